This design comes from an exercise in tuning for small area and a short achievable clock period on the open sky130 flow, not from production work. At most, simulation tests tie the RTL to the original design; equivalence was not proved. The runs stand in the order in which they began. Some may have run side by side, so a run need not build on the results above it, and the first need not be the original design. Some runs may be left out. An edit can pass the tests and still lose a function that they never use. The RTL of runs 3 to 5, 11 and 18 was laid out without a check of its function. Power and IR drop assume default switching activity.

**flow/run.sh**
```bash
#!/bin/bash
# synth_recipe.tcl (not shown) runs the flow's synth.tcl, then flattens the netlist and writes it again
# the make line also repeats each setting of config.mk as NAME=value (left out here)
make -C /OpenROAD-flow-scripts/flow DESIGN_CONFIG=/design/flow/config.mk WORK_HOME=/design/flow/orfs CLKGATE_MAP_FILE= SYNTH_SCRIPT=/design/flow/synth_recipe.tcl finish
```
**flow/config.mk**
```make
export PLATFORM = sky130hd
export DESIGN_NAME = risc6_core
export DESIGN_NICKNAME = risc6_core
export VERILOG_FILES = /design/flow/design.v
export SDC_FILE = /design/flow/constraint.sdc
export NUM_CORES = 4
export LEC_CHECK = 0
export ABC_AREA = 1
export CAP_MARGIN = 20
export CORE_MARGIN = 2
export CORE_UTILIZATION = 40
export SLEW_MARGIN = 20
```
**flow/constraint.sdc**
```tcl
create_clock -name core_clock -period 6.0 [get_ports {clk}]
set_input_delay 1.2000 -clock core_clock [delete_from_list [all_inputs] [get_ports {clk}]]
set_output_delay 1.2000 -clock core_clock [all_outputs]
set_load 0.01 [all_outputs]
```
**flow/design.v**
```verilog
module risc6_core (
    input clk,
    input rst,
    input [31:0] instr,
    output reg [31:0] pc,
    output reg [31:0] R0, R1, R2, R3,
    output [31:0] R4, R5, R6, R7,
    output reg halt
);
    assign R4 = 32'd0;
    assign R5 = 32'd0;
    assign R6 = 32'd0;
    assign R7 = 32'd0;
    wire [5:0] op = instr[31:26];
    reg        ir_we;
    reg [2:0]  ir_op;
    reg [1:0]  ir_rd;
    reg [23:0] ir_imm;
    always @(posedge clk or posedge rst) begin
        if (rst)
            ir_we <= 1'b0;
        else
            ir_we <= (op[5:3] == 3'd0) && (op[2:1] != 2'b11);
    end
    always @(posedge clk) begin
        ir_op  <= op[2:0];
        ir_rd  <= instr[25:24];
        ir_imm <= instr[23:0];
    end
    always @(posedge clk or posedge rst) begin
        if (rst) begin
            pc   <= 32'd0;
            halt <= 1'b0;
        end else begin
            pc   <= (op == 6'd6) ? {8'd0, instr[23:0]} : pc + 32'd1;
            halt <= halt | (op[5:3] != 3'd0);
        end
    end
    wire [1:0] ra = ir_imm[23:22];
    wire [1:0] rb = ir_imm[21:20];
    reg [31:0] a, b;
    always @(*) begin
        case (ra)
            2'd0: a = R0;
            2'd1: a = R1;
            2'd2: a = R2;
            default: a = R3;
        endcase
        case (rb)
            2'd0: b = R0;
            2'd1: b = R1;
            2'd2: b = R2;
            default: b = R3;
        endcase
    end
    reg [31:0] res;
    always @(*) begin
        case (ir_op)
            3'd0: res = {8'd0, ir_imm};
            3'd1: res = a + b;
            3'd2: res = a - b;
            3'd3: res = a & b;
            3'd4: res = a | b;
            default: res = a ^ b;
        endcase
    end
    always @(posedge clk or posedge rst) begin
        if (rst) begin
            R0 <= 32'd0; R1 <= 32'd0; R2 <= 32'd0; R3 <= 32'd0;
        end else if (ir_we) begin
            case (ir_rd)
                2'd0: R0 <= res;
                2'd1: R1 <= res;
                2'd2: R2 <= res;
                default: R3 <= res;
            endcase
        end
    end
endmodule
```
==> results.tsv, run 1 <==
metric	value	unit
synth_simple_gate_area_share	31.2	%
post-synth-top-area-fraction	27.6	%
synth_top_family_by_area	simple AND/OR/NAND/NOR gates	
yosys.area.top_type	dfrtp_1	
gp_congestion	0.999	
syn_inst	2090	
insertion_delay	0.46	ns
reg2reg_from	ir_imm[20]	
routed_via_density	5.48	
ys.flop_type	dfrtp_1	
ys_seq_area_share	31.5	%
min_period	5.40	ns
yosys.area_share.adder	9.08	%
vias	14900	
clock_sinks	191	
r2r-end	R1[21]	
synth_xor_area_share	2.86	%
final_nets	2384	
port_buffers	194	
rsz0062_at_grt	no	
cp.arrival	5.75	ns
synthTopCellsByArea	dfrtp_1, nand2_1, ha_1	
drive_gt1_share	5.45	%
fp-row-count	70	
dieArea	0.0383	mm²
coreArea	0.0363	mm²
diodes	0	
final_util	47.3	%
grt_first_pass_wirelength	84300	µm
area_growth	17.1	%
fin_ws	0.600	ns
ys_types	49	
synthArstFlopShare	84.8	%
hp-class	flop to flop	
final_cell_mix	nand2_1, nand3_1, o21ai_0	
crit_family	simple AND/OR/NAND/NOR gates	
tightestPinTransition	1.00	ns
fmax	0.185	GHz
cts.htree.levels	4	
vdd_ir_drop_max	0.000247	V
die_y	196	µm
reg2reg_slack	0.60	ns
hold_viol	0	
syn_area	0.0147	mm²
clock_skew	0.0121	ns
layout_commonest_cell	nand2_1	
grt_pass1_vias	13900	
worst_ep_required_time	6.35	ns
outcome	no timing/DRC/antenna violations	
power.leakage	8.37	nW
slowest_delay	0.80	ns
die_x	196	µm
setup_viol	0	
path_depth	27	
synth_compound_area_share	11.7	%
grt_max_degree	75	
cts-root-buf	clkbuf_16	
drt.antenna.violating_nets	0	
post_drt_wl_per_cell	20.3	µm
slew_viol_final	0	
muxShareOfSynthArea	0	%
cp-end-kind	flop	
critPathKind	flop to flop	
holdBufCountCts	0	
cts_resized	0	
fin_crit_sh	90.0	%
ys_warn_count	1	
hpwl	42400	µm
syn-mean-instance-area	7.03	µm²
dp_worst_setup_slack	0.829	ns
cap_violations	0	
cts_setup_buffers	0	
grt_use_total	28.8	%
cts_buffers	17	
cts.clk_slew.worst_paths	0.07	ns
crit_end	R1[21]	
overflow	0	
path_max_fanout	37	
initial_core_util	40.4	%
reg2reg_depth	27	
crit_buf_inv	2	
antenna_found_initial	0	
cts-root-to-sink-buffers	2	
ios	323	
cts_tree	yes	
path_common_cell	nand2_1	
power.density	407	mW/mm²
crit_slowest_cell	dfxtp_2	
max-slew-margin-rel	32.9	%
synth-edff-count	0	
drtPass1Iterations	6	
crit_path_start_kind	flop	
setup-tns-final	0	ns
worstSetupStartpoint	ir_imm[20]	
drt_iter0_drc	1520	
route.detailed.drc	0	
totalWireLength	55400	µm
ys_ff_latch	191	
## kinds of logic after synthesis
| logic type | after synthesis |
|---|---|
| xor+xnor | 48 |
| buf+inv | 384 |
| simple gates | 1044 |
| compound gates | 316 |
| fa+ha+maj | 106 |
| other cells | 1 |
| flops | 191 |
## cell type report
class | count | area [µm²]
well taps | 468 | 586
repair buffers | 219 | 2130
inverters | 173 | 657
multi-input cells | 1642 | 8580
clock inverters | 11 | 115
flip-flops and latches | 191 | 4640
clock buffers | 21 | 504
fillers | 3584 | 19100
## power breakdown
part	switching, W	total, W	internal, W
clock network	0.000562	0.00122	0.000659
logic	0.00216	0.00361	0.00145
registers	0.000537	0.00217	0.00163
## worst min path at each step
stage,from,to,slack [ns],depth (start not counted)
6_report,halt,halt,0.47,1
5_1_grt,halt,halt,0.50,1
4_1_cts,halt,halt,0.47,1
3_5_place_dp,halt,halt,0.45,1
3_3_place_gp,halt,halt,0.45,1
2_1_floorplan,halt,halt,0.51,1
## metal layers
layer  up-vias  routed length [µm]  track usage (%)  part of all wire (%)
li1       6919                   -                -                     -
met1      7040               25000             41.6                    45
met2       875               23500             42.9                    42
met3        86                5490             6.23                   9.9
met4         0                1390             8.76                   2.5
met5         -                   0                0                     0
## cell usage after synthesis (all sizes together), types with 2 or more instances
library cell,count
nor3,30
o21ai,203
or2,19
xnor2,8
o21bai,5
dfrtp,162
clkinv,4
nor4,7
a221oi,10
buf,145
dfxtp,29
a21oi,64
xor2,40
ha,105
clkbuf,66
inv,169
nand3b,8
a31oi,6
nand3,212
o2111ai,5
a21boi,2
a211oi,8
nand4,38
o21a,4
nand2,606
nor2,122
a21o,6
## worst reg2reg max path, stage by stage (launching register included)
cell	delay, ns
dfxtp_2	0.80
inv_2	0.43
nor2_1	0.23
nand2_1	0.08
nand3_1	0.10
nor2_2	0.06
ha_1	0.20
inv_1	0.11
nor2_2	0.06
nand2_1	0.12
nor2_4	0.06
nand2_2	0.10
nand2_1	0.09
xor2_1	0.19
ha_1	0.37
nand2_1	0.14
nor2_1	0.18
nand4_1	0.10
o21ai_0	0.62
nand2_1	0.11
nand2_1	0.21
nand2_1	0.08
nand2_1	0.11
a21oi_1	0.07
o21ai_0	0.21
nand2_1	0.26
nand3_1	0.13
nand2_1	0.06
## flip-flops by register name, indices dropped and copies added, names as in the netlist
signal and count:
ir_we 1, ir_imm 24, R2 32, R0 32, ir_rd 2, ir_op 3, halt 1, pc 32
R3 32, R1 32
## through the flow
step,total power [W],hold slack [ns],cell area (µm²),instances
floorplan,0.00413,0.512,15200,2217
global placement,0.00567,0.451,16600,2693
detailed placement,0.00570,0.452,16600,2693
CTS,0.00694,0.470,17200,2725
global route,0.00745,0.502,17200,2725
finish,0.00700,0.468,17200,2725
==> run 2: changes to the inputs <==
--- a/flow/config.mk
+++ b/flow/config.mk
@@ -9,4 +9,5 @@
 export CAP_MARGIN = 20
 export CORE_MARGIN = 2
 export CORE_UTILIZATION = 40
+export SETUP_SLACK_MARGIN = 3
 export SLEW_MARGIN = 20
==> results.tsv, run 2 <==
metric	value	unit	change
cts.clk_slew.worst_paths	0.08	ns	about the same
syn_inst	2090		unchanged
gp_congestion	0.945		-5.5%
hpwl	41700	µm	-1.8%
port_buffers	194		unchanged
route.detailed.drc	0		unchanged
tightestPinTransition	1.22	ns	+0.213 ns
layout_commonest_cell	nand2_1		
drt_iter0_drc	1549		+1.9%
overflow	0		unchanged
vias	15900		+6.8%
die_x	196	µm	unchanged
ys_ff_latch	191		unchanged
synth-edff-count	0		unchanged
cts_tree	yes		
synthTopCellsByArea	dfrtp_1, nand2_1, ha_1		
grt_use_total	30.7	%	+1.9 points
ys_warn_count	1		unchanged
nFillCells	3282		-8.4%
min_period	4.15	ns	-1.25 ns
dieArea	0.0383	mm²	unchanged
fmax	0.241	GHz	+30%
cap_violations	0		unchanged
cts-root-to-sink-buffers	2		unchanged
worst_ep_required_time	6.35	ns	about the same
yosys.cell_count.top_type	nand2_1		
ys_types	49		unchanged
setup_viol	0		unchanged
rsz0062_at_grt	yes		
syn-mean-instance-area	7.03	µm²	unchanged
path_max_fanout	8		-78%
cts.htree.levels	4		unchanged
drive_gt1_share	25.5	%	+20 points
holdBufCountCts	0		unchanged
routed_via_density	5.48		about the same
coreArea	0.0363	mm²	unchanged
hold_viol	0		unchanged
drt.antenna.violating_nets	0		unchanged
syn_area	0.0147	mm²	unchanged
initial_core_util	40.4	%	unchanged
grt_first_pass_wirelength	90100	µm	+6.8%
outcome	no timing/DRC/antenna violations		
antenna_found_initial	1		+1
totalWireLength	60200	µm	+8.6%
ys_seq_area_share	31.5	%	unchanged
cp-end-kind	flop		
insertion_delay	0.46	ns	about the same
power.leakage	9.74	nW	+16%
cp.arrival	4.50	ns	-1.25 ns
critPathKind	flop to flop		
post_drt_wl_per_cell	20.7	µm	+1.8%
cts_buffers	17		unchanged
drtPass1Iterations	6		unchanged
area_growth	42.4	%	
clock_skew	0.0116	ns	-0.000477 ns
hp-class	flop to flop		
power.density	423	mW/mm²	+3.9%
cts-root-buf	clkbuf_16		
dp_worst_setup_slack	0.797	ns	-0.0322 ns
ys.flop_type	dfrtp_1		
slew_viol_final	0		unchanged
clock_sinks	191		unchanged
ios	323		unchanged
grt_pass1_vias	15300		+10%
fin_crit_sh	69.1	%	-21 points
fp-row-count	70		unchanged
final_cell_mix	nand2_1, clkdlybuf4s50_1, dfrtp_1		
post-synth-top-area-fraction	27.6	%	unchanged
multi_input_area	0.0105	mm²	+22%
synthArstFlopShare	84.8	%	unchanged
final_nets	2567		+7.7%
die_y	196	µm	unchanged
max-slew-margin-rel	18.9	%	-14 points
yosys.area.top_type	dfrtp_1		
grt_max_degree	163		+120%
crit_path_start_kind	flop		
hold_ws	0.487	ns	+0.0188 ns
setup-tns-final	0	ns	unchanged
vdd_ir_drop_max	0.000227	V	-8.2%
fin_ws	1.85	ns	+1.25 ns
register_area	0.00464	mm²	+0.13%
synth.top_cells.by_count	nand2_1, nand3_1, o21ai_0		
-- run 2: cell counts after synthesis --
Identical to the previous run, type by type.
-- run 2: kinds of logic after synthesis --
| logic type | count (synthesis) | share of synthesized area [%] |
|---|---|---|
| simple gates | 1044 | 31.2 |
| xor+xnor | 48 | 2.86 |
| other cells | 1 | 0.0255 |
| compound gates | 316 | 11.7 |
| fa+ha+maj | 106 | 9.08 |
| buf+inv | 384 | 13.6 |
| flops | 191 | 31.5 |
-- run 2: cell type report --
cell class	count	area share (%)
Timing Repair inverter	3	0.144
Clock buffer	18	2.05
Antenna cell	1	0.0120
Sequential cell	191	22.2
Tap cell	468	2.80
Clock inverter	14	0.891
Timing Repair Buffer	399	18.4
Multi-Input combinational cell	1642	50.1
Inverter	173	3.45
-- run 2: routing by layer --
layer  routed length, µm  track usage [%]  up-vias
li1                    -                -     7278
met1               25600             42.4     7577
met2               26400             46.9      923
met3                5670             5.84      156
met4                2520             13.4        0
met5                   0                0        -
-- run 2: what timing repair did --
action / CTS / global route
setup buffers: 129 / 46
resized for setup: 410 / 118
pin swaps: 139 / 108
endpoints found under the setup margin: 124 / 124
gates cloned: 6 / 1
-- run 2: worst paths after layout --
path | cells after the start | startpoint | endpoint | slack (ns)
max in group asynchronous | 3 | rst | pc[12] | 3.77
setup reg to reg | 27 | ir_imm[20] | R3[31] | 1.85
min in group asynchronous | 3 | rst | R1[27] | 1.16
hold reg to reg | 1 | halt | halt | 0.49
hold / removal | 1 | halt | halt | 0.49
setup / recovery | 27 | ir_imm[20] | R3[31] | 1.85
-- run 2: power by group --
group | switching (W) | internal [W]
clock | 0.000547 | 0.000664
combinational | 0.00299 | 0.00247
sequential | 0.000536 | 0.00163
-- run 2: per-stage QoR --
step | util (%) | area [µm²] | cells | power, W
6_report | 57.5 | 20900 | 2909 | 0.00884
5_1_grt | 57.5 | 20900 | 2908 | 0.00934
4_1_cts | 55.1 | 20000 | 2861 | 0.00823
3_5_place_dp | 46.0 | 16700 | 2694 | 0.00575
3_3_place_gp | 46.0 | 16700 | 2694 | 0.00572
2_1_floorplan | - | 15300 | 2217 | 0.00421
-- run 2: critical path: stages (launching register included) --
cell and delay, ns:
dfxtp_4 0.47, buf_12 0.14, nand2_8 0.04, buf_4 0.15
or2_1 0.25, nand2_4 0.11, nand2_4 0.07, nor2_4 0.10
nand2_2 0.09, nor2_4 0.17, nand2_4 0.08, nor2_4 0.19
a21oi_4 0.10, nor2_4 0.19, nand2_2 0.11, xor2_4 0.17
ha_4 0.26, a21o_1 0.20, nor2_2 0.10, nor2_1 0.06
nor3_2 0.13, o21ai_1 0.11, a21oi_2 0.23, nand3_1 0.13
nand3_2 0.10, nand3_2 0.12, nand2_1 0.07, nand2_1 0.06
==> run 3: changes to the inputs <==
--- a/flow/design.v
+++ b/flow/design.v
@@ -53,15 +53,36 @@
             default: b = R3;
         endcase
     end
+    wire arith = (ir_op == 3'd1) | (ir_op == 3'd2);
+    wire sub   = (ir_op == 3'd2);
+    wire [31:0] bx = b ^ {32{sub}};
+    wire [31:0] g  = a & bx & {32{arith}};
+    wire [31:0] p  = a ^ bx;
+    reg [31:0] G, P;
+    reg [31:0] c;
+    integer l, i, j;
+    always @(*) begin
+        G = g;
+        P = p;
+        G[0] = g[0] | (p[0] & sub);
+        for (l = 0; l < 5; l = l + 1) begin
+            for (i = 31; i >= 0; i = i - 1) begin
+                if (i[l]) begin
+                    j = ((i >> l) << l) - 1;
+                    G[i] = G[i] | (P[i] & G[j]);
+                    P[i] = P[i] & P[j];
+                end
+            end
+        end
+        c = {G[30:0], sub};
+    end
     reg [31:0] res;
     always @(*) begin
         case (ir_op)
             3'd0: res = {8'd0, ir_imm};
-            3'd1: res = a + b;
-            3'd2: res = a - b;
             3'd3: res = a & b;
             3'd4: res = a | b;
-            default: res = a ^ b;
+            default: res = p ^ c;
         endcase
     end
     always @(posedge clk or posedge rst) begin
==> results.tsv, run 3 <==
metric	value	unit	change
outcome	no timing/DRC/antenna violations		
ys_ff_latch	191		unchanged
yosys.area.top_type	dfrtp_1		
synth.top_cells.by_count	nand2_1, dfrtp_1, o21ai_0		
path_max_fanout	27		+19
die_y	183	µm	-6.7%
fin_area	0.0168	mm²	-20%
drt.antenna.violating_nets	0		unchanged
vdd_ir_drop_max	0.000190	V	-16%
critPathKind	flop to flop		
clock_sinks	191		unchanged
routed_via_density	5.33		-2.7%
slew_viol_final	0		unchanged
register_area	0.00465	mm²	+0.13%
cts.htree.levels	4		unchanged
ys_warn_count	1		unchanged
cp-end-kind	flop		
crit_path_start_kind	flop		
tightestPinTransition	0.722	ns	-0.494 ns
clock_skew	0.0139	ns	+0.00228 ns
gp_congestion	0.890		-5.8%
drive_gt1_share	16.1	%	-9.4 points
place_area	0.0146	mm²	-12%
cts_tree	yes		
setup_viol	0		unchanged
fp-row-count	65		-7.1%
nFillCells	2917		-11%
antenna_found_initial	0		-1
drtPass1Iterations	7		+1
ios	323		unchanged
post_drt_wl_per_cell	19.3	µm	-6.6%
yosys.cell_count.top_type	nand2_1		
ys_seq_area_share	36.3	%	+4.8 points
layout_commonest_cell	nand2_1		
grt_use_total	27.2	%	-3.5 points
post-synth-top-area-fraction	31.8	%	+4.2 points
final_nets	2087		-19%
overflow	0		unchanged
rsz0062_at_grt	yes		
hold_viol	0		unchanged
syn_inst	1791		-14%
hpwl	30600	µm	-27%
power.leakage	8.18	nW	-16%
initial_core_util	40.5	%	+0.13 points
setup-tns-final	0	ns	unchanged
cap_violations	0		unchanged
final_cell_mix	nand2_1, clkdlybuf4s50_1, dfrtp_1		
port_buffers	194		unchanged
min_period	3.40	ns	-0.745 ns
power.density	374	mW/mm²	-12%
grt_pass1_vias	11900		-23%
dieArea	0.0334	mm²	-13%
grt_max_degree	120		-26%
area_growth	31.3	%	
cts_buffers	17		unchanged
ys.flop_type	dfrtp_1		
holdBufCountCts	0		unchanged
fmax	0.294	GHz	+22%
ys_types	55		+12%
hp-class	flop to flop		
cp.arrival	3.72	ns	-0.78 ns
multi_input_area	0.00754	mm²	-28%
die_x	183	µm	-6.7%
insertion_delay	0.45	ns	about the same
route.detailed.drc	0		unchanged
totalWireLength	46900	µm	-22%
vias	13000		-19%
fin_crit_sh	56.7	%	-12 points
cts-root-to-sink-buffers	2		unchanged
synthArstFlopShare	84.8	%	unchanged
grt_first_pass_wirelength	69300	µm	-23%
cts.clk_slew.worst_paths	0.07	ns	about the same
drt_iter0_drc	1318		-15%
synth-edff-count	0		unchanged
syn-mean-instance-area	7.13	µm²	+1.4%
coreArea	0.0315	mm²	-13%
synthTopCellsByArea	dfrtp_1, nand2_1, buf_4		
cts-root-buf	clkbuf_16		
syn_area	0.0128	mm²	-13%
diodes	0		-1
max-slew-margin-rel	51.8	%	+33 points
worst_ep_required_time	6.32	ns	-0.03 ns
==> run 3: cell types whose count changed after synthesis, moves of 14 or more <==
cell       before  now
a21oi_1        63   31
clkbuf_1       66   52
ha_1          105   38
inv_1         164  108
nand2_1       603  676
nand3_1       211   79
nand4_1        27   10
nor2_1        115   59
o2111ai_1       5   23
o21ai_0       199  162
==> run 3: worst paths after layout <==
check / endpoint / cells after the start / slack [ns] / start
worst max-delay path: R2[17] / 23 / 2.60 / ir_imm[20]
max in group asynchronous: R1[21] / 3 / 3.94 / rst
min in group asynchronous: R1[26] / 2 / 1.07 / rst
worst min-delay path: halt / 1 / 0.49 / halt
worst max register to register: R2[17] / 23 / 2.60 / ir_imm[20]
worst min register to register: halt / 1 / 0.49 / halt
==> run 3: layout make-up <==
cell class              instances  area share, %
clock buffers                  18           2.56
clock inverters                13           1.11
inverters                     122           3.03
multi-input cells            1401           45.0
flip-flops and latches        191           27.8
well taps                     402           3.00
repair buffers                279           17.4
repair inverters                3          0.127
==> run 3: worst max-delay path, stage by stage, from the launching register on <==
cell	delay, ns
dfxtp_4	0.35
buf_12	0.15
nand2_8	0.15
buf_12	0.22
o2111ai_1	0.18
o21ai_2	0.13
xor2_1	0.23
ha_1	0.28
ha_2	0.19
inv_2	0.05
nand2_2	0.06
nand2_2	0.06
nand2_2	0.06
nand2_2	0.07
nand2_4	0.07
nand2_4	0.10
nand2_8	0.07
ha_4	0.15
a21o_1	0.15
xor2_1	0.14
nand2_1	0.08
o2111ai_2	0.14
nand2_1	0.09
o21ai_1	0.06
==> run 3: metal layers <==
layer  part of all wire [%]  vias to the layer above  global-route usage, %  wire length, µm
li1                       -                     6007                      -                -
met5                      0                        -                      0                0
met3                    7.4                      128                   4.17             3460
met2                     46                      665                   44.3            21400
met4                    5.1                        0                   13.5             2390
met1                     42                     6151                   35.4            19600
==> run 3: cells by family after synthesis <==
logic type	Yosys count	synth area share (%)
adder cells (fa/ha/maj)	38	3.73
other	1	0.0294
buffers and inverters	327	13.8
AO/OA/AOI/OAI	285	13.4
XOR/XNOR	57	3.91
AND/OR/NAND/NOR	892	28.9
flip-flops	191	36.3
==> run 3: timing repair <==
item                                   in CTS  in global routing
gates cloned                                9                  1
resized for setup                         124                127
setup endpoints to repair                 128                123
buffers inserted                           32                 25
pin swaps                                  34                 43
endpoints found under the hold margin       0                  0
==> run 3: through the flow <==
stage | setup WS, ns | cells | hold WS [ns] | util (%) | power (W)
after floorplan | 2.68 | 1918 | 0.512 | - | 0.00344
after global placement | 1.94 | 2330 | 0.456 | 46.5 | 0.00462
after detailed placement | 1.77 | 2330 | 0.455 | 46.5 | 0.00465
after CTS | 2.66 | 2402 | 0.485 | 51.1 | 0.00606
after global routing | 2.42 | 2429 | 0.540 | 53.2 | 0.00663
final | 2.60 | 2429 | 0.488 | 53.2 | 0.00626
==> run 3: power breakdown <==
group	switching (W)	internal [W]
logic	0.00152	0.00133
clock network	0.000536	0.000699
registers	0.000531	0.00164
total	0.00259	0.00367
==> run 4: changes to the inputs <==
==> flow/design.v (replaced) <==
module risc6_core (
    input clk,
    input rst,
    input [31:0] instr,
    output reg [31:0] pc,
    output reg [31:0] R0, R1, R2, R3,
    output [31:0] R4, R5, R6, R7,
    output reg halt
);
    assign R4 = 32'd0;
    assign R5 = 32'd0;
    assign R6 = 32'd0;
    assign R7 = 32'd0;
    wire [5:0] op = instr[31:26];
    wire       lo = (op[5:3] == 3'd0);
    reg        ir_we;       
    reg [1:0]  ir_rd;
    reg        ir_ldi;
    reg        ir_and;
    reg        ir_or;
    reg        ir_arith;    
    reg        ir_sub;
    reg [3:0]  ir_sa;       
    reg [3:0]  ir_sb;       
    reg [19:0] ir_imm;      
    always @(posedge clk or posedge rst) begin
        if (rst)
            ir_we <= 1'b0;
        else
            ir_we <= lo && (op[2:1] != 2'b11);
    end
    always @(posedge clk) begin
        ir_rd    <= instr[25:24];
        ir_ldi   <= (op[2:0] == 3'd0);
        ir_and   <= (op[2:0] == 3'd3);
        ir_or    <= (op[2:0] == 3'd4);
        ir_arith <= (op[2:1] == 2'b00) && op[0] || (op[2:0] == 3'd2);
        ir_sub   <= (op[2:0] == 3'd2);
        ir_sa    <= 4'b0001 << instr[23:22];
        ir_sb    <= 4'b0001 << instr[21:20];
        ir_imm   <= instr[19:0];
    end
    always @(posedge clk or posedge rst) begin
        if (rst) begin
            pc   <= 32'd0;
            halt <= 1'b0;
        end else begin
            pc   <= (op == 6'd6) ? {8'd0, instr[23:0]} : pc + 32'd1;
            halt <= halt | ~lo;
        end
    end
    wire [31:0] a = ({32{ir_sa[0]}} & R0) | ({32{ir_sa[1]}} & R1) |
                    ({32{ir_sa[2]}} & R2) | ({32{ir_sa[3]}} & R3);
    wire [31:0] b = ({32{ir_sb[0]}} & R0) | ({32{ir_sb[1]}} & R1) |
                    ({32{ir_sb[2]}} & R2) | ({32{ir_sb[3]}} & R3);
    wire [31:0] bx = b ^ {32{ir_sub}};
    wire [31:0] g  = a & (bx & {32{ir_arith}});
    wire [31:0] p  = a ^ bx;
    reg [31:0] G, P;
    reg [31:0] c;
    integer l, i, j;
    always @(*) begin
        G = g;
        P = p;
        G[0] = g[0] | (p[0] & ir_sub);
        for (l = 0; l < 5; l = l + 1) begin
            for (i = 31; i >= 0; i = i - 1) begin
                if (i[l]) begin
                    j = ((i >> l) << l) - 1;
                    G[i] = G[i] | (P[i] & G[j]);
                    P[i] = P[i] & P[j];
                end
            end
        end
        c = {G[30:0], ir_sub};
    end
    wire [23:0] imm = {ir_sa[3] | ir_sa[2], ir_sa[3] | ir_sa[1],
                       ir_sb[3] | ir_sb[2], ir_sb[3] | ir_sb[1], ir_imm};
    reg [31:0] res;
    always @(*) begin
        if (ir_ldi)
            res = {8'd0, imm};
        else if (ir_and)
            res = a & b;
        else if (ir_or)
            res = a | b;
        else
            res = p ^ c;
    end
    always @(posedge clk or posedge rst) begin
        if (rst) begin
            R0 <= 32'd0; R1 <= 32'd0; R2 <= 32'd0; R3 <= 32'd0;
        end else if (ir_we) begin
            case (ir_rd)
                2'd0: R0 <= res;
                2'd1: R1 <= res;
                2'd2: R2 <= res;
                default: R3 <= res;
            endcase
        end
    end
endmodule
==> results.tsv, run 4 <==
metric	value	unit	change
ios	323		unchanged
min_period	3.42	ns	+0.0174 ns
grt_max_degree	163		+36%
grt_pass1_vias	13500		+14%
power.leakage	8.85	nW	+8.3%
port_buffers	194		unchanged
placedCellCount	2761		+18%
ys_ff_latch	197		+3.1%
die_y	192	µm	+4.9%
drt_iter0_drc	1318		unchanged
fin_crit_sh	57.0	%	+0.29 points
cts_buffers	17		unchanged
syn_area	0.0141	mm²	+10%
syn-mean-instance-area	6.46	µm²	-9.3%
die_x	192	µm	+4.9%
crit_family	compound AO/OA/AOI/OAI gates		
rsz0062_at_grt	yes		
grt_use_total	27.0	%	-0.26 points
syn_inst	2176		+21%
clock_skew	0.0157	ns	+0.00183 ns
cap_violations	0		unchanged
cts.htree.levels	4		unchanged
initial_core_util	40.6	%	+0.075 points
post_drt_wl_per_cell	17.6	µm	-8.6%
synthTopCellsByArea	dfrtp_1, nand2_1, nand3_1		
hold_viol	0		unchanged
gp_congestion	0.888		-0.12%
path_max_fanout	17		-37%
totalWireLength	49900	µm	+6.4%
ys.flop_type	dfrtp_1		
yosys.area.top_type	dfrtp_1		
drive_gt1_share	14.0	%	-2.1 points
routed_via_density	5.17		-3.0%
holdBufCountCts	0		unchanged
critPathKind	flop to flop		
setup-tns-final	0	ns	unchanged
synthArstFlopShare	82.2	%	-2.6 points
cp.arrival	3.80	ns	+0.08 ns
ys_warn_count	1		unchanged
outcome	no timing/DRC/antenna violations		
cts.clk_slew.worst_paths	0.08	ns	about the same
layout_commonest_cell	nand2_1		
coreArea	0.0346	mm²	+10%
fp-row-count	68		+4.6%
total_power	0.00591	W	-5.6%
power.density	337	mW/mm²	-9.7%
vdd_ir_drop_max	0.000247	V	+30%
multi_input_area	0.00820	mm²	+8.7%
crit_buf_inv	3		unchanged
post-synth-top-area-fraction	28.8	%	-2.9 points
antenna_found_initial	0		unchanged
worst_ep_required_time	6.38	ns	+0.06 ns
hpwl	31600	µm	+3.3%
path_common_cell	nand2_4		
tightestPinTransition	1.11	ns	+0.389 ns
drtPass1Iterations	7		unchanged
ys_seq_area_share	33.8	%	-2.5 points
diodes	0		unchanged
slowest_delay	0.36	ns	about the same
final_cell_count_no_fill	2828		+16%
drt.antenna.violating_nets	0		unchanged
synth.top_cells.by_count	nand2_1, nand3_1, inv_1		
crit_slowest_cell	dfxtp_4		
max-slew-margin-rel	25.9	%	-26 points
cp-end-kind	flop		
crit_path_start_kind	flop		
grt_first_pass_wirelength	75700	µm	+9.3%
area_growth	24.5	%	
register_area	0.00478	mm²	+2.8%
ys_types	47		-15%
setup_viol	0		unchanged
fmax	0.293	GHz	-0.51%
fin_area	0.0175	mm²	+4.6%
place_area	0.0160	mm²	+9.2%
route.detailed.drc	0		unchanged
yosys.cell_count.top_type	nand2_1		
clock_sinks	197		+3.1%
overflow	0		unchanged
final_nets	2401		+15%
insertion_delay	0.47	ns	+0.02 ns
cts-root-buf	clkbuf_16		
cts-root-to-sink-buffers	2		unchanged
final_cell_mix	nand2_1, clkdlybuf4s50_1, inv_1		
dieArea	0.0367	mm²	+10%
synth-edff-count	0		unchanged
nFillCells	3475		+19%
hp-class	flop to flop		
vias	14600		+13%
slew_viol_final	0		unchanged
crit_chain	buf_12, a221oi_4, xor2_2, xor2_1, inv_1, ha_2, o21bai_1, ha_2, inv_2, nand2_2, nand3_2, nand2_4, nand2_4, nand2_4, nand2_4, nand2_8, ha_4, a31oi_4, xor2_1, nand2_1, a21oi_2, o22ai_2, o21ai_1		
cts_tree	yes		
[run 4: path summary, 6_finish.rpt]
check | from | to | slack, ns | cells past startpoint
max | ir_sb[3] | R2[17] | 2.58 | 23
min | halt | halt | 0.47 | 1
max reg2reg | ir_sb[3] | R2[17] | 2.58 | 23
min reg2reg | halt | halt | 0.47 | 1
max in group asynchronous | rst | R2[0] | 3.75 | 3
min in group asynchronous | rst | halt | 1.23 | 3
[run 4: cell families after synthesis]
group | synth area share (%)
other cells | 0.0267
compound gates | 6.90
fa+ha+maj | 0.623
buf+inv | 15.7
simple gates | 41.3
flops | 33.8
xor+xnor | 1.62
[run 4: area by class of cell]
cell class	instances	area share (%)
multi-input cells	1693	46.8
clock inverters	14	0.772
well taps	455	3.25
inverters	201	4.46
clock buffers	18	2.51
repair buffers	250	14.9
flip-flops and latches	197	27.3
[run 4: repair_timing]
item,in CTS,in global routing
pin swaps,13,39
cloned,3,3
setup endpoints to repair,137,124
resized for setup,50,99
buffers inserted,19,10
[run 4: report_power, final]
| part | internal [W] | switching [W] | total, W |
|---|---|---|---|
| clock | 0.000563 | 0.000597 | 0.00116 |
| sequential | 0.00164 | 0.000434 | 0.00207 |
| combinational | 0.00118 | 0.00150 | 0.00268 |
| total | 0.00338 | 0.00253 | 0.00591 |
[run 4: stage by stage]
| stage | hold WS [ns] | setup WS, ns | utilization [%] |
|---|---|---|---|
| after global placement | 0.458 | 2.08 | 46.2 |
| after detailed placement | 0.460 | 1.97 | 46.2 |
| after CTS | 0.480 | 2.65 | 49.0 |
| after floorplan | 0.512 | 2.57 | - |
| final | 0.474 | 2.58 | 50.6 |
| after global routing | 0.507 | 2.43 | 50.6 |
[run 4: routing by layer]
layer / up-vias / share of wire, % / GRT usage [%]
met5: - / 0 / 0
met3: 97 / 9.2 / 6.61
met1: 6880 / 43 / 35.3
met2: 644 / 45 / 42.8
li1: 7001 / - / -
met4: 0 / 2.7 / 10.3
==> run 5: changes to the inputs <==
--- a/flow/config.mk
+++ b/flow/config.mk
@@ -5,7 +5,7 @@
 export SDC_FILE = /design/flow/constraint.sdc
 export NUM_CORES = 4
 export LEC_CHECK = 0
-export ABC_AREA = 1
+export ABC_AREA = 0
 export CAP_MARGIN = 20
 export CORE_MARGIN = 2
 export CORE_UTILIZATION = 40
==> results.tsv, run 5 <==
metric	value	unit	change
drtPass1Iterations	5		-2
max-slew-margin-rel	23.6	%	-2.3 points
ys_types	86		+83%
drt.antenna.violating_nets	0		unchanged
final_cell_mix	nand2_1, clkdlybuf4s50_1, dfrtp_1		
totalWireLength	46300	µm	-7.1%
syn-mean-instance-area	8.40	µm²	+30%
antenna_found_initial	0		unchanged
post-synth-top-area-fraction	29.7	%	+0.92 points
cts-root-buf	clkbuf_16		
power.density	362	mW/mm²	+7.3%
rsz0062_at_grt	yes		
critPathKind	flop to flop		
ys_seq_area_share	34.9	%	+1.1 points
hpwl	30600	µm	-3.2%
tightestPinTransition	1.14	ns	+0.0309 ns
diodes	0		unchanged
final_nets	1870		-22%
port_buffers	194		unchanged
register_area	0.00478	mm²	unchanged
synth.top_cells.by_count	nand2_1, dfrtp_1, o21ai_0		
outcome	no timing/DRC/antenna violations		
cts_buffers	17		unchanged
layout_commonest_cell	nand2_1		
area_growth	29.1	%	
ys_warn_count	1		unchanged
hold_ws	0.487	ns	+0.0130 ns
slew_viol_final	0		unchanged
cts-root-to-sink-buffers	2		unchanged
min_period	3.80	ns	+0.380 ns
synthArstFlopShare	82.2	%	unchanged
clock_sinks	197		unchanged
post_drt_wl_per_cell	20.2	µm	+15%
grt_max_degree	163		unchanged
path_max_fanout	5		-12
fin_crit_sh	63.3	%	+6.3 points
drive_gt1_share	17.0	%	+3.0 points
ios	323		unchanged
syn_inst	1624		-25%
fp-row-count	67		-1.5%
gp_congestion	0.882		-0.75%
clock_skew	0.0213	ns	+0.00561 ns
cp-end-kind	flop		
overflow	0		unchanged
cts.clk_slew.worst_paths	0.08	ns	about the same
drt_iter0_drc	900		-32%
cap_violations	0		unchanged
grt_pass1_vias	12400		-8.7%
synth-edff-count	0		unchanged
vdd_ir_drop_max	0.000236	V	-4.5%
ys.flop_type	dfrtp_1		
setup_viol	0		unchanged
yosys.area.top_type	dfrtp_1		
vias	13100		-10%
setup-tns-final	0	ns	unchanged
crit_path_start_kind	flop		
die_x	189	µm	-1.5%
grt_first_pass_wirelength	70600	µm	-6.7%
cp.arrival	4.20	ns	+0.40 ns
total_power	0.00638	W	+7.9%
die_y	189	µm	-1.5%
coreArea	0.0335	mm²	-3.2%
multi_input_area	0.00877	mm²	+7.0%
cts_tree	yes		
insertion_delay	0.48	ns	about the same
ys_ff_latch	197		unchanged
syn_area	0.0136	mm²	-3.1%
hp-class	flop to flop		
nFillCells	3128		-10%
initial_core_util	40.7	%	about the same
fmax	0.263	GHz	-10%
worst_ep_required_time	6.40	ns	+0.02 ns
power.leakage	7.14	nW	-19%
routed_via_density	5.72		+11%
cts.htree.levels	4		unchanged
synthTopCellsByArea	dfrtp_1, buf_4, nand2_1		
yosys.cell_count.top_type	nand2_1		
grt_use_total	25.4	%	-1.5 points
route.detailed.drc	0		unchanged
hold_viol	0		unchanged
dieArea	0.0356	mm²	-3.0%
-- run 5: cell types whose count changed after synthesis, moves of 20 or more --
cell / change
nor2_2: -22
xnor2_1: +44
nand2_2: -43
mux2_2: +24
o211ai_1: +21
inv_1: -165
o21ai_0: +86
a22oi_1: +107
a22o_1: +37
a21oi_1: +32
nand4_1: -20
nand2_1: -634
nand3_1: -173
inv_2: -22
-- run 5: per-layer routing --
layer  GRT usage, %  share of wire, %
met5              0                 0
met4           9.31               2.6
met3           6.80               8.5
met2           40.4                46
met1           33.3                43
-- run 5: final timing paths --
| path | start | endpoint | slack, ns | cells past startpoint |
|---|---|---|---|---|
| max | ir_sb[1] | R3[9] | 2.20 | 24 |
| max reg2reg | ir_sb[1] | R3[9] | 2.20 | 24 |
| max in group asynchronous | rst | R0[23] | 4.03 | 3 |
| min in group asynchronous | rst | R1[19] | 1.36 | 3 |
| min reg2reg | halt | halt | 0.49 | 1 |
| min | halt | halt | 0.49 | 1 |
-- run 5: worst max-delay path, stage by stage (launching register included) --
cell and delay [ns]:
dfxtp_2 0.33, buf_12 0.13, a22oi_2 0.15, nand2_2 0.12, xnor2_4 0.16, xor2_1 0.14, ha_2 0.19, a31o_4 0.21
ha_4 0.15, a31o_4 0.22, o21ai_4 0.09, nand2_2 0.08, a22o_4 0.26, nand2_2 0.07, o21ai_2 0.06, ha_4 0.20
nor2_4 0.09, xnor2_2 0.10, nand3_1 0.09, o21ai_1 0.06, a22oi_1 0.19, nor2_1 0.09, a2111oi_2 0.28, a21oi_2 0.10
o21ai_1 0.16
-- run 5: report_power, final --
group / internal, W / switching [W]
registers: 0.00166 / 0.000474
logic: 0.00145 / 0.00152
clock network: 0.000650 / 0.000618
-- run 5: cells by family after synthesis --
kind of cell    count (synthesis)  share of synthesized area [%]
compound gates                552                           28.3
xor+xnor                       83                           5.74
fa+ha+maj                      15                           1.23
buf+inv                       232                           10.8
flops                         197                           34.9
mux                            32                           2.57
other cells                     1                         0.0275
simple gates                  512                           16.5
-- run 5: area by class of cell --
type	count	share of cell area (%)
Clock buffer	17	2.42
Tap cell	448	3.18
Multi-Input combinational cell	1322	49.8
Sequential cell	197	27.2
Timing Repair Buffer	284	16.0
Clock inverter	15	1.29
Inverter	7	0.185
-- run 5: repair_timing --
action,CTS,global route
setup buffers,48,14
cloned,3,0
hold buffers,0,0
pin swaps,40,53
endpoints found under the setup margin,124,119
gates resized for setup,121,102
-- run 5: through the flow --
step / cell area [µm²] / worst slack [ns] / util (%) / cells
2_1_floorplan: 14300 / 1.90 / - / 1751
6_report: 17600 / 2.20 / 52.5 / 2290
3_3_place_gp: 15500 / 1.61 / 46.3 / 2193
3_5_place_dp: 15500 / 1.54 / 46.3 / 2193
5_1_grt: 17600 / 2.03 / 52.5 / 2290
4_1_cts: 17100 / 2.13 / 51.1 / 2276
==> run 6: changes to the inputs <==
==> flow/design.v (replaced) <==
module r6_mux4h (input [3:0] s, input [3:0] d, output y);
    assign y = (s[0] & d[0]) | (s[1] & d[1]) | (s[2] & d[2]) | (s[3] & d[3]);
endmodule
module r6_xor (input a, input b, output y);
    assign y = a ^ b;
endmodule
module r6_gt (input a, input bx, input b, input arith,
              output ng, output nt, output nab);
    assign ng  = ~(a & (bx & arith));
    assign nt  = ~(a | bx);
    assign nab = ~(a & b);
endmodule
module r6_pe #(parameter IMM = 1, parameter INV = 0) (
    input p, input nab, input nt, input imm,
    input ldi, input andf, input orf, input xcls,
    output pe);
    wire e = (IMM ? (ldi & imm) : 1'b0) | (andf & ~nab) | (orf & ~nt) | (xcls & p);
    assign pe = INV ? ~e : e;
endmodule
module r6_wb (
    input c, input pe, input [3:0] we, input [3:0] r,
    output [3:0] d);
    wire res = pe ^ c;
    assign d = ({4{res}} & we) | (r & ~we);
endmodule
module r6_pgn #(parameter HN = 0, parameter LN = 0, parameter ON = 1) (
    input gh, input ph, input gl, input pl, output go, output po);
    wire Gh = HN ? ~gh : gh;
    wire Ph = HN ? ~ph : ph;
    wire Gl = LN ? ~gl : gl;
    wire Pl = LN ? ~pl : pl;
    wire G = Gh | (Ph & Gl);
    wire P = Ph & Pl;
    assign go = ON ? ~G : G;
    assign po = ON ? ~P : P;
endmodule
module r6_gn #(parameter HN = 0, parameter LN = 0, parameter ON = 1) (
    input gh, input ph, input gl, output go);
    wire Gh = HN ? ~gh : gh;
    wire Ph = HN ? ~ph : ph;
    wire Gl = LN ? ~gl : gl;
    wire G = Gh | (Ph & Gl);
    assign go = ON ? ~G : G;
endmodule
module risc6_core (
    input clk,
    input rst,
    input [31:0] instr,
    output reg [31:0] pc,
    output reg [31:0] R0, R1, R2, R3,
    output [31:0] R4, R5, R6, R7,
    output reg halt
);
    assign R4 = 32'd0;
    assign R5 = 32'd0;
    assign R6 = 32'd0;
    assign R7 = 32'd0;
    wire [5:0] op = instr[31:26];
    wire       lo = (op[5:3] == 3'd0);
    reg        ir_we;       
    reg [1:0]  ir_rd;
    reg        ir_ldi;
    reg        ir_and;
    reg        ir_or;
    reg        ir_xcls;     
    reg        ir_arith;    
    reg        ir_sub;
    reg [3:0]  ir_sa;       
    reg [3:0]  ir_sb;       
    reg [19:0] ir_imm;      
    always @(posedge clk or posedge rst) begin
        if (rst)
            ir_we <= 1'b0;
        else
            ir_we <= lo && (op[2:1] != 2'b11);
    end
    always @(posedge clk) begin
        ir_rd    <= instr[25:24];
        ir_ldi   <= (op[2:0] == 3'd0);
        ir_and   <= (op[2:0] == 3'd3);
        ir_or    <= (op[2:0] == 3'd4);
        ir_xcls  <= (op[2:0] == 3'd1) || (op[2:0] == 3'd2) || (op[2:0] == 3'd5);
        ir_arith <= (op[2:0] == 3'd1) || (op[2:0] == 3'd2);
        ir_sub   <= (op[2:0] == 3'd2);
        ir_sa    <= 4'b0001 << instr[23:22];
        ir_sb    <= 4'b0001 << instr[21:20];
        ir_imm   <= instr[19:0];
    end
    always @(posedge clk or posedge rst) begin
        if (rst) begin
            pc   <= 32'd0;
            halt <= 1'b0;
        end else begin
            pc   <= (op == 6'd6) ? {8'd0, instr[23:0]} : pc + 32'd1;
            halt <= halt | ~lo;
        end
    end
    wire [23:0] imm = {ir_sa[3] | ir_sa[2], ir_sa[3] | ir_sa[1],
                       ir_sb[3] | ir_sb[2], ir_sb[3] | ir_sb[1], ir_imm};
    wire [3:0] wen = {4{ir_we}} & (4'b0001 << ir_rd);
    wire [31:0] a, b, bx, p, ng, nt, nab, pe;
    wire [31:0] d0, d1, d2, d3;
    r6_mux4h ma0 (.s(ir_sa), .d({R3[0], R2[0], R1[0], R0[0]}), .y(a[0]));
    r6_mux4h mb0 (.s(ir_sb), .d({R3[0], R2[0], R1[0], R0[0]}), .y(b[0]));
    r6_xor   xb0 (.a(b[0]), .b(ir_sub), .y(bx[0]));
    r6_xor   xp0 (.a(a[0]), .b(bx[0]), .y(p[0]));
    r6_gt    gt0 (.a(a[0]), .bx(bx[0]), .b(b[0]), .arith(ir_arith), .ng(ng[0]), .nt(nt[0]), .nab(nab[0]));
    r6_mux4h ma1 (.s(ir_sa), .d({R3[1], R2[1], R1[1], R0[1]}), .y(a[1]));
    r6_mux4h mb1 (.s(ir_sb), .d({R3[1], R2[1], R1[1], R0[1]}), .y(b[1]));
    r6_xor   xb1 (.a(b[1]), .b(ir_sub), .y(bx[1]));
    r6_xor   xp1 (.a(a[1]), .b(bx[1]), .y(p[1]));
    r6_gt    gt1 (.a(a[1]), .bx(bx[1]), .b(b[1]), .arith(ir_arith), .ng(ng[1]), .nt(nt[1]), .nab(nab[1]));
    r6_mux4h ma2 (.s(ir_sa), .d({R3[2], R2[2], R1[2], R0[2]}), .y(a[2]));
    r6_mux4h mb2 (.s(ir_sb), .d({R3[2], R2[2], R1[2], R0[2]}), .y(b[2]));
    r6_xor   xb2 (.a(b[2]), .b(ir_sub), .y(bx[2]));
    r6_xor   xp2 (.a(a[2]), .b(bx[2]), .y(p[2]));
    r6_gt    gt2 (.a(a[2]), .bx(bx[2]), .b(b[2]), .arith(ir_arith), .ng(ng[2]), .nt(nt[2]), .nab(nab[2]));
    r6_mux4h ma3 (.s(ir_sa), .d({R3[3], R2[3], R1[3], R0[3]}), .y(a[3]));
    r6_mux4h mb3 (.s(ir_sb), .d({R3[3], R2[3], R1[3], R0[3]}), .y(b[3]));
    r6_xor   xb3 (.a(b[3]), .b(ir_sub), .y(bx[3]));
    r6_xor   xp3 (.a(a[3]), .b(bx[3]), .y(p[3]));
    r6_gt    gt3 (.a(a[3]), .bx(bx[3]), .b(b[3]), .arith(ir_arith), .ng(ng[3]), .nt(nt[3]), .nab(nab[3]));
    r6_mux4h ma4 (.s(ir_sa), .d({R3[4], R2[4], R1[4], R0[4]}), .y(a[4]));
    r6_mux4h mb4 (.s(ir_sb), .d({R3[4], R2[4], R1[4], R0[4]}), .y(b[4]));
    r6_xor   xb4 (.a(b[4]), .b(ir_sub), .y(bx[4]));
    r6_xor   xp4 (.a(a[4]), .b(bx[4]), .y(p[4]));
    r6_gt    gt4 (.a(a[4]), .bx(bx[4]), .b(b[4]), .arith(ir_arith), .ng(ng[4]), .nt(nt[4]), .nab(nab[4]));
    r6_mux4h ma5 (.s(ir_sa), .d({R3[5], R2[5], R1[5], R0[5]}), .y(a[5]));
    r6_mux4h mb5 (.s(ir_sb), .d({R3[5], R2[5], R1[5], R0[5]}), .y(b[5]));
    r6_xor   xb5 (.a(b[5]), .b(ir_sub), .y(bx[5]));
    r6_xor   xp5 (.a(a[5]), .b(bx[5]), .y(p[5]));
    r6_gt    gt5 (.a(a[5]), .bx(bx[5]), .b(b[5]), .arith(ir_arith), .ng(ng[5]), .nt(nt[5]), .nab(nab[5]));
    r6_mux4h ma6 (.s(ir_sa), .d({R3[6], R2[6], R1[6], R0[6]}), .y(a[6]));
    r6_mux4h mb6 (.s(ir_sb), .d({R3[6], R2[6], R1[6], R0[6]}), .y(b[6]));
    r6_xor   xb6 (.a(b[6]), .b(ir_sub), .y(bx[6]));
    r6_xor   xp6 (.a(a[6]), .b(bx[6]), .y(p[6]));
    r6_gt    gt6 (.a(a[6]), .bx(bx[6]), .b(b[6]), .arith(ir_arith), .ng(ng[6]), .nt(nt[6]), .nab(nab[6]));
    r6_mux4h ma7 (.s(ir_sa), .d({R3[7], R2[7], R1[7], R0[7]}), .y(a[7]));
    r6_mux4h mb7 (.s(ir_sb), .d({R3[7], R2[7], R1[7], R0[7]}), .y(b[7]));
    r6_xor   xb7 (.a(b[7]), .b(ir_sub), .y(bx[7]));
    r6_xor   xp7 (.a(a[7]), .b(bx[7]), .y(p[7]));
    r6_gt    gt7 (.a(a[7]), .bx(bx[7]), .b(b[7]), .arith(ir_arith), .ng(ng[7]), .nt(nt[7]), .nab(nab[7]));
    r6_mux4h ma8 (.s(ir_sa), .d({R3[8], R2[8], R1[8], R0[8]}), .y(a[8]));
    r6_mux4h mb8 (.s(ir_sb), .d({R3[8], R2[8], R1[8], R0[8]}), .y(b[8]));
    r6_xor   xb8 (.a(b[8]), .b(ir_sub), .y(bx[8]));
    r6_xor   xp8 (.a(a[8]), .b(bx[8]), .y(p[8]));
    r6_gt    gt8 (.a(a[8]), .bx(bx[8]), .b(b[8]), .arith(ir_arith), .ng(ng[8]), .nt(nt[8]), .nab(nab[8]));
    r6_mux4h ma9 (.s(ir_sa), .d({R3[9], R2[9], R1[9], R0[9]}), .y(a[9]));
    r6_mux4h mb9 (.s(ir_sb), .d({R3[9], R2[9], R1[9], R0[9]}), .y(b[9]));
    r6_xor   xb9 (.a(b[9]), .b(ir_sub), .y(bx[9]));
    r6_xor   xp9 (.a(a[9]), .b(bx[9]), .y(p[9]));
    r6_gt    gt9 (.a(a[9]), .bx(bx[9]), .b(b[9]), .arith(ir_arith), .ng(ng[9]), .nt(nt[9]), .nab(nab[9]));
    r6_mux4h ma10 (.s(ir_sa), .d({R3[10], R2[10], R1[10], R0[10]}), .y(a[10]));
    r6_mux4h mb10 (.s(ir_sb), .d({R3[10], R2[10], R1[10], R0[10]}), .y(b[10]));
    r6_xor   xb10 (.a(b[10]), .b(ir_sub), .y(bx[10]));
    r6_xor   xp10 (.a(a[10]), .b(bx[10]), .y(p[10]));
    r6_gt    gt10 (.a(a[10]), .bx(bx[10]), .b(b[10]), .arith(ir_arith), .ng(ng[10]), .nt(nt[10]), .nab(nab[10]));
    r6_mux4h ma11 (.s(ir_sa), .d({R3[11], R2[11], R1[11], R0[11]}), .y(a[11]));
    r6_mux4h mb11 (.s(ir_sb), .d({R3[11], R2[11], R1[11], R0[11]}), .y(b[11]));
    r6_xor   xb11 (.a(b[11]), .b(ir_sub), .y(bx[11]));
    r6_xor   xp11 (.a(a[11]), .b(bx[11]), .y(p[11]));
    r6_gt    gt11 (.a(a[11]), .bx(bx[11]), .b(b[11]), .arith(ir_arith), .ng(ng[11]), .nt(nt[11]), .nab(nab[11]));
    r6_mux4h ma12 (.s(ir_sa), .d({R3[12], R2[12], R1[12], R0[12]}), .y(a[12]));
    r6_mux4h mb12 (.s(ir_sb), .d({R3[12], R2[12], R1[12], R0[12]}), .y(b[12]));
    r6_xor   xb12 (.a(b[12]), .b(ir_sub), .y(bx[12]));
    r6_xor   xp12 (.a(a[12]), .b(bx[12]), .y(p[12]));
    r6_gt    gt12 (.a(a[12]), .bx(bx[12]), .b(b[12]), .arith(ir_arith), .ng(ng[12]), .nt(nt[12]), .nab(nab[12]));
    r6_mux4h ma13 (.s(ir_sa), .d({R3[13], R2[13], R1[13], R0[13]}), .y(a[13]));
    r6_mux4h mb13 (.s(ir_sb), .d({R3[13], R2[13], R1[13], R0[13]}), .y(b[13]));
    r6_xor   xb13 (.a(b[13]), .b(ir_sub), .y(bx[13]));
    r6_xor   xp13 (.a(a[13]), .b(bx[13]), .y(p[13]));
    r6_gt    gt13 (.a(a[13]), .bx(bx[13]), .b(b[13]), .arith(ir_arith), .ng(ng[13]), .nt(nt[13]), .nab(nab[13]));
    r6_mux4h ma14 (.s(ir_sa), .d({R3[14], R2[14], R1[14], R0[14]}), .y(a[14]));
    r6_mux4h mb14 (.s(ir_sb), .d({R3[14], R2[14], R1[14], R0[14]}), .y(b[14]));
    r6_xor   xb14 (.a(b[14]), .b(ir_sub), .y(bx[14]));
    r6_xor   xp14 (.a(a[14]), .b(bx[14]), .y(p[14]));
    r6_gt    gt14 (.a(a[14]), .bx(bx[14]), .b(b[14]), .arith(ir_arith), .ng(ng[14]), .nt(nt[14]), .nab(nab[14]));
    r6_mux4h ma15 (.s(ir_sa), .d({R3[15], R2[15], R1[15], R0[15]}), .y(a[15]));
    r6_mux4h mb15 (.s(ir_sb), .d({R3[15], R2[15], R1[15], R0[15]}), .y(b[15]));
    r6_xor   xb15 (.a(b[15]), .b(ir_sub), .y(bx[15]));
    r6_xor   xp15 (.a(a[15]), .b(bx[15]), .y(p[15]));
    r6_gt    gt15 (.a(a[15]), .bx(bx[15]), .b(b[15]), .arith(ir_arith), .ng(ng[15]), .nt(nt[15]), .nab(nab[15]));
    r6_mux4h ma16 (.s(ir_sa), .d({R3[16], R2[16], R1[16], R0[16]}), .y(a[16]));
    r6_mux4h mb16 (.s(ir_sb), .d({R3[16], R2[16], R1[16], R0[16]}), .y(b[16]));
    r6_xor   xb16 (.a(b[16]), .b(ir_sub), .y(bx[16]));
    r6_xor   xp16 (.a(a[16]), .b(bx[16]), .y(p[16]));
    r6_gt    gt16 (.a(a[16]), .bx(bx[16]), .b(b[16]), .arith(ir_arith), .ng(ng[16]), .nt(nt[16]), .nab(nab[16]));
    r6_mux4h ma17 (.s(ir_sa), .d({R3[17], R2[17], R1[17], R0[17]}), .y(a[17]));
    r6_mux4h mb17 (.s(ir_sb), .d({R3[17], R2[17], R1[17], R0[17]}), .y(b[17]));
    r6_xor   xb17 (.a(b[17]), .b(ir_sub), .y(bx[17]));
    r6_xor   xp17 (.a(a[17]), .b(bx[17]), .y(p[17]));
    r6_gt    gt17 (.a(a[17]), .bx(bx[17]), .b(b[17]), .arith(ir_arith), .ng(ng[17]), .nt(nt[17]), .nab(nab[17]));
    r6_mux4h ma18 (.s(ir_sa), .d({R3[18], R2[18], R1[18], R0[18]}), .y(a[18]));
    r6_mux4h mb18 (.s(ir_sb), .d({R3[18], R2[18], R1[18], R0[18]}), .y(b[18]));
    r6_xor   xb18 (.a(b[18]), .b(ir_sub), .y(bx[18]));
    r6_xor   xp18 (.a(a[18]), .b(bx[18]), .y(p[18]));
    r6_gt    gt18 (.a(a[18]), .bx(bx[18]), .b(b[18]), .arith(ir_arith), .ng(ng[18]), .nt(nt[18]), .nab(nab[18]));
    r6_mux4h ma19 (.s(ir_sa), .d({R3[19], R2[19], R1[19], R0[19]}), .y(a[19]));
    r6_mux4h mb19 (.s(ir_sb), .d({R3[19], R2[19], R1[19], R0[19]}), .y(b[19]));
    r6_xor   xb19 (.a(b[19]), .b(ir_sub), .y(bx[19]));
    r6_xor   xp19 (.a(a[19]), .b(bx[19]), .y(p[19]));
    r6_gt    gt19 (.a(a[19]), .bx(bx[19]), .b(b[19]), .arith(ir_arith), .ng(ng[19]), .nt(nt[19]), .nab(nab[19]));
    r6_mux4h ma20 (.s(ir_sa), .d({R3[20], R2[20], R1[20], R0[20]}), .y(a[20]));
    r6_mux4h mb20 (.s(ir_sb), .d({R3[20], R2[20], R1[20], R0[20]}), .y(b[20]));
    r6_xor   xb20 (.a(b[20]), .b(ir_sub), .y(bx[20]));
    r6_xor   xp20 (.a(a[20]), .b(bx[20]), .y(p[20]));
    r6_gt    gt20 (.a(a[20]), .bx(bx[20]), .b(b[20]), .arith(ir_arith), .ng(ng[20]), .nt(nt[20]), .nab(nab[20]));
    r6_mux4h ma21 (.s(ir_sa), .d({R3[21], R2[21], R1[21], R0[21]}), .y(a[21]));
    r6_mux4h mb21 (.s(ir_sb), .d({R3[21], R2[21], R1[21], R0[21]}), .y(b[21]));
    r6_xor   xb21 (.a(b[21]), .b(ir_sub), .y(bx[21]));
    r6_xor   xp21 (.a(a[21]), .b(bx[21]), .y(p[21]));
    r6_gt    gt21 (.a(a[21]), .bx(bx[21]), .b(b[21]), .arith(ir_arith), .ng(ng[21]), .nt(nt[21]), .nab(nab[21]));
    r6_mux4h ma22 (.s(ir_sa), .d({R3[22], R2[22], R1[22], R0[22]}), .y(a[22]));
    r6_mux4h mb22 (.s(ir_sb), .d({R3[22], R2[22], R1[22], R0[22]}), .y(b[22]));
    r6_xor   xb22 (.a(b[22]), .b(ir_sub), .y(bx[22]));
    r6_xor   xp22 (.a(a[22]), .b(bx[22]), .y(p[22]));
    r6_gt    gt22 (.a(a[22]), .bx(bx[22]), .b(b[22]), .arith(ir_arith), .ng(ng[22]), .nt(nt[22]), .nab(nab[22]));
    r6_mux4h ma23 (.s(ir_sa), .d({R3[23], R2[23], R1[23], R0[23]}), .y(a[23]));
    r6_mux4h mb23 (.s(ir_sb), .d({R3[23], R2[23], R1[23], R0[23]}), .y(b[23]));
    r6_xor   xb23 (.a(b[23]), .b(ir_sub), .y(bx[23]));
    r6_xor   xp23 (.a(a[23]), .b(bx[23]), .y(p[23]));
    r6_gt    gt23 (.a(a[23]), .bx(bx[23]), .b(b[23]), .arith(ir_arith), .ng(ng[23]), .nt(nt[23]), .nab(nab[23]));
    r6_mux4h ma24 (.s(ir_sa), .d({R3[24], R2[24], R1[24], R0[24]}), .y(a[24]));
    r6_mux4h mb24 (.s(ir_sb), .d({R3[24], R2[24], R1[24], R0[24]}), .y(b[24]));
    r6_xor   xb24 (.a(b[24]), .b(ir_sub), .y(bx[24]));
    r6_xor   xp24 (.a(a[24]), .b(bx[24]), .y(p[24]));
    r6_gt    gt24 (.a(a[24]), .bx(bx[24]), .b(b[24]), .arith(ir_arith), .ng(ng[24]), .nt(nt[24]), .nab(nab[24]));
    r6_mux4h ma25 (.s(ir_sa), .d({R3[25], R2[25], R1[25], R0[25]}), .y(a[25]));
    r6_mux4h mb25 (.s(ir_sb), .d({R3[25], R2[25], R1[25], R0[25]}), .y(b[25]));
    r6_xor   xb25 (.a(b[25]), .b(ir_sub), .y(bx[25]));
    r6_xor   xp25 (.a(a[25]), .b(bx[25]), .y(p[25]));
    r6_gt    gt25 (.a(a[25]), .bx(bx[25]), .b(b[25]), .arith(ir_arith), .ng(ng[25]), .nt(nt[25]), .nab(nab[25]));
    r6_mux4h ma26 (.s(ir_sa), .d({R3[26], R2[26], R1[26], R0[26]}), .y(a[26]));
    r6_mux4h mb26 (.s(ir_sb), .d({R3[26], R2[26], R1[26], R0[26]}), .y(b[26]));
    r6_xor   xb26 (.a(b[26]), .b(ir_sub), .y(bx[26]));
    r6_xor   xp26 (.a(a[26]), .b(bx[26]), .y(p[26]));
    r6_gt    gt26 (.a(a[26]), .bx(bx[26]), .b(b[26]), .arith(ir_arith), .ng(ng[26]), .nt(nt[26]), .nab(nab[26]));
    r6_mux4h ma27 (.s(ir_sa), .d({R3[27], R2[27], R1[27], R0[27]}), .y(a[27]));
    r6_mux4h mb27 (.s(ir_sb), .d({R3[27], R2[27], R1[27], R0[27]}), .y(b[27]));
    r6_xor   xb27 (.a(b[27]), .b(ir_sub), .y(bx[27]));
    r6_xor   xp27 (.a(a[27]), .b(bx[27]), .y(p[27]));
    r6_gt    gt27 (.a(a[27]), .bx(bx[27]), .b(b[27]), .arith(ir_arith), .ng(ng[27]), .nt(nt[27]), .nab(nab[27]));
    r6_mux4h ma28 (.s(ir_sa), .d({R3[28], R2[28], R1[28], R0[28]}), .y(a[28]));
    r6_mux4h mb28 (.s(ir_sb), .d({R3[28], R2[28], R1[28], R0[28]}), .y(b[28]));
    r6_xor   xb28 (.a(b[28]), .b(ir_sub), .y(bx[28]));
    r6_xor   xp28 (.a(a[28]), .b(bx[28]), .y(p[28]));
    r6_gt    gt28 (.a(a[28]), .bx(bx[28]), .b(b[28]), .arith(ir_arith), .ng(ng[28]), .nt(nt[28]), .nab(nab[28]));
    r6_mux4h ma29 (.s(ir_sa), .d({R3[29], R2[29], R1[29], R0[29]}), .y(a[29]));
    r6_mux4h mb29 (.s(ir_sb), .d({R3[29], R2[29], R1[29], R0[29]}), .y(b[29]));
    r6_xor   xb29 (.a(b[29]), .b(ir_sub), .y(bx[29]));
    r6_xor   xp29 (.a(a[29]), .b(bx[29]), .y(p[29]));
    r6_gt    gt29 (.a(a[29]), .bx(bx[29]), .b(b[29]), .arith(ir_arith), .ng(ng[29]), .nt(nt[29]), .nab(nab[29]));
    r6_mux4h ma30 (.s(ir_sa), .d({R3[30], R2[30], R1[30], R0[30]}), .y(a[30]));
    r6_mux4h mb30 (.s(ir_sb), .d({R3[30], R2[30], R1[30], R0[30]}), .y(b[30]));
    r6_xor   xb30 (.a(b[30]), .b(ir_sub), .y(bx[30]));
    r6_xor   xp30 (.a(a[30]), .b(bx[30]), .y(p[30]));
    r6_gt    gt30 (.a(a[30]), .bx(bx[30]), .b(b[30]), .arith(ir_arith), .ng(ng[30]), .nt(nt[30]), .nab(nab[30]));
    r6_mux4h ma31 (.s(ir_sa), .d({R3[31], R2[31], R1[31], R0[31]}), .y(a[31]));
    r6_mux4h mb31 (.s(ir_sb), .d({R3[31], R2[31], R1[31], R0[31]}), .y(b[31]));
    r6_xor   xb31 (.a(b[31]), .b(ir_sub), .y(bx[31]));
    r6_xor   xp31 (.a(a[31]), .b(bx[31]), .y(p[31]));
    r6_gt    gt31 (.a(a[31]), .bx(bx[31]), .b(b[31]), .arith(ir_arith), .ng(ng[31]), .nt(nt[31]), .nab(nab[31]));
    wire pgc_0_g;
    r6_gn #(.HN(1), .LN(0), .ON(0)) nc_0 (.gh(ng[0]), .ph(nt[0]), .gl(ir_sub), .go(pgc_0_g));
    wire pg0_1_g;
    r6_gn #(.HN(1), .LN(0), .ON(0)) n0_1 (.gh(ng[1]), .ph(nt[1]), .gl(pgc_0_g), .go(pg0_1_g));
    wire pg0_3_g;
    wire pg0_3_p;
    r6_pgn #(.HN(1), .LN(1), .ON(0)) n0_3 (.gh(ng[3]), .ph(nt[3]), .gl(ng[2]), .pl(nt[2]), .go(pg0_3_g), .po(pg0_3_p));
    wire pg0_5_g;
    wire pg0_5_p;
    r6_pgn #(.HN(1), .LN(1), .ON(0)) n0_5 (.gh(ng[5]), .ph(nt[5]), .gl(ng[4]), .pl(nt[4]), .go(pg0_5_g), .po(pg0_5_p));
    wire pg0_7_g;
    wire pg0_7_p;
    r6_pgn #(.HN(1), .LN(1), .ON(0)) n0_7 (.gh(ng[7]), .ph(nt[7]), .gl(ng[6]), .pl(nt[6]), .go(pg0_7_g), .po(pg0_7_p));
    wire pg0_9_g;
    wire pg0_9_p;
    r6_pgn #(.HN(1), .LN(1), .ON(0)) n0_9 (.gh(ng[9]), .ph(nt[9]), .gl(ng[8]), .pl(nt[8]), .go(pg0_9_g), .po(pg0_9_p));
    wire pg0_11_g;
    wire pg0_11_p;
    r6_pgn #(.HN(1), .LN(1), .ON(0)) n0_11 (.gh(ng[11]), .ph(nt[11]), .gl(ng[10]), .pl(nt[10]), .go(pg0_11_g), .po(pg0_11_p));
    wire pg0_13_g;
    wire pg0_13_p;
    r6_pgn #(.HN(1), .LN(1), .ON(0)) n0_13 (.gh(ng[13]), .ph(nt[13]), .gl(ng[12]), .pl(nt[12]), .go(pg0_13_g), .po(pg0_13_p));
    wire pg0_15_g;
    wire pg0_15_p;
    r6_pgn #(.HN(1), .LN(1), .ON(0)) n0_15 (.gh(ng[15]), .ph(nt[15]), .gl(ng[14]), .pl(nt[14]), .go(pg0_15_g), .po(pg0_15_p));
    wire pg0_17_g;
    wire pg0_17_p;
    r6_pgn #(.HN(1), .LN(1), .ON(0)) n0_17 (.gh(ng[17]), .ph(nt[17]), .gl(ng[16]), .pl(nt[16]), .go(pg0_17_g), .po(pg0_17_p));
    wire pg0_19_g;
    wire pg0_19_p;
    r6_pgn #(.HN(1), .LN(1), .ON(0)) n0_19 (.gh(ng[19]), .ph(nt[19]), .gl(ng[18]), .pl(nt[18]), .go(pg0_19_g), .po(pg0_19_p));
    wire pg0_21_g;
    wire pg0_21_p;
    r6_pgn #(.HN(1), .LN(1), .ON(0)) n0_21 (.gh(ng[21]), .ph(nt[21]), .gl(ng[20]), .pl(nt[20]), .go(pg0_21_g), .po(pg0_21_p));
    wire pg0_23_g;
    wire pg0_23_p;
    r6_pgn #(.HN(1), .LN(1), .ON(0)) n0_23 (.gh(ng[23]), .ph(nt[23]), .gl(ng[22]), .pl(nt[22]), .go(pg0_23_g), .po(pg0_23_p));
    wire pg0_25_g;
    wire pg0_25_p;
    r6_pgn #(.HN(1), .LN(1), .ON(0)) n0_25 (.gh(ng[25]), .ph(nt[25]), .gl(ng[24]), .pl(nt[24]), .go(pg0_25_g), .po(pg0_25_p));
    wire pg0_27_g;
    wire pg0_27_p;
    r6_pgn #(.HN(1), .LN(1), .ON(0)) n0_27 (.gh(ng[27]), .ph(nt[27]), .gl(ng[26]), .pl(nt[26]), .go(pg0_27_g), .po(pg0_27_p));
    wire pg0_29_g;
    wire pg0_29_p;
    r6_pgn #(.HN(1), .LN(1), .ON(0)) n0_29 (.gh(ng[29]), .ph(nt[29]), .gl(ng[28]), .pl(nt[28]), .go(pg0_29_g), .po(pg0_29_p));
    wire pg0_31_g;
    wire pg0_31_p;
    r6_pgn #(.HN(1), .LN(1), .ON(0)) n0_31 (.gh(ng[31]), .ph(nt[31]), .gl(ng[30]), .pl(nt[30]), .go(pg0_31_g), .po(pg0_31_p));
    wire pg1_2_g;
    r6_gn #(.HN(1), .LN(0), .ON(0)) n1_2 (.gh(ng[2]), .ph(nt[2]), .gl(pg0_1_g), .go(pg1_2_g));
    wire pg1_3_g;
    r6_gn #(.HN(0), .LN(0), .ON(1)) n1_3 (.gh(pg0_3_g), .ph(pg0_3_p), .gl(pg0_1_g), .go(pg1_3_g));
    wire pg1_6_g;
    wire pg1_6_p;
    r6_pgn #(.HN(1), .LN(0), .ON(0)) n1_6 (.gh(ng[6]), .ph(nt[6]), .gl(pg0_5_g), .pl(pg0_5_p), .go(pg1_6_g), .po(pg1_6_p));
    wire pg1_7_g;
    wire pg1_7_p;
    r6_pgn #(.HN(0), .LN(0), .ON(1)) n1_7 (.gh(pg0_7_g), .ph(pg0_7_p), .gl(pg0_5_g), .pl(pg0_5_p), .go(pg1_7_g), .po(pg1_7_p));
    wire pg1_10_g;
    wire pg1_10_p;
    r6_pgn #(.HN(1), .LN(0), .ON(0)) n1_10 (.gh(ng[10]), .ph(nt[10]), .gl(pg0_9_g), .pl(pg0_9_p), .go(pg1_10_g), .po(pg1_10_p));
    wire pg1_11_g;
    wire pg1_11_p;
    r6_pgn #(.HN(0), .LN(0), .ON(1)) n1_11 (.gh(pg0_11_g), .ph(pg0_11_p), .gl(pg0_9_g), .pl(pg0_9_p), .go(pg1_11_g), .po(pg1_11_p));
    wire pg1_14_g;
    wire pg1_14_p;
    r6_pgn #(.HN(1), .LN(0), .ON(0)) n1_14 (.gh(ng[14]), .ph(nt[14]), .gl(pg0_13_g), .pl(pg0_13_p), .go(pg1_14_g), .po(pg1_14_p));
    wire pg1_15_g;
    wire pg1_15_p;
    r6_pgn #(.HN(0), .LN(0), .ON(1)) n1_15 (.gh(pg0_15_g), .ph(pg0_15_p), .gl(pg0_13_g), .pl(pg0_13_p), .go(pg1_15_g), .po(pg1_15_p));
    wire pg1_18_g;
    wire pg1_18_p;
    r6_pgn #(.HN(1), .LN(0), .ON(0)) n1_18 (.gh(ng[18]), .ph(nt[18]), .gl(pg0_17_g), .pl(pg0_17_p), .go(pg1_18_g), .po(pg1_18_p));
    wire pg1_19_g;
    wire pg1_19_p;
    r6_pgn #(.HN(0), .LN(0), .ON(1)) n1_19 (.gh(pg0_19_g), .ph(pg0_19_p), .gl(pg0_17_g), .pl(pg0_17_p), .go(pg1_19_g), .po(pg1_19_p));
    wire pg1_22_g;
    wire pg1_22_p;
    r6_pgn #(.HN(1), .LN(0), .ON(0)) n1_22 (.gh(ng[22]), .ph(nt[22]), .gl(pg0_21_g), .pl(pg0_21_p), .go(pg1_22_g), .po(pg1_22_p));
    wire pg1_23_g;
    wire pg1_23_p;
    r6_pgn #(.HN(0), .LN(0), .ON(1)) n1_23 (.gh(pg0_23_g), .ph(pg0_23_p), .gl(pg0_21_g), .pl(pg0_21_p), .go(pg1_23_g), .po(pg1_23_p));
    wire pg1_26_g;
    wire pg1_26_p;
    r6_pgn #(.HN(1), .LN(0), .ON(0)) n1_26 (.gh(ng[26]), .ph(nt[26]), .gl(pg0_25_g), .pl(pg0_25_p), .go(pg1_26_g), .po(pg1_26_p));
    wire pg1_27_g;
    wire pg1_27_p;
    r6_pgn #(.HN(0), .LN(0), .ON(1)) n1_27 (.gh(pg0_27_g), .ph(pg0_27_p), .gl(pg0_25_g), .pl(pg0_25_p), .go(pg1_27_g), .po(pg1_27_p));
    wire pg1_30_g;
    wire pg1_30_p;
    r6_pgn #(.HN(1), .LN(0), .ON(0)) n1_30 (.gh(ng[30]), .ph(nt[30]), .gl(pg0_29_g), .pl(pg0_29_p), .go(pg1_30_g), .po(pg1_30_p));
    wire pg1_31_g;
    wire pg1_31_p;
    r6_pgn #(.HN(0), .LN(0), .ON(1)) n1_31 (.gh(pg0_31_g), .ph(pg0_31_p), .gl(pg0_29_g), .pl(pg0_29_p), .go(pg1_31_g), .po(pg1_31_p));
    wire pg2_4_g;
    r6_gn #(.HN(1), .LN(1), .ON(0)) n2_4 (.gh(ng[4]), .ph(nt[4]), .gl(pg1_3_g), .go(pg2_4_g));
    wire pg2_5_g;
    r6_gn #(.HN(0), .LN(1), .ON(1)) n2_5 (.gh(pg0_5_g), .ph(pg0_5_p), .gl(pg1_3_g), .go(pg2_5_g));
    wire pg2_6_g;
    r6_gn #(.HN(0), .LN(1), .ON(1)) n2_6 (.gh(pg1_6_g), .ph(pg1_6_p), .gl(pg1_3_g), .go(pg2_6_g));
    wire pg2_7_g;
    r6_gn #(.HN(1), .LN(1), .ON(0)) n2_7 (.gh(pg1_7_g), .ph(pg1_7_p), .gl(pg1_3_g), .go(pg2_7_g));
    wire pg2_12_g;
    wire pg2_12_p;
    r6_pgn #(.HN(1), .LN(1), .ON(0)) n2_12 (.gh(ng[12]), .ph(nt[12]), .gl(pg1_11_g), .pl(pg1_11_p), .go(pg2_12_g), .po(pg2_12_p));
    wire pg2_13_g;
    wire pg2_13_p;
    r6_pgn #(.HN(0), .LN(1), .ON(1)) n2_13 (.gh(pg0_13_g), .ph(pg0_13_p), .gl(pg1_11_g), .pl(pg1_11_p), .go(pg2_13_g), .po(pg2_13_p));
    wire pg2_14_g;
    wire pg2_14_p;
    r6_pgn #(.HN(0), .LN(1), .ON(1)) n2_14 (.gh(pg1_14_g), .ph(pg1_14_p), .gl(pg1_11_g), .pl(pg1_11_p), .go(pg2_14_g), .po(pg2_14_p));
    wire pg2_15_g;
    wire pg2_15_p;
    r6_pgn #(.HN(1), .LN(1), .ON(0)) n2_15 (.gh(pg1_15_g), .ph(pg1_15_p), .gl(pg1_11_g), .pl(pg1_11_p), .go(pg2_15_g), .po(pg2_15_p));
    wire pg2_20_g;
    wire pg2_20_p;
    r6_pgn #(.HN(1), .LN(1), .ON(0)) n2_20 (.gh(ng[20]), .ph(nt[20]), .gl(pg1_19_g), .pl(pg1_19_p), .go(pg2_20_g), .po(pg2_20_p));
    wire pg2_21_g;
    wire pg2_21_p;
    r6_pgn #(.HN(0), .LN(1), .ON(1)) n2_21 (.gh(pg0_21_g), .ph(pg0_21_p), .gl(pg1_19_g), .pl(pg1_19_p), .go(pg2_21_g), .po(pg2_21_p));
    wire pg2_22_g;
    wire pg2_22_p;
    r6_pgn #(.HN(0), .LN(1), .ON(1)) n2_22 (.gh(pg1_22_g), .ph(pg1_22_p), .gl(pg1_19_g), .pl(pg1_19_p), .go(pg2_22_g), .po(pg2_22_p));
    wire pg2_23_g;
    wire pg2_23_p;
    r6_pgn #(.HN(1), .LN(1), .ON(0)) n2_23 (.gh(pg1_23_g), .ph(pg1_23_p), .gl(pg1_19_g), .pl(pg1_19_p), .go(pg2_23_g), .po(pg2_23_p));
    wire pg2_28_g;
    wire pg2_28_p;
    r6_pgn #(.HN(1), .LN(1), .ON(0)) n2_28 (.gh(ng[28]), .ph(nt[28]), .gl(pg1_27_g), .pl(pg1_27_p), .go(pg2_28_g), .po(pg2_28_p));
    wire pg2_29_g;
    wire pg2_29_p;
    r6_pgn #(.HN(0), .LN(1), .ON(1)) n2_29 (.gh(pg0_29_g), .ph(pg0_29_p), .gl(pg1_27_g), .pl(pg1_27_p), .go(pg2_29_g), .po(pg2_29_p));
    wire pg2_30_g;
    wire pg2_30_p;
    r6_pgn #(.HN(0), .LN(1), .ON(1)) n2_30 (.gh(pg1_30_g), .ph(pg1_30_p), .gl(pg1_27_g), .pl(pg1_27_p), .go(pg2_30_g), .po(pg2_30_p));
    wire pg2_31_g;
    wire pg2_31_p;
    r6_pgn #(.HN(1), .LN(1), .ON(0)) n2_31 (.gh(pg1_31_g), .ph(pg1_31_p), .gl(pg1_27_g), .pl(pg1_27_p), .go(pg2_31_g), .po(pg2_31_p));
    wire pg3_8_g;
    r6_gn #(.HN(1), .LN(0), .ON(0)) n3_8 (.gh(ng[8]), .ph(nt[8]), .gl(pg2_7_g), .go(pg3_8_g));
    wire pg3_9_g;
    r6_gn #(.HN(0), .LN(0), .ON(1)) n3_9 (.gh(pg0_9_g), .ph(pg0_9_p), .gl(pg2_7_g), .go(pg3_9_g));
    wire pg3_10_g;
    r6_gn #(.HN(0), .LN(0), .ON(1)) n3_10 (.gh(pg1_10_g), .ph(pg1_10_p), .gl(pg2_7_g), .go(pg3_10_g));
    wire pg3_11_g;
    r6_gn #(.HN(1), .LN(0), .ON(0)) n3_11 (.gh(pg1_11_g), .ph(pg1_11_p), .gl(pg2_7_g), .go(pg3_11_g));
    wire pg3_12_g;
    r6_gn #(.HN(0), .LN(0), .ON(1)) n3_12 (.gh(pg2_12_g), .ph(pg2_12_p), .gl(pg2_7_g), .go(pg3_12_g));
    wire pg3_13_g;
    r6_gn #(.HN(1), .LN(0), .ON(0)) n3_13 (.gh(pg2_13_g), .ph(pg2_13_p), .gl(pg2_7_g), .go(pg3_13_g));
    wire pg3_14_g;
    r6_gn #(.HN(1), .LN(0), .ON(0)) n3_14 (.gh(pg2_14_g), .ph(pg2_14_p), .gl(pg2_7_g), .go(pg3_14_g));
    wire pg3_15_g;
    r6_gn #(.HN(0), .LN(0), .ON(1)) n3_15 (.gh(pg2_15_g), .ph(pg2_15_p), .gl(pg2_7_g), .go(pg3_15_g));
    wire pg3_24_g;
    wire pg3_24_p;
    r6_pgn #(.HN(1), .LN(0), .ON(0)) n3_24 (.gh(ng[24]), .ph(nt[24]), .gl(pg2_23_g), .pl(pg2_23_p), .go(pg3_24_g), .po(pg3_24_p));
    wire pg3_25_g;
    wire pg3_25_p;
    r6_pgn #(.HN(0), .LN(0), .ON(1)) n3_25 (.gh(pg0_25_g), .ph(pg0_25_p), .gl(pg2_23_g), .pl(pg2_23_p), .go(pg3_25_g), .po(pg3_25_p));
    wire pg3_26_g;
    wire pg3_26_p;
    r6_pgn #(.HN(0), .LN(0), .ON(1)) n3_26 (.gh(pg1_26_g), .ph(pg1_26_p), .gl(pg2_23_g), .pl(pg2_23_p), .go(pg3_26_g), .po(pg3_26_p));
    wire pg3_27_g;
    wire pg3_27_p;
    r6_pgn #(.HN(1), .LN(0), .ON(0)) n3_27 (.gh(pg1_27_g), .ph(pg1_27_p), .gl(pg2_23_g), .pl(pg2_23_p), .go(pg3_27_g), .po(pg3_27_p));
    wire pg3_28_g;
    wire pg3_28_p;
    r6_pgn #(.HN(0), .LN(0), .ON(1)) n3_28 (.gh(pg2_28_g), .ph(pg2_28_p), .gl(pg2_23_g), .pl(pg2_23_p), .go(pg3_28_g), .po(pg3_28_p));
    wire pg3_29_g;
    wire pg3_29_p;
    r6_pgn #(.HN(1), .LN(0), .ON(0)) n3_29 (.gh(pg2_29_g), .ph(pg2_29_p), .gl(pg2_23_g), .pl(pg2_23_p), .go(pg3_29_g), .po(pg3_29_p));
    wire pg3_30_g;
    wire pg3_30_p;
    r6_pgn #(.HN(1), .LN(0), .ON(0)) n3_30 (.gh(pg2_30_g), .ph(pg2_30_p), .gl(pg2_23_g), .pl(pg2_23_p), .go(pg3_30_g), .po(pg3_30_p));
    wire pg3_31_g;
    wire pg3_31_p;
    r6_pgn #(.HN(0), .LN(0), .ON(1)) n3_31 (.gh(pg2_31_g), .ph(pg2_31_p), .gl(pg2_23_g), .pl(pg2_23_p), .go(pg3_31_g), .po(pg3_31_p));
    wire pg4_16_g;
    r6_gn #(.HN(1), .LN(1), .ON(0)) n4_16 (.gh(ng[16]), .ph(nt[16]), .gl(pg3_15_g), .go(pg4_16_g));
    wire pg4_17_g;
    r6_gn #(.HN(0), .LN(1), .ON(1)) n4_17 (.gh(pg0_17_g), .ph(pg0_17_p), .gl(pg3_15_g), .go(pg4_17_g));
    wire pg4_18_g;
    r6_gn #(.HN(0), .LN(1), .ON(1)) n4_18 (.gh(pg1_18_g), .ph(pg1_18_p), .gl(pg3_15_g), .go(pg4_18_g));
    wire pg4_19_g;
    r6_gn #(.HN(1), .LN(1), .ON(0)) n4_19 (.gh(pg1_19_g), .ph(pg1_19_p), .gl(pg3_15_g), .go(pg4_19_g));
    wire pg4_20_g;
    r6_gn #(.HN(0), .LN(1), .ON(1)) n4_20 (.gh(pg2_20_g), .ph(pg2_20_p), .gl(pg3_15_g), .go(pg4_20_g));
    wire pg4_21_g;
    r6_gn #(.HN(1), .LN(1), .ON(0)) n4_21 (.gh(pg2_21_g), .ph(pg2_21_p), .gl(pg3_15_g), .go(pg4_21_g));
    wire pg4_22_g;
    r6_gn #(.HN(1), .LN(1), .ON(0)) n4_22 (.gh(pg2_22_g), .ph(pg2_22_p), .gl(pg3_15_g), .go(pg4_22_g));
    wire pg4_23_g;
    r6_gn #(.HN(0), .LN(1), .ON(1)) n4_23 (.gh(pg2_23_g), .ph(pg2_23_p), .gl(pg3_15_g), .go(pg4_23_g));
    wire pg4_24_g;
    r6_gn #(.HN(0), .LN(1), .ON(1)) n4_24 (.gh(pg3_24_g), .ph(pg3_24_p), .gl(pg3_15_g), .go(pg4_24_g));
    wire pg4_25_g;
    r6_gn #(.HN(1), .LN(1), .ON(0)) n4_25 (.gh(pg3_25_g), .ph(pg3_25_p), .gl(pg3_15_g), .go(pg4_25_g));
    wire pg4_26_g;
    r6_gn #(.HN(1), .LN(1), .ON(0)) n4_26 (.gh(pg3_26_g), .ph(pg3_26_p), .gl(pg3_15_g), .go(pg4_26_g));
    wire pg4_27_g;
    r6_gn #(.HN(0), .LN(1), .ON(1)) n4_27 (.gh(pg3_27_g), .ph(pg3_27_p), .gl(pg3_15_g), .go(pg4_27_g));
    wire pg4_28_g;
    r6_gn #(.HN(1), .LN(1), .ON(0)) n4_28 (.gh(pg3_28_g), .ph(pg3_28_p), .gl(pg3_15_g), .go(pg4_28_g));
    wire pg4_29_g;
    r6_gn #(.HN(0), .LN(1), .ON(1)) n4_29 (.gh(pg3_29_g), .ph(pg3_29_p), .gl(pg3_15_g), .go(pg4_29_g));
    wire pg4_30_g;
    r6_gn #(.HN(0), .LN(1), .ON(1)) n4_30 (.gh(pg3_30_g), .ph(pg3_30_p), .gl(pg3_15_g), .go(pg4_30_g));
    wire pg4_31_g;
    r6_gn #(.HN(1), .LN(1), .ON(0)) n4_31 (.gh(pg3_31_g), .ph(pg3_31_p), .gl(pg3_15_g), .go(pg4_31_g));
    r6_pe #(.IMM(1), .INV(0)) pe0 (.p(p[0]), .nab(nab[0]), .nt(nt[0]), .imm(imm[0]), .ldi(ir_ldi), .andf(ir_and), .orf(ir_or), .xcls(ir_xcls), .pe(pe[0]));
    r6_wb wb0 (.c(ir_sub), .pe(pe[0]), .we(wen), .r({R3[0], R2[0], R1[0], R0[0]}), .d({d3[0], d2[0], d1[0], d0[0]}));
    r6_pe #(.IMM(1), .INV(0)) pe1 (.p(p[1]), .nab(nab[1]), .nt(nt[1]), .imm(imm[1]), .ldi(ir_ldi), .andf(ir_and), .orf(ir_or), .xcls(ir_xcls), .pe(pe[1]));
    r6_wb wb1 (.c(pgc_0_g), .pe(pe[1]), .we(wen), .r({R3[1], R2[1], R1[1], R0[1]}), .d({d3[1], d2[1], d1[1], d0[1]}));
    r6_pe #(.IMM(1), .INV(0)) pe2 (.p(p[2]), .nab(nab[2]), .nt(nt[2]), .imm(imm[2]), .ldi(ir_ldi), .andf(ir_and), .orf(ir_or), .xcls(ir_xcls), .pe(pe[2]));
    r6_wb wb2 (.c(pg0_1_g), .pe(pe[2]), .we(wen), .r({R3[2], R2[2], R1[2], R0[2]}), .d({d3[2], d2[2], d1[2], d0[2]}));
    r6_pe #(.IMM(1), .INV(0)) pe3 (.p(p[3]), .nab(nab[3]), .nt(nt[3]), .imm(imm[3]), .ldi(ir_ldi), .andf(ir_and), .orf(ir_or), .xcls(ir_xcls), .pe(pe[3]));
    r6_wb wb3 (.c(pg1_2_g), .pe(pe[3]), .we(wen), .r({R3[3], R2[3], R1[3], R0[3]}), .d({d3[3], d2[3], d1[3], d0[3]}));
    r6_pe #(.IMM(1), .INV(1)) pe4 (.p(p[4]), .nab(nab[4]), .nt(nt[4]), .imm(imm[4]), .ldi(ir_ldi), .andf(ir_and), .orf(ir_or), .xcls(ir_xcls), .pe(pe[4]));
    r6_wb wb4 (.c(pg1_3_g), .pe(pe[4]), .we(wen), .r({R3[4], R2[4], R1[4], R0[4]}), .d({d3[4], d2[4], d1[4], d0[4]}));
    r6_pe #(.IMM(1), .INV(0)) pe5 (.p(p[5]), .nab(nab[5]), .nt(nt[5]), .imm(imm[5]), .ldi(ir_ldi), .andf(ir_and), .orf(ir_or), .xcls(ir_xcls), .pe(pe[5]));
    r6_wb wb5 (.c(pg2_4_g), .pe(pe[5]), .we(wen), .r({R3[5], R2[5], R1[5], R0[5]}), .d({d3[5], d2[5], d1[5], d0[5]}));
    r6_pe #(.IMM(1), .INV(1)) pe6 (.p(p[6]), .nab(nab[6]), .nt(nt[6]), .imm(imm[6]), .ldi(ir_ldi), .andf(ir_and), .orf(ir_or), .xcls(ir_xcls), .pe(pe[6]));
    r6_wb wb6 (.c(pg2_5_g), .pe(pe[6]), .we(wen), .r({R3[6], R2[6], R1[6], R0[6]}), .d({d3[6], d2[6], d1[6], d0[6]}));
    r6_pe #(.IMM(1), .INV(1)) pe7 (.p(p[7]), .nab(nab[7]), .nt(nt[7]), .imm(imm[7]), .ldi(ir_ldi), .andf(ir_and), .orf(ir_or), .xcls(ir_xcls), .pe(pe[7]));
    r6_wb wb7 (.c(pg2_6_g), .pe(pe[7]), .we(wen), .r({R3[7], R2[7], R1[7], R0[7]}), .d({d3[7], d2[7], d1[7], d0[7]}));
    r6_pe #(.IMM(1), .INV(0)) pe8 (.p(p[8]), .nab(nab[8]), .nt(nt[8]), .imm(imm[8]), .ldi(ir_ldi), .andf(ir_and), .orf(ir_or), .xcls(ir_xcls), .pe(pe[8]));
    r6_wb wb8 (.c(pg2_7_g), .pe(pe[8]), .we(wen), .r({R3[8], R2[8], R1[8], R0[8]}), .d({d3[8], d2[8], d1[8], d0[8]}));
    r6_pe #(.IMM(1), .INV(0)) pe9 (.p(p[9]), .nab(nab[9]), .nt(nt[9]), .imm(imm[9]), .ldi(ir_ldi), .andf(ir_and), .orf(ir_or), .xcls(ir_xcls), .pe(pe[9]));
    r6_wb wb9 (.c(pg3_8_g), .pe(pe[9]), .we(wen), .r({R3[9], R2[9], R1[9], R0[9]}), .d({d3[9], d2[9], d1[9], d0[9]}));
    r6_pe #(.IMM(1), .INV(1)) pe10 (.p(p[10]), .nab(nab[10]), .nt(nt[10]), .imm(imm[10]), .ldi(ir_ldi), .andf(ir_and), .orf(ir_or), .xcls(ir_xcls), .pe(pe[10]));
    r6_wb wb10 (.c(pg3_9_g), .pe(pe[10]), .we(wen), .r({R3[10], R2[10], R1[10], R0[10]}), .d({d3[10], d2[10], d1[10], d0[10]}));
    r6_pe #(.IMM(1), .INV(1)) pe11 (.p(p[11]), .nab(nab[11]), .nt(nt[11]), .imm(imm[11]), .ldi(ir_ldi), .andf(ir_and), .orf(ir_or), .xcls(ir_xcls), .pe(pe[11]));
    r6_wb wb11 (.c(pg3_10_g), .pe(pe[11]), .we(wen), .r({R3[11], R2[11], R1[11], R0[11]}), .d({d3[11], d2[11], d1[11], d0[11]}));
    r6_pe #(.IMM(1), .INV(0)) pe12 (.p(p[12]), .nab(nab[12]), .nt(nt[12]), .imm(imm[12]), .ldi(ir_ldi), .andf(ir_and), .orf(ir_or), .xcls(ir_xcls), .pe(pe[12]));
    r6_wb wb12 (.c(pg3_11_g), .pe(pe[12]), .we(wen), .r({R3[12], R2[12], R1[12], R0[12]}), .d({d3[12], d2[12], d1[12], d0[12]}));
    r6_pe #(.IMM(1), .INV(1)) pe13 (.p(p[13]), .nab(nab[13]), .nt(nt[13]), .imm(imm[13]), .ldi(ir_ldi), .andf(ir_and), .orf(ir_or), .xcls(ir_xcls), .pe(pe[13]));
    r6_wb wb13 (.c(pg3_12_g), .pe(pe[13]), .we(wen), .r({R3[13], R2[13], R1[13], R0[13]}), .d({d3[13], d2[13], d1[13], d0[13]}));
    r6_pe #(.IMM(1), .INV(0)) pe14 (.p(p[14]), .nab(nab[14]), .nt(nt[14]), .imm(imm[14]), .ldi(ir_ldi), .andf(ir_and), .orf(ir_or), .xcls(ir_xcls), .pe(pe[14]));
    r6_wb wb14 (.c(pg3_13_g), .pe(pe[14]), .we(wen), .r({R3[14], R2[14], R1[14], R0[14]}), .d({d3[14], d2[14], d1[14], d0[14]}));
    r6_pe #(.IMM(1), .INV(0)) pe15 (.p(p[15]), .nab(nab[15]), .nt(nt[15]), .imm(imm[15]), .ldi(ir_ldi), .andf(ir_and), .orf(ir_or), .xcls(ir_xcls), .pe(pe[15]));
    r6_wb wb15 (.c(pg3_14_g), .pe(pe[15]), .we(wen), .r({R3[15], R2[15], R1[15], R0[15]}), .d({d3[15], d2[15], d1[15], d0[15]}));
    r6_pe #(.IMM(1), .INV(1)) pe16 (.p(p[16]), .nab(nab[16]), .nt(nt[16]), .imm(imm[16]), .ldi(ir_ldi), .andf(ir_and), .orf(ir_or), .xcls(ir_xcls), .pe(pe[16]));
    r6_wb wb16 (.c(pg3_15_g), .pe(pe[16]), .we(wen), .r({R3[16], R2[16], R1[16], R0[16]}), .d({d3[16], d2[16], d1[16], d0[16]}));
    r6_pe #(.IMM(1), .INV(0)) pe17 (.p(p[17]), .nab(nab[17]), .nt(nt[17]), .imm(imm[17]), .ldi(ir_ldi), .andf(ir_and), .orf(ir_or), .xcls(ir_xcls), .pe(pe[17]));
    r6_wb wb17 (.c(pg4_16_g), .pe(pe[17]), .we(wen), .r({R3[17], R2[17], R1[17], R0[17]}), .d({d3[17], d2[17], d1[17], d0[17]}));
    r6_pe #(.IMM(1), .INV(1)) pe18 (.p(p[18]), .nab(nab[18]), .nt(nt[18]), .imm(imm[18]), .ldi(ir_ldi), .andf(ir_and), .orf(ir_or), .xcls(ir_xcls), .pe(pe[18]));
    r6_wb wb18 (.c(pg4_17_g), .pe(pe[18]), .we(wen), .r({R3[18], R2[18], R1[18], R0[18]}), .d({d3[18], d2[18], d1[18], d0[18]}));
    r6_pe #(.IMM(1), .INV(1)) pe19 (.p(p[19]), .nab(nab[19]), .nt(nt[19]), .imm(imm[19]), .ldi(ir_ldi), .andf(ir_and), .orf(ir_or), .xcls(ir_xcls), .pe(pe[19]));
    r6_wb wb19 (.c(pg4_18_g), .pe(pe[19]), .we(wen), .r({R3[19], R2[19], R1[19], R0[19]}), .d({d3[19], d2[19], d1[19], d0[19]}));
    r6_pe #(.IMM(1), .INV(0)) pe20 (.p(p[20]), .nab(nab[20]), .nt(nt[20]), .imm(imm[20]), .ldi(ir_ldi), .andf(ir_and), .orf(ir_or), .xcls(ir_xcls), .pe(pe[20]));
    r6_wb wb20 (.c(pg4_19_g), .pe(pe[20]), .we(wen), .r({R3[20], R2[20], R1[20], R0[20]}), .d({d3[20], d2[20], d1[20], d0[20]}));
    r6_pe #(.IMM(1), .INV(1)) pe21 (.p(p[21]), .nab(nab[21]), .nt(nt[21]), .imm(imm[21]), .ldi(ir_ldi), .andf(ir_and), .orf(ir_or), .xcls(ir_xcls), .pe(pe[21]));
    r6_wb wb21 (.c(pg4_20_g), .pe(pe[21]), .we(wen), .r({R3[21], R2[21], R1[21], R0[21]}), .d({d3[21], d2[21], d1[21], d0[21]}));
    r6_pe #(.IMM(1), .INV(0)) pe22 (.p(p[22]), .nab(nab[22]), .nt(nt[22]), .imm(imm[22]), .ldi(ir_ldi), .andf(ir_and), .orf(ir_or), .xcls(ir_xcls), .pe(pe[22]));
    r6_wb wb22 (.c(pg4_21_g), .pe(pe[22]), .we(wen), .r({R3[22], R2[22], R1[22], R0[22]}), .d({d3[22], d2[22], d1[22], d0[22]}));
    r6_pe #(.IMM(1), .INV(0)) pe23 (.p(p[23]), .nab(nab[23]), .nt(nt[23]), .imm(imm[23]), .ldi(ir_ldi), .andf(ir_and), .orf(ir_or), .xcls(ir_xcls), .pe(pe[23]));
    r6_wb wb23 (.c(pg4_22_g), .pe(pe[23]), .we(wen), .r({R3[23], R2[23], R1[23], R0[23]}), .d({d3[23], d2[23], d1[23], d0[23]}));
    r6_pe #(.IMM(0), .INV(1)) pe24 (.p(p[24]), .nab(nab[24]), .nt(nt[24]), .imm(1'b0), .ldi(ir_ldi), .andf(ir_and), .orf(ir_or), .xcls(ir_xcls), .pe(pe[24]));
    r6_wb wb24 (.c(pg4_23_g), .pe(pe[24]), .we(wen), .r({R3[24], R2[24], R1[24], R0[24]}), .d({d3[24], d2[24], d1[24], d0[24]}));
    r6_pe #(.IMM(0), .INV(1)) pe25 (.p(p[25]), .nab(nab[25]), .nt(nt[25]), .imm(1'b0), .ldi(ir_ldi), .andf(ir_and), .orf(ir_or), .xcls(ir_xcls), .pe(pe[25]));
    r6_wb wb25 (.c(pg4_24_g), .pe(pe[25]), .we(wen), .r({R3[25], R2[25], R1[25], R0[25]}), .d({d3[25], d2[25], d1[25], d0[25]}));
    r6_pe #(.IMM(0), .INV(0)) pe26 (.p(p[26]), .nab(nab[26]), .nt(nt[26]), .imm(1'b0), .ldi(ir_ldi), .andf(ir_and), .orf(ir_or), .xcls(ir_xcls), .pe(pe[26]));
    r6_wb wb26 (.c(pg4_25_g), .pe(pe[26]), .we(wen), .r({R3[26], R2[26], R1[26], R0[26]}), .d({d3[26], d2[26], d1[26], d0[26]}));
    r6_pe #(.IMM(0), .INV(0)) pe27 (.p(p[27]), .nab(nab[27]), .nt(nt[27]), .imm(1'b0), .ldi(ir_ldi), .andf(ir_and), .orf(ir_or), .xcls(ir_xcls), .pe(pe[27]));
    r6_wb wb27 (.c(pg4_26_g), .pe(pe[27]), .we(wen), .r({R3[27], R2[27], R1[27], R0[27]}), .d({d3[27], d2[27], d1[27], d0[27]}));
    r6_pe #(.IMM(0), .INV(1)) pe28 (.p(p[28]), .nab(nab[28]), .nt(nt[28]), .imm(1'b0), .ldi(ir_ldi), .andf(ir_and), .orf(ir_or), .xcls(ir_xcls), .pe(pe[28]));
    r6_wb wb28 (.c(pg4_27_g), .pe(pe[28]), .we(wen), .r({R3[28], R2[28], R1[28], R0[28]}), .d({d3[28], d2[28], d1[28], d0[28]}));
    r6_pe #(.IMM(0), .INV(0)) pe29 (.p(p[29]), .nab(nab[29]), .nt(nt[29]), .imm(1'b0), .ldi(ir_ldi), .andf(ir_and), .orf(ir_or), .xcls(ir_xcls), .pe(pe[29]));
    r6_wb wb29 (.c(pg4_28_g), .pe(pe[29]), .we(wen), .r({R3[29], R2[29], R1[29], R0[29]}), .d({d3[29], d2[29], d1[29], d0[29]}));
    r6_pe #(.IMM(0), .INV(1)) pe30 (.p(p[30]), .nab(nab[30]), .nt(nt[30]), .imm(1'b0), .ldi(ir_ldi), .andf(ir_and), .orf(ir_or), .xcls(ir_xcls), .pe(pe[30]));
    r6_wb wb30 (.c(pg4_29_g), .pe(pe[30]), .we(wen), .r({R3[30], R2[30], R1[30], R0[30]}), .d({d3[30], d2[30], d1[30], d0[30]}));
    r6_pe #(.IMM(0), .INV(1)) pe31 (.p(p[31]), .nab(nab[31]), .nt(nt[31]), .imm(1'b0), .ldi(ir_ldi), .andf(ir_and), .orf(ir_or), .xcls(ir_xcls), .pe(pe[31]));
    r6_wb wb31 (.c(pg4_30_g), .pe(pe[31]), .we(wen), .r({R3[31], R2[31], R1[31], R0[31]}), .d({d3[31], d2[31], d1[31], d0[31]}));
    always @(posedge clk or posedge rst) begin
        if (rst) begin
            R0 <= 32'd0; R1 <= 32'd0; R2 <= 32'd0; R3 <= 32'd0;
        end else begin
            R0 <= d0; R1 <= d1; R2 <= d2; R3 <= d3;
        end
    end
endmodule
--- a/flow/config.mk
+++ b/flow/config.mk
@@ -9,5 +9,6 @@
 export CAP_MARGIN = 20
 export CORE_MARGIN = 2
 export CORE_UTILIZATION = 40
-export SETUP_SLACK_MARGIN = 3
+export SETUP_SLACK_MARGIN = 3.5
 export SLEW_MARGIN = 20
+export SYNTH_HIERARCHICAL = 1
==> results.tsv, run 6 <==
metric	value	unit	change
outcome	no timing/DRC/antenna violations		
hp-class	flop to flop		
fmax	0.350	GHz	+33%
critPathKind	flop to flop		
hold_viol	0		unchanged
cp-end-kind	flop		
cap_violations	0		unchanged
ys_warn_count	7		+6
path_max_fanout	6		+1
port_buffers	194		unchanged
fp-row-count	64		-4.5%
cp.arrival	3.15	ns	-1.05 ns
max-slew-margin-rel	34.6	%	+11 points
clock_skew	0.0126	ns	-0.00876 ns
drive_gt1_share	28.2	%	+11 points
cts_tree	yes		
total_power	0.00680	W	+6.7%
p_seq_share	31.8	%	-1.7 points
setup_viol	0		unchanged
p_switching	0.00290	W	+11%
cts-root-to-sink-buffers	2		unchanged
use_met3	4.66	%	-2.1 points
cts.htree.levels	4		unchanged
worstSetupStartpoint	ir_sb[0]		
insertion_delay	0.45	ns	-0.03 ns
cts.clk_slew.worst_paths	0.08	ns	about the same
ios	323		unchanged
drt.antenna.violating_nets	0		unchanged
final_cell_mix	dlygate4sd2_1, nor2_1, nand2_1		
syn_inst	1466		-9.7%
dieArea	0.0327	mm²	-8.0%
p_sw_share	42.7	%	+1.7 points
internal_power	0.00390	W	+3.6%
met1_usage	33.9	%	+0.66 points
crit_path_start_kind	flop		
layout_commonest_cell	dlygate4sd2_1		
overflow	0		unchanged
drt_iter0_drc	1068		+19%
rsz0062_at_grt	yes		
reg2reg_from	ir_sb[0]		
route.detailed.drc	0		unchanged
antenna_found_initial	0		unchanged
grt_max_degree	163		unchanged
hold_ws	0.469	ns	-0.0180 ns
grt_pass1_vias	12100		-1.7%
tightestPinTransition	0.981	ns	-0.161 ns
grt_use_total	26.8	%	+1.3 points
coreArea	0.0307	mm²	-8.3%
slew_viol_final	0		unchanged
power.leakage	7.72	nW	+8.0%
cts-root-buf	clkbuf_16		
die_y	181	µm	-4.1%
post_drt_wl_per_cell	19.6	µm	-3.0%
final_cell_count_no_fill	2263		-1.2%
totalWireLength	44400	µm	-4.1%
pwr-share-comb	51.7	%	+5.0 points
drtPass1Iterations	6		+1
hpwl	25400	µm	-17%
vias	12400		-5.4%
area_growth	42.8	%	
cts_buffers	17		unchanged
top_usage_layer	met2		
vdd_ir_drop_max	0.000193	V	-18%
grt.met2_usage	45.3	%	+5.0 points
syn-mean-instance-area	8.54	µm²	+1.8%
holdBufCountCts	0		unchanged
min_period	2.86	ns	-0.942 ns
setup-tns-final	0	ns	unchanged
placedCellCount	2050		-6.5%
clock_sinks	198		+0.51%
routed_via_density	5.47		-4.2%
fin_crit_sh	47.6	%	-16 points
syn_area	0.0125	mm²	-8.1%
initial_core_util	40.7	%	+0.074 points
worst_ep_required_time	6.29	ns	-0.11 ns
clkPwrFrac	16.5	%	-3.4 points
min_from	halt		
power.density	380	mW/mm²	+5.0%
gp_congestion	0.883		+0.12%
die_x	181	µm	-4.1%
grt_first_pass_wirelength	68500	µm	-2.9%
diodes	0		unchanged
final_nets	1889		+1.0%
## run 6: cell count changes in the layout (fill, tap and decap cells not counted), moves of 38 or more
cell / previous run / this run
dlygate4sd2_1: 0 / 163
nand2_1: 249 / 154
a22o_1: 38 / 0
buf_4: 66 / 146
o21ai_1: 62 / 15
clkdlybuf4s50_1: 194 / 30
inv_1: 3 / 56
nor2_1: 91 / 160
a21oi_1: 45 / 111
o21ai_0: 90 / 19
## run 6: metrics by stage
step                area [µm²]  setup WS (ns)  utilization (%)
finish                   17900           3.14             58.2
CTS                      17300           3.26             56.2
detailed placement       14700           2.58             47.9
global placement         14700           2.67             47.9
floorplan                13200           2.74                -
global route             17900           3.05             58.2
## run 6: cell type report
class	count	area (µm²)
Tap cell	396	495
Sequential cell	198	4840
Multi-Input combinational cell	1186	8170
Inverter	68	269
Fill cell	2732	12900
Timing Repair Buffer	383	3560
Clock buffer	19	433
Clock inverter	13	115
## run 6: repair_timing
action	CTS	global route
resized for setup	325	94
pin swaps	71	93
buffers inserted	158	22
endpoints found under the setup margin	282	113
cloned	1	0
## run 6: final timing paths
kind | endpoint | slack [ns] | cells past startpoint
setup reg to reg | R0[30] | 3.14 | 16
min in group asynchronous | pc[20] | 1.36 | 3
setup / recovery | R0[30] | 3.14 | 16
max in group asynchronous | R0[12] | 3.93 | 3
hold / removal | halt | 0.47 | 1
hold reg to reg | halt | 0.47 | 1
## run 6: power groups by stage
stage / logic [W] / registers [W] / clock network, W
after floorplan: 0.00153 / 0.00230 / 0
after global placement: 0.00266 / 0.00232 / 0
after detailed placement: 0.00270 / 0.00232 / 0
after CTS: 0.00325 / 0.00215 / 0.00114
after global routing: 0.00380 / 0.00222 / 0.00119
final: 0.00352 / 0.00216 / 0.00112
## run 6: routing by layer
layer / wire [µm] / up-vias
met1: 17900 / 6041
met4: 1340 / 0
met5: 0 / -
met3: 3480 / 102
li1: - / 5648
met2: 21700 / 595
## run 6: critical path, stage by stage (launching register included)
cell and delay, ns:
dfxtp_4 0.38, buf_8 0.15, buf_6 0.13, a22oi_2 0.19
nand2_2 0.13, xor2_4 0.21, nor2_2 0.14, nor2_2 0.07
a21oi_2 0.20, o21ai_4 0.10, a21oi_4 0.18, buf_12 0.14
buf_12 0.14, inv_2 0.05, a21oi_4 0.19, xnor2_4 0.17
a21oi_1 0.09
==> run 7: changes to the inputs <==
--- a/flow/config.mk
+++ b/flow/config.mk
@@ -8,7 +8,7 @@
 export ABC_AREA = 0
 export CAP_MARGIN = 20
 export CORE_MARGIN = 2
-export CORE_UTILIZATION = 40
+export CORE_UTILIZATION = 55
 export SETUP_SLACK_MARGIN = 3.5
 export SLEW_MARGIN = 20
 export SYNTH_HIERARCHICAL = 1
==> results.tsv, run 7 <==
metric	value	unit	change
cts_buffers	17		unchanged
route.detailed.drc	0		unchanged
syn-mean-instance-area	8.54	µm²	unchanged
holdBufCountCts	0		unchanged
cts-root-buf	clkbuf_16		
die_y	155	µm	-14%
setup-tns-final	0	ns	unchanged
top_usage_layer	met2		
clock_skew	0.0182	ns	+0.00566 ns
drt.antenna.violating_nets	0		unchanged
vdd_ir_drop_max	0.000227	V	+18%
dieArea	0.0240	mm²	-27%
cts_tree	yes		
hp-class	flop to flop		
initial_core_util	55.7	%	+15 points
grt_first_pass_wirelength	65900	µm	-3.9%
totalWireLength	44000	µm	-1.0%
drtPass1Iterations	7		+1
met1_usage	45.4	%	+12 points
dp_worst_setup_slack	2.66	ns	+0.0763 ns
max-slew-margin-rel	24.7	%	-9.9 points
insertion_delay	0.45	ns	about the same
syn_inst	1466		unchanged
cp.arrival	3.11	ns	-0.04 ns
setup_viol	0		unchanged
fmax	0.356	GHz	+1.7%
diodes	0		unchanged
hold_viol	0		unchanged
drive_gt1_share	26.4	%	-1.8 points
grt.met2_usage	57.1	%	+12 points
cts.clk_slew.worst_paths	0.09	ns	about the same
cts.htree.levels	4		unchanged
fin_crit_sh	46.8	%	-0.78 points
grt_use_total	35.1	%	+8.4 points
path_max_fanout	7		+1
power.leakage	7.58	nW	-1.7%
antenna_found_initial	1		+1
ios	323		unchanged
min_from	halt		
crit_path_start_kind	flop		
tightestPinTransition	1.13	ns	+0.148 ns
critPathKind	flop to flop		
cp-end-kind	flop		
ys_warn_count	7		unchanged
die_x	155	µm	-14%
power.density	389	mW/mm²	+2.3%
vias	12700		+2.5%
slew_viol_final	0		unchanged
drt_iter0_drc	1128		+5.6%
overflow	0		unchanged
coreArea	0.0225	mm²	-27%
final_nets	1863		-1.4%
final_cell_mix	dlygate4sd2_1, nor2_1, nand2_1		
area_growth	38.8	%	
worst_ep_required_time	6.30	ns	about the same
clock_sinks	198		unchanged
cap_violations	0		unchanged
total_power	0.00676	W	-0.57%
port_buffers	194		unchanged
hpwl	23700	µm	-6.8%
outcome	no timing/DRC/antenna violations		
min_period	2.81	ns	-0.0466 ns
grt_max_degree	163		unchanged
reg2reg_from	ir_sb[0]		
use_met3	7.05	%	+2.4 points
routed_via_density	5.97		+9.1%
worstSetupStartpoint	ir_sb[0]		
rsz0062_at_grt	yes		
layout_commonest_cell	dlygate4sd2_1		
grt_pass1_vias	12000		-1.6%
cts-root-to-sink-buffers	2		unchanged
syn_area	0.0125	mm²	unchanged
fin_ws	3.19	ns	+0.0466 ns
fp-row-count	55		-14%
hold_ws	0.478	ns	+0.00925 ns
post_drt_wl_per_cell	20.7	µm	+5.4%
gp_congestion	0.880		-0.37%
-- run 7: worst max-delay path, stage by stage, from the launching register on --
cell	delay, ns
dfxtp_4	0.41
buf_12	0.16
buf_6	0.12
a22oi_2	0.18
nand2_2	0.13
xor2_4	0.19
nor2_4	0.15
o21ai_2	0.09
a21oi_4	0.16
o21ai_4	0.08
buf_12	0.14
a21oi_4	0.18
buf_8	0.17
o21ai_2	0.08
xnor2_2	0.28
a21oi_1	0.11
-- run 7: metal layers --
| layer | up-vias | wire (µm) |
|---|---|---|
| met4 | 0 | 2110 |
| met2 | 808 | 20500 |
| met3 | 154 | 4530 |
| met1 | 6143 | 16800 |
| met5 | - | 0 |
| li1 | 5587 | - |
-- run 7: path summary, 6_finish.rpt --
| check | slack, ns | cells after the start | endpoint |
|---|---|---|---|
| setup / recovery | 3.19 | 15 | R3[17] |
| hold / removal | 0.48 | 1 | halt |
| setup reg to reg | 3.19 | 15 | R3[17] |
| hold reg to reg | 0.48 | 1 | halt |
| max in group asynchronous | 3.75 | 3 | R1[3] |
| min in group asynchronous | 1.17 | 3 | halt |
-- run 7: layout make-up --
type | instances | area, µm²
Sequential cell | 198 | 4830
Multi-Input combinational cell | 1187 | 8020
Clock buffer | 17 | 425
Clock inverter | 15 | 214
Fill cell | 1612 | 5120
Timing Repair Buffer | 356 | 3280
Inverter | 68 | 259
Tap cell | 285 | 357
-- run 7: timing repair --
action / CTS / global route
gates cloned: 1 / 0
setup endpoints to repair: 281 / 126
buffers inserted: 124 / 29
gates resized for setup: 260 / 110
pin swaps: 43 / 91
-- run 7: power by group --
part / internal (W) / switching (W) / total, W
Combinational: 0.00152 / 0.00185 / 0.00337
Clock: 0.000587 / 0.000646 / 0.00123
Sequential: 0.00172 / 0.000439 / 0.00216
Total: 0.00383 / 0.00293 / 0.00676
-- run 7: metrics by stage --
stage | area, µm² | cells | utilization [%]
floorplan | 13200 | 1593 | -
global placement | 14600 | 1940 | 64.9
detailed placement | 14600 | 1940 | 64.9
CTS | 16600 | 2097 | 74.0
global route | 17400 | 2126 | 77.3
finish | 17400 | 2126 | 77.3
--- run 8: outline of the changes from run 7 ---
flow/design.v: 545 -> 760 lines; modules unchanged: 6
  r6_ao: new, 3 lines
  r6_lx: new, 3 lines
  r6_pe: edited, 7 -> 3 lines
  risc6_core: edited, 501 -> 714 lines, shown in part
==> module r6_ao as of run 8 <==
module r6_ao (input andn, input nab, input orn, input nt, output x);
    assign x = ~((andn | nab) & (orn | nt));
endmodule
==> module r6_lx as of run 8 <==
module r6_lx #(parameter IMM = 1) (input ldi, input imm, input xcls, input p, output y);
    assign y = ~((IMM ? (ldi & imm) : 1'b0) | (xcls & p));
endmodule
==> module r6_pe as of run 8 <==
module r6_pe #(parameter INV = 0) (input x, input y, output pe);
    assign pe = INV ? ~(x | ~y) : (x | ~y);
endmodule
==> module risc6_core, changes in run 8, first 43 of 804 lines <==
@@ -16,13 +16,13 @@
     reg        ir_we;       
     reg [1:0]  ir_rd;
     reg        ir_ldi;
-    reg        ir_and;
-    reg        ir_or;
+    reg        ir_andn;     
+    reg        ir_orn;      
     reg        ir_xcls;     
     reg        ir_arith;    
     reg        ir_sub;
-    reg [3:0]  ir_sa;       
-    reg [3:0]  ir_sb;       
+    reg [3:0]  ir_sa, ir_sa_h;    
+    reg [3:0]  ir_sb, ir_sb_h;    
     reg [19:0] ir_imm;      
     always @(posedge clk or posedge rst) begin
         if (rst)
@@ -33,13 +33,15 @@
     always @(posedge clk) begin
         ir_rd    <= instr[25:24];
         ir_ldi   <= (op[2:0] == 3'd0);
-        ir_and   <= (op[2:0] == 3'd3);
-        ir_or    <= (op[2:0] == 3'd4);
+        ir_andn  <= (op[2:0] != 3'd3);
+        ir_orn   <= (op[2:0] != 3'd4);
         ir_xcls  <= (op[2:0] == 3'd1) || (op[2:0] == 3'd2) || (op[2:0] == 3'd5);
         ir_arith <= (op[2:0] == 3'd1) || (op[2:0] == 3'd2);
         ir_sub   <= (op[2:0] == 3'd2);
         ir_sa    <= 4'b0001 << instr[23:22];
         ir_sb    <= 4'b0001 << instr[21:20];
+        ir_sa_h  <= {instr[23:22] == 2'd3, instr[23:22] == 2'd2, instr[23:22] == 2'd1, instr[23:22] == 2'd0};
+        ir_sb_h  <= {instr[21:20] == 2'd3, instr[21:20] == 2'd2, instr[21:20] == 2'd1, instr[21:20] == 2'd0};
         ir_imm   <= instr[19:0];
     end
     always @(posedge clk or posedge rst) begin
@@ -54,442 +56,653 @@
     wire [23:0] imm = {ir_sa[3] | ir_sa[2], ir_sa[3] | ir_sa[1],
                        ir_sb[3] | ir_sb[2], ir_sb[3] | ir_sb[1], ir_imm};
     wire [3:0] wen = {4{ir_we}} & (4'b0001 << ir_rd);
-    wire [31:0] a, b, bx, p, ng, nt, nab, pe;
+    wire [31:0] a, b, bx, p, ng, nt, nab, x, y, pe;
     wire [31:0] d0, d1, d2, d3;
removed: flow/run.sh
==> flow/flow/run.sh (new file) <==
#!/bin/bash
# Standard layout, with plain buffers (not delay cells) on the ports.
set -e
cp standard.sh standard_sh_copy.log
export BUFFER_PORTS_ARGS="-buffer_cell sky130_fd_sc_hd__buf_1"
bash standard.sh > standard.log 2>&1
==> flow/standard.sh (new file) <==
#!/bin/bash
# synth_recipe.tcl (not shown) runs the flow's synth.tcl, then flattens the netlist and writes it again
# the make line also repeats each setting of config.mk as NAME=value (left out here)
make -C /OpenROAD-flow-scripts/flow DESIGN_CONFIG=/design/flow/config.mk WORK_HOME=/design/flow/orfs CLKGATE_MAP_FILE= SYNTH_SCRIPT=/design/flow/synth_recipe.tcl "${@:-finish}"
==> results.tsv, run 8 <==
metric	value	unit	change
crit_end	R1[31]		
final_cell_mix	buf_1, nor2_1, dfrtp_1		
clkPwrFrac	22.5	%	+4.3 points
hold_viol	0		unchanged
clock_skew	0.00834	ns	-0.00990 ns
pwr-share-comb	43.9	%	-5.9 points
crit_family	compound AO/OA/AOI/OAI gates		
cts-root-buf	clkbuf_16		
grt_pass1_vias	10900		-8.7%
post_drt_wl_per_cell	20.2	µm	-2.3%
die_x	156	µm	+0.80%
drt_iter0_drc	1185		+5.1%
path_max_fanout	8		+1
dp_worst_setup_slack	2.78	ns	+0.116 ns
syn_area	0.0127	mm²	+1.7%
reg2reg_from	ir_sb[0]		
fin_crit_sh	45.5	%	-1.4 points
overflow	0		unchanged
path_depth	12		-3
antenna_found_initial	0		-1
fin_area	0.0165	mm²	-5.0%
fmax	0.366	GHz	+3.0%
cp-end-kind	flop		
crit_chain	buf_8, a22oi_1, nand2_1, xor2_2, nand3_2, o21ai_4, a21oi_4, o21ai_4, a21oi_4, o21ai_2, xnor2_2, a21oi_1		
r2r-end	R1[31]		
final_nets	1816		-2.5%
p_seq_share	33.5	%	+1.6 points
max-slew-margin-rel	34.4	%	+9.6 points
coreArea	0.0227	mm²	+0.92%
ys_warn_count	7		unchanged
setup_viol	0		unchanged
crit_path_start_kind	flop		
reg2reg_slack	3.27	ns	+0.08 ns
power.leakage	6.56	nW	-13%
grt_use_total	31.4	%	-3.8 points
crit_buf_inv	1		-3
fin_ws	3.27	ns	+0.0815 ns
cap_violations	0		unchanged
holdBufCountCts	0		unchanged
tightestPinTransition	0.984	ns	-0.145 ns
worstSetupStartpoint	ir_sb[0]		
routed_via_density	5.95		-0.27%
crit_slowest_cell	dfxtp_4		
final_util	72.7	%	-4.6 points
clock_sinks	206		+4.0%
vdd_ir_drop_max	0.000272	V	+20%
cts.htree.levels	1		-3
port_buffers	194		unchanged
vias	12400		-2.3%
drive_gt1_share	24.9	%	-1.5 points
cts_tree	yes		
hp-class	flop to flop		
fp-row-count	55		unchanged
internal_power	0.00390	W	+1.8%
drtPass1Iterations	7		unchanged
dieArea	0.0244	mm²	+1.6%
slew_viol_final	0		unchanged
min_period	2.73	ns	-0.0815 ns
hpwl	27600	µm	+17%
ios	323		unchanged
cts.clk_slew.worst_paths	0.06	ns	-0.03 ns
insertion_delay	0.54	ns	+0.09 ns
rsz0062_at_grt	yes		
cts_buffers	23		+6
outcome	no timing/DRC/antenna violations		
route.detailed.drc	0		unchanged
total_power	0.00698	W	+3.2%
layout_commonest_cell	buf_1		
power.density	423	mW/mm²	+8.7%
gp_congestion	1.05		+19%
cp.arrival	3.12	ns	about the same
critPathKind	flop to flop		
initial_core_util	56.1	%	+0.41 points
reg2reg_depth	12		-3
die_y	156	µm	+0.80%
grt_max_degree	163		unchanged
syn_inst	1509		+2.9%
drt.antenna.violating_nets	0		unchanged
worst_ep_required_time	6.39	ns	+0.09 ns
slowest_delay	0.38	ns	-0.03 ns
p_switching	0.00308	W	+5.0%
totalWireLength	42100	µm	-4.3%
place_area	0.0134	mm²	-8.0%
setup-tns-final	0	ns	unchanged
cts-root-to-sink-buffers	3		+1
diodes	0		unchanged
syn-mean-instance-area	8.44	µm²	-1.2%
area_growth	29.6	%	
p_sw_share	44.1	%	+0.77 points
grt_first_pass_wirelength	61000	µm	-7.4%
==> run 8: power by group through the flow <==
stage / logic [W] / registers, W / clock network, W
floorplan: 0.00153 / 0.00237 / 0
global placement: 0.00225 / 0.00234 / 0
detailed placement: 0.00230 / 0.00233 / 0
CTS: 0.00258 / 0.00231 / 0.00160
global route: 0.00333 / 0.00239 / 0.00164
finish: 0.00307 / 0.00234 / 0.00157
==> run 8: repair_timing <==
action / CTS / global route
gates resized for setup: 149 / 191
endpoints found under the setup margin: 119 / 122
pin swaps: 18 / 135
endpoints found under the hold margin: 0 / 0
buffers inserted: 26 / 29
==> run 8: layout make-up <==
class                           count  area [µm²]
Multi-Input combinational cell   1272        8910
Fill cell                        1713        6200
Sequential cell                   206        4980
Timing Repair Buffer              259        1340
Clock buffer                       31         678
Tap cell                          285         357
Clock inverter                     11         174
Inverter                           19        75.1
==> run 8: layer usage <==
metal | track usage (%) | wire, µm
met4 | 7.86 | 1490
met2 | 52.3 | 20500
met5 | 0 | 0
met3 | 3.89 | 3040
met1 | 43.7 | 17100
==> run 8: stage by stage <==
stage / hold WS (ns) / instances
final: 0.471 / 2083
after global routing: 0.496 / 2083
after floorplan: 0.504 / 1636
after detailed placement: 0.459 / 1986
after CTS: 0.473 / 2054
after global placement: 0.448 / 1986
==> run 8: worst min-delay path by stage <==
stage,endpoint,cells after the start,from
after floorplan,halt,1,halt
after global placement,halt,1,halt
after detailed placement,halt,1,halt
after CTS,halt,1,halt
after global routing,halt,1,halt
final,halt,1,halt
==> run 9: changes to the inputs <==
--- a/flow/config.mk
+++ b/flow/config.mk
@@ -9,6 +9,6 @@
 export CAP_MARGIN = 20
 export CORE_MARGIN = 2
 export CORE_UTILIZATION = 55
-export SETUP_SLACK_MARGIN = 3.5
+export SETUP_SLACK_MARGIN = 3.2
 export SLEW_MARGIN = 20
 export SYNTH_HIERARCHICAL = 1
==> results.tsv, run 9 <==
metric	value	unit	change
outcome	no timing/DRC/antenna violations		
cp.arrival	3.13	ns	about the same
diodes	0		unchanged
crit_chain	a22oi_1, nand2_1, xor2_1, nor2_1, o21ai_1, a21oi_2, o21ai_1, a21oi_2, o21ai_2, xnor2_2, a21oi_1		
overflow	0		unchanged
reg2reg_from	ir_sb[2]		
nFillCells	2004		+17%
path_max_fanout	17		+9
fmax	0.362	GHz	-1.1%
hold_viol	0		unchanged
slew_viol_final	0		unchanged
route.detailed.drc	0		unchanged
critPathKind	flop to flop		
syn_area	0.0127	mm²	unchanged
cts-root-buf	clkbuf_16		
tightestPinTransition	0.924	ns	-0.0604 ns
drt_iter0_drc	1024		-14%
ys_warn_count	7		unchanged
cap_violations	0		unchanged
crit_family	compound AO/OA/AOI/OAI gates		
crit_buf_inv	0		-1
antenna_found_initial	0		unchanged
worstSetupStartpoint	ir_sb[2]		
fin_crit_sh	46.0	%	+0.52 points
layout_commonest_cell	nor2_1		
die_x	156	µm	unchanged
hpwl	28100	µm	+1.7%
setup-tns-final	0	ns	unchanged
grt_use_total	31.0	%	-0.42 points
routed_via_density	5.83		-2.0%
clock_sinks	206		unchanged
total_power	0.00622	W	-11%
port_buffers	194		unchanged
drt.antenna.violating_nets	0		unchanged
drive_gt1_share	15.0	%	-9.8 points
min_period	2.76	ns	+0.0312 ns
cts.htree.levels	1		unchanged
max-slew-margin-rel	38.4	%	+4.0 points
die_y	156	µm	unchanged
grt_first_pass_wirelength	60200	µm	-1.4%
rsz0062_at_grt	yes		
power.leakage	6.04	nW	-7.9%
final_cell_mix	nor2_1, buf_1, nand2_1		
area_growth	15.7	%	
min_from	halt		
coreArea	0.0227	mm²	unchanged
cts_tree	yes		
syn-mean-instance-area	8.44	µm²	unchanged
cts.clk_slew.worst_paths	0.06	ns	about the same
wl_met1	16500	µm	-3.5%
slowest_delay	0.42	ns	+0.04 ns
fp-row-count	55		unchanged
post_drt_wl_per_cell	19.2	µm	-5.1%
clock_skew	0.0137	ns	+0.00533 ns
crit_path_start_kind	flop		
setup_viol	0		unchanged
top_layer_used	met4		
dieArea	0.0244	mm²	unchanged
gp_congestion	0.972		-7.4%
syn_inst	1509		unchanged
cp-end-kind	flop		
grt_max_degree	163		unchanged
worst_ep_required_time	6.37	ns	-0.02 ns
drtPass1Iterations	6		-1
hp-class	flop to flop		
final_nets	1774		-2.3%
multi_input_area	0.00761	mm²	-15%
hold_ws	0.474	ns	+0.00272 ns
grt_pass1_vias	11000		+0.49%
wl_met3	2550	µm	-16%
vdd_ir_drop_max	0.000334	V	+23%
ios	323		unchanged
holdBufCountCts	0		unchanged
crit_slowest_cell	dfxtp_4		
cts_buffers	23		unchanged
cts-root-to-sink-buffers	3		unchanged
reg2reg_slack	3.24	ns	-0.03 ns
insertion_delay	0.54	ns	about the same
wl_met2	19000	µm	-7.1%
vias	11900		-4.0%
register_area	0.00498	mm²	about the same
initial_core_util	56.1	%	unchanged
totalWireLength	39100	µm	-7.0%
power.density	422	mW/mm²	-0.15%
==> run 9: cell type report <==
type	instances	share of cell area, %
clock buffer	30	4.49
clock inverter	12	0.739
inverter	19	0.510
multi-input combinational	1272	51.7
sequential	206	33.8
tap	285	2.42
timing repair buffer	217	6.37
==> run 9: report_power, final <==
part	internal, W	leakage [nW]	switching (W)
Clock	0.000826	0.383	0.000597
Combinational	0.000891	3.40	0.00157
Sequential	0.00178	2.26	0.000557
==> run 9: layer usage <==
| metal | GRT usage, % | vias up |
|---|---|---|
| met4 | 8.91 | 0 |
| li1 | - | 5591 |
| met1 | 42.9 | 5747 |
| met5 | 0 | - |
| met2 | 51.6 | 501 |
| met3 | 3.25 | 70 |
==> run 9: worst reg2reg max path: stages (launching register included) <==
cell and delay, ns:
dfxtp_4 0.42, a22oi_1 0.21, nand2_1 0.12, xor2_1 0.19
nor2_1 0.34, o21ai_1 0.19, a21oi_2 0.19, o21ai_1 0.13
a21oi_2 0.26, o21ai_2 0.15, xnor2_2 0.28, a21oi_1 0.11
==> run 9: path summary, 6_finish.rpt <==
path	endpoint	depth (start not counted)
worst max register to register	R2[26]	11
worst min register to register	halt	1
min in group asynchronous	R0[13]	3
max in group asynchronous	pc[8]	3
worst max-delay path	R2[26]	11
worst min-delay path	halt	1
==> run 9: per-stage QoR <==
step                area (µm²)  instances  util (%)  setup slack [ns]
finish                   14700       2041      64.9              3.24
global route             14700       2041      64.9              3.08
CTS                      14300       2031      63.0              3.21
detailed placement       13400       1987      59.1              2.66
global placement         13400       1987      59.1              2.76
floorplan                13200       1636         -              2.74
==> run 9: what timing repair did <==
action,4_1_cts,5_1_grt
setup buffers,2,10
pin swaps,1,14
gates resized for setup,31,72
endpoints found under the setup margin,108,96
gates cloned,0,0
==> run 10: changes to the inputs <==
==> flow/design.v: back to that of run 6 <==
--- a/flow/config.mk
+++ b/flow/config.mk
@@ -9,6 +9,6 @@
 export CAP_MARGIN = 20
 export CORE_MARGIN = 2
 export CORE_UTILIZATION = 55
-export SETUP_SLACK_MARGIN = 3.2
+export SETUP_SLACK_MARGIN = 3.5
 export SLEW_MARGIN = 20
 export SYNTH_HIERARCHICAL = 1
==> results.tsv, run 10 <==
metric	value	unit	change
crit_chain	buf_8, a22oi_1, nand2_1, xor2_2, nor2_2, nor2_2, a21oi_4, o21ai_4, a21oi_4, buf_12, inv_4, a21oi_4, xnor2_4, a21oi_1		
final_cell_mix	buf_1, dfrtp_1, nand2_1, nor2_1, conb_1		
final_nets	1799		+1.4%
diodes	0		unchanged
clock_skew	0.0185	ns	+0.00487 ns
p_seq_share	36.2	%	-1.3 points
path_max_fanout	8		-9
total_power	0.00628	W	+0.96%
grt_first_pass_wirelength	62900	µm	+4.5%
cp.arrival	3.10	ns	-0.03 ns
grt_use_total	33.5	%	+2.6 points
die_y	155	µm	-0.80%
setup_viol	0		unchanged
p_sw_share	45.7	%	+1.9 points
reg2reg_from	ir_sb[2]		
setup-tns-final	0	ns	unchanged
overflow	0		unchanged
fin_ws	3.20	ns	-0.0385 ns
crit_end	R3[18]		
ys_warn_count	7		unchanged
cts.htree.levels	4		+3
rsz0062_at_grt	yes		
slowest_delay	0.42	ns	about the same
cts_buffers	17		-26%
drive_gt1_share	22.5	%	+7.4 points
p_switching	0.00287	W	+5.3%
layout_commonest_cell	buf_1		
reg2reg_depth	14		+3
clkPwrFrac	19.6	%	-3.3 points
crit_slowest_cell	dfxtp_4		
fp-row-count	55		unchanged
drt.antenna.violating_nets	0		unchanged
dieArea	0.0240	mm²	-1.6%
reg2reg_slack	3.20	ns	-0.04 ns
final_util	70.2	%	+5.3 points
gp_congestion	0.869		-11%
initial_core_util	55.7	%	-0.41 points
fmax	0.357	GHz	-1.4%
cts-root-buf	clkbuf_16		
syn-mean-instance-area	8.54	µm²	+1.3%
die_x	155	µm	-0.80%
crit_path_start_kind	flop		
vdd_ir_drop_max	0.000231	V	-31%
slew_viol_final	0		unchanged
clock_sinks	198		-3.9%
syn_area	0.0125	mm²	-1.6%
dp_worst_setup_slack	2.72	ns	+0.0524 ns
power.density	397	mW/mm²	-5.9%
grt_pass1_vias	11200		+2.1%
routed_via_density	5.80		-0.62%
max-slew-margin-rel	34.7	%	-3.7 points
r2r-end	R3[18]		
cts_tree	yes		
coreArea	0.0225	mm²	-0.91%
internal_power	0.00341	W	-2.4%
route.detailed.drc	0		unchanged
power.leakage	6.50	nW	+7.5%
hpwl	23600	µm	-16%
cts-root-to-sink-buffers	2		-1
drt_iter0_drc	1204		+18%
ios	323		unchanged
nFillCells	1781		-11%
vias	12000		+0.40%
tightestPinTransition	0.979	ns	+0.0552 ns
drtPass1Iterations	6		unchanged
hold_viol	0		unchanged
area_growth	26.1	%	
hp-class	flop to flop		
port_buffers	194		unchanged
critPathKind	flop to flop		
cap_violations	0		unchanged
syn_inst	1466		-2.8%
worst_ep_required_time	6.30	ns	-0.07 ns
antenna_found_initial	0		unchanged
path_common_cell	a21oi_4		
worstSetupStartpoint	ir_sb[2]		
totalWireLength	41400	µm	+5.7%
outcome	no timing/DRC/antenna violations		
cp-end-kind	flop		
grt_max_degree	163		unchanged
cts.clk_slew.worst_paths	0.09	ns	+0.03 ns
pwr-share-comb	44.1	%	+4.5 points
insertion_delay	0.45	ns	-0.09 ns
post_drt_wl_per_cell	20.1	µm	+4.6%
min_period	2.80	ns	+0.0385 ns
fin_crit_sh	46.6	%	+0.64 points
## run 10: cell types whose count changed in the layout (fill, tap and decap cells not counted), sizes merged, moves of 24 or more
cell,delta
buf,+75
o22ai,-32
o21ai,-26
nor2,-36
inv,+54
a22oi,-24
## run 10: critical path, delay by kind of cell, from the launching register on
family                 cells  cell delay (ns)
AO/OA/AOI/OAI              6             1.02
XOR/XNOR                   2             0.36
buffers and inverters      3             0.38
flip-flops                 1             0.42
AND/OR/NAND/NOR            3             0.47
## run 10: what timing repair did
item | CTS | global route
gates resized for setup | 101 | 93
pin swaps | 65 | 75
setup endpoints to repair | 119 | 116
cloned | 1 | 0
hold buffers | 0 | 0
setup buffers | 72 | 17
## run 10: power groups by stage
stage	registers, W	logic, W	clock network (W)
floorplan	0.00230	0.00153	0
global placement	0.00230	0.00218	0
detailed placement	0.00230	0.00222	0
CTS	0.00225	0.00253	0.00124
global route	0.00233	0.00303	0.00129
finish	0.00228	0.00277	0.00123
## run 10: worst min-delay path by stage
stage                     start   end  slack, ns  cells after the start
after floorplan            halt  halt       0.50                      1
after global placement     halt  halt       0.45                      1
after detailed placement   halt  halt       0.45                      1
after CTS                  halt  halt       0.47                      1
after global routing       halt  halt       0.54                      1
final                      halt  halt       0.47                      1
## run 10: layout make-up
class	count	area, µm²	share of cell area (%)
clock buffer	17	425	2.69
tap	285	357	2.26
multi-input combinational	1187	8040	50.9
sequential	198	4810	30.5
timing repair buffer	292	1680	10.6
inverter	68	269	1.70
clock inverter	15	216	1.37
## run 10: metal layers
metal	global-route usage, %	up-vias	wire, µm
li1	-	5458	-
met1	43.9	5714	16700
met2	55.9	671	19500
met3	5.85	114	3640
met4	12.7	0	1520
met5	0	-	0
## run 10: per-stage QoR
| stage | hold slack, ns | instances | cell area [µm²] |
|---|---|---|---|
| floorplan | 0.504 | 1593 | 13200 |
| global placement | 0.449 | 1940 | 13400 |
| detailed placement | 0.454 | 1940 | 13400 |
| CTS | 0.475 | 2045 | 15200 |
| global route | 0.540 | 2062 | 15800 |
| finish | 0.474 | 2062 | 15800 |
==> run 11: changes to the inputs <==
--- a/flow/design.v
+++ b/flow/design.v
@@ -10,12 +10,14 @@
     assign nt  = ~(a | bx);
     assign nab = ~(a & b);
 endmodule
-module r6_pe #(parameter IMM = 1, parameter INV = 0) (
-    input p, input nab, input nt, input imm,
-    input ldi, input andf, input orf, input xcls,
-    output pe);
-    wire e = (IMM ? (ldi & imm) : 1'b0) | (andf & ~nab) | (orf & ~nt) | (xcls & p);
-    assign pe = INV ? ~e : e;
+module r6_ao (input andn, input nab, input orn, input nt, output x);
+    assign x = ~((andn | nab) & (orn | nt));
+endmodule
+module r6_lx #(parameter IMM = 1) (input ldi, input imm, input xcls, input p, output y);
+    assign y = ~((IMM ? (ldi & imm) : 1'b0) | (xcls & p));
+endmodule
+module r6_pe #(parameter INV = 0) (input x, input y, output pe);
+    assign pe = INV ? ~(x | ~y) : (x | ~y);
 endmodule
 module r6_wb (
     input c, input pe, input [3:0] we, input [3:0] r,
@@ -60,13 +62,13 @@
     reg        ir_we;       
     reg [1:0]  ir_rd;
     reg        ir_ldi;
-    reg        ir_and;
-    reg        ir_or;
+    reg        ir_andn;     
+    reg        ir_orn;      
     reg        ir_xcls;     
     reg        ir_arith;    
     reg        ir_sub;
-    reg [3:0]  ir_sa;       
-    reg [3:0]  ir_sb;       
+    reg [3:0]  ir_sa, ir_sa_h;    
+    reg [3:0]  ir_sb, ir_sb_h;    
     reg [19:0] ir_imm;      
     always @(posedge clk or posedge rst) begin
         if (rst)
@@ -77,13 +79,15 @@
     always @(posedge clk) begin
         ir_rd    <= instr[25:24];
         ir_ldi   <= (op[2:0] == 3'd0);
-        ir_and   <= (op[2:0] == 3'd3);
-        ir_or    <= (op[2:0] == 3'd4);
+        ir_andn  <= (op[2:0] != 3'd3);
+        ir_orn   <= (op[2:0] != 3'd4);
         ir_xcls  <= (op[2:0] == 3'd1) || (op[2:0] == 3'd2) || (op[2:0] == 3'd5);
         ir_arith <= (op[2:0] == 3'd1) || (op[2:0] == 3'd2);
         ir_sub   <= (op[2:0] == 3'd2);
         ir_sa    <= 4'b0001 << instr[23:22];
         ir_sb    <= 4'b0001 << instr[21:20];
+        ir_sa_h  <= {instr[23:22] == 2'd3, instr[23:22] == 2'd2, instr[23:22] == 2'd1, instr[23:22] == 2'd0};
+        ir_sb_h  <= {instr[21:20] == 2'd3, instr[21:20] == 2'd2, instr[21:20] == 2'd1, instr[21:20] == 2'd0};
         ir_imm   <= instr[19:0];
     end
     always @(posedge clk or posedge rst) begin
@@ -98,168 +102,232 @@
     wire [23:0] imm = {ir_sa[3] | ir_sa[2], ir_sa[3] | ir_sa[1],
                        ir_sb[3] | ir_sb[2], ir_sb[3] | ir_sb[1], ir_imm};
     wire [3:0] wen = {4{ir_we}} & (4'b0001 << ir_rd);
-    wire [31:0] a, b, bx, p, ng, nt, nab, pe;
+    wire [31:0] a, b, bx, p, ng, nt, nab, x, y, pe;
     wire [31:0] d0, d1, d2, d3;
     r6_mux4h ma0 (.s(ir_sa), .d({R3[0], R2[0], R1[0], R0[0]}), .y(a[0]));
     r6_mux4h mb0 (.s(ir_sb), .d({R3[0], R2[0], R1[0], R0[0]}), .y(b[0]));
     r6_xor   xb0 (.a(b[0]), .b(ir_sub), .y(bx[0]));
     r6_xor   xp0 (.a(a[0]), .b(bx[0]), .y(p[0]));
     r6_gt    gt0 (.a(a[0]), .bx(bx[0]), .b(b[0]), .arith(ir_arith), .ng(ng[0]), .nt(nt[0]), .nab(nab[0]));
+    r6_ao    ao0 (.andn(ir_andn), .nab(nab[0]), .orn(ir_orn), .nt(nt[0]), .x(x[0]));
+    r6_lx #(.IMM(1)) lx0 (.ldi(ir_ldi), .imm(imm[0]), .xcls(ir_xcls), .p(p[0]), .y(y[0]));
     r6_mux4h ma1 (.s(ir_sa), .d({R3[1], R2[1], R1[1], R0[1]}), .y(a[1]));
     r6_mux4h mb1 (.s(ir_sb), .d({R3[1], R2[1], R1[1], R0[1]}), .y(b[1]));
     r6_xor   xb1 (.a(b[1]), .b(ir_sub), .y(bx[1]));
     r6_xor   xp1 (.a(a[1]), .b(bx[1]), .y(p[1]));
     r6_gt    gt1 (.a(a[1]), .bx(bx[1]), .b(b[1]), .arith(ir_arith), .ng(ng[1]), .nt(nt[1]), .nab(nab[1]));
+    r6_ao    ao1 (.andn(ir_andn), .nab(nab[1]), .orn(ir_orn), .nt(nt[1]), .x(x[1]));
+    r6_lx #(.IMM(1)) lx1 (.ldi(ir_ldi), .imm(imm[1]), .xcls(ir_xcls), .p(p[1]), .y(y[1]));
     r6_mux4h ma2 (.s(ir_sa), .d({R3[2], R2[2], R1[2], R0[2]}), .y(a[2]));
     r6_mux4h mb2 (.s(ir_sb), .d({R3[2], R2[2], R1[2], R0[2]}), .y(b[2]));
     r6_xor   xb2 (.a(b[2]), .b(ir_sub), .y(bx[2]));
     r6_xor   xp2 (.a(a[2]), .b(bx[2]), .y(p[2]));
     r6_gt    gt2 (.a(a[2]), .bx(bx[2]), .b(b[2]), .arith(ir_arith), .ng(ng[2]), .nt(nt[2]), .nab(nab[2]));
+    r6_ao    ao2 (.andn(ir_andn), .nab(nab[2]), .orn(ir_orn), .nt(nt[2]), .x(x[2]));
+    r6_lx #(.IMM(1)) lx2 (.ldi(ir_ldi), .imm(imm[2]), .xcls(ir_xcls), .p(p[2]), .y(y[2]));
     r6_mux4h ma3 (.s(ir_sa), .d({R3[3], R2[3], R1[3], R0[3]}), .y(a[3]));
     r6_mux4h mb3 (.s(ir_sb), .d({R3[3], R2[3], R1[3], R0[3]}), .y(b[3]));
     r6_xor   xb3 (.a(b[3]), .b(ir_sub), .y(bx[3]));
     r6_xor   xp3 (.a(a[3]), .b(bx[3]), .y(p[3]));
     r6_gt    gt3 (.a(a[3]), .bx(bx[3]), .b(b[3]), .arith(ir_arith), .ng(ng[3]), .nt(nt[3]), .nab(nab[3]));
+    r6_ao    ao3 (.andn(ir_andn), .nab(nab[3]), .orn(ir_orn), .nt(nt[3]), .x(x[3]));
+    r6_lx #(.IMM(1)) lx3 (.ldi(ir_ldi), .imm(imm[3]), .xcls(ir_xcls), .p(p[3]), .y(y[3]));
     r6_mux4h ma4 (.s(ir_sa), .d({R3[4], R2[4], R1[4], R0[4]}), .y(a[4]));
     r6_mux4h mb4 (.s(ir_sb), .d({R3[4], R2[4], R1[4], R0[4]}), .y(b[4]));
     r6_xor   xb4 (.a(b[4]), .b(ir_sub), .y(bx[4]));
     r6_xor   xp4 (.a(a[4]), .b(bx[4]), .y(p[4]));
     r6_gt    gt4 (.a(a[4]), .bx(bx[4]), .b(b[4]), .arith(ir_arith), .ng(ng[4]), .nt(nt[4]), .nab(nab[4]));
+    r6_ao    ao4 (.andn(ir_andn), .nab(nab[4]), .orn(ir_orn), .nt(nt[4]), .x(x[4]));
+    r6_lx #(.IMM(1)) lx4 (.ldi(ir_ldi), .imm(imm[4]), .xcls(ir_xcls), .p(p[4]), .y(y[4]));
     r6_mux4h ma5 (.s(ir_sa), .d({R3[5], R2[5], R1[5], R0[5]}), .y(a[5]));
     r6_mux4h mb5 (.s(ir_sb), .d({R3[5], R2[5], R1[5], R0[5]}), .y(b[5]));
     r6_xor   xb5 (.a(b[5]), .b(ir_sub), .y(bx[5]));
     r6_xor   xp5 (.a(a[5]), .b(bx[5]), .y(p[5]));
     r6_gt    gt5 (.a(a[5]), .bx(bx[5]), .b(b[5]), .arith(ir_arith), .ng(ng[5]), .nt(nt[5]), .nab(nab[5]));
+    r6_ao    ao5 (.andn(ir_andn), .nab(nab[5]), .orn(ir_orn), .nt(nt[5]), .x(x[5]));
+    r6_lx #(.IMM(1)) lx5 (.ldi(ir_ldi), .imm(imm[5]), .xcls(ir_xcls), .p(p[5]), .y(y[5]));
     r6_mux4h ma6 (.s(ir_sa), .d({R3[6], R2[6], R1[6], R0[6]}), .y(a[6]));
     r6_mux4h mb6 (.s(ir_sb), .d({R3[6], R2[6], R1[6], R0[6]}), .y(b[6]));
     r6_xor   xb6 (.a(b[6]), .b(ir_sub), .y(bx[6]));
     r6_xor   xp6 (.a(a[6]), .b(bx[6]), .y(p[6]));
     r6_gt    gt6 (.a(a[6]), .bx(bx[6]), .b(b[6]), .arith(ir_arith), .ng(ng[6]), .nt(nt[6]), .nab(nab[6]));
+    r6_ao    ao6 (.andn(ir_andn), .nab(nab[6]), .orn(ir_orn), .nt(nt[6]), .x(x[6]));
+    r6_lx #(.IMM(1)) lx6 (.ldi(ir_ldi), .imm(imm[6]), .xcls(ir_xcls), .p(p[6]), .y(y[6]));
     r6_mux4h ma7 (.s(ir_sa), .d({R3[7], R2[7], R1[7], R0[7]}), .y(a[7]));
     r6_mux4h mb7 (.s(ir_sb), .d({R3[7], R2[7], R1[7], R0[7]}), .y(b[7]));
     r6_xor   xb7 (.a(b[7]), .b(ir_sub), .y(bx[7]));
     r6_xor   xp7 (.a(a[7]), .b(bx[7]), .y(p[7]));
     r6_gt    gt7 (.a(a[7]), .bx(bx[7]), .b(b[7]), .arith(ir_arith), .ng(ng[7]), .nt(nt[7]), .nab(nab[7]));
+    r6_ao    ao7 (.andn(ir_andn), .nab(nab[7]), .orn(ir_orn), .nt(nt[7]), .x(x[7]));
+    r6_lx #(.IMM(1)) lx7 (.ldi(ir_ldi), .imm(imm[7]), .xcls(ir_xcls), .p(p[7]), .y(y[7]));
     r6_mux4h ma8 (.s(ir_sa), .d({R3[8], R2[8], R1[8], R0[8]}), .y(a[8]));
     r6_mux4h mb8 (.s(ir_sb), .d({R3[8], R2[8], R1[8], R0[8]}), .y(b[8]));
     r6_xor   xb8 (.a(b[8]), .b(ir_sub), .y(bx[8]));
     r6_xor   xp8 (.a(a[8]), .b(bx[8]), .y(p[8]));
     r6_gt    gt8 (.a(a[8]), .bx(bx[8]), .b(b[8]), .arith(ir_arith), .ng(ng[8]), .nt(nt[8]), .nab(nab[8]));
+    r6_ao    ao8 (.andn(ir_andn), .nab(nab[8]), .orn(ir_orn), .nt(nt[8]), .x(x[8]));
+    r6_lx #(.IMM(1)) lx8 (.ldi(ir_ldi), .imm(imm[8]), .xcls(ir_xcls), .p(p[8]), .y(y[8]));
     r6_mux4h ma9 (.s(ir_sa), .d({R3[9], R2[9], R1[9], R0[9]}), .y(a[9]));
     r6_mux4h mb9 (.s(ir_sb), .d({R3[9], R2[9], R1[9], R0[9]}), .y(b[9]));
     r6_xor   xb9 (.a(b[9]), .b(ir_sub), .y(bx[9]));
     r6_xor   xp9 (.a(a[9]), .b(bx[9]), .y(p[9]));
     r6_gt    gt9 (.a(a[9]), .bx(bx[9]), .b(b[9]), .arith(ir_arith), .ng(ng[9]), .nt(nt[9]), .nab(nab[9]));
+    r6_ao    ao9 (.andn(ir_andn), .nab(nab[9]), .orn(ir_orn), .nt(nt[9]), .x(x[9]));
+    r6_lx #(.IMM(1)) lx9 (.ldi(ir_ldi), .imm(imm[9]), .xcls(ir_xcls), .p(p[9]), .y(y[9]));
     r6_mux4h ma10 (.s(ir_sa), .d({R3[10], R2[10], R1[10], R0[10]}), .y(a[10]));
     r6_mux4h mb10 (.s(ir_sb), .d({R3[10], R2[10], R1[10], R0[10]}), .y(b[10]));
     r6_xor   xb10 (.a(b[10]), .b(ir_sub), .y(bx[10]));
     r6_xor   xp10 (.a(a[10]), .b(bx[10]), .y(p[10]));
     r6_gt    gt10 (.a(a[10]), .bx(bx[10]), .b(b[10]), .arith(ir_arith), .ng(ng[10]), .nt(nt[10]), .nab(nab[10]));
+    r6_ao    ao10 (.andn(ir_andn), .nab(nab[10]), .orn(ir_orn), .nt(nt[10]), .x(x[10]));
+    r6_lx #(.IMM(1)) lx10 (.ldi(ir_ldi), .imm(imm[10]), .xcls(ir_xcls), .p(p[10]), .y(y[10]));
     r6_mux4h ma11 (.s(ir_sa), .d({R3[11], R2[11], R1[11], R0[11]}), .y(a[11]));
     r6_mux4h mb11 (.s(ir_sb), .d({R3[11], R2[11], R1[11], R0[11]}), .y(b[11]));
     r6_xor   xb11 (.a(b[11]), .b(ir_sub), .y(bx[11]));
     r6_xor   xp11 (.a(a[11]), .b(bx[11]), .y(p[11]));
     r6_gt    gt11 (.a(a[11]), .bx(bx[11]), .b(b[11]), .arith(ir_arith), .ng(ng[11]), .nt(nt[11]), .nab(nab[11]));
+    r6_ao    ao11 (.andn(ir_andn), .nab(nab[11]), .orn(ir_orn), .nt(nt[11]), .x(x[11]));
+    r6_lx #(.IMM(1)) lx11 (.ldi(ir_ldi), .imm(imm[11]), .xcls(ir_xcls), .p(p[11]), .y(y[11]));
     r6_mux4h ma12 (.s(ir_sa), .d({R3[12], R2[12], R1[12], R0[12]}), .y(a[12]));
     r6_mux4h mb12 (.s(ir_sb), .d({R3[12], R2[12], R1[12], R0[12]}), .y(b[12]));
     r6_xor   xb12 (.a(b[12]), .b(ir_sub), .y(bx[12]));
     r6_xor   xp12 (.a(a[12]), .b(bx[12]), .y(p[12]));
     r6_gt    gt12 (.a(a[12]), .bx(bx[12]), .b(b[12]), .arith(ir_arith), .ng(ng[12]), .nt(nt[12]), .nab(nab[12]));
+    r6_ao    ao12 (.andn(ir_andn), .nab(nab[12]), .orn(ir_orn), .nt(nt[12]), .x(x[12]));
+    r6_lx #(.IMM(1)) lx12 (.ldi(ir_ldi), .imm(imm[12]), .xcls(ir_xcls), .p(p[12]), .y(y[12]));
     r6_mux4h ma13 (.s(ir_sa), .d({R3[13], R2[13], R1[13], R0[13]}), .y(a[13]));
     r6_mux4h mb13 (.s(ir_sb), .d({R3[13], R2[13], R1[13], R0[13]}), .y(b[13]));
     r6_xor   xb13 (.a(b[13]), .b(ir_sub), .y(bx[13]));
     r6_xor   xp13 (.a(a[13]), .b(bx[13]), .y(p[13]));
     r6_gt    gt13 (.a(a[13]), .bx(bx[13]), .b(b[13]), .arith(ir_arith), .ng(ng[13]), .nt(nt[13]), .nab(nab[13]));
+    r6_ao    ao13 (.andn(ir_andn), .nab(nab[13]), .orn(ir_orn), .nt(nt[13]), .x(x[13]));
+    r6_lx #(.IMM(1)) lx13 (.ldi(ir_ldi), .imm(imm[13]), .xcls(ir_xcls), .p(p[13]), .y(y[13]));
     r6_mux4h ma14 (.s(ir_sa), .d({R3[14], R2[14], R1[14], R0[14]}), .y(a[14]));
     r6_mux4h mb14 (.s(ir_sb), .d({R3[14], R2[14], R1[14], R0[14]}), .y(b[14]));
     r6_xor   xb14 (.a(b[14]), .b(ir_sub), .y(bx[14]));
     r6_xor   xp14 (.a(a[14]), .b(bx[14]), .y(p[14]));
     r6_gt    gt14 (.a(a[14]), .bx(bx[14]), .b(b[14]), .arith(ir_arith), .ng(ng[14]), .nt(nt[14]), .nab(nab[14]));
+    r6_ao    ao14 (.andn(ir_andn), .nab(nab[14]), .orn(ir_orn), .nt(nt[14]), .x(x[14]));
+    r6_lx #(.IMM(1)) lx14 (.ldi(ir_ldi), .imm(imm[14]), .xcls(ir_xcls), .p(p[14]), .y(y[14]));
     r6_mux4h ma15 (.s(ir_sa), .d({R3[15], R2[15], R1[15], R0[15]}), .y(a[15]));
     r6_mux4h mb15 (.s(ir_sb), .d({R3[15], R2[15], R1[15], R0[15]}), .y(b[15]));
     r6_xor   xb15 (.a(b[15]), .b(ir_sub), .y(bx[15]));
     r6_xor   xp15 (.a(a[15]), .b(bx[15]), .y(p[15]));
     r6_gt    gt15 (.a(a[15]), .bx(bx[15]), .b(b[15]), .arith(ir_arith), .ng(ng[15]), .nt(nt[15]), .nab(nab[15]));
-    r6_mux4h ma16 (.s(ir_sa), .d({R3[16], R2[16], R1[16], R0[16]}), .y(a[16]));
-    r6_mux4h mb16 (.s(ir_sb), .d({R3[16], R2[16], R1[16], R0[16]}), .y(b[16]));
+    r6_ao    ao15 (.andn(ir_andn), .nab(nab[15]), .orn(ir_orn), .nt(nt[15]), .x(x[15]));
+    r6_lx #(.IMM(1)) lx15 (.ldi(ir_ldi), .imm(imm[15]), .xcls(ir_xcls), .p(p[15]), .y(y[15]));
+    r6_mux4h ma16 (.s(ir_sa_h), .d({R3[16], R2[16], R1[16], R0[16]}), .y(a[16]));
+    r6_mux4h mb16 (.s(ir_sb_h), .d({R3[16], R2[16], R1[16], R0[16]}), .y(b[16]));
     r6_xor   xb16 (.a(b[16]), .b(ir_sub), .y(bx[16]));
     r6_xor   xp16 (.a(a[16]), .b(bx[16]), .y(p[16]));
     r6_gt    gt16 (.a(a[16]), .bx(bx[16]), .b(b[16]), .arith(ir_arith), .ng(ng[16]), .nt(nt[16]), .nab(nab[16]));
-    r6_mux4h ma17 (.s(ir_sa), .d({R3[17], R2[17], R1[17], R0[17]}), .y(a[17]));
-    r6_mux4h mb17 (.s(ir_sb), .d({R3[17], R2[17], R1[17], R0[17]}), .y(b[17]));
+    r6_ao    ao16 (.andn(ir_andn), .nab(nab[16]), .orn(ir_orn), .nt(nt[16]), .x(x[16]));
+    r6_lx #(.IMM(1)) lx16 (.ldi(ir_ldi), .imm(imm[16]), .xcls(ir_xcls), .p(p[16]), .y(y[16]));
+    r6_mux4h ma17 (.s(ir_sa_h), .d({R3[17], R2[17], R1[17], R0[17]}), .y(a[17]));
+    r6_mux4h mb17 (.s(ir_sb_h), .d({R3[17], R2[17], R1[17], R0[17]}), .y(b[17]));
     r6_xor   xb17 (.a(b[17]), .b(ir_sub), .y(bx[17]));
     r6_xor   xp17 (.a(a[17]), .b(bx[17]), .y(p[17]));
     r6_gt    gt17 (.a(a[17]), .bx(bx[17]), .b(b[17]), .arith(ir_arith), .ng(ng[17]), .nt(nt[17]), .nab(nab[17]));
-    r6_mux4h ma18 (.s(ir_sa), .d({R3[18], R2[18], R1[18], R0[18]}), .y(a[18]));
-    r6_mux4h mb18 (.s(ir_sb), .d({R3[18], R2[18], R1[18], R0[18]}), .y(b[18]));
+    r6_ao    ao17 (.andn(ir_andn), .nab(nab[17]), .orn(ir_orn), .nt(nt[17]), .x(x[17]));
+    r6_lx #(.IMM(1)) lx17 (.ldi(ir_ldi), .imm(imm[17]), .xcls(ir_xcls), .p(p[17]), .y(y[17]));
+    r6_mux4h ma18 (.s(ir_sa_h), .d({R3[18], R2[18], R1[18], R0[18]}), .y(a[18]));
+    r6_mux4h mb18 (.s(ir_sb_h), .d({R3[18], R2[18], R1[18], R0[18]}), .y(b[18]));
     r6_xor   xb18 (.a(b[18]), .b(ir_sub), .y(bx[18]));
     r6_xor   xp18 (.a(a[18]), .b(bx[18]), .y(p[18]));
     r6_gt    gt18 (.a(a[18]), .bx(bx[18]), .b(b[18]), .arith(ir_arith), .ng(ng[18]), .nt(nt[18]), .nab(nab[18]));
-    r6_mux4h ma19 (.s(ir_sa), .d({R3[19], R2[19], R1[19], R0[19]}), .y(a[19]));
-    r6_mux4h mb19 (.s(ir_sb), .d({R3[19], R2[19], R1[19], R0[19]}), .y(b[19]));
+    r6_ao    ao18 (.andn(ir_andn), .nab(nab[18]), .orn(ir_orn), .nt(nt[18]), .x(x[18]));
+    r6_lx #(.IMM(1)) lx18 (.ldi(ir_ldi), .imm(imm[18]), .xcls(ir_xcls), .p(p[18]), .y(y[18]));
+    r6_mux4h ma19 (.s(ir_sa_h), .d({R3[19], R2[19], R1[19], R0[19]}), .y(a[19]));
+    r6_mux4h mb19 (.s(ir_sb_h), .d({R3[19], R2[19], R1[19], R0[19]}), .y(b[19]));
     r6_xor   xb19 (.a(b[19]), .b(ir_sub), .y(bx[19]));
     r6_xor   xp19 (.a(a[19]), .b(bx[19]), .y(p[19]));
     r6_gt    gt19 (.a(a[19]), .bx(bx[19]), .b(b[19]), .arith(ir_arith), .ng(ng[19]), .nt(nt[19]), .nab(nab[19]));
-    r6_mux4h ma20 (.s(ir_sa), .d({R3[20], R2[20], R1[20], R0[20]}), .y(a[20]));
-    r6_mux4h mb20 (.s(ir_sb), .d({R3[20], R2[20], R1[20], R0[20]}), .y(b[20]));
+    r6_ao    ao19 (.andn(ir_andn), .nab(nab[19]), .orn(ir_orn), .nt(nt[19]), .x(x[19]));
+    r6_lx #(.IMM(1)) lx19 (.ldi(ir_ldi), .imm(imm[19]), .xcls(ir_xcls), .p(p[19]), .y(y[19]));
+    r6_mux4h ma20 (.s(ir_sa_h), .d({R3[20], R2[20], R1[20], R0[20]}), .y(a[20]));
+    r6_mux4h mb20 (.s(ir_sb_h), .d({R3[20], R2[20], R1[20], R0[20]}), .y(b[20]));
     r6_xor   xb20 (.a(b[20]), .b(ir_sub), .y(bx[20]));
     r6_xor   xp20 (.a(a[20]), .b(bx[20]), .y(p[20]));
     r6_gt    gt20 (.a(a[20]), .bx(bx[20]), .b(b[20]), .arith(ir_arith), .ng(ng[20]), .nt(nt[20]), .nab(nab[20]));
-    r6_mux4h ma21 (.s(ir_sa), .d({R3[21], R2[21], R1[21], R0[21]}), .y(a[21]));
-    r6_mux4h mb21 (.s(ir_sb), .d({R3[21], R2[21], R1[21], R0[21]}), .y(b[21]));
+    r6_ao    ao20 (.andn(ir_andn), .nab(nab[20]), .orn(ir_orn), .nt(nt[20]), .x(x[20]));
+    r6_lx #(.IMM(1)) lx20 (.ldi(ir_ldi), .imm(imm[20]), .xcls(ir_xcls), .p(p[20]), .y(y[20]));
+    r6_mux4h ma21 (.s(ir_sa_h), .d({R3[21], R2[21], R1[21], R0[21]}), .y(a[21]));
+    r6_mux4h mb21 (.s(ir_sb_h), .d({R3[21], R2[21], R1[21], R0[21]}), .y(b[21]));
     r6_xor   xb21 (.a(b[21]), .b(ir_sub), .y(bx[21]));
     r6_xor   xp21 (.a(a[21]), .b(bx[21]), .y(p[21]));
     r6_gt    gt21 (.a(a[21]), .bx(bx[21]), .b(b[21]), .arith(ir_arith), .ng(ng[21]), .nt(nt[21]), .nab(nab[21]));
-    r6_mux4h ma22 (.s(ir_sa), .d({R3[22], R2[22], R1[22], R0[22]}), .y(a[22]));
-    r6_mux4h mb22 (.s(ir_sb), .d({R3[22], R2[22], R1[22], R0[22]}), .y(b[22]));
+    r6_ao    ao21 (.andn(ir_andn), .nab(nab[21]), .orn(ir_orn), .nt(nt[21]), .x(x[21]));
+    r6_lx #(.IMM(1)) lx21 (.ldi(ir_ldi), .imm(imm[21]), .xcls(ir_xcls), .p(p[21]), .y(y[21]));
+    r6_mux4h ma22 (.s(ir_sa_h), .d({R3[22], R2[22], R1[22], R0[22]}), .y(a[22]));
+    r6_mux4h mb22 (.s(ir_sb_h), .d({R3[22], R2[22], R1[22], R0[22]}), .y(b[22]));
     r6_xor   xb22 (.a(b[22]), .b(ir_sub), .y(bx[22]));
     r6_xor   xp22 (.a(a[22]), .b(bx[22]), .y(p[22]));
     r6_gt    gt22 (.a(a[22]), .bx(bx[22]), .b(b[22]), .arith(ir_arith), .ng(ng[22]), .nt(nt[22]), .nab(nab[22]));
-    r6_mux4h ma23 (.s(ir_sa), .d({R3[23], R2[23], R1[23], R0[23]}), .y(a[23]));
-    r6_mux4h mb23 (.s(ir_sb), .d({R3[23], R2[23], R1[23], R0[23]}), .y(b[23]));
+    r6_ao    ao22 (.andn(ir_andn), .nab(nab[22]), .orn(ir_orn), .nt(nt[22]), .x(x[22]));
+    r6_lx #(.IMM(1)) lx22 (.ldi(ir_ldi), .imm(imm[22]), .xcls(ir_xcls), .p(p[22]), .y(y[22]));
+    r6_mux4h ma23 (.s(ir_sa_h), .d({R3[23], R2[23], R1[23], R0[23]}), .y(a[23]));
+    r6_mux4h mb23 (.s(ir_sb_h), .d({R3[23], R2[23], R1[23], R0[23]}), .y(b[23]));
     r6_xor   xb23 (.a(b[23]), .b(ir_sub), .y(bx[23]));
     r6_xor   xp23 (.a(a[23]), .b(bx[23]), .y(p[23]));
     r6_gt    gt23 (.a(a[23]), .bx(bx[23]), .b(b[23]), .arith(ir_arith), .ng(ng[23]), .nt(nt[23]), .nab(nab[23]));
-    r6_mux4h ma24 (.s(ir_sa), .d({R3[24], R2[24], R1[24], R0[24]}), .y(a[24]));
-    r6_mux4h mb24 (.s(ir_sb), .d({R3[24], R2[24], R1[24], R0[24]}), .y(b[24]));
+    r6_ao    ao23 (.andn(ir_andn), .nab(nab[23]), .orn(ir_orn), .nt(nt[23]), .x(x[23]));
+    r6_lx #(.IMM(1)) lx23 (.ldi(ir_ldi), .imm(imm[23]), .xcls(ir_xcls), .p(p[23]), .y(y[23]));
+    r6_mux4h ma24 (.s(ir_sa_h), .d({R3[24], R2[24], R1[24], R0[24]}), .y(a[24]));
+    r6_mux4h mb24 (.s(ir_sb_h), .d({R3[24], R2[24], R1[24], R0[24]}), .y(b[24]));
     r6_xor   xb24 (.a(b[24]), .b(ir_sub), .y(bx[24]));
     r6_xor   xp24 (.a(a[24]), .b(bx[24]), .y(p[24]));
     r6_gt    gt24 (.a(a[24]), .bx(bx[24]), .b(b[24]), .arith(ir_arith), .ng(ng[24]), .nt(nt[24]), .nab(nab[24]));
-    r6_mux4h ma25 (.s(ir_sa), .d({R3[25], R2[25], R1[25], R0[25]}), .y(a[25]));
-    r6_mux4h mb25 (.s(ir_sb), .d({R3[25], R2[25], R1[25], R0[25]}), .y(b[25]));
+    r6_ao    ao24 (.andn(ir_andn), .nab(nab[24]), .orn(ir_orn), .nt(nt[24]), .x(x[24]));
+    r6_lx #(.IMM(0)) lx24 (.ldi(ir_ldi), .imm(1'b0), .xcls(ir_xcls), .p(p[24]), .y(y[24]));
+    r6_mux4h ma25 (.s(ir_sa_h), .d({R3[25], R2[25], R1[25], R0[25]}), .y(a[25]));
+    r6_mux4h mb25 (.s(ir_sb_h), .d({R3[25], R2[25], R1[25], R0[25]}), .y(b[25]));
     r6_xor   xb25 (.a(b[25]), .b(ir_sub), .y(bx[25]));
     r6_xor   xp25 (.a(a[25]), .b(bx[25]), .y(p[25]));
     r6_gt    gt25 (.a(a[25]), .bx(bx[25]), .b(b[25]), .arith(ir_arith), .ng(ng[25]), .nt(nt[25]), .nab(nab[25]));
-    r6_mux4h ma26 (.s(ir_sa), .d({R3[26], R2[26], R1[26], R0[26]}), .y(a[26]));
-    r6_mux4h mb26 (.s(ir_sb), .d({R3[26], R2[26], R1[26], R0[26]}), .y(b[26]));
+    r6_ao    ao25 (.andn(ir_andn), .nab(nab[25]), .orn(ir_orn), .nt(nt[25]), .x(x[25]));
+    r6_lx #(.IMM(0)) lx25 (.ldi(ir_ldi), .imm(1'b0), .xcls(ir_xcls), .p(p[25]), .y(y[25]));
+    r6_mux4h ma26 (.s(ir_sa_h), .d({R3[26], R2[26], R1[26], R0[26]}), .y(a[26]));
+    r6_mux4h mb26 (.s(ir_sb_h), .d({R3[26], R2[26], R1[26], R0[26]}), .y(b[26]));
     r6_xor   xb26 (.a(b[26]), .b(ir_sub), .y(bx[26]));
     r6_xor   xp26 (.a(a[26]), .b(bx[26]), .y(p[26]));
     r6_gt    gt26 (.a(a[26]), .bx(bx[26]), .b(b[26]), .arith(ir_arith), .ng(ng[26]), .nt(nt[26]), .nab(nab[26]));
-    r6_mux4h ma27 (.s(ir_sa), .d({R3[27], R2[27], R1[27], R0[27]}), .y(a[27]));
-    r6_mux4h mb27 (.s(ir_sb), .d({R3[27], R2[27], R1[27], R0[27]}), .y(b[27]));
+    r6_ao    ao26 (.andn(ir_andn), .nab(nab[26]), .orn(ir_orn), .nt(nt[26]), .x(x[26]));
+    r6_lx #(.IMM(0)) lx26 (.ldi(ir_ldi), .imm(1'b0), .xcls(ir_xcls), .p(p[26]), .y(y[26]));
+    r6_mux4h ma27 (.s(ir_sa_h), .d({R3[27], R2[27], R1[27], R0[27]}), .y(a[27]));
+    r6_mux4h mb27 (.s(ir_sb_h), .d({R3[27], R2[27], R1[27], R0[27]}), .y(b[27]));
     r6_xor   xb27 (.a(b[27]), .b(ir_sub), .y(bx[27]));
     r6_xor   xp27 (.a(a[27]), .b(bx[27]), .y(p[27]));
     r6_gt    gt27 (.a(a[27]), .bx(bx[27]), .b(b[27]), .arith(ir_arith), .ng(ng[27]), .nt(nt[27]), .nab(nab[27]));
-    r6_mux4h ma28 (.s(ir_sa), .d({R3[28], R2[28], R1[28], R0[28]}), .y(a[28]));
-    r6_mux4h mb28 (.s(ir_sb), .d({R3[28], R2[28], R1[28], R0[28]}), .y(b[28]));
+    r6_ao    ao27 (.andn(ir_andn), .nab(nab[27]), .orn(ir_orn), .nt(nt[27]), .x(x[27]));
+    r6_lx #(.IMM(0)) lx27 (.ldi(ir_ldi), .imm(1'b0), .xcls(ir_xcls), .p(p[27]), .y(y[27]));
+    r6_mux4h ma28 (.s(ir_sa_h), .d({R3[28], R2[28], R1[28], R0[28]}), .y(a[28]));
+    r6_mux4h mb28 (.s(ir_sb_h), .d({R3[28], R2[28], R1[28], R0[28]}), .y(b[28]));
     r6_xor   xb28 (.a(b[28]), .b(ir_sub), .y(bx[28]));
     r6_xor   xp28 (.a(a[28]), .b(bx[28]), .y(p[28]));
     r6_gt    gt28 (.a(a[28]), .bx(bx[28]), .b(b[28]), .arith(ir_arith), .ng(ng[28]), .nt(nt[28]), .nab(nab[28]));
-    r6_mux4h ma29 (.s(ir_sa), .d({R3[29], R2[29], R1[29], R0[29]}), .y(a[29]));
-    r6_mux4h mb29 (.s(ir_sb), .d({R3[29], R2[29], R1[29], R0[29]}), .y(b[29]));
+    r6_ao    ao28 (.andn(ir_andn), .nab(nab[28]), .orn(ir_orn), .nt(nt[28]), .x(x[28]));
+    r6_lx #(.IMM(0)) lx28 (.ldi(ir_ldi), .imm(1'b0), .xcls(ir_xcls), .p(p[28]), .y(y[28]));
+    r6_mux4h ma29 (.s(ir_sa_h), .d({R3[29], R2[29], R1[29], R0[29]}), .y(a[29]));
+    r6_mux4h mb29 (.s(ir_sb_h), .d({R3[29], R2[29], R1[29], R0[29]}), .y(b[29]));
     r6_xor   xb29 (.a(b[29]), .b(ir_sub), .y(bx[29]));
     r6_xor   xp29 (.a(a[29]), .b(bx[29]), .y(p[29]));
     r6_gt    gt29 (.a(a[29]), .bx(bx[29]), .b(b[29]), .arith(ir_arith), .ng(ng[29]), .nt(nt[29]), .nab(nab[29]));
-    r6_mux4h ma30 (.s(ir_sa), .d({R3[30], R2[30], R1[30], R0[30]}), .y(a[30]));
-    r6_mux4h mb30 (.s(ir_sb), .d({R3[30], R2[30], R1[30], R0[30]}), .y(b[30]));
+    r6_ao    ao29 (.andn(ir_andn), .nab(nab[29]), .orn(ir_orn), .nt(nt[29]), .x(x[29]));
+    r6_lx #(.IMM(0)) lx29 (.ldi(ir_ldi), .imm(1'b0), .xcls(ir_xcls), .p(p[29]), .y(y[29]));
+    r6_mux4h ma30 (.s(ir_sa_h), .d({R3[30], R2[30], R1[30], R0[30]}), .y(a[30]));
+    r6_mux4h mb30 (.s(ir_sb_h), .d({R3[30], R2[30], R1[30], R0[30]}), .y(b[30]));
     r6_xor   xb30 (.a(b[30]), .b(ir_sub), .y(bx[30]));
     r6_xor   xp30 (.a(a[30]), .b(bx[30]), .y(p[30]));
     r6_gt    gt30 (.a(a[30]), .bx(bx[30]), .b(b[30]), .arith(ir_arith), .ng(ng[30]), .nt(nt[30]), .nab(nab[30]));
-    r6_mux4h ma31 (.s(ir_sa), .d({R3[31], R2[31], R1[31], R0[31]}), .y(a[31]));
-    r6_mux4h mb31 (.s(ir_sb), .d({R3[31], R2[31], R1[31], R0[31]}), .y(b[31]));
+    r6_ao    ao30 (.andn(ir_andn), .nab(nab[30]), .orn(ir_orn), .nt(nt[30]), .x(x[30]));
+    r6_lx #(.IMM(0)) lx30 (.ldi(ir_ldi), .imm(1'b0), .xcls(ir_xcls), .p(p[30]), .y(y[30]));
+    r6_mux4h ma31 (.s(ir_sa_h), .d({R3[31], R2[31], R1[31], R0[31]}), .y(a[31]));
+    r6_mux4h mb31 (.s(ir_sb_h), .d({R3[31], R2[31], R1[31], R0[31]}), .y(b[31]));
     r6_xor   xb31 (.a(b[31]), .b(ir_sub), .y(bx[31]));
     r6_xor   xp31 (.a(a[31]), .b(bx[31]), .y(p[31]));
     r6_gt    gt31 (.a(a[31]), .bx(bx[31]), .b(b[31]), .arith(ir_arith), .ng(ng[31]), .nt(nt[31]), .nab(nab[31]));
+    r6_ao    ao31 (.andn(ir_andn), .nab(nab[31]), .orn(ir_orn), .nt(nt[31]), .x(x[31]));
+    r6_lx #(.IMM(0)) lx31 (.ldi(ir_ldi), .imm(1'b0), .xcls(ir_xcls), .p(p[31]), .y(y[31]));
     wire pgc_0_g;
     r6_gn #(.HN(1), .LN(0), .ON(0)) nc_0 (.gh(ng[0]), .ph(nt[0]), .gl(ir_sub), .go(pgc_0_g));
     wire pg0_1_g;
@@ -471,69 +539,69 @@
     r6_gn #(.HN(0), .LN(1), .ON(1)) n4_30 (.gh(pg3_30_g), .ph(pg3_30_p), .gl(pg3_15_g), .go(pg4_30_g));
     wire pg4_31_g;
     r6_gn #(.HN(1), .LN(1), .ON(0)) n4_31 (.gh(pg3_31_g), .ph(pg3_31_p), .gl(pg3_15_g), .go(pg4_31_g));
-    r6_pe #(.IMM(1), .INV(0)) pe0 (.p(p[0]), .nab(nab[0]), .nt(nt[0]), .imm(imm[0]), .ldi(ir_ldi), .andf(ir_and), .orf(ir_or), .xcls(ir_xcls), .pe(pe[0]));
+    r6_pe #(.INV(0)) pe0 (.x(x[0]), .y(y[0]), .pe(pe[0]));
     r6_wb wb0 (.c(ir_sub), .pe(pe[0]), .we(wen), .r({R3[0], R2[0], R1[0], R0[0]}), .d({d3[0], d2[0], d1[0], d0[0]}));
-    r6_pe #(.IMM(1), .INV(0)) pe1 (.p(p[1]), .nab(nab[1]), .nt(nt[1]), .imm(imm[1]), .ldi(ir_ldi), .andf(ir_and), .orf(ir_or), .xcls(ir_xcls), .pe(pe[1]));
+    r6_pe #(.INV(0)) pe1 (.x(x[1]), .y(y[1]), .pe(pe[1]));
     r6_wb wb1 (.c(pgc_0_g), .pe(pe[1]), .we(wen), .r({R3[1], R2[1], R1[1], R0[1]}), .d({d3[1], d2[1], d1[1], d0[1]}));
-    r6_pe #(.IMM(1), .INV(0)) pe2 (.p(p[2]), .nab(nab[2]), .nt(nt[2]), .imm(imm[2]), .ldi(ir_ldi), .andf(ir_and), .orf(ir_or), .xcls(ir_xcls), .pe(pe[2]));
+    r6_pe #(.INV(0)) pe2 (.x(x[2]), .y(y[2]), .pe(pe[2]));
     r6_wb wb2 (.c(pg0_1_g), .pe(pe[2]), .we(wen), .r({R3[2], R2[2], R1[2], R0[2]}), .d({d3[2], d2[2], d1[2], d0[2]}));
-    r6_pe #(.IMM(1), .INV(0)) pe3 (.p(p[3]), .nab(nab[3]), .nt(nt[3]), .imm(imm[3]), .ldi(ir_ldi), .andf(ir_and), .orf(ir_or), .xcls(ir_xcls), .pe(pe[3]));
+    r6_pe #(.INV(0)) pe3 (.x(x[3]), .y(y[3]), .pe(pe[3]));
     r6_wb wb3 (.c(pg1_2_g), .pe(pe[3]), .we(wen), .r({R3[3], R2[3], R1[3], R0[3]}), .d({d3[3], d2[3], d1[3], d0[3]}));
-    r6_pe #(.IMM(1), .INV(1)) pe4 (.p(p[4]), .nab(nab[4]), .nt(nt[4]), .imm(imm[4]), .ldi(ir_ldi), .andf(ir_and), .orf(ir_or), .xcls(ir_xcls), .pe(pe[4]));
+    r6_pe #(.INV(1)) pe4 (.x(x[4]), .y(y[4]), .pe(pe[4]));
     r6_wb wb4 (.c(pg1_3_g), .pe(pe[4]), .we(wen), .r({R3[4], R2[4], R1[4], R0[4]}), .d({d3[4], d2[4], d1[4], d0[4]}));
-    r6_pe #(.IMM(1), .INV(0)) pe5 (.p(p[5]), .nab(nab[5]), .nt(nt[5]), .imm(imm[5]), .ldi(ir_ldi), .andf(ir_and), .orf(ir_or), .xcls(ir_xcls), .pe(pe[5]));
+    r6_pe #(.INV(0)) pe5 (.x(x[5]), .y(y[5]), .pe(pe[5]));
     r6_wb wb5 (.c(pg2_4_g), .pe(pe[5]), .we(wen), .r({R3[5], R2[5], R1[5], R0[5]}), .d({d3[5], d2[5], d1[5], d0[5]}));
-    r6_pe #(.IMM(1), .INV(1)) pe6 (.p(p[6]), .nab(nab[6]), .nt(nt[6]), .imm(imm[6]), .ldi(ir_ldi), .andf(ir_and), .orf(ir_or), .xcls(ir_xcls), .pe(pe[6]));
+    r6_pe #(.INV(1)) pe6 (.x(x[6]), .y(y[6]), .pe(pe[6]));
     r6_wb wb6 (.c(pg2_5_g), .pe(pe[6]), .we(wen), .r({R3[6], R2[6], R1[6], R0[6]}), .d({d3[6], d2[6], d1[6], d0[6]}));
-    r6_pe #(.IMM(1), .INV(1)) pe7 (.p(p[7]), .nab(nab[7]), .nt(nt[7]), .imm(imm[7]), .ldi(ir_ldi), .andf(ir_and), .orf(ir_or), .xcls(ir_xcls), .pe(pe[7]));
+    r6_pe #(.INV(1)) pe7 (.x(x[7]), .y(y[7]), .pe(pe[7]));
     r6_wb wb7 (.c(pg2_6_g), .pe(pe[7]), .we(wen), .r({R3[7], R2[7], R1[7], R0[7]}), .d({d3[7], d2[7], d1[7], d0[7]}));
-    r6_pe #(.IMM(1), .INV(0)) pe8 (.p(p[8]), .nab(nab[8]), .nt(nt[8]), .imm(imm[8]), .ldi(ir_ldi), .andf(ir_and), .orf(ir_or), .xcls(ir_xcls), .pe(pe[8]));
+    r6_pe #(.INV(0)) pe8 (.x(x[8]), .y(y[8]), .pe(pe[8]));
     r6_wb wb8 (.c(pg2_7_g), .pe(pe[8]), .we(wen), .r({R3[8], R2[8], R1[8], R0[8]}), .d({d3[8], d2[8], d1[8], d0[8]}));
-    r6_pe #(.IMM(1), .INV(0)) pe9 (.p(p[9]), .nab(nab[9]), .nt(nt[9]), .imm(imm[9]), .ldi(ir_ldi), .andf(ir_and), .orf(ir_or), .xcls(ir_xcls), .pe(pe[9]));
+    r6_pe #(.INV(0)) pe9 (.x(x[9]), .y(y[9]), .pe(pe[9]));
     r6_wb wb9 (.c(pg3_8_g), .pe(pe[9]), .we(wen), .r({R3[9], R2[9], R1[9], R0[9]}), .d({d3[9], d2[9], d1[9], d0[9]}));
-    r6_pe #(.IMM(1), .INV(1)) pe10 (.p(p[10]), .nab(nab[10]), .nt(nt[10]), .imm(imm[10]), .ldi(ir_ldi), .andf(ir_and), .orf(ir_or), .xcls(ir_xcls), .pe(pe[10]));
+    r6_pe #(.INV(1)) pe10 (.x(x[10]), .y(y[10]), .pe(pe[10]));
     r6_wb wb10 (.c(pg3_9_g), .pe(pe[10]), .we(wen), .r({R3[10], R2[10], R1[10], R0[10]}), .d({d3[10], d2[10], d1[10], d0[10]}));
-    r6_pe #(.IMM(1), .INV(1)) pe11 (.p(p[11]), .nab(nab[11]), .nt(nt[11]), .imm(imm[11]), .ldi(ir_ldi), .andf(ir_and), .orf(ir_or), .xcls(ir_xcls), .pe(pe[11]));
+    r6_pe #(.INV(1)) pe11 (.x(x[11]), .y(y[11]), .pe(pe[11]));
     r6_wb wb11 (.c(pg3_10_g), .pe(pe[11]), .we(wen), .r({R3[11], R2[11], R1[11], R0[11]}), .d({d3[11], d2[11], d1[11], d0[11]}));
-    r6_pe #(.IMM(1), .INV(0)) pe12 (.p(p[12]), .nab(nab[12]), .nt(nt[12]), .imm(imm[12]), .ldi(ir_ldi), .andf(ir_and), .orf(ir_or), .xcls(ir_xcls), .pe(pe[12]));
+    r6_pe #(.INV(0)) pe12 (.x(x[12]), .y(y[12]), .pe(pe[12]));
     r6_wb wb12 (.c(pg3_11_g), .pe(pe[12]), .we(wen), .r({R3[12], R2[12], R1[12], R0[12]}), .d({d3[12], d2[12], d1[12], d0[12]}));
-    r6_pe #(.IMM(1), .INV(1)) pe13 (.p(p[13]), .nab(nab[13]), .nt(nt[13]), .imm(imm[13]), .ldi(ir_ldi), .andf(ir_and), .orf(ir_or), .xcls(ir_xcls), .pe(pe[13]));
+    r6_pe #(.INV(1)) pe13 (.x(x[13]), .y(y[13]), .pe(pe[13]));
     r6_wb wb13 (.c(pg3_12_g), .pe(pe[13]), .we(wen), .r({R3[13], R2[13], R1[13], R0[13]}), .d({d3[13], d2[13], d1[13], d0[13]}));
-    r6_pe #(.IMM(1), .INV(0)) pe14 (.p(p[14]), .nab(nab[14]), .nt(nt[14]), .imm(imm[14]), .ldi(ir_ldi), .andf(ir_and), .orf(ir_or), .xcls(ir_xcls), .pe(pe[14]));
+    r6_pe #(.INV(0)) pe14 (.x(x[14]), .y(y[14]), .pe(pe[14]));
     r6_wb wb14 (.c(pg3_13_g), .pe(pe[14]), .we(wen), .r({R3[14], R2[14], R1[14], R0[14]}), .d({d3[14], d2[14], d1[14], d0[14]}));
-    r6_pe #(.IMM(1), .INV(0)) pe15 (.p(p[15]), .nab(nab[15]), .nt(nt[15]), .imm(imm[15]), .ldi(ir_ldi), .andf(ir_and), .orf(ir_or), .xcls(ir_xcls), .pe(pe[15]));
+    r6_pe #(.INV(0)) pe15 (.x(x[15]), .y(y[15]), .pe(pe[15]));
     r6_wb wb15 (.c(pg3_14_g), .pe(pe[15]), .we(wen), .r({R3[15], R2[15], R1[15], R0[15]}), .d({d3[15], d2[15], d1[15], d0[15]}));
-    r6_pe #(.IMM(1), .INV(1)) pe16 (.p(p[16]), .nab(nab[16]), .nt(nt[16]), .imm(imm[16]), .ldi(ir_ldi), .andf(ir_and), .orf(ir_or), .xcls(ir_xcls), .pe(pe[16]));
+    r6_pe #(.INV(1)) pe16 (.x(x[16]), .y(y[16]), .pe(pe[16]));
     r6_wb wb16 (.c(pg3_15_g), .pe(pe[16]), .we(wen), .r({R3[16], R2[16], R1[16], R0[16]}), .d({d3[16], d2[16], d1[16], d0[16]}));
-    r6_pe #(.IMM(1), .INV(0)) pe17 (.p(p[17]), .nab(nab[17]), .nt(nt[17]), .imm(imm[17]), .ldi(ir_ldi), .andf(ir_and), .orf(ir_or), .xcls(ir_xcls), .pe(pe[17]));
+    r6_pe #(.INV(0)) pe17 (.x(x[17]), .y(y[17]), .pe(pe[17]));
     r6_wb wb17 (.c(pg4_16_g), .pe(pe[17]), .we(wen), .r({R3[17], R2[17], R1[17], R0[17]}), .d({d3[17], d2[17], d1[17], d0[17]}));
-    r6_pe #(.IMM(1), .INV(1)) pe18 (.p(p[18]), .nab(nab[18]), .nt(nt[18]), .imm(imm[18]), .ldi(ir_ldi), .andf(ir_and), .orf(ir_or), .xcls(ir_xcls), .pe(pe[18]));
+    r6_pe #(.INV(1)) pe18 (.x(x[18]), .y(y[18]), .pe(pe[18]));
     r6_wb wb18 (.c(pg4_17_g), .pe(pe[18]), .we(wen), .r({R3[18], R2[18], R1[18], R0[18]}), .d({d3[18], d2[18], d1[18], d0[18]}));
-    r6_pe #(.IMM(1), .INV(1)) pe19 (.p(p[19]), .nab(nab[19]), .nt(nt[19]), .imm(imm[19]), .ldi(ir_ldi), .andf(ir_and), .orf(ir_or), .xcls(ir_xcls), .pe(pe[19]));
+    r6_pe #(.INV(1)) pe19 (.x(x[19]), .y(y[19]), .pe(pe[19]));
     r6_wb wb19 (.c(pg4_18_g), .pe(pe[19]), .we(wen), .r({R3[19], R2[19], R1[19], R0[19]}), .d({d3[19], d2[19], d1[19], d0[19]}));
-    r6_pe #(.IMM(1), .INV(0)) pe20 (.p(p[20]), .nab(nab[20]), .nt(nt[20]), .imm(imm[20]), .ldi(ir_ldi), .andf(ir_and), .orf(ir_or), .xcls(ir_xcls), .pe(pe[20]));
+    r6_pe #(.INV(0)) pe20 (.x(x[20]), .y(y[20]), .pe(pe[20]));
     r6_wb wb20 (.c(pg4_19_g), .pe(pe[20]), .we(wen), .r({R3[20], R2[20], R1[20], R0[20]}), .d({d3[20], d2[20], d1[20], d0[20]}));
-    r6_pe #(.IMM(1), .INV(1)) pe21 (.p(p[21]), .nab(nab[21]), .nt(nt[21]), .imm(imm[21]), .ldi(ir_ldi), .andf(ir_and), .orf(ir_or), .xcls(ir_xcls), .pe(pe[21]));
+    r6_pe #(.INV(1)) pe21 (.x(x[21]), .y(y[21]), .pe(pe[21]));
     r6_wb wb21 (.c(pg4_20_g), .pe(pe[21]), .we(wen), .r({R3[21], R2[21], R1[21], R0[21]}), .d({d3[21], d2[21], d1[21], d0[21]}));
-    r6_pe #(.IMM(1), .INV(0)) pe22 (.p(p[22]), .nab(nab[22]), .nt(nt[22]), .imm(imm[22]), .ldi(ir_ldi), .andf(ir_and), .orf(ir_or), .xcls(ir_xcls), .pe(pe[22]));
+    r6_pe #(.INV(0)) pe22 (.x(x[22]), .y(y[22]), .pe(pe[22]));
     r6_wb wb22 (.c(pg4_21_g), .pe(pe[22]), .we(wen), .r({R3[22], R2[22], R1[22], R0[22]}), .d({d3[22], d2[22], d1[22], d0[22]}));
-    r6_pe #(.IMM(1), .INV(0)) pe23 (.p(p[23]), .nab(nab[23]), .nt(nt[23]), .imm(imm[23]), .ldi(ir_ldi), .andf(ir_and), .orf(ir_or), .xcls(ir_xcls), .pe(pe[23]));
+    r6_pe #(.INV(0)) pe23 (.x(x[23]), .y(y[23]), .pe(pe[23]));
     r6_wb wb23 (.c(pg4_22_g), .pe(pe[23]), .we(wen), .r({R3[23], R2[23], R1[23], R0[23]}), .d({d3[23], d2[23], d1[23], d0[23]}));
-    r6_pe #(.IMM(0), .INV(1)) pe24 (.p(p[24]), .nab(nab[24]), .nt(nt[24]), .imm(1'b0), .ldi(ir_ldi), .andf(ir_and), .orf(ir_or), .xcls(ir_xcls), .pe(pe[24]));
+    r6_pe #(.INV(1)) pe24 (.x(x[24]), .y(y[24]), .pe(pe[24]));
     r6_wb wb24 (.c(pg4_23_g), .pe(pe[24]), .we(wen), .r({R3[24], R2[24], R1[24], R0[24]}), .d({d3[24], d2[24], d1[24], d0[24]}));
-    r6_pe #(.IMM(0), .INV(1)) pe25 (.p(p[25]), .nab(nab[25]), .nt(nt[25]), .imm(1'b0), .ldi(ir_ldi), .andf(ir_and), .orf(ir_or), .xcls(ir_xcls), .pe(pe[25]));
+    r6_pe #(.INV(1)) pe25 (.x(x[25]), .y(y[25]), .pe(pe[25]));
     r6_wb wb25 (.c(pg4_24_g), .pe(pe[25]), .we(wen), .r({R3[25], R2[25], R1[25], R0[25]}), .d({d3[25], d2[25], d1[25], d0[25]}));
-    r6_pe #(.IMM(0), .INV(0)) pe26 (.p(p[26]), .nab(nab[26]), .nt(nt[26]), .imm(1'b0), .ldi(ir_ldi), .andf(ir_and), .orf(ir_or), .xcls(ir_xcls), .pe(pe[26]));
+    r6_pe #(.INV(0)) pe26 (.x(x[26]), .y(y[26]), .pe(pe[26]));
     r6_wb wb26 (.c(pg4_25_g), .pe(pe[26]), .we(wen), .r({R3[26], R2[26], R1[26], R0[26]}), .d({d3[26], d2[26], d1[26], d0[26]}));
-    r6_pe #(.IMM(0), .INV(0)) pe27 (.p(p[27]), .nab(nab[27]), .nt(nt[27]), .imm(1'b0), .ldi(ir_ldi), .andf(ir_and), .orf(ir_or), .xcls(ir_xcls), .pe(pe[27]));
+    r6_pe #(.INV(0)) pe27 (.x(x[27]), .y(y[27]), .pe(pe[27]));
     r6_wb wb27 (.c(pg4_26_g), .pe(pe[27]), .we(wen), .r({R3[27], R2[27], R1[27], R0[27]}), .d({d3[27], d2[27], d1[27], d0[27]}));
-    r6_pe #(.IMM(0), .INV(1)) pe28 (.p(p[28]), .nab(nab[28]), .nt(nt[28]), .imm(1'b0), .ldi(ir_ldi), .andf(ir_and), .orf(ir_or), .xcls(ir_xcls), .pe(pe[28]));
+    r6_pe #(.INV(1)) pe28 (.x(x[28]), .y(y[28]), .pe(pe[28]));
     r6_wb wb28 (.c(pg4_27_g), .pe(pe[28]), .we(wen), .r({R3[28], R2[28], R1[28], R0[28]}), .d({d3[28], d2[28], d1[28], d0[28]}));
-    r6_pe #(.IMM(0), .INV(0)) pe29 (.p(p[29]), .nab(nab[29]), .nt(nt[29]), .imm(1'b0), .ldi(ir_ldi), .andf(ir_and), .orf(ir_or), .xcls(ir_xcls), .pe(pe[29]));
+    r6_pe #(.INV(0)) pe29 (.x(x[29]), .y(y[29]), .pe(pe[29]));
     r6_wb wb29 (.c(pg4_28_g), .pe(pe[29]), .we(wen), .r({R3[29], R2[29], R1[29], R0[29]}), .d({d3[29], d2[29], d1[29], d0[29]}));
-    r6_pe #(.IMM(0), .INV(1)) pe30 (.p(p[30]), .nab(nab[30]), .nt(nt[30]), .imm(1'b0), .ldi(ir_ldi), .andf(ir_and), .orf(ir_or), .xcls(ir_xcls), .pe(pe[30]));
+    r6_pe #(.INV(1)) pe30 (.x(x[30]), .y(y[30]), .pe(pe[30]));
     r6_wb wb30 (.c(pg4_29_g), .pe(pe[30]), .we(wen), .r({R3[30], R2[30], R1[30], R0[30]}), .d({d3[30], d2[30], d1[30], d0[30]}));
-    r6_pe #(.IMM(0), .INV(1)) pe31 (.p(p[31]), .nab(nab[31]), .nt(nt[31]), .imm(1'b0), .ldi(ir_ldi), .andf(ir_and), .orf(ir_or), .xcls(ir_xcls), .pe(pe[31]));
+    r6_pe #(.INV(1)) pe31 (.x(x[31]), .y(y[31]), .pe(pe[31]));
     r6_wb wb31 (.c(pg4_30_g), .pe(pe[31]), .we(wen), .r({R3[31], R2[31], R1[31], R0[31]}), .d({d3[31], d2[31], d1[31], d0[31]}));
     always @(posedge clk or posedge rst) begin
         if (rst) begin
--- a/flow/config.mk
+++ b/flow/config.mk
@@ -9,6 +9,6 @@
 export CAP_MARGIN = 20
 export CORE_MARGIN = 2
 export CORE_UTILIZATION = 55
-export SETUP_SLACK_MARGIN = 3.5
+export SETUP_SLACK_MARGIN = 3.2
 export SLEW_MARGIN = 20
 export SYNTH_HIERARCHICAL = 1
==> results.tsv, run 11 <==
metric	value	unit	change
outcome	no timing/DRC/antenna violations		
path_max_fanout	8		unchanged
reg2reg_slack	3.21	ns	about the same
reg2reg_from	ir_sb[2]		
crit_chain	buf_8, a22oi_2, nand2_2, xor2_2, nor2_2, nor2_2, a21oi_4, o21ai_4, buf_12, a21oi_4, inv_1, a21oi_2, xnor2_2, a21oi_1		
rsz0062_at_grt	yes		
max-slew-margin-rel	24.9	%	-9.9 points
min_period	2.79	ns	-0.00472 ns
cts_tree	yes		
tightestPinTransition	1.13	ns	+0.148 ns
antenna_found_initial	0		unchanged
fmax	0.358	GHz	+0.17%
internal_power	0.00360	W	+5.7%
cts-root-buf	clkbuf_16		
cp.arrival	3.16	ns	+0.06 ns
critPathKind	flop to flop		
crit_path_start_kind	flop		
power.leakage	6.33	nW	-2.7%
cts_buffers	24		+7
area_growth	21.1	%	
worstSetupStartpoint	ir_sb[2]		
vdd_ir_drop_max	0.000252	V	+9.0%
insertion_delay	0.53	ns	+0.08 ns
cap_violations	0		unchanged
setup_viol	0		unchanged
fin_ws	3.21	ns	+0.00472 ns
hold_viol	0		unchanged
p_sw_share	42.8	%	-2.9 points
worst_ep_required_time	6.36	ns	+0.06 ns
cts.htree.levels	1		-3
crit_slowest_cell	dfxtp_4		
syn-mean-instance-area	8.63	µm²	+1.1%
grt_first_pass_wirelength	58300	µm	-7.3%
fin_crit_sh	46.6	%	-0.079 points
min_to	halt		
final_util	68.2	%	-2.0 points
port_buffers	194		unchanged
slowest_delay	0.40	ns	-0.02 ns
hold_ws	0.481	ns	+0.00725 ns
pwr-share-comb	39.7	%	-4.4 points
final_cell_mix	buf_1, nor2_1, dfrtp_1		
coreArea	0.0220	mm²	-2.4%
r2r-end	R3[21]		
overflow	0		unchanged
grt_use_total	30.9	%	-2.7 points
ys_warn_count	7		unchanged
dieArea	0.0237	mm²	-1.2%
nFillCells	1830		+2.8%
die_x	154	µm	-0.59%
placedCellCount	1903		-1.9%
vias	11700		-2.2%
cts-root-to-sink-buffers	3		+1
syn_inst	1433		-2.3%
diodes	0		unchanged
grt_pass1_vias	10600		-5.5%
hold_path_depth	1		unchanged
initial_core_util	56.3	%	+0.68 points
gp_congestion	0.836		-3.8%
setup-tns-final	0	ns	unchanged
reg2reg_depth	14		unchanged
dp_worst_setup_slack	2.66	ns	-0.0562 ns
syn_area	0.0124	mm²	-1.2%
route.detailed.drc	0		unchanged
drtPass1Iterations	7		+1
final_cell_count_no_fill	2000		-3.0%
ios	323		unchanged
clkPwrFrac	23.0	%	+3.4 points
min_from	halt		
fp-row-count	54		-1.8%
totalWireLength	39900	µm	-3.6%
clock_sinks	206		+4.0%
layout_commonest_cell	buf_1		
crit_buf_inv	3		unchanged
hp-class	flop to flop		
die_y	154	µm	-0.59%
crit_family	compound AO/OA/AOI/OAI gates		
slew_viol_final	0		unchanged
post_drt_wl_per_cell	19.9	µm	-0.60%
power.density	420	mW/mm²	+5.7%
cp-end-kind	flop		
p_switching	0.00269	W	-6.1%
drt_iter0_drc	1043		-13%
final_nets	1737		-3.4%
drive_gt1_share	18.8	%	-3.7 points
p_seq_share	37.4	%	+1.2 points
cts.clk_slew.worst_paths	0.06	ns	-0.03 ns
routed_via_density	5.85		+0.87%
grt_max_degree	163		unchanged
clock_skew	0.0154	ns	-0.00310 ns
hpwl	24100	µm	+2.0%
drt.antenna.violating_nets	0		unchanged
## run 11: changes by cell type in the layout (fill, tap and decap cells not counted), moves of 12 or more
cell / change
a21oi_1: +16
a21oi_2: -12
a22oi_2: +27
buf_4: -23
inv_1: -20
nand2_1: -24
o2111ai_2: -14
o22ai_1: +32
## run 11: layout make-up
| type | instances | area (µm²) | share of cell area (%) |
|---|---|---|---|
| Multi-Input combinational cell | 1175 | 7440 | 49.7 |
| Sequential cell | 206 | 4990 | 33.3 |
| Timing Repair Buffer | 254 | 1270 | 8.48 |
| Clock buffer | 35 | 693 | 4.63 |
| Tap cell | 280 | 350 | 2.34 |
| Inverter | 41 | 158 | 1.05 |
| Clock inverter | 9 | 78.8 | 0.526 |
## run 11: timing repair
item / 4_1_cts / 5_1_grt
cloned: 1 / 0
endpoints found under the setup margin: 96 / 92
hold buffers: 0 / 0
gates resized for setup: 50 / 109
pin swaps: 8 / 75
buffers inserted: 16 / 36
## run 11: metal layers
layer | up-vias | global-route usage (%) | part of all wire [%]
li1 | 5362 | - | -
met5 | - | 0 | 0
met2 | 590 | 51.1 | 48
met4 | 0 | 10.9 | 3.8
met3 | 106 | 4.17 | 7.6
met1 | 5640 | 41.7 | 41
## run 11: worst max-delay path by stage
stage                         to  slack [ns]  cells after the start
final                     R3[21]        3.21                     14
after CTS                 R3[27]        3.21                     15
after detailed placement  R3[21]        2.66                     13
after global placement    R1[24]        2.69                     13
after floorplan            R0[0]        2.74                      1
after global routing      R1[30]        3.14                     14
## run 11: power by group through the flow
stage               Sequential (W)  Combinational, W  Clock (W)
floorplan                  0.00237           0.00143          0
global placement           0.00235           0.00209          0
detailed placement         0.00236           0.00214          0
CTS                        0.00233           0.00225    0.00145
global route               0.00240           0.00274    0.00151
finish                     0.00235           0.00250    0.00145
## run 11: per-stage QoR
stage | power (W) | area, µm²
after floorplan | 0.00380 | 12900
after global placement | 0.00444 | 13100
after detailed placement | 0.00450 | 13100
after CTS | 0.00604 | 14200
after global routing | 0.00665 | 15000
final | 0.00630 | 15000
==> run 12: changes to the inputs <==
==> flow/design.v: back to that of run 8 <==
--- a/flow/config.mk
+++ b/flow/config.mk
@@ -9,6 +9,7 @@
 export CAP_MARGIN = 20
 export CORE_MARGIN = 2
 export CORE_UTILIZATION = 55
+export CTS_BUF_LIST = sky130_fd_sc_hd__clkbuf_8
 export SETUP_SLACK_MARGIN = 3.2
 export SLEW_MARGIN = 20
 export SYNTH_HIERARCHICAL = 1
==> results.tsv, run 12 <==
metric	value	unit	change
min_period	2.79	ns	-0.000530 ns
clock_skew	0.0309	ns	+0.0154 ns
total_power	0.00616	W	-2.2%
post_drt_wl_per_cell	19.2	µm	-3.9%
path_max_fanout	9		+1
cp-end-kind	flop		
p_switching	0.00277	W	+2.9%
ios	323		unchanged
cts_tree	yes		
cts-root-to-sink-buffers	3		unchanged
antenna_found_initial	0		unchanged
grt_use_total	31.0	%	+0.13 points
crit_buf_inv	1		-2
rsz0062_at_grt	yes		
reg2reg_from	ir_sb[0]		
fp-row-count	55		+1.9%
p_sw_share	45.1	%	+2.3 points
grt_max_degree	163		unchanged
power.leakage	6.15	nW	-2.8%
route.detailed.drc	0		unchanged
vias	12100		+3.3%
critPathKind	flop to flop		
clock_sinks	206		unchanged
die_y	156	µm	+1.4%
tightestPinTransition	0.950	ns	-0.177 ns
initial_core_util	56.1	%	-0.28 points
slowest_delay	0.39	ns	about the same
max-slew-margin-rel	36.7	%	+12 points
fin_crit_sh	46.6	%	about the same
fin_area	0.0150	mm²	-0.18%
crit_slowest_cell	dfxtp_4		
outcome	no timing/DRC/antenna violations		
syn_inst	1509		+5.3%
grt_pass1_vias	11100		+4.6%
hold_ws	0.476	ns	-0.00496 ns
internal_power	0.00338	W	-6.1%
overflow	0		unchanged
ys_warn_count	7		unchanged
cts.htree.levels	2		+1
hpwl	28100	µm	+17%
layout_commonest_cell	buf_1		
cts_buffers	36		+50%
cap_violations	0		unchanged
insertion_delay	0.54	ns	about the same
area_growth	17.5	%	
worst_ep_required_time	6.36	ns	about the same
vdd_ir_drop_max	0.000233	V	-7.6%
drtPass1Iterations	6		-1
hp-class	flop to flop		
fmax	0.358	GHz	about the same
drt_iter0_drc	970		-7.0%
grt_first_pass_wirelength	60000	µm	+2.8%
crit_family	compound AO/OA/AOI/OAI gates		
crit_path_start_kind	flop		
drive_gt1_share	17.3	%	-1.5 points
port_buffers	194		unchanged
coreArea	0.0227	mm²	+3.4%
diodes	0		unchanged
pwr-share-comb	41.8	%	+2.1 points
place_area	0.0134	mm²	+2.7%
final_nets	1793		+3.2%
crit_chain	buf_4, a22oi_1, nand2_1, xor2_2, nand3_1, o21ai_2, a21oi_2, o21ai_2, a21oi_4, o21ai_2, xnor2_2, a21oi_1		
setup_viol	0		unchanged
power.density	412	mW/mm²	-2.1%
final_cell_mix	buf_1, nor2_1, nand2_1		
slew_viol_final	0		unchanged
path_common_cell	o21ai_2		
gp_congestion	0.972		+16%
hold_viol	0		unchanged
fin_ws	3.21	ns	+0.000530 ns
clkPwrFrac	20.4	%	-2.6 points
drt.antenna.violating_nets	0		unchanged
p_seq_share	37.8	%	+0.4 points
dieArea	0.0244	mm²	+2.8%
syn_area	0.0127	mm²	+2.9%
min_from	halt		
routed_via_density	5.84		-0.21%
holdBufCountCts	0		unchanged
worstSetupStartpoint	ir_sb[0]		
setup-tns-final	0	ns	unchanged
cp.arrival	3.15	ns	about the same
syn-mean-instance-area	8.44	µm²	-2.3%
cts-root-buf	clkbuf_8		
totalWireLength	39700	µm	-0.53%
dp_worst_setup_slack	2.66	ns	+0.00379 ns
cts.clk_slew.worst_paths	0.06	ns	about the same
die_x	156	µm	+1.4%
## run 12: layer usage
metal | up-vias | part of all wire [%] | global-route usage, %
li1 | 5635 | - | -
met1 | 5794 | 42 | 42.4
met2 | 557 | 48 | 51.5
met3 | 96 | 6.8 | 3.83
met4 | 0 | 3.4 | 9.70
met5 | - | 0 | 0
## run 12: worst paths after layout
check                           cells past startpoint  slack (ns)      to
max in group asynchronous                           3        4.35  R0[18]
min in group asynchronous                           3        0.88  R0[13]
worst min register to register                      1        0.48    halt
worst max-delay path                               12        3.21  R2[26]
worst max register to register                     12        3.21  R2[26]
worst min-delay path                                1        0.48    halt
## run 12: power by group through the flow
| stage | Combinational (W) | Sequential (W) | Clock [W] |
|---|---|---|---|
| global route | 0.00284 | 0.00238 | 0.00133 |
| finish | 0.00257 | 0.00233 | 0.00125 |
| detailed placement | 0.00230 | 0.00234 | 0 |
| floorplan | 0.00152 | 0.00237 | 0 |
| global placement | 0.00225 | 0.00234 | 0 |
| CTS | 0.00233 | 0.00232 | 0.00127 |
## run 12: cell type report
class | instances | area [µm²]
Timing Repair Buffer | 223 | 996
Clock inverter | 21 | 95.1
Multi-Input combinational cell | 1272 | 7850
Clock buffer | 44 | 606
Tap cell | 285 | 357
Sequential cell | 206 | 4980
Fill cell | 1995 | 7750
Inverter | 19 | 75.1
## run 12: through the flow
stage                     utilization [%]  std cells
final                                65.9       2070
after global routing                 65.9       2070
after CTS                            62.7       2054
after detailed placement             59.1       1987
after global placement               59.1       1987
after floorplan                         -       1636
## run 12: timing repair
action / CTS / global route
buffers inserted: 2 / 16
resized for setup: 30 / 119
pin swaps: 1 / 21
setup endpoints to repair: 108 / 97
cloned: 0 / 0
==> run 13: changes to the inputs <==
==> flow/flow/run.sh (replaced) <==
#!/bin/bash
# Standard layout, with plain buffers (not delay cells) on the ports and
# no dummy loads in the clock tree.
set -e
export BUFFER_PORTS_ARGS="-buffer_cell sky130_fd_sc_hd__buf_1"
export CTS_ARGS="-sink_clustering_enable -repair_clock_nets -dont_use_dummy_load"
bash standard.sh > standard.log 2>&1
--- a/flow/config.mk
+++ b/flow/config.mk
@@ -9,7 +9,6 @@
 export CAP_MARGIN = 20
 export CORE_MARGIN = 2
 export CORE_UTILIZATION = 55
-export CTS_BUF_LIST = sky130_fd_sc_hd__clkbuf_8
 export SETUP_SLACK_MARGIN = 3.2
 export SLEW_MARGIN = 20
 export SYNTH_HIERARCHICAL = 1
==> results.tsv, run 13 <==
metric	value	unit	change
diodes	0		unchanged
cp.arrival	3.07	ns	-0.08 ns
syn_area	0.0127	mm²	unchanged
die_y	156	µm	unchanged
gp_congestion	0.972		unchanged
final_util	64.1	%	-1.7 points
power.density	410	mW/mm²	-0.33%
overflow	0		unchanged
drtPass1Iterations	5		-1
hp-class	flop to flop		
path_common_cell	nand2_1		
hpwl	28100	µm	unchanged
min_period	2.74	ns	-0.0559 ns
cts-root-to-sink-buffers	3		unchanged
slowest_delay	0.41	ns	+0.02 ns
clock_skew	0.0461	ns	+0.0153 ns
antenna_found_initial	0		unchanged
vias	11900		-1.8%
max-slew-margin-rel	36.5	%	-0.15 points
final_cell_mix	nor2_1, buf_1, nand2_1		
hold_viol	0		unchanged
area_growth	14.4	%	
final_cell_count_no_fill	2022		-2.3%
ios	323		unchanged
cts.htree.levels	1		-1
fp-row-count	55		unchanged
insertion_delay	0.53	ns	about the same
vdd_ir_drop_max	0.000304	V	+31%
crit_path_start_kind	flop		
setup_viol	0		unchanged
grt.met2_usage	51.7	%	+0.17 points
cts_tree	yes		
setup-tns-final	0	ns	unchanged
power.leakage	5.94	nW	-3.4%
dieArea	0.0244	mm²	unchanged
tightestPinTransition	0.952	ns	+0.00228 ns
grt_max_degree	163		unchanged
route.detailed.drc	0		unchanged
drive_gt1_share	14.3	%	-3.0 points
use_met3	3.33	%	-0.50 points
rsz0062_at_grt	yes		
cap_violations	0		unchanged
drt.antenna.violating_nets	0		unchanged
ys_warn_count	7		unchanged
port_buffers	194		unchanged
syn-mean-instance-area	8.44	µm²	unchanged
fin_crit_sh	45.6	%	-0.93 points
final_nets	1774		-1.1%
post_drt_wl_per_cell	19.2	µm	+0.20%
crit_slowest_cell	dfxtp_4		
syn_inst	1509		unchanged
drt_iter0_drc	1051		+8.4%
fmax	0.365	GHz	+2.0%
worst_ep_required_time	6.33	ns	-0.03 ns
coreArea	0.0227	mm²	unchanged
placedCellCount	1987		unchanged
cts-root-buf	clkbuf_16		
crit_chain	a22oi_1, nand2_1, xor2_2, nor2_2, nor2_1, nand2_1, o21ai_4, a21oi_4, o21ai_2, xnor2_2, a21oi_1		
grt_use_total	30.8	%	-0.21 points
top_usage_layer	met2		
slew_viol_final	0		unchanged
totalWireLength	38800	µm	-2.1%
cts_buffers	23		-36%
initial_core_util	56.1	%	unchanged
layout_commonest_cell	nor2_1		
die_x	156	µm	unchanged
grt_pass1_vias	10900		-1.0%
cts.clk_slew.worst_paths	0.05	ns	about the same
critPathKind	flop to flop		
outcome	no timing/DRC/antenna violations		
grt_first_pass_wirelength	59900	µm	about the same
clock_sinks	206		unchanged
cp-end-kind	flop		
path_max_fanout	17		+8
holdBufCountCts	0		unchanged
routed_via_density	5.87		+0.58%
hold_ws	0.473	ns	-0.00358 ns
met1_usage	42.4	%	+0.046 points
-- run 13: final timing paths --
| check | startpoint | to | slack, ns | depth (start not counted) |
|---|---|---|---|---|
| worst max-delay path | ir_sb[2] | R2[29] | 3.26 | 11 |
| worst min-delay path | halt | halt | 0.47 | 1 |
| worst max register to register | ir_sb[2] | R2[29] | 3.26 | 11 |
| worst min register to register | halt | halt | 0.47 | 1 |
| max in group asynchronous | rst | pc[8] | 4.34 | 3 |
| min in group asynchronous | rst | R0[15] | 0.93 | 3 |
-- run 13: worst max-delay path: cells and delay by family, from the launching register on --
family           cells  cell delay (ns)
AO/OA/AOI/OAI        5             0.97
XOR/XNOR             2             0.44
flip-flops           1             0.41
AND/OR/NAND/NOR      4             0.71
-- run 13: metrics by stage --
stage                     cell area [µm²]  power, W  worst slack [ns]
after floorplan                     13200   0.00389              2.74
final                               14600   0.00597              3.26
after detailed placement            13400   0.00464              2.66
after global placement              13400   0.00459              2.76
after global routing                14600   0.00637              3.07
after CTS                           14200   0.00586              3.21
-- run 13: report_power, final --
part	leakage, nW	switching (W)	internal (W)
logic	3.39	0.00158	0.000891
registers	2.26	0.000550	0.00178
clock network	0.283	0.000511	0.000668
-- run 13: routing by layer --
metal  part of all wire, %  vias up
met4                   2.4        0
met3                   6.0       68
met2                    49      487
met5                     0        -
li1                      -     5564
met1                    43     5751
-- run 13: cell type report --
cell class | instances | area, µm²
Tap cell | 285 | 357
Timing Repair Buffer | 217 | 951
Inverter | 19 | 75.1
Clock buffer | 23 | 576
Sequential cell | 206 | 4980
Multi-Input combinational cell | 1272 | 7620
Fill cell | 2006 | 8150
-- run 13: repair_timing --
| item | 4_1_cts | 5_1_grt |
|---|---|---|
| pin swaps | 1 | 11 |
| gates resized for setup | 35 | 71 |
| setup buffers | 5 | 7 |
| setup endpoints to repair | 108 | 98 |
| gates cloned | 0 | 0 |
| endpoints found under the hold margin | 0 | 0 |
==> run 14: changes to the inputs <==
==> flow/flow/run.sh (replaced) <==
#!/bin/bash
# Standard layout, with plain buffers (not delay cells) on the ports.
set -e
cp standard.sh standard_sh_copy.log
export BUFFER_PORTS_ARGS="-buffer_cell sky130_fd_sc_hd__buf_1"
bash standard.sh > standard.log 2>&1
--- a/flow/config.mk
+++ b/flow/config.mk
@@ -9,6 +9,6 @@
 export CAP_MARGIN = 20
 export CORE_MARGIN = 2
 export CORE_UTILIZATION = 55
-export SETUP_SLACK_MARGIN = 3.2
+export SETUP_SLACK_MARGIN = 3.0
 export SLEW_MARGIN = 20
 export SYNTH_HIERARCHICAL = 1
==> results.tsv, run 14 <==
metric	value	unit	change
layout_commonest_cell	nor2_1		
fp-row-count	55		unchanged
slew_viol_final	0		unchanged
hp-class	flop to flop		
setup-tns-final	0	ns	unchanged
fin_area	0.0143	mm²	-2.0%
crit_end	R1[27]		
drt_iter0_drc	1091		+3.8%
syn-mean-instance-area	8.44	µm²	unchanged
overflow	0		unchanged
insertion_delay	0.53	ns	about the same
fin_crit_sh	47.0	%	+1.4 points
power.density	424	mW/mm²	+3.4%
initial_core_util	56.1	%	unchanged
dieArea	0.0244	mm²	unchanged
cts.htree.levels	1		unchanged
ios	323		unchanged
path_max_fanout	17		unchanged
reg2reg_slack	3.18	ns	-0.08 ns
vias	11900		+0.25%
cts-root-buf	clkbuf_16		
gp_congestion	0.968		-0.39%
grt_first_pass_wirelength	60000	µm	+0.10%
cap_violations	0		unchanged
critPathKind	flop to flop		
diodes	0		unchanged
ys_warn_count	7		unchanged
cts-root-to-sink-buffers	3		unchanged
power.leakage	5.87	nW	-1.2%
post_drt_wl_per_cell	19.2	µm	-0.25%
drtPass1Iterations	5		unchanged
tightestPinTransition	1.08	ns	+0.129 ns
fmax	0.354	GHz	-3.0%
die_y	156	µm	unchanged
vdd_ir_drop_max	0.000264	V	-13%
drt.antenna.violating_nets	0		unchanged
grt_pass1_vias	10900		-0.64%
worstSetupStartpoint	ir_sb[2]		
cts_buffers	23		unchanged
worst_ep_required_time	6.37	ns	+0.04 ns
routed_via_density	5.86		-0.19%
final_cell_mix	nor2_1, buf_1, nand2_1		
syn_inst	1509		unchanged
min_period	2.82	ns	+0.0841 ns
max-slew-margin-rel	27.9	%	-8.6 points
place_area	0.0134	mm²	about the same
cts_tree	yes		
cp-end-kind	flop		
rsz0062_at_grt	yes		
reg2reg_depth	11		unchanged
final_util	62.8	%	-1.3 points
final_cell_count_no_fill	2031		+0.45%
coreArea	0.0227	mm²	unchanged
grt_use_total	31.0	%	+0.24 points
cts.clk_slew.worst_paths	0.06	ns	about the same
hold_viol	0		unchanged
final_nets	1764		-0.56%
setup_viol	0		unchanged
reg2reg_from	ir_sb[2]		
r2r-end	R1[27]		
crit_path_start_kind	flop		
hpwl	27800	µm	-0.91%
syn_area	0.0127	mm²	unchanged
placedCellCount	1986		-0.050%
clock_sinks	206		unchanged
holdBufCountCts	0		unchanged
route.detailed.drc	0		unchanged
outcome	no timing/DRC/antenna violations		
totalWireLength	38900	µm	+0.19%
area_growth	12.1	%	
die_x	156	µm	unchanged
cp.arrival	3.19	ns	+0.12 ns
drive_gt1_share	10.7	%	-3.6 points
clock_skew	0.0112	ns	-0.0349 ns
grt_max_degree	163		unchanged
port_buffers	194		unchanged
antenna_found_initial	0		unchanged
## run 14: worst min path at each step
stage,start,to,slack [ns],cells after the start
final,halt,halt,0.49,1
after global routing,halt,halt,0.52,1
after CTS,halt,halt,0.50,1
after detailed placement,halt,halt,0.48,1
after global placement,halt,halt,0.45,1
after floorplan,halt,halt,0.50,1
## run 14: cell type report
cell class,instances,area (µm²)
tap,285,357
clock inverter,5,43.8
sequential,206,4980
fill,2038,8440
clock buffer,37,699
multi-input combinational,1272,7270
inverter,19,75.1
timing repair buffer,207,851
## run 14: routing by layer
layer / vias to the layer above / part of all wire, % / global-route usage (%)
met5: - / 0 / 0
met4: 0 / 3.4 / 11.0
met3: 88 / 6.7 / 3.86
met2: 513 / 48 / 50.9
met1: 5730 / 42 / 42.5
li1: 5569 / - / -
## run 14: where the power goes
group | internal [W] | total (W) | switching (W)
registers | 0.00178 | 0.00233 | 0.000556
logic | 0.000827 | 0.00233 | 0.00151
clock network | 0.000803 | 0.00139 | 0.000583
## run 14: critical path: stages (launching register included)
cell and delay (ns):
dfxtp_4 0.41, a22oi_1 0.20, nand2_1 0.14, xor2_1 0.20, nor2_1 0.32, nor2_1 0.13
a21oi_2 0.30, inv_1 0.09, a21oi_2 0.21, o21ai_1 0.14, xnor2_1 0.38, a21oi_1 0.13
## run 14: metrics by stage
| stage | worst slack, ns | power, W | hold WS, ns |
|---|---|---|---|
| final | 3.18 | 0.00605 | 0.486 |
| after global routing | 2.96 | 0.00645 | 0.522 |
| after CTS | 3.12 | 0.00603 | 0.497 |
| after detailed placement | 2.58 | 0.00463 | 0.478 |
| after global placement | 2.70 | 0.00459 | 0.450 |
| after floorplan | 2.74 | 0.00389 | 0.504 |
## run 14: timing repair
item,in CTS,in global routing
setup endpoints to repair,91,64
pin swaps,1,0
resized for setup,16,18
buffers inserted,3,0
==> run 15: changes to the inputs <==
==> flow/flow/run.sh (replaced) <==
#!/bin/bash
# Standard layout, with plain buffers (not delay cells) on the ports, and
# a clock tree with larger sink clusters and no dummy loads.
set -e
export BUFFER_PORTS_ARGS="-buffer_cell sky130_fd_sc_hd__buf_1"
export CTS_ARGS="-sink_clustering_enable -repair_clock_nets -dont_use_dummy_load -sink_clustering_size 30 -sink_clustering_max_diameter 120"
bash standard.sh > standard.log 2>&1
==> results.tsv, run 15 <==
metric	value	unit	change
drtPass1Iterations	6		+1
fmax	0.350	GHz	-1.3%
post_drt_wl_per_cell	19.1	µm	-0.22%
cp.arrival	3.20	ns	about the same
setup-tns-final	0	ns	unchanged
power.density	390	mW/mm²	-8.0%
setup_viol	0		unchanged
routed_via_density	5.89		+0.46%
route.detailed.drc	0		unchanged
vias	11800		-0.97%
ys_warn_count	7		unchanged
cts_tree	yes		
clock_sinks	206		unchanged
final_cell_count_no_fill	2002		-1.4%
insertion_delay	0.48	ns	-0.05 ns
clock_skew	0.0157	ns	+0.00448 ns
grt_first_pass_wirelength	59000	µm	-1.7%
slew_viol_final	0		unchanged
area_growth	8.76	%	
critPathKind	flop to flop		
fp-row-count	55		unchanged
p_sw_share	46.2	%	+2.4 points
ios	323		unchanged
hold_viol	0		unchanged
final_cell_mix	nor2_1, buf_1, nand2_1		
die_x	156	µm	unchanged
power.leakage	5.65	nW	-3.7%
rsz0062_at_grt	yes		
cap_violations	0		unchanged
placedCellCount	1986		unchanged
hpwl	27800	µm	unchanged
antenna_found_initial	0		unchanged
final_util	61.0	%	-1.9 points
syn-mean-instance-area	8.44	µm²	unchanged
cts_buffers	10		-57%
cts.htree.levels	1		unchanged
gp_congestion	0.968		unchanged
drt.antenna.violating_nets	0		unchanged
path_max_fanout	4		-13
dieArea	0.0244	mm²	unchanged
cts-root-buf	clkbuf_16		
vdd_ir_drop_max	0.000268	V	+1.7%
final_nets	1754		-0.57%
max-slew-margin-rel	32.9	%	+4.9 points
syn_inst	1509		unchanged
overflow	0		unchanged
p_switching	0.00249	W	-5.8%
tightestPinTransition	1.01	ns	-0.0742 ns
initial_core_util	56.1	%	unchanged
grt_use_total	30.5	%	-0.54 points
min_period	2.86	ns	+0.0371 ns
port_buffers	194		unchanged
cts-root-to-sink-buffers	3		unchanged
pwr-share-comb	43.4	%	+4.8 points
drt_iter0_drc	1017		-6.8%
outcome	no timing/DRC/antenna violations		
grt_max_degree	163		unchanged
cp-end-kind	flop		
drive_gt1_share	9.84	%	-0.87 points
syn_area	0.0127	mm²	unchanged
place_area	0.0134	mm²	unchanged
worst_ep_required_time	6.34	ns	-0.03 ns
die_y	156	µm	unchanged
fin_crit_sh	47.6	%	+0.62 points
hold_ws	0.501	ns	+0.0152 ns
fin_area	0.0138	mm²	-3.0%
diodes	0		unchanged
crit_path_start_kind	flop		
hp-class	flop to flop		
internal_power	0.00291	W	-15%
layout_commonest_cell	nor2_1		
p_seq_share	43.0	%	+4.5 points
coreArea	0.0227	mm²	unchanged
totalWireLength	38300	µm	-1.6%
grt_pass1_vias	10700		-1.5%
cts.clk_slew.worst_paths	0.11	ns	+0.05 ns
clkPwrFrac	13.6	%	-9.3 points
-- run 15: repair_timing --
item                                    4_1_cts  5_1_grt
pin swaps                                     1        1
hold buffers                                  0        0
endpoints found under the setup margin       95       68
setup buffers                                 1        5
gates resized for setup                      18       21
-- run 15: worst paths after layout --
kind | startpoint | end | slack (ns) | depth (start not counted)
setup / recovery | R0[1] | R3[15] | 3.14 | 10
hold / removal | halt | halt | 0.50 | 1
setup reg to reg | R0[1] | R3[15] | 3.14 | 10
hold reg to reg | halt | halt | 0.50 | 1
max in group asynchronous | rst | R2[18] | 4.37 | 3
min in group asynchronous | rst | R2[13] | 0.94 | 3
-- run 15: through the flow --
stage | setup slack [ns] | total power [W]
3_3_place_gp | 2.70 | 0.00459
2_1_floorplan | 2.74 | 0.00389
4_1_cts | 3.02 | 0.00537
5_1_grt | 2.93 | 0.00578
6_report | 3.14 | 0.00540
3_5_place_dp | 2.58 | 0.00463
-- run 15: final cells by class --
class	instances	area, µm²
Multi-Input combinational cell	1272	7300
Clock buffer	10	250
Timing Repair Buffer	210	886
Sequential cell	206	4980
Fill cell	2083	8860
Inverter	19	75.1
Tap cell	285	357
-- run 15: power by group through the flow --
stage	Combinational, W	Sequential, W	Clock (W)
3_3_place_gp	0.00225	0.00233	0
2_1_floorplan	0.00152	0.00237	0
4_1_cts	0.00231	0.00231	0.000752
6_report	0.00234	0.00232	0.000734
3_5_place_dp	0.00230	0.00234	0
5_1_grt	0.00262	0.00238	0.000789
-- run 15: routing by layer --
metal	up-vias	wire length (µm)	track usage, %
met5	-	0	0
met4	0	1250	9.92
met3	80	2620	3.25
met2	511	18300	50.2
met1	5658	16100	42.3
li1	5535	-	-
-- run 15: worst max-delay path, stage by stage, from the launching register on --
cell     delay (ns)
dfrtp_1        0.45
a22oi_1        0.19
nand2_1        0.14
xor2_1         0.28
nand3_1        0.20
o21ai_1        0.28
a21oi_2        0.11
o21ai_1        0.35
a21oi_2        0.12
xnor2_1        0.47
a21oi_1        0.14
==> run 16: changes to the inputs <==
--- a/flow/config.mk
+++ b/flow/config.mk
@@ -8,7 +8,8 @@
 export ABC_AREA = 0
 export CAP_MARGIN = 20
 export CORE_MARGIN = 2
-export CORE_UTILIZATION = 55
-export SETUP_SLACK_MARGIN = 3.0
+export CORE_UTILIZATION = 65
+export PLACE_DENSITY = 0.72
+export SETUP_SLACK_MARGIN = 3.2
 export SLEW_MARGIN = 20
 export SYNTH_HIERARCHICAL = 1
==> results.tsv, run 16 <==
metric	value	unit	change
outcome	no timing/DRC/antenna violations		
drive_gt1_share	14.0	%	+4.1 points
cap_violations	0		unchanged
syn_area	0.0127	mm²	unchanged
p_switching	0.00257	W	+2.9%
cts.htree.levels	1		unchanged
cp.arrival	3.08	ns	-0.12 ns
internal_power	0.00296	W	+2.0%
clock_sinks	206		unchanged
setup-tns-final	0	ns	unchanged
antenna_found_initial	0		unchanged
ys_warn_count	7		unchanged
post_drt_wl_per_cell	19.2	µm	+0.36%
drt.antenna.violating_nets	0		unchanged
layout_commonest_cell	nor2_1		
vias	12100		+2.4%
max-slew-margin-rel	38.2	%	+5.4 points
syn_inst	1509		unchanged
p_sw_share	46.4	%	+0.22 points
die_y	144	µm	-7.8%
place_area	0.0134	mm²	-0.18%
cts_buffers	10		unchanged
vdd_ir_drop_max	0.000327	V	+22%
cts-root-buf	clkbuf_16		
final_cell_mix	nor2_1, buf_1, nand2_1		
port_buffers	194		unchanged
critPathKind	flop to flop		
grt_max_degree	163		unchanged
routed_via_density	6.07		+3.1%
cts-root-to-sink-buffers	3		unchanged
clkPwrFrac	13.1	%	-0.5 points
tightestPinTransition	0.918	ns	-0.0887 ns
coreArea	0.0193	mm²	-15%
insertion_delay	0.50	ns	+0.02 ns
area_growth	11.8	%	
die_x	144	µm	-7.8%
cp-end-kind	flop		
worst_ep_required_time	6.30	ns	-0.04 ns
hold_ws	0.489	ns	-0.0114 ns
pwr-share-comb	44.8	%	+1.4 points
syn-mean-instance-area	8.44	µm²	unchanged
dieArea	0.0207	mm²	-15%
diodes	0		unchanged
final_nets	1762		+0.46%
grt_use_total	35.3	%	+4.8 points
slew_viol_final	0		unchanged
ios	323		unchanged
fp-row-count	51		-7.3%
grt_first_pass_wirelength	57900	µm	-1.8%
clock_skew	0.0594	ns	+0.0436 ns
hp-class	flop to flop		
cts.clk_slew.worst_paths	0.11	ns	about the same
drt_iter0_drc	1008		-0.88%
power.density	388	mW/mm²	-0.37%
path_max_fanout	17		+13
rsz0062_at_grt	yes		
fin_area	0.0142	mm²	+2.8%
totalWireLength	38200	µm	-0.25%
power.leakage	5.78	nW	+2.3%
holdBufCountCts	0		unchanged
grt_pass1_vias	10900		+1.8%
initial_core_util	65.9	%	+9.8 points
drtPass1Iterations	6		unchanged
hpwl	27400	µm	-1.7%
total_power	0.00553	W	+2.4%
min_period	2.78	ns	-0.0775 ns
cts_tree	yes		
overflow	0		unchanged
fin_crit_sh	46.4	%	-1.3 points
hold_viol	0		unchanged
crit_path_start_kind	flop		
fmax	0.360	GHz	+2.8%
route.detailed.drc	0		unchanged
gp_congestion	1.03		+6.9%
p_seq_share	42.1	%	-0.9 points
setup_viol	0		unchanged
run 16: layout make-up:
cell class,instances,area (µm²)
inverter,19,75.1
fill,1579,5100
sequential,206,4980
clock buffer,10,250
tap,265,332
multi-input combinational,1272,7650
timing repair buffer,218,946
run 16: worst paths after layout:
| path | slack, ns | cells after the start | from | end |
|---|---|---|---|---|
| max | 3.22 | 13 | ir_sb[2] | R0[30] |
| min | 0.49 | 1 | halt | halt |
| max reg2reg | 3.22 | 13 | ir_sb[2] | R0[30] |
| min reg2reg | 0.49 | 1 | halt | halt |
| max in group asynchronous | 4.40 | 3 | rst | R2[18] |
| min in group asynchronous | 0.96 | 3 | rst | R0[25] |
run 16: critical path, stage by stage, from the launching register on:
cell and delay [ns]:
dfxtp_4 0.43, a22oi_1 0.21, nand2_1 0.13, xor2_2 0.21, nor2_1 0.10, o21ai_2 0.24, inv_1 0.12, o21ai_4 0.24
inv_1 0.11, o21ai_4 0.19, a21oi_2 0.12, o21ai_2 0.21, xnor2_2 0.17, a21oi_1 0.10
run 16: timing repair:
action                                  in CTS  in global routing
pin swaps                                    1                  9
endpoints found under the hold margin        0                  0
endpoints found under the setup margin     108                 98
setup buffers                                6                  8
gates resized for setup                     34                 78
run 16: stage by stage:
stage / instances / setup slack [ns] / util (%)
finish: 1990 / 3.22 / 73.6
global route: 1990 / 3.00 / 73.6
CTS: 1982 / 3.19 / 71.4
detailed placement: 1966 / 2.66 / 69.2
global placement: 1966 / 2.83 / 69.2
floorplan: 1636 / 2.74 / -
run 16: layer usage:
layer  up-vias  track usage, %  wire (µm)
li1       5533               -          -
met1      5756            46.2      14800
met2       684            58.6      18900
met3        98            5.40       3100
met4         0            14.4       1300
met5         -               0          0
run 16: power groups by stage:
stage | Sequential, W | Combinational [W] | Clock (W)
6_report | 0.00233 | 0.00248 | 0.000726
4_1_cts | 0.00231 | 0.00232 | 0.000737
2_1_floorplan | 0.00237 | 0.00152 | 0
5_1_grt | 0.00238 | 0.00274 | 0.000786
3_5_place_dp | 0.00234 | 0.00228 | 0
3_3_place_gp | 0.00233 | 0.00222 | 0
==> run 17: changes to the inputs <==
--- a/flow/config.mk
+++ b/flow/config.mk
@@ -8,8 +8,7 @@
 export ABC_AREA = 0
 export CAP_MARGIN = 20
 export CORE_MARGIN = 2
-export CORE_UTILIZATION = 65
-export PLACE_DENSITY = 0.72
+export CORE_UTILIZATION = 55
 export SETUP_SLACK_MARGIN = 3.2
 export SLEW_MARGIN = 20
 export SYNTH_HIERARCHICAL = 1
==> results.tsv, run 17 <==
metric	value	unit	change
outcome	no timing/DRC/antenna violations		
fin_crit_sh	46.7	%	+0.38 points
clkPwrFrac	13.2	%	about the same
min_period	2.80	ns	+0.0229 ns
cp.arrival	3.13	ns	+0.05 ns
internal_power	0.00295	W	-0.39%
nFillCells	2081		+32%
p_seq_share	42.3	%	+0.2 points
cts-root-to-sink-buffers	3		unchanged
final_cell_mix	nor2_1, buf_1, nand2_1		
cp-end-kind	flop		
setup_viol	0		unchanged
min_to	halt		
diodes	0		unchanged
die_y	156	µm	+8.5%
crit_chain	a22oi_1, nand2_1, xor2_1, nor2_1, o21ai_1, a21oi_2, o21ai_1, a21oi_2, o21ai_2, xnor2_2, a21oi_1		
grt_max_degree	163		unchanged
die_x	156	µm	+8.5%
route.detailed.drc	0		unchanged
multi_input_area	0.00754	mm²	-1.4%
overflow	0		unchanged
cts_buffers	10		unchanged
totalWireLength	38500	µm	+0.90%
drtPass1Iterations	5		-1
vdd_ir_drop_max	0.000241	V	-26%
p_switching	0.00253	W	-1.2%
rsz0062_at_grt	yes		
reg2reg_slack	3.20	ns	-0.02 ns
insertion_delay	0.47	ns	-0.03 ns
fmax	0.357	GHz	-0.81%
crit_path_start_kind	flop		
final_cell_count_no_fill	2007		+0.85%
hold_ws	0.487	ns	-0.00209 ns
crit_slowest_cell	dfxtp_4		
area_growth	11.0	%	
grt_first_pass_wirelength	59100	µm	+2.1%
grt_use_total	30.4	%	-4.8 points
tightestPinTransition	0.920	ns	+0.00252 ns
clock_sinks	206		unchanged
slowest_delay	0.44	ns	about the same
syn_inst	1509		unchanged
layout_commonest_cell	nor2_1		
drt.antenna.violating_nets	0		unchanged
cts_tree	yes		
worst_ep_required_time	6.32	ns	+0.02 ns
cts-root-buf	clkbuf_16		
cts.htree.levels	1		unchanged
gp_congestion	0.972		-6.1%
min_from	halt		
routed_via_density	5.85		-3.5%
initial_core_util	56.1	%	-9.8 points
power.leakage	5.76	nW	-0.30%
vias	11700		-2.7%
clock_skew	0.0120	ns	-0.0473 ns
pwr-share-comb	44.5	%	-0.3 points
hp-class	flop to flop		
hold_path_depth	1		unchanged
ios	323		unchanged
r2r-end	R2[26]		
placedCellCount	1987		+1.1%
hpwl	28100	µm	+2.6%
fin_ws	3.20	ns	-0.0229 ns
dieArea	0.0244	mm²	+18%
reg2reg_depth	11		-2
syn-mean-instance-area	8.44	µm²	unchanged
final_nets	1759		-0.17%
max-slew-margin-rel	38.6	%	+0.40 points
cts.clk_slew.worst_paths	0.11	ns	about the same
fp-row-count	55		+7.8%
port_buffers	194		unchanged
ys_warn_count	7		unchanged
drt_iter0_drc	1018		+0.99%
reg2reg_from	ir_sb[2]		
setup-tns-final	0	ns	unchanged
coreArea	0.0227	mm²	+17%
path_max_fanout	17		unchanged
p_sw_share	46.2	%	-0.20 points
final_util	62.2	%	-11 points
power.density	388	mW/mm²	about the same
grt_pass1_vias	10800		-0.56%
drive_gt1_share	12.8	%	-1.2 points
post_drt_wl_per_cell	19.2	µm	about the same
critPathKind	flop to flop		
slew_viol_final	0		unchanged
dp_worst_setup_slack	2.66	ns	+0.00360 ns
hold_viol	0		unchanged
register_area	0.00498	mm²	about the same
cap_violations	0		unchanged
antenna_found_initial	0		unchanged
syn_area	0.0127	mm²	unchanged
run 17: per-stage QoR:
stage	instance area [µm²]	power [W]
after CTS	13800	0.00539
final	14100	0.00549
after floorplan	13200	0.00389
after detailed placement	13400	0.00464
after global placement	13400	0.00459
after global routing	14100	0.00587
run 17: power groups by stage:
stage | combinational [W] | sequential [W] | clock, W
after floorplan | 0.00152 | 0.00237 | 0
after global placement | 0.00225 | 0.00234 | 0
after detailed placement | 0.00230 | 0.00234 | 0
after CTS | 0.00233 | 0.00231 | 0.000748
after global routing | 0.00270 | 0.00238 | 0.000788
final | 0.00244 | 0.00232 | 0.000725
run 17: timing repair:
action / in CTS / in global routing
setup endpoints to repair: 108 / 100
hold buffers: 0 / 0
buffers inserted: 2 / 8
pin swaps: 1 / 5
gates resized for setup: 30 / 57
gates cloned: 0 / 0
run 17: worst max-delay path: cells and delay by family, from the launching register on:
kind | cells | cell delay (ns)
DFF | 1 | 0.44
AOI/OAI and AO/OA | 7 | 1.27
xor gates and xnor gates | 2 | 0.49
and+or+nand+nor | 2 | 0.44
run 17: worst max-delay path by stage:
| stage | start | to | depth (start not counted) |
|---|---|---|---|
| final | ir_sb[2] | R2[26] | 11 |
| after global routing | ir_sb_h[2] | R2[20] | 11 |
| after CTS | R0[0] | R2[28] | 13 |
| after detailed placement | ir_sb[3] | R2[24] | 13 |
| after global placement | ir_sb[2] | R2[24] | 13 |
| after floorplan | rst | R0[0] | 1 |
run 17: layout make-up:
type	instances	area share (%)
tap	285	2.52
sequential	206	35.3
timing repair buffer	215	6.54
multi-input combinational	1272	53.4
clock buffer	10	1.77
inverter	19	0.531
run 17: routing by layer:
metal / track usage, % / vias to the layer above / wire [µm]
li1: - / 5535 / -
met1: 42.1 / 5662 / 16400
met2: 51.2 / 489 / 18800
met3: 2.78 / 57 / 2390
met4: 8.61 / 0 / 968
met5: 0 / - / 0
==> run 18: changes to the inputs <==
--- a/flow/design.v
+++ b/flow/design.v
@@ -332,424 +332,277 @@
     r6_gn #(.HN(1), .LN(0), .ON(0)) nc_0 (.gh(ng[0]), .ph(nt[0]), .gl(ir_sub), .go(pgc_0_g));
     wire pg0_1_g;
     r6_gn #(.HN(1), .LN(0), .ON(0)) n0_1 (.gh(ng[1]), .ph(nt[1]), .gl(pgc_0_g), .go(pg0_1_g));
-    wire pg0_2_g;
-    wire pg0_2_p;
-    r6_pgn #(.HN(1), .LN(1), .ON(0)) n0_2 (.gh(ng[2]), .ph(nt[2]), .gl(ng[1]), .pl(nt[1]), .go(pg0_2_g), .po(pg0_2_p));
     wire pg0_3_g;
     wire pg0_3_p;
     r6_pgn #(.HN(1), .LN(1), .ON(0)) n0_3 (.gh(ng[3]), .ph(nt[3]), .gl(ng[2]), .pl(nt[2]), .go(pg0_3_g), .po(pg0_3_p));
-    wire pg0_4_g;
-    wire pg0_4_p;
-    r6_pgn #(.HN(1), .LN(1), .ON(0)) n0_4 (.gh(ng[4]), .ph(nt[4]), .gl(ng[3]), .pl(nt[3]), .go(pg0_4_g), .po(pg0_4_p));
     wire pg0_5_g;
     wire pg0_5_p;
     r6_pgn #(.HN(1), .LN(1), .ON(0)) n0_5 (.gh(ng[5]), .ph(nt[5]), .gl(ng[4]), .pl(nt[4]), .go(pg0_5_g), .po(pg0_5_p));
-    wire pg0_6_g;
-    wire pg0_6_p;
-    r6_pgn #(.HN(1), .LN(1), .ON(0)) n0_6 (.gh(ng[6]), .ph(nt[6]), .gl(ng[5]), .pl(nt[5]), .go(pg0_6_g), .po(pg0_6_p));
     wire pg0_7_g;
     wire pg0_7_p;
     r6_pgn #(.HN(1), .LN(1), .ON(0)) n0_7 (.gh(ng[7]), .ph(nt[7]), .gl(ng[6]), .pl(nt[6]), .go(pg0_7_g), .po(pg0_7_p));
-    wire pg0_8_g;
-    wire pg0_8_p;
-    r6_pgn #(.HN(1), .LN(1), .ON(0)) n0_8 (.gh(ng[8]), .ph(nt[8]), .gl(ng[7]), .pl(nt[7]), .go(pg0_8_g), .po(pg0_8_p));
     wire pg0_9_g;
     wire pg0_9_p;
     r6_pgn #(.HN(1), .LN(1), .ON(0)) n0_9 (.gh(ng[9]), .ph(nt[9]), .gl(ng[8]), .pl(nt[8]), .go(pg0_9_g), .po(pg0_9_p));
-    wire pg0_10_g;
-    wire pg0_10_p;
-    r6_pgn #(.HN(1), .LN(1), .ON(0)) n0_10 (.gh(ng[10]), .ph(nt[10]), .gl(ng[9]), .pl(nt[9]), .go(pg0_10_g), .po(pg0_10_p));
     wire pg0_11_g;
     wire pg0_11_p;
     r6_pgn #(.HN(1), .LN(1), .ON(0)) n0_11 (.gh(ng[11]), .ph(nt[11]), .gl(ng[10]), .pl(nt[10]), .go(pg0_11_g), .po(pg0_11_p));
-    wire pg0_12_g;
-    wire pg0_12_p;
-    r6_pgn #(.HN(1), .LN(1), .ON(0)) n0_12 (.gh(ng[12]), .ph(nt[12]), .gl(ng[11]), .pl(nt[11]), .go(pg0_12_g), .po(pg0_12_p));
     wire pg0_13_g;
     wire pg0_13_p;
     r6_pgn #(.HN(1), .LN(1), .ON(0)) n0_13 (.gh(ng[13]), .ph(nt[13]), .gl(ng[12]), .pl(nt[12]), .go(pg0_13_g), .po(pg0_13_p));
-    wire pg0_14_g;
-    wire pg0_14_p;
-    r6_pgn #(.HN(1), .LN(1), .ON(0)) n0_14 (.gh(ng[14]), .ph(nt[14]), .gl(ng[13]), .pl(nt[13]), .go(pg0_14_g), .po(pg0_14_p));
     wire pg0_15_g;
     wire pg0_15_p;
     r6_pgn #(.HN(1), .LN(1), .ON(0)) n0_15 (.gh(ng[15]), .ph(nt[15]), .gl(ng[14]), .pl(nt[14]), .go(pg0_15_g), .po(pg0_15_p));
-    wire pg0_16_g;
-    wire pg0_16_p;
-    r6_pgn #(.HN(1), .LN(1), .ON(0)) n0_16 (.gh(ng[16]), .ph(nt[16]), .gl(ng[15]), .pl(nt[15]), .go(pg0_16_g), .po(pg0_16_p));
     wire pg0_17_g;
     wire pg0_17_p;
     r6_pgn #(.HN(1), .LN(1), .ON(0)) n0_17 (.gh(ng[17]), .ph(nt[17]), .gl(ng[16]), .pl(nt[16]), .go(pg0_17_g), .po(pg0_17_p));
-    wire pg0_18_g;
-    wire pg0_18_p;
-    r6_pgn #(.HN(1), .LN(1), .ON(0)) n0_18 (.gh(ng[18]), .ph(nt[18]), .gl(ng[17]), .pl(nt[17]), .go(pg0_18_g), .po(pg0_18_p));
     wire pg0_19_g;
     wire pg0_19_p;
     r6_pgn #(.HN(1), .LN(1), .ON(0)) n0_19 (.gh(ng[19]), .ph(nt[19]), .gl(ng[18]), .pl(nt[18]), .go(pg0_19_g), .po(pg0_19_p));
-    wire pg0_20_g;
-    wire pg0_20_p;
-    r6_pgn #(.HN(1), .LN(1), .ON(0)) n0_20 (.gh(ng[20]), .ph(nt[20]), .gl(ng[19]), .pl(nt[19]), .go(pg0_20_g), .po(pg0_20_p));
     wire pg0_21_g;
     wire pg0_21_p;
     r6_pgn #(.HN(1), .LN(1), .ON(0)) n0_21 (.gh(ng[21]), .ph(nt[21]), .gl(ng[20]), .pl(nt[20]), .go(pg0_21_g), .po(pg0_21_p));
-    wire pg0_22_g;
-    wire pg0_22_p;
-    r6_pgn #(.HN(1), .LN(1), .ON(0)) n0_22 (.gh(ng[22]), .ph(nt[22]), .gl(ng[21]), .pl(nt[21]), .go(pg0_22_g), .po(pg0_22_p));
     wire pg0_23_g;
     wire pg0_23_p;
     r6_pgn #(.HN(1), .LN(1), .ON(0)) n0_23 (.gh(ng[23]), .ph(nt[23]), .gl(ng[22]), .pl(nt[22]), .go(pg0_23_g), .po(pg0_23_p));
-    wire pg0_24_g;
-    wire pg0_24_p;
-    r6_pgn #(.HN(1), .LN(1), .ON(0)) n0_24 (.gh(ng[24]), .ph(nt[24]), .gl(ng[23]), .pl(nt[23]), .go(pg0_24_g), .po(pg0_24_p));
     wire pg0_25_g;
     wire pg0_25_p;
     r6_pgn #(.HN(1), .LN(1), .ON(0)) n0_25 (.gh(ng[25]), .ph(nt[25]), .gl(ng[24]), .pl(nt[24]), .go(pg0_25_g), .po(pg0_25_p));
-    wire pg0_26_g;
-    wire pg0_26_p;
-    r6_pgn #(.HN(1), .LN(1), .ON(0)) n0_26 (.gh(ng[26]), .ph(nt[26]), .gl(ng[25]), .pl(nt[25]), .go(pg0_26_g), .po(pg0_26_p));
     wire pg0_27_g;
     wire pg0_27_p;
     r6_pgn #(.HN(1), .LN(1), .ON(0)) n0_27 (.gh(ng[27]), .ph(nt[27]), .gl(ng[26]), .pl(nt[26]), .go(pg0_27_g), .po(pg0_27_p));
-    wire pg0_28_g;
-    wire pg0_28_p;
-    r6_pgn #(.HN(1), .LN(1), .ON(0)) n0_28 (.gh(ng[28]), .ph(nt[28]), .gl(ng[27]), .pl(nt[27]), .go(pg0_28_g), .po(pg0_28_p));
     wire pg0_29_g;
     wire pg0_29_p;
     r6_pgn #(.HN(1), .LN(1), .ON(0)) n0_29 (.gh(ng[29]), .ph(nt[29]), .gl(ng[28]), .pl(nt[28]), .go(pg0_29_g), .po(pg0_29_p));
-    wire pg0_30_g;
-    wire pg0_30_p;
-    r6_pgn #(.HN(1), .LN(1), .ON(0)) n0_30 (.gh(ng[30]), .ph(nt[30]), .gl(ng[29]), .pl(nt[29]), .go(pg0_30_g), .po(pg0_30_p));
     wire pg0_31_g;
     wire pg0_31_p;
     r6_pgn #(.HN(1), .LN(1), .ON(0)) n0_31 (.gh(ng[31]), .ph(nt[31]), .gl(ng[30]), .pl(nt[30]), .go(pg0_31_g), .po(pg0_31_p));
-    wire pg1_2_g;
-    r6_gn #(.HN(0), .LN(0), .ON(1)) n1_2 (.gh(pg0_2_g), .ph(pg0_2_p), .gl(pgc_0_g), .go(pg1_2_g));
     wire pg1_3_g;
     r6_gn #(.HN(0), .LN(0), .ON(1)) n1_3 (.gh(pg0_3_g), .ph(pg0_3_p), .gl(pg0_1_g), .go(pg1_3_g));
-    wire pg1_4_g;
-    wire pg1_4_p;
-    r6_pgn #(.HN(0), .LN(0), .ON(1)) n1_4 (.gh(pg0_4_g), .ph(pg0_4_p), .gl(pg0_2_g), .pl(pg0_2_p), .go(pg1_4_g), .po(pg1_4_p));
     wire pg1_5_g;
     wire pg1_5_p;
     r6_pgn #(.HN(0), .LN(0), .ON(1)) n1_5 (.gh(pg0_5_g), .ph(pg0_5_p), .gl(pg0_3_g), .pl(pg0_3_p), .go(pg1_5_g), .po(pg1_5_p));
-    wire pg1_6_g;
-    wire pg1_6_p;
-    r6_pgn #(.HN(0), .LN(0), .ON(1)) n1_6 (.gh(pg0_6_g), .ph(pg0_6_p), .gl(pg0_4_g), .pl(pg0_4_p), .go(pg1_6_g), .po(pg1_6_p));
     wire pg1_7_g;
     wire pg1_7_p;
     r6_pgn #(.HN(0), .LN(0), .ON(1)) n1_7 (.gh(pg0_7_g), .ph(pg0_7_p), .gl(pg0_5_g), .pl(pg0_5_p), .go(pg1_7_g), .po(pg1_7_p));
-    wire pg1_8_g;
-    wire pg1_8_p;
-    r6_pgn #(.HN(0), .LN(0), .ON(1)) n1_8 (.gh(pg0_8_g), .ph(pg0_8_p), .gl(pg0_6_g), .pl(pg0_6_p), .go(pg1_8_g), .po(pg1_8_p));
     wire pg1_9_g;
     wire pg1_9_p;
     r6_pgn #(.HN(0), .LN(0), .ON(1)) n1_9 (.gh(pg0_9_g), .ph(pg0_9_p), .gl(pg0_7_g), .pl(pg0_7_p), .go(pg1_9_g), .po(pg1_9_p));
-    wire pg1_10_g;
-    wire pg1_10_p;
-    r6_pgn #(.HN(0), .LN(0), .ON(1)) n1_10 (.gh(pg0_10_g), .ph(pg0_10_p), .gl(pg0_8_g), .pl(pg0_8_p), .go(pg1_10_g), .po(pg1_10_p));
     wire pg1_11_g;
     wire pg1_11_p;
     r6_pgn #(.HN(0), .LN(0), .ON(1)) n1_11 (.gh(pg0_11_g), .ph(pg0_11_p), .gl(pg0_9_g), .pl(pg0_9_p), .go(pg1_11_g), .po(pg1_11_p));
-    wire pg1_12_g;
-    wire pg1_12_p;
-    r6_pgn #(.HN(0), .LN(0), .ON(1)) n1_12 (.gh(pg0_12_g), .ph(pg0_12_p), .gl(pg0_10_g), .pl(pg0_10_p), .go(pg1_12_g), .po(pg1_12_p));
     wire pg1_13_g;
     wire pg1_13_p;
     r6_pgn #(.HN(0), .LN(0), .ON(1)) n1_13 (.gh(pg0_13_g), .ph(pg0_13_p), .gl(pg0_11_g), .pl(pg0_11_p), .go(pg1_13_g), .po(pg1_13_p));
-    wire pg1_14_g;
-    wire pg1_14_p;
-    r6_pgn #(.HN(0), .LN(0), .ON(1)) n1_14 (.gh(pg0_14_g), .ph(pg0_14_p), .gl(pg0_12_g), .pl(pg0_12_p), .go(pg1_14_g), .po(pg1_14_p));
     wire pg1_15_g;
     wire pg1_15_p;
     r6_pgn #(.HN(0), .LN(0), .ON(1)) n1_15 (.gh(pg0_15_g), .ph(pg0_15_p), .gl(pg0_13_g), .pl(pg0_13_p), .go(pg1_15_g), .po(pg1_15_p));
-    wire pg1_16_g;
-    wire pg1_16_p;
-    r6_pgn #(.HN(0), .LN(0), .ON(1)) n1_16 (.gh(pg0_16_g), .ph(pg0_16_p), .gl(pg0_14_g), .pl(pg0_14_p), .go(pg1_16_g), .po(pg1_16_p));
     wire pg1_17_g;
     wire pg1_17_p;
     r6_pgn #(.HN(0), .LN(0), .ON(1)) n1_17 (.gh(pg0_17_g), .ph(pg0_17_p), .gl(pg0_15_g), .pl(pg0_15_p), .go(pg1_17_g), .po(pg1_17_p));
-    wire pg1_18_g;
-    wire pg1_18_p;
-    r6_pgn #(.HN(0), .LN(0), .ON(1)) n1_18 (.gh(pg0_18_g), .ph(pg0_18_p), .gl(pg0_16_g), .pl(pg0_16_p), .go(pg1_18_g), .po(pg1_18_p));
     wire pg1_19_g;
     wire pg1_19_p;
     r6_pgn #(.HN(0), .LN(0), .ON(1)) n1_19 (.gh(pg0_19_g), .ph(pg0_19_p), .gl(pg0_17_g), .pl(pg0_17_p), .go(pg1_19_g), .po(pg1_19_p));
-    wire pg1_20_g;
-    wire pg1_20_p;
-    r6_pgn #(.HN(0), .LN(0), .ON(1)) n1_20 (.gh(pg0_20_g), .ph(pg0_20_p), .gl(pg0_18_g), .pl(pg0_18_p), .go(pg1_20_g), .po(pg1_20_p));
     wire pg1_21_g;
     wire pg1_21_p;
     r6_pgn #(.HN(0), .LN(0), .ON(1)) n1_21 (.gh(pg0_21_g), .ph(pg0_21_p), .gl(pg0_19_g), .pl(pg0_19_p), .go(pg1_21_g), .po(pg1_21_p));
-    wire pg1_22_g;
-    wire pg1_22_p;
-    r6_pgn #(.HN(0), .LN(0), .ON(1)) n1_22 (.gh(pg0_22_g), .ph(pg0_22_p), .gl(pg0_20_g), .pl(pg0_20_p), .go(pg1_22_g), .po(pg1_22_p));
     wire pg1_23_g;
     wire pg1_23_p;
     r6_pgn #(.HN(0), .LN(0), .ON(1)) n1_23 (.gh(pg0_23_g), .ph(pg0_23_p), .gl(pg0_21_g), .pl(pg0_21_p), .go(pg1_23_g), .po(pg1_23_p));
-    wire pg1_24_g;
-    wire pg1_24_p;
-    r6_pgn #(.HN(0), .LN(0), .ON(1)) n1_24 (.gh(pg0_24_g), .ph(pg0_24_p), .gl(pg0_22_g), .pl(pg0_22_p), .go(pg1_24_g), .po(pg1_24_p));
     wire pg1_25_g;
     wire pg1_25_p;
     r6_pgn #(.HN(0), .LN(0), .ON(1)) n1_25 (.gh(pg0_25_g), .ph(pg0_25_p), .gl(pg0_23_g), .pl(pg0_23_p), .go(pg1_25_g), .po(pg1_25_p));
-    wire pg1_26_g;
-    wire pg1_26_p;
-    r6_pgn #(.HN(0), .LN(0), .ON(1)) n1_26 (.gh(pg0_26_g), .ph(pg0_26_p), .gl(pg0_24_g), .pl(pg0_24_p), .go(pg1_26_g), .po(pg1_26_p));
     wire pg1_27_g;
     wire pg1_27_p;
     r6_pgn #(.HN(0), .LN(0), .ON(1)) n1_27 (.gh(pg0_27_g), .ph(pg0_27_p), .gl(pg0_25_g), .pl(pg0_25_p), .go(pg1_27_g), .po(pg1_27_p));
-    wire pg1_28_g;
-    wire pg1_28_p;
-    r6_pgn #(.HN(0), .LN(0), .ON(1)) n1_28 (.gh(pg0_28_g), .ph(pg0_28_p), .gl(pg0_26_g), .pl(pg0_26_p), .go(pg1_28_g), .po(pg1_28_p));
     wire pg1_29_g;
     wire pg1_29_p;
     r6_pgn #(.HN(0), .LN(0), .ON(1)) n1_29 (.gh(pg0_29_g), .ph(pg0_29_p), .gl(pg0_27_g), .pl(pg0_27_p), .go(pg1_29_g), .po(pg1_29_p));
-    wire pg1_30_g;
-    wire pg1_30_p;
-    r6_pgn #(.HN(0), .LN(0), .ON(1)) n1_30 (.gh(pg0_30_g), .ph(pg0_30_p), .gl(pg0_28_g), .pl(pg0_28_p), .go(pg1_30_g), .po(pg1_30_p));
     wire pg1_31_g;
     wire pg1_31_p;
     r6_pgn #(.HN(0), .LN(0), .ON(1)) n1_31 (.gh(pg0_31_g), .ph(pg0_31_p), .gl(pg0_29_g), .pl(pg0_29_p), .go(pg1_31_g), .po(pg1_31_p));
-    wire pg2_4_g;
-    r6_gn #(.HN(1), .LN(0), .ON(0)) n2_4 (.gh(pg1_4_g), .ph(pg1_4_p), .gl(pgc_0_g), .go(pg2_4_g));
     wire pg2_5_g;
     r6_gn #(.HN(1), .LN(0), .ON(0)) n2_5 (.gh(pg1_5_g), .ph(pg1_5_p), .gl(pg0_1_g), .go(pg2_5_g));
-    wire pg2_6_g;
-    r6_gn #(.HN(1), .LN(1), .ON(0)) n2_6 (.gh(pg1_6_g), .ph(pg1_6_p), .gl(pg1_2_g), .go(pg2_6_g));
     wire pg2_7_g;
     r6_gn #(.HN(1), .LN(1), .ON(0)) n2_7 (.gh(pg1_7_g), .ph(pg1_7_p), .gl(pg1_3_g), .go(pg2_7_g));
-    wire pg2_8_g;
-    wire pg2_8_p;
-    r6_pgn #(.HN(1), .LN(1), .ON(0)) n2_8 (.gh(pg1_8_g), .ph(pg1_8_p), .gl(pg1_4_g), .pl(pg1_4_p), .go(pg2_8_g), .po(pg2_8_p));
     wire pg2_9_g;
     wire pg2_9_p;
     r6_pgn #(.HN(1), .LN(1), .ON(0)) n2_9 (.gh(pg1_9_g), .ph(pg1_9_p), .gl(pg1_5_g), .pl(pg1_5_p), .go(pg2_9_g), .po(pg2_9_p));
-    wire pg2_10_g;
-    wire pg2_10_p;
-    r6_pgn #(.HN(1), .LN(1), .ON(0)) n2_10 (.gh(pg1_10_g), .ph(pg1_10_p), .gl(pg1_6_g), .pl(pg1_6_p), .go(pg2_10_g), .po(pg2_10_p));
     wire pg2_11_g;
     wire pg2_11_p;
     r6_pgn #(.HN(1), .LN(1), .ON(0)) n2_11 (.gh(pg1_11_g), .ph(pg1_11_p), .gl(pg1_7_g), .pl(pg1_7_p), .go(pg2_11_g), .po(pg2_11_p));
-    wire pg2_12_g;
-    wire pg2_12_p;
-    r6_pgn #(.HN(1), .LN(1), .ON(0)) n2_12 (.gh(pg1_12_g), .ph(pg1_12_p), .gl(pg1_8_g), .pl(pg1_8_p), .go(pg2_12_g), .po(pg2_12_p));
     wire pg2_13_g;
     wire pg2_13_p;
     r6_pgn #(.HN(1), .LN(1), .ON(0)) n2_13 (.gh(pg1_13_g), .ph(pg1_13_p), .gl(pg1_9_g), .pl(pg1_9_p), .go(pg2_13_g), .po(pg2_13_p));
-    wire pg2_14_g;
-    wire pg2_14_p;
-    r6_pgn #(.HN(1), .LN(1), .ON(0)) n2_14 (.gh(pg1_14_g), .ph(pg1_14_p), .gl(pg1_10_g), .pl(pg1_10_p), .go(pg2_14_g), .po(pg2_14_p));
     wire pg2_15_g;
     wire pg2_15_p;
     r6_pgn #(.HN(1), .LN(1), .ON(0)) n2_15 (.gh(pg1_15_g), .ph(pg1_15_p), .gl(pg1_11_g), .pl(pg1_11_p), .go(pg2_15_g), .po(pg2_15_p));
-    wire pg2_16_g;
-    wire pg2_16_p;
-    r6_pgn #(.HN(1), .LN(1), .ON(0)) n2_16 (.gh(pg1_16_g), .ph(pg1_16_p), .gl(pg1_12_g), .pl(pg1_12_p), .go(pg2_16_g), .po(pg2_16_p));
     wire pg2_17_g;
     wire pg2_17_p;
     r6_pgn #(.HN(1), .LN(1), .ON(0)) n2_17 (.gh(pg1_17_g), .ph(pg1_17_p), .gl(pg1_13_g), .pl(pg1_13_p), .go(pg2_17_g), .po(pg2_17_p));
-    wire pg2_18_g;
-    wire pg2_18_p;
-    r6_pgn #(.HN(1), .LN(1), .ON(0)) n2_18 (.gh(pg1_18_g), .ph(pg1_18_p), .gl(pg1_14_g), .pl(pg1_14_p), .go(pg2_18_g), .po(pg2_18_p));
     wire pg2_19_g;
     wire pg2_19_p;
     r6_pgn #(.HN(1), .LN(1), .ON(0)) n2_19 (.gh(pg1_19_g), .ph(pg1_19_p), .gl(pg1_15_g), .pl(pg1_15_p), .go(pg2_19_g), .po(pg2_19_p));
-    wire pg2_20_g;
-    wire pg2_20_p;
-    r6_pgn #(.HN(1), .LN(1), .ON(0)) n2_20 (.gh(pg1_20_g), .ph(pg1_20_p), .gl(pg1_16_g), .pl(pg1_16_p), .go(pg2_20_g), .po(pg2_20_p));
     wire pg2_21_g;
     wire pg2_21_p;
     r6_pgn #(.HN(1), .LN(1), .ON(0)) n2_21 (.gh(pg1_21_g), .ph(pg1_21_p), .gl(pg1_17_g), .pl(pg1_17_p), .go(pg2_21_g), .po(pg2_21_p));
-    wire pg2_22_g;
-    wire pg2_22_p;
-    r6_pgn #(.HN(1), .LN(1), .ON(0)) n2_22 (.gh(pg1_22_g), .ph(pg1_22_p), .gl(pg1_18_g), .pl(pg1_18_p), .go(pg2_22_g), .po(pg2_22_p));
     wire pg2_23_g;
     wire pg2_23_p;
     r6_pgn #(.HN(1), .LN(1), .ON(0)) n2_23 (.gh(pg1_23_g), .ph(pg1_23_p), .gl(pg1_19_g), .pl(pg1_19_p), .go(pg2_23_g), .po(pg2_23_p));
-    wire pg2_24_g;
-    wire pg2_24_p;
-    r6_pgn #(.HN(1), .LN(1), .ON(0)) n2_24 (.gh(pg1_24_g), .ph(pg1_24_p), .gl(pg1_20_g), .pl(pg1_20_p), .go(pg2_24_g), .po(pg2_24_p));
     wire pg2_25_g;
     wire pg2_25_p;
     r6_pgn #(.HN(1), .LN(1), .ON(0)) n2_25 (.gh(pg1_25_g), .ph(pg1_25_p), .gl(pg1_21_g), .pl(pg1_21_p), .go(pg2_25_g), .po(pg2_25_p));
-    wire pg2_26_g;
-    wire pg2_26_p;
-    r6_pgn #(.HN(1), .LN(1), .ON(0)) n2_26 (.gh(pg1_26_g), .ph(pg1_26_p), .gl(pg1_22_g), .pl(pg1_22_p), .go(pg2_26_g), .po(pg2_26_p));
     wire pg2_27_g;
     wire pg2_27_p;
     r6_pgn #(.HN(1), .LN(1), .ON(0)) n2_27 (.gh(pg1_27_g), .ph(pg1_27_p), .gl(pg1_23_g), .pl(pg1_23_p), .go(pg2_27_g), .po(pg2_27_p));
-    wire pg2_28_g;
-    wire pg2_28_p;
-    r6_pgn #(.HN(1), .LN(1), .ON(0)) n2_28 (.gh(pg1_28_g), .ph(pg1_28_p), .gl(pg1_24_g), .pl(pg1_24_p), .go(pg2_28_g), .po(pg2_28_p));
     wire pg2_29_g;
     wire pg2_29_p;
     r6_pgn #(.HN(1), .LN(1), .ON(0)) n2_29 (.gh(pg1_29_g), .ph(pg1_29_p), .gl(pg1_25_g), .pl(pg1_25_p), .go(pg2_29_g), .po(pg2_29_p));
-    wire pg2_30_g;
-    wire pg2_30_p;
-    r6_pgn #(.HN(1), .LN(1), .ON(0)) n2_30 (.gh(pg1_30_g), .ph(pg1_30_p), .gl(pg1_26_g), .pl(pg1_26_p), .go(pg2_30_g), .po(pg2_30_p));
     wire pg2_31_g;
     wire pg2_31_p;
     r6_pgn #(.HN(1), .LN(1), .ON(0)) n2_31 (.gh(pg1_31_g), .ph(pg1_31_p), .gl(pg1_27_g), .pl(pg1_27_p), .go(pg2_31_g), .po(pg2_31_p));
-    wire pg3_8_g;
-    r6_gn #(.HN(0), .LN(0), .ON(1)) n3_8 (.gh(pg2_8_g), .ph(pg2_8_p), .gl(pgc_0_g), .go(pg3_8_g));
     wire pg3_9_g;
     r6_gn #(.HN(0), .LN(0), .ON(1)) n3_9 (.gh(pg2_9_g), .ph(pg2_9_p), .gl(pg0_1_g), .go(pg3_9_g));
-    wire pg3_10_g;
-    r6_gn #(.HN(0), .LN(1), .ON(1)) n3_10 (.gh(pg2_10_g), .ph(pg2_10_p), .gl(pg1_2_g), .go(pg3_10_g));
     wire pg3_11_g;
     r6_gn #(.HN(0), .LN(1), .ON(1)) n3_11 (.gh(pg2_11_g), .ph(pg2_11_p), .gl(pg1_3_g), .go(pg3_11_g));
-    wire pg3_12_g;
-    r6_gn #(.HN(0), .LN(0), .ON(1)) n3_12 (.gh(pg2_12_g), .ph(pg2_12_p), .gl(pg2_4_g), .go(pg3_12_g));
     wire pg3_13_g;
     r6_gn #(.HN(0), .LN(0), .ON(1)) n3_13 (.gh(pg2_13_g), .ph(pg2_13_p), .gl(pg2_5_g), .go(pg3_13_g));
-    wire pg3_14_g;
-    r6_gn #(.HN(0), .LN(0), .ON(1)) n3_14 (.gh(pg2_14_g), .ph(pg2_14_p), .gl(pg2_6_g), .go(pg3_14_g));
     wire pg3_15_g;
     r6_gn #(.HN(0), .LN(0), .ON(1)) n3_15 (.gh(pg2_15_g), .ph(pg2_15_p), .gl(pg2_7_g), .go(pg3_15_g));
-    wire pg3_16_g;
-    wire pg3_16_p;
-    r6_pgn #(.HN(0), .LN(0), .ON(1)) n3_16 (.gh(pg2_16_g), .ph(pg2_16_p), .gl(pg2_8_g), .pl(pg2_8_p), .go(pg3_16_g), .po(pg3_16_p));
     wire pg3_17_g;
     wire pg3_17_p;
     r6_pgn #(.HN(0), .LN(0), .ON(1)) n3_17 (.gh(pg2_17_g), .ph(pg2_17_p), .gl(pg2_9_g), .pl(pg2_9_p), .go(pg3_17_g), .po(pg3_17_p));
-    wire pg3_18_g;
-    wire pg3_18_p;
-    r6_pgn #(.HN(0), .LN(0), .ON(1)) n3_18 (.gh(pg2_18_g), .ph(pg2_18_p), .gl(pg2_10_g), .pl(pg2_10_p), .go(pg3_18_g), .po(pg3_18_p));
     wire pg3_19_g;
     wire pg3_19_p;
     r6_pgn #(.HN(0), .LN(0), .ON(1)) n3_19 (.gh(pg2_19_g), .ph(pg2_19_p), .gl(pg2_11_g), .pl(pg2_11_p), .go(pg3_19_g), .po(pg3_19_p));
-    wire pg3_20_g;
-    wire pg3_20_p;
-    r6_pgn #(.HN(0), .LN(0), .ON(1)) n3_20 (.gh(pg2_20_g), .ph(pg2_20_p), .gl(pg2_12_g), .pl(pg2_12_p), .go(pg3_20_g), .po(pg3_20_p));
     wire pg3_21_g;
     wire pg3_21_p;
     r6_pgn #(.HN(0), .LN(0), .ON(1)) n3_21 (.gh(pg2_21_g), .ph(pg2_21_p), .gl(pg2_13_g), .pl(pg2_13_p), .go(pg3_21_g), .po(pg3_21_p));
-    wire pg3_22_g;
-    wire pg3_22_p;
-    r6_pgn #(.HN(0), .LN(0), .ON(1)) n3_22 (.gh(pg2_22_g), .ph(pg2_22_p), .gl(pg2_14_g), .pl(pg2_14_p), .go(pg3_22_g), .po(pg3_22_p));
     wire pg3_23_g;
     wire pg3_23_p;
     r6_pgn #(.HN(0), .LN(0), .ON(1)) n3_23 (.gh(pg2_23_g), .ph(pg2_23_p), .gl(pg2_15_g), .pl(pg2_15_p), .go(pg3_23_g), .po(pg3_23_p));
-    wire pg3_24_g;
-    wire pg3_24_p;
-    r6_pgn #(.HN(0), .LN(0), .ON(1)) n3_24 (.gh(pg2_24_g), .ph(pg2_24_p), .gl(pg2_16_g), .pl(pg2_16_p), .go(pg3_24_g), .po(pg3_24_p));
     wire pg3_25_g;
     wire pg3_25_p;
     r6_pgn #(.HN(0), .LN(0), .ON(1)) n3_25 (.gh(pg2_25_g), .ph(pg2_25_p), .gl(pg2_17_g), .pl(pg2_17_p), .go(pg3_25_g), .po(pg3_25_p));
-    wire pg3_26_g;
-    wire pg3_26_p;
-    r6_pgn #(.HN(0), .LN(0), .ON(1)) n3_26 (.gh(pg2_26_g), .ph(pg2_26_p), .gl(pg2_18_g), .pl(pg2_18_p), .go(pg3_26_g), .po(pg3_26_p));
     wire pg3_27_g;
     wire pg3_27_p;
     r6_pgn #(.HN(0), .LN(0), .ON(1)) n3_27 (.gh(pg2_27_g), .ph(pg2_27_p), .gl(pg2_19_g), .pl(pg2_19_p), .go(pg3_27_g), .po(pg3_27_p));
-    wire pg3_28_g;
-    wire pg3_28_p;
-    r6_pgn #(.HN(0), .LN(0), .ON(1)) n3_28 (.gh(pg2_28_g), .ph(pg2_28_p), .gl(pg2_20_g), .pl(pg2_20_p), .go(pg3_28_g), .po(pg3_28_p));
     wire pg3_29_g;
     wire pg3_29_p;
     r6_pgn #(.HN(0), .LN(0), .ON(1)) n3_29 (.gh(pg2_29_g), .ph(pg2_29_p), .gl(pg2_21_g), .pl(pg2_21_p), .go(pg3_29_g), .po(pg3_29_p));
-    wire pg3_30_g;
-    wire pg3_30_p;
-    r6_pgn #(.HN(0), .LN(0), .ON(1)) n3_30 (.gh(pg2_30_g), .ph(pg2_30_p), .gl(pg2_22_g), .pl(pg2_22_p), .go(pg3_30_g), .po(pg3_30_p));
     wire pg3_31_g;
     wire pg3_31_p;
     r6_pgn #(.HN(0), .LN(0), .ON(1)) n3_31 (.gh(pg2_31_g), .ph(pg2_31_p), .gl(pg2_23_g), .pl(pg2_23_p), .go(pg3_31_g), .po(pg3_31_p));
-    wire pg4_16_g;
-    r6_gn #(.HN(1), .LN(0), .ON(0)) n4_16 (.gh(pg3_16_g), .ph(pg3_16_p), .gl(pgc_0_g), .go(pg4_16_g));
     wire pg4_17_g;
     r6_gn #(.HN(1), .LN(0), .ON(0)) n4_17 (.gh(pg3_17_g), .ph(pg3_17_p), .gl(pg0_1_g), .go(pg4_17_g));
-    wire pg4_18_g;
-    r6_gn #(.HN(1), .LN(1), .ON(0)) n4_18 (.gh(pg3_18_g), .ph(pg3_18_p), .gl(pg1_2_g), .go(pg4_18_g));
     wire pg4_19_g;
     r6_gn #(.HN(1), .LN(1), .ON(0)) n4_19 (.gh(pg3_19_g), .ph(pg3_19_p), .gl(pg1_3_g), .go(pg4_19_g));
-    wire pg4_20_g;
-    r6_gn #(.HN(1), .LN(0), .ON(0)) n4_20 (.gh(pg3_20_g), .ph(pg3_20_p), .gl(pg2_4_g), .go(pg4_20_g));
     wire pg4_21_g;
     r6_gn #(.HN(1), .LN(0), .ON(0)) n4_21 (.gh(pg3_21_g), .ph(pg3_21_p), .gl(pg2_5_g), .go(pg4_21_g));
-    wire pg4_22_g;
-    r6_gn #(.HN(1), .LN(0), .ON(0)) n4_22 (.gh(pg3_22_g), .ph(pg3_22_p), .gl(pg2_6_g), .go(pg4_22_g));
     wire pg4_23_g;
     r6_gn #(.HN(1), .LN(0), .ON(0)) n4_23 (.gh(pg3_23_g), .ph(pg3_23_p), .gl(pg2_7_g), .go(pg4_23_g));
-    wire pg4_24_g;
-    r6_gn #(.HN(1), .LN(1), .ON(0)) n4_24 (.gh(pg3_24_g), .ph(pg3_24_p), .gl(pg3_8_g), .go(pg4_24_g));
     wire pg4_25_g;
     r6_gn #(.HN(1), .LN(1), .ON(0)) n4_25 (.gh(pg3_25_g), .ph(pg3_25_p), .gl(pg3_9_g), .go(pg4_25_g));
-    wire pg4_26_g;
-    r6_gn #(.HN(1), .LN(1), .ON(0)) n4_26 (.gh(pg3_26_g), .ph(pg3_26_p), .gl(pg3_10_g), .go(pg4_26_g));
     wire pg4_27_g;
     r6_gn #(.HN(1), .LN(1), .ON(0)) n4_27 (.gh(pg3_27_g), .ph(pg3_27_p), .gl(pg3_11_g), .go(pg4_27_g));
-    wire pg4_28_g;
-    r6_gn #(.HN(1), .LN(1), .ON(0)) n4_28 (.gh(pg3_28_g), .ph(pg3_28_p), .gl(pg3_12_g), .go(pg4_28_g));
     wire pg4_29_g;
     r6_gn #(.HN(1), .LN(1), .ON(0)) n4_29 (.gh(pg3_29_g), .ph(pg3_29_p), .gl(pg3_13_g), .go(pg4_29_g));
-    wire pg4_30_g;
-    r6_gn #(.HN(1), .LN(1), .ON(0)) n4_30 (.gh(pg3_30_g), .ph(pg3_30_p), .gl(pg3_14_g), .go(pg4_30_g));
     wire pg4_31_g;
     r6_gn #(.HN(1), .LN(1), .ON(0)) n4_31 (.gh(pg3_31_g), .ph(pg3_31_p), .gl(pg3_15_g), .go(pg4_31_g));
+    wire pg5_2_g;
+    r6_gn #(.HN(1), .LN(0), .ON(0)) n5_2 (.gh(ng[2]), .ph(nt[2]), .gl(pg0_1_g), .go(pg5_2_g));
+    wire pg5_4_g;
+    r6_gn #(.HN(1), .LN(1), .ON(0)) n5_4 (.gh(ng[4]), .ph(nt[4]), .gl(pg1_3_g), .go(pg5_4_g));
+    wire pg5_6_g;
+    r6_gn #(.HN(1), .LN(0), .ON(0)) n5_6 (.gh(ng[6]), .ph(nt[6]), .gl(pg2_5_g), .go(pg5_6_g));
+    wire pg5_8_g;
+    r6_gn #(.HN(1), .LN(0), .ON(0)) n5_8 (.gh(ng[8]), .ph(nt[8]), .gl(pg2_7_g), .go(pg5_8_g));
+    wire pg5_10_g;
+    r6_gn #(.HN(1), .LN(1), .ON(0)) n5_10 (.gh(ng[10]), .ph(nt[10]), .gl(pg3_9_g), .go(pg5_10_g));
+    wire pg5_12_g;
+    r6_gn #(.HN(1), .LN(1), .ON(0)) n5_12 (.gh(ng[12]), .ph(nt[12]), .gl(pg3_11_g), .go(pg5_12_g));
+    wire pg5_14_g;
+    r6_gn #(.HN(1), .LN(1), .ON(0)) n5_14 (.gh(ng[14]), .ph(nt[14]), .gl(pg3_13_g), .go(pg5_14_g));
+    wire pg5_16_g;
+    r6_gn #(.HN(1), .LN(1), .ON(0)) n5_16 (.gh(ng[16]), .ph(nt[16]), .gl(pg3_15_g), .go(pg5_16_g));
+    wire pg5_18_g;
+    r6_gn #(.HN(1), .LN(0), .ON(0)) n5_18 (.gh(ng[18]), .ph(nt[18]), .gl(pg4_17_g), .go(pg5_18_g));
+    wire pg5_20_g;
+    r6_gn #(.HN(1), .LN(0), .ON(0)) n5_20 (.gh(ng[20]), .ph(nt[20]), .gl(pg4_19_g), .go(pg5_20_g));
+    wire pg5_22_g;
+    r6_gn #(.HN(1), .LN(0), .ON(0)) n5_22 (.gh(ng[22]), .ph(nt[22]), .gl(pg4_21_g), .go(pg5_22_g));
+    wire pg5_24_g;
+    r6_gn #(.HN(1), .LN(0), .ON(0)) n5_24 (.gh(ng[24]), .ph(nt[24]), .gl(pg4_23_g), .go(pg5_24_g));
+    wire pg5_26_g;
+    r6_gn #(.HN(1), .LN(0), .ON(0)) n5_26 (.gh(ng[26]), .ph(nt[26]), .gl(pg4_25_g), .go(pg5_26_g));
+    wire pg5_28_g;
+    r6_gn #(.HN(1), .LN(0), .ON(0)) n5_28 (.gh(ng[28]), .ph(nt[28]), .gl(pg4_27_g), .go(pg5_28_g));
+    wire pg5_30_g;
+    r6_gn #(.HN(1), .LN(0), .ON(0)) n5_30 (.gh(ng[30]), .ph(nt[30]), .gl(pg4_29_g), .go(pg5_30_g));
     r6_pe #(.INV(0)) pe0 (.x(x[0]), .y(y[0]), .pe(pe[0]));
     r6_wb wb0 (.c(ir_sub), .pe(pe[0]), .we(wen), .r({R3[0], R2[0], R1[0], R0[0]}), .d({d3[0], d2[0], d1[0], d0[0]}));
     r6_pe #(.INV(0)) pe1 (.x(x[1]), .y(y[1]), .pe(pe[1]));
     r6_wb wb1 (.c(pgc_0_g), .pe(pe[1]), .we(wen), .r({R3[1], R2[1], R1[1], R0[1]}), .d({d3[1], d2[1], d1[1], d0[1]}));
     r6_pe #(.INV(0)) pe2 (.x(x[2]), .y(y[2]), .pe(pe[2]));
     r6_wb wb2 (.c(pg0_1_g), .pe(pe[2]), .we(wen), .r({R3[2], R2[2], R1[2], R0[2]}), .d({d3[2], d2[2], d1[2], d0[2]}));
-    r6_pe #(.INV(1)) pe3 (.x(x[3]), .y(y[3]), .pe(pe[3]));
-    r6_wb wb3 (.c(pg1_2_g), .pe(pe[3]), .we(wen), .r({R3[3], R2[3], R1[3], R0[3]}), .d({d3[3], d2[3], d1[3], d0[3]}));
+    r6_pe #(.INV(0)) pe3 (.x(x[3]), .y(y[3]), .pe(pe[3]));
+    r6_wb wb3 (.c(pg5_2_g), .pe(pe[3]), .we(wen), .r({R3[3], R2[3], R1[3], R0[3]}), .d({d3[3], d2[3], d1[3], d0[3]}));
     r6_pe #(.INV(1)) pe4 (.x(x[4]), .y(y[4]), .pe(pe[4]));
     r6_wb wb4 (.c(pg1_3_g), .pe(pe[4]), .we(wen), .r({R3[4], R2[4], R1[4], R0[4]}), .d({d3[4], d2[4], d1[4], d0[4]}));
     r6_pe #(.INV(0)) pe5 (.x(x[5]), .y(y[5]), .pe(pe[5]));
-    r6_wb wb5 (.c(pg2_4_g), .pe(pe[5]), .we(wen), .r({R3[5], R2[5], R1[5], R0[5]}), .d({d3[5], d2[5], d1[5], d0[5]}));
+    r6_wb wb5 (.c(pg5_4_g), .pe(pe[5]), .we(wen), .r({R3[5], R2[5], R1[5], R0[5]}), .d({d3[5], d2[5], d1[5], d0[5]}));
     r6_pe #(.INV(0)) pe6 (.x(x[6]), .y(y[6]), .pe(pe[6]));
     r6_wb wb6 (.c(pg2_5_g), .pe(pe[6]), .we(wen), .r({R3[6], R2[6], R1[6], R0[6]}), .d({d3[6], d2[6], d1[6], d0[6]}));
     r6_pe #(.INV(0)) pe7 (.x(x[7]), .y(y[7]), .pe(pe[7]));
-    r6_wb wb7 (.c(pg2_6_g), .pe(pe[7]), .we(wen), .r({R3[7], R2[7], R1[7], R0[7]}), .d({d3[7], d2[7], d1[7], d0[7]}));
+    r6_wb wb7 (.c(pg5_6_g), .pe(pe[7]), .we(wen), .r({R3[7], R2[7], R1[7], R0[7]}), .d({d3[7], d2[7], d1[7], d0[7]}));
     r6_pe #(.INV(0)) pe8 (.x(x[8]), .y(y[8]), .pe(pe[8]));
     r6_wb wb8 (.c(pg2_7_g), .pe(pe[8]), .we(wen), .r({R3[8], R2[8], R1[8], R0[8]}), .d({d3[8], d2[8], d1[8], d0[8]}));
-    r6_pe #(.INV(1)) pe9 (.x(x[9]), .y(y[9]), .pe(pe[9]));
-    r6_wb wb9 (.c(pg3_8_g), .pe(pe[9]), .we(wen), .r({R3[9], R2[9], R1[9], R0[9]}), .d({d3[9], d2[9], d1[9], d0[9]}));
+    r6_pe #(.INV(0)) pe9 (.x(x[9]), .y(y[9]), .pe(pe[9]));
+    r6_wb wb9 (.c(pg5_8_g), .pe(pe[9]), .we(wen), .r({R3[9], R2[9], R1[9], R0[9]}), .d({d3[9], d2[9], d1[9], d0[9]}));
     r6_pe #(.INV(1)) pe10 (.x(x[10]), .y(y[10]), .pe(pe[10]));
     r6_wb wb10 (.c(pg3_9_g), .pe(pe[10]), .we(wen), .r({R3[10], R2[10], R1[10], R0[10]}), .d({d3[10], d2[10], d1[10], d0[10]}));
-    r6_pe #(.INV(1)) pe11 (.x(x[11]), .y(y[11]), .pe(pe[11]));
-    r6_wb wb11 (.c(pg3_10_g), .pe(pe[11]), .we(wen), .r({R3[11], R2[11], R1[11], R0[11]}), .d({d3[11], d2[11], d1[11], d0[11]}));
+    r6_pe #(.INV(0)) pe11 (.x(x[11]), .y(y[11]), .pe(pe[11]));
+    r6_wb wb11 (.c(pg5_10_g), .pe(pe[11]), .we(wen), .r({R3[11], R2[11], R1[11], R0[11]}), .d({d3[11], d2[11], d1[11], d0[11]}));
     r6_pe #(.INV(1)) pe12 (.x(x[12]), .y(y[12]), .pe(pe[12]));
     r6_wb wb12 (.c(pg3_11_g), .pe(pe[12]), .we(wen), .r({R3[12], R2[12], R1[12], R0[12]}), .d({d3[12], d2[12], d1[12], d0[12]}));
-    r6_pe #(.INV(1)) pe13 (.x(x[13]), .y(y[13]), .pe(pe[13]));
-    r6_wb wb13 (.c(pg3_12_g), .pe(pe[13]), .we(wen), .r({R3[13], R2[13], R1[13], R0[13]}), .d({d3[13], d2[13], d1[13], d0[13]}));
+    r6_pe #(.INV(0)) pe13 (.x(x[13]), .y(y[13]), .pe(pe[13]));
+    r6_wb wb13 (.c(pg5_12_g), .pe(pe[13]), .we(wen), .r({R3[13], R2[13], R1[13], R0[13]}), .d({d3[13], d2[13], d1[13], d0[13]}));
     r6_pe #(.INV(1)) pe14 (.x(x[14]), .y(y[14]), .pe(pe[14]));
     r6_wb wb14 (.c(pg3_13_g), .pe(pe[14]), .we(wen), .r({R3[14], R2[14], R1[14], R0[14]}), .d({d3[14], d2[14], d1[14], d0[14]}));
-    r6_pe #(.INV(1)) pe15 (.x(x[15]), .y(y[15]), .pe(pe[15]));
-    r6_wb wb15 (.c(pg3_14_g), .pe(pe[15]), .we(wen), .r({R3[15], R2[15], R1[15], R0[15]}), .d({d3[15], d2[15], d1[15], d0[15]}));
+    r6_pe #(.INV(0)) pe15 (.x(x[15]), .y(y[15]), .pe(pe[15]));
+    r6_wb wb15 (.c(pg5_14_g), .pe(pe[15]), .we(wen), .r({R3[15], R2[15], R1[15], R0[15]}), .d({d3[15], d2[15], d1[15], d0[15]}));
     r6_pe #(.INV(1)) pe16 (.x(x[16]), .y(y[16]), .pe(pe[16]));
     r6_wb wb16 (.c(pg3_15_g), .pe(pe[16]), .we(wen), .r({R3[16], R2[16], R1[16], R0[16]}), .d({d3[16], d2[16], d1[16], d0[16]}));
     r6_pe #(.INV(0)) pe17 (.x(x[17]), .y(y[17]), .pe(pe[17]));
-    r6_wb wb17 (.c(pg4_16_g), .pe(pe[17]), .we(wen), .r({R3[17], R2[17], R1[17], R0[17]}), .d({d3[17], d2[17], d1[17], d0[17]}));
+    r6_wb wb17 (.c(pg5_16_g), .pe(pe[17]), .we(wen), .r({R3[17], R2[17], R1[17], R0[17]}), .d({d3[17], d2[17], d1[17], d0[17]}));
     r6_pe #(.INV(0)) pe18 (.x(x[18]), .y(y[18]), .pe(pe[18]));
     r6_wb wb18 (.c(pg4_17_g), .pe(pe[18]), .we(wen), .r({R3[18], R2[18], R1[18], R0[18]}), .d({d3[18], d2[18], d1[18], d0[18]}));
     r6_pe #(.INV(0)) pe19 (.x(x[19]), .y(y[19]), .pe(pe[19]));
-    r6_wb wb19 (.c(pg4_18_g), .pe(pe[19]), .we(wen), .r({R3[19], R2[19], R1[19], R0[19]}), .d({d3[19], d2[19], d1[19], d0[19]}));
+    r6_wb wb19 (.c(pg5_18_g), .pe(pe[19]), .we(wen), .r({R3[19], R2[19], R1[19], R0[19]}), .d({d3[19], d2[19], d1[19], d0[19]}));
     r6_pe #(.INV(0)) pe20 (.x(x[20]), .y(y[20]), .pe(pe[20]));
     r6_wb wb20 (.c(pg4_19_g), .pe(pe[20]), .we(wen), .r({R3[20], R2[20], R1[20], R0[20]}), .d({d3[20], d2[20], d1[20], d0[20]}));
     r6_pe #(.INV(0)) pe21 (.x(x[21]), .y(y[21]), .pe(pe[21]));
-    r6_wb wb21 (.c(pg4_20_g), .pe(pe[21]), .we(wen), .r({R3[21], R2[21], R1[21], R0[21]}), .d({d3[21], d2[21], d1[21], d0[21]}));
+    r6_wb wb21 (.c(pg5_20_g), .pe(pe[21]), .we(wen), .r({R3[21], R2[21], R1[21], R0[21]}), .d({d3[21], d2[21], d1[21], d0[21]}));
     r6_pe #(.INV(0)) pe22 (.x(x[22]), .y(y[22]), .pe(pe[22]));
     r6_wb wb22 (.c(pg4_21_g), .pe(pe[22]), .we(wen), .r({R3[22], R2[22], R1[22], R0[22]}), .d({d3[22], d2[22], d1[22], d0[22]}));
     r6_pe #(.INV(0)) pe23 (.x(x[23]), .y(y[23]), .pe(pe[23]));
-    r6_wb wb23 (.c(pg4_22_g), .pe(pe[23]), .we(wen), .r({R3[23], R2[23], R1[23], R0[23]}), .d({d3[23], d2[23], d1[23], d0[23]}));
+    r6_wb wb23 (.c(pg5_22_g), .pe(pe[23]), .we(wen), .r({R3[23], R2[23], R1[23], R0[23]}), .d({d3[23], d2[23], d1[23], d0[23]}));
     r6_pe #(.INV(0)) pe24 (.x(x[24]), .y(y[24]), .pe(pe[24]));
     r6_wb wb24 (.c(pg4_23_g), .pe(pe[24]), .we(wen), .r({R3[24], R2[24], R1[24], R0[24]}), .d({d3[24], d2[24], d1[24], d0[24]}));
     r6_pe #(.INV(0)) pe25 (.x(x[25]), .y(y[25]), .pe(pe[25]));
-    r6_wb wb25 (.c(pg4_24_g), .pe(pe[25]), .we(wen), .r({R3[25], R2[25], R1[25], R0[25]}), .d({d3[25], d2[25], d1[25], d0[25]}));
+    r6_wb wb25 (.c(pg5_24_g), .pe(pe[25]), .we(wen), .r({R3[25], R2[25], R1[25], R0[25]}), .d({d3[25], d2[25], d1[25], d0[25]}));
     r6_pe #(.INV(0)) pe26 (.x(x[26]), .y(y[26]), .pe(pe[26]));
     r6_wb wb26 (.c(pg4_25_g), .pe(pe[26]), .we(wen), .r({R3[26], R2[26], R1[26], R0[26]}), .d({d3[26], d2[26], d1[26], d0[26]}));
     r6_pe #(.INV(0)) pe27 (.x(x[27]), .y(y[27]), .pe(pe[27]));
-    r6_wb wb27 (.c(pg4_26_g), .pe(pe[27]), .we(wen), .r({R3[27], R2[27], R1[27], R0[27]}), .d({d3[27], d2[27], d1[27], d0[27]}));
+    r6_wb wb27 (.c(pg5_26_g), .pe(pe[27]), .we(wen), .r({R3[27], R2[27], R1[27], R0[27]}), .d({d3[27], d2[27], d1[27], d0[27]}));
     r6_pe #(.INV(0)) pe28 (.x(x[28]), .y(y[28]), .pe(pe[28]));
     r6_wb wb28 (.c(pg4_27_g), .pe(pe[28]), .we(wen), .r({R3[28], R2[28], R1[28], R0[28]}), .d({d3[28], d2[28], d1[28], d0[28]}));
     r6_pe #(.INV(0)) pe29 (.x(x[29]), .y(y[29]), .pe(pe[29]));
-    r6_wb wb29 (.c(pg4_28_g), .pe(pe[29]), .we(wen), .r({R3[29], R2[29], R1[29], R0[29]}), .d({d3[29], d2[29], d1[29], d0[29]}));
+    r6_wb wb29 (.c(pg5_28_g), .pe(pe[29]), .we(wen), .r({R3[29], R2[29], R1[29], R0[29]}), .d({d3[29], d2[29], d1[29], d0[29]}));
     r6_pe #(.INV(0)) pe30 (.x(x[30]), .y(y[30]), .pe(pe[30]));
     r6_wb wb30 (.c(pg4_29_g), .pe(pe[30]), .we(wen), .r({R3[30], R2[30], R1[30], R0[30]}), .d({d3[30], d2[30], d1[30], d0[30]}));
     r6_pe #(.INV(0)) pe31 (.x(x[31]), .y(y[31]), .pe(pe[31]));
-    r6_wb wb31 (.c(pg4_30_g), .pe(pe[31]), .we(wen), .r({R3[31], R2[31], R1[31], R0[31]}), .d({d3[31], d2[31], d1[31], d0[31]}));
+    r6_wb wb31 (.c(pg5_30_g), .pe(pe[31]), .we(wen), .r({R3[31], R2[31], R1[31], R0[31]}), .d({d3[31], d2[31], d1[31], d0[31]}));
     always @(posedge clk or posedge rst) begin
         if (rst) begin
             R0 <= 32'd0; R1 <= 32'd0; R2 <= 32'd0; R3 <= 32'd0;
==> results.tsv, run 18 <==
metric	value	unit	change
outcome	no timing/DRC/antenna violations		
syn_inst	1416		-6.2%
grt_max_degree	163		unchanged
route.detailed.drc	0		unchanged
clock_skew	0.0697	ns	+0.0577 ns
syn-mean-instance-area	8.62	µm²	+2.2%
port_buffers	194		unchanged
gp_congestion	0.902		-7.1%
tightestPinTransition	1.06	ns	+0.144 ns
dp_worst_setup_slack	2.52	ns	-0.143 ns
overflow	0		unchanged
ys_warn_count	7		unchanged
cts.clk_slew.worst_paths	0.12	ns	about the same
nFillCells	1781		-14%
crit_chain	buf_8, a22oi_2, nand2_2, xor2_4, nand3_1, o21ai_4, a21oi_4, o21ai_4, a21oi_4, o21ai_4, inv_2, o21ai_4, xnor2_4, a21oi_1		
reg2reg_slack	3.15	ns	-0.04 ns
cts_tree	yes		
clock_sinks	206		unchanged
fin_ws	3.15	ns	-0.0420 ns
layout_commonest_cell	buf_1		
min_to	halt		
cts_buffers	10		unchanged
grt_first_pass_wirelength	57500	µm	-2.7%
final_util	68.4	%	+6.1 points
setup-tns-final	0	ns	unchanged
reg2reg_from	ir_sb[2]		
area_growth	22.2	%	
drt_iter0_drc	929		-8.7%
fmax	0.351	GHz	-1.5%
power.density	385	mW/mm²	-0.78%
vdd_ir_drop_max	0.000304	V	+26%
diodes	0		unchanged
grt_pass1_vias	10400		-4.3%
fin_crit_sh	47.4	%	+0.70 points
cts-root-buf	clkbuf_16		
die_y	153	µm	-2.0%
drt.antenna.violating_nets	0		unchanged
antenna_found_initial	0		unchanged
slew_viol_final	0		unchanged
cts-root-to-sink-buffers	3		unchanged
cp-end-kind	flop		
final_cell_mix	buf_1, dfrtp_1, nor2_1		
insertion_delay	0.50	ns	+0.03 ns
hp-class	flop to flop		
max-slew-margin-rel	29.1	%	-9.6 points
min_period	2.85	ns	+0.0420 ns
drive_gt1_share	20.7	%	+7.9 points
register_area	0.00498	mm²	about the same
worst_ep_required_time	6.30	ns	-0.02 ns
crit_slowest_cell	dfxtp_4		
place_area	0.0129	mm²	-4.0%
fin_area	0.0149	mm²	+5.6%
path_common_cell	o21ai_4		
setup_viol	0		unchanged
r2r-end	R3[31]		
die_x	153	µm	-2.0%
totalWireLength	38700	µm	+0.51%
worstSetupStartpoint	ir_sb[2]		
syn_area	0.0122	mm²	-4.1%
ios	323		unchanged
cp.arrival	3.15	ns	+0.02 ns
final_nets	1718		-2.3%
min_from	halt		
initial_core_util	55.9	%	-0.14 points
routed_via_density	5.88		+0.57%
cap_violations	0		unchanged
hpwl	24400	µm	-13%
power.leakage	6.00	nW	+4.1%
drtPass1Iterations	8		+3
vias	11500		-1.7%
coreArea	0.0218	mm²	-3.9%
path_max_fanout	8		-9
dieArea	0.0234	mm²	-4.0%
rsz0062_at_grt	yes		
total_power	0.00575	W	+4.8%
hold_path_depth	1		unchanged
hold_viol	0		unchanged
grt_use_total	30.4	%	-0.065 points
holdBufCountCts	0		unchanged
post_drt_wl_per_cell	19.7	µm	+2.9%
critPathKind	flop to flop		
reg2reg_depth	14		+3
cts.htree.levels	1		unchanged
multi_input_area	0.00786	mm²	+4.2%
crit_path_start_kind	flop		
slowest_delay	0.42	ns	-0.02 ns
fp-row-count	54		-1.8%
## run 18: cell count changes in the layout (fill, tap and decap cells not counted), moves of 9 or more
cell	previous run	this run
nor2_1	211	162
buf_4	18	57
nand2_1	175	138
o21ai_1	50	15
a21oi_2	51	26
nor2_4	2	27
a22oi_1	128	110
a22oi_2	24	42
xor2_1	64	46
o21ai_4	4	19
xor2_2	8	21
a21oi_1	137	127
nand2_2	0	10
buf_6	0	9
## run 18: through the flow
step	instances	hold WS, ns
5_1_grt	1961	0.532
3_5_place_dp	1887	0.458
4_1_cts	1915	0.484
6_report	1961	0.480
2_1_floorplan	1543	0.504
3_3_place_gp	1887	0.449
## run 18: per-layer routing
layer	track usage [%]	wire, µm	part of all wire (%)
met1	43.4	16000	41
met2	49.0	18400	47
met3	3.66	3090	8.0
met4	8.60	1240	3.2
met5	0	0	0
## run 18: worst max path at each step
stage / endpoint / slack [ns] / cells past startpoint
CTS: R3[31] / 3.17 / 14
global route: R3[25] / 3.05 / 13
floorplan: R0[0] / 2.74 / 1
detailed placement: R2[25] / 2.52 / 14
finish: R3[31] / 3.15 / 14
global placement: R2[25] / 2.57 / 14
## run 18: area by class of cell
cell class	count	share of cell area (%)
clock buffers	10	1.68
inverters	24	0.629
repair buffers	267	9.23
flip-flops and latches	206	33.4
multi-input cells	1174	52.7
well taps	280	2.35
## run 18: worst max-delay path: cells and delay by family, from the launching register on
kind	cells	cell delay [ns]
xor gates and xnor gates	2	0.42
buffers and inverters	2	0.23
AOI/OAI and AO/OA	8	1.26
and+or+nand+nor	2	0.30
DFF	1	0.42
## run 18: what timing repair did
item	CTS	global route
pin swaps	7	95
endpoints found under the setup margin	104	100
gates resized for setup	85	182
buffers inserted	18	45
## run 18: where the power goes
part           leakage (nW)  internal [W]  switching, W  total, W
clock                 0.123      0.000303      0.000435  0.000738
sequential             2.26       0.00177      0.000578   0.00235
combinational          3.61       0.00103       0.00163   0.00266
total                  6.00       0.00310       0.00264   0.00575
==> run 19: changes to the inputs <==
--- a/flow/design.v
+++ b/flow/design.v
@@ -216,113 +216,113 @@
     r6_gt    gt15 (.a(a[15]), .bx(bx[15]), .b(b[15]), .arith(ir_arith), .ng(ng[15]), .nt(nt[15]), .nab(nab[15]));
     r6_ao    ao15 (.andn(ir_andn), .nab(nab[15]), .orn(ir_orn), .nt(nt[15]), .x(x[15]));
     r6_lx #(.IMM(1)) lx15 (.ldi(ir_ldi), .imm(imm[15]), .xcls(ir_xcls), .p(p[15]), .y(y[15]));
-    r6_mux4h ma16 (.s(ir_sa_h), .d({R3[16], R2[16], R1[16], R0[16]}), .y(a[16]));
-    r6_mux4h mb16 (.s(ir_sb_h), .d({R3[16], R2[16], R1[16], R0[16]}), .y(b[16]));
+    r6_mux4h ma16 (.s(ir_sa), .d({R3[16], R2[16], R1[16], R0[16]}), .y(a[16]));
+    r6_mux4h mb16 (.s(ir_sb), .d({R3[16], R2[16], R1[16], R0[16]}), .y(b[16]));
     r6_xor   xb16 (.a(b[16]), .b(ir_sub), .y(bx[16]));
     r6_xor   xp16 (.a(a[16]), .b(bx[16]), .y(p[16]));
     r6_gt    gt16 (.a(a[16]), .bx(bx[16]), .b(b[16]), .arith(ir_arith), .ng(ng[16]), .nt(nt[16]), .nab(nab[16]));
     r6_ao    ao16 (.andn(ir_andn), .nab(nab[16]), .orn(ir_orn), .nt(nt[16]), .x(x[16]));
     r6_lx #(.IMM(1)) lx16 (.ldi(ir_ldi), .imm(imm[16]), .xcls(ir_xcls), .p(p[16]), .y(y[16]));
-    r6_mux4h ma17 (.s(ir_sa_h), .d({R3[17], R2[17], R1[17], R0[17]}), .y(a[17]));
-    r6_mux4h mb17 (.s(ir_sb_h), .d({R3[17], R2[17], R1[17], R0[17]}), .y(b[17]));
+    r6_mux4h ma17 (.s(ir_sa), .d({R3[17], R2[17], R1[17], R0[17]}), .y(a[17]));
+    r6_mux4h mb17 (.s(ir_sb), .d({R3[17], R2[17], R1[17], R0[17]}), .y(b[17]));
     r6_xor   xb17 (.a(b[17]), .b(ir_sub), .y(bx[17]));
     r6_xor   xp17 (.a(a[17]), .b(bx[17]), .y(p[17]));
     r6_gt    gt17 (.a(a[17]), .bx(bx[17]), .b(b[17]), .arith(ir_arith), .ng(ng[17]), .nt(nt[17]), .nab(nab[17]));
     r6_ao    ao17 (.andn(ir_andn), .nab(nab[17]), .orn(ir_orn), .nt(nt[17]), .x(x[17]));
     r6_lx #(.IMM(1)) lx17 (.ldi(ir_ldi), .imm(imm[17]), .xcls(ir_xcls), .p(p[17]), .y(y[17]));
-    r6_mux4h ma18 (.s(ir_sa_h), .d({R3[18], R2[18], R1[18], R0[18]}), .y(a[18]));
-    r6_mux4h mb18 (.s(ir_sb_h), .d({R3[18], R2[18], R1[18], R0[18]}), .y(b[18]));
+    r6_mux4h ma18 (.s(ir_sa), .d({R3[18], R2[18], R1[18], R0[18]}), .y(a[18]));
+    r6_mux4h mb18 (.s(ir_sb), .d({R3[18], R2[18], R1[18], R0[18]}), .y(b[18]));
     r6_xor   xb18 (.a(b[18]), .b(ir_sub), .y(bx[18]));
     r6_xor   xp18 (.a(a[18]), .b(bx[18]), .y(p[18]));
     r6_gt    gt18 (.a(a[18]), .bx(bx[18]), .b(b[18]), .arith(ir_arith), .ng(ng[18]), .nt(nt[18]), .nab(nab[18]));
     r6_ao    ao18 (.andn(ir_andn), .nab(nab[18]), .orn(ir_orn), .nt(nt[18]), .x(x[18]));
     r6_lx #(.IMM(1)) lx18 (.ldi(ir_ldi), .imm(imm[18]), .xcls(ir_xcls), .p(p[18]), .y(y[18]));
-    r6_mux4h ma19 (.s(ir_sa_h), .d({R3[19], R2[19], R1[19], R0[19]}), .y(a[19]));
-    r6_mux4h mb19 (.s(ir_sb_h), .d({R3[19], R2[19], R1[19], R0[19]}), .y(b[19]));
+    r6_mux4h ma19 (.s(ir_sa), .d({R3[19], R2[19], R1[19], R0[19]}), .y(a[19]));
+    r6_mux4h mb19 (.s(ir_sb), .d({R3[19], R2[19], R1[19], R0[19]}), .y(b[19]));
     r6_xor   xb19 (.a(b[19]), .b(ir_sub), .y(bx[19]));
     r6_xor   xp19 (.a(a[19]), .b(bx[19]), .y(p[19]));
     r6_gt    gt19 (.a(a[19]), .bx(bx[19]), .b(b[19]), .arith(ir_arith), .ng(ng[19]), .nt(nt[19]), .nab(nab[19]));
     r6_ao    ao19 (.andn(ir_andn), .nab(nab[19]), .orn(ir_orn), .nt(nt[19]), .x(x[19]));
     r6_lx #(.IMM(1)) lx19 (.ldi(ir_ldi), .imm(imm[19]), .xcls(ir_xcls), .p(p[19]), .y(y[19]));
-    r6_mux4h ma20 (.s(ir_sa_h), .d({R3[20], R2[20], R1[20], R0[20]}), .y(a[20]));
-    r6_mux4h mb20 (.s(ir_sb_h), .d({R3[20], R2[20], R1[20], R0[20]}), .y(b[20]));
+    r6_mux4h ma20 (.s(ir_sa), .d({R3[20], R2[20], R1[20], R0[20]}), .y(a[20]));
+    r6_mux4h mb20 (.s(ir_sb), .d({R3[20], R2[20], R1[20], R0[20]}), .y(b[20]));
     r6_xor   xb20 (.a(b[20]), .b(ir_sub), .y(bx[20]));
     r6_xor   xp20 (.a(a[20]), .b(bx[20]), .y(p[20]));
     r6_gt    gt20 (.a(a[20]), .bx(bx[20]), .b(b[20]), .arith(ir_arith), .ng(ng[20]), .nt(nt[20]), .nab(nab[20]));
     r6_ao    ao20 (.andn(ir_andn), .nab(nab[20]), .orn(ir_orn), .nt(nt[20]), .x(x[20]));
     r6_lx #(.IMM(1)) lx20 (.ldi(ir_ldi), .imm(imm[20]), .xcls(ir_xcls), .p(p[20]), .y(y[20]));
-    r6_mux4h ma21 (.s(ir_sa_h), .d({R3[21], R2[21], R1[21], R0[21]}), .y(a[21]));
-    r6_mux4h mb21 (.s(ir_sb_h), .d({R3[21], R2[21], R1[21], R0[21]}), .y(b[21]));
+    r6_mux4h ma21 (.s(ir_sa), .d({R3[21], R2[21], R1[21], R0[21]}), .y(a[21]));
+    r6_mux4h mb21 (.s(ir_sb), .d({R3[21], R2[21], R1[21], R0[21]}), .y(b[21]));
     r6_xor   xb21 (.a(b[21]), .b(ir_sub), .y(bx[21]));
     r6_xor   xp21 (.a(a[21]), .b(bx[21]), .y(p[21]));
     r6_gt    gt21 (.a(a[21]), .bx(bx[21]), .b(b[21]), .arith(ir_arith), .ng(ng[21]), .nt(nt[21]), .nab(nab[21]));
     r6_ao    ao21 (.andn(ir_andn), .nab(nab[21]), .orn(ir_orn), .nt(nt[21]), .x(x[21]));
     r6_lx #(.IMM(1)) lx21 (.ldi(ir_ldi), .imm(imm[21]), .xcls(ir_xcls), .p(p[21]), .y(y[21]));
-    r6_mux4h ma22 (.s(ir_sa_h), .d({R3[22], R2[22], R1[22], R0[22]}), .y(a[22]));
-    r6_mux4h mb22 (.s(ir_sb_h), .d({R3[22], R2[22], R1[22], R0[22]}), .y(b[22]));
+    r6_mux4h ma22 (.s(ir_sa), .d({R3[22], R2[22], R1[22], R0[22]}), .y(a[22]));
+    r6_mux4h mb22 (.s(ir_sb), .d({R3[22], R2[22], R1[22], R0[22]}), .y(b[22]));
     r6_xor   xb22 (.a(b[22]), .b(ir_sub), .y(bx[22]));
     r6_xor   xp22 (.a(a[22]), .b(bx[22]), .y(p[22]));
     r6_gt    gt22 (.a(a[22]), .bx(bx[22]), .b(b[22]), .arith(ir_arith), .ng(ng[22]), .nt(nt[22]), .nab(nab[22]));
     r6_ao    ao22 (.andn(ir_andn), .nab(nab[22]), .orn(ir_orn), .nt(nt[22]), .x(x[22]));
     r6_lx #(.IMM(1)) lx22 (.ldi(ir_ldi), .imm(imm[22]), .xcls(ir_xcls), .p(p[22]), .y(y[22]));
-    r6_mux4h ma23 (.s(ir_sa_h), .d({R3[23], R2[23], R1[23], R0[23]}), .y(a[23]));
-    r6_mux4h mb23 (.s(ir_sb_h), .d({R3[23], R2[23], R1[23], R0[23]}), .y(b[23]));
+    r6_mux4h ma23 (.s(ir_sa), .d({R3[23], R2[23], R1[23], R0[23]}), .y(a[23]));
+    r6_mux4h mb23 (.s(ir_sb), .d({R3[23], R2[23], R1[23], R0[23]}), .y(b[23]));
     r6_xor   xb23 (.a(b[23]), .b(ir_sub), .y(bx[23]));
     r6_xor   xp23 (.a(a[23]), .b(bx[23]), .y(p[23]));
     r6_gt    gt23 (.a(a[23]), .bx(bx[23]), .b(b[23]), .arith(ir_arith), .ng(ng[23]), .nt(nt[23]), .nab(nab[23]));
     r6_ao    ao23 (.andn(ir_andn), .nab(nab[23]), .orn(ir_orn), .nt(nt[23]), .x(x[23]));
     r6_lx #(.IMM(1)) lx23 (.ldi(ir_ldi), .imm(imm[23]), .xcls(ir_xcls), .p(p[23]), .y(y[23]));
-    r6_mux4h ma24 (.s(ir_sa_h), .d({R3[24], R2[24], R1[24], R0[24]}), .y(a[24]));
-    r6_mux4h mb24 (.s(ir_sb_h), .d({R3[24], R2[24], R1[24], R0[24]}), .y(b[24]));
+    r6_mux4h ma24 (.s(ir_sa), .d({R3[24], R2[24], R1[24], R0[24]}), .y(a[24]));
+    r6_mux4h mb24 (.s(ir_sb), .d({R3[24], R2[24], R1[24], R0[24]}), .y(b[24]));
     r6_xor   xb24 (.a(b[24]), .b(ir_sub), .y(bx[24]));
     r6_xor   xp24 (.a(a[24]), .b(bx[24]), .y(p[24]));
     r6_gt    gt24 (.a(a[24]), .bx(bx[24]), .b(b[24]), .arith(ir_arith), .ng(ng[24]), .nt(nt[24]), .nab(nab[24]));
     r6_ao    ao24 (.andn(ir_andn), .nab(nab[24]), .orn(ir_orn), .nt(nt[24]), .x(x[24]));
     r6_lx #(.IMM(0)) lx24 (.ldi(ir_ldi), .imm(1'b0), .xcls(ir_xcls), .p(p[24]), .y(y[24]));
-    r6_mux4h ma25 (.s(ir_sa_h), .d({R3[25], R2[25], R1[25], R0[25]}), .y(a[25]));
-    r6_mux4h mb25 (.s(ir_sb_h), .d({R3[25], R2[25], R1[25], R0[25]}), .y(b[25]));
+    r6_mux4h ma25 (.s(ir_sa), .d({R3[25], R2[25], R1[25], R0[25]}), .y(a[25]));
+    r6_mux4h mb25 (.s(ir_sb), .d({R3[25], R2[25], R1[25], R0[25]}), .y(b[25]));
     r6_xor   xb25 (.a(b[25]), .b(ir_sub), .y(bx[25]));
     r6_xor   xp25 (.a(a[25]), .b(bx[25]), .y(p[25]));
     r6_gt    gt25 (.a(a[25]), .bx(bx[25]), .b(b[25]), .arith(ir_arith), .ng(ng[25]), .nt(nt[25]), .nab(nab[25]));
     r6_ao    ao25 (.andn(ir_andn), .nab(nab[25]), .orn(ir_orn), .nt(nt[25]), .x(x[25]));
     r6_lx #(.IMM(0)) lx25 (.ldi(ir_ldi), .imm(1'b0), .xcls(ir_xcls), .p(p[25]), .y(y[25]));
-    r6_mux4h ma26 (.s(ir_sa_h), .d({R3[26], R2[26], R1[26], R0[26]}), .y(a[26]));
-    r6_mux4h mb26 (.s(ir_sb_h), .d({R3[26], R2[26], R1[26], R0[26]}), .y(b[26]));
+    r6_mux4h ma26 (.s(ir_sa), .d({R3[26], R2[26], R1[26], R0[26]}), .y(a[26]));
+    r6_mux4h mb26 (.s(ir_sb), .d({R3[26], R2[26], R1[26], R0[26]}), .y(b[26]));
     r6_xor   xb26 (.a(b[26]), .b(ir_sub), .y(bx[26]));
     r6_xor   xp26 (.a(a[26]), .b(bx[26]), .y(p[26]));
     r6_gt    gt26 (.a(a[26]), .bx(bx[26]), .b(b[26]), .arith(ir_arith), .ng(ng[26]), .nt(nt[26]), .nab(nab[26]));
     r6_ao    ao26 (.andn(ir_andn), .nab(nab[26]), .orn(ir_orn), .nt(nt[26]), .x(x[26]));
     r6_lx #(.IMM(0)) lx26 (.ldi(ir_ldi), .imm(1'b0), .xcls(ir_xcls), .p(p[26]), .y(y[26]));
-    r6_mux4h ma27 (.s(ir_sa_h), .d({R3[27], R2[27], R1[27], R0[27]}), .y(a[27]));
-    r6_mux4h mb27 (.s(ir_sb_h), .d({R3[27], R2[27], R1[27], R0[27]}), .y(b[27]));
+    r6_mux4h ma27 (.s(ir_sa), .d({R3[27], R2[27], R1[27], R0[27]}), .y(a[27]));
+    r6_mux4h mb27 (.s(ir_sb), .d({R3[27], R2[27], R1[27], R0[27]}), .y(b[27]));
     r6_xor   xb27 (.a(b[27]), .b(ir_sub), .y(bx[27]));
     r6_xor   xp27 (.a(a[27]), .b(bx[27]), .y(p[27]));
     r6_gt    gt27 (.a(a[27]), .bx(bx[27]), .b(b[27]), .arith(ir_arith), .ng(ng[27]), .nt(nt[27]), .nab(nab[27]));
     r6_ao    ao27 (.andn(ir_andn), .nab(nab[27]), .orn(ir_orn), .nt(nt[27]), .x(x[27]));
     r6_lx #(.IMM(0)) lx27 (.ldi(ir_ldi), .imm(1'b0), .xcls(ir_xcls), .p(p[27]), .y(y[27]));
-    r6_mux4h ma28 (.s(ir_sa_h), .d({R3[28], R2[28], R1[28], R0[28]}), .y(a[28]));
-    r6_mux4h mb28 (.s(ir_sb_h), .d({R3[28], R2[28], R1[28], R0[28]}), .y(b[28]));
+    r6_mux4h ma28 (.s(ir_sa), .d({R3[28], R2[28], R1[28], R0[28]}), .y(a[28]));
+    r6_mux4h mb28 (.s(ir_sb), .d({R3[28], R2[28], R1[28], R0[28]}), .y(b[28]));
     r6_xor   xb28 (.a(b[28]), .b(ir_sub), .y(bx[28]));
     r6_xor   xp28 (.a(a[28]), .b(bx[28]), .y(p[28]));
     r6_gt    gt28 (.a(a[28]), .bx(bx[28]), .b(b[28]), .arith(ir_arith), .ng(ng[28]), .nt(nt[28]), .nab(nab[28]));
     r6_ao    ao28 (.andn(ir_andn), .nab(nab[28]), .orn(ir_orn), .nt(nt[28]), .x(x[28]));
     r6_lx #(.IMM(0)) lx28 (.ldi(ir_ldi), .imm(1'b0), .xcls(ir_xcls), .p(p[28]), .y(y[28]));
-    r6_mux4h ma29 (.s(ir_sa_h), .d({R3[29], R2[29], R1[29], R0[29]}), .y(a[29]));
-    r6_mux4h mb29 (.s(ir_sb_h), .d({R3[29], R2[29], R1[29], R0[29]}), .y(b[29]));
+    r6_mux4h ma29 (.s(ir_sa), .d({R3[29], R2[29], R1[29], R0[29]}), .y(a[29]));
+    r6_mux4h mb29 (.s(ir_sb), .d({R3[29], R2[29], R1[29], R0[29]}), .y(b[29]));
     r6_xor   xb29 (.a(b[29]), .b(ir_sub), .y(bx[29]));
     r6_xor   xp29 (.a(a[29]), .b(bx[29]), .y(p[29]));
     r6_gt    gt29 (.a(a[29]), .bx(bx[29]), .b(b[29]), .arith(ir_arith), .ng(ng[29]), .nt(nt[29]), .nab(nab[29]));
     r6_ao    ao29 (.andn(ir_andn), .nab(nab[29]), .orn(ir_orn), .nt(nt[29]), .x(x[29]));
     r6_lx #(.IMM(0)) lx29 (.ldi(ir_ldi), .imm(1'b0), .xcls(ir_xcls), .p(p[29]), .y(y[29]));
-    r6_mux4h ma30 (.s(ir_sa_h), .d({R3[30], R2[30], R1[30], R0[30]}), .y(a[30]));
-    r6_mux4h mb30 (.s(ir_sb_h), .d({R3[30], R2[30], R1[30], R0[30]}), .y(b[30]));
+    r6_mux4h ma30 (.s(ir_sa), .d({R3[30], R2[30], R1[30], R0[30]}), .y(a[30]));
+    r6_mux4h mb30 (.s(ir_sb), .d({R3[30], R2[30], R1[30], R0[30]}), .y(b[30]));
     r6_xor   xb30 (.a(b[30]), .b(ir_sub), .y(bx[30]));
     r6_xor   xp30 (.a(a[30]), .b(bx[30]), .y(p[30]));
     r6_gt    gt30 (.a(a[30]), .bx(bx[30]), .b(b[30]), .arith(ir_arith), .ng(ng[30]), .nt(nt[30]), .nab(nab[30]));
     r6_ao    ao30 (.andn(ir_andn), .nab(nab[30]), .orn(ir_orn), .nt(nt[30]), .x(x[30]));
     r6_lx #(.IMM(0)) lx30 (.ldi(ir_ldi), .imm(1'b0), .xcls(ir_xcls), .p(p[30]), .y(y[30]));
-    r6_mux4h ma31 (.s(ir_sa_h), .d({R3[31], R2[31], R1[31], R0[31]}), .y(a[31]));
-    r6_mux4h mb31 (.s(ir_sb_h), .d({R3[31], R2[31], R1[31], R0[31]}), .y(b[31]));
+    r6_mux4h ma31 (.s(ir_sa), .d({R3[31], R2[31], R1[31], R0[31]}), .y(a[31]));
+    r6_mux4h mb31 (.s(ir_sb), .d({R3[31], R2[31], R1[31], R0[31]}), .y(b[31]));
     r6_xor   xb31 (.a(b[31]), .b(ir_sub), .y(bx[31]));
     r6_xor   xp31 (.a(a[31]), .b(bx[31]), .y(p[31]));
     r6_gt    gt31 (.a(a[31]), .bx(bx[31]), .b(b[31]), .arith(ir_arith), .ng(ng[31]), .nt(nt[31]), .nab(nab[31]));
@@ -332,277 +332,424 @@
     r6_gn #(.HN(1), .LN(0), .ON(0)) nc_0 (.gh(ng[0]), .ph(nt[0]), .gl(ir_sub), .go(pgc_0_g));
     wire pg0_1_g;
     r6_gn #(.HN(1), .LN(0), .ON(0)) n0_1 (.gh(ng[1]), .ph(nt[1]), .gl(pgc_0_g), .go(pg0_1_g));
+    wire pg0_2_g;
+    wire pg0_2_p;
+    r6_pgn #(.HN(1), .LN(1), .ON(0)) n0_2 (.gh(ng[2]), .ph(nt[2]), .gl(ng[1]), .pl(nt[1]), .go(pg0_2_g), .po(pg0_2_p));
     wire pg0_3_g;
     wire pg0_3_p;
     r6_pgn #(.HN(1), .LN(1), .ON(0)) n0_3 (.gh(ng[3]), .ph(nt[3]), .gl(ng[2]), .pl(nt[2]), .go(pg0_3_g), .po(pg0_3_p));
+    wire pg0_4_g;
+    wire pg0_4_p;
+    r6_pgn #(.HN(1), .LN(1), .ON(0)) n0_4 (.gh(ng[4]), .ph(nt[4]), .gl(ng[3]), .pl(nt[3]), .go(pg0_4_g), .po(pg0_4_p));
     wire pg0_5_g;
     wire pg0_5_p;
     r6_pgn #(.HN(1), .LN(1), .ON(0)) n0_5 (.gh(ng[5]), .ph(nt[5]), .gl(ng[4]), .pl(nt[4]), .go(pg0_5_g), .po(pg0_5_p));
+    wire pg0_6_g;
+    wire pg0_6_p;
+    r6_pgn #(.HN(1), .LN(1), .ON(0)) n0_6 (.gh(ng[6]), .ph(nt[6]), .gl(ng[5]), .pl(nt[5]), .go(pg0_6_g), .po(pg0_6_p));
     wire pg0_7_g;
     wire pg0_7_p;
     r6_pgn #(.HN(1), .LN(1), .ON(0)) n0_7 (.gh(ng[7]), .ph(nt[7]), .gl(ng[6]), .pl(nt[6]), .go(pg0_7_g), .po(pg0_7_p));
+    wire pg0_8_g;
+    wire pg0_8_p;
+    r6_pgn #(.HN(1), .LN(1), .ON(0)) n0_8 (.gh(ng[8]), .ph(nt[8]), .gl(ng[7]), .pl(nt[7]), .go(pg0_8_g), .po(pg0_8_p));
     wire pg0_9_g;
     wire pg0_9_p;
     r6_pgn #(.HN(1), .LN(1), .ON(0)) n0_9 (.gh(ng[9]), .ph(nt[9]), .gl(ng[8]), .pl(nt[8]), .go(pg0_9_g), .po(pg0_9_p));
+    wire pg0_10_g;
+    wire pg0_10_p;
+    r6_pgn #(.HN(1), .LN(1), .ON(0)) n0_10 (.gh(ng[10]), .ph(nt[10]), .gl(ng[9]), .pl(nt[9]), .go(pg0_10_g), .po(pg0_10_p));
     wire pg0_11_g;
     wire pg0_11_p;
     r6_pgn #(.HN(1), .LN(1), .ON(0)) n0_11 (.gh(ng[11]), .ph(nt[11]), .gl(ng[10]), .pl(nt[10]), .go(pg0_11_g), .po(pg0_11_p));
+    wire pg0_12_g;
+    wire pg0_12_p;
+    r6_pgn #(.HN(1), .LN(1), .ON(0)) n0_12 (.gh(ng[12]), .ph(nt[12]), .gl(ng[11]), .pl(nt[11]), .go(pg0_12_g), .po(pg0_12_p));
     wire pg0_13_g;
     wire pg0_13_p;
     r6_pgn #(.HN(1), .LN(1), .ON(0)) n0_13 (.gh(ng[13]), .ph(nt[13]), .gl(ng[12]), .pl(nt[12]), .go(pg0_13_g), .po(pg0_13_p));
+    wire pg0_14_g;
+    wire pg0_14_p;
+    r6_pgn #(.HN(1), .LN(1), .ON(0)) n0_14 (.gh(ng[14]), .ph(nt[14]), .gl(ng[13]), .pl(nt[13]), .go(pg0_14_g), .po(pg0_14_p));
     wire pg0_15_g;
     wire pg0_15_p;
     r6_pgn #(.HN(1), .LN(1), .ON(0)) n0_15 (.gh(ng[15]), .ph(nt[15]), .gl(ng[14]), .pl(nt[14]), .go(pg0_15_g), .po(pg0_15_p));
+    wire pg0_16_g;
+    wire pg0_16_p;
+    r6_pgn #(.HN(1), .LN(1), .ON(0)) n0_16 (.gh(ng[16]), .ph(nt[16]), .gl(ng[15]), .pl(nt[15]), .go(pg0_16_g), .po(pg0_16_p));
     wire pg0_17_g;
     wire pg0_17_p;
     r6_pgn #(.HN(1), .LN(1), .ON(0)) n0_17 (.gh(ng[17]), .ph(nt[17]), .gl(ng[16]), .pl(nt[16]), .go(pg0_17_g), .po(pg0_17_p));
+    wire pg0_18_g;
+    wire pg0_18_p;
+    r6_pgn #(.HN(1), .LN(1), .ON(0)) n0_18 (.gh(ng[18]), .ph(nt[18]), .gl(ng[17]), .pl(nt[17]), .go(pg0_18_g), .po(pg0_18_p));
     wire pg0_19_g;
     wire pg0_19_p;
     r6_pgn #(.HN(1), .LN(1), .ON(0)) n0_19 (.gh(ng[19]), .ph(nt[19]), .gl(ng[18]), .pl(nt[18]), .go(pg0_19_g), .po(pg0_19_p));
+    wire pg0_20_g;
+    wire pg0_20_p;
+    r6_pgn #(.HN(1), .LN(1), .ON(0)) n0_20 (.gh(ng[20]), .ph(nt[20]), .gl(ng[19]), .pl(nt[19]), .go(pg0_20_g), .po(pg0_20_p));
     wire pg0_21_g;
     wire pg0_21_p;
     r6_pgn #(.HN(1), .LN(1), .ON(0)) n0_21 (.gh(ng[21]), .ph(nt[21]), .gl(ng[20]), .pl(nt[20]), .go(pg0_21_g), .po(pg0_21_p));
+    wire pg0_22_g;
+    wire pg0_22_p;
+    r6_pgn #(.HN(1), .LN(1), .ON(0)) n0_22 (.gh(ng[22]), .ph(nt[22]), .gl(ng[21]), .pl(nt[21]), .go(pg0_22_g), .po(pg0_22_p));
     wire pg0_23_g;
     wire pg0_23_p;
     r6_pgn #(.HN(1), .LN(1), .ON(0)) n0_23 (.gh(ng[23]), .ph(nt[23]), .gl(ng[22]), .pl(nt[22]), .go(pg0_23_g), .po(pg0_23_p));
+    wire pg0_24_g;
+    wire pg0_24_p;
+    r6_pgn #(.HN(1), .LN(1), .ON(0)) n0_24 (.gh(ng[24]), .ph(nt[24]), .gl(ng[23]), .pl(nt[23]), .go(pg0_24_g), .po(pg0_24_p));
     wire pg0_25_g;
     wire pg0_25_p;
     r6_pgn #(.HN(1), .LN(1), .ON(0)) n0_25 (.gh(ng[25]), .ph(nt[25]), .gl(ng[24]), .pl(nt[24]), .go(pg0_25_g), .po(pg0_25_p));
+    wire pg0_26_g;
+    wire pg0_26_p;
+    r6_pgn #(.HN(1), .LN(1), .ON(0)) n0_26 (.gh(ng[26]), .ph(nt[26]), .gl(ng[25]), .pl(nt[25]), .go(pg0_26_g), .po(pg0_26_p));
     wire pg0_27_g;
     wire pg0_27_p;
     r6_pgn #(.HN(1), .LN(1), .ON(0)) n0_27 (.gh(ng[27]), .ph(nt[27]), .gl(ng[26]), .pl(nt[26]), .go(pg0_27_g), .po(pg0_27_p));
+    wire pg0_28_g;
+    wire pg0_28_p;
+    r6_pgn #(.HN(1), .LN(1), .ON(0)) n0_28 (.gh(ng[28]), .ph(nt[28]), .gl(ng[27]), .pl(nt[27]), .go(pg0_28_g), .po(pg0_28_p));
     wire pg0_29_g;
     wire pg0_29_p;
     r6_pgn #(.HN(1), .LN(1), .ON(0)) n0_29 (.gh(ng[29]), .ph(nt[29]), .gl(ng[28]), .pl(nt[28]), .go(pg0_29_g), .po(pg0_29_p));
+    wire pg0_30_g;
+    wire pg0_30_p;
+    r6_pgn #(.HN(1), .LN(1), .ON(0)) n0_30 (.gh(ng[30]), .ph(nt[30]), .gl(ng[29]), .pl(nt[29]), .go(pg0_30_g), .po(pg0_30_p));
     wire pg0_31_g;
     wire pg0_31_p;
     r6_pgn #(.HN(1), .LN(1), .ON(0)) n0_31 (.gh(ng[31]), .ph(nt[31]), .gl(ng[30]), .pl(nt[30]), .go(pg0_31_g), .po(pg0_31_p));
+    wire pg1_2_g;
+    r6_gn #(.HN(0), .LN(0), .ON(1)) n1_2 (.gh(pg0_2_g), .ph(pg0_2_p), .gl(pgc_0_g), .go(pg1_2_g));
     wire pg1_3_g;
     r6_gn #(.HN(0), .LN(0), .ON(1)) n1_3 (.gh(pg0_3_g), .ph(pg0_3_p), .gl(pg0_1_g), .go(pg1_3_g));
+    wire pg1_4_g;
+    wire pg1_4_p;
+    r6_pgn #(.HN(0), .LN(0), .ON(1)) n1_4 (.gh(pg0_4_g), .ph(pg0_4_p), .gl(pg0_2_g), .pl(pg0_2_p), .go(pg1_4_g), .po(pg1_4_p));
     wire pg1_5_g;
     wire pg1_5_p;
     r6_pgn #(.HN(0), .LN(0), .ON(1)) n1_5 (.gh(pg0_5_g), .ph(pg0_5_p), .gl(pg0_3_g), .pl(pg0_3_p), .go(pg1_5_g), .po(pg1_5_p));
+    wire pg1_6_g;
+    wire pg1_6_p;
+    r6_pgn #(.HN(0), .LN(0), .ON(1)) n1_6 (.gh(pg0_6_g), .ph(pg0_6_p), .gl(pg0_4_g), .pl(pg0_4_p), .go(pg1_6_g), .po(pg1_6_p));
     wire pg1_7_g;
     wire pg1_7_p;
     r6_pgn #(.HN(0), .LN(0), .ON(1)) n1_7 (.gh(pg0_7_g), .ph(pg0_7_p), .gl(pg0_5_g), .pl(pg0_5_p), .go(pg1_7_g), .po(pg1_7_p));
+    wire pg1_8_g;
+    wire pg1_8_p;
+    r6_pgn #(.HN(0), .LN(0), .ON(1)) n1_8 (.gh(pg0_8_g), .ph(pg0_8_p), .gl(pg0_6_g), .pl(pg0_6_p), .go(pg1_8_g), .po(pg1_8_p));
     wire pg1_9_g;
     wire pg1_9_p;
     r6_pgn #(.HN(0), .LN(0), .ON(1)) n1_9 (.gh(pg0_9_g), .ph(pg0_9_p), .gl(pg0_7_g), .pl(pg0_7_p), .go(pg1_9_g), .po(pg1_9_p));
+    wire pg1_10_g;
+    wire pg1_10_p;
+    r6_pgn #(.HN(0), .LN(0), .ON(1)) n1_10 (.gh(pg0_10_g), .ph(pg0_10_p), .gl(pg0_8_g), .pl(pg0_8_p), .go(pg1_10_g), .po(pg1_10_p));
     wire pg1_11_g;
     wire pg1_11_p;
     r6_pgn #(.HN(0), .LN(0), .ON(1)) n1_11 (.gh(pg0_11_g), .ph(pg0_11_p), .gl(pg0_9_g), .pl(pg0_9_p), .go(pg1_11_g), .po(pg1_11_p));
+    wire pg1_12_g;
+    wire pg1_12_p;
+    r6_pgn #(.HN(0), .LN(0), .ON(1)) n1_12 (.gh(pg0_12_g), .ph(pg0_12_p), .gl(pg0_10_g), .pl(pg0_10_p), .go(pg1_12_g), .po(pg1_12_p));
     wire pg1_13_g;
     wire pg1_13_p;
     r6_pgn #(.HN(0), .LN(0), .ON(1)) n1_13 (.gh(pg0_13_g), .ph(pg0_13_p), .gl(pg0_11_g), .pl(pg0_11_p), .go(pg1_13_g), .po(pg1_13_p));
+    wire pg1_14_g;
+    wire pg1_14_p;
+    r6_pgn #(.HN(0), .LN(0), .ON(1)) n1_14 (.gh(pg0_14_g), .ph(pg0_14_p), .gl(pg0_12_g), .pl(pg0_12_p), .go(pg1_14_g), .po(pg1_14_p));
     wire pg1_15_g;
     wire pg1_15_p;
     r6_pgn #(.HN(0), .LN(0), .ON(1)) n1_15 (.gh(pg0_15_g), .ph(pg0_15_p), .gl(pg0_13_g), .pl(pg0_13_p), .go(pg1_15_g), .po(pg1_15_p));
+    wire pg1_16_g;
+    wire pg1_16_p;
+    r6_pgn #(.HN(0), .LN(0), .ON(1)) n1_16 (.gh(pg0_16_g), .ph(pg0_16_p), .gl(pg0_14_g), .pl(pg0_14_p), .go(pg1_16_g), .po(pg1_16_p));
     wire pg1_17_g;
     wire pg1_17_p;
     r6_pgn #(.HN(0), .LN(0), .ON(1)) n1_17 (.gh(pg0_17_g), .ph(pg0_17_p), .gl(pg0_15_g), .pl(pg0_15_p), .go(pg1_17_g), .po(pg1_17_p));
+    wire pg1_18_g;
+    wire pg1_18_p;
+    r6_pgn #(.HN(0), .LN(0), .ON(1)) n1_18 (.gh(pg0_18_g), .ph(pg0_18_p), .gl(pg0_16_g), .pl(pg0_16_p), .go(pg1_18_g), .po(pg1_18_p));
     wire pg1_19_g;
     wire pg1_19_p;
     r6_pgn #(.HN(0), .LN(0), .ON(1)) n1_19 (.gh(pg0_19_g), .ph(pg0_19_p), .gl(pg0_17_g), .pl(pg0_17_p), .go(pg1_19_g), .po(pg1_19_p));
+    wire pg1_20_g;
+    wire pg1_20_p;
+    r6_pgn #(.HN(0), .LN(0), .ON(1)) n1_20 (.gh(pg0_20_g), .ph(pg0_20_p), .gl(pg0_18_g), .pl(pg0_18_p), .go(pg1_20_g), .po(pg1_20_p));
     wire pg1_21_g;
     wire pg1_21_p;
     r6_pgn #(.HN(0), .LN(0), .ON(1)) n1_21 (.gh(pg0_21_g), .ph(pg0_21_p), .gl(pg0_19_g), .pl(pg0_19_p), .go(pg1_21_g), .po(pg1_21_p));
+    wire pg1_22_g;
+    wire pg1_22_p;
+    r6_pgn #(.HN(0), .LN(0), .ON(1)) n1_22 (.gh(pg0_22_g), .ph(pg0_22_p), .gl(pg0_20_g), .pl(pg0_20_p), .go(pg1_22_g), .po(pg1_22_p));
     wire pg1_23_g;
     wire pg1_23_p;
     r6_pgn #(.HN(0), .LN(0), .ON(1)) n1_23 (.gh(pg0_23_g), .ph(pg0_23_p), .gl(pg0_21_g), .pl(pg0_21_p), .go(pg1_23_g), .po(pg1_23_p));
+    wire pg1_24_g;
+    wire pg1_24_p;
+    r6_pgn #(.HN(0), .LN(0), .ON(1)) n1_24 (.gh(pg0_24_g), .ph(pg0_24_p), .gl(pg0_22_g), .pl(pg0_22_p), .go(pg1_24_g), .po(pg1_24_p));
     wire pg1_25_g;
     wire pg1_25_p;
     r6_pgn #(.HN(0), .LN(0), .ON(1)) n1_25 (.gh(pg0_25_g), .ph(pg0_25_p), .gl(pg0_23_g), .pl(pg0_23_p), .go(pg1_25_g), .po(pg1_25_p));
+    wire pg1_26_g;
+    wire pg1_26_p;
+    r6_pgn #(.HN(0), .LN(0), .ON(1)) n1_26 (.gh(pg0_26_g), .ph(pg0_26_p), .gl(pg0_24_g), .pl(pg0_24_p), .go(pg1_26_g), .po(pg1_26_p));
     wire pg1_27_g;
     wire pg1_27_p;
     r6_pgn #(.HN(0), .LN(0), .ON(1)) n1_27 (.gh(pg0_27_g), .ph(pg0_27_p), .gl(pg0_25_g), .pl(pg0_25_p), .go(pg1_27_g), .po(pg1_27_p));
+    wire pg1_28_g;
+    wire pg1_28_p;
+    r6_pgn #(.HN(0), .LN(0), .ON(1)) n1_28 (.gh(pg0_28_g), .ph(pg0_28_p), .gl(pg0_26_g), .pl(pg0_26_p), .go(pg1_28_g), .po(pg1_28_p));
     wire pg1_29_g;
     wire pg1_29_p;
     r6_pgn #(.HN(0), .LN(0), .ON(1)) n1_29 (.gh(pg0_29_g), .ph(pg0_29_p), .gl(pg0_27_g), .pl(pg0_27_p), .go(pg1_29_g), .po(pg1_29_p));
+    wire pg1_30_g;
+    wire pg1_30_p;
+    r6_pgn #(.HN(0), .LN(0), .ON(1)) n1_30 (.gh(pg0_30_g), .ph(pg0_30_p), .gl(pg0_28_g), .pl(pg0_28_p), .go(pg1_30_g), .po(pg1_30_p));
     wire pg1_31_g;
     wire pg1_31_p;
     r6_pgn #(.HN(0), .LN(0), .ON(1)) n1_31 (.gh(pg0_31_g), .ph(pg0_31_p), .gl(pg0_29_g), .pl(pg0_29_p), .go(pg1_31_g), .po(pg1_31_p));
+    wire pg2_4_g;
+    r6_gn #(.HN(1), .LN(0), .ON(0)) n2_4 (.gh(pg1_4_g), .ph(pg1_4_p), .gl(pgc_0_g), .go(pg2_4_g));
     wire pg2_5_g;
     r6_gn #(.HN(1), .LN(0), .ON(0)) n2_5 (.gh(pg1_5_g), .ph(pg1_5_p), .gl(pg0_1_g), .go(pg2_5_g));
+    wire pg2_6_g;
+    r6_gn #(.HN(1), .LN(1), .ON(0)) n2_6 (.gh(pg1_6_g), .ph(pg1_6_p), .gl(pg1_2_g), .go(pg2_6_g));
     wire pg2_7_g;
     r6_gn #(.HN(1), .LN(1), .ON(0)) n2_7 (.gh(pg1_7_g), .ph(pg1_7_p), .gl(pg1_3_g), .go(pg2_7_g));
+    wire pg2_8_g;
+    wire pg2_8_p;
+    r6_pgn #(.HN(1), .LN(1), .ON(0)) n2_8 (.gh(pg1_8_g), .ph(pg1_8_p), .gl(pg1_4_g), .pl(pg1_4_p), .go(pg2_8_g), .po(pg2_8_p));
     wire pg2_9_g;
     wire pg2_9_p;
     r6_pgn #(.HN(1), .LN(1), .ON(0)) n2_9 (.gh(pg1_9_g), .ph(pg1_9_p), .gl(pg1_5_g), .pl(pg1_5_p), .go(pg2_9_g), .po(pg2_9_p));
+    wire pg2_10_g;
+    wire pg2_10_p;
+    r6_pgn #(.HN(1), .LN(1), .ON(0)) n2_10 (.gh(pg1_10_g), .ph(pg1_10_p), .gl(pg1_6_g), .pl(pg1_6_p), .go(pg2_10_g), .po(pg2_10_p));
     wire pg2_11_g;
     wire pg2_11_p;
     r6_pgn #(.HN(1), .LN(1), .ON(0)) n2_11 (.gh(pg1_11_g), .ph(pg1_11_p), .gl(pg1_7_g), .pl(pg1_7_p), .go(pg2_11_g), .po(pg2_11_p));
+    wire pg2_12_g;
+    wire pg2_12_p;
+    r6_pgn #(.HN(1), .LN(1), .ON(0)) n2_12 (.gh(pg1_12_g), .ph(pg1_12_p), .gl(pg1_8_g), .pl(pg1_8_p), .go(pg2_12_g), .po(pg2_12_p));
     wire pg2_13_g;
     wire pg2_13_p;
     r6_pgn #(.HN(1), .LN(1), .ON(0)) n2_13 (.gh(pg1_13_g), .ph(pg1_13_p), .gl(pg1_9_g), .pl(pg1_9_p), .go(pg2_13_g), .po(pg2_13_p));
+    wire pg2_14_g;
+    wire pg2_14_p;
+    r6_pgn #(.HN(1), .LN(1), .ON(0)) n2_14 (.gh(pg1_14_g), .ph(pg1_14_p), .gl(pg1_10_g), .pl(pg1_10_p), .go(pg2_14_g), .po(pg2_14_p));
     wire pg2_15_g;
     wire pg2_15_p;
     r6_pgn #(.HN(1), .LN(1), .ON(0)) n2_15 (.gh(pg1_15_g), .ph(pg1_15_p), .gl(pg1_11_g), .pl(pg1_11_p), .go(pg2_15_g), .po(pg2_15_p));
+    wire pg2_16_g;
+    wire pg2_16_p;
+    r6_pgn #(.HN(1), .LN(1), .ON(0)) n2_16 (.gh(pg1_16_g), .ph(pg1_16_p), .gl(pg1_12_g), .pl(pg1_12_p), .go(pg2_16_g), .po(pg2_16_p));
     wire pg2_17_g;
     wire pg2_17_p;
     r6_pgn #(.HN(1), .LN(1), .ON(0)) n2_17 (.gh(pg1_17_g), .ph(pg1_17_p), .gl(pg1_13_g), .pl(pg1_13_p), .go(pg2_17_g), .po(pg2_17_p));
+    wire pg2_18_g;
+    wire pg2_18_p;
+    r6_pgn #(.HN(1), .LN(1), .ON(0)) n2_18 (.gh(pg1_18_g), .ph(pg1_18_p), .gl(pg1_14_g), .pl(pg1_14_p), .go(pg2_18_g), .po(pg2_18_p));
     wire pg2_19_g;
     wire pg2_19_p;
     r6_pgn #(.HN(1), .LN(1), .ON(0)) n2_19 (.gh(pg1_19_g), .ph(pg1_19_p), .gl(pg1_15_g), .pl(pg1_15_p), .go(pg2_19_g), .po(pg2_19_p));
+    wire pg2_20_g;
+    wire pg2_20_p;
+    r6_pgn #(.HN(1), .LN(1), .ON(0)) n2_20 (.gh(pg1_20_g), .ph(pg1_20_p), .gl(pg1_16_g), .pl(pg1_16_p), .go(pg2_20_g), .po(pg2_20_p));
     wire pg2_21_g;
     wire pg2_21_p;
     r6_pgn #(.HN(1), .LN(1), .ON(0)) n2_21 (.gh(pg1_21_g), .ph(pg1_21_p), .gl(pg1_17_g), .pl(pg1_17_p), .go(pg2_21_g), .po(pg2_21_p));
+    wire pg2_22_g;
+    wire pg2_22_p;
+    r6_pgn #(.HN(1), .LN(1), .ON(0)) n2_22 (.gh(pg1_22_g), .ph(pg1_22_p), .gl(pg1_18_g), .pl(pg1_18_p), .go(pg2_22_g), .po(pg2_22_p));
     wire pg2_23_g;
     wire pg2_23_p;
     r6_pgn #(.HN(1), .LN(1), .ON(0)) n2_23 (.gh(pg1_23_g), .ph(pg1_23_p), .gl(pg1_19_g), .pl(pg1_19_p), .go(pg2_23_g), .po(pg2_23_p));
+    wire pg2_24_g;
+    wire pg2_24_p;
+    r6_pgn #(.HN(1), .LN(1), .ON(0)) n2_24 (.gh(pg1_24_g), .ph(pg1_24_p), .gl(pg1_20_g), .pl(pg1_20_p), .go(pg2_24_g), .po(pg2_24_p));
     wire pg2_25_g;
     wire pg2_25_p;
     r6_pgn #(.HN(1), .LN(1), .ON(0)) n2_25 (.gh(pg1_25_g), .ph(pg1_25_p), .gl(pg1_21_g), .pl(pg1_21_p), .go(pg2_25_g), .po(pg2_25_p));
+    wire pg2_26_g;
+    wire pg2_26_p;
+    r6_pgn #(.HN(1), .LN(1), .ON(0)) n2_26 (.gh(pg1_26_g), .ph(pg1_26_p), .gl(pg1_22_g), .pl(pg1_22_p), .go(pg2_26_g), .po(pg2_26_p));
     wire pg2_27_g;
     wire pg2_27_p;
     r6_pgn #(.HN(1), .LN(1), .ON(0)) n2_27 (.gh(pg1_27_g), .ph(pg1_27_p), .gl(pg1_23_g), .pl(pg1_23_p), .go(pg2_27_g), .po(pg2_27_p));
+    wire pg2_28_g;
+    wire pg2_28_p;
+    r6_pgn #(.HN(1), .LN(1), .ON(0)) n2_28 (.gh(pg1_28_g), .ph(pg1_28_p), .gl(pg1_24_g), .pl(pg1_24_p), .go(pg2_28_g), .po(pg2_28_p));
     wire pg2_29_g;
     wire pg2_29_p;
     r6_pgn #(.HN(1), .LN(1), .ON(0)) n2_29 (.gh(pg1_29_g), .ph(pg1_29_p), .gl(pg1_25_g), .pl(pg1_25_p), .go(pg2_29_g), .po(pg2_29_p));
+    wire pg2_30_g;
+    wire pg2_30_p;
+    r6_pgn #(.HN(1), .LN(1), .ON(0)) n2_30 (.gh(pg1_30_g), .ph(pg1_30_p), .gl(pg1_26_g), .pl(pg1_26_p), .go(pg2_30_g), .po(pg2_30_p));
     wire pg2_31_g;
     wire pg2_31_p;
     r6_pgn #(.HN(1), .LN(1), .ON(0)) n2_31 (.gh(pg1_31_g), .ph(pg1_31_p), .gl(pg1_27_g), .pl(pg1_27_p), .go(pg2_31_g), .po(pg2_31_p));
+    wire pg3_8_g;
+    r6_gn #(.HN(0), .LN(0), .ON(1)) n3_8 (.gh(pg2_8_g), .ph(pg2_8_p), .gl(pgc_0_g), .go(pg3_8_g));
     wire pg3_9_g;
     r6_gn #(.HN(0), .LN(0), .ON(1)) n3_9 (.gh(pg2_9_g), .ph(pg2_9_p), .gl(pg0_1_g), .go(pg3_9_g));
+    wire pg3_10_g;
+    r6_gn #(.HN(0), .LN(1), .ON(1)) n3_10 (.gh(pg2_10_g), .ph(pg2_10_p), .gl(pg1_2_g), .go(pg3_10_g));
     wire pg3_11_g;
     r6_gn #(.HN(0), .LN(1), .ON(1)) n3_11 (.gh(pg2_11_g), .ph(pg2_11_p), .gl(pg1_3_g), .go(pg3_11_g));
+    wire pg3_12_g;
+    r6_gn #(.HN(0), .LN(0), .ON(1)) n3_12 (.gh(pg2_12_g), .ph(pg2_12_p), .gl(pg2_4_g), .go(pg3_12_g));
     wire pg3_13_g;
     r6_gn #(.HN(0), .LN(0), .ON(1)) n3_13 (.gh(pg2_13_g), .ph(pg2_13_p), .gl(pg2_5_g), .go(pg3_13_g));
+    wire pg3_14_g;
+    r6_gn #(.HN(0), .LN(0), .ON(1)) n3_14 (.gh(pg2_14_g), .ph(pg2_14_p), .gl(pg2_6_g), .go(pg3_14_g));
     wire pg3_15_g;
     r6_gn #(.HN(0), .LN(0), .ON(1)) n3_15 (.gh(pg2_15_g), .ph(pg2_15_p), .gl(pg2_7_g), .go(pg3_15_g));
+    wire pg3_16_g;
+    wire pg3_16_p;
+    r6_pgn #(.HN(0), .LN(0), .ON(1)) n3_16 (.gh(pg2_16_g), .ph(pg2_16_p), .gl(pg2_8_g), .pl(pg2_8_p), .go(pg3_16_g), .po(pg3_16_p));
     wire pg3_17_g;
     wire pg3_17_p;
     r6_pgn #(.HN(0), .LN(0), .ON(1)) n3_17 (.gh(pg2_17_g), .ph(pg2_17_p), .gl(pg2_9_g), .pl(pg2_9_p), .go(pg3_17_g), .po(pg3_17_p));
+    wire pg3_18_g;
+    wire pg3_18_p;
+    r6_pgn #(.HN(0), .LN(0), .ON(1)) n3_18 (.gh(pg2_18_g), .ph(pg2_18_p), .gl(pg2_10_g), .pl(pg2_10_p), .go(pg3_18_g), .po(pg3_18_p));
     wire pg3_19_g;
     wire pg3_19_p;
     r6_pgn #(.HN(0), .LN(0), .ON(1)) n3_19 (.gh(pg2_19_g), .ph(pg2_19_p), .gl(pg2_11_g), .pl(pg2_11_p), .go(pg3_19_g), .po(pg3_19_p));
+    wire pg3_20_g;
+    wire pg3_20_p;
+    r6_pgn #(.HN(0), .LN(0), .ON(1)) n3_20 (.gh(pg2_20_g), .ph(pg2_20_p), .gl(pg2_12_g), .pl(pg2_12_p), .go(pg3_20_g), .po(pg3_20_p));
     wire pg3_21_g;
     wire pg3_21_p;
     r6_pgn #(.HN(0), .LN(0), .ON(1)) n3_21 (.gh(pg2_21_g), .ph(pg2_21_p), .gl(pg2_13_g), .pl(pg2_13_p), .go(pg3_21_g), .po(pg3_21_p));
+    wire pg3_22_g;
+    wire pg3_22_p;
+    r6_pgn #(.HN(0), .LN(0), .ON(1)) n3_22 (.gh(pg2_22_g), .ph(pg2_22_p), .gl(pg2_14_g), .pl(pg2_14_p), .go(pg3_22_g), .po(pg3_22_p));
     wire pg3_23_g;
     wire pg3_23_p;
     r6_pgn #(.HN(0), .LN(0), .ON(1)) n3_23 (.gh(pg2_23_g), .ph(pg2_23_p), .gl(pg2_15_g), .pl(pg2_15_p), .go(pg3_23_g), .po(pg3_23_p));
+    wire pg3_24_g;
+    wire pg3_24_p;
+    r6_pgn #(.HN(0), .LN(0), .ON(1)) n3_24 (.gh(pg2_24_g), .ph(pg2_24_p), .gl(pg2_16_g), .pl(pg2_16_p), .go(pg3_24_g), .po(pg3_24_p));
     wire pg3_25_g;
     wire pg3_25_p;
     r6_pgn #(.HN(0), .LN(0), .ON(1)) n3_25 (.gh(pg2_25_g), .ph(pg2_25_p), .gl(pg2_17_g), .pl(pg2_17_p), .go(pg3_25_g), .po(pg3_25_p));
+    wire pg3_26_g;
+    wire pg3_26_p;
+    r6_pgn #(.HN(0), .LN(0), .ON(1)) n3_26 (.gh(pg2_26_g), .ph(pg2_26_p), .gl(pg2_18_g), .pl(pg2_18_p), .go(pg3_26_g), .po(pg3_26_p));
     wire pg3_27_g;
     wire pg3_27_p;
     r6_pgn #(.HN(0), .LN(0), .ON(1)) n3_27 (.gh(pg2_27_g), .ph(pg2_27_p), .gl(pg2_19_g), .pl(pg2_19_p), .go(pg3_27_g), .po(pg3_27_p));
+    wire pg3_28_g;
+    wire pg3_28_p;
+    r6_pgn #(.HN(0), .LN(0), .ON(1)) n3_28 (.gh(pg2_28_g), .ph(pg2_28_p), .gl(pg2_20_g), .pl(pg2_20_p), .go(pg3_28_g), .po(pg3_28_p));
     wire pg3_29_g;
     wire pg3_29_p;
     r6_pgn #(.HN(0), .LN(0), .ON(1)) n3_29 (.gh(pg2_29_g), .ph(pg2_29_p), .gl(pg2_21_g), .pl(pg2_21_p), .go(pg3_29_g), .po(pg3_29_p));
+    wire pg3_30_g;
+    wire pg3_30_p;
+    r6_pgn #(.HN(0), .LN(0), .ON(1)) n3_30 (.gh(pg2_30_g), .ph(pg2_30_p), .gl(pg2_22_g), .pl(pg2_22_p), .go(pg3_30_g), .po(pg3_30_p));
     wire pg3_31_g;
     wire pg3_31_p;
     r6_pgn #(.HN(0), .LN(0), .ON(1)) n3_31 (.gh(pg2_31_g), .ph(pg2_31_p), .gl(pg2_23_g), .pl(pg2_23_p), .go(pg3_31_g), .po(pg3_31_p));
+    wire pg4_16_g;
+    r6_gn #(.HN(1), .LN(0), .ON(0)) n4_16 (.gh(pg3_16_g), .ph(pg3_16_p), .gl(pgc_0_g), .go(pg4_16_g));
     wire pg4_17_g;
     r6_gn #(.HN(1), .LN(0), .ON(0)) n4_17 (.gh(pg3_17_g), .ph(pg3_17_p), .gl(pg0_1_g), .go(pg4_17_g));
+    wire pg4_18_g;
+    r6_gn #(.HN(1), .LN(1), .ON(0)) n4_18 (.gh(pg3_18_g), .ph(pg3_18_p), .gl(pg1_2_g), .go(pg4_18_g));
     wire pg4_19_g;
     r6_gn #(.HN(1), .LN(1), .ON(0)) n4_19 (.gh(pg3_19_g), .ph(pg3_19_p), .gl(pg1_3_g), .go(pg4_19_g));
+    wire pg4_20_g;
+    r6_gn #(.HN(1), .LN(0), .ON(0)) n4_20 (.gh(pg3_20_g), .ph(pg3_20_p), .gl(pg2_4_g), .go(pg4_20_g));
     wire pg4_21_g;
     r6_gn #(.HN(1), .LN(0), .ON(0)) n4_21 (.gh(pg3_21_g), .ph(pg3_21_p), .gl(pg2_5_g), .go(pg4_21_g));
+    wire pg4_22_g;
+    r6_gn #(.HN(1), .LN(0), .ON(0)) n4_22 (.gh(pg3_22_g), .ph(pg3_22_p), .gl(pg2_6_g), .go(pg4_22_g));
     wire pg4_23_g;
     r6_gn #(.HN(1), .LN(0), .ON(0)) n4_23 (.gh(pg3_23_g), .ph(pg3_23_p), .gl(pg2_7_g), .go(pg4_23_g));
+    wire pg4_24_g;
+    r6_gn #(.HN(1), .LN(1), .ON(0)) n4_24 (.gh(pg3_24_g), .ph(pg3_24_p), .gl(pg3_8_g), .go(pg4_24_g));
     wire pg4_25_g;
     r6_gn #(.HN(1), .LN(1), .ON(0)) n4_25 (.gh(pg3_25_g), .ph(pg3_25_p), .gl(pg3_9_g), .go(pg4_25_g));
+    wire pg4_26_g;
+    r6_gn #(.HN(1), .LN(1), .ON(0)) n4_26 (.gh(pg3_26_g), .ph(pg3_26_p), .gl(pg3_10_g), .go(pg4_26_g));
     wire pg4_27_g;
     r6_gn #(.HN(1), .LN(1), .ON(0)) n4_27 (.gh(pg3_27_g), .ph(pg3_27_p), .gl(pg3_11_g), .go(pg4_27_g));
+    wire pg4_28_g;
+    r6_gn #(.HN(1), .LN(1), .ON(0)) n4_28 (.gh(pg3_28_g), .ph(pg3_28_p), .gl(pg3_12_g), .go(pg4_28_g));
     wire pg4_29_g;
     r6_gn #(.HN(1), .LN(1), .ON(0)) n4_29 (.gh(pg3_29_g), .ph(pg3_29_p), .gl(pg3_13_g), .go(pg4_29_g));
+    wire pg4_30_g;
+    r6_gn #(.HN(1), .LN(1), .ON(0)) n4_30 (.gh(pg3_30_g), .ph(pg3_30_p), .gl(pg3_14_g), .go(pg4_30_g));
     wire pg4_31_g;
     r6_gn #(.HN(1), .LN(1), .ON(0)) n4_31 (.gh(pg3_31_g), .ph(pg3_31_p), .gl(pg3_15_g), .go(pg4_31_g));
-    wire pg5_2_g;
-    r6_gn #(.HN(1), .LN(0), .ON(0)) n5_2 (.gh(ng[2]), .ph(nt[2]), .gl(pg0_1_g), .go(pg5_2_g));
-    wire pg5_4_g;
-    r6_gn #(.HN(1), .LN(1), .ON(0)) n5_4 (.gh(ng[4]), .ph(nt[4]), .gl(pg1_3_g), .go(pg5_4_g));
-    wire pg5_6_g;
-    r6_gn #(.HN(1), .LN(0), .ON(0)) n5_6 (.gh(ng[6]), .ph(nt[6]), .gl(pg2_5_g), .go(pg5_6_g));
-    wire pg5_8_g;
-    r6_gn #(.HN(1), .LN(0), .ON(0)) n5_8 (.gh(ng[8]), .ph(nt[8]), .gl(pg2_7_g), .go(pg5_8_g));
-    wire pg5_10_g;
-    r6_gn #(.HN(1), .LN(1), .ON(0)) n5_10 (.gh(ng[10]), .ph(nt[10]), .gl(pg3_9_g), .go(pg5_10_g));
-    wire pg5_12_g;
-    r6_gn #(.HN(1), .LN(1), .ON(0)) n5_12 (.gh(ng[12]), .ph(nt[12]), .gl(pg3_11_g), .go(pg5_12_g));
-    wire pg5_14_g;
-    r6_gn #(.HN(1), .LN(1), .ON(0)) n5_14 (.gh(ng[14]), .ph(nt[14]), .gl(pg3_13_g), .go(pg5_14_g));
-    wire pg5_16_g;
-    r6_gn #(.HN(1), .LN(1), .ON(0)) n5_16 (.gh(ng[16]), .ph(nt[16]), .gl(pg3_15_g), .go(pg5_16_g));
-    wire pg5_18_g;
-    r6_gn #(.HN(1), .LN(0), .ON(0)) n5_18 (.gh(ng[18]), .ph(nt[18]), .gl(pg4_17_g), .go(pg5_18_g));
-    wire pg5_20_g;
-    r6_gn #(.HN(1), .LN(0), .ON(0)) n5_20 (.gh(ng[20]), .ph(nt[20]), .gl(pg4_19_g), .go(pg5_20_g));
-    wire pg5_22_g;
-    r6_gn #(.HN(1), .LN(0), .ON(0)) n5_22 (.gh(ng[22]), .ph(nt[22]), .gl(pg4_21_g), .go(pg5_22_g));
-    wire pg5_24_g;
-    r6_gn #(.HN(1), .LN(0), .ON(0)) n5_24 (.gh(ng[24]), .ph(nt[24]), .gl(pg4_23_g), .go(pg5_24_g));
-    wire pg5_26_g;
-    r6_gn #(.HN(1), .LN(0), .ON(0)) n5_26 (.gh(ng[26]), .ph(nt[26]), .gl(pg4_25_g), .go(pg5_26_g));
-    wire pg5_28_g;
-    r6_gn #(.HN(1), .LN(0), .ON(0)) n5_28 (.gh(ng[28]), .ph(nt[28]), .gl(pg4_27_g), .go(pg5_28_g));
-    wire pg5_30_g;
-    r6_gn #(.HN(1), .LN(0), .ON(0)) n5_30 (.gh(ng[30]), .ph(nt[30]), .gl(pg4_29_g), .go(pg5_30_g));
     r6_pe #(.INV(0)) pe0 (.x(x[0]), .y(y[0]), .pe(pe[0]));
     r6_wb wb0 (.c(ir_sub), .pe(pe[0]), .we(wen), .r({R3[0], R2[0], R1[0], R0[0]}), .d({d3[0], d2[0], d1[0], d0[0]}));
     r6_pe #(.INV(0)) pe1 (.x(x[1]), .y(y[1]), .pe(pe[1]));
     r6_wb wb1 (.c(pgc_0_g), .pe(pe[1]), .we(wen), .r({R3[1], R2[1], R1[1], R0[1]}), .d({d3[1], d2[1], d1[1], d0[1]}));
     r6_pe #(.INV(0)) pe2 (.x(x[2]), .y(y[2]), .pe(pe[2]));
     r6_wb wb2 (.c(pg0_1_g), .pe(pe[2]), .we(wen), .r({R3[2], R2[2], R1[2], R0[2]}), .d({d3[2], d2[2], d1[2], d0[2]}));
-    r6_pe #(.INV(0)) pe3 (.x(x[3]), .y(y[3]), .pe(pe[3]));
-    r6_wb wb3 (.c(pg5_2_g), .pe(pe[3]), .we(wen), .r({R3[3], R2[3], R1[3], R0[3]}), .d({d3[3], d2[3], d1[3], d0[3]}));
+    r6_pe #(.INV(1)) pe3 (.x(x[3]), .y(y[3]), .pe(pe[3]));
+    r6_wb wb3 (.c(pg1_2_g), .pe(pe[3]), .we(wen), .r({R3[3], R2[3], R1[3], R0[3]}), .d({d3[3], d2[3], d1[3], d0[3]}));
     r6_pe #(.INV(1)) pe4 (.x(x[4]), .y(y[4]), .pe(pe[4]));
     r6_wb wb4 (.c(pg1_3_g), .pe(pe[4]), .we(wen), .r({R3[4], R2[4], R1[4], R0[4]}), .d({d3[4], d2[4], d1[4], d0[4]}));
     r6_pe #(.INV(0)) pe5 (.x(x[5]), .y(y[5]), .pe(pe[5]));
-    r6_wb wb5 (.c(pg5_4_g), .pe(pe[5]), .we(wen), .r({R3[5], R2[5], R1[5], R0[5]}), .d({d3[5], d2[5], d1[5], d0[5]}));
+    r6_wb wb5 (.c(pg2_4_g), .pe(pe[5]), .we(wen), .r({R3[5], R2[5], R1[5], R0[5]}), .d({d3[5], d2[5], d1[5], d0[5]}));
     r6_pe #(.INV(0)) pe6 (.x(x[6]), .y(y[6]), .pe(pe[6]));
     r6_wb wb6 (.c(pg2_5_g), .pe(pe[6]), .we(wen), .r({R3[6], R2[6], R1[6], R0[6]}), .d({d3[6], d2[6], d1[6], d0[6]}));
     r6_pe #(.INV(0)) pe7 (.x(x[7]), .y(y[7]), .pe(pe[7]));
-    r6_wb wb7 (.c(pg5_6_g), .pe(pe[7]), .we(wen), .r({R3[7], R2[7], R1[7], R0[7]}), .d({d3[7], d2[7], d1[7], d0[7]}));
+    r6_wb wb7 (.c(pg2_6_g), .pe(pe[7]), .we(wen), .r({R3[7], R2[7], R1[7], R0[7]}), .d({d3[7], d2[7], d1[7], d0[7]}));
     r6_pe #(.INV(0)) pe8 (.x(x[8]), .y(y[8]), .pe(pe[8]));
     r6_wb wb8 (.c(pg2_7_g), .pe(pe[8]), .we(wen), .r({R3[8], R2[8], R1[8], R0[8]}), .d({d3[8], d2[8], d1[8], d0[8]}));
-    r6_pe #(.INV(0)) pe9 (.x(x[9]), .y(y[9]), .pe(pe[9]));
-    r6_wb wb9 (.c(pg5_8_g), .pe(pe[9]), .we(wen), .r({R3[9], R2[9], R1[9], R0[9]}), .d({d3[9], d2[9], d1[9], d0[9]}));
+    r6_pe #(.INV(1)) pe9 (.x(x[9]), .y(y[9]), .pe(pe[9]));
+    r6_wb wb9 (.c(pg3_8_g), .pe(pe[9]), .we(wen), .r({R3[9], R2[9], R1[9], R0[9]}), .d({d3[9], d2[9], d1[9], d0[9]}));
     r6_pe #(.INV(1)) pe10 (.x(x[10]), .y(y[10]), .pe(pe[10]));
     r6_wb wb10 (.c(pg3_9_g), .pe(pe[10]), .we(wen), .r({R3[10], R2[10], R1[10], R0[10]}), .d({d3[10], d2[10], d1[10], d0[10]}));
-    r6_pe #(.INV(0)) pe11 (.x(x[11]), .y(y[11]), .pe(pe[11]));
-    r6_wb wb11 (.c(pg5_10_g), .pe(pe[11]), .we(wen), .r({R3[11], R2[11], R1[11], R0[11]}), .d({d3[11], d2[11], d1[11], d0[11]}));
+    r6_pe #(.INV(1)) pe11 (.x(x[11]), .y(y[11]), .pe(pe[11]));
+    r6_wb wb11 (.c(pg3_10_g), .pe(pe[11]), .we(wen), .r({R3[11], R2[11], R1[11], R0[11]}), .d({d3[11], d2[11], d1[11], d0[11]}));
     r6_pe #(.INV(1)) pe12 (.x(x[12]), .y(y[12]), .pe(pe[12]));
     r6_wb wb12 (.c(pg3_11_g), .pe(pe[12]), .we(wen), .r({R3[12], R2[12], R1[12], R0[12]}), .d({d3[12], d2[12], d1[12], d0[12]}));
-    r6_pe #(.INV(0)) pe13 (.x(x[13]), .y(y[13]), .pe(pe[13]));
-    r6_wb wb13 (.c(pg5_12_g), .pe(pe[13]), .we(wen), .r({R3[13], R2[13], R1[13], R0[13]}), .d({d3[13], d2[13], d1[13], d0[13]}));
+    r6_pe #(.INV(1)) pe13 (.x(x[13]), .y(y[13]), .pe(pe[13]));
+    r6_wb wb13 (.c(pg3_12_g), .pe(pe[13]), .we(wen), .r({R3[13], R2[13], R1[13], R0[13]}), .d({d3[13], d2[13], d1[13], d0[13]}));
     r6_pe #(.INV(1)) pe14 (.x(x[14]), .y(y[14]), .pe(pe[14]));
     r6_wb wb14 (.c(pg3_13_g), .pe(pe[14]), .we(wen), .r({R3[14], R2[14], R1[14], R0[14]}), .d({d3[14], d2[14], d1[14], d0[14]}));
-    r6_pe #(.INV(0)) pe15 (.x(x[15]), .y(y[15]), .pe(pe[15]));
-    r6_wb wb15 (.c(pg5_14_g), .pe(pe[15]), .we(wen), .r({R3[15], R2[15], R1[15], R0[15]}), .d({d3[15], d2[15], d1[15], d0[15]}));
+    r6_pe #(.INV(1)) pe15 (.x(x[15]), .y(y[15]), .pe(pe[15]));
+    r6_wb wb15 (.c(pg3_14_g), .pe(pe[15]), .we(wen), .r({R3[15], R2[15], R1[15], R0[15]}), .d({d3[15], d2[15], d1[15], d0[15]}));
     r6_pe #(.INV(1)) pe16 (.x(x[16]), .y(y[16]), .pe(pe[16]));
     r6_wb wb16 (.c(pg3_15_g), .pe(pe[16]), .we(wen), .r({R3[16], R2[16], R1[16], R0[16]}), .d({d3[16], d2[16], d1[16], d0[16]}));
     r6_pe #(.INV(0)) pe17 (.x(x[17]), .y(y[17]), .pe(pe[17]));
-    r6_wb wb17 (.c(pg5_16_g), .pe(pe[17]), .we(wen), .r({R3[17], R2[17], R1[17], R0[17]}), .d({d3[17], d2[17], d1[17], d0[17]}));
+    r6_wb wb17 (.c(pg4_16_g), .pe(pe[17]), .we(wen), .r({R3[17], R2[17], R1[17], R0[17]}), .d({d3[17], d2[17], d1[17], d0[17]}));
     r6_pe #(.INV(0)) pe18 (.x(x[18]), .y(y[18]), .pe(pe[18]));
     r6_wb wb18 (.c(pg4_17_g), .pe(pe[18]), .we(wen), .r({R3[18], R2[18], R1[18], R0[18]}), .d({d3[18], d2[18], d1[18], d0[18]}));
     r6_pe #(.INV(0)) pe19 (.x(x[19]), .y(y[19]), .pe(pe[19]));
-    r6_wb wb19 (.c(pg5_18_g), .pe(pe[19]), .we(wen), .r({R3[19], R2[19], R1[19], R0[19]}), .d({d3[19], d2[19], d1[19], d0[19]}));
+    r6_wb wb19 (.c(pg4_18_g), .pe(pe[19]), .we(wen), .r({R3[19], R2[19], R1[19], R0[19]}), .d({d3[19], d2[19], d1[19], d0[19]}));
     r6_pe #(.INV(0)) pe20 (.x(x[20]), .y(y[20]), .pe(pe[20]));
     r6_wb wb20 (.c(pg4_19_g), .pe(pe[20]), .we(wen), .r({R3[20], R2[20], R1[20], R0[20]}), .d({d3[20], d2[20], d1[20], d0[20]}));
     r6_pe #(.INV(0)) pe21 (.x(x[21]), .y(y[21]), .pe(pe[21]));
-    r6_wb wb21 (.c(pg5_20_g), .pe(pe[21]), .we(wen), .r({R3[21], R2[21], R1[21], R0[21]}), .d({d3[21], d2[21], d1[21], d0[21]}));
+    r6_wb wb21 (.c(pg4_20_g), .pe(pe[21]), .we(wen), .r({R3[21], R2[21], R1[21], R0[21]}), .d({d3[21], d2[21], d1[21], d0[21]}));
     r6_pe #(.INV(0)) pe22 (.x(x[22]), .y(y[22]), .pe(pe[22]));
     r6_wb wb22 (.c(pg4_21_g), .pe(pe[22]), .we(wen), .r({R3[22], R2[22], R1[22], R0[22]}), .d({d3[22], d2[22], d1[22], d0[22]}));
     r6_pe #(.INV(0)) pe23 (.x(x[23]), .y(y[23]), .pe(pe[23]));
-    r6_wb wb23 (.c(pg5_22_g), .pe(pe[23]), .we(wen), .r({R3[23], R2[23], R1[23], R0[23]}), .d({d3[23], d2[23], d1[23], d0[23]}));
+    r6_wb wb23 (.c(pg4_22_g), .pe(pe[23]), .we(wen), .r({R3[23], R2[23], R1[23], R0[23]}), .d({d3[23], d2[23], d1[23], d0[23]}));
     r6_pe #(.INV(0)) pe24 (.x(x[24]), .y(y[24]), .pe(pe[24]));
     r6_wb wb24 (.c(pg4_23_g), .pe(pe[24]), .we(wen), .r({R3[24], R2[24], R1[24], R0[24]}), .d({d3[24], d2[24], d1[24], d0[24]}));
     r6_pe #(.INV(0)) pe25 (.x(x[25]), .y(y[25]), .pe(pe[25]));
-    r6_wb wb25 (.c(pg5_24_g), .pe(pe[25]), .we(wen), .r({R3[25], R2[25], R1[25], R0[25]}), .d({d3[25], d2[25], d1[25], d0[25]}));
+    r6_wb wb25 (.c(pg4_24_g), .pe(pe[25]), .we(wen), .r({R3[25], R2[25], R1[25], R0[25]}), .d({d3[25], d2[25], d1[25], d0[25]}));
     r6_pe #(.INV(0)) pe26 (.x(x[26]), .y(y[26]), .pe(pe[26]));
     r6_wb wb26 (.c(pg4_25_g), .pe(pe[26]), .we(wen), .r({R3[26], R2[26], R1[26], R0[26]}), .d({d3[26], d2[26], d1[26], d0[26]}));
     r6_pe #(.INV(0)) pe27 (.x(x[27]), .y(y[27]), .pe(pe[27]));
-    r6_wb wb27 (.c(pg5_26_g), .pe(pe[27]), .we(wen), .r({R3[27], R2[27], R1[27], R0[27]}), .d({d3[27], d2[27], d1[27], d0[27]}));
+    r6_wb wb27 (.c(pg4_26_g), .pe(pe[27]), .we(wen), .r({R3[27], R2[27], R1[27], R0[27]}), .d({d3[27], d2[27], d1[27], d0[27]}));
     r6_pe #(.INV(0)) pe28 (.x(x[28]), .y(y[28]), .pe(pe[28]));
     r6_wb wb28 (.c(pg4_27_g), .pe(pe[28]), .we(wen), .r({R3[28], R2[28], R1[28], R0[28]}), .d({d3[28], d2[28], d1[28], d0[28]}));
     r6_pe #(.INV(0)) pe29 (.x(x[29]), .y(y[29]), .pe(pe[29]));
-    r6_wb wb29 (.c(pg5_28_g), .pe(pe[29]), .we(wen), .r({R3[29], R2[29], R1[29], R0[29]}), .d({d3[29], d2[29], d1[29], d0[29]}));
+    r6_wb wb29 (.c(pg4_28_g), .pe(pe[29]), .we(wen), .r({R3[29], R2[29], R1[29], R0[29]}), .d({d3[29], d2[29], d1[29], d0[29]}));
     r6_pe #(.INV(0)) pe30 (.x(x[30]), .y(y[30]), .pe(pe[30]));
     r6_wb wb30 (.c(pg4_29_g), .pe(pe[30]), .we(wen), .r({R3[30], R2[30], R1[30], R0[30]}), .d({d3[30], d2[30], d1[30], d0[30]}));
     r6_pe #(.INV(0)) pe31 (.x(x[31]), .y(y[31]), .pe(pe[31]));
-    r6_wb wb31 (.c(pg5_30_g), .pe(pe[31]), .we(wen), .r({R3[31], R2[31], R1[31], R0[31]}), .d({d3[31], d2[31], d1[31], d0[31]}));
+    r6_wb wb31 (.c(pg4_30_g), .pe(pe[31]), .we(wen), .r({R3[31], R2[31], R1[31], R0[31]}), .d({d3[31], d2[31], d1[31], d0[31]}));
     always @(posedge clk or posedge rst) begin
         if (rst) begin
             R0 <= 32'd0; R1 <= 32'd0; R2 <= 32'd0; R3 <= 32'd0;
==> results.tsv, run 19 <==
metric	value	unit	change
initial_core_util	55.7	%	-0.19 points
overflow	0		unchanged
nFillCells	2013		+13%
cts_buffers	17		+7
slew_viol_final	0		unchanged
fmax	0.373	GHz	+6.2%
area_growth	16.5	%	
crit_slowest_cell	dfxtp_4		
insertion_delay	0.44	ns	-0.06 ns
min_from	halt		
cap_violations	0		unchanged
fin_crit_sh	44.7	%	-2.8 points
port_buffers	194		unchanged
reg2reg_from	ir_sa[0]		
hold_viol	0		unchanged
path_max_fanout	32		+24
fin_area	0.0146	mm²	-2.1%
dieArea	0.0240	mm²	+2.7%
clock_skew	0.0274	ns	-0.0424 ns
power.density	395	mW/mm²	+2.5%
reg2reg_depth	10		-4
diodes	0		unchanged
drtPass1Iterations	5		-3
grt_max_degree	163		unchanged
r2r-end	R3[15]		
grt_use_total	31.3	%	+0.95 points
syn_area	0.0125	mm²	+2.8%
setup_viol	0		unchanged
final_cell_mix	buf_1, nand2_1, nor2_1		
outcome	no timing/DRC/antenna violations		
post_drt_wl_per_cell	18.8	µm	-4.6%
final_nets	1776		+3.4%
min_to	halt		
p_switching	0.00262	W	-0.93%
ios	323		unchanged
cts.clk_slew.worst_paths	0.08	ns	-0.04 ns
crit_buf_inv	1		-1
clkPwrFrac	16.5	%	+3.7 points
ys_warn_count	7		unchanged
vias	11700		+1.5%
hp-class	flop to flop		
drt.antenna.violating_nets	0		unchanged
gp_congestion	0.959		+6.3%
pwr-share-comb	44.7	%	-1.6 points
hold_path_depth	1		unchanged
cts-root-buf	clkbuf_16		
tightestPinTransition	1.04	ns	-0.0252 ns
cp-end-kind	flop		
hold_ws	0.475	ns	-0.00516 ns
min_period	2.68	ns	-0.165 ns
crit_path_start_kind	flop		
cp.arrival	2.95	ns	-0.20 ns
internal_power	0.00315	W	+1.5%
grt_first_pass_wirelength	59700	µm	+3.8%
slowest_delay	0.66	ns	+0.24 ns
critPathKind	flop to flop		
crit_chain	a22oi_1, nand2_1, nor2_1, o21ai_2, buf_4, a21oi_2, o21ai_2, a21oi_2, xnor2_1, a21oi_1		
totalWireLength	38100	µm	-1.6%
syn_inst	1502		+6.1%
die_x	155	µm	+1.3%
clock_sinks	198		-3.9%
reg2reg_slack	3.32	ns	+0.17 ns
holdBufCountCts	0		unchanged
drive_gt1_share	16.8	%	-3.9 points
routed_via_density	5.78		-1.7%
syn-mean-instance-area	8.35	µm²	-3.1%
die_y	155	µm	+1.3%
antenna_found_initial	0		unchanged
setup-tns-final	0	ns	unchanged
fp-row-count	55		+1.9%
max-slew-margin-rel	30.7	%	+1.7 points
power.leakage	5.87	nW	-2.2%
p_sw_share	45.4	%	-0.59 points
total_power	0.00577	W	+0.37%
place_area	0.0132	mm²	+2.9%
cts_tree	yes		
cts.htree.levels	4		+3
grt_pass1_vias	11200		+7.6%
route.detailed.drc	0		unchanged
drt_iter0_drc	886		-4.6%
vdd_ir_drop_max	0.000214	V	-30%
p_seq_share	38.8	%	-2.0 points
coreArea	0.0225	mm²	+3.1%
hpwl	25900	µm	+6.1%
crit_family	compound AO/OA/AOI/OAI gates		
cts-root-to-sink-buffers	2		-1
layout_commonest_cell	buf_1		
rsz0062_at_grt	yes		
worst_ep_required_time	6.27	ns	-0.03 ns
==> run 19: worst register-to-register path, delay by kind of cell, from the launching register on <==
kind | cells | cell delay, ns
xor gates and xnor gates | 1 | 0.42
buffers and inverters | 1 | 0.15
AOI/OAI and AO/OA | 6 | 1.04
DFF | 1 | 0.66
and+or+nand+nor | 2 | 0.24
==> run 19: repair_timing <==
action,in CTS,in global routing
hold endpoints to repair,0,0
gates resized for setup,24,119
setup buffers,16,13
setup endpoints to repair,109,98
pin swaps,1,8
gates cloned,0,0
==> run 19: per-stage QoR <==
step	std cells	setup slack, ns	utilization, %
global route	2024	3.14	64.9
detailed placement	1978	2.59	58.8
global placement	1978	2.67	58.8
floorplan	1629	2.74	-
finish	2024	3.32	64.9
CTS	2011	3.16	61.9
==> run 19: final cells by class <==
type / count / area, µm² / area share [%]
clock buffer: 17 / 425 / 2.91
timing repair buffer: 234 / 1110 / 7.62
tap: 285 / 357 / 2.44
sequential: 198 / 4810 / 32.9
inverter: 16 / 63.8 / 0.437
multi-input combinational: 1274 / 7840 / 53.7
==> run 19: how the worst max path moves through the flow <==
stage | from | end | slack, ns | depth (start not counted)
after floorplan | rst | R0[0] | 2.74 | 1
after global placement | ir_sb[3] | R3[24] | 2.67 | 13
after detailed placement | ir_sb[1] | R0[24] | 2.59 | 13
after CTS | ir_sb[0] | R1[31] | 3.16 | 12
after global routing | R0[1] | R1[31] | 3.14 | 11
final | ir_sa[0] | R3[15] | 3.32 | 10
==> run 19: power by group through the flow <==
stage | clock [W] | sequential, W | combinational, W
after floorplan | 0 | 0.00231 | 0.00153
after global placement | 0 | 0.00226 | 0.00226
after detailed placement | 0 | 0.00226 | 0.00230
after CTS | 0.000970 | 0.00223 | 0.00237
after global routing | 0.00102 | 0.00230 | 0.00286
final | 0.000952 | 0.00224 | 0.00258
==> run 19: layer usage <==
layer	up-vias	part of all wire, %	GRT usage, %
li1	5562	-	-
met1	5603	41	39.9
met2	469	50	54.0
met3	74	6.5	5.52
met4	0	2.3	10.5
met5	-	0	0
==> run 20: changes to the inputs <==
--- a/flow/config.mk
+++ b/flow/config.mk
@@ -12,3 +12,4 @@
 export SETUP_SLACK_MARGIN = 3.2
 export SLEW_MARGIN = 20
 export SYNTH_HIERARCHICAL = 1
+export TNS_END_PERCENT = 0
==> results.tsv, run 20 <==
metric	value	unit	change
power.density	398	mW/mm²	+0.77%
cts-root-buf	clkbuf_16		
fin_ws	3.21	ns	-0.111 ns
overflow	0		unchanged
ys_warn_count	7		unchanged
routed_via_density	5.88		+1.7%
holdBufCountCts	0		unchanged
drt_iter0_drc	1067		+20%
syn-mean-instance-area	8.35	µm²	unchanged
pwr-share-comb	44.7	%	about the same
power.leakage	5.86	nW	-0.18%
slew_viol_final	0		unchanged
ios	323		unchanged
dp_worst_setup_slack	2.31	ns	-0.276 ns
fp-row-count	55		unchanged
setup-tns-final	0	ns	unchanged
grt_first_pass_wirelength	60200	µm	+0.89%
grt_max_degree	79		-52%
place_area	0.0133	mm²	+0.24%
crit_path_start_kind	flop		
route.detailed.drc	0		unchanged
final_cell_count_no_fill	2020		-0.20%
hold_path_depth	1		unchanged
clkPwrFrac	16.6	%	about the same
final_nets	1772		-0.23%
clock_sinks	198		unchanged
setup_viol	0		unchanged
grt_pass1_vias	11100		-0.59%
worst_ep_required_time	6.26	ns	about the same
placedCellCount	1986		+0.40%
vdd_ir_drop_max	0.000260	V	+21%
rsz0062_at_grt	yes		
cts_tree	yes		
cts.clk_slew.worst_paths	0.09	ns	about the same
fmax	0.358	GHz	-4.0%
coreArea	0.0225	mm²	unchanged
hold_viol	0		unchanged
drive_gt1_share	15.3	%	-1.6 points
critPathKind	flop to flop		
die_x	155	µm	unchanged
dieArea	0.0240	mm²	unchanged
internal_power	0.00314	W	-0.38%
p_sw_share	45.6	%	+0.15 points
clock_skew	0.0321	ns	+0.00476 ns
insertion_delay	0.44	ns	about the same
post_drt_wl_per_cell	19.7	µm	+4.8%
hpwl	26400	µm	+1.9%
die_y	155	µm	unchanged
cts_buffers	17		unchanged
syn_area	0.0125	mm²	unchanged
area_growth	15.4	%	
cts.htree.levels	4		unchanged
hp-class	flop to flop		
antenna_found_initial	0		unchanged
grt_use_total	31.7	%	+0.40 points
totalWireLength	39900	µm	+4.6%
cp.arrival	3.05	ns	+0.10 ns
tightestPinTransition	1.08	ns	+0.0361 ns
p_switching	0.00263	W	+0.21%
cap_violations	0		unchanged
min_period	2.79	ns	+0.111 ns
port_buffers	194		unchanged
layout_commonest_cell	buf_1		
reg2reg_depth	12		+2
diodes	0		unchanged
initial_core_util	55.7	%	unchanged
syn_inst	1502		unchanged
path_max_fanout	16		-50%
drtPass1Iterations	6		+1
final_cell_mix	buf_1, nor2_1, nand2_1		
p_seq_share	38.7	%	about the same
max-slew-margin-rel	28.3	%	-2.4 points
outcome	no timing/DRC/antenna violations		
gp_congestion	0.937		-2.3%
fin_crit_sh	46.5	%	+1.9 points
drt.antenna.violating_nets	0		unchanged
cts-root-to-sink-buffers	2		unchanged
vias	11900		+1.5%
fin_area	0.0145	mm²	-0.87%
cp-end-kind	flop		
==> run 20: changes by cell type in the layout (fill, tap and decap cells not counted), sizes merged <==
cell	before	now
clkbuf	17	18
buf	234	229
==> run 20: path summary, 6_finish.rpt <==
| check | startpoint | to | slack (ns) |
|---|---|---|---|
| worst max register to register | ir_sb[2] | R2[29] | 3.21 |
| worst min register to register | halt | halt | 0.48 |
| worst max-delay path | ir_sb[2] | R2[29] | 3.21 |
| worst min-delay path | halt | halt | 0.48 |
| min in group asynchronous | rst | pc[0] | 0.82 |
| max in group asynchronous | rst | R2[24] | 3.94 |
==> run 20: critical path, stage by stage, from the launching register on <==
cell       delay [ns]
dfxtp_4          0.39
clkbuf_16        0.20
a22oi_1          0.24
nand2_1          0.16
xor2_2           0.29
nand3_1          0.19
o21ai_2          0.24
a21oi_2          0.11
o21ai_2          0.21
a21oi_4          0.07
o21ai_2          0.21
xnor2_2          0.17
a21oi_1          0.11
==> run 20: area by class of cell <==
| class | instances | area [µm²] |
|---|---|---|
| fillers | 2007 | 8020 |
| multi-input cells | 1274 | 7750 |
| flip-flops and latches | 198 | 4790 |
| repair buffers | 230 | 1100 |
| clock buffers | 17 | 425 |
| well taps | 285 | 357 |
| inverters | 16 | 63.8 |
==> run 20: power groups by stage <==
stage	combinational [W]	sequential, W	clock, W
after floorplan	0.00153	0.00231	0
after global placement	0.00228	0.00224	0
after detailed placement	0.00233	0.00224	0
after CTS	0.00236	0.00222	0.000972
after global routing	0.00284	0.00228	0.00102
final	0.00258	0.00223	0.000957
==> run 20: timing repair <==
item / CTS / global route
pin swaps: 1 / 11
setup endpoints to repair: 120 / 103
resized for setup: 23 / 109
setup buffers: 4 / 12
cloned: 0 / 1
==> run 20: metrics by stage <==
step	hold slack [ns]	power, W	utilization [%]
floorplan	0.504	0.00384	-
global placement	0.451	0.00452	59.0
detailed placement	0.456	0.00457	59.0
global route	0.515	0.00614	64.4
CTS	0.480	0.00555	61.5
finish	0.478	0.00576	64.4
==> run 20: per-layer routing <==
| metal | routed length, µm | track usage [%] |
|---|---|---|
| met4 | 829 | 8.51 |
| met3 | 2900 | 5.57 |
| met1 | 16100 | 40.9 |
| met5 | 0 | 0 |
| met2 | 20000 | 55.1 |
==> run 21: changes to the inputs <==
--- a/flow/config.mk
+++ b/flow/config.mk
@@ -8,8 +8,8 @@
 export ABC_AREA = 0
 export CAP_MARGIN = 20
 export CORE_MARGIN = 2
-export CORE_UTILIZATION = 55
+export CORE_UTILIZATION = 65
+export PLACE_DENSITY = 0.72
 export SETUP_SLACK_MARGIN = 3.2
 export SLEW_MARGIN = 20
 export SYNTH_HIERARCHICAL = 1
-export TNS_END_PERCENT = 0
==> results.tsv, run 21 <==
metric	value	unit	change
vdd_ir_drop_max	0.000257	V	-1.2%
grt_use_total	36.9	%	+5.2 points
crit_buf_inv	3		+2
hold_viol	0		unchanged
initial_core_util	66.6	%	+11 points
internal_power	0.00317	W	+1.1%
drt.antenna.violating_nets	0		unchanged
path_max_fanout	10		-6
area_growth	18.0	%	
port_buffers	194		unchanged
cp-end-kind	flop		
insertion_delay	0.45	ns	about the same
syn-mean-instance-area	8.35	µm²	unchanged
clock_skew	0.0316	ns	-0.000508 ns
slew_viol_final	0		unchanged
p_switching	0.00271	W	+3.4%
power.density	398	mW/mm²	about the same
gp_congestion	0.968		+3.3%
crit_slowest_cell	dfxtp_4		
p_sw_share	46.1	%	+0.54 points
drtPass1Iterations	5		-1
pwr-share-comb	45.7	%	+1.0 points
final_cell_mix	buf_1, nand2_1, nor2_1		
clock_sinks	198		unchanged
grt_pass1_vias	11100		+0.22%
fp-row-count	50		-9.1%
syn_inst	1502		unchanged
route.detailed.drc	0		unchanged
cap_violations	0		unchanged
hpwl	25500	µm	-3.1%
outcome	no timing/DRC/antenna violations		
tightestPinTransition	0.866	ns	-0.209 ns
fin_crit_sh	46.6	%	+0.085 points
place_area	0.0132	mm²	-0.47%
power.leakage	5.95	nW	+1.6%
layout_commonest_cell	buf_1		
overflow	0		unchanged
die_y	143	µm	-7.8%
slowest_delay	0.42	ns	+0.03 ns
fmax	0.357	GHz	-0.18%
cts_tree	yes		
ios	323		unchanged
cts-root-to-sink-buffers	2		unchanged
post_drt_wl_per_cell	19.8	µm	+0.27%
antenna_found_initial	0		unchanged
hp-class	flop to flop		
crit_chain	a22oi_1, nand2_1, xor2_2, nor2_1, o21ai_2, inv_2, o21ai_4, inv_1, o21ai_4, inv_1, o21ai_2, xnor2_2, a21oi_1		
cts.clk_slew.worst_paths	0.07	ns	-0.02 ns
setup-tns-final	0	ns	unchanged
coreArea	0.0188	mm²	-16%
drive_gt1_share	18.2	%	+2.9 points
die_x	143	µm	-7.8%
drt_iter0_drc	1268		+19%
crit_path_start_kind	flop		
vias	12400		+4.5%
crit_family	compound AO/OA/AOI/OAI gates		
min_period	2.80	ns	+0.00509 ns
syn_area	0.0125	mm²	unchanged
diodes	0		unchanged
dieArea	0.0204	mm²	-15%
worst_ep_required_time	6.27	ns	about the same
cts_buffers	17		unchanged
clkPwrFrac	16.0	%	-0.6 points
cts-root-buf	clkbuf_16		
totalWireLength	39700	µm	-0.38%
critPathKind	flop to flop		
routed_via_density	6.18		+5.1%
grt_max_degree	163		+110%
p_seq_share	38.2	%	-0.5 points
setup_viol	0		unchanged
max-slew-margin-rel	42.3	%	+14 points
hold_ws	0.471	ns	-0.00764 ns
cp.arrival	3.07	ns	+0.02 ns
ys_warn_count	7		unchanged
final_nets	1784		+0.68%
grt_first_pass_wirelength	59000	µm	-2.1%
fin_area	0.0148	mm²	+2.2%
cts.htree.levels	4		unchanged
rsz0062_at_grt	yes		
-- run 21: final timing paths --
path / slack, ns / cells after the start / from / end
min in group asynchronous: 1.01 / 3 / rst / halt
worst max register to register: 3.20 / 13 / ir_sb[2] / R2[22]
worst min-delay path: 0.47 / 1 / halt / halt
worst min register to register: 0.47 / 1 / halt / halt
worst max-delay path: 3.20 / 13 / ir_sb[2] / R2[22]
max in group asynchronous: 4.33 / 3 / rst / R0[21]
-- run 21: worst reg2reg max path, cell delays in order (launching register included) --
cell     delay, ns
dfxtp_4       0.42
a22oi_1       0.22
nand2_1       0.13
xor2_2        0.26
nor2_1        0.12
o21ai_2       0.29
inv_2         0.09
o21ai_4       0.21
inv_1         0.10
o21ai_4       0.24
inv_1         0.08
o21ai_2       0.19
xnor2_2       0.18
a21oi_1       0.11
-- run 21: through the flow --
stage	power [W]	instances	setup WS (ns)	util (%)
detailed placement	0.00456	1953	2.57	70.1
global placement	0.00449	1953	2.73	70.1
CTS	0.00558	1991	3.18	74.3
global route	0.00625	2007	3.07	78.6
floorplan	0.00384	1629	2.74	-
finish	0.00589	2007	3.20	78.6
-- run 21: final cells by class --
class	instances	area, µm²
inverter	16	63.8
tap	260	325
sequential	198	4810
multi-input combinational	1274	8020
timing repair buffer	242	1160
clock buffer	17	425
fill	1321	4020
-- run 21: per-layer routing --
metal / part of all wire (%) / track usage [%] / vias up
met4: 3.9 / 14.1 / 0
met5: 0 / 0 / -
li1: - / - / 5567
met3: 9.2 / 6.94 / 144
met2: 50 / 63.1 / 786
met1: 37 / 46.4 / 5916
-- run 21: power groups by stage --
stage | Combinational, W | Sequential [W] | Clock, W
floorplan | 0.00153 | 0.00231 | 0
global placement | 0.00224 | 0.00225 | 0
detailed placement | 0.00230 | 0.00225 | 0
CTS | 0.00241 | 0.00222 | 0.000947
global route | 0.00295 | 0.00230 | 0.000999
finish | 0.00269 | 0.00225 | 0.000944
-- run 21: repair_timing --
action,4_1_cts,5_1_grt
endpoints found under the setup margin,110,103
hold buffers,0,0
setup buffers,21,16
gates resized for setup,40,136
pin swaps,1,23
hold endpoints to repair,0,0
==> run 22: changes to the inputs <==
--- a/flow/config.mk
+++ b/flow/config.mk
@@ -8,8 +8,7 @@
 export ABC_AREA = 0
 export CAP_MARGIN = 20
 export CORE_MARGIN = 2
-export CORE_UTILIZATION = 65
-export PLACE_DENSITY = 0.72
-export SETUP_SLACK_MARGIN = 3.2
+export CORE_UTILIZATION = 55
+export SETUP_SLACK_MARGIN = 3.35
 export SLEW_MARGIN = 20
 export SYNTH_HIERARCHICAL = 1
==> results.tsv, run 22 <==
metric	value	unit	change
outcome	no timing/DRC/antenna violations		
initial_core_util	55.7	%	-11 points
total_power	0.00597	W	+1.3%
cts_tree	yes		
clock_skew	0.0300	ns	-0.00157 ns
power.density	395	mW/mm²	-0.65%
tightestPinTransition	1.06	ns	+0.197 ns
nFillCells	1941		+47%
crit_path_start_kind	flop		
hp-class	flop to flop		
min_period	2.68	ns	-0.114 ns
cts.clk_slew.worst_paths	0.08	ns	about the same
ios	323		unchanged
fin_crit_sh	44.7	%	-1.9 points
gp_congestion	0.943		-2.6%
post_drt_wl_per_cell	19.4	µm	-1.9%
antenna_found_initial	0		unchanged
overflow	0		unchanged
drt_iter0_drc	1067		-16%
syn_inst	1502		unchanged
path_max_fanout	16		+6
routed_via_density	5.92		-4.3%
grt_use_total	31.2	%	-5.7 points
ys_warn_count	7		unchanged
fmax	0.373	GHz	+4.2%
place_area	0.0132	mm²	+0.26%
fin_area	0.0151	mm²	+2.0%
cts_buffers	17		unchanged
vdd_ir_drop_max	0.000203	V	-21%
syn-mean-instance-area	8.35	µm²	unchanged
final_cell_mix	buf_1, nand2_1, dfrtp_1		
totalWireLength	39400	µm	-0.69%
slew_viol_final	0		unchanged
cts-root-to-sink-buffers	2		unchanged
drtPass1Iterations	6		+1
vias	12000		-3.1%
power.leakage	6.01	nW	+1.0%
fp-row-count	55		+10%
setup-tns-final	0	ns	unchanged
cts-root-buf	clkbuf_16		
rsz0062_at_grt	yes		
drive_gt1_share	19.9	%	+1.7 points
route.detailed.drc	0		unchanged
drt.antenna.violating_nets	0		unchanged
cp.arrival	2.96	ns	-0.11 ns
cap_violations	0		unchanged
diodes	0		unchanged
grt_max_degree	163		unchanged
coreArea	0.0225	mm²	+20%
hpwl	26200	µm	+2.7%
port_buffers	194		unchanged
worst_ep_required_time	6.28	ns	about the same
max-slew-margin-rel	29.1	%	-13 points
critPathKind	flop to flop		
die_y	155	µm	+8.5%
layout_commonest_cell	buf_1		
hold_ws	0.466	ns	-0.00501 ns
cts.htree.levels	4		unchanged
final_nets	1784		unchanged
area_growth	20.4	%	
grt_pass1_vias	11300		+2.0%
die_x	155	µm	+8.5%
dieArea	0.0240	mm²	+18%
grt_first_pass_wirelength	59700	µm	+1.3%
cp-end-kind	flop		
hold_viol	0		unchanged
syn_area	0.0125	mm²	unchanged
insertion_delay	0.44	ns	about the same
clock_sinks	198		unchanged
holdBufCountCts	0		unchanged
setup_viol	0		unchanged
run 22: layout make-up:
| class | count | area, µm² | area share [%] |
|---|---|---|---|
| well taps | 285 | 357 | 2.36 |
| multi-input cells | 1274 | 8230 | 54.5 |
| clock buffers | 17 | 425 | 2.82 |
| flip-flops and latches | 198 | 4810 | 31.8 |
| repair buffers | 242 | 1220 | 8.06 |
| inverters | 16 | 63.8 | 0.422 |
run 22: worst paths after layout:
path	start	end	slack [ns]	depth (start not counted)
hold reg to reg	halt	halt	0.47	1
max in group asynchronous	rst	R0[26]	4.29	3
setup reg to reg	ir_sb[0]	R3[30]	3.32	12
hold / removal	halt	halt	0.47	1
setup / recovery	ir_sb[0]	R3[30]	3.32	12
min in group asynchronous	rst	pc[21]	1.00	3
run 22: what timing repair did:
| action | CTS | global route |
|---|---|---|
| setup endpoints to repair | 108 | 111 |
| pin swaps | 4 | 22 |
| gates resized for setup | 68 | 152 |
| buffers inserted | 22 | 16 |
run 22: critical path: stages, from the launching register on:
cell and delay (ns):
dfxtp_4 0.41, buf_6 0.19, a22oi_1 0.19, nand2_1 0.13, xor2_2 0.22, nor2_4 0.20
o21ai_2 0.14, a21oi_2 0.24, o21ai_4 0.11, a21oi_4 0.20, o21ai_2 0.11, xnor2_2 0.27
a21oi_1 0.11
run 22: layer usage:
layer / up-vias / track usage (%) / wire (µm)
li1: 5572 / - / -
met1: 5780 / 39.1 / 15600
met2: 563 / 53.9 / 19800
met3: 107 / 5.71 / 2710
met4: 0 / 11.3 / 1270
met5: - / 0 / 0
run 22: stage by stage:
stage	worst slack, ns	util [%]	cells
after floorplan	2.74	-	1629
after global placement	2.95	58.8	1977
after detailed placement	2.86	58.8	1977
after CTS	3.30	63.3	2016
after global routing	3.17	67.1	2032
final	3.32	67.1	2032
run 22: where the power goes:
group          internal [W]  leakage (nW)  switching, W
sequential          0.00172          2.19      0.000543
combinational       0.00100          3.61       0.00175
clock              0.000494         0.209      0.000455
==> run 23: changes to the inputs <==
==> flow/flow/run.sh (replaced) <==
#!/bin/bash
# Standard layout, with plain buffers (not delay cells) on the ports, and
# a clock tree with larger sink clusters and no dummy loads.
set -e
export BUFFER_PORTS_ARGS="-buffer_cell sky130_fd_sc_hd__buf_1"
export CTS_ARGS="-sink_clustering_enable -repair_clock_nets -dont_use_dummy_load -sink_clustering_size 24 -sink_clustering_max_diameter 100"
bash standard.sh > standard.log 2>&1
--- a/flow/config.mk
+++ b/flow/config.mk
@@ -9,6 +9,6 @@
 export CAP_MARGIN = 20
 export CORE_MARGIN = 2
 export CORE_UTILIZATION = 55
-export SETUP_SLACK_MARGIN = 3.35
+export SETUP_SLACK_MARGIN = 3.2
 export SLEW_MARGIN = 20
 export SYNTH_HIERARCHICAL = 1
==> results.tsv, run 23 <==
metric	value	unit	change
drtPass1Iterations	5		-1
ios	323		unchanged
final_cell_count_no_fill	2024		-0.39%
syn-mean-instance-area	8.35	µm²	unchanged
diodes	0		unchanged
crit_path_start_kind	flop		
cp-end-kind	flop		
cp.arrival	2.95	ns	about the same
drt.antenna.violating_nets	0		unchanged
gp_congestion	0.959		+1.7%
r2r-end	R3[15]		
syn_inst	1502		unchanged
post_drt_wl_per_cell	18.8	µm	-3.0%
crit_end	R3[15]		
totalWireLength	38100	µm	-3.4%
route.detailed.drc	0		unchanged
cts-root-to-sink-buffers	2		unchanged
ys_warn_count	7		unchanged
setup_viol	0		unchanged
nFillCells	2013		+3.7%
wl_met3	2460	µm	-9.2%
power.density	395	mW/mm²	about the same
layout_commonest_cell	buf_1		
cts_buffers	17		unchanged
setup-tns-final	0	ns	unchanged
clock_sinks	198		unchanged
hold_viol	0		unchanged
overflow	0		unchanged
holdBufCountCts	0		unchanged
antenna_found_initial	0		unchanged
drt_iter0_drc	886		-17%
rsz0062_at_grt	yes		
final_cell_mix	buf_1, nand2_1, nor2_1		
hpwl	25900	µm	-1.3%
worst_ep_required_time	6.27	ns	about the same
critPathKind	flop to flop		
dieArea	0.0240	mm²	unchanged
coreArea	0.0225	mm²	unchanged
hold_ws	0.475	ns	+0.00940 ns
die_x	155	µm	unchanged
top_layer_used	met4		
slew_viol_final	0		unchanged
reg2reg_slack	3.32	ns	about the same
routed_via_density	5.78		-2.2%
port_buffers	194		unchanged
insertion_delay	0.44	ns	about the same
initial_core_util	55.7	%	unchanged
clock_skew	0.0274	ns	-0.00267 ns
placedCellCount	1978		+0.051%
syn_area	0.0125	mm²	unchanged
reg2reg_from	ir_sa[0]		
outcome	no timing/DRC/antenna violations		
die_y	155	µm	unchanged
drive_gt1_share	16.8	%	-3.0 points
min_period	2.68	ns	-0.00249 ns
cts.clk_slew.worst_paths	0.08	ns	about the same
vias	11700		-2.6%
grt_max_degree	163		unchanged
final_nets	1776		-0.45%
cts-root-buf	clkbuf_16		
vdd_ir_drop_max	0.000214	V	+5.8%
wl_met1	15600	µm	-0.15%
fmax	0.373	GHz	about the same
cts_tree	yes		
worstSetupStartpoint	ir_sa[0]		
power.leakage	5.87	nW	-2.4%
reg2reg_depth	10		-2
grt_pass1_vias	11200		-1.6%
cts.htree.levels	4		unchanged
grt_first_pass_wirelength	59700	µm	about the same
hp-class	flop to flop		
fp-row-count	55		unchanged
area_growth	16.5	%	
cap_violations	0		unchanged
max-slew-margin-rel	30.7	%	+1.6 points
path_max_fanout	32		+16
fin_crit_sh	44.7	%	about the same
grt_use_total	31.3	%	+0.14 points
tightestPinTransition	1.04	ns	-0.0240 ns
wl_met2	19100	µm	-3.4%
register_area	0.00481	mm²	about the same
multi_input_area	0.00784	mm²	-4.7%
[run 23: through the flow]
step	power, W	setup WS (ns)	cell area (µm²)	utilization [%]
floorplan	0.00384	2.74	13000	-
global placement	0.00451	2.67	13200	58.8
detailed placement	0.00456	2.59	13200	58.8
CTS	0.00556	3.16	13900	61.9
global route	0.00618	3.14	14600	64.9
finish	0.00577	3.32	14600	64.9
[run 23: layout make-up]
type / instances / area share (%)
multi-input combinational: 1274 / 53.7
sequential: 198 / 32.9
timing repair buffer: 234 / 7.62
clock buffer: 17 / 2.91
tap: 285 / 2.44
inverter: 16 / 0.437
[run 23: timing repair]
action	in CTS	in global routing
setup endpoints to repair	109	98
resized for setup	24	119
pin swaps	1	8
buffers inserted	16	13
[run 23: how the worst min path moves through the flow]
stage	from	endpoint	depth (start not counted)
CTS	halt	halt	1
global route	halt	halt	1
finish	halt	halt	1
detailed placement	halt	halt	1
floorplan	halt	halt	1
global placement	halt	halt	1
[run 23: report_power, final]
part / total, W / leakage (nW) / internal, W / switching, W
Clock: 0.000952 / 0.209 / 0.000494 / 0.000457
Sequential: 0.00224 / 2.19 / 0.00172 / 0.000522
Combinational: 0.00258 / 3.47 / 0.000938 / 0.00164
Total: 0.00577 / 5.87 / 0.00315 / 0.00262
[run 23: metal layers]
| layer | vias to the layer above | track usage, % |
|---|---|---|
| met2 | 469 | 54.0 |
| met5 | - | 0 |
| li1 | 5562 | - |
| met1 | 5603 | 39.9 |
| met3 | 74 | 5.52 |
| met4 | 0 | 10.5 |
[run 23: critical path, cell delays in order, from the launching register on]
cell	delay, ns
dfxtp_4	0.66
a22oi_1	0.17
nand2_1	0.16
nor2_1	0.08
o21ai_2	0.22
buf_4	0.15
a21oi_2	0.08
o21ai_2	0.30
a21oi_2	0.12
xnor2_1	0.42
a21oi_1	0.14
==> run 24: changes to the inputs <==
==> flow/flow/run.sh (replaced) <==
#!/bin/bash
# Standard layout, with plain buffers (not delay cells) on the ports, and
# a clock tree with larger sink clusters and no dummy loads.
set -e
export BUFFER_PORTS_ARGS="-buffer_cell sky130_fd_sc_hd__buf_1"
export CTS_ARGS="-sink_clustering_enable -repair_clock_nets -dont_use_dummy_load -sink_clustering_size 36 -sink_clustering_max_diameter 150"
bash standard.sh > standard.log 2>&1
==> results.tsv, run 24 <==
metric	value	unit	change
setup_viol	0		unchanged
total_power	0.00577	W	unchanged
min_period	2.68	ns	unchanged
cap_violations	0		unchanged
cp-end-kind	flop		
pwr-share-comb	44.7	%	about the same
clkPwrFrac	16.5	%	about the same
clock_skew	0.0274	ns	unchanged
crit_slowest_cell	dfxtp_4		
holdBufCountCts	0		unchanged
worstSetupStartpoint	ir_sa[0]		
grt_max_degree	163		unchanged
fin_crit_sh	44.7	%	unchanged
cts-root-buf	clkbuf_16		
overflow	0		unchanged
nFillCells	2013		unchanged
antenna_found_initial	0		unchanged
cts_tree	yes		
power.density	395	mW/mm²	unchanged
crit_path_start_kind	flop		
reg2reg_from	ir_sa[0]		
totalWireLength	38100	µm	unchanged
max-slew-margin-rel	30.7	%	unchanged
drive_gt1_share	16.8	%	unchanged
cts-root-to-sink-buffers	2		unchanged
crit_family	compound AO/OA/AOI/OAI gates		
multi_input_area	0.00784	mm²	unchanged
min_from	halt		
worst_ep_required_time	6.27	ns	about the same
syn_inst	1502		unchanged
power.leakage	5.87	nW	unchanged
path_max_fanout	32		unchanged
insertion_delay	0.44	ns	about the same
hp-class	flop to flop		
fmax	0.373	GHz	unchanged
die_x	155	µm	unchanged
die_y	155	µm	unchanged
setup-tns-final	0	ns	unchanged
tightestPinTransition	1.04	ns	unchanged
grt_first_pass_wirelength	59700	µm	unchanged
cts.clk_slew.worst_paths	0.08	ns	about the same
syn-mean-instance-area	8.35	µm²	unchanged
cts.htree.levels	4		unchanged
cp.arrival	2.95	ns	about the same
clock_sinks	198		unchanged
final_nets	1776		unchanged
layout_commonest_cell	buf_1		
post_drt_wl_per_cell	18.8	µm	unchanged
drtPass1Iterations	5		unchanged
final_cell_mix	buf_1, nand2_1, nor2_1		
diodes	0		unchanged
ios	323		unchanged
slew_viol_final	0		unchanged
grt_use_total	31.3	%	unchanged
route.detailed.drc	0		unchanged
grt_pass1_vias	11200		unchanged
vdd_ir_drop_max	0.000214	V	unchanged
register_area	0.00481	mm²	unchanged
hold_viol	0		unchanged
initial_core_util	55.7	%	unchanged
cts_buffers	17		unchanged
p_sw_share	45.4	%	unchanged
rsz0062_at_grt	yes		
area_growth	16.5	%	unchanged
ys_warn_count	7		unchanged
critPathKind	flop to flop		
fp-row-count	55		unchanged
gp_congestion	0.959		unchanged
slowest_delay	0.66	ns	about the same
crit_buf_inv	1		unchanged
vias	11700		unchanged
routed_via_density	5.78		unchanged
outcome	no timing/DRC/antenna violations		
p_seq_share	38.8	%	about the same
dieArea	0.0240	mm²	unchanged
hpwl	25900	µm	unchanged
internal_power	0.00315	W	unchanged
drt.antenna.violating_nets	0		unchanged
crit_chain	a22oi_1, nand2_1, nor2_1, o21ai_2, buf_4, a21oi_2, o21ai_2, a21oi_2, xnor2_1, a21oi_1		
p_switching	0.00262	W	unchanged
drt_iter0_drc	886		unchanged
syn_area	0.0125	mm²	unchanged
port_buffers	194		unchanged
coreArea	0.0225	mm²	unchanged
## run 24: cell type report
cell class	count	share of cell area [%]
multi-input combinational	1274	53.7
clock buffer	17	2.91
sequential	198	32.9
timing repair buffer	234	7.62
tap	285	2.44
inverter	16	0.437
## run 24: power by group through the flow
stage | clock, W | combinational, W | sequential, W
floorplan | 0 | 0.00153 | 0.00231
global placement | 0 | 0.00226 | 0.00226
detailed placement | 0 | 0.00230 | 0.00226
CTS | 0.000970 | 0.00237 | 0.00223
global route | 0.00102 | 0.00286 | 0.00230
finish | 0.000952 | 0.00258 | 0.00224
## run 24: worst paths after layout
kind,to,slack [ns],cells after the start
max,R3[15],3.32,10
max reg2reg,R3[15],3.32,10
min in group asynchronous,R3[11],0.91,3
min reg2reg,halt,0.48,1
min,halt,0.48,1
max in group asynchronous,R3[14],4.20,3
## run 24: timing repair
item,CTS,global route
buffers inserted,16,13
endpoints found under the setup margin,109,98
pin swaps,1,8
gates resized for setup,24,119
## run 24: per-stage QoR
stage | hold WS (ns) | cell area [µm²] | instances | util [%] | setup slack, ns
after global placement | 0.456 | 13200 | 1978 | 58.8 | 2.67
after global routing | 0.534 | 14600 | 2024 | 64.9 | 3.14
after CTS | 0.483 | 13900 | 2011 | 61.9 | 3.16
after detailed placement | 0.462 | 13200 | 1978 | 58.8 | 2.59
after floorplan | 0.504 | 13000 | 1629 | - | 2.74
final | 0.475 | 14600 | 2024 | 64.9 | 3.32
## run 24: layer usage
metal	GRT usage, %	share of wire [%]
met5	0	0
met3	5.52	6.5
met2	54.0	50
met1	39.9	41
met4	10.5	2.3
==> run 25: changes to the inputs <==
==> flow/flow/run.sh (replaced) <==
#!/bin/bash
# Standard layout, with plain buffers (not delay cells) on the ports, and
# a clock tree with larger sink clusters and no dummy loads.
set -e
export BUFFER_PORTS_ARGS="-buffer_cell sky130_fd_sc_hd__buf_1"
export CTS_ARGS="-sink_clustering_enable -repair_clock_nets -dont_use_dummy_load -sink_clustering_size 30 -sink_clustering_max_diameter 120"
bash standard.sh > standard.log 2>&1
--- a/flow/config.mk
+++ b/flow/config.mk
@@ -9,6 +9,6 @@
 export CAP_MARGIN = 20
 export CORE_MARGIN = 2
 export CORE_UTILIZATION = 55
-export SETUP_SLACK_MARGIN = 3.2
+export SETUP_SLACK_MARGIN = 3.25
 export SLEW_MARGIN = 20
 export SYNTH_HIERARCHICAL = 1
==> results.tsv, run 25 <==
metric	value	unit	change
outcome	no timing/DRC/antenna violations		
fin_ws	3.34	ns	+0.0223 ns
setup-tns-final	0	ns	unchanged
min_period	2.66	ns	-0.0223 ns
routed_via_density	5.82		+0.58%
insertion_delay	0.44	ns	about the same
cts-root-buf	clkbuf_16		
drt.antenna.violating_nets	0		unchanged
top_usage_layer	met2		
fin_crit_sh	44.3	%	-0.37 points
total_power	0.00583	W	+1.0%
slew_viol_final	0		unchanged
syn_area	0.0125	mm²	unchanged
drive_gt1_share	18.0	%	+1.1 points
cp.arrival	2.92	ns	-0.03 ns
tightestPinTransition	1.01	ns	-0.0257 ns
vias	11800		+0.63%
die_y	155	µm	unchanged
hp-class	flop to flop		
layout_commonest_cell	buf_1		
grt_use_total	30.8	%	-0.48 points
grt_max_degree	163		unchanged
fmax	0.376	GHz	+0.84%
path_max_fanout	12		-63%
met1_usage	40.5	%	+0.59 points
cts_buffers	17		unchanged
area_growth	17.8	%	
rsz0062_at_grt	yes		
grt_pass1_vias	10900		-2.8%
crit_path_start_kind	flop		
reg2reg_from	ir_sb[0]		
critPathKind	flop to flop		
clock_sinks	198		unchanged
crit_end	R2[22]		
final_nets	1777		+0.056%
cp-end-kind	flop		
reg2reg_slack	3.34	ns	+0.02 ns
use_met3	4.43	%	-1.1 points
dieArea	0.0240	mm²	unchanged
cts.htree.levels	4		unchanged
cap_violations	0		unchanged
reg2reg_depth	12		+2
overflow	0		unchanged
final_util	65.7	%	+0.74 points
cts_tree	yes		
r2r-end	R2[22]		
antenna_found_initial	0		unchanged
grt_first_pass_wirelength	59000	µm	-1.2%
ys_warn_count	7		unchanged
post_drt_wl_per_cell	18.9	µm	+0.61%
diodes	0		unchanged
syn_inst	1502		unchanged
dp_worst_setup_slack	2.75	ns	+0.162 ns
max-slew-margin-rel	32.5	%	+1.7 points
coreArea	0.0225	mm²	unchanged
power.density	395	mW/mm²	-0.10%
route.detailed.drc	0		unchanged
initial_core_util	55.7	%	unchanged
drtPass1Iterations	6		+1
final_cell_mix	buf_1, nand2_1, nor2_1		
setup_viol	0		unchanged
drt_iter0_drc	964		+8.8%
cts-root-to-sink-buffers	2		unchanged
gp_congestion	0.927		-3.3%
hpwl	26000	µm	+0.57%
clock_skew	0.0329	ns	+0.00558 ns
hold_viol	0		unchanged
ios	323		unchanged
fp-row-count	55		unchanged
grt.met2_usage	52.6	%	-1.4 points
power.leakage	5.91	nW	+0.68%
vdd_ir_drop_max	0.000244	V	+14%
syn-mean-instance-area	8.35	µm²	unchanged
port_buffers	194		unchanged
worst_ep_required_time	6.26	ns	about the same
die_x	155	µm	unchanged
worstSetupStartpoint	ir_sb[0]		
totalWireLength	38400	µm	+0.66%
cts.clk_slew.worst_paths	0.08	ns	about the same
-- run 25: worst min-delay path by stage --
stage / startpoint / depth (start not counted) / endpoint
global placement: halt / 1 / halt
global route: halt / 1 / halt
floorplan: halt / 1 / halt
detailed placement: halt / 1 / halt
finish: halt / 1 / halt
CTS: halt / 1 / halt
-- run 25: area by class of cell --
class	count	area (µm²)
fill	1961	7730
multi-input combinational	1274	7990
clock buffer	17	425
inverter	16	63.8
tap	285	357
sequential	198	4810
timing repair buffer	235	1130
-- run 25: worst max-delay path, cell delays in order, from the launching register on --
cell,delay [ns]
dfxtp_4,0.40
buf_4,0.18
a22oi_1,0.19
nand2_1,0.15
xor2_2,0.30
nor2_4,0.10
nor2_2,0.18
nand2_1,0.14
nor2_1,0.24
nand2_1,0.12
o21ai_2,0.22
xnor2_2,0.17
a21oi_1,0.10
-- run 25: metrics by stage --
step | instance area [µm²] | std cells | hold slack, ns
global route | 14800 | 2025 | 0.527
global placement | 13200 | 1977 | 0.457
detailed placement | 13200 | 1977 | 0.461
CTS | 13900 | 2009 | 0.482
finish | 14800 | 2025 | 0.475
floorplan | 13100 | 1629 | 0.504
-- run 25: metal layers --
metal,vias to the layer above,part of all wire [%]
met4,0,2.2
met3,64,6.3
met5,-,0
met2,496,50
met1,5660,41
li1,5562,-
-- run 25: timing repair --
item,4_1_cts,5_1_grt
gates cloned,0,0
buffers inserted,15,16
pin swaps,1,26
resized for setup,30,143
endpoints found under the setup margin,101,104
hold buffers,0,0
-- run 25: power breakdown --
group          total (W)  internal (W)  leakage (nW)  switching (W)
logic            0.00263      0.000956          3.51        0.00167
clock network   0.000942      0.000494         0.209       0.000448
registers        0.00226       0.00172          2.19       0.000542
total            0.00583       0.00317          5.91        0.00266
==> run 26: changes to the inputs <==
--- a/flow/config.mk
+++ b/flow/config.mk
@@ -9,6 +9,6 @@
 export CAP_MARGIN = 20
 export CORE_MARGIN = 2
 export CORE_UTILIZATION = 55
-export SETUP_SLACK_MARGIN = 3.25
+export SETUP_SLACK_MARGIN = 3.1
 export SLEW_MARGIN = 20
 export SYNTH_HIERARCHICAL = 1
==> results.tsv, run 26 <==
metric	value	unit	change
outcome	no timing/DRC/antenna violations		
area_growth	14.1	%	
grt_use_total	32.1	%	+1.3 points
ios	323		unchanged
drt.antenna.violating_nets	0		unchanged
reg2reg_from	ir_sb[1]		
grt.met2_usage	55.0	%	+2.5 points
final_nets	1776		-0.056%
hpwl	26100	µm	+0.41%
ys_warn_count	7		unchanged
use_met3	5.13	%	+0.70 points
path_max_fanout	11		-1
register_area	0.00480	mm²	-0.23%
vdd_ir_drop_max	0.000197	V	-19%
tightestPinTransition	1.10	ns	+0.0906 ns
cp.arrival	3.03	ns	+0.11 ns
gp_congestion	0.945		+1.9%
setup_viol	0		unchanged
nFillCells	2040		+4.0%
diodes	0		unchanged
antenna_found_initial	0		unchanged
route.detailed.drc	0		unchanged
min_to	halt		
die_x	155	µm	unchanged
slowest_delay	0.42	ns	+0.02 ns
critPathKind	flop to flop		
power.density	397	mW/mm²	+0.61%
syn-mean-instance-area	8.35	µm²	unchanged
crit_path_start_kind	flop		
cts.clk_slew.worst_paths	0.09	ns	about the same
insertion_delay	0.45	ns	about the same
setup-tns-final	0	ns	unchanged
cts_tree	yes		
multi_input_area	0.00754	mm²	-5.6%
hold_path_depth	1		unchanged
clock_sinks	198		unchanged
final_cell_mix	nor2_1, buf_1, nand2_1		
r2r-end	R2[25]		
fin_area	0.0143	mm²	-3.1%
place_area	0.0133	mm²	+0.15%
fp-row-count	55		unchanged
grt_pass1_vias	11200		+2.9%
grt_first_pass_wirelength	60900	µm	+3.3%
syn_inst	1502		unchanged
met1_usage	41.2	%	+0.75 points
vias	11900		+1.1%
drive_gt1_share	13.2	%	-4.8 points
worst_ep_required_time	6.25	ns	about the same
cts-root-to-sink-buffers	2		unchanged
initial_core_util	55.7	%	unchanged
max-slew-margin-rel	26.4	%	-6.0 points
post_drt_wl_per_cell	19.4	µm	+2.5%
slew_viol_final	0		unchanged
crit_slowest_cell	dfxtp_4		
syn_area	0.0125	mm²	unchanged
dieArea	0.0240	mm²	unchanged
layout_commonest_cell	nor2_1		
cts-root-buf	clkbuf_16		
hp-class	flop to flop		
cts.htree.levels	4		unchanged
reg2reg_depth	12		unchanged
min_period	2.78	ns	+0.122 ns
die_y	155	µm	unchanged
reg2reg_slack	3.22	ns	-0.12 ns
grt_max_degree	163		unchanged
drt_iter0_drc	1047		+8.6%
top_usage_layer	met2		
cts_buffers	17		unchanged
min_from	halt		
crit_chain	buf_12, a22oi_1, nand2_1, xor2_1, nor2_1, nor2_1, nand2_1, o21ai_1, a21oi_2, o21ai_2, xnor2_2, a21oi_1		
totalWireLength	39300	µm	+2.5%
overflow	0		unchanged
drtPass1Iterations	7		+1
cap_violations	0		unchanged
hold_viol	0		unchanged
cp-end-kind	flop		
clock_skew	0.0392	ns	+0.00630 ns
routed_via_density	5.89		+1.2%
power.leakage	5.83	nW	-1.3%
fin_crit_sh	46.3	%	+2.0 points
port_buffers	194		unchanged
fmax	0.360	GHz	-4.4%
rsz0062_at_grt	yes		
coreArea	0.0225	mm²	unchanged
run 26: how the worst max path moves through the flow:
stage | from | endpoint | slack, ns
2_1_floorplan | rst | R0[0] | 2.74
3_3_place_gp | ir_sa[3] | R0[24] | 2.52
3_5_place_dp | ir_sa[3] | R3[24] | 2.40
4_1_cts | ir_sa[3] | R1[24] | 3.05
5_1_grt | R2[0] | R1[24] | 3.01
6_report | ir_sb[1] | R2[25] | 3.22
run 26: area by class of cell:
class | instances | share of cell area [%]
clock buffers | 17 | 2.97
flip-flops and latches | 198 | 33.5
repair buffers | 234 | 7.90
inverters | 16 | 0.446
multi-input cells | 1274 | 52.7
well taps | 285 | 2.49
run 26: critical path: cells and delay by family, from the launching register on:
family                    cells  cell delay (ns)
AOI/OAI and AO/OA             5             0.88
xor gates and xnor gates      2             0.44
buffers and inverters         1             0.16
DFF                           1             0.42
and+or+nand+nor               4             0.71
run 26: layer usage:
| metal | wire length [µm] | vias up | part of all wire [%] |
|---|---|---|---|
| li1 | - | 5573 | - |
| met1 | 16100 | 5714 | 41 |
| met2 | 19500 | 558 | 50 |
| met3 | 2650 | 67 | 6.7 |
| met4 | 1060 | 0 | 2.7 |
| met5 | 0 | - | 0 |
run 26: power breakdown:
part,leakage (nW),internal [W],switching [W]
logic,3.43,0.000893,0.00158
registers,2.19,0.00172,0.000533
clock network,0.209,0.000495,0.000461
total,5.83,0.00311,0.00258
run 26: through the flow:
stage | utilization, % | power, W | cells | setup WS, ns | hold WS (ns)
final | 63.6 | 0.00568 | 2024 | 3.22 | 0.482
after CTS | 61.5 | 0.00555 | 2011 | 3.05 | 0.487
after global placement | 58.9 | 0.00453 | 1982 | 2.52 | 0.458
after global routing | 63.6 | 0.00609 | 2024 | 3.01 | 0.502
after floorplan | - | 0.00384 | 1629 | 2.74 | 0.504
after detailed placement | 58.9 | 0.00457 | 1982 | 2.40 | 0.463
run 26: timing repair:
| action | CTS | global route |
|---|---|---|
| gates cloned | 0 | 0 |
| setup endpoints to repair | 112 | 97 |
| hold endpoints to repair | 0 | 0 |
| pin swaps | 1 | 5 |
| hold buffers | 0 | 0 |
| resized for setup | 9 | 66 |
| setup buffers | 12 | 13 |

-- what the ideal ports hide --
Ports are ideal in the flow. The routed layouts listed here were re-timed in OpenROAD. Step 1 assumes that a clkbuf_16 drives the clock port and a buf_2 every other input. Step 2, shift: input delay + t, output delay - t, t = (earliest + latest rising clock arrival at the registers) / 2. This alone moves slack from input paths to output paths. Slacks: no drivers / after step 1 / after step 2; pairs: no drivers / after step 1.
| run | shift t [ns] | setup slack, ns | worst setup path at the end |
|---|---|---|---|
| run 1 | 0.511 | 0.600 / 0.600 / 0.600 | register to register |
| run 2 | 0.511 | 1.853 / 1.853 / 1.853 | register to register |
| run 3 | 0.495 | 2.599 / 2.599 / 2.599 | register to register |
| run 4 | 0.512 | 2.581 / 2.581 / 2.581 | register to register |
| run 5 | 0.517 | 2.201 / 2.201 / 2.201 | register to register |
| run 6 | 0.492 | 3.143 / 3.143 / 3.143 | register to register |
| run 7 | 0.489 | 3.189 / 3.189 / 3.155 | input to register |
| run 8 | 0.584 | 3.271 / 3.271 / 3.271 | register to register |
| run 9 | 0.581 | 3.240 / 3.240 / 3.240 | input to register |
| run 10 | 0.485 | 3.201 / 3.201 / 3.201 | register to register |
| run 11 | 0.567 | 3.206 / 3.206 / 3.206 | register to register |
| run 12 | 0.572 | 3.207 / 3.207 / 3.207 | register to register |
| run 13 | 0.558 | 3.262 / 3.262 / 3.247 | input to register |
| run 14 | 0.573 | 3.178 / 3.178 / 3.178 | register to register |
| run 15 | 0.521 | 3.141 / 3.141 / 3.141 | register to register |
| run 16 | 0.506 | 3.219 / 3.219 / 3.219 | register to register |
| run 17 | 0.517 | 3.196 / 3.196 / 3.196 | register to register |
| run 18 | 0.514 | 3.154 / 3.154 / 3.154 | register to register |
| run 19 | 0.475 | 3.319 / 3.319 / 3.230 | input to register |
| run 20 | 0.471 | 3.208 / 3.208 / 3.208 | register to register |
| run 21 | 0.480 | 3.203 / 3.203 / 3.197 | input to register |
| run 22 | 0.478 | 3.317 / 3.317 / 3.284 | input to register |
| run 23 | 0.475 | 3.319 / 3.319 / 3.230 | input to register |
| run 24 | 0.475 | 3.319 / 3.319 / 3.230 | input to register |
| run 25 | 0.476 | 3.342 / 3.342 / 3.223 | input to register |
| run 26 | 0.475 | 3.219 / 3.219 / 3.219 | register to register |
After both steps every run listed still meets setup and hold. The setup slack of run 25, which loses most, moves by 0.000 ns with the drivers and by -0.119 ns with both steps.
